Source: an optimization exercise on an open RTL-to-GDS flow (aim: small area). Production flows keep margins and buffers that such runs may drop. RTL that was checked went through simulation tests only; none was proved equivalent to the original. Order is by start time. A run may have started before the one above it ended, and the first run may already hold edits. The series may have gaps, and a smaller design here may also do less where the tests do not look. No functional check of the RTL was part of runs 8 and 9. Power figures rest on the tool's default switching activity, not on a simulated workload.

==> flow/design.v <==
module car_ram_lut 
   #(
    parameter ADDR_WIDTH = 10,   
              DATA_WIDTH = 2     
   )
   (
    input  logic clk,
    input  logic we,
    input  logic [ADDR_WIDTH-1:0] addr_r,
    input  logic [ADDR_WIDTH-1:0] addr_w,
    input  logic [DATA_WIDTH-1:0] din,
    output logic [DATA_WIDTH-1:0] dout
   );
   logic [DATA_WIDTH-1:0] ram [0:2**ADDR_WIDTH-1];
   logic [DATA_WIDTH-1:0] data_reg;
   initial 
      $readmemb("car.mem", ram);
   always_ff @(posedge clk)
   begin
      data_reg <= ram[addr_r];
   end
   assign dout = data_reg;
endmodule   
module car_src 
   #(
    parameter CD = 12,       
              ADDR = 10,     
              KEY_COLOR =0   
   )
   (
    input  logic clk,
    input  logic [10:0] x, y,    
    input  logic [10:0] x0, y0,  
    input  logic [10:0] x1, y1,  
    input  logic [10:0] x2, y2,  
    input  logic [10:0] x3, y3,  
    input  logic [10:0] x4, y4,  
    input  logic [10:0] x5, y5,  
    input  logic [10:0] x6, y6,  
    input  logic [10:0] x7, y7,  
    input  logic [10:0] x8, y8,  
    input  logic [10:0] x9, y9,  
    input  logic [10:0] x10, y10,  
    input  logic [10:0] x11, y11,  
    input  logic [10:0] x12, y12,  
    input  logic [10:0] x13, y13,  
    input  logic [10:0] x14, y14,  
    input  logic [10:0] x15, y15,  
    input  logic [10:0] x16, y16,  
    input  logic [10:0] x17, y17,  
    input  logic [10:0] x18, y18,  
    input  logic [10:0] x19, y19,  
    input  logic [3:0] ctrl_0,     
    input  logic [3:0] ctrl_1,     
    input  logic [3:0] ctrl_2,     
    input  logic [3:0] ctrl_3,     
    input  logic [3:0] ctrl_4,     
    input  logic [3:0] ctrl_5,     
    input  logic [3:0] ctrl_6,     
    input  logic [3:0] ctrl_7,     
    input  logic [3:0] ctrl_8,     
    input  logic [3:0] ctrl_9,     
    input  logic [3:0] ctrl_10,     
    input  logic [3:0] ctrl_11,     
    input  logic [3:0] ctrl_12,     
    input  logic [3:0] ctrl_13,     
    input  logic [3:0] ctrl_14,     
    input  logic [3:0] ctrl_15,     
    input  logic [3:0] ctrl_16,     
    input  logic [3:0] ctrl_17,     
    input  logic [3:0] ctrl_18,     
    input  logic [3:0] ctrl_19,     
    input  logic we ,
    input  logic [ADDR-1:0] addr_w,
    input  logic [1:0] pixel_in,
    output logic [CD-1:0] sprite_rgb
   );
   localparam H_SIZE = 32;  
   localparam V_SIZE = 32;  
   logic signed [11:0] xr0, yr0, xr1, yr1, xr2, yr2, xr3, yr3,   
                        xr4, yr4, xr5, yr5, xr6, yr6, xr7, yr7,
                        xr8, yr8, xr9, yr9, xr10, yr10, xr11, yr11,
                        xr12, yr12, xr13, yr13, xr14, yr14, xr15, yr15,
                        xr16, yr16, xr17, yr17, xr18, yr18, xr19, yr19;  
   logic in_region, in_region0, in_region1, in_region2, in_region3,
            in_region4, in_region5, in_region6, in_region7,
            in_region8, in_region9, in_region10, in_region11,
            in_region12, in_region13, in_region14, in_region15,
            in_region16, in_region17, in_region18, in_region19;
   logic [ADDR-1:0] addr_r;
   logic [1:0] plt_code;      
   logic [10:0] x_d1_reg;
   logic [CD-1:0]  out_rgb;
   logic [CD-1:0] full_rgb, sel_rgb;
   logic [CD-1:0] out_rgb_d1_reg;
   logic [1:0] color_sel, color_sel_0, color_sel_1, color_sel_2, color_sel_3,    
                    color_sel_4, color_sel_5, color_sel_6, color_sel_7,  
                    color_sel_8, color_sel_9, color_sel_10, color_sel_11,  
                    color_sel_12, color_sel_13, color_sel_14, color_sel_15,  
                    color_sel_16, color_sel_17, color_sel_18, color_sel_19;
   logic [1:0] id_sel_0, id_sel_1, id_sel_2, id_sel_3, 
                id_sel_4, id_sel_5, id_sel_6, id_sel_7,   
                id_sel_8, id_sel_9, id_sel_10, id_sel_11, 
                id_sel_12, id_sel_13, id_sel_14, id_sel_15, 
                id_sel_16, id_sel_17, id_sel_18, id_sel_19;
    assign color_sel_0 = ctrl_0[3:2];
    assign id_sel_0 = ctrl_0[1:0];
    assign color_sel_1 = ctrl_1[3:2];
    assign id_sel_1 = ctrl_1[1:0];
    assign color_sel_2 = ctrl_2[3:2];
    assign id_sel_2 = ctrl_2[1:0];
    assign color_sel_3 = ctrl_3[3:2];
    assign id_sel_3 = ctrl_3[1:0];
    assign color_sel_4 = ctrl_4[3:2];
    assign id_sel_4 = ctrl_4[1:0];
    assign color_sel_5 = ctrl_5[3:2];
    assign id_sel_5 = ctrl_5[1:0];
    assign color_sel_6 = ctrl_6[3:2];
    assign id_sel_6 = ctrl_6[1:0];
    assign color_sel_7 = ctrl_7[3:2];
    assign id_sel_7 = ctrl_7[1:0];
    assign color_sel_8 = ctrl_8[3:2];
    assign id_sel_8 = ctrl_8[1:0];
    assign color_sel_9 = ctrl_9[3:2];
    assign id_sel_9 = ctrl_9[1:0];
    assign color_sel_10 = ctrl_10[3:2];
    assign id_sel_10 = ctrl_10[1:0];
    assign color_sel_11 = ctrl_11[3:2];
    assign id_sel_11 = ctrl_11[1:0];
    assign color_sel_12 = ctrl_12[3:2];
    assign id_sel_12 = ctrl_12[1:0];
    assign color_sel_13 = ctrl_13[3:2];
    assign id_sel_13 = ctrl_13[1:0];
    assign color_sel_14 = ctrl_14[3:2];
    assign id_sel_14 = ctrl_14[1:0];
    assign color_sel_15 = ctrl_15[3:2];
    assign id_sel_15 = ctrl_15[1:0];
    assign color_sel_16 = ctrl_16[3:2];
    assign id_sel_16 = ctrl_16[1:0];
    assign color_sel_17 = ctrl_17[3:2];
    assign id_sel_17 = ctrl_17[1:0];
    assign color_sel_18 = ctrl_18[3:2];
    assign id_sel_18 = ctrl_18[1:0];
    assign color_sel_19 = ctrl_19[3:2];
    assign id_sel_19 = ctrl_19[1:0];
   car_ram_lut #(.ADDR_WIDTH(ADDR), .DATA_WIDTH(2)) ram_unit (
      .clk(clk), .we(we), .addr_w(addr_w), .din(pixel_in),
      .addr_r(addr_r), .dout(plt_code));
   always_comb
      case (color_sel)
         2'b00:   sel_rgb = 12'hfff;   
         2'b01:   sel_rgb = 12'hf00;   
         2'b10:   sel_rgb = 12'hfa0;   
         default: sel_rgb = 12'h088;   
      endcase   
   always_comb
      case (plt_code)
         2'b00:   full_rgb = 12'h000;    
         2'b01:   full_rgb = 12'h0f0;    
         2'b10:   full_rgb = sel_rgb;    
         default: full_rgb = 12'hf00;    
      endcase     
    assign xr0 = $signed({1'b0, x}) - $signed({1'b0, x0});
    assign yr0 = $signed({1'b0, y}) - $signed({1'b0, y0});
    assign xr1 = $signed({1'b0, x}) - $signed({1'b0, x1});
    assign yr1 = $signed({1'b0, y}) - $signed({1'b0, y1});
    assign xr2 = $signed({1'b0, x}) - $signed({1'b0, x2});
    assign yr2 = $signed({1'b0, y}) - $signed({1'b0, y2});
    assign xr3 = $signed({1'b0, x}) - $signed({1'b0, x3});
    assign yr3 = $signed({1'b0, y}) - $signed({1'b0, y3});
    assign xr4 = $signed({1'b0, x}) - $signed({1'b0, x4});
    assign yr4 = $signed({1'b0, y}) - $signed({1'b0, y4});
    assign xr5 = $signed({1'b0, x}) - $signed({1'b0, x5});
    assign yr5 = $signed({1'b0, y}) - $signed({1'b0, y5});
    assign xr6 = $signed({1'b0, x}) - $signed({1'b0, x6});
    assign yr6 = $signed({1'b0, y}) - $signed({1'b0, y6});
    assign xr7 = $signed({1'b0, x}) - $signed({1'b0, x7});
    assign yr7 = $signed({1'b0, y}) - $signed({1'b0, y7});
    assign xr8 = $signed({1'b0, x}) - $signed({1'b0, x8});
    assign yr8 = $signed({1'b0, y}) - $signed({1'b0, y8});
    assign xr9 = $signed({1'b0, x}) - $signed({1'b0, x9});
    assign yr9 = $signed({1'b0, y}) - $signed({1'b0, y9});
    assign xr10 = $signed({1'b0, x}) - $signed({1'b0, x10});
    assign yr10 = $signed({1'b0, y}) - $signed({1'b0, y10});
    assign xr11 = $signed({1'b0, x}) - $signed({1'b0, x11});
    assign yr11 = $signed({1'b0, y}) - $signed({1'b0, y11});
    assign xr12 = $signed({1'b0, x}) - $signed({1'b0, x12});
    assign yr12 = $signed({1'b0, y}) - $signed({1'b0, y12});
    assign xr13 = $signed({1'b0, x}) - $signed({1'b0, x13});
    assign yr13 = $signed({1'b0, y}) - $signed({1'b0, y13});
    assign xr14 = $signed({1'b0, x}) - $signed({1'b0, x14});
    assign yr14 = $signed({1'b0, y}) - $signed({1'b0, y14});
    assign xr15 = $signed({1'b0, x}) - $signed({1'b0, x15});
    assign yr15 = $signed({1'b0, y}) - $signed({1'b0, y15});
    assign xr16 = $signed({1'b0, x}) - $signed({1'b0, x16});
    assign yr16 = $signed({1'b0, y}) - $signed({1'b0, y16});
    assign xr17 = $signed({1'b0, x}) - $signed({1'b0, x17});
    assign yr17 = $signed({1'b0, y}) - $signed({1'b0, y17});
    assign xr18 = $signed({1'b0, x}) - $signed({1'b0, x18});
    assign yr18 = $signed({1'b0, y}) - $signed({1'b0, y18});
    assign xr19 = $signed({1'b0, x}) - $signed({1'b0, x19});
    assign yr19 = $signed({1'b0, y}) - $signed({1'b0, y19});
    assign in_region0 = ((0<= xr0) && (xr0<H_SIZE) && (0<=yr0) && (yr0<V_SIZE));
    assign in_region1 = ((0<= xr1) && (xr1<H_SIZE) && (0<=yr1) && (yr1<V_SIZE));
    assign in_region2 = ((0<= xr2) && (xr2<H_SIZE) && (0<=yr2) && (yr2<V_SIZE));
    assign in_region3 = ((0<= xr3) && (xr3<H_SIZE) && (0<=yr3) && (yr3<V_SIZE));
    assign in_region4 = ((0<= xr4) && (xr4<H_SIZE) && (0<=yr4) && (yr4<V_SIZE));
    assign in_region5 = ((0<= xr5) && (xr5<H_SIZE) && (0<=yr5) && (yr5<V_SIZE));
    assign in_region6 = ((0<= xr6) && (xr6<H_SIZE) && (0<=yr6) && (yr6<V_SIZE));
    assign in_region7 = ((0<= xr7) && (xr7<H_SIZE) && (0<=yr7) && (yr7<V_SIZE));
    assign in_region8 = ((0<= xr8) && (xr8<H_SIZE) && (0<=yr8) && (yr8<V_SIZE));
    assign in_region9 = ((0<= xr9) && (xr9<H_SIZE) && (0<=yr9) && (yr9<V_SIZE));
    assign in_region10 = ((0<= xr10) && (xr10<H_SIZE) && (0<=yr10) && (yr10<V_SIZE));
    assign in_region11 = ((0<= xr11) && (xr11<H_SIZE) && (0<=yr11) && (yr11<V_SIZE));
    assign in_region12 = ((0<= xr12) && (xr12<H_SIZE) && (0<=yr12) && (yr12<V_SIZE));
    assign in_region13 = ((0<= xr13) && (xr13<H_SIZE) && (0<=yr13) && (yr13<V_SIZE));
    assign in_region14 = ((0<= xr14) && (xr14<H_SIZE) && (0<=yr14) && (yr14<V_SIZE));
    assign in_region15 = ((0<= xr15) && (xr15<H_SIZE) && (0<=yr15) && (yr15<V_SIZE));
    assign in_region16 = ((0<= xr16) && (xr16<H_SIZE) && (0<=yr16) && (yr16<V_SIZE));
    assign in_region17 = ((0<= xr17) && (xr17<H_SIZE) && (0<=yr17) && (yr17<V_SIZE));
    assign in_region18 = ((0<= xr18) && (xr18<H_SIZE) && (0<=yr18) && (yr18<V_SIZE));
    assign in_region19 = ((0<= xr19) && (xr19<H_SIZE) && (0<=yr19) && (yr19<V_SIZE));
    always_comb 
    begin
        if (in_region0) begin addr_r = {id_sel_0, yr0[4:0], xr0[4:0]}; color_sel = color_sel_0; end
        else if (in_region1) begin addr_r = {id_sel_1, yr1[4:0], xr1[4:0]}; color_sel = color_sel_1; end
        else if (in_region2) begin addr_r = {id_sel_2, yr2[4:0], xr2[4:0]}; color_sel = color_sel_2; end
        else if (in_region3) begin addr_r = {id_sel_3, yr3[4:0], xr3[4:0]}; color_sel = color_sel_3; end
        else if (in_region4) begin addr_r = {id_sel_4, yr4[4:0], xr4[4:0]}; color_sel = color_sel_4; end
        else if (in_region5) begin addr_r = {id_sel_5, yr5[4:0], xr5[4:0]}; color_sel = color_sel_5; end
        else if (in_region6) begin addr_r = {id_sel_6, yr6[4:0], xr6[4:0]}; color_sel = color_sel_6; end
        else if (in_region7) begin addr_r = {id_sel_7, yr7[4:0], xr7[4:0]}; color_sel = color_sel_7; end
        else if (in_region8) begin addr_r = {id_sel_8, yr8[4:0], xr8[4:0]}; color_sel = color_sel_8; end
        else if (in_region9) begin addr_r = {id_sel_9, yr9[4:0], xr9[4:0]}; color_sel = color_sel_9; end
        else if (in_region10) begin addr_r = {id_sel_10, yr10[4:0], xr10[4:0]}; color_sel = color_sel_10; end
        else if (in_region11) begin addr_r = {id_sel_11, yr11[4:0], xr11[4:0]}; color_sel = color_sel_11; end
        else if (in_region12) begin addr_r = {id_sel_12, yr12[4:0], xr12[4:0]}; color_sel = color_sel_12; end
        else if (in_region13) begin addr_r = {id_sel_13, yr13[4:0], xr13[4:0]}; color_sel = color_sel_13; end
        else if (in_region14) begin addr_r = {id_sel_14, yr14[4:0], xr14[4:0]}; color_sel = color_sel_14; end
        else if (in_region15) begin addr_r = {id_sel_15, yr15[4:0], xr15[4:0]}; color_sel = color_sel_15; end
        else if (in_region16) begin addr_r = {id_sel_16, yr16[4:0], xr16[4:0]}; color_sel = color_sel_16; end
        else if (in_region17) begin addr_r = {id_sel_17, yr17[4:0], xr17[4:0]}; color_sel = color_sel_17; end
        else if (in_region18) begin addr_r = {id_sel_18, yr18[4:0], xr18[4:0]}; color_sel = color_sel_18; end
        else begin addr_r = {id_sel_19, yr19[4:0], xr19[4:0]}; color_sel = color_sel_19; end
    end
   assign in_region = (in_region0) | (in_region1) | (in_region2) | (in_region3) |
            (in_region4) | (in_region5) | (in_region6) | (in_region7) |
            (in_region8) | (in_region9) | (in_region10) | (in_region11) |
            (in_region12) | (in_region13) | (in_region14) | (in_region15) |
            (in_region16) | (in_region17) | (in_region18) | (in_region19);
   assign out_rgb = in_region ? full_rgb : KEY_COLOR;
   always_ff @(posedge clk) begin
      x_d1_reg <= x;
   end
   always_ff @(posedge clk) 
      out_rgb_d1_reg <= out_rgb;
   assign sprite_rgb = out_rgb_d1_reg;
endmodule
module vga_sprite_car_core
   #(parameter CD = 12,    
               ADDR_WIDTH = 13,
               KEY_COLOR = 0
   )
   (
    input  logic clk, reset,
    input logic [10:0] x, y,
    input  logic cs,      
    input  logic write,  
    input  logic [13:0] addr,    
    input  logic [31:0] wr_data,
    input  logic [11:0] si_rgb,
    output logic [11:0] so_rgb
   );
   logic wr_en, wr_ram, wr_reg, wr_bypass;  
   logic wr_ctrl_0, wr_x0, wr_y0, wr_ctrl_1, wr_x1, wr_y1, wr_ctrl_2, wr_x2, wr_y2, wr_ctrl_3, wr_x3, wr_y3,
            wr_ctrl_4, wr_x4, wr_y4, wr_ctrl_5, wr_x5, wr_y5, wr_ctrl_6, wr_x6, wr_y6, wr_ctrl_7, wr_x7, wr_y7,
            wr_ctrl_8, wr_x8, wr_y8, wr_ctrl_9, wr_x9, wr_y9, wr_ctrl_10, wr_x10, wr_y10, wr_ctrl_11, wr_x11, wr_y11,
            wr_ctrl_12, wr_x12, wr_y12, wr_ctrl_13, wr_x13, wr_y13, wr_ctrl_14, wr_x14, wr_y14, wr_ctrl_15, wr_x15, wr_y15,
            wr_ctrl_16, wr_x16, wr_y16, wr_ctrl_17, wr_x17, wr_y17, wr_ctrl_18, wr_x18, wr_y18, wr_ctrl_19, wr_x19, wr_y19;
   logic [CD-1:0] sprite_rgb, chrom_rgb;
   logic [10:0] x0_reg, y0_reg, x1_reg, y1_reg, x2_reg, y2_reg, x3_reg, y3_reg, 
                x4_reg, y4_reg, x5_reg, y5_reg, x6_reg, y6_reg, x7_reg, y7_reg, 
                x8_reg, y8_reg, x9_reg, y9_reg, x10_reg, y10_reg, x11_reg, y11_reg, 
                x12_reg, y12_reg, x13_reg, y13_reg, x14_reg, y14_reg, x15_reg, y15_reg,
                x16_reg, y16_reg, x17_reg, y17_reg, x18_reg, y18_reg, x19_reg, y19_reg;
   logic [3:0] ctrl_0_reg, ctrl_1_reg, ctrl_2_reg, ctrl_3_reg,
                ctrl_4_reg, ctrl_5_reg, ctrl_6_reg, ctrl_7_reg,
                ctrl_8_reg, ctrl_9_reg, ctrl_10_reg, ctrl_11_reg,
                ctrl_12_reg, ctrl_13_reg, ctrl_14_reg, ctrl_15_reg,
            ctrl_16_reg, ctrl_17_reg, ctrl_18_reg, ctrl_19_reg;
   logic bypass_reg;
    car_src #(.CD(12), .KEY_COLOR(0), .ADDR(ADDR_WIDTH)) car_src_unit (
       .clk(clk), .x(x), .y(y), 
       .x0(x0_reg), .y0(y0_reg), .x1(x1_reg), .y1(y1_reg), .x2(x2_reg), .y2(y2_reg), .x3(x3_reg), .y3(y3_reg),
        .x4(x4_reg), .y4(y4_reg), .x5(x5_reg), .y5(y5_reg), .x6(x6_reg), .y6(y6_reg), .x7(x7_reg), .y7(y7_reg),
        .x8(x8_reg), .y8(y8_reg), .x9(x9_reg), .y9(y9_reg), .x10(x10_reg), .y10(y10_reg), .x11(x11_reg), .y11(y11_reg),
        .x12(x12_reg), .y12(y12_reg), .x13(x13_reg), .y13(y13_reg), .x14(x14_reg), .y14(y14_reg), .x15(x15_reg), .y15(y15_reg),
        .x16(x16_reg), .y16(y16_reg), .x17(x17_reg), .y17(y17_reg), .x18(x18_reg), .y18(y18_reg), .x19(x19_reg), .y19(y19_reg),
        .ctrl_0(ctrl_0_reg), .ctrl_1(ctrl_1_reg), .ctrl_2(ctrl_2_reg), .ctrl_3(ctrl_3_reg), 
        .ctrl_4(ctrl_4_reg), .ctrl_5(ctrl_5_reg), .ctrl_6(ctrl_6_reg), .ctrl_7(ctrl_7_reg), 
        .ctrl_8(ctrl_8_reg), .ctrl_9(ctrl_9_reg), .ctrl_10(ctrl_10_reg), .ctrl_11(ctrl_11_reg), 
        .ctrl_12(ctrl_12_reg), .ctrl_13(ctrl_13_reg), .ctrl_14(ctrl_14_reg), .ctrl_15(ctrl_15_reg), 
        .ctrl_16(ctrl_16_reg), .ctrl_17(ctrl_17_reg), .ctrl_18(ctrl_18_reg), .ctrl_19(ctrl_19_reg), 
       .we(wr_ram), .addr_w(addr[ADDR_WIDTH-1:0]),
       .pixel_in(wr_data[1:0]), .sprite_rgb(sprite_rgb));
   always_ff @(posedge clk, posedge reset)
      if (reset) begin
        x0_reg <= 0;
        y0_reg <= 0;
        x1_reg <= 0;
        y1_reg <= 0;
        x2_reg <= 0;
        y2_reg <= 0;
        x3_reg <= 0;
        y3_reg <= 0;
        x4_reg <= 0;
        y4_reg <= 0;
        x5_reg <= 0;
        y5_reg <= 0;
        x6_reg <= 0;
        y6_reg <= 0;
        x7_reg <= 0;
        y7_reg <= 0;
        x8_reg <= 0;
        y8_reg <= 0;
        x9_reg <= 0;
        y9_reg <= 0;
        x10_reg <= 0;
        y10_reg <= 0;
        x11_reg <= 0;
        y11_reg <= 0;
        x12_reg <= 0;
        y12_reg <= 0;
        x13_reg <= 0;
        y13_reg <= 0;
        x14_reg <= 0;
        y14_reg <= 0;
        x15_reg <= 0;
        y15_reg <= 0;
        x16_reg <= 0;
        y16_reg <= 0;
        x17_reg <= 0;
        y17_reg <= 0;
        x18_reg <= 0;
        y18_reg <= 0;
        x19_reg <= 0;
        y19_reg <= 0;
        ctrl_0_reg <= 4'b0000;    
        ctrl_1_reg <= 4'b0000;
        ctrl_2_reg <= 4'b0000;
        ctrl_3_reg <= 4'b0000;
        ctrl_4_reg <= 4'b0000;
        ctrl_5_reg <= 4'b0000;
        ctrl_6_reg <= 4'b0000;
        ctrl_7_reg <= 4'b0000;
        ctrl_8_reg <= 4'b0000;
        ctrl_9_reg <= 4'b0000;
        ctrl_10_reg <= 4'b0000;
        ctrl_11_reg <= 4'b0000;
        ctrl_12_reg <= 4'b0000;
        ctrl_13_reg <= 4'b0000;
        ctrl_14_reg <= 4'b0000;
        ctrl_15_reg <= 4'b0000;
        ctrl_16_reg <= 4'b0000;
        ctrl_17_reg <= 4'b0000;
        ctrl_18_reg <= 4'b0000;
        ctrl_19_reg <= 4'b0000;
        bypass_reg <= 0;
      end   
      else begin
        if (wr_x0)
            x0_reg <= wr_data[10:0];
        if (wr_y0)
            y0_reg <= wr_data[10:0];
        if (wr_x1)
            x1_reg <= wr_data[10:0];
        if (wr_y1)
            y1_reg <= wr_data[10:0];
        if (wr_x2)
            x2_reg <= wr_data[10:0];
        if (wr_y2)
            y2_reg <= wr_data[10:0];
        if (wr_x3)
            x3_reg <= wr_data[10:0];
        if (wr_y3)
            y3_reg <= wr_data[10:0];
        if (wr_x4)
            x4_reg <= wr_data[10:0];
        if (wr_y4)
            y4_reg <= wr_data[10:0];
        if (wr_x5)
            x5_reg <= wr_data[10:0];
        if (wr_y5)
            y5_reg <= wr_data[10:0];
        if (wr_x6)
            x6_reg <= wr_data[10:0];
        if (wr_y6)
            y6_reg <= wr_data[10:0];
        if (wr_x7)
            x7_reg <= wr_data[10:0];
        if (wr_y7)
            y7_reg <= wr_data[10:0];
        if (wr_x8)
            x8_reg <= wr_data[10:0];
        if (wr_y8)
            y8_reg <= wr_data[10:0];
        if (wr_x9)
            x9_reg <= wr_data[10:0];
        if (wr_y9)
            y9_reg <= wr_data[10:0];
        if (wr_x10)
            x10_reg <= wr_data[10:0];
        if (wr_y10)
            y10_reg <= wr_data[10:0];
        if (wr_x11)
            x11_reg <= wr_data[10:0];
        if (wr_y11)
            y11_reg <= wr_data[10:0];
        if (wr_x12)
            x12_reg <= wr_data[10:0];
        if (wr_y12)
            y12_reg <= wr_data[10:0];
        if (wr_x13)
            x13_reg <= wr_data[10:0];
        if (wr_y13)
            y13_reg <= wr_data[10:0];
        if (wr_x14)
            x14_reg <= wr_data[10:0];
        if (wr_y14)
            y14_reg <= wr_data[10:0];
        if (wr_x15)
            x15_reg <= wr_data[10:0];
        if (wr_y15)
            y15_reg <= wr_data[10:0];
        if (wr_x16)
            x16_reg <= wr_data[10:0];
        if (wr_y16)
            y16_reg <= wr_data[10:0];
        if (wr_x17)
            x17_reg <= wr_data[10:0];
        if (wr_y17)
            y17_reg <= wr_data[10:0];
        if (wr_x18)
            x18_reg <= wr_data[10:0];
        if (wr_y18)
            y18_reg <= wr_data[10:0];
        if (wr_x19)
            x19_reg <= wr_data[10:0];
        if (wr_y19)
            y19_reg <= wr_data[10:0];
         if (wr_bypass)
            bypass_reg <= wr_data[0];
        if (wr_ctrl_0)
            ctrl_0_reg <= wr_data[3:0];
        if (wr_ctrl_1)
            ctrl_1_reg <= wr_data[3:0];
        if (wr_ctrl_2)
            ctrl_2_reg <= wr_data[3:0];
        if (wr_ctrl_3)
            ctrl_3_reg <= wr_data[3:0];
        if (wr_ctrl_4)
            ctrl_4_reg <= wr_data[3:0];
        if (wr_ctrl_5)
            ctrl_5_reg <= wr_data[3:0];
        if (wr_ctrl_6)
            ctrl_6_reg <= wr_data[3:0];
        if (wr_ctrl_7)
            ctrl_7_reg <= wr_data[3:0];
        if (wr_ctrl_8)
            ctrl_8_reg <= wr_data[3:0];
        if (wr_ctrl_9)
            ctrl_9_reg <= wr_data[3:0];
        if (wr_ctrl_10)
            ctrl_10_reg <= wr_data[3:0];
        if (wr_ctrl_11)
            ctrl_11_reg <= wr_data[3:0];
        if (wr_ctrl_12)
            ctrl_12_reg <= wr_data[3:0];
        if (wr_ctrl_13)
            ctrl_13_reg <= wr_data[3:0];
        if (wr_ctrl_14)
            ctrl_14_reg <= wr_data[3:0];
        if (wr_ctrl_15)
            ctrl_15_reg <= wr_data[3:0];
        if (wr_ctrl_16)
            ctrl_16_reg <= wr_data[3:0];
        if (wr_ctrl_17)
            ctrl_17_reg <= wr_data[3:0];
        if (wr_ctrl_18)
            ctrl_18_reg <= wr_data[3:0];
        if (wr_ctrl_19)
            ctrl_19_reg <= wr_data[3:0];
      end      
    assign wr_en = write & cs;
    assign wr_ram = ~addr[13] && wr_en;
    assign wr_reg = addr[13] && wr_en;
    assign wr_bypass = wr_reg && (addr[5:0]==6'b000000);
    assign wr_x0 = wr_reg && (addr[5:0]==1);
    assign wr_y0 = wr_reg && (addr[5:0]==2);
    assign wr_ctrl_0 = wr_reg && (addr[5:0]==3);
    assign wr_x1 = wr_reg && (addr[5:0]==4);
    assign wr_y1 = wr_reg && (addr[5:0]==5);
    assign wr_ctrl_1 = wr_reg && (addr[5:0]==6);
    assign wr_x2 = wr_reg && (addr[5:0]==7);
    assign wr_y2 = wr_reg && (addr[5:0]==8);
    assign wr_ctrl_2 = wr_reg && (addr[5:0]==9);
    assign wr_x3 = wr_reg && (addr[5:0]==10);
    assign wr_y3 = wr_reg && (addr[5:0]==11);
    assign wr_ctrl_3 = wr_reg && (addr[5:0]==12);
    assign wr_x4 = wr_reg && (addr[5:0]==13);
    assign wr_y4 = wr_reg && (addr[5:0]==14);
    assign wr_ctrl_4 = wr_reg && (addr[5:0]==15);
    assign wr_x5 = wr_reg && (addr[5:0]==16);
    assign wr_y5 = wr_reg && (addr[5:0]==17);
    assign wr_ctrl_5 = wr_reg && (addr[5:0]==18);
    assign wr_x6 = wr_reg && (addr[5:0]==19);
    assign wr_y6 = wr_reg && (addr[5:0]==20);
    assign wr_ctrl_6 = wr_reg && (addr[5:0]==21);
    assign wr_x7 = wr_reg && (addr[5:0]==22);
    assign wr_y7 = wr_reg && (addr[5:0]==23);
    assign wr_ctrl_7 = wr_reg && (addr[5:0]==24);
    assign wr_x8 = wr_reg && (addr[5:0]==25);
    assign wr_y8 = wr_reg && (addr[5:0]==26);
    assign wr_ctrl_8 = wr_reg && (addr[5:0]==27);
    assign wr_x9 = wr_reg && (addr[5:0]==28);
    assign wr_y9 = wr_reg && (addr[5:0]==29);
    assign wr_ctrl_9 = wr_reg && (addr[5:0]==30);
    assign wr_x10 = wr_reg && (addr[5:0]==31);
    assign wr_y10 = wr_reg && (addr[5:0]==32);
    assign wr_ctrl_10 = wr_reg && (addr[5:0]==33);
    assign wr_x11 = wr_reg && (addr[5:0]==34);
    assign wr_y11 = wr_reg && (addr[5:0]==35);
    assign wr_ctrl_11 = wr_reg && (addr[5:0]==36);
    assign wr_x12 = wr_reg && (addr[5:0]==37);
    assign wr_y12 = wr_reg && (addr[5:0]==38);
    assign wr_ctrl_12 = wr_reg && (addr[5:0]==39);
    assign wr_x13 = wr_reg && (addr[5:0]==40);
    assign wr_y13 = wr_reg && (addr[5:0]==41);
    assign wr_ctrl_13 = wr_reg && (addr[5:0]==42);
    assign wr_x14 = wr_reg && (addr[5:0]==43);
    assign wr_y14 = wr_reg && (addr[5:0]==44);
    assign wr_ctrl_14 = wr_reg && (addr[5:0]==45);
    assign wr_x15 = wr_reg && (addr[5:0]==46);
    assign wr_y15 = wr_reg && (addr[5:0]==47);
    assign wr_ctrl_15 = wr_reg && (addr[5:0]==48);
    assign wr_x16 = wr_reg && (addr[5:0]==49);
    assign wr_y16 = wr_reg && (addr[5:0]==50);
    assign wr_ctrl_16 = wr_reg && (addr[5:0]==51);
    assign wr_x17 = wr_reg && (addr[5:0]==52);
    assign wr_y17 = wr_reg && (addr[5:0]==53);
    assign wr_ctrl_17 = wr_reg && (addr[5:0]==54);
    assign wr_x18 = wr_reg && (addr[5:0]==55);
    assign wr_y18 = wr_reg && (addr[5:0]==56);
    assign wr_ctrl_18 = wr_reg && (addr[5:0]==57);
    assign wr_x19 = wr_reg && (addr[5:0]==58);
    assign wr_y19 = wr_reg && (addr[5:0]==59);
    assign wr_ctrl_19 = wr_reg && (addr[5:0]==60);
   assign chrom_rgb = (sprite_rgb != KEY_COLOR) ? sprite_rgb : si_rgb;
   assign so_rgb = (bypass_reg) ? si_rgb : chrom_rgb;
endmodule
==> flow/car.mem <==
00
00
11
11
11
11
11
11
11
11
11
11
00
00
00
00
00
00
00
00
00
00
00
00
00
00
00
00
00
00
00
00
00
00
11
11
11
11
11
11
11
11
11
11
00
00
00
00
00
00
00
00
00
00
00
00
00
00
00
00
00
00
00
00
00
00
11
11
11
11
11
11
11
11
11
11
00
00
00
00
00
00
11
11
11
11
11
11
11
11
11
11
00
00
00
00
00
00
11
11
11
11
11
11
11
11
11
11
00
00
00
00
00
00
11
11
11
11
11
11
11
11
11
11
00
00
00
00
00
00
11
11
11
11
11
11
11
11
11
11
00
00
00
00
00
00
11
11
11
11
11
11
11
11
11
11
00
00
00
00
00
00
11
11
11
11
11
11
11
11
11
11
00
00
00
00
00
00
11
11
11
11
11
11
11
11
11
11
00
00
00
00
00
00
11
11
11
11
11
11
11
11
11
11
00
00
00
00
00
00
11
11
11
11
11
11
11
11
11
11
00
00
00
00
00
00
00
00
00
01
01
01
00
00
00
00
00
00
00
00
00
00
00
00
00
00
01
01
00
00
00
00
00
00
00
00
00
00
00
00
00
01
01
01
00
00
00
00
00
00
00
00
00
00
00
00
00
00
01
01
00
00
00
00
00
00
00
00
00
00
10
10
10
10
10
10
10
10
10
10
10
10
10
10
10
10
10
10
10
10
10
10
10
10
10
10
00
00
00
00
00
00
10
10
10
10
10
10
10
10
10
10
10
10
10
10
10
10
10
10
10
10
10
10
10
10
10
10
00
00
00
00
01
01
01
01
01
01
01
01
01
01
01
01
10
10
10
10
01
01
01
01
01
01
10
10
10
10
10
10
10
10
00
00
01
01
01
01
01
01
01
01
01
01
01
01
10
10
10
10
01
01
01
01
01
01
10
10
10
10
10
10
10
10
00
00
01
01
10
10
11
11
10
10
11
11
10
10
11
10
10
10
10
10
01
01
01
01
01
01
10
10
10
10
10
10
10
00
00
00
10
10
11
11
10
10
11
11
10
10
11
11
10
10
10
10
01
01
01
01
01
01
10
10
10
10
10
10
10
10
00
00
10
10
11
11
10
10
11
11
10
10
11
11
10
10
10
10
01
01
01
01
01
01
10
10
10
10
10
10
10
10
00
00
10
10
11
11
10
10
11
11
10
10
11
11
10
10
10
10
01
01
01
01
01
01
10
10
10
10
10
10
10
10
00
00
10
10
11
11
10
10
11
11
10
10
11
11
10
10
10
10
01
01
01
01
01
01
10
10
10
10
10
10
10
10
01
01
10
10
11
11
10
10
11
11
10
10
11
10
10
10
10
10
01
01
01
01
01
01
10
10
10
10
10
10
10
00
01
01
01
01
01
01
01
01
01
01
01
01
10
10
10
10
01
01
01
01
01
01
10
10
10
10
10
10
10
10
00
00
01
01
01
01
01
01
01
01
01
01
01
01
10
10
10
10
01
01
01
01
01
01
10
10
10
10
10
10
10
10
00
00
00
00
10
10
10
10
10
10
10
10
10
10
10
10
10
10
10
10
10
10
10
10
10
10
10
10
10
10
00
00
00
00
00
00
10
10
10
10
10
10
10
10
10
10
10
10
10
10
10
10
10
10
10
10
10
10
10
10
10
10
00
00
00
00
00
00
00
00
00
01
01
01
00
00
00
00
00
00
00
00
00
00
00
00
00
00
01
01
00
00
00
00
00
00
00
00
00
00
00
00
00
01
01
01
00
00
00
00
00
00
00
00
00
00
00
00
00
00
01
01
00
00
00
00
00
00
00
00
00
00
11
11
11
11
11
11
11
11
11
11
00
00
00
00
00
00
11
11
11
11
11
11
11
11
11
11
00
00
00
00
00
00
11
11
11
11
11
11
11
11
11
11
00
00
00
00
00
00
11
11
11
11
11
11
11
11
11
11
00
00
00
00
00
00
11
11
11
11
11
11
11
11
11
11
00
00
00
00
00
00
11
11
11
11
11
11
11
11
11
11
00
00
00
00
00
00
11
11
11
11
11
11
11
11
11
11
00
00
00
00
00
00
11
11
11
11
11
11
11
11
11
11
00
00
00
00
00
00
11
11
11
11
11
11
11
11
11
11
00
00
00
00
00
00
11
11
11
11
11
11
11
11
11
11
00
00
00
00
00
00
11
11
11
11
11
11
11
11
11
11
00
00
00
00
00
00
00
00
00
00
00
00
00
00
00
00
00
00
00
00
00
00
11
11
11
11
11
11
11
11
11
11
00
00
00
00
00
00
00
00
00
00
00
00
00
00
00
00
00
00
00
00
00
00
00
00
00
00
00
00
00
00
00
00
00
00
00
00
00
00
00
00
11
11
11
11
11
11
11
11
11
11
00
00
00
00
00
00
00
00
00
00
00
00
00
00
00
00
00
00
00
00
00
00
11
11
11
11
11
11
11
11
11
11
00
00
00
00
00
00
11
11
11
11
11
11
11
11
11
11
00
00
00
00
00
00
11
11
11
11
11
11
11
11
11
11
00
00
00
00
00
00
11
11
11
11
11
11
11
11
11
11
00
00
00
00
00
00
11
11
11
11
11
11
11
11
11
11
00
00
00
00
00
00
11
11
11
11
11
11
11
11
11
11
00
00
00
00
00
00
11
11
11
11
11
11
11
11
11
11
00
00
00
00
00
00
11
11
11
11
11
11
11
11
11
11
00
00
00
00
00
00
11
11
11
11
11
11
11
11
11
11
00
00
00
00
00
00
11
11
11
11
11
11
11
11
11
11
00
00
00
00
00
00
11
11
11
11
11
11
11
11
11
11
00
00
00
00
00
00
00
00
00
00
01
01
00
00
00
00
00
00
00
00
00
00
00
00
00
00
01
01
01
00
00
00
00
00
00
00
00
00
00
00
00
00
01
01
00
00
00
00
00
00
00
00
00
00
00
00
00
00
01
01
01
00
00
00
00
00
00
00
00
00
10
10
10
10
10
10
10
10
10
10
10
10
10
10
10
10
10
10
10
10
10
10
10
10
10
10
00
00
00
00
00
00
10
10
10
10
10
10
10
10
10
10
10
10
10
10
10
10
10
10
10
10
10
10
10
10
10
10
00
00
00
00
10
10
10
10
10
10
10
10
01
01
01
01
01
01
10
10
10
10
01
01
01
01
01
01
01
01
01
01
01
01
00
00
10
10
10
10
10
10
10
10
01
01
01
01
01
01
10
10
10
10
01
01
01
01
01
01
01
01
01
01
01
01
00
10
10
10
10
10
10
10
01
01
01
01
01
01
10
10
10
10
10
11
10
10
11
11
10
10
11
11
10
10
01
01
10
10
10
10
10
10
10
10
01
01
01
01
01
01
10
10
10
10
11
11
10
10
11
11
10
10
11
11
10
10
00
00
10
10
10
10
10
10
10
10
01
01
01
01
01
01
10
10
10
10
11
11
10
10
11
11
10
10
11
11
10
10
00
00
10
10
10
10
10
10
10
10
01
01
01
01
01
01
10
10
10
10
11
11
10
10
11
11
10
10
11
11
10
10
00
00
10
10
10
10
10
10
10
10
01
01
01
01
01
01
10
10
10
10
11
11
10
10
11
11
10
10
11
11
10
10
00
00
00
10
10
10
10
10
10
10
01
01
01
01
01
01
10
10
10
10
10
11
10
10
11
11
10
10
11
11
10
10
01
01
00
00
10
10
10
10
10
10
10
10
01
01
01
01
01
01
10
10
10
10
01
01
01
01
01
01
01
01
01
01
01
01
00
00
10
10
10
10
10
10
10
10
01
01
01
01
01
01
10
10
10
10
01
01
01
01
01
01
01
01
01
01
01
01
00
00
00
00
10
10
10
10
10
10
10
10
10
10
10
10
10
10
10
10
10
10
10
10
10
10
10
10
10
10
00
00
00
00
00
00
10
10
10
10
10
10
10
10
10
10
10
10
10
10
10
10
10
10
10
10
10
10
10
10
10
10
00
00
00
00
00
00
00
00
00
00
01
01
00
00
00
00
00
00
00
00
00
00
00
00
00
00
01
01
01
00
00
00
00
00
00
00
00
00
00
00
00
00
01
01
00
00
00
00
00
00
00
00
00
00
00
00
00
00
01
01
01
00
00
00
00
00
00
00
00
00
11
11
11
11
11
11
11
11
11
11
00
00
00
00
00
00
11
11
11
11
11
11
11
11
11
11
00
00
00
00
00
00
11
11
11
11
11
11
11
11
11
11
00
00
00
00
00
00
11
11
11
11
11
11
11
11
11
11
00
00
00
00
00
00
11
11
11
11
11
11
11
11
11
11
00
00
00
00
00
00
11
11
11
11
11
11
11
11
11
11
00
00
00
00
00
00
11
11
11
11
11
11
11
11
11
11
00
00
00
00
00
00
11
11
11
11
11
11
11
11
11
11
00
00
00
00
00
00
11
11
11
11
11
11
11
11
11
11
00
00
00
00
00
00
11
11
11
11
11
11
11
11
11
11
00
00
00
00
00
00
00
00
00
00
00
00
00
00
00
00
00
00
00
00
00
00
11
11
11
11
11
11
11
11
11
11
00
00
00
00
00
00
00
00
00
00
00
00
00
00
00
00
00
00
00
00
00
00
11
11
11
11
11
11
11
11
11
11
00
00
00
00
00
00
00
00
00
00
00
00
00
00
00
00
00
00
00
00
00
00
00
00
00
00
00
00
00
00
00
00
00
00
00
00
00
00
00
00
00
00
00
00
00
00
00
00
00
00
00
00
00
00
00
00
00
00
00
00
00
00
00
00
00
00
00
00
00
00
00
00
00
00
00
00
00
00
00
00
00
00
00
00
00
00
00
00
00
00
00
00
00
00
00
00
00
00
00
00
00
00
00
00
00
00
00
00
00
00
00
00
00
00
00
00
00
00
00
00
00
00
00
00
00
00
00
00
00
00
00
00
00
00
00
00
00
00
00
00
00
00
00
00
00
00
00
00
00
00
00
00
00
00
00
00
00
00
00
00
00
00
00
00
00
00
00
00
00
00
00
00
00
00
00
00
00
00
00
00
00
00
00
00
00
00
00
00
00
00
00
00
00
00
00
00
00
00
00
00
00
00
00
00
00
00
00
00
00
00
00
00
00
00
00
00
00
00
00
00
00
00
00
00
00
00
00
00
00
00
00
00
00
00
00
00
00
00
00
00
00
00
00
00
00
00
00
00
00
00
00
00
00
00
00
00
00
00
00
00
00
00
00
00
00
00
00
00
00
00
00
00
00
00
00
00
00
00
00
00
00
00
00
00
00
00
00
00
00
00
00
00
00
00
00
00
00
00
00
00
00
00
00
00
00
00
00
00
00
00
00
00
00
00
00
00
00
00
00
00
00
00
00
00
00
00
00
00
00
00
00
00
00
00
00
00
00
00
00
00
00
00
00
00
00
00
00
00
00
00
00
00
00
00
00
00
00
00
00
00
00
00
00
00
00
00
00
00
00
00
00
00
00
00
00
00
00
00
00
00
00
00
00
00
00
00
00
00
00
00
00
00
00
00
00
00
00
00
00
00
00
00
00
00
00
00
00
00
00
00
00
00
00
00
00
00
00
00
00
00
00
00
00
00
00
00
00
00
00
00
00
00
00
00
00
00
00
00
00
00
00
00
00
00
00
00
00
00
00
00
00
00
00
00
00
00
00
00
00
00
00
00
00
00
00
00
00
00
00
00
00
00
00
00
00
00
00
00
00
00
00
00
00
00
00
00
00
00
00
00
00
00
00
00
00
00
00
00
00
00
00
00
00
00
00
00
00
00
00
00
00
00
00
00
00
00
00
00
00
00
00
00
00
00
00
00
00
00
00
00
00
00
00
00
00
00
00
00
00
00
00
00
00
00
00
00
00
00
00
00
00
00
00
00
00
00
00
00
00
00
00
00
00
00
00
00
00
00
00
00
00
00
00
00
00
00
00
00
00
00
00
00
00
00
00
00
00
00
00
00
00
00
00
00
00
00
00
00
00
00
00
00
00
00
00
00
00
00
00
00
00
00
00
00
00
00
00
00
00
00
00
00
00
00
00
00
00
00
00
00
00
00
00
00
00
00
00
00
00
00
00
00
00
00
00
00
00
00
00
00
00
00
00
00
00
00
00
00
00
00
00
00
00
00
00
00
00
00
00
00
00
00
00
00
00
00
00
00
00
00
00
00
00
00
00
00
00
00
00
00
00
00
00
00
00
00
00
00
00
00
00
00
00
00
00
00
00
00
00
00
00
00
00
00
00
00
00
00
00
00
00
00
00
00
00
00
00
00
00
00
00
00
00
00
00
00
00
00
00
00
00
00
00
00
00
00
00
00
00
00
00
00
00
00
00
00
00
00
00
00
00
00
00
00
00
00
00
00
00
00
00
00
00
00
00
00
00
00
00
00
00
00
00
00
00
00
00
00
00
00
00
00
00
00
00
00
00
00
00
00
00
00
00
00
00
00
00
00
00
00
00
00
00
00
00
00
00
00
00
00
00
00
00
00
00
00
00
00
00
00
00
00
00
00
00
00
00
00
00
00
00
00
00
00
00
00
00
00
00
00
00
00
00
00
00
00
00
00
00
00
00
00
00
00
00
00
00
00
00
00
00
00
00
00
00
00
00
00
00
00
00
00
00
00
00
00
00
00
00
00
00
00
00
00
00
00
00
00
00
00
00
00
00
00
00
00
00
00
00
00
00
00
00
00
00
00
00
00
00
00
00
00
00
00
00
00
00
00
00
00
00
00
00
00
00
00
00
00
00
00
00
00
00
00
00
00
00
00
00
00
00
00
00
00
00
00
00
00
00
00
00
00
00
00
00
00
00
00
00
00
00
00
00
00
00
00
00
00
00
00
00
00
00
00
00
00
00
00
00
00
00
00
00
00
00
00
00
00
00
00
00
00
00
00
00
00
00
00
00
00
00
00
00
00
00
00
00
00
00
00
00
00
00
00
00
00
00
00
00
00
00
00
00
00
00
00
00
00
00
00
00
00
00
00
00
00
00
00
00
00
00
00
00
00
00
00
00
00
00
00
00
00
00
00
00
00
00
00
00
00
00
00
00
00
00
00
00
00
00
00
00
00
00
00
00
00
00
00
00
00
00
00
00
00
00
00
00
00
00
00
00
00
00
00
00
00
00
00
00
00
00
00
00
00
00
00
00
00
00
00
00
00
00
00
00
00
00
00
00
00
00
00
00
00
00
00
00
00
00
00
00
00
00
00
00
00
00
00
00
00
00
00
00
00
00
00
00
00
00
00
00
00
00
00
00
00
00
00
00
00
00
00
00
00
00
00
00
00
00
00
00
00
00
00
00
00
00
00
00
00
00
00
00
00
00
00
00
00
00
00
00
00
00
00
00
00
00
00
00
00
00
00
00
00
00
00
00
00
00
00
00
00
00
00
00
00
00
00
00
00
00
00
00
00
00
00
00
00
00
00
00
00
00
00
00
00
00
00
00
00
00
00
00
00
00
00
00
00
00
00
00
00
00
00
00
00
00
00
00
00
00
00
00
00
00
00
00
00
00
00
00
00
00
00
00
00
00
00
00
00
00
00
00
00
00
00
00
00
00
00
00
00
00
00
00
00
00
00
00
00
00
00
00
00
00
00
00
00
00
00
00
00
00
00
00
00
00
00
00
00
00
00
00
00
00
00
00
00
00
00
00
00
00
00
00
00
00
00
00
00
00
00
00
00
00
00
00
00
00
00
00
00
00
00
00
00
00
00
00
00
00
00
00
00
00
00
00
00
00
00
00
00
00
00
00
00
00
00
00
00
00
00
00
00
00
00
00
00
00
00
00
00
00
00
00
00
00
00
00
00
00
00
00
00
00
00
00
00
00
00
00
00
00
00
00
00
00
00
00
00
00
00
00
00
00
00
00
00
00
00
00
00
00
00
00
00
00
00
00
00
00
00
00
00
00
00
00
00
00
00
00
00
00
00
00
00
00
00
00
00
00
00
00
00
00
00
00
00
00
00
00
00
00
00
00
00
00
00
00
00
00
00
00
00
00
00
00
00
00
00
00
00
00
00
00
00
00
00
00
00
00
00
00
00
00
00
00
00
00
00
00
00
00
00
00
00
00
00
00
00
00
00
00
00
00
00
00
00
00
00
00
00
00
00
00
00
00
00
00
00
00
00
00
00
00
00
00
00
00
00
00
00
00
00
00
00
00
00
00
00
00
00
00
00
00
00
00
00
00
00
00
00
00
00
00
00
00
00
00
00
00
00
00
00
00
00
00
00
00
00
00
00
00
00
00
00
00
00
00
00
00
00
00
00
00
00
00
00
00
00
00
00
00
00
00
00
00
00
00
00
00
00
00
00
00
00
00
00
00
00
00
00
00
00
00
00
00
00
00
00
00
00
00
00
00
00
00
00
00
00
00
00
00
00
00
00
00
00
00
00
00
00
00
00
00
00
00
00
00
00
00
00
00
00
00
00
00
00
00
00
00
00
00
00
00
00
00
00
00
00
00
00
00
00
00
00
00
00
00
00
00
00
00
00
00
00
00
00
00
00
00
00
00
00
00
00
00
00
00
00
00
00
00
00
00
00
00
00
00
00
00
00
00
00
00
00
00
00
00
00
00
00
00
00
00
00
00
00
00
00
00
00
00
00
00
00
00
00
00
00
00
00
00
00
00
00
00
00
00
00
00
00
00
00
00
00
00
00
00
00
00
00
00
00
00
00
00
00
00
00
00
00
00
00
00
00
00
00
00
00
00
00
00
00
00
00
00
00
00
00
00
00
00
00
00
00
00
00
00
00
00
00
00
00
00
00
00
00
00
00
00
00
00
00
00
00
00
00
00
00
00
00
00
00
00
00
00
00
00
00
00
00
00
00
00
00
00
00
00
00
00
00
00
00
00
00
00
00
00
00
00
00
00
00
00
00
00
00
00
00
00
00
00
00
00
00
00
00
00
00
00
00
00
00
00
00
00
00
00
00
00
00
00
00
00
00
00
00
00
00
00
00
00
00
00
00
00
00
00
00
00
00
00
00
00
00
00
00
00
00
00
00
00
00
00
00
00
00
00
00
00
00
00
00
00
00
00
00
00
00
00
00
00
00
00
00
00
00
00
00
00
00
00
00
00
00
00
00
00
00
00
00
00
00
00
00
00
00
00
00
00
00
00
00
00
00
00
00
00
00
00
00
00
00
00
00
00
00
00
00
00
00
00
00
00
00
00
00
00
00
00
00
00
00
00
00
00
00
00
00
00
00
00
00
00
00
00
00
00
00
00
00
00
00
00
00
00
00
00
00
00
00
00
00
00
00
00
00
00
00
00
00
00
00
00
00
00
00
00
00
00
00
00
00
00
00
00
00
00
00
00
00
00
00
00
00
00
00
00
00
00
00
00
00
00
00
00
00
00
00
00
00
00
00
00
00
00
00
00
00
00
00
00
00
00
00
00
00
00
00
00
00
00
00
00
00
00
00
00
00
00
00
00
00
00
00
00
00
00
00
00
00
00
00
00
00
00
00
00
00
00
00
00
00
00
00
00
00
00
00
00
00
00
00
00
00
00
00
00
00
00
00
00
00
00
00
00
00
00
00
00
00
00
00
00
00
00
00
00
00
00
00
00
00
00
00
00
00
00
00
00
00
00
00
00
00
00
00
00
00
00
00
00
00
00
00
00
00
00
00
00
00
00
00
00
00
00
00
00
00
00
00
00
00
00
00
00
00
00
00
00
00
00
00
00
00
00
00
00
00
00
00
00
00
00
00
00
00
00
00
00
00
00
00
00
00
00
00
00
00
00
00
00
00
00
00
00
00
00
00
00
00
00
00
00
00
00
00
00
00
00
00
00
00
00
00
00
00
00
00
00
00
00
00
00
00
00
00
00
00
00
00
00
00
00
00
00
00
00
00
00
00
00
00
00
00
00
00
00
00
00
00
00
00
00
00
00
00
00
00
00
00
00
00
00
00
00
00
00
00
00
00
00
00
00
00
00
00
00
00
00
00
00
00
00
00
00
00
00
00
00
00
00
00
00
00
00
00
00
00
00
00
00
00
00
00
00
00
00
00
00
00
00
00
00
00
00
00
00
00
00
00
00
00
00
00
00
00
00
00
00
00
00
00
00
00
00
00
00
00
00
00
00
00
00
00
00
00
00
00
00
00
00
00
00
00
00
00
00
00
00
00
00
00
00
00
00
00
00
00
00
00
00
00
00
00
00
00
00
00
00
00
00
00
00
00
00
00
00
00
00
00
00
00
00
00
00
00
00
00
00
00
00
00
00
00
00
00
00
00
00
00
00
00
00
00
00
00
00
00
00
00
00
00
00
00
00
00
00
00
00
00
00
00
00
00
00
00
00
00
00
00
00
00
00
00
00
00
00
00
00
00
00
00
00
00
00
00
00
00
00
00
00
00
00
00
00
00
00
00
00
00
00
00
00
00
00
00
00
00
00
00
00
00
00
00
00
00
00
00
00
00
00
00
00
00
00
00
00
00
00
00
00
00
00
00
00
00
00
00
00
00
00
00
00
00
00
00
00
00
00
00
00
00
00
00
00
00
00
00
00
00
00
00
00
00
00
00
00
00
00
00
00
00
00
00
00
00
00
00
00
00
00
00
00
00
00
00
00
00
00
00
00
00
00
00
00
00
00
00
00
00
00
00
00
00
00
00
00
00
00
00
00
00
00
00
00
00
00
00
00
00
00
00
00
00
00
00
00
00
00
00
00
00
00
00
00
00
00
00
00
00
00
00
00
00
00
00
00
00
00
00
00
00
00
00
00
00
00
00
00
00
00
00
00
00
00
00
00
00
00
00
00
00
00
00
00
00
00
00
00
00
00
00
00
00
00
00
00
00
00
00
00
00
00
00
00
00
00
00
00
00
00
00
00
00
00
00
00
00
00
00
00
00
00
00
00
00
00
00
00
00
00
00
00
00
00
00
00
00
00
00
00
00
00
00
00
00
00
00
00
00
00
00
00
00
00
00
00
00
00
00
00
00
00
00
00
00
00
00
00
00
00
00
00
00
00
00
00
00
00
00
00
00
00
00
00
00
00
00
00
00
00
00
00
00
00
00
00
00
00
00
00
00
00
00
00
00
00
00
00
00
00
00
00
00
00
00
00
00
00
00
00
00
00
00
00
00
00
00
00
00
00
00
00
00
00
00
00
00
00
00
00
00
00
00
00
00
00
00
00
00
00
00
00
00
00
00
00
00
00
00
00
00
00
00
00
00
00
00
00
00
00
00
00
00
00
00
00
00
00
00
00
00
00
00
00
00
00
00
00
00
00
00
00
00
00
00
00
00
00
00
00
00
00
00
00
00
00
00
00
00
00
00
00
00
00
00
00
00
00
00
00
00
00
00
00
00
00
00
00
00
00
00
00
00
00
00
00
00
00
00
00
00
00
00
00
00
00
00
00
00
00
00
00
00
00
00
00
00
00
00
00
00
00
00
00
00
00
00
00
00
00
00
00
00
00
00
00
00
00
00
00
00
00
00
00
00
00
00
00
00
00
00
00
00
00
00
00
00
00
00
00
00
00
00
00
00
00
00
00
00
00
00
00
00
00
00
00
00
00
00
00
00
00
00
00
00
00
00
00
00
00
00
00
00
00
00
00
00
00
00
00
00
00
00
00
00
00
00
00
00
00
00
00
00
00
00
00
00
00
00
00
00
00
00
00
00
00
00
00
00
00
00
00
00
00
00
00
00
00
00
00
00
00
00
00
00
00
00
00
00
00
00
00
00
00
00
00
00
00
00
00
00
00
00
00
00
00
00
00
00
00
00
00
00
00
00
00
00
00
00
00
00
00
00
00
00
00
00
00
00
00
00
00
00
00
00
00
00
00
00
00
00
00
00
00
00
00
00
00
00
00
00
00
00
00
00
00
00
00
00
00
00
00
00
00
00
00
00
00
00
00
00
00
00
00
00
00
00
00
00
00
00
00
00
00
00
00
00
00
00
00
00
00
00
00
00
00
00
00
00
00
00
00
00
00
00
00
00
00
00
00
00
00
00
00
00
00
00
00
00
00
00
00
00
00
00
00
00
00
00
00
00
00
00
00
00
00
00
00
00
00
00
00
00
00
00
00
00
00
00
00
00
00
00
00
00
00
00
00
00
00
00
00
00
00
00
00
00
00
00
00
00
00
00
00
00
00
00
00
00
00
00
00
00
00
00
00
00
00
00
00
00
00
00
00
00
00
00
00
00
00
00
00
00
00
00
00
00
00
00
00
00
00
00
00
00
00
00
00
00
00
00
00
00
00
00
00
00
00
00
00
00
00
00
00
00
00
00
00
00
00
00
00
00
00
00
00
00
00
00
00
00
00
00
00
00
00
00
00
00
00
00
00
00
00
00
00
00
00
00
00
00
00
00
00
00
00
00
00
00
00
00
00
00
00
00
00
00
00
00
00
00
00
00
00
00
00
00
00
00
00
00
00
00
00
00
00
00
00
00
00
00
00
00
00
00
00
00
00
00
00
00
00
00
00
00
00
00
00
00
00
00
00
00
00
00
00
00
00
00
00
00
00
00
00
00
00
00
00
00
00
00
00
00
00
00
00
00
00
00
00
00
00
00
00
00
00
00
00
00
00
00
00
00
00
00
00
00
00
00
00
00
00
00
00
00
00
00
00
00
00
00
00
00
00
00
00
00
00
00
00
00
00
00
00
00
00
00
00
00
00
00
00
00
00
00
00
00
00
00
00
00
00
00
00
00
00
00
00
00
00
00
00
00
00
00
00
00
00
00
00
00
00
00
00
00
00
00
00
00
00
00
00
00
00
00
00
00
00
00
00
00
00
00
00
00
00
00
00
00
00
00
00
00
00
00
00
00
00
00
00
00
00
00
00
00
00
00
00
00
00
00
00
00
00
00
00
00
00
00
00
00
00
00
00
00
00
00
00
00
00
00
00
00
00
00
00
00
00
00
00
00
00
00
00
00
00
00
00
00
00
00
00
00
00
00
00
00
00
00
00
00
00
00
00
00
00
00
00
00
00
00
00
00
00
00
00
00
00
00
00
00
00
00
00
00
00
00
00
00
00
00
00
00
00
00
00
00
00
00
00
00
00
00
00
00
00
00
00
00
00
00
00
00
00
00
00
00
00
00
00
00
00
00
00
00
00
00
00
00
00
00
00
00
00
00
00
00
00
00
00
00
00
00
00
00
00
00
00
00
00
00
00
00
00
00
00
00
00
00
00
00
00
00
00
00
00
00
00
00
00
00
00
00
00
00
00
00
00
00
00
00
00
00
00
00
00
00
00
00
00
00
00
00
00
00
00
00
00
00
00
00
00
00
00
00
00
00
00
00
00
00
00
00
00
00
00
00
00
00
00
00
00
00
00
00
00
00
00
00
00
00
00
00
00
00
00
00
00
00
00
00
00
00
00
00
00
00
00
00
00
00
00
00
00
00
00
00
00
00
00
00
00
00
00
00
00
00
00
00
00
00
00
00
00
00
00
00
00
00
00
00
00
00
00
00
00
00
00
00
00
00
00
00
00
00
00
00
00
00
00
00
00
00
00
00
00
00
00
00
00
00
00
00
00
00
00
00
00
00
00
00
00
00
00
00
00
00
00
00
00
00
00
00
00
00
00
00
00
00
00
00
00
00
00
00
00
00
00
00
00
00
00
00
00
00
00
00
00
00
00
00
00
00
00
00
00
00
00
00
00
00
00
00
00
00
00
00
00
00
00
00
00
00
00
00
00
00
00
00
00
00
00
00
00
00
00
00
00
00
00
00
00
00
00
00
00
00
00
00
00
00
00
00
00
00
00
00
00
00
00
00
00
00
00
00
00
00
00
00
00
00
00
00
00
00
00
00
00
00
00
00
00
00
00
00
00
00
00
00
00
00
00
00
00
00
00
00
00
00
00
00
00
00
00
00
00
00
00
00
00
00
00
00
00
00
00
00
00
00
00
00
00
00
00
00
00
00
00
00
00
00
00
00
00
00
00
00
00
00
00
00
00
00
00
00
00
00
00
00
00
00
00
00
00
00
00
00
00
00
00
00
00
00
00
00
00
00
00
00
00
00
00
00
00
00
00
00
00
00
00
00
00
00
00
00
00
00
00
00
00
00
00
00
00
00
00
00
00
00
00
00
00
00
00
00
00
00
00
00
00
00
00
00
00
00
00
00
00
00
00
00
00
00
00
00
00
00
00
00
00
00
00
00
00
00
00
00
00
00
00
00
00
00
00
00
00
00
00
00
00
00
00
00
00
00
00
00
00
00
00
00
00
00
00
00
00
00
00
00
00
00
00
00
00
00
00
00
00
00
00
00
00
00
00
00
00
00
00
00
00
00
00
00
00
00
00
00
00
00
00
00
00
00
00
00
00
00
00
00
00
00
00
00
00
00
00
00
00
00
00
00
00
00
00
00
00
00
00
00
00
00
00
00
00
00
00
00
00
00
00
00
00
00
00
00
00
00
00
00
00
00
00
00
00
00
00
00
00
00
00
00
00
00
00
00
00
00
00
00
00
00
00
00
00
00
00
00
00
00
00
00
00
00
00
00
00
00
00
00
00
00
00
00
00
00
00
00
00
00
00
00
00
00
00
00
00
00
00
00
00
00
00
00
00
00
00
00
00
00
00
00
00
00
00
00
00
00
00
00
00
00
00
00
00
00
00
00
00
00
00
00
00
00
00
00
00
00
00
00
00
00
00
00
00
00
00
00
00
00
00
00
00
00
00
00
00
00
00
00
00
00
00
00
00
00
00
00
00
00
00
00
00
00
00
00
00
00
00
00
00
00
00
00
00
00
00
00
00
00
00
00
00
00
00
00
00
00
00
00
00
00
00
00
00
00
00
00
00
00
00
00
00
00
00
00
00
00
00
00
00
00
00
00
00
00
00
00
00
00
00
00
00
00
00
00
00
00
00
00
00
00
00
00
00
00
00
00
00
00
00
00
00
00
00
00
00
00
00
00
00
00
00
00
00
00
00
00
00
00
00
00
00
00
00
00
00
00
00
00
00
00
00
00
00
00
00
00
00
00
00
00
00
00
00
00
00
00
00
00
00
00
00
00
00
00
00
00
00
00
00
00
00
00
00
00
00
00
00
00
00
00
00
00
00
00
00
00
00
00
00
00
00
00
00
00
00
00
00
00
00
00
00
00
00
00
00
00
00
00
00
00
00
00
00
00
00
00
00
00
00
00
00
00
00
00
00
00
00
00
00
00
00
00
00
00
00
00
00
00
00
00
00
00
00
00
00
00
00
00
00
00
00
00
00
00
00
00
00
00
00
00
00
00
00
00
00
00
00
00
00
00
00
00
00
00
00
00
00
00
00
00
00
00
00
00
00
00
00
00
00
00
00
00
00
00
00
00
00
00
00
00
00
00
00
00
00
00
00
00
00
00
00
00
00
00
00
00
00
00
00
00
00
00
00
00
00
00
00
00
00
00
00
00
00
00
00
00
00
00
00
00
00
00
00
00
00
00
00
00
00
00
00
00
00
00
00
00
00
00
00
00
00
00
00
00
00
00
00
00
00
00
00
00
00
00
00
00
00
00
00
00
00
00
00
00
00
00
00
00
00
00
00
00
00
00
00
00
00
00
00
00
00
00
00
00
00
00
00
00
00
00
00
00
00
00
00
00
00
00
00
00
00
00
00
00
00
00
00
00
00
00
00
00
00
00
00
00
00
00
00
00
00
00
00
00
00
00
00
00
00
00
00
00
00
00
00
00
00
00
00
00
00
00
00
00
00
00
00
00
00
00
00
00
00
00
00
00
00
00
00
00
00
00
00
00
00
00
00
00
00
00
00
00
00
00
00
00
00
00
00
00
00
00
00
00
00
00
00
00
00
00
00
00
00
00
00
00
00
00
00
00
00
00
00
00
00
00
00
00
00
00
00
00
00
00
00
00
00
00
00
00
00
00
00
00
00
00
00
00
00
00
00
00
00
00
00
00
00
00
00
00
00
00
00
00
00
00
00
00
00
00
00
00
00
00
00
00
00
00
00
00
00
00
00
00
00
00
00
00
00
00
00
00
00
00
00
00
00
00
00
00
00
00
00
00
00
00
00
00
00
00
00
00
00
00
00
00
00
00
00
00
00
00
00
00
00
00
00
00
00
00
00
00
00
00
00
00
00
00
00
00
00
00
00
00
00
00
00
00
00
00
00
00
00
00
00
00
00
00
00
00
00
00
00
00
00
00
00
00
00
00
00
00
00
00
00
00
00
00
00
00
00
00
00
00
00
00
00
00
00
00
00
00
00
00
00
00
00
00
00
00
00
00
00
00
00
00
00
00
00
00
00
00
00
00
00
00
00
00
00
00
00
00
00
00
00
00
00
00
00
00
00
00
00
00
00
00
00
00
00
00
00
00
00
00
00
00
00
00
00
00
00
00
00
00
00
00
00
00
00
00
00
00
00
00
00
00
00
00
00
00
00
00
00
00
00
00
00
00
00
00
00
00
00
00
00
00
00
00
00
00
00
00
00
00
00
00
00
00
00
00
00
00
00
00
00
00
00
00
00
00
00
00
00
00
00
00
00
00
00
00
00
00
00
00
00
00
00
00
00
00
00
00
00
00
00
00
00
00
00
00
00
00
00
00
00
00
00
00
00
00
00
00
00
00
00
00
00
00
00
00
00
00
00
00
00
00
00
00
00
00
00
00
00
00
00
00
00
00
00
00
00
00
00
00
00
00
00
00
00
00
00
00
00
00
00
00
00
00
00
00
00
00
00
00
00
00
00
00
00
00
00
00
00
00
00
00
00
00
00
00
00
00
00
00
00
00
00
00
00
00
00
00
00
00
00
00
00
00
00
00
00
00
00
00
00
00
00
00
00
00
00
00
00
00
00
00
00
00
00
00
00
00
00
00
00
00
00
00
00
00
00
00
00
00
00
00
00
00
00
00
00
00
00
00
00
00
00
00
00
00
00
00
00
00
00
00
00
00
00
00
00
00
00
00
00
00
00
00
00
00
00
00
00
00
00
00
00
00
00
00
00
00
00
00
00
00
00
00
00
00
00
00
00
00
00
00
00
00
00
00
00
00
00
00
00
00
00
00
00
00
00
00
00
00
00
00
00
00
00
00
00
00
00
00
00
00
00
00
00
00
00
00
00
00
00
00
00
00
00
00
00
00
00
00
00
00
00
00
00
00
00
00
00
00
00
00
00
00
00
00
00
00
00
00
00
00
00
00
00
00
00
00
00
00
00
00
00
00
00
00
00
00
00
00
00
00
00
00
00
00
00
00
00
00
00
00
00
00
00
00
00
00
00
00
00
00
00
00
00
00
00
00
00
00
00
00
00
00
00
00
00
00
00
00
00
00
00
00
00
00
00
00
00
00
00
00
00
00
00
00
00
00
00
00
00
00
00
00
00
00
00
00
00
00
00
00
00
00
00
00
00
00
00
00
00
00
00
00
00
00
00
00
00
00
00
00
00
00
00
00
00
00
00
00
00
00
00
00
00
00
00
00
00
00
00
00
00
00
00
00
00
00
00
00
00
00
00
00
00
00
00
00
00
00
00
00
00
00
00
00
00
00
00
00
00
00
00
00
00
00
00
00
00
00
00
00
00
00
00
00
00
00
00
00
00
00
00
00
00
00
00
00
00
00
00
00
00
00
00
00
00
00
00
00
00
00
00
00
00
00
00
00
00
00
00
00
00
00
00
00
00
00
00
00
00
00
00
00
00
00
00
00
00
00
00
00
00
00
00
00
00
00
00
00
00
00
00
00
00
00
00
00
00
00
00
00
00
00
00
00
00
00
00
00
00
00
00
00
00
00
00
00
00
00
00
00
00
00
00
00
00
00
00
00
00
00
00
00
00
00
00
00
00
00
00
00
00
00
00
00
00
00
00
00
00
00
00
00
00
00
00
00
00
00
00
00
00
00
00
00
00
00
00
00
00
00
00
00
00
00
00
00
00
00
00
00
00
00
00
00
00
00
00
00
00
00
00
00
00
00
00
00
00
00
00
00
00
00
00
00
00
00
00
00
00
00
00
00
00
00
00
00
00
00
00
00
00
00
00
00
00
00
00
00
00
00
00
00
00
00
00
00
00
00
00
00
00
00
00
00
00
00
00
00
00
00
00
00
00
00
00
00
00
00
00
00
00
00
00
00
00
00
00
00
00
00
00
00
00
00
00
00
00
00
00
00
00
00
00
00
00
00
00
00
00
00
00
00
00
00
00
00
00
00
00
00
00
00
00
00
00
00
00
00
00
00
00
00
00
00
00
00
00
00
00
00
00
00
00
00
00
00
00
00
00
00
00
00
00
00
00
00
00
00
00
00
00
00
00
00
00
00
00
00
00
00
00
00
00
00
00
00
00
00
00
00
00
00
00
00
00
00
00
00
00
00
00
00
00
00
00
00
00
00
00
00
00
00
00
00
00
00
00
00
00
00
00
00
00
00
00
00
00
00
00
00
00
00
00
00
00
00
00
00
00
00
00
00
00
00
00
00
00
00
00
00
00
00
00
00
00
00
00
00
00
00
00
00
00
00
00
00
00
00
00
00
00
00
00
00
00
00
00
00
00
00
00
00
00
00
00
00
==> flow/run.sh <==
#!/bin/bash
# synth_recipe.tcl (not shown) runs the flow's synth.tcl, then flattens the netlist and writes it again
# the make line also repeats each setting of config.mk as NAME=value (left out here)
make -C /OpenROAD-flow-scripts/flow DESIGN_CONFIG=/design/flow/config.mk WORK_HOME=/design/flow/orfs CLKGATE_MAP_FILE= SYNTH_SCRIPT=/design/flow/synth_recipe.tcl finish
==> flow/config.mk <==
export PLATFORM = sky130hd
export DESIGN_NAME = vga_sprite_car_core
export DESIGN_NICKNAME = vga_sprite_car_core
export VERILOG_FILES = /design/flow/design.v
export SDC_FILE = /design/flow/constraint.sdc
export NUM_CORES = 4
export LEC_CHECK = 0
export CAP_MARGIN = 20
export CORE_MARGIN = 2
export CORE_UTILIZATION = 40
export PLACE_DENSITY = 0.6
export SLEW_MARGIN = 20
export SYNTH_MEMORY_MAX_BITS = 16384
==> flow/constraint.sdc <==
create_clock -name core_clock -period 10.0 [get_ports {clk}]
set_input_delay 2.0000 -clock core_clock [delete_from_list [all_inputs] [get_ports {clk}]]
set_output_delay 2.0000 -clock core_clock [all_outputs]
set_load 0.01 [all_outputs]
==> Flow_metrics.wiki, run 1 <==
{| class="wikitable"
! Metric !! Value
|-
| Clk root buf || sky130_fd_sc_hd__clkbuf_16
|-
| XOR/XNOR share of the synthesized area || 2.24%
|-
| Arithmetic-cell share of the synthesized area counting full adders, half adders and majority gates || 13.3%
|-
| Final Hold Vio Count || 0
|-
| Flops & latches, synth || about 530
|-
| Length of the first detailed-routing pass in iterations || 7
|-
| Die height || roughly 350 microns
|-
| Fraction of power consumed by combinational cells || 31.4%
|-
| Total grt overflow || 0
|-
| Average wire per cell in the routed design || 23.3 microns
|-
| Power per Cell Area || roughly 130 mW/mm^2
|-
| Vias/cell || 6.04
|-
| Insertion delay to the later sink of the worst-skew pair || 0.65 ns
|-
| Leakage power figure || 24.0 nW
|-
| Setup Skew || 0.0225 ns
|-
| CP dominant cell by count || sky130_fd_sc_hd__inv_1
|-
| Internal Dissipation || about 0.0046 W
|-
| Combined buffer and inverter count along the critical path || 4
|-
| Clock edge transition at the registers on the reported setup and hold paths || 0.06 ns
|-
| Part of the power in the clock network || ~36%
|-
| Transition time at the pin with the least slew margin || 1.17 ns
|-
| Cell total after placement || 7342
|-
| Filler Cell Count || 11900
|-
| Delay of the slowest cell on the worst path || roughly 0.64 ns
|-
| Setup slack at placement || 0.683 ns
|-
| Share of the synthesized area in compound gates (AO/OA/AOI/OAI) || 23.5%
|-
| Combinational family with the most area after synthesis || compound AO/OA/AOI/OAI gates
|-
| Data required time of the critical path || about 11 ns
|-
| Post-synthesis instance area || ~0.048 sq mm
|-
| Fin crit period || 8.81 ns
|-
| Ports placed on the boundary || 96
|-
| Slowest library cell on the worst path || sky130_fd_sc_hd__or4b_1
|-
| Routability cong. || slightly below 1
|-
| Number of synthesized flops with an enable pin || 0
|-
| Starting Density || approximately two fifths
|-
| Worst hold margin || around 0.46 ns
|-
| Routed wire length || 174 mm
|-
| Cell with the most instances after synthesis || sky130_fd_sc_hd__inv_1
|-
| Number of cells upsized or downsized after cts || 0
|-
| FF-to-FF setup slack || 3.01 ns
|-
| Tightest Hold Check Type || flip-flop to flip-flop
|-
| Clock tree from TritonCTS || yes
|-
| Post-DRT Antenna Nets || 0
|-
| Sinks on Clock Net || 529
|-
| Via Count || 45100
|-
| Core area || 0.120 sq mm
|-
| # DRC || 0
|-
| Post-cts hold buffer count || 0
|-
| Cell type contributing the most total cell area after synthesis || sky130_fd_sc_hd__dfrtp_1
|-
| Most used flip-flop cell after synthesis || sky130_fd_sc_hd__dfrtp_1
|-
| Switching share of total power || roughly a third
|-
| Part of the cycle the worst path needs || a little under 90%
|-
| Die Area || 0.124 sq mm
|-
| Number of setup buffers added after CTS || 0
|-
| Count of non-filler cells in the finished layout || 7461
|-
| DIE WIDTH || 352 microns
|-
| Remaining max-slew budget at the tightest pin || 21.9%
|-
| Max-slew violations || 0
|-
| Launching element type of the critical path || input pin
|-
| Top area cells in the synthesized netlist || sky130_fd_sc_hd__dfrtp_1 27%, sky130_fd_sc_hd__ha_1 12%, sky130_fd_sc_hd__mux2_2 7.8%
|-
| Setup TNS after final layout || 0 ns
|-
| Total of warnings raised by yosys || 3
|-
| Part of the Yosys area used for sequential elements || 27.3%
|-
| Ranking of synthesized cells by instance count || 603 x sky130_fd_sc_hd__inv_1, 521 x sky130_fd_sc_hd__dfrtp_1, 476 x sky130_fd_sc_hd__nand2_1
|-
| Final net count || 6372
|-
| Switching power summed over all nets || 0.00247 W
|-
| Critical path class || input pin to flip-flop
|-
| Global routing usage summed across all routing layers || 27.3%
|-
| Multiplexer fraction of the synthesized cell area || a little under a tenth
|-
| Detailed-placement wirelength estimate || ~130 mm
|-
| Result of the run || finished clean
|-
| Post-Synthesis Net Count || about 6300
|-
| Share of post-route cells with drive strength above 1 || 11.8%
|-
| Synthesis-to-finish area growth || 10.2%
|-
| Max-cap violations || 0
|-
| Vias in the first global route || 42000
|-
| Number of levels the H-tree was split into || 3
|-
| Top Family by Delay on Critical Path || compound AO/OA/AOI/OAI gates
|-
| Seq pwr share || 33.0%
|-
| Final core area utilization || approximately 44%
|-
| Count of different cell masters after synthesis || 112
|-
| Maximum ir drop on the vdd rail || 0.125 mV
|-
| Worst-case clock buffer depth || 3
|-
| Data arrival at the endpoint of the critical path || 9.35 ns
|-
| TritonCTS Buffers || 67
|-
| Post-synthesis average cell area || roughly 8.4 sq um
|-
| Antenna violations before repair || 14
|-
| Post-synth ARST share || 98.5%
|-
| Maximum fanout along the worst path || 7
|-
| Number of I/O port buffers || 67
|-
| Achievable Freq || about 110 MHz
|-
| Share of synthesized cell area in and, or, nand and nor gates || 18.3%
|-
| Wire length of the first global-routing pass || between 200 and 300 mm
|-
| Unrepaired setup endpoints after global routing || false
|-
| Starting DRT DRC Count || 4317
|-
| Pin count of the biggest net entering global routing || 151
|-
| Nature of the critical path endpoint || flip-flop
|-
| Share of Yosys cell area claimed by the top area cell type || around 27%
|-
| Post-synthesis instance total || 5756
|-
| Number of failing setup endpoints in the final timing report || 0
|-
| Cell Rows || 127
|-
| Post-route setup slack || 1.19 ns
|}
kinds of logic (layout without fill, tap and decap cells):
logic type      after synthesis  in the layout
buf+inv                     816            907
other cells                   0              2
fa+ha+maj                   489            489
mux                         395            395
flops                       529            529
simple gates               1727           1727
xor+xnor                    124            124
compound gates             1676           1676
per-layer routing:
layer  vias to the layer above  routed length, microns  track usage (%)
met3                       316                   14500             4.99
li1                      21100                       -                -
met1                     22000                   79800             39.0
met2                      1626                   72400             40.5
met5                         -                     107                0
met4                        16                    7150             10.4
tightest hold or removal path: stages (launching register included):
cell,delay [ns]
sky130_fd_sc_hd__dfxtp_1,0.32
sky130_fd_sc_hd__nand2_1,0.06
sky130_fd_sc_hd__a21oi_1,0.04
cell usage in the layout (no fill, tap or decap), types with 40 or more instances in the layout:
cell type                   synthesis  routed
sky130_fd_sc_hd__a211oi_1          73      73
sky130_fd_sc_hd__a21o_1            99      99
sky130_fd_sc_hd__a21oi_1          281     281
sky130_fd_sc_hd__buf_4              3     116
sky130_fd_sc_hd__clkbuf_16          0      68
sky130_fd_sc_hd__dfrtp_1          521     521
sky130_fd_sc_hd__fa_1              40      40
sky130_fd_sc_hd__ha_1             449     449
sky130_fd_sc_hd__inv_1            603     602
sky130_fd_sc_hd__mux2_2           336     336
sky130_fd_sc_hd__mux2i_1           58      58
sky130_fd_sc_hd__nand2_1          476     476
sky130_fd_sc_hd__nand2b_1         114     114
sky130_fd_sc_hd__nand3_1          106     106
sky130_fd_sc_hd__nand4_1           58      58
sky130_fd_sc_hd__nor2_1           361     357
sky130_fd_sc_hd__nor2b_1           92      92
sky130_fd_sc_hd__nor3_1           117     117
sky130_fd_sc_hd__nor4_1            70      68
sky130_fd_sc_hd__o2111ai_1         47      46
sky130_fd_sc_hd__o211ai_1          68      68
sky130_fd_sc_hd__o21a_1           110     110
sky130_fd_sc_hd__o21ai_0          461     461
sky130_fd_sc_hd__o22ai_1           41      41
sky130_fd_sc_hd__o31ai_1           42      42
sky130_fd_sc_hd__or3_1             44      44
sky130_fd_sc_hd__xnor2_1           71      71
sky130_fd_sc_hd__xor2_1            53      53
layout make-up:
class	count	area [sq um]	area share, %
flip-flops and latches	529	13200	24.7
diodes	2	5.00	0.00938
well taps	1612	2020	3.78
inverters	603	2270	4.25
clock inverters	21	254	0.476
clock buffers	96	1950	3.65
multi-input cells	4411	32200	60.3
repair buffers	187	1510	2.83
power by group through the flow:
stage	logic, W	clock network (W)	registers [W]
after detailed placement	0.00215	0	0.00236
final	0.00221	0.00250	0.00232
after global routing	0.00242	0.00263	0.00233
after CTS	0.00216	0.00255	0.00232
after floorplan	0.00151	0	0.00235
after global placement	0.00213	0	0.00235
through the flow:
stage | total power, W | cell area, sq um
floorplan | 0.00386 | 48400
global placement | 0.00448 | 51100
detailed placement | 0.00451 | 51100
CTS | 0.00703 | 53300
global route | 0.00739 | 53300
finish | 0.00703 | 53400
worst paths after layout:
check | start | end | cells after the start
hold reg to reg | car_src_unit.ram_unit.data_reg[1] | car_src_unit.out_rgb_d1_reg[10] | 2
hold / removal | car_src_unit.ram_unit.data_reg[1] | car_src_unit.out_rgb_d1_reg[10] | 2
setup reg to reg | y17_reg[0] | car_src_unit.ram_unit.data_reg[0] | 23
min in group asynchronous | reset | y15_reg[10] | 2
setup / recovery | x[0] | car_src_unit.ram_unit.data_reg[0] | 25
max in group asynchronous | reset | x3_reg[7] | 4
==> inputs of run 2 (changes only) <==
==> flow/design.v (replaced) <==
module car_ram_lut (
   input  logic [3:0] yf,
   input  logic [4:0] xm,
   output logic [1:0] code
);
   always_comb
      case ({yf, xm})
         9'd2: code = 2'd3;
         9'd3: code = 2'd3;
         9'd4: code = 2'd3;
         9'd5: code = 2'd3;
         9'd6: code = 2'd3;
         9'd7: code = 2'd3;
         9'd8: code = 2'd3;
         9'd9: code = 2'd3;
         9'd10: code = 2'd3;
         9'd11: code = 2'd3;
         9'd34: code = 2'd3;
         9'd35: code = 2'd3;
         9'd36: code = 2'd3;
         9'd37: code = 2'd3;
         9'd38: code = 2'd3;
         9'd39: code = 2'd3;
         9'd40: code = 2'd3;
         9'd41: code = 2'd3;
         9'd42: code = 2'd3;
         9'd43: code = 2'd3;
         9'd66: code = 2'd3;
         9'd67: code = 2'd3;
         9'd68: code = 2'd3;
         9'd69: code = 2'd3;
         9'd70: code = 2'd3;
         9'd71: code = 2'd3;
         9'd72: code = 2'd3;
         9'd73: code = 2'd3;
         9'd74: code = 2'd3;
         9'd75: code = 2'd3;
         9'd82: code = 2'd3;
         9'd83: code = 2'd3;
         9'd84: code = 2'd3;
         9'd85: code = 2'd3;
         9'd86: code = 2'd3;
         9'd87: code = 2'd3;
         9'd88: code = 2'd3;
         9'd89: code = 2'd3;
         9'd90: code = 2'd3;
         9'd91: code = 2'd3;
         9'd98: code = 2'd3;
         9'd99: code = 2'd3;
         9'd100: code = 2'd3;
         9'd101: code = 2'd3;
         9'd102: code = 2'd3;
         9'd103: code = 2'd3;
         9'd104: code = 2'd3;
         9'd105: code = 2'd3;
         9'd106: code = 2'd3;
         9'd107: code = 2'd3;
         9'd114: code = 2'd3;
         9'd115: code = 2'd3;
         9'd116: code = 2'd3;
         9'd117: code = 2'd3;
         9'd118: code = 2'd3;
         9'd119: code = 2'd3;
         9'd120: code = 2'd3;
         9'd121: code = 2'd3;
         9'd122: code = 2'd3;
         9'd123: code = 2'd3;
         9'd130: code = 2'd3;
         9'd131: code = 2'd3;
         9'd132: code = 2'd3;
         9'd133: code = 2'd3;
         9'd134: code = 2'd3;
         9'd135: code = 2'd3;
         9'd136: code = 2'd3;
         9'd137: code = 2'd3;
         9'd138: code = 2'd3;
         9'd139: code = 2'd3;
         9'd146: code = 2'd3;
         9'd147: code = 2'd3;
         9'd148: code = 2'd3;
         9'd149: code = 2'd3;
         9'd150: code = 2'd3;
         9'd151: code = 2'd3;
         9'd152: code = 2'd3;
         9'd153: code = 2'd3;
         9'd154: code = 2'd3;
         9'd155: code = 2'd3;
         9'd162: code = 2'd3;
         9'd163: code = 2'd3;
         9'd164: code = 2'd3;
         9'd165: code = 2'd3;
         9'd166: code = 2'd3;
         9'd167: code = 2'd3;
         9'd168: code = 2'd3;
         9'd169: code = 2'd3;
         9'd170: code = 2'd3;
         9'd171: code = 2'd3;
         9'd178: code = 2'd3;
         9'd179: code = 2'd3;
         9'd180: code = 2'd3;
         9'd181: code = 2'd3;
         9'd182: code = 2'd3;
         9'd183: code = 2'd3;
         9'd184: code = 2'd3;
         9'd185: code = 2'd3;
         9'd186: code = 2'd3;
         9'd187: code = 2'd3;
         9'd194: code = 2'd3;
         9'd195: code = 2'd3;
         9'd196: code = 2'd3;
         9'd197: code = 2'd3;
         9'd198: code = 2'd3;
         9'd199: code = 2'd3;
         9'd200: code = 2'd3;
         9'd201: code = 2'd3;
         9'd202: code = 2'd3;
         9'd203: code = 2'd3;
         9'd210: code = 2'd3;
         9'd211: code = 2'd3;
         9'd212: code = 2'd3;
         9'd213: code = 2'd3;
         9'd214: code = 2'd3;
         9'd215: code = 2'd3;
         9'd216: code = 2'd3;
         9'd217: code = 2'd3;
         9'd218: code = 2'd3;
         9'd219: code = 2'd3;
         9'd229: code = 2'd1;
         9'd230: code = 2'd1;
         9'd231: code = 2'd1;
         9'd246: code = 2'd1;
         9'd247: code = 2'd1;
         9'd261: code = 2'd1;
         9'd262: code = 2'd1;
         9'd263: code = 2'd1;
         9'd278: code = 2'd1;
         9'd279: code = 2'd1;
         9'd290: code = 2'd2;
         9'd291: code = 2'd2;
         9'd292: code = 2'd2;
         9'd293: code = 2'd2;
         9'd294: code = 2'd2;
         9'd295: code = 2'd2;
         9'd296: code = 2'd2;
         9'd297: code = 2'd2;
         9'd298: code = 2'd2;
         9'd299: code = 2'd2;
         9'd300: code = 2'd2;
         9'd301: code = 2'd2;
         9'd302: code = 2'd2;
         9'd303: code = 2'd2;
         9'd304: code = 2'd2;
         9'd305: code = 2'd2;
         9'd306: code = 2'd2;
         9'd307: code = 2'd2;
         9'd308: code = 2'd2;
         9'd309: code = 2'd2;
         9'd310: code = 2'd2;
         9'd311: code = 2'd2;
         9'd312: code = 2'd2;
         9'd313: code = 2'd2;
         9'd314: code = 2'd2;
         9'd315: code = 2'd2;
         9'd322: code = 2'd2;
         9'd323: code = 2'd2;
         9'd324: code = 2'd2;
         9'd325: code = 2'd2;
         9'd326: code = 2'd2;
         9'd327: code = 2'd2;
         9'd328: code = 2'd2;
         9'd329: code = 2'd2;
         9'd330: code = 2'd2;
         9'd331: code = 2'd2;
         9'd332: code = 2'd2;
         9'd333: code = 2'd2;
         9'd334: code = 2'd2;
         9'd335: code = 2'd2;
         9'd336: code = 2'd2;
         9'd337: code = 2'd2;
         9'd338: code = 2'd2;
         9'd339: code = 2'd2;
         9'd340: code = 2'd2;
         9'd341: code = 2'd2;
         9'd342: code = 2'd2;
         9'd343: code = 2'd2;
         9'd344: code = 2'd2;
         9'd345: code = 2'd2;
         9'd346: code = 2'd2;
         9'd347: code = 2'd2;
         9'd352: code = 2'd1;
         9'd353: code = 2'd1;
         9'd354: code = 2'd1;
         9'd355: code = 2'd1;
         9'd356: code = 2'd1;
         9'd357: code = 2'd1;
         9'd358: code = 2'd1;
         9'd359: code = 2'd1;
         9'd360: code = 2'd1;
         9'd361: code = 2'd1;
         9'd362: code = 2'd1;
         9'd363: code = 2'd1;
         9'd364: code = 2'd2;
         9'd365: code = 2'd2;
         9'd366: code = 2'd2;
         9'd367: code = 2'd2;
         9'd368: code = 2'd1;
         9'd369: code = 2'd1;
         9'd370: code = 2'd1;
         9'd371: code = 2'd1;
         9'd372: code = 2'd1;
         9'd373: code = 2'd1;
         9'd374: code = 2'd2;
         9'd375: code = 2'd2;
         9'd376: code = 2'd2;
         9'd377: code = 2'd2;
         9'd378: code = 2'd2;
         9'd379: code = 2'd2;
         9'd380: code = 2'd2;
         9'd381: code = 2'd2;
         9'd384: code = 2'd1;
         9'd385: code = 2'd1;
         9'd386: code = 2'd1;
         9'd387: code = 2'd1;
         9'd388: code = 2'd1;
         9'd389: code = 2'd1;
         9'd390: code = 2'd1;
         9'd391: code = 2'd1;
         9'd392: code = 2'd1;
         9'd393: code = 2'd1;
         9'd394: code = 2'd1;
         9'd395: code = 2'd1;
         9'd396: code = 2'd2;
         9'd397: code = 2'd2;
         9'd398: code = 2'd2;
         9'd399: code = 2'd2;
         9'd400: code = 2'd1;
         9'd401: code = 2'd1;
         9'd402: code = 2'd1;
         9'd403: code = 2'd1;
         9'd404: code = 2'd1;
         9'd405: code = 2'd1;
         9'd406: code = 2'd2;
         9'd407: code = 2'd2;
         9'd408: code = 2'd2;
         9'd409: code = 2'd2;
         9'd410: code = 2'd2;
         9'd411: code = 2'd2;
         9'd412: code = 2'd2;
         9'd413: code = 2'd2;
         9'd416: code = 2'd1;
         9'd417: code = 2'd1;
         9'd418: code = 2'd2;
         9'd419: code = 2'd2;
         9'd420: code = 2'd3;
         9'd421: code = 2'd3;
         9'd422: code = 2'd2;
         9'd423: code = 2'd2;
         9'd424: code = 2'd3;
         9'd425: code = 2'd3;
         9'd426: code = 2'd2;
         9'd427: code = 2'd2;
         9'd428: code = 2'd3;
         9'd429: code = 2'd2;
         9'd430: code = 2'd2;
         9'd431: code = 2'd2;
         9'd432: code = 2'd2;
         9'd433: code = 2'd2;
         9'd434: code = 2'd1;
         9'd435: code = 2'd1;
         9'd436: code = 2'd1;
         9'd437: code = 2'd1;
         9'd438: code = 2'd1;
         9'd439: code = 2'd1;
         9'd440: code = 2'd2;
         9'd441: code = 2'd2;
         9'd442: code = 2'd2;
         9'd443: code = 2'd2;
         9'd444: code = 2'd2;
         9'd445: code = 2'd2;
         9'd446: code = 2'd2;
         9'd450: code = 2'd2;
         9'd451: code = 2'd2;
         9'd452: code = 2'd3;
         9'd453: code = 2'd3;
         9'd454: code = 2'd2;
         9'd455: code = 2'd2;
         9'd456: code = 2'd3;
         9'd457: code = 2'd3;
         9'd458: code = 2'd2;
         9'd459: code = 2'd2;
         9'd460: code = 2'd3;
         9'd461: code = 2'd3;
         9'd462: code = 2'd2;
         9'd463: code = 2'd2;
         9'd464: code = 2'd2;
         9'd465: code = 2'd2;
         9'd466: code = 2'd1;
         9'd467: code = 2'd1;
         9'd468: code = 2'd1;
         9'd469: code = 2'd1;
         9'd470: code = 2'd1;
         9'd471: code = 2'd1;
         9'd472: code = 2'd2;
         9'd473: code = 2'd2;
         9'd474: code = 2'd2;
         9'd475: code = 2'd2;
         9'd476: code = 2'd2;
         9'd477: code = 2'd2;
         9'd478: code = 2'd2;
         9'd479: code = 2'd2;
         9'd482: code = 2'd2;
         9'd483: code = 2'd2;
         9'd484: code = 2'd3;
         9'd485: code = 2'd3;
         9'd486: code = 2'd2;
         9'd487: code = 2'd2;
         9'd488: code = 2'd3;
         9'd489: code = 2'd3;
         9'd490: code = 2'd2;
         9'd491: code = 2'd2;
         9'd492: code = 2'd3;
         9'd493: code = 2'd3;
         9'd494: code = 2'd2;
         9'd495: code = 2'd2;
         9'd496: code = 2'd2;
         9'd497: code = 2'd2;
         9'd498: code = 2'd1;
         9'd499: code = 2'd1;
         9'd500: code = 2'd1;
         9'd501: code = 2'd1;
         9'd502: code = 2'd1;
         9'd503: code = 2'd1;
         9'd504: code = 2'd2;
         9'd505: code = 2'd2;
         9'd506: code = 2'd2;
         9'd507: code = 2'd2;
         9'd508: code = 2'd2;
         9'd509: code = 2'd2;
         9'd510: code = 2'd2;
         9'd511: code = 2'd2;
         default: code = 2'd0;
      endcase
endmodule
module car_src (
   input  logic [10:0] p,
   input  logic [5:0]  p_hi_m1,
   input  logic        p_hi_nz,
   input  logic [10:0] p0,
   output logic        hit
);
   logic lo_ok;
   assign lo_ok = p0[4:0] <= p[4:0];
   assign hit = lo_ok ? (p0[10:5] == p[10:5])
                      : (p_hi_nz && (p0[10:5] == p_hi_m1));
endmodule
module vga_sprite_car_core
   #(parameter CD = 12,    
               ADDR_WIDTH = 13,
               KEY_COLOR = 0
   )
   (
    input  logic clk, reset,
    input  logic [10:0] x, y,
    input  logic cs,
    input  logic write,
    input  logic [13:0] addr,
    input  logic [31:0] wr_data,
    input  logic [11:0] si_rgb,
    output logic [11:0] so_rgb
   );
   localparam N = 20;
   logic [10:0] xo [0:N-1];
   logic [10:0] yo [0:N-1];
   logic [3:0]  ct [0:N-1];
   logic [N-1:0] vld;
   logic bypass_reg;
   logic wr_reg;
   logic [5:0] a;
   logic a_x, a_y, a_c;
   assign wr_reg = cs & write & addr[13];
   assign a = addr[5:0];
   always_comb begin
      a_x = 1'b0; a_y = 1'b0; a_c = 1'b0;
      for (int k = 0; k < N; k++) begin
         if (a == 6'(3*k+1)) a_x = 1'b1;
         if (a == 6'(3*k+2)) a_y = 1'b1;
         if (a == 6'(3*k+3)) a_c = 1'b1;
      end
   end
   logic [10:0] dx, dy;
   logic [3:0]  dc;
   assign dx = wr_data[10:0] & {11{a_x}};
   assign dy = wr_data[10:0] & {11{a_y}};
   assign dc = wr_data[3:0] & {4{a_c}};
   always_ff @(posedge clk, posedge reset)
      if (reset)
         bypass_reg <= 1'b0;
      else if (wr_reg && a == 6'd0)
         bypass_reg <= wr_data[0];
   logic [5:0] x_hi_m1, y_hi_m1;
   logic x_hi_nz, y_hi_nz, base_hit;
   assign x_hi_m1 = x[10:5] - 6'd1;
   assign y_hi_m1 = y[10:5] - 6'd1;
   assign x_hi_nz = |x[10:5];
   assign y_hi_nz = |y[10:5];
   assign base_hit = ~x_hi_nz & ~y_hi_nz;    
   logic [N-1:0] hit;
   logic [14:0] d [0:N-1];
   genvar i;
   generate
      for (i = 0; i < N; i++) begin : spr
         logic wx, wy, wc, ws, hx, hy;
         assign wx = wr_reg && a == 6'(3*i+1);
         assign wy = wr_reg && a == 6'(3*i+2);
         assign wc = wr_reg && a == 6'(3*i+3);
         assign ws = wx | wy | wc;
         always_ff @(posedge clk)
            if (wx | (ws & ~vld[i])) xo[i] <= dx;
         always_ff @(posedge clk)
            if (wy | (ws & ~vld[i])) yo[i] <= dy;
         always_ff @(posedge clk)
            if (wc | (ws & ~vld[i])) ct[i] <= dc;
         always_ff @(posedge clk, posedge reset)
            if (reset)
               vld[i] <= 1'b0;
            else if (ws)
               vld[i] <= 1'b1;
         car_src hxu (.p(x), .p_hi_m1(x_hi_m1), .p_hi_nz(x_hi_nz), .p0(xo[i]), .hit(hx));
         car_src hyu (.p(y), .p_hi_m1(y_hi_m1), .p_hi_nz(y_hi_nz), .p0(yo[i]), .hit(hy));
         assign hit[i] = vld[i] ? (hx & hy) : base_hit;
         assign d[i] = {vld[i], ct[i], yo[i][4:0], xo[i][4:0]};
      end
   endgenerate
   logic [14:0] ds, de;
   always_comb begin
      ds = d[N-1];
      for (int k = N-2; k >= 0; k--)
         if (hit[k]) ds = d[k];
   end
   assign de = ds[14] ? ds : 15'd0;
   logic covered;
   assign covered = |hit;
   logic [4:0] xr, yr, xm;
   logic [3:0] yf;
   logic [1:0] img, body, code;
   assign xr = x[4:0] - de[4:0];
   assign yr = y[4:0] - de[9:5];
   assign img = de[11:10];
   assign body = de[13:12];
   assign xm = xr ^ {5{img[0]}};
   assign yf = yr[3:0] ^ {4{yr[4]}};
   car_ram_lut rom (.yf(yf), .xm(xm), .code(code));
   logic [1:0] code_reg, ecode_reg, body_reg;
   always_ff @(posedge clk)
      code_reg <= img[1] ? 2'd0 : code;
   always_ff @(posedge clk) begin
      ecode_reg <= covered ? code_reg : 2'd0;
      body_reg <= body;
   end
   logic [11:0] spr_rgb;
   always_comb
      case (ecode_reg)
         2'd1: spr_rgb = 12'h0f0;
         2'd2:
            case (body_reg)
               2'd0: spr_rgb = 12'hfff;
               2'd1: spr_rgb = 12'hf00;
               2'd2: spr_rgb = 12'hfa0;
               default: spr_rgb = 12'h088;
            endcase
         default: spr_rgb = 12'hf00;
      endcase
   assign so_rgb = (bypass_reg || ecode_reg == 2'd0) ? si_rgb : spr_rgb;
endmodule
--- a/flow/config.mk
+++ b/flow/config.mk
@@ -6,4 +6,5 @@
 export NUM_CORES = 4
 export LEC_CHECK = 0
+export ABC_AREA = 1
 export CAP_MARGIN = 20
 export CORE_MARGIN = 2
removed: flow/car.mem
==> run 2 against run 1 <==
Sequential power increased by 9.9%. Final cell count decreased by 38%. Setup slack got worse by 0.11 ns.
==> Flow_metrics.wiki, run 2 <==
{| class="wikitable"
! Metric !! Value
|-
| Maximum fanout along the worst path || 20 (+13)
|-
| Length of the first detailed-routing pass in iterations || 5 (-2)
|-
| FF-to-FF setup slack || 3.02 ns (about the same)
|-
| Antenna violations before repair || 1 (-13)
|-
| Ports placed on the boundary || 96 (unchanged)
|-
| Insertion delay to the later sink of the worst-skew pair || 0.63 ns (-0.02 ns)
|-
| Part of the cycle the worst path needs || 89.3% (+1.1 points)
|-
| Starting Density || 40.3% (-0.097 points)
|-
| Fin crit period || 8.93 ns (+0.115 ns)
|-
| Vias in the first global route || 24300 (-42%)
|-
| Via Count || 25000 (-44%)
|-
| Global routing usage summed across all routing layers || 23.1% (-4.2 points)
|-
| Registers with the highest flip-flop counts || xo (220), yo (220), ct (80)
|-
| Filler Cell Count || 7660 (-36%)
|-
| Worst-case clock buffer depth || 3 (unchanged)
|-
| DIE WIDTH || 291 microns (-17%)
|-
| Number of synthesized flops with an enable pin || 520 (+520)
|-
| Most common cell after layout, fill and taps aside || sky130_fd_sc_hd__nand2_1
|-
| Count of non-filler cells in the finished layout || 4609 (-38%)
|-
| Starting DRT DRC Count || 2166 (-50%)
|-
| TritonCTS Buffers || 59 (-12%)
|-
| Worst hold path cell count || 2 (unchanged)
|-
| Unrepaired setup endpoints after global routing || false
|-
| Cell type contributing the most total cell area after synthesis || sky130_fd_sc_hd__edfxtp_1
|-
| Endpoint, Worst Hold || ecode_reg[0]
|-
| Post-DRT Antenna Nets || 0 (unchanged)
|-
| Top area cells in the synthesized netlist || sky130_fd_sc_hd__edfxtp_1 47%, sky130_fd_sc_hd__ha_1 8.3%, sky130_fd_sc_hd__nand2_1 7.2%
|-
| Synthesis-to-finish area growth || 12.9%
|-
| Number of cells upsized or downsized after cts || 0 (unchanged)
|-
| Power per Cell Area || 151 mW/mm^2 (+15%)
|-
| Endpoint of the lowest-slack register-to-register path || code_reg[0]
|-
| Detailed-placement wirelength estimate || 73.2 mm (-42%)
|-
| Data arrival at the endpoint of the critical path || 9.48 ns (+0.13 ns)
|-
| FF-to-FF path depth || 42 (+83%)
|-
| Max-cap violations || 0 (unchanged)
|-
| Leakage power figure || 14.6 nW (-39%)
|-
| Share of Yosys cell area claimed by the top area cell type || 47.4% (+20 points)
|-
| Total of warnings raised by yosys || 10 (+7)
|-
| Clock edge transition at the registers on the reported setup and hold paths || 0.06 ns (about the same)
|-
| Part of the Yosys area used for sequential elements || 49.3% (+22 points)
|-
| Achievable Freq || 112 MHz (-1.3%)
|-
| Post-cts hold buffer count || 0 (unchanged)
|-
| CP dominant cell by count || sky130_fd_sc_hd__nand2_1
|-
| Launching element type of the critical path || input pin
|-
| Wire length of the first global-routing pass || 148 mm (-43%)
|-
| Setup TNS after final layout || 0 ns (unchanged)
|-
| Final net count || 3796 (-40%)
|-
| Number of failing setup endpoints in the final timing report || 0 (unchanged)
|-
| Final antenna diode count || 0 (-2)
|-
| Clk root buf || sky130_fd_sc_hd__clkbuf_16
|-
| Count of different cell masters after synthesis || 76 (-32%)
|-
| Pin count of the biggest net entering global routing || 35 (-77%)
|-
| Setup Skew || 0.0144 ns (-0.00804 ns)
|-
| Die height || 291 microns (-17%)
|-
| Core area || 0.0818 sq mm (-32%)
|-
| Clock tree from TritonCTS || yes
|-
| Nature of the critical path endpoint || flip-flop
|-
| Post-synthesis instance total || 3371 (-41%)
|-
| Critical path class || input pin to flip-flop
|-
| Delay of the slowest cell on the worst path || 0.62 ns (-0.02 ns)
|-
| Number of levels the H-tree was split into || 2 (-1)
|-
| Routed wire length || 99.1 mm (-43%)
|-
| Slowest library cell on the worst path || sky130_fd_sc_hd__a2111oi_0
|-
| Total grt overflow || 0 (unchanged)
|-
| Tightest Hold Check Type || flip-flop to flip-flop
|-
| Flops & latches, synth || 547 (+3.4%)
|-
| Number of setup buffers added after CTS || 0 (unchanged)
|-
| Vias/cell || 5.43 (-10%)
|-
| Sinks on Clock Net || 547 (+3.4%)
|-
| # DRC || 0 (unchanged)
|-
| Remaining max-slew budget at the tightest pin || 24.1% (+2.2 points)
|-
| Post-Synthesis Net Count || 3676 (-42%)
|-
| Worst reg2reg startpoint || yo[16][4]
|-
| Post-synthesis instance area || 0.0330 sq mm (-32%)
|-
| Data required time of the critical path || 10.55 ns (about the same)
|-
| Max-slew violations || 0 (unchanged)
|-
| Post-synthesis average cell area || 9.78 sq um (+16%)
|-
| Post-synth ARST share || 3.84% (-95 points)
|-
| Final Hold Vio Count || 0 (unchanged)
|-
| Most used flip-flop cell after synthesis || sky130_fd_sc_hd__edfxtp_1
|-
| Start point of the worst hold path || code_reg[0]
|-
| Average wire per cell in the routed design || 21.5 microns (-7.7%)
|-
| Routability cong. || 0.921 (-6.9%)
|-
| Ranking of synthesized cells by instance count || 632 x sky130_fd_sc_hd__nand2_1, 520 x sky130_fd_sc_hd__edfxtp_1, 302 x sky130_fd_sc_hd__nor2_1
|-
| Cell with the most instances after synthesis || sky130_fd_sc_hd__nand2_1
|-
| Die Area || 0.0847 sq mm (-32%)
|-
| Number of I/O port buffers || 67 (unchanged)
|-
| Transition time at the pin with the least slew margin || 1.13 ns (-0.0438 ns)
|-
| Cell Rows || 105 (-17%)
|-
| Cell total after placement || 4500 (-39%)
|-
| Maximum ir drop on the vdd rail || 0.125 mV (+0.24%)
|-
| Most frequent cells in the layout || 632 x sky130_fd_sc_hd__nand2_1, 520 x sky130_fd_sc_hd__edfxtp_1, 301 x sky130_fd_sc_hd__inv_1
|-
| Share of post-route cells with drive strength above 1 || 8.17% (-3.6 points)
|-
| Result of the run || finished clean
|}
==> run 2: cell types whose count changed after synthesis, sizes merged, moves of 206 or more <==
cell / delta
edfxtp: +520
dfrtp: -500
o21ai: -355
mux2: -337
inv: -287
ha: -230
xor2: +206
==> run 2: stage by stage <==
step	setup WS [ns]	hold WS [ns]	area (sq um)	power, W	utilization [%]
2_1_floorplan	2.06	0.394	33000	0.00310	-
3_3_place_gp	0.620	0.428	35200	0.00337	43.0
3_5_place_dp	0.487	0.418	35200	0.00337	43.0
4_1_cts	1.16	0.436	37200	0.00566	45.5
5_1_grt	0.385	0.448	37200	0.00583	45.5
6_report	1.07	0.428	37200	0.00563	45.5
==> run 2: final cells by class <==
class | count | area, sq um | area share [%]
flip-flops and latches | 547 | 16300 | 43.7
multi-input cells | 2402 | 15000 | 40.4
clock buffers | 79 | 1670 | 4.50
well taps | 1070 | 1340 | 3.60
repair buffers | 159 | 1340 | 3.59
inverters | 322 | 1210 | 3.25
clock inverters | 30 | 355 | 0.955
==> run 2: kinds of logic after synthesis <==
kind of cell               after synthesis  share of synthesized area, %
AOI/OAI and AO/OA                      576                          11.0
xor gates and xnor gates               356                          9.66
adders and majority gates              221                          8.43
buffers and inverters                  422                          5.19
DFF                                    547                          49.3
muxes                                    2                        0.0607
and+or+nand+nor                       1247                          16.3
==> run 2: per-layer routing <==
metal	wire (microns)	GRT usage [%]	part of all wire (%)	up-vias
met5	0	0	0	-
met2	45600	37.8	46	787
met4	3350	7.70	3.4	0
li1	-	-	-	12000
met1	44300	31.6	45	12100
met3	5870	2.99	5.9	158
==> run 2: worst max-delay path, delay by kind of cell <==
kind            cells  cell delay, ns
compound gates     15            2.98
xor+xnor            1            0.20
fa+ha+maj           3            1.02
buf+inv             6            1.39
simple gates       15            1.85
==> run 2: worst max-delay path by stage <==
stage / start / end / slack (ns)
2_1_floorplan: y[5] / code_reg[0] / 2.06
3_3_place_gp: x[1] / code_reg[0] / 0.62
3_5_place_dp: x[5] / code_reg[0] / 0.49
4_1_cts: x[5] / code_reg[0] / 1.16
5_1_grt: x[5] / code_reg[0] / 0.39
6_report: x[5] / code_reg[0] / 1.07
==> run 2: where the power goes <==
| part | internal (W) | switching (W) | total (W) |
|---|---|---|---|
| Clock | 0.00137 | 0.000928 | 0.00230 |
| Combinational | 0.000265 | 0.000516 | 0.000781 |
| Sequential | 0.00254 | 0.00000722 | 0.00255 |
==> inputs of run 3 (changes only) <==
--- a/flow/design.v
+++ b/flow/design.v
@@ -349,8 +349,11 @@
    output logic        hit
 );
-   logic lo_ok;
-   assign lo_ok = p0[4:0] <= p[4:0];
-   assign hit = lo_ok ? (p0[10:5] == p[10:5])
-                      : (p_hi_nz && (p0[10:5] == p_hi_m1));
+   logic [5:0] g;
+   assign g[0] = 1'b1;
+   for (genvar k = 0; k < 5; k++) begin : c
+      assign g[k+1] = (~p0[k] & p[k]) | (~p0[k] & g[k]) | (p[k] & g[k]);
+   end
+   assign hit = g[5] ? (p0[10:5] == p[10:5])
+                     : (p_hi_nz && (p0[10:5] == p_hi_m1));
 endmodule
 module vga_sprite_car_core
@@ -390,6 +393,6 @@
    logic [10:0] dx, dy;
    logic [3:0]  dc;
-   assign dx = wr_data[10:0] & {11{a_x}};
-   assign dy = wr_data[10:0] & {11{a_y}};
+   assign dx = ~(wr_data[10:0] & {11{a_x}});    
+   assign dy = ~(wr_data[10:0] & {11{a_y}});
    assign dc = wr_data[3:0] & {4{a_c}};
    always_ff @(posedge clk, posedge reset)
@@ -426,8 +429,8 @@
             else if (ws)
                vld[i] <= 1'b1;
-         car_src hxu (.p(x), .p_hi_m1(x_hi_m1), .p_hi_nz(x_hi_nz), .p0(xo[i]), .hit(hx));
-         car_src hyu (.p(y), .p_hi_m1(y_hi_m1), .p_hi_nz(y_hi_nz), .p0(yo[i]), .hit(hy));
+         car_src hxu (.p(x), .p_hi_m1(x_hi_m1), .p_hi_nz(x_hi_nz), .p0(~xo[i]), .hit(hx));
+         car_src hyu (.p(y), .p_hi_m1(y_hi_m1), .p_hi_nz(y_hi_nz), .p0(~yo[i]), .hit(hy));
          assign hit[i] = vld[i] ? (hx & hy) : base_hit;
-         assign d[i] = {vld[i], ct[i], yo[i][4:0], xo[i][4:0]};
+         assign d[i] = {vld[i], ct[i], ~yo[i][4:0], ~xo[i][4:0]};
       end
    endgenerate
--- a/flow/config.mk
+++ b/flow/config.mk
@@ -10,4 +10,5 @@
 export CORE_MARGIN = 2
 export CORE_UTILIZATION = 40
+export CTS_BUF_LIST = sky130_fd_sc_hd__clkbuf_8
 export PLACE_DENSITY = 0.6
 export SLEW_MARGIN = 20
==> run 3 against run 2 <==
Setup slack gained 0.0067 ns. Total power shrank 9.8%. Clock power shrank 15%. Critical path depth grew 1. Non-clock buffer count shrank 5. Largest cell class unchanged. Largest power group unchanged.
==> Flow_metrics.wiki, run 3 <==
{| class="wikitable"
! Metric !! Value
|-
| Routed wire length || 94.0 mm (-5.2%)
|-
| Share of post-route cells with drive strength above 1 || 8.17% (+0.0088 points)
|-
| Setup Skew || 0.0264 ns (+0.0120 ns)
|-
| Internal Dissipation || 0.00373 W (-11%)
|-
| Pin count of the biggest net entering global routing || 36 (+2.9%)
|-
| Clock tree from TritonCTS || yes
|-
| Number of cells upsized or downsized after cts || 0 (unchanged)
|-
| Remaining max-slew budget at the tightest pin || 28.8% (+4.7 points)
|-
| Critical path class || input pin to flip-flop
|-
| Worst-case clock buffer depth || 3 (unchanged)
|-
| Unrepaired setup endpoints after global routing || false
|-
| Core area || 0.0747 sq mm (-8.7%)
|-
| Most frequent cells in the layout || 586 x sky130_fd_sc_hd__nand2_1, 520 x sky130_fd_sc_hd__edfxtp_1, 304 x sky130_fd_sc_hd__inv_1
|-
| Synthesis-to-finish area growth || 12.2%
|-
| Fin crit period || 8.92 ns (-0.00666 ns)
|-
| Cell total after placement || 4109 (-8.7%)
|-
| Post-synthesis instance total || 3119 (-7.5%)
|-
| Switching power summed over all nets || 0.00134 W (-7.4%)
|-
| Part of the cycle the worst path needs || 89.2% (about the same)
|-
| Number of synthesized flops with an enable pin || 520 (unchanged)
|-
| Ranking of synthesized cells by instance count || 586 x sky130_fd_sc_hd__nand2_1, 520 x sky130_fd_sc_hd__edfxtp_1, 269 x sky130_fd_sc_hd__inv_1
|-
| Post-DRT Antenna Nets || 0 (unchanged)
|-
| Wire length of the first global-routing pass || 139 mm (-6.1%)
|-
| Count of different cell masters after synthesis || 69 (-9.2%)
|-
| Leakage power figure || 13.7 nW (-6.4%)
|-
| Max-slew violations || 0 (unchanged)
|-
| Starting DRT DRC Count || 2263 (+4.5%)
|-
| Top Family by Delay on Critical Path || compound AO/OA/AOI/OAI gates
|-
| Average wire per cell in the routed design || 21.9 microns (+2.0%)
|-
| Ports placed on the boundary || 96 (unchanged)
|-
| Final Hold Vio Count || 0 (unchanged)
|-
| Share of Yosys cell area claimed by the top area cell type || 51.5% (+4.1 points)
|-
| Clock edge transition at the registers on the reported setup and hold paths || 0.06 ns (about the same)
|-
| Total grt overflow || 0 (unchanged)
|-
| Worst reg2reg startpoint || yo[17][6]
|-
| Final core area utilization || 45.6% (+0.082 points)
|-
| Post-Synthesis Net Count || 3224 (-12%)
|-
| Part of the power in the clock network || 38.5% (-2.4 points)
|-
| TritonCTS Buffers || 92 (+56%)
|-
| Top area cells in the synthesized netlist || sky130_fd_sc_hd__edfxtp_1 51%, sky130_fd_sc_hd__nand2_1 7.3%, sky130_fd_sc_hd__xor2_1 5.9%
|-
| Start point of the worst hold path || code_reg[0]
|-
| Post-synth ARST share || 3.84% (unchanged)
|-
| DIE WIDTH || 279 microns (-4.0%)
|-
| Delay of the slowest cell on the worst path || 0.48 ns (-0.14 ns)
|-
| Vias in the first global route || 22500 (-7.6%)
|-
| Instance area after placement || 0.0322 sq mm (-8.4%)
|-
| Combined buffer and inverter count along the critical path || 5 (-1)
|-
| Max-cap violations || 0 (unchanged)
|-
| Starting Density || 40.6% (+0.33 points)
|-
| Post-synthesis average cell area || 9.72 sq um (-0.56%)
|-
| # DRC || 0 (unchanged)
|-
| Achievable Freq || 112 MHz (about the same)
|-
| Count of non-filler cells in the finished layout || 4285 (-7.0%)
|-
| Post-cts hold buffer count || 0 (unchanged)
|-
| Maximum ir drop on the vdd rail || 0.0886 mV (-29%)
|-
| Switching share of total power || 26.5% (+0.69 points)
|-
| Die height || 279 microns (-4.0%)
|-
| Detailed-placement wirelength estimate || 68.8 mm (-6.0%)
|-
| Tightest Hold Check Type || flip-flop to flip-flop
|-
| Most common cell after layout, fill and taps aside || sky130_fd_sc_hd__nand2_1
|-
| Post-synthesis instance area || 0.0303 sq mm (-8.0%)
|-
| Launching element type of the critical path || input pin
|-
| Worst setup path startpoint || x[6]
|-
| Register area || 0.0163 sq mm (unchanged)
|-
| Final net count || 3340 (-12%)
|-
| Summed area of non-filler cells in the final layout || 0.0340 sq mm (-8.6%)
|-
| Insertion delay to the later sink of the worst-skew pair || 0.70 ns (+0.07 ns)
|-
| Clk root buf || sky130_fd_sc_hd__clkbuf_8
|-
| Power per Cell Area || 149 mW/mm^2 (-1.3%)
|-
| Flops & latches, synth || 547 (unchanged)
|-
| Worst hold margin || 0.427 ns (-0.00183 ns)
|-
| Routability cong. || 0.955 (+3.7%)
|-
| Cell Rows || 100 (-4.8%)
|-
| CP dominant cell by count || sky130_fd_sc_hd__nand2_1
|-
| Data required time of the critical path || 10.62 ns (+0.07 ns)
|-
| Result of the run || finished clean
|-
| Part of the Yosys area used for sequential elements || 53.6% (+4.3 points)
|-
| Number of I/O port buffers || 67 (unchanged)
|-
| Number of setup buffers added after CTS || 0 (unchanged)
|-
| Length of the first detailed-routing pass in iterations || 5 (unchanged)
|-
| Sinks on Clock Net || 547 (unchanged)
|-
| Global routing usage summed across all routing layers || 23.9% (+0.83 points)
|-
| Filler Cell Count || 7049 (-8.0%)
|-
| Fraction of power consumed by combinational cells || 11.4% (-2.5 points)
|-
| Via Count || 23700 (-5.4%)
|-
| Die Area || 0.0780 sq mm (-7.9%)
|-
| Number of levels the H-tree was split into || 3 (+1)
|-
| Total of warnings raised by yosys || 6 (-4)
|-
| Maximum fanout along the worst path || 15 (-25%)
|-
| Most used flip-flop cell after synthesis || sky130_fd_sc_hd__edfxtp_1
|-
| Number of failing setup endpoints in the final timing report || 0 (unchanged)
|-
| Cell with the most instances after synthesis || sky130_fd_sc_hd__nand2_1
|-
| Seq pwr share || 50.1% (+4.8 points)
|-
| Registers with the highest flip-flop counts || xo (220), yo (220), ct (80)
|-
| Transition time at the pin with the least slew margin || 1.05 ns (-0.0734 ns)
|-
| Combined area of the multi-input logic cells || 0.0123 sq mm (-18%)
|-
| Cell type contributing the most total cell area after synthesis || sky130_fd_sc_hd__edfxtp_1
|-
| Antenna violations before repair || 1 (unchanged)
|-
| Setup TNS after final layout || 0 ns (unchanged)
|-
| Slowest library cell on the worst path || sky130_fd_sc_hd__inv_1
|-
| Nature of the critical path endpoint || flip-flop
|-
| Vias/cell || 5.53 (+1.8%)
|-
| Data arrival at the endpoint of the critical path || 9.54 ns (+0.06 ns)
|}
[run 3: final cells by class]
cell class,count,area share (%)
clock buffer,97,3.92
antenna,1,0.00735
timing repair buffer,154,3.90
inverter,294,3.26
clock inverter,77,1.32
tap,969,3.56
multi-input combinational,2146,36.3
sequential,547,47.8
[run 3: per-stage QoR]
stage / power (W) / setup WS, ns
6_report: 0.00508 / 1.08
5_1_grt: 0.00528 / 0.296
4_1_cts: 0.00511 / 1.14
3_5_place_dp: 0.00316 / 0.428
3_3_place_gp: 0.00316 / 0.431
2_1_floorplan: 0.00296 / 2.51
[run 3: power by group through the flow]
| stage | Clock (W) | Combinational (W) | Sequential (W) |
|---|---|---|---|
| 2_1_floorplan | 0 | 0.000370 | 0.00259 |
| 3_3_place_gp | 0 | 0.000570 | 0.00259 |
| 3_5_place_dp | 0 | 0.000572 | 0.00259 |
| 4_1_cts | 0.00199 | 0.000574 | 0.00254 |
| 5_1_grt | 0.00210 | 0.000634 | 0.00254 |
| 6_report | 0.00196 | 0.000577 | 0.00254 |
[run 3: final timing paths]
check	slack (ns)	end	cells after the start
worst min register to register	0.43	ecode_reg[0]	2
max in group asynchronous	7.73	vld[10]	2
worst min-delay path	0.43	ecode_reg[0]	2
worst max register to register	3.30	code_reg[0]	40
min in group asynchronous	1.80	vld[17]	2
worst max-delay path	1.08	code_reg[0]	41
[run 3: worst register-to-register path: cells and delay by family, from the launching register on]
kind	cells	cell delay, ns
AO/OA/AOI/OAI	21	3.36
flip-flops	1	0.41
AND/OR/NAND/NOR	15	1.78
buffers and inverters	1	0.24
XOR/XNOR	1	0.22
adder cells (fa/ha/maj)	2	0.64
[run 3: cell families (layout without fill, tap and decap cells)]
| family | Yosys count | count (layout) | share of synthesized area [%] |
|---|---|---|---|
| flops | 547 | 547 | 53.6 |
| xor+xnor | 363 | 363 | 10.6 |
| other cells | 0 | 1 | 0 |
| compound gates | 649 | 649 | 13.2 |
| buf+inv | 426 | 622 | 5.69 |
| simple gates | 1109 | 1109 | 15.8 |
| fa+ha+maj | 25 | 25 | 1.05 |
[run 3: per-layer routing]
metal | up-vias | routed length, microns | track usage [%]
met5 | - | 0 | 0
met4 | 0 | 3160 | 8.92
met3 | 138 | 5970 | 3.20
met2 | 813 | 43000 | 38.5
met1 | 11500 | 41800 | 32.9
li1 | 11200 | - | -
==> inputs of run 4 (changes only) <==
--- a/flow/config.mk
+++ b/flow/config.mk
@@ -10,5 +10,5 @@
 export CORE_MARGIN = 2
 export CORE_UTILIZATION = 40
-export CTS_BUF_LIST = sky130_fd_sc_hd__clkbuf_8
+export CTS_BUF_LIST = sky130_fd_sc_hd__clkbuf_4
 export PLACE_DENSITY = 0.6
 export SLEW_MARGIN = 20
==> run 4 against run 3 <==
Still clean on timing, DRC and antenna. Count of clock-buffer cells in the layout is 115 higher. Total power is 3.4% higher. Register-to-register slack worse by 0.02 ns. Combinational power hardly changed. Clock skew is 0.023 ns higher. Critical path depth stayed put. Area after synthesis stayed put. First-iteration DRC count is 8.3% lower. Sequential share of layout area is 0.30 points lower.
==> Flow_metrics.wiki, run 4 <==
{| class="wikitable"
! Metric !! Value
|-
| Post-synth ARST share || 3.84% (unchanged)
|-
| Arithmetic-cell share of the synthesized area counting full adders, half adders and majority gates || 1.05% (unchanged)
|-
| Share of synthesized cell area in and, or, nand and nor gates || 15.8% (unchanged)
|-
| Power, Total || 0.00525 W (+3.4%)
|-
| Worst hold path cell count || 2 (unchanged)
|-
| Max-slew violations || 0 (unchanged)
|-
| Maximum ir drop on the vdd rail || 0.0765 mV (-14%)
|-
| Starting DRT DRC Count || 2075 (-8.3%)
|-
| Post-route setup slack || 1.36 ns (+0.283 ns)
|-
| Insertion delay to the later sink of the worst-skew pair || 1.01 ns (+0.31 ns)
|-
| Final net count || 3396 (+1.7%)
|-
| Setup TNS after final layout || 0 ns (unchanged)
|-
| Post-Synthesis Net Count || 3224 (unchanged)
|-
| Nature of the critical path endpoint || flip-flop
|-
| Clock tree from TritonCTS || yes
|-
| Count of non-filler cells in the finished layout || 4378 (+2.2%)
|-
| Number of cells upsized or downsized after cts || 0 (unchanged)
|-
| Most used flip-flop cell after synthesis || sky130_fd_sc_hd__edfxtp_1
|-
| Combinational family with the most area after synthesis || simple AND/OR/NAND/NOR gates
|-
| Wire length of the first global-routing pass || 140 mm (+0.39%)
|-
| Die height || 279 microns (unchanged)
|-
| Post-synthesis average cell area || 9.72 sq um (unchanged)
|-
| Data required time of the critical path || 10.92 ns (+0.30 ns)
|-
| Flops & latches, synth || 547 (unchanged)
|-
| Vias in the first global route || 22900 (+2.1%)
|-
| Ports placed on the boundary || 96 (unchanged)
|-
| Number of synthesized flops with an enable pin || 520 (unchanged)
|-
| Critical path class || input pin to flip-flop
|-
| Sinks on Clock Net || 547 (unchanged)
|-
| Total grt overflow || 0 (unchanged)
|-
| Cell Rows || 100 (unchanged)
|-
| FF-to-FF path depth || 40 (unchanged)
|-
| Result of the run || finished clean
|-
| Pin count of the biggest net entering global routing || 36 (unchanged)
|-
| Top area cells in the synthesized netlist || sky130_fd_sc_hd__edfxtp_1 51%, sky130_fd_sc_hd__nand2_1 7.3%, sky130_fd_sc_hd__xor2_1 5.9%
|-
| Post-cts hold buffer count || 0 (unchanged)
|-
| Multiplexer fraction of the synthesized cell area || 0% (unchanged)
|-
| Endpoint of the lowest-slack register-to-register path || code_reg[0]
|-
| Setup Skew || 0.0495 ns (+0.0230 ns)
|-
| Number of failing setup endpoints in the final timing report || 0 (unchanged)
|-
| Clk root buf || sky130_fd_sc_hd__clkbuf_4
|-
| Max-cap violations || 0 (unchanged)
|-
| Registers with the highest flip-flop counts || xo (220), yo (220), ct (80)
|-
| Endpoint, Worst Hold || ecode_reg[0]
|-
| Launching element type of the critical path || input pin
|-
| Transition time at the pin with the least slew margin || 1.09 ns (+0.0336 ns)
|-
| TritonCTS Buffers || 148 (+61%)
|-
| Post-synthesis instance total || 3119 (unchanged)
|-
| Unrepaired setup endpoints after global routing || false
|-
| Number of levels the H-tree was split into || 4 (+1)
|-
| Routability cong. || 0.955 (unchanged)
|-
| Worst hold margin || 0.434 ns (+0.00698 ns)
|-
| XOR/XNOR share of the synthesized area || 10.6% (unchanged)
|-
| Share of post-route cells with drive strength above 1 || 11.3% (+3.2 points)
|-
| Maximum fanout along the worst path || 15 (unchanged)
|-
| FF-to-FF setup slack || 3.28 ns (-0.02 ns)
|-
| Total of warnings raised by yosys || 6 (unchanged)
|-
| Cell type contributing the most total cell area after synthesis || sky130_fd_sc_hd__edfxtp_1
|-
| Data arrival at the endpoint of the critical path || 9.56 ns (+0.02 ns)
|-
| Remaining max-slew budget at the tightest pin || 27.3% (-1.5 points)
|-
| Antenna violations before repair || 2 (+1)
|-
| Final Hold Vio Count || 0 (unchanged)
|-
| CP dominant cell by count || sky130_fd_sc_hd__nand2_1
|-
| Part of the Yosys area used for sequential elements || 53.6% (unchanged)
|-
| Length of the first detailed-routing pass in iterations || 6 (+1)
|-
| Post-synthesis instance area || 0.0303 sq mm (unchanged)
|-
| Share of the synthesized area in compound gates (AO/OA/AOI/OAI) || 13.2% (unchanged)
|-
| Fin crit period || 8.64 ns (-0.283 ns)
|-
| Part of the cycle the worst path needs || 86.4% (-2.8 points)
|-
| Delay of the slowest cell on the worst path || 0.47 ns (about the same)
|-
| Detailed-placement wirelength estimate || 68.8 mm (unchanged)
|-
| Starting Density || 40.6% (unchanged)
|-
| Cell with the most instances after synthesis || sky130_fd_sc_hd__nand2_1
|-
| Average wire per cell in the routed design || 21.6 microns (-1.6%)
|-
| Number of I/O port buffers || 67 (unchanged)
|-
| Number of setup buffers added after CTS || 0 (unchanged)
|-
| DIE WIDTH || 279 microns (unchanged)
|-
| # DRC || 0 (unchanged)
|-
| Power per Cell Area || 153 mW/mm^2 (+2.8%)
|-
| Global routing usage summed across all routing layers || 24.1% (+0.22 points)
|-
| Cell total after placement || 4109 (unchanged)
|-
| Most frequent cells in the layout || 586 x sky130_fd_sc_hd__nand2_1, 520 x sky130_fd_sc_hd__edfxtp_1, 268 x sky130_fd_sc_hd__inv_1
|-
| Routed wire length || 94.4 mm (+0.50%)
|-
| Tightest Hold Check Type || flip-flop to flip-flop
|-
| Vias/cell || 5.51 (-0.37%)
|-
| Clock edge transition at the registers on the reported setup and hold paths || 0.06 ns (about the same)
|-
| Share of Yosys cell area claimed by the top area cell type || 51.5% (unchanged)
|-
| Setup slack at placement || 0.428 ns (unchanged)
|-
| Die Area || 0.0780 sq mm (unchanged)
|-
| Achievable Freq || 116 MHz (+3.3%)
|-
| Count of different cell masters after synthesis || 69 (unchanged)
|-
| Filler Cell Count || 7073 (+0.34%)
|-
| Worst-case clock buffer depth || 3 (unchanged)
|-
| Via Count || 24100 (+1.8%)
|-
| Worst reg2reg startpoint || yo[17][6]
|-
| Most common cell after layout, fill and taps aside || sky130_fd_sc_hd__nand2_1
|-
| Start point of the worst hold path || code_reg[0]
|-
| Slowest library cell on the worst path || sky130_fd_sc_hd__inv_1
|-
| Post-DRT Antenna Nets || 0 (unchanged)
|-
| Synthesis-to-finish area growth || 12.9%
|-
| Ranking of synthesized cells by instance count || 586 x sky130_fd_sc_hd__nand2_1, 520 x sky130_fd_sc_hd__edfxtp_1, 269 x sky130_fd_sc_hd__inv_1
|-
| Core area || 0.0747 sq mm (unchanged)
|-
| Leakage power figure || 13.8 nW (+0.92%)
|}
==> run 4: logic make-up (layout without fill, tap and decap cells) <==
logic type	after synthesis	in the layout
AOI/OAI and AO/OA	649	649
xor gates and xnor gates	363	363
adders and majority gates	25	25
buffers and inverters	426	711
DFF	547	547
other	0	5
and+or+nand+nor	1109	1109
==> run 4: where the power goes <==
group | leakage [nW] | internal (W) | switching, W
Sequential | 5.68 | 0.00254 | 0.00000447
Clock | 1.16 | 0.00116 | 0.000975
Combinational | 6.95 | 0.000186 | 0.000391
==> run 4: worst max-delay path by stage <==
stage | start | end | depth (start not counted)
6_report | x[6] | code_reg[0] | 41
5_1_grt | x[7] | code_reg[0] | 43
4_1_cts | x[5] | code_reg[0] | 41
3_5_place_dp | x[5] | code_reg[0] | 41
3_3_place_gp | x[5] | code_reg[1] | 43
2_1_floorplan | x[6] | code_reg[0] | 44
==> run 4: routing by layer <==
metal | track usage, % | share of wire [%] | up-vias
li1 | - | - | 11400
met1 | 32.5 | 44 | 11600
met2 | 38.5 | 46 | 945
met3 | 4.52 | 7.5 | 167
met4 | 9.48 | 3.3 | 0
met5 | 0 | 0 | -
==> run 4: layout make-up <==
cell class	count	area [sq um]	area share [%]
antenna	5	12.5	0.0365
clock inverter	51	399	1.17
sequential	547	16300	47.5
clock buffer	212	1590	4.65
timing repair buffer	154	1330	3.87
tap	969	1210	3.54
inverter	294	1110	3.24
multi-input combinational	2146	12300	36.0
==> run 4: worst max-delay path: cells and delay by family <==
family / cells / cell delay, ns
XOR/XNOR: 1 / 0.22
AO/OA/AOI/OAI: 16 / 2.60
adder cells (fa/ha/maj): 3 / 0.85
buffers and inverters: 5 / 1.78
AND/OR/NAND/NOR: 16 / 2.09
==> run 4: through the flow <==
step                instance area [sq um]  utilization (%)
floorplan                           30300                -
global placement                    32200             43.2
detailed placement                  32200             43.2
CTS                                 34200             45.8
global route                        34300             45.9
finish                              34300             45.9
==> inputs of run 5 (changes only) <==
--- a/flow/config.mk
+++ b/flow/config.mk
@@ -7,9 +7,11 @@
 export LEC_CHECK = 0
 export ABC_AREA = 1
-export CAP_MARGIN = 20
+export CAP_MARGIN = 0
 export CORE_MARGIN = 2
 export CORE_UTILIZATION = 40
-export CTS_BUF_LIST = sky130_fd_sc_hd__clkbuf_4
+export CTS_BUF_LIST = sky130_fd_sc_hd__clkbuf_16
+export CTS_CLUSTER_DIAMETER = 100
+export CTS_CLUSTER_SIZE = 30
 export PLACE_DENSITY = 0.6
-export SLEW_MARGIN = 20
+export SLEW_MARGIN = 0
 export SYNTH_MEMORY_MAX_BITS = 16384
==> run 5 against run 4 <==
Still clean. Final cell count fell by 5.2%. Global-route usage down 0.83 points. Setup slack worse by 0.41 ns. Fmax down 4.5%. Non-clock buffer count down 1. Worst hold slack gained 0.011 ns. Clock skew shrank 0.028 ns. Cell area down 4.0%. Critical endpoint unchanged.
==> Flow_metrics.wiki, run 5 <==
{| class="wikitable"
! Metric !! Value
|-
| Endpoint of the lowest-slack register-to-register path || code_reg[0]
|-
| Antenna violations before repair || 0 (-2)
|-
| Average wire per cell in the routed design || 22.2 microns (+3.1%)
|-
| Number of failing setup endpoints in the final timing report || 0 (unchanged)
|-
| Detailed-placement wirelength estimate || 68.8 mm (unchanged)
|-
| Worst setup path startpoint || x[5]
|-
| Leakage power figure || 13.0 nW (-5.8%)
|-
| Nature of the critical path endpoint || flip-flop
|-
| Number of setup buffers added after CTS || 0 (unchanged)
|-
| Final antenna diode count || 0 (-5)
|-
| Count of different cell masters after synthesis || 69 (unchanged)
|-
| Data required time of the critical path || 10.54 ns (-0.38 ns)
|-
| Number of synthesized flops with an enable pin || 520 (unchanged)
|-
| Ports placed on the boundary || 96 (unchanged)
|-
| # DRC || 0 (unchanged)
|-
| Wire length of the first global-routing pass || 137 mm (-2.2%)
|-
| Synthesis-to-finish area growth || 8.45%
|-
| Instance area after placement || 0.0322 sq mm (unchanged)
|-
| Post-synthesis instance total || 3119 (unchanged)
|-
| Amount of wire on met2 after detailed routing || 43.0 mm (-0.38%)
|-
| Clock edge transition at the registers on the reported setup and hold paths || 0.12 ns (+0.06 ns)
|-
| Starting Density || 40.6% (unchanged)
|-
| Most frequent cells in the layout || 586 x sky130_fd_sc_hd__nand2_1, 520 x sky130_fd_sc_hd__edfxtp_1, 282 x sky130_fd_sc_hd__inv_1
|-
| Remaining max-slew budget at the tightest pin || 26.9% (-0.36 points)
|-
| Via Count || 23100 (-4.2%)
|-
| Part of the Yosys area used for sequential elements || 53.6% (unchanged)
|-
| Most common cell after layout, fill and taps aside || sky130_fd_sc_hd__nand2_1
|-
| FF-to-FF setup slack || 3.22 ns (-0.06 ns)
|-
| Achievable Freq || 111 MHz (-4.5%)
|-
| Unrepaired setup endpoints after global routing || false
|-
| Number of cells upsized or downsized after cts || 0 (unchanged)
|-
| Total of warnings raised by yosys || 6 (unchanged)
|-
| Setup TNS after final layout || 0 ns (unchanged)
|-
| Launching element type of the critical path || input pin
|-
| Number of levels the H-tree was split into || 1 (-3)
|-
| Wl on met1 || 41.4 mm (+0.69%)
|-
| Sinks on Clock Net || 547 (unchanged)
|-
| Cell with the most instances after synthesis || sky130_fd_sc_hd__nand2_1
|-
| Worst-case clock buffer depth || 3 (unchanged)
|-
| Registers with the highest flip-flop counts || xo (220), yo (220), ct (80)
|-
| Post-synth ARST share || 3.84% (unchanged)
|-
| Vias in the first global route || 21700 (-5.4%)
|-
| Worst hold margin || 0.445 ns (+0.0114 ns)
|-
| Post-synthesis average cell area || 9.72 sq um (unchanged)
|-
| Top area cells in the synthesized netlist || sky130_fd_sc_hd__edfxtp_1 51%, sky130_fd_sc_hd__nand2_1 7.3%, sky130_fd_sc_hd__xor2_1 5.9%
|-
| Die Area || 0.0780 sq mm (unchanged)
|-
| Flops & latches, synth || 547 (unchanged)
|-
| Slowest library cell on the worst path || sky130_fd_sc_hd__clkdlybuf4s50_1
|-
| Summed area of non-filler cells in the final layout || 0.0329 sq mm (-4.0%)
|-
| CP dominant cell by count || sky130_fd_sc_hd__nand2_1
|-
| Die height || 279 microns (unchanged)
|-
| Routed wire length || 92.3 mm (-2.3%)
|-
| WL met3 || 5.67 mm (-19%)
|-
| Fin crit period || 9.05 ns (+0.409 ns)
|-
| Cell Rows || 100 (unchanged)
|-
| Tightest Hold Check Type || flip-flop to flip-flop
|-
| Pin count of the biggest net entering global routing || 36 (unchanged)
|-
| Most used flip-flop cell after synthesis || sky130_fd_sc_hd__edfxtp_1
|-
| Post-synthesis instance area || 0.0303 sq mm (unchanged)
|-
| Max-slew violations || 0 (unchanged)
|-
| Data arrival at the endpoint of the critical path || 9.58 ns (+0.02 ns)
|-
| Global routing usage summed across all routing layers || 23.3% (-0.83 points)
|-
| Worst reg2reg startpoint || yo[17][6]
|-
| Power per Cell Area || 129 mW/mm^2 (-16%)
|-
| Share of post-route cells with drive strength above 1 || 5.72% (-5.6 points)
|-
| Insertion delay to the later sink of the worst-skew pair || 0.61 ns (-0.40 ns)
|-
| FF-to-FF path depth || 40 (unchanged)
|-
| Ranking of synthesized cells by instance count || 586 x sky130_fd_sc_hd__nand2_1, 520 x sky130_fd_sc_hd__edfxtp_1, 269 x sky130_fd_sc_hd__inv_1
|-
| DIE WIDTH || 279 microns (unchanged)
|-
| Critical path class || input pin to flip-flop
|-
| Maximum ir drop on the vdd rail || 0.0954 mV (+25%)
|-
| Cell type contributing the most total cell area after synthesis || sky130_fd_sc_hd__edfxtp_1
|-
| Max-cap violations || 0 (unchanged)
|-
| Post-DRT Antenna Nets || 0 (unchanged)
|-
| Number of I/O port buffers || 67 (unchanged)
|-
| Length of the first detailed-routing pass in iterations || 6 (unchanged)
|-
| Part of the cycle the worst path needs || 90.5% (+4.1 points)
|-
| Post-cts hold buffer count || 0 (unchanged)
|-
| Starting DRT DRC Count || 2443 (+18%)
|-
| Final core area utilization || 44.0% (-1.8 points)
|-
| Maximum fanout along the worst path || 15 (unchanged)
|-
| Vias/cell || 5.57 (+1.1%)
|-
| Post-Synthesis Net Count || 3224 (unchanged)
|-
| Total grt overflow || 0 (unchanged)
|-
| TritonCTS Buffers || 22 (-85%)
|-
| Share of Yosys cell area claimed by the top area cell type || 51.5% (unchanged)
|-
| Routability cong. || 0.955 (unchanged)
|-
| Core area || 0.0747 sq mm (unchanged)
|-
| Clk root buf || sky130_fd_sc_hd__clkbuf_16
|-
| Final Hold Vio Count || 0 (unchanged)
|-
| Final net count || 3269 (-3.7%)
|-
| Setup Skew || 0.0210 ns (-0.0285 ns)
|-
| Clock tree from TritonCTS || yes
|-
| Result of the run || finished clean
|-
| Transition time at the pin with the least slew margin || 1.09 ns (+0.000710 ns)
|-
| Capture point of the critical path || code_reg[0]
|-
| Post-route setup slack || 0.954 ns (-0.409 ns)
|-
| Setup slack at placement || 0.428 ns (unchanged)
|-
| Delay of the slowest cell on the worst path || 0.49 ns (+0.02 ns)
|-
| Top routing layer in use || met4
|}
[run 5: routing by layer]
metal,global-route usage [%],vias to the layer above
li1,-,11000
met1,33.2,11200
met2,38.7,772
met3,1.78,88
met4,5.64,0
met5,0,-
[run 5: cell type report]
class | count | area (sq um)
clock buffer | 22 | 551
clock inverter | 18 | 96.3
fill | 7078 | 41800
inverter | 294 | 1110
multi-input combinational | 2146 | 12300
sequential | 547 | 16300
tap | 969 | 1210
timing repair buffer | 153 | 1320
[run 5: worst min path at each step]
stage,start,end,slack (ns),cells past startpoint
3_5_place_dp,code_reg[0],ecode_reg[0],0.42,2
3_3_place_gp,code_reg[1],ecode_reg[1],0.42,2
2_1_floorplan,code_reg[0],ecode_reg[0],0.39,2
6_report,code_reg[0],ecode_reg[0],0.44,2
4_1_cts,code_reg[0],ecode_reg[0],0.44,2
5_1_grt,code_reg[1],ecode_reg[1],0.47,2
[run 5: logic make-up (layout without fill, tap and decap cells)]
kind of cell               count (synthesis)  after routing  synth area share (%)
and+or+nand+nor                         1109           1109                  15.8
AOI/OAI and AO/OA                        649            649                  13.2
buffers and inverters                    426            487                  5.69
adders and majority gates                 25             25                  1.05
xor gates and xnor gates                 363            363                  10.6
DFF                                      547            547                  53.6
[run 5: report_power, final]
| group | total [W] | switching, W | internal [W] |
|---|---|---|---|
| Clock | 0.00113 | 0.000717 | 0.000416 |
| Sequential | 0.00254 | 0.00000447 | 0.00254 |
| Combinational | 0.000577 | 0.000391 | 0.000186 |
| Total | 0.00425 | 0.00111 | 0.00314 |
[run 5: worst max-delay path: cells and delay by family]
kind	cells	cell delay [ns]
XOR/XNOR	1	0.22
adder cells (fa/ha/maj)	3	0.84
AND/OR/NAND/NOR	16	2.11
buffers and inverters	5	1.82
AO/OA/AOI/OAI	16	2.60
[run 5: stage by stage]
step | total power [W] | std cells
2_1_floorplan | 0.00296 | 3119
3_3_place_gp | 0.00316 | 4109
3_5_place_dp | 0.00316 | 4109
4_1_cts | 0.00426 | 4149
5_1_grt | 0.00440 | 4149
6_report | 0.00425 | 4149
==> inputs of run 6 (changes only) <==
==> flow/flow/run.sh (new file) <==
#!/bin/bash
# The standard layout (standard.sh, the standard synthesis script included) with
# three changes made through ORFS's own variables:
#  - ABC maps the logic for area only (flow/abc_area.script: deepsyn, then an
#    area-recovering map, no delay-driven buffering or upsizing);
#  - clock tree synthesis without dummy loads;
#  - the port buffers are the smallest buffer cell.
# Registers are untouched: ABC runs without -dff, so the standard synthesis's
# flip-flops, their names and cell types, are kept.
set -euo pipefail
W=$PWD
rm -rf "$W/scripts_local"
cp -r "$FLOW_HOME/scripts" "$W/scripts_local"
cp "$W/flow/abc_area.script" "$W/scripts_local/abc_area.script"
export SCRIPTS_DIR="$W/scripts_local"
export CTS_ARGS="-sink_clustering_enable -repair_clock_nets -dont_use_dummy_load -buf_list sky130_fd_sc_hd__clkbuf_16 -sink_clustering_size 20 -sink_clustering_max_diameter 100"
export BUFFER_PORTS_ARGS="-buffer_cell sky130_fd_sc_hd__buf_1"
bash standard.sh > "$W/standard_flow.log" 2>&1
==> flow/flow/abc_area.script (new file) <==
strash
&get -n
&deepsyn -T 60
&put
dch -f
map -a
topo
dnsize -c
==> flow/standard.sh (new file) <==
#!/bin/bash
# synth_recipe.tcl (not shown) runs the flow's synth.tcl, then flattens the netlist and writes it again
# the make line also repeats each setting of config.mk as NAME=value (left out here)
make -C /OpenROAD-flow-scripts/flow DESIGN_CONFIG=/design/flow/config.mk WORK_HOME=/design/flow/orfs CLKGATE_MAP_FILE= SYNTH_SCRIPT=/design/flow/synth_recipe.tcl "${@:-finish}"
--- a/flow/config.mk
+++ b/flow/config.mk
@@ -12,5 +12,5 @@
 export CTS_BUF_LIST = sky130_fd_sc_hd__clkbuf_16
 export CTS_CLUSTER_DIAMETER = 100
-export CTS_CLUSTER_SIZE = 30
+export CTS_CLUSTER_SIZE = 20
 export PLACE_DENSITY = 0.6
 export SLEW_MARGIN = 0
removed: flow/run.sh
==> run 6 against run 5 <==
Critical path depth is 6 higher. Sequential share of layout area up 2.1 points. Clock skew fell by 0.00092 ns. Global-route usage grew 2.9 points. Area after synthesis fell by 7.1%. Final cell count is 7.3% lower. Register-to-register slack worse by 0.72 ns. Critical endpoint unchanged. Largest cell class unchanged. Largest power group unchanged.
==> Flow_metrics.wiki, run 6 <==
{| class="wikitable"
! Metric !! Value
|-
| Count of different cell masters after synthesis || 55 (-20%)
|-
| Vias in the first global route || 21800 (+0.72%)
|-
| Worst reg2reg startpoint || xo[15][1]
|-
| Top Family by Delay on Critical Path || compound AO/OA/AOI/OAI gates
|-
| Remaining max-slew budget at the tightest pin || 12.1% (-15 points)
|-
| Combinational family with the most area after synthesis || compound AO/OA/AOI/OAI gates
|-
| Met3 Use GR || 3.64% (+1.9 points)
|-
| Wire length of the first global-routing pass || 142 mm (+3.8%)
|-
| Share of post-route cells with drive strength above 1 || 8.26% (+2.5 points)
|-
| Most common cell after layout, fill and taps aside || sky130_fd_sc_hd__edfxtp_1
|-
| Setup slack at placement || -0.102 ns (-0.530 ns)
|-
| Power, Total || 0.00443 W (+4.3%)
|-
| Share of Yosys cell area claimed by the top area cell type || 55.5% (+4.0 points)
|-
| Maximum fanout along the worst path || 9 (-6)
|-
| Worst-case clock buffer depth || 3 (unchanged)
|-
| Antenna violations before repair || 3 (+3)
|-
| Cell type contributing the most total cell area after synthesis || sky130_fd_sc_hd__edfxtp_1
|-
| Worst setup path startpoint || y[5]
|-
| Met2 track utilization from global routing || 43.2% (+4.5 points)
|-
| Share of synthesized cell area in and, or, nand and nor gates || 11.6% (-4.2 points)
|-
| Number of I/O port buffers || 67 (unchanged)
|-
| Post-synthesis average cell area || 10.6 sq um (+9.0%)
|-
| Post-cts hold buffer count || 0 (unchanged)
|-
| Nature of the critical path endpoint || flip-flop
|-
| Leakage power figure || 10.9 nW (-16%)
|-
| Power per Cell Area || 140 mW/mm^2 (+8.7%)
|-
| Critical path class || input pin to flip-flop
|-
| DIE WIDTH || 269 microns (-3.6%)
|-
| Multiplexer fraction of the synthesized cell area || 0% (unchanged)
|-
| Launching element type of the critical path || input pin
|-
| Data arrival at the endpoint of the critical path || 9.79 ns (+0.21 ns)
|-
| Count of non-filler cells in the finished layout || 3846 (-7.3%)
|-
| Post-synthesis instance area || 0.0282 sq mm (-7.1%)
|-
| Post-route setup slack || 0.735 ns (-0.219 ns)
|-
| Insertion delay to the later sink of the worst-skew pair || 0.63 ns (+0.02 ns)
|-
| Length of the first detailed-routing pass in iterations || 5 (-1)
|-
| Tightest Hold Check Type || flip-flop to flip-flop
|-
| Max-slew violations || 0 (unchanged)
|-
| Detailed-placement wirelength estimate || 74.0 mm (+7.4%)
|-
| Slowest library cell on the worst path || sky130_fd_sc_hd__o41ai_1
|-
| Ports placed on the boundary || 96 (unchanged)
|-
| Final net count || 3013 (-7.8%)
|-
| Max-cap violations || 0 (unchanged)
|-
| Final antenna diode count || 0 (unchanged)
|-
| Top area cells in the synthesized netlist || sky130_fd_sc_hd__edfxtp_1 55%, sky130_fd_sc_hd__nand2_1 4.5%, sky130_fd_sc_hd__xor2_1 4.2%
|-
| Post-synthesis instance total || 2658 (-15%)
|-
| XOR/XNOR share of the synthesized area || 7.81% (-2.8 points)
|-
| Vias/cell || 5.95 (+6.8%)
|-
| Cell total after placement || 3813 (-7.2%)
|-
| Combined buffer and inverter count along the critical path || 8 (+3)
|-
| Routed wire length || 97.7 mm (+5.8%)
|-
| Result of the run || finished clean
|-
| Final core area utilization || 45.1% (+1.1 points)
|-
| Setup Skew || 0.0201 ns (-0.000924 ns)
|-
| Post-Synthesis Net Count || 2763 (-14%)
|-
| Part of the cycle the worst path needs || 92.6% (+2.2 points)
|-
| Die height || 269 microns (-3.6%)
|-
| Number of failing setup endpoints in the final timing report || 0 (unchanged)
|-
| Cell with the most instances after synthesis || sky130_fd_sc_hd__edfxtp_1
|-
| Share of the synthesized area in compound gates (AO/OA/AOI/OAI) || 18.0% (+4.8 points)
|-
| Post-synth ARST share || 3.84% (unchanged)
|-
| TritonCTS Buffers || 31 (+41%)
|-
| Ranking of synthesized cells by instance count || 520 x sky130_fd_sc_hd__edfxtp_1, 336 x sky130_fd_sc_hd__nand2_1, 280 x sky130_fd_sc_hd__clkinv_1
|-
| Via Count || 22900 (-1.0%)
|-
| Pin count of the biggest net entering global routing || 36 (unchanged)
|-
| # DRC || 0 (unchanged)
|-
| Start point of the worst hold path || code_reg[0]
|-
| Most frequent cells in the layout || 520 x sky130_fd_sc_hd__edfxtp_1, 336 x sky130_fd_sc_hd__nand2_1, 278 x sky130_fd_sc_hd__clkinv_1
|-
| Global routing usage summed across all routing layers || 26.2% (+2.9 points)
|-
| Synthesis-to-finish area growth || 12.0%
|-
| Cell Rows || 97 (-3.0%)
|-
| Instance area after placement || 0.0307 sq mm (-4.7%)
|-
| Delay of the slowest cell on the worst path || 0.86 ns (+0.37 ns)
|-
| Clock edge transition at the registers on the reported setup and hold paths || 0.09 ns (-0.03 ns)
|-
| Clk root buf || sky130_fd_sc_hd__clkbuf_16
|-
| Registers with the highest flip-flop counts || xo (220), yo (220), ct (80)
|-
| Post-DRT Antenna Nets || 0 (unchanged)
|-
| Part of the Yosys area used for sequential elements || 57.7% (+4.1 points)
|-
| Core area || 0.0699 sq mm (-6.4%)
|-
| Achievable Freq || 108 MHz (-2.4%)
|-
| Starting DRT DRC Count || 2417 (-1.1%)
|-
| Met1 usage || 35.6% (+2.5 points)
|-
| Number of synthesized flops with an enable pin || 520 (unchanged)
|-
| Total of warnings raised by yosys || 6 (unchanged)
|-
| Starting Density || 40.3% (-0.32 points)
|-
| Routability cong. || 1.03 (+7.5%)
|-
| Clock tree from TritonCTS || yes
|-
| Average wire per cell in the routed design || 25.4 microns (+14%)
|-
| Layer carrying the most global-route usage || met2
|-
| Arithmetic-cell share of the synthesized area counting full adders, half adders and majority gates || 1.06% (+0.0096 points)
|-
| CP dominant cell by count || sky130_fd_sc_hd__nand2_1
|-
| Fin crit period || 9.26 ns (+0.219 ns)
|-
| Die Area || 0.0725 sq mm (-7.0%)
|-
| Data required time of the critical path || 10.52 ns (-0.02 ns)
|-
| Summed area of non-filler cells in the final layout || 0.0315 sq mm (-4.1%)
|-
| Final Hold Vio Count || 0 (unchanged)
|-
| Number of levels the H-tree was split into || 1 (unchanged)
|-
| Total grt overflow || 0 (unchanged)
|-
| Flops & latches, synth || 547 (unchanged)
|-
| Sinks on Clock Net || 547 (unchanged)
|-
| Maximum ir drop on the vdd rail || 0.181 mV (+89%)
|-
| Transition time at the pin with the least slew margin || 1.32 ns (+0.230 ns)
|-
| Most used flip-flop cell after synthesis || sky130_fd_sc_hd__edfxtp_1
|}
[run 6: metrics by stage]
step / hold WS, ns / setup TNS [ns]
final: 0.440 / 0
after global routing: 0.467 / -0.0162
after CTS: 0.444 / 0
after detailed placement: 0.425 / -0.102
after global placement: 0.426 / -0.0224
after floorplan: 0.388 / 0
[run 6: final cells by class]
type | instances | area (sq um)
Inverter | 280 | 1050
Tap cell | 940 | 1180
Fill cell | 6625 | 38400
Timing Repair Buffer | 217 | 1400
Sequential cell | 547 | 16300
Multi-Input combinational cell | 1831 | 10900
Clock buffer | 31 | 776
[run 6: metal layers]
| metal | up-vias | share of wire (%) | wire length, microns |
|---|---|---|---|
| li1 | 10400 | - | - |
| met1 | 11100 | 42 | 40600 |
| met2 | 1085 | 46 | 45400 |
| met3 | 207 | 8.1 | 7930 |
| met4 | 6 | 3.8 | 3750 |
| met5 | - | 0.036 | 35 |
[run 6: logic make-up (layout without fill, tap and decap cells)]
| logic type | Yosys count | after routing |
|---|---|---|
| AND/OR/NAND/NOR | 783 | 783 |
| adder cells (fa/ha/maj) | 23 | 23 |
| flip-flops | 547 | 547 |
| XOR/XNOR | 251 | 251 |
| buffers and inverters | 280 | 528 |
| AO/OA/AOI/OAI | 774 | 774 |
[run 6: worst reg2reg max path: cells and delay by family (launching register included)]
family / cells / cell delay, ns
fa+ha+maj: 2 / 0.64
compound gates: 16 / 3.77
flops: 1 / 0.43
simple gates: 15 / 1.85
xor+xnor: 1 / 0.15
buf+inv: 5 / 0.62
[run 6: power by group]
part	switching (W)	internal (W)
Sequential	0.0000104	0.00255
Clock	0.000723	0.000547
Combinational	0.000428	0.000177
Total	0.00116	0.00327
[run 6: path summary, 6_finish.rpt]
| path | slack, ns | cells past startpoint | end |
|---|---|---|---|
| hold reg to reg | 0.44 | 2 | ecode_reg[0] |
| hold / removal | 0.44 | 2 | ecode_reg[0] |
| setup reg to reg | 2.50 | 39 | code_reg[0] |
| setup / recovery | 0.74 | 47 | code_reg[0] |
| min in group asynchronous | 1.53 | 2 | vld[11] |
| max in group asynchronous | 8.01 | 2 | vld[1] |
[run 6: timing repair]
item / 4_1_cts / 5_1_grt
setup buffers: 0 / 1
resized for setup: 0 / 6
endpoints found under the setup margin: 0 / 2
==> inputs of run 7 (changes only) <==
--- a/flow/config.mk
+++ b/flow/config.mk
@@ -13,4 +13,5 @@
 export CTS_CLUSTER_DIAMETER = 100
 export CTS_CLUSTER_SIZE = 20
+export GPL_TIMING_DRIVEN = 0
 export PLACE_DENSITY = 0.6
 export SLEW_MARGIN = 0
==> run 7 against run 6 <==
Largest cell class unchanged. Routed wire length down 1.9%. Setup slack got worse by 0.33 ns. Register-to-register slack worse by 0.03 ns. Critical endpoint unchanged. Global-route usage down 0.56 points. Count of clock-buffer cells in the layout unchanged. Via count hardly changed. Combinational power fell by 2%. Total power fell by 0.19%. Critical path depth shrank 3. Core utilization shrank 0.47 points.
==> Flow_metrics.wiki, run 7 <==
{| class="wikitable"
! Metric !! Value
|-
| Register area || 0.0163 sq mm (unchanged)
|-
| Number of failing setup endpoints in the final timing report || 0 (unchanged)
|-
| Via Count || 22900 (+0.070%)
|-
| Final net count || 2901 (-3.7%)
|-
| Top area cells in the synthesized netlist || sky130_fd_sc_hd__edfxtp_1 55%, sky130_fd_sc_hd__nand2_1 4.5%, sky130_fd_sc_hd__xor2_1 4.2%
|-
| Synthesis-to-finish area growth || 10.9%
|-
| Total grt overflow || 0 (unchanged)
|-
| Ports placed on the boundary || 96 (unchanged)
|-
| Top Family by Delay on Critical Path || compound AO/OA/AOI/OAI gates
|-
| Switching share of total power || 26.3% (+0.087 points)
|-
| Internal Dissipation || 0.00326 W (-0.31%)
|-
| Global routing usage summed across all routing layers || 25.6% (-0.56 points)
|-
| Delay of the slowest cell on the worst path || 0.44 ns (-0.42 ns)
|-
| Tightest Hold Check Type || flip-flop to flip-flop
|-
| Post-DRT Antenna Nets || 0 (unchanged)
|-
| Slowest library cell on the worst path || sky130_fd_sc_hd__fa_1
|-
| Worst hold margin || 0.422 ns (-0.0181 ns)
|-
| Most frequent cells in the layout || 520 x sky130_fd_sc_hd__edfxtp_1, 328 x sky130_fd_sc_hd__nand2_1, 253 x sky130_fd_sc_hd__clkinv_1
|-
| Seq pwr share || 57.8% (about the same)
|-
| Launching element type of the critical path || input pin
|-
| Remaining max-slew budget at the tightest pin || 6.89% (-5.2 points)
|-
| Post-route setup slack || 0.406 ns (-0.329 ns)
|-
| Length of the first detailed-routing pass in iterations || 6 (+1)
|-
| Total of warnings raised by yosys || 6 (unchanged)
|-
| Die Area || 0.0725 sq mm (unchanged)
|-
| Number of levels the H-tree was split into || 1 (unchanged)
|-
| Cell Rows || 97 (unchanged)
|-
| Number of synthesized flops with an enable pin || 520 (unchanged)
|-
| Starting Density || 40.3% (unchanged)
|-
| Registers with the highest flip-flop counts || xo (220), yo (220), ct (80)
|-
| Data arrival at the endpoint of the critical path || 10.11 ns (+0.32 ns)
|-
| Part of the cycle the worst path needs || 95.9% (+3.3 points)
|-
| Vias/cell || 6.13 (+3.1%)
|-
| Clock edge transition at the registers on the reported setup and hold paths || 0.08 ns (about the same)
|-
| Count of non-filler cells in the finished layout || 3734 (-2.9%)
|-
| Nature of the critical path endpoint || flip-flop
|-
| Flops & latches, synth || 547 (unchanged)
|-
| Setup Skew || 0.0350 ns (+0.0149 ns)
|-
| Routed wire length || 95.9 mm (-1.9%)
|-
| Most used flip-flop cell after synthesis || sky130_fd_sc_hd__edfxtp_1
|-
| Post-cts hold buffer count || 0 (unchanged)
|-
| Share of post-route cells with drive strength above 1 || 7.62% (-0.64 points)
|-
| Cell with the most instances after synthesis || sky130_fd_sc_hd__edfxtp_1
|-
| Pin count of the biggest net entering global routing || 42 (+17%)
|-
| Switching power summed over all nets || 0.00116 W (+0.14%)
|-
| # DRC || 0 (unchanged)
|-
| Starting DRT DRC Count || 2269 (-6.1%)
|-
| Setup slack at placement || -4.33 ns (-4.23 ns)
|-
| Achievable Freq || 104 MHz (-3.4%)
|-
| Insertion delay to the later sink of the worst-skew pair || 0.63 ns (about the same)
|-
| DIE WIDTH || 269 microns (unchanged)
|-
| Final core area utilization || 44.7% (-0.47 points)
|-
| Part of the Yosys area used for sequential elements || 57.7% (unchanged)
|-
| Final Hold Vio Count || 0 (unchanged)
|-
| Post-synthesis instance area || 0.0282 sq mm (unchanged)
|-
| Maximum fanout along the worst path || 21 (+12)
|-
| Power, Total || 0.00442 W (-0.19%)
|-
| Cell type contributing the most total cell area after synthesis || sky130_fd_sc_hd__edfxtp_1
|-
| Post-synthesis instance total || 2658 (unchanged)
|-
| Core area || 0.0699 sq mm (unchanged)
|-
| Power per Cell Area || 142 mW/mm^2 (+0.85%)
|-
| Wire length of the first global-routing pass || 140 mm (-1.2%)
|-
| Ranking of synthesized cells by instance count || 520 x sky130_fd_sc_hd__edfxtp_1, 336 x sky130_fd_sc_hd__nand2_1, 280 x sky130_fd_sc_hd__clkinv_1
|-
| Fin crit period || 9.59 ns (+0.329 ns)
|-
| Final antenna diode count || 0 (unchanged)
|-
| Average wire per cell in the routed design || 25.7 microns (+1.1%)
|-
| Combined area of the multi-input logic cells || 0.0112 sq mm (+2.6%)
|-
| Result of the run || finished clean
|-
| CP dominant cell by count || sky130_fd_sc_hd__nand2_1
|-
| Sinks on Clock Net || 547 (unchanged)
|-
| Post-synthesis average cell area || 10.6 sq um (unchanged)
|-
| Count of different cell masters after synthesis || 55 (unchanged)
|-
| Unrepaired setup endpoints after global routing || false
|-
| Max-slew violations || 0 (unchanged)
|-
| Share of Yosys cell area claimed by the top area cell type || 55.5% (unchanged)
|-
| Most common cell after layout, fill and taps aside || sky130_fd_sc_hd__edfxtp_1
|-
| Data required time of the critical path || 10.51 ns (about the same)
|-
| Die height || 269 microns (unchanged)
|-
| Leakage power figure || 10.5 nW (-3.5%)
|-
| Vias in the first global route || 21700 (-0.81%)
|-
| Worst-case clock buffer depth || 3 (unchanged)
|-
| Maximum ir drop on the vdd rail || 0.159 mV (-12%)
|-
| Detailed-placement wirelength estimate || 70.1 mm (-5.3%)
|-
| Critical path class || input pin to flip-flop
|-
| Fraction of power consumed by combinational cells || 13.4% (-0.2 points)
|-
| Transition time at the pin with the least slew margin || 1.40 ns (+0.0786 ns)
|-
| Clock tree from TritonCTS || yes
|-
| Cell total after placement || 3690 (-3.2%)
|-
| Number of I/O port buffers || 67 (unchanged)
|-
| Max-cap violations || 0 (unchanged)
|-
| Clk root buf || sky130_fd_sc_hd__clkbuf_16
|-
| Post-Synthesis Net Count || 2763 (unchanged)
|-
| Combined buffer and inverter count along the critical path || 9 (+1)
|-
| Part of the power in the clock network || 28.8% (about the same)
|-
| Antenna violations before repair || 3 (unchanged)
|-
| TritonCTS Buffers || 31 (unchanged)
|-
| Routability cong. || 1.01 (-1.6%)
|-
| Filler Cell Count || 6644 (+0.29%)
|-
| Post-synth ARST share || 3.84% (unchanged)
|}
==> run 7: cell count changes in the layout (fill, tap and decap cells not counted), moves of 8 or more <==
cell and delta:
sky130_fd_sc_hd__buf_4 -124, sky130_fd_sc_hd__clkinv_1 -25, sky130_fd_sc_hd__nor2_1 -21, sky130_fd_sc_hd__clkbuf_2 -13
sky130_fd_sc_hd__nor2_4 +13, sky130_fd_sc_hd__buf_6 +12, sky130_fd_sc_hd__buf_2 +11, sky130_fd_sc_hd__o21ai_0 -10
sky130_fd_sc_hd__a21oi_1 -8, sky130_fd_sc_hd__nand2_1 -8, sky130_fd_sc_hd__nor2_2 +8
==> run 7: worst paths after layout <==
check | from | endpoint | slack (ns) | depth (start not counted)
max | y[6] | code_reg[0] | 0.41 | 44
min | code_reg[1] | ecode_reg[1] | 0.42 | 2
max reg2reg | xo[6][2] | code_reg[0] | 2.47 | 36
min reg2reg | code_reg[1] | ecode_reg[1] | 0.42 | 2
max in group asynchronous | reset | vld[9] | 7.94 | 2
min in group asynchronous | reset | vld[3] | 1.56 | 2
==> run 7: cell families after synthesis <==
group	share of synthesized area, %
AOI/OAI and AO/OA	18.0
xor gates and xnor gates	7.81
DFF	57.7
adders and majority gates	1.06
buffers and inverters	3.73
and+or+nand+nor	11.6
==> run 7: area by class of cell <==
| type | count | share of cell area [%] |
|---|---|---|
| Clock buffer | 31 | 2.49 |
| Inverter | 280 | 3.64 |
| Tap cell | 940 | 3.77 |
| Timing Repair Buffer | 105 | 2.24 |
| Sequential cell | 547 | 52.1 |
| Multi-Input combinational cell | 1831 | 35.8 |
==> run 7: worst reg2reg max path, delay by kind of cell, from the launching register on <==
kind	cells	cell delay [ns]
AO/OA/AOI/OAI	18	3.50
AND/OR/NAND/NOR	10	1.80
flip-flops	1	0.39
XOR/XNOR	1	0.15
adder cells (fa/ha/maj)	2	0.61
buffers and inverters	5	0.96
==> run 7: per-stage QoR <==
step	TNS, ns	instance area (sq um)
final	0	31200
after global routing	0	31200
after CTS	0	30900
after detailed placement	-14.35	29900
after global placement	-26.94	29600
after floorplan	0	28200
==> run 7: per-layer routing <==
metal  up-vias  part of all wire, %  track usage (%)
met2      1185                   46             41.8
li1      10200                    -                -
met1     11300                   42             35.5
met3       180                  8.7             3.31
met4         4                  3.5             8.26
met5         -                0.022                0
==> run 7: what timing repair did <==
item / in CTS / in global routing
resized for setup: 65 / 65
buffers inserted: 4 / 8
pin swaps: 5 / 3
endpoints found under the setup margin: 6 / 2
==> run 7: power by group through the flow <==
stage / clock (W) / sequential (W) / combinational [W]
6_report: 0.00127 / 0.00256 / 0.000592
5_1_grt: 0.00136 / 0.00256 / 0.000642
4_1_cts: 0.00129 / 0.00256 / 0.000574
3_5_place_dp: 0 / 0.00261 / 0.000565
3_3_place_gp: 0 / 0.00261 / 0.000542
2_1_floorplan: 0 / 0.00260 / 0.000322
==> inputs of run 8 (changes only) <==
--- a/flow/design.v
+++ b/flow/design.v
@@ -354,6 +354,7 @@
       assign g[k+1] = (~p0[k] & p[k]) | (~p0[k] & g[k]) | (p[k] & g[k]);
    end
-   assign hit = g[5] ? (p0[10:5] == p[10:5])
-                     : (p_hi_nz && (p0[10:5] == p_hi_m1));
+   logic [5:0] tgt;
+   assign tgt = g[5] ? p[10:5] : p_hi_m1;
+   assign hit = (g[5] | p_hi_nz) & (p0[10:5] == tgt);
 endmodule
 module vga_sprite_car_core
@@ -413,15 +414,12 @@
    generate
       for (i = 0; i < N; i++) begin : spr
-         logic wx, wy, wc, ws, hx, hy;
-         assign wx = wr_reg && a == 6'(3*i+1);
-         assign wy = wr_reg && a == 6'(3*i+2);
-         assign wc = wr_reg && a == 6'(3*i+3);
-         assign ws = wx | wy | wc;
+         logic ws, hx, hy;
+         assign ws = wr_reg && a >= 6'(3*i+1) && a <= 6'(3*i+3);
          always_ff @(posedge clk)
-            if (wx | (ws & ~vld[i])) xo[i] <= dx;
+            if (ws & (a_x | ~vld[i])) xo[i] <= dx;
          always_ff @(posedge clk)
-            if (wy | (ws & ~vld[i])) yo[i] <= dy;
+            if (ws & (a_y | ~vld[i])) yo[i] <= dy;
          always_ff @(posedge clk)
-            if (wc | (ws & ~vld[i])) ct[i] <= dc;
+            if (ws & (a_c | ~vld[i])) ct[i] <= dc;
          always_ff @(posedge clk, posedge reset)
             if (reset)
@@ -435,11 +433,18 @@
       end
    endgenerate
-   logic [14:0] ds, de;
+   logic [N-1:0] sel, above;
    always_comb begin
-      ds = d[N-1];
-      for (int k = N-2; k >= 0; k--)
-         if (hit[k]) ds = d[k];
+      above[0] = 1'b0;
+      for (int k = 1; k < N; k++)
+         above[k] = above[k-1] | hit[k-1];
+      for (int k = 0; k < N; k++)
+         sel[k] = (k == N-1 ? 1'b1 : hit[k]) & ~above[k] & vld[k];
+   end
+   logic [13:0] de;
+   always_comb begin
+      de = 14'd0;
+      for (int k = 0; k < N; k++)
+         de = de | ({14{sel[k]}} & d[k][13:0]);
    end
-   assign de = ds[14] ? ds : 15'd0;
    logic covered;
    assign covered = |hit;
--- a/flow/flow/run.sh
+++ b/flow/flow/run.sh
@@ -2,6 +2,6 @@
 # The standard layout (standard.sh, the standard synthesis script included) with
 # three changes made through ORFS's own variables:
-#  - ABC maps the logic for area only (flow/abc_area.script: deepsyn, then an
-#    area-recovering map, no delay-driven buffering or upsizing);
+#  - ABC maps the logic for area only (flow/abc_area.script: deepsyn, then
+#    area-oriented &nf map with the delay target relaxed, no buffering or upsizing);
 #  - clock tree synthesis without dummy loads;
 #  - the port buffers are the smallest buffer cell.
==> flow/flow/abc_area.script (replaced) <==
strash
&get -n
&deepsyn -J 10 -T 900
&put
strash
&get -n
&nf -p -R 1000
&put
topo
dnsize -c
==> flow/config.mk (replaced) <==
export PLATFORM = sky130hd
export DESIGN_NAME = vga_sprite_car_core
export DESIGN_NICKNAME = vga_sprite_car_core
export VERILOG_FILES = /design/flow/design.v
export SDC_FILE = /design/flow/constraint.sdc
export NUM_CORES = 4
export LEC_CHECK = 0
export ABC_AREA = 1
export CAP_MARGIN = 10
export CORE_MARGIN = 2
export CORE_UTILIZATION = 40
export PLACE_DENSITY = 0.6
export SLEW_MARGIN = 10
export SYNTH_MEMORY_MAX_BITS = 16384
==> run 8 against run 7 <==
Now fails the layout checks on negative setup slack. Sequential power rose by 2%. Die area fell by 3.2%. Count of clock-buffer cells in the layout did not move. Clock skew rose by 0.0052 ns. Combinational power rose by 36%. Area after synthesis fell by 3.2%. Largest power group unchanged. Worst hold slack improved by 0.019 ns. Register-to-register slack got worse by 2.0 ns. Critical endpoint is now code_reg[1]. Cell area rose by 0.96%. Final cell count fell by 9.8%. Sequential cell count did not move. Synthesized cell count fell by 18%.
==> Flow_metrics.wiki, run 8 <==
{| class="wikitable"
! Metric !! Value
|-
| Post-route setup slack || -0.605 ns (-1.01 ns)
|-
| Total of warnings raised by yosys || 6 (unchanged)
|-
| # DRC || 0 (unchanged)
|-
| Total grt overflow || 0 (unchanged)
|-
| Unrepaired setup endpoints after global routing || true
|-
| CP dominant cell by count || sky130_fd_sc_hd__buf_4
|-
| Wire length of the first global-routing pass || 121 mm (-14%)
|-
| Number of levels the H-tree was split into || 1 (unchanged)
|-
| Post-synthesis instance total || 2171 (-18%)
|-
| Worst-case clock buffer depth || 3 (unchanged)
|-
| Data arrival at the endpoint of the critical path || 11.15 ns (+1.04 ns)
|-
| Post-cts hold buffer count || 0 (unchanged)
|-
| Setup TNS after final layout || -1.14 ns (-1.14 ns)
|-
| Fraction of power consumed by combinational cells || 17.2% (+3.8 points)
|-
| Most common cell after layout, fill and taps aside || sky130_fd_sc_hd__edfxtp_1
|-
| Internal Dissipation || 0.00343 W (+5.3%)
|-
| Power per Cell Area || 149 mW/mm^2 (+4.9%)
|-
| Fin crit period || 10.60 ns (+1.01 ns)
|-
| Vias/cell || 5.73 (-6.6%)
|-
| Met3 Use GR || 3.68% (+0.36 points)
|-
| Die Area || 0.0702 sq mm (-3.2%)
|-
| FF-to-FF path depth || 43 (+19%)
|-
| Worst hold path cell count || 1 (-1)
|-
| Number of synthesized flops with an enable pin || 520 (unchanged)
|-
| Antenna violations before repair || 2 (-1)
|-
| Checks that blocked a clean result || negative setup slack
|-
| Maximum fanout along the worst path || 8 (-62%)
|-
| Most frequent cells in the layout || 520 x sky130_fd_sc_hd__edfxtp_1, 218 x sky130_fd_sc_hd__buf_4, 154 x sky130_fd_sc_hd__a21oi_1
|-
| Sinks on Clock Net || 547 (unchanged)
|-
| Registers with the highest flip-flop counts || xo (220), yo (220), ct (80)
|-
| Count of different cell masters after synthesis || 54 (-1.8%)
|-
| Core area || 0.0673 sq mm (-3.8%)
|-
| Part of the cycle the worst path needs || 106% (+10 points)
|-
| Part of the Yosys area used for sequential elements || 59.7% (+1.9 points)
|-
| Remaining max-slew budget at the tightest pin || 18.4% (+11 points)
|-
| Global routing usage summed across all routing layers || 22.8% (-2.8 points)
|-
| Starting Density || 40.5% (+0.23 points)
|-
| Clk root buf || sky130_fd_sc_hd__clkbuf_16
|-
| Arithmetic-cell share of the synthesized area counting full adders, half adders and majority gates || 5.43% (+4.4 points)
|-
| Die height || 265 microns (-1.6%)
|-
| Final net count || 2602 (-10%)
|-
| Post-synthesis average cell area || 12.6 sq um (+18%)
|-
| Length of the first detailed-routing pass in iterations || 6 (unchanged)
|-
| Delay of the slowest cell on the worst path || 0.54 ns (+0.10 ns)
|-
| Start point of the worst hold path || code_reg[0]
|-
| Clock edge transition at the registers on the reported setup and hold paths || 0.09 ns (about the same)
|-
| Post-synthesis instance area || 0.0273 sq mm (-3.2%)
|-
| DIE WIDTH || 265 microns (-1.6%)
|-
| Nature of the critical path endpoint || flip-flop
|-
| Transition time at the pin with the least slew margin || 1.19 ns (-0.203 ns)
|-
| Worst setup path startpoint || x[0]
|-
| Met1 usage || 32.4% (-3.1 points)
|-
| Share of synthesized cell area in and, or, nand and nor gates || 8.18% (-3.4 points)
|-
| Vias in the first global route || 18600 (-14%)
|-
| Combinational family with the most area after synthesis || compound AO/OA/AOI/OAI gates
|-
| Cell type contributing the most total cell area after synthesis || sky130_fd_sc_hd__edfxtp_1
|-
| Starting DRT DRC Count || 1853 (-18%)
|-
| Final Hold Vio Count || 0 (unchanged)
|-
| Insertion delay to the later sink of the worst-skew pair || 0.62 ns (about the same)
|-
| Slowest library cell on the worst path || sky130_fd_sc_hd__xnor2_1
|-
| Final antenna diode count || 0 (unchanged)
|-
| Cell with the most instances after synthesis || sky130_fd_sc_hd__edfxtp_1
|-
| Part of the power in the clock network || 27.1% (-1.7 points)
|-
| Average wire per cell in the routed design || 24.2 microns (-5.8%)
|-
| Result of the run || finished with violations
|-
| Share of Yosys cell area claimed by the top area cell type || 57.3% (+1.8 points)
|-
| Routability cong. || 0.905 (-11%)
|-
| Share of post-route cells with drive strength above 1 || 13.8% (+6.2 points)
|-
| Via Count || 19300 (-16%)
|-
| Post-DRT Antenna Nets || 0 (unchanged)
|-
| Final core area utilization || 46.8% (+2.2 points)
|-
| Number of I/O port buffers || 67 (unchanged)
|-
| Layer carrying the most global-route usage || met2
|-
| Detailed-placement wirelength estimate || 62.4 mm (-11%)
|-
| Critical path class || input pin to flip-flop
|-
| Post-synth ARST share || 3.84% (unchanged)
|-
| Ranking of synthesized cells by instance count || 520 x sky130_fd_sc_hd__edfxtp_1, 164 x sky130_fd_sc_hd__a21oi_1, 155 x sky130_fd_sc_hd__nor2_1
|-
| Maximum ir drop on the vdd rail || 0.134 mV (-16%)
|-
| TritonCTS Buffers || 31 (unchanged)
|-
| Met2 track utilization from global routing || 36.7% (-5.1 points)
|-
| Synthesis-to-finish area growth || 15.6%
|-
| Switching power summed over all nets || 0.00125 W (+7.4%)
|-
| Switching share of total power || 26.7% (+0.37 points)
|-
| Launching element type of the critical path || input pin
|-
| Data required time of the critical path || 10.54 ns (+0.03 ns)
|-
| Count of non-filler cells in the finished layout || 3368 (-9.8%)
|-
| Pin count of the biggest net entering global routing || 29 (-31%)
|-
| Number of failing setup endpoints in the final timing report || 2 (+2)
|-
| Max-cap violations || 0 (unchanged)
|-
| Seq pwr share || 55.7% (-2.1 points)
|-
| XOR/XNOR share of the synthesized area || 7.81% (about the same)
|-
| Worst reg2reg startpoint || xo[0][1]
|-
| Leakage power figure || 11.2 nW (+6.8%)
|-
| Routed wire length || 81.5 mm (-15%)
|-
| Top area cells in the synthesized netlist || sky130_fd_sc_hd__edfxtp_1 57%, sky130_fd_sc_hd__maj3_1 4.4%, sky130_fd_sc_hd__xnor2_1 4.0%
|-
| Max-slew violations || 0 (unchanged)
|-
| Cell total after placement || 3322 (-10%)
|-
| Achievable Freq || 94.3 MHz (-9.5%)
|-
| Most used flip-flop cell after synthesis || sky130_fd_sc_hd__edfxtp_1
|-
| Post-Synthesis Net Count || 2276 (-18%)
|-
| Clock tree from TritonCTS || yes
|-
| Share of the synthesized area in compound gates (AO/OA/AOI/OAI) || 12.4% (-5.7 points)
|-
| Cell Rows || 95 (-2.1%)
|-
| Tightest Hold Check Type || flip-flop to flip-flop
|-
| FF-to-FF setup slack || 0.49 ns (-1.98 ns)
|-
| Multiplexer fraction of the synthesized cell area || 4.71% (+4.7 points)
|-
| Setup Skew || 0.0402 ns (+0.00518 ns)
|-
| Flops & latches, synth || 547 (unchanged)
|-
| Ports placed on the boundary || 96 (unchanged)
|}
[run 8: changes by cell type after synthesis, sizes merged, moves of 58 or more]
cell,before,now
a22oi,67,2
clkinv,280,133
maj3,2,120
mux2i,0,98
nand2,336,104
nand3,80,22
nor2,263,155
o22ai,120,28
[run 8: logic make-up after synthesis]
kind of cell,count (synthesis)
DFF,547
AOI/OAI and AO/OA,519
and+or+nand+nor,463
xor gates and xnor gates,243
adders and majority gates,141
buffers and inverters,133
muxes,125
[run 8: final timing paths]
check / end
min in group asynchronous: bypass_reg
max in group asynchronous: vld[12]
setup reg to reg: code_reg[1]
hold / removal: ecode_reg[0]
hold reg to reg: ecode_reg[0]
setup / recovery: code_reg[1]
[run 8: layout make-up]
cell class / count / area, sq um
Multi-Input combinational cell: 1491 / 10900
Sequential cell: 547 / 16300
Timing Repair Buffer: 293 / 2020
Fill cell: 6095 / 35800
Inverter: 133 / 503
Tap cell: 873 / 1090
Clock buffer: 31 / 776
[run 8: per-layer routing]
metal | vias up | routed length [microns] | share of wire (%)
li1 | 8954 | - | -
met1 | 9517 | 36100 | 44
met2 | 715 | 37300 | 46
met3 | 105 | 6050 | 7.4
met4 | 0 | 2030 | 2.5
met5 | - | 0 | 0
[run 8: per-stage QoR]
| step | hold WS (ns) | total power (W) | area, sq um | worst slack [ns] |
|---|---|---|---|---|
| 6_report | 0.441 | 0.00468 | 31500 | -0.605 |
| 5_1_grt | 0.470 | 0.00485 | 31500 | -1.06 |
| 4_1_cts | 0.448 | 0.00467 | 31400 | -0.391 |
| 3_5_place_dp | 0.427 | 0.00341 | 30400 | -1.48 |
| 3_3_place_gp | 0.425 | 0.00340 | 30400 | -1.30 |
| 2_1_floorplan | 0.414 | 0.00307 | 27400 | -0.334 |
[run 8: timing repair]
item / 4_1_cts / 5_1_grt
buffers inserted: 8 / 6
gates resized for setup: 45 / 15
setup endpoints to repair: 2 / 2
pin swaps: 28 / 20
[run 8: worst max-delay path, delay by kind of cell]
kind	cells	cell delay, ns
and+or+nand+nor	13	3.45
AOI/OAI and AO/OA	19	2.77
buffers and inverters	8	1.20
adders and majority gates	3	1.04
xor gates and xnor gates	2	0.67
[run 8: power by group through the flow]
stage / clock (W) / sequential [W] / combinational, W
2_1_floorplan: 0 / 0.00264 / 0.000425
3_3_place_gp: 0 / 0.00265 / 0.000741
3_5_place_dp: 0 / 0.00266 / 0.000754
4_1_cts: 0.00129 / 0.00260 / 0.000775
5_1_grt: 0.00137 / 0.00261 / 0.000869
6_report: 0.00127 / 0.00261 / 0.000807
==> inputs of run 9 (changes only) <==
--- a/flow/config.mk
+++ b/flow/config.mk
@@ -10,4 +10,5 @@
 export CORE_MARGIN = 2
 export CORE_UTILIZATION = 40
+export GPL_TIMING_DRIVEN = 0
 export PLACE_DENSITY = 0.6
 export SLEW_MARGIN = 10
==> run 9 against run 8 <==
The layout still fails its checks (negative setup slack). Cell area fell by 1.8%. Worst hold slack improved by 0.0013 ns. Routed wire length down 0.10%. Sequential cell count unchanged. Largest cell class unchanged. Highest routed layer unchanged.
==> Flow_metrics.wiki, run 9 <==
{| class="wikitable"
! Metric !! Value
|-
| DIE WIDTH || 265 microns (unchanged)
|-
| Number of levels the H-tree was split into || 1 (unchanged)
|-
| Post-route setup slack || -0.760 ns (-0.155 ns)
|-
| Endpoint, Worst Hold || ecode_reg[1]
|-
| Setup slack at placement || -4.21 ns (-2.74 ns)
|-
| Cell with the most instances after synthesis || sky130_fd_sc_hd__edfxtp_1
|-
| Endpoint of the lowest-slack register-to-register path || code_reg[1]
|-
| Total of warnings raised by yosys || 6 (unchanged)
|-
| # DRC || 0 (unchanged)
|-
| Critical path class || input pin to flip-flop
|-
| Final antenna diode count || 0 (unchanged)
|-
| Achievable Freq || 92.9 MHz (-1.4%)
|-
| Start point of the worst hold path || code_reg[1]
|-
| Post-synth ARST share || 3.84% (unchanged)
|-
| Post-Synthesis Net Count || 2276 (unchanged)
|-
| Post-synthesis instance total || 2171 (unchanged)
|-
| Transition time at the pin with the least slew margin || 1.23 ns (+0.0371 ns)
|-
| Setup Skew || 0.0386 ns (-0.00157 ns)
|-
| Power per Cell Area || 151 mW/mm^2 (+1.9%)
|-
| Maximum fanout along the worst path || 33 (+25)
|-
| TritonCTS Buffers || 31 (unchanged)
|-
| Wire length of the first global-routing pass || 119 mm (-0.88%)
|-
| Detailed-placement wirelength estimate || 58.0 mm (-6.9%)
|-
| Cell total after placement || 3117 (-6.2%)
|-
| Maximum ir drop on the vdd rail || 0.122 mV (-8.9%)
|-
| Die height || 265 microns (unchanged)
|-
| Leakage power figure || 10.7 nW (-5.1%)
|-
| Starting Density || 40.5% (unchanged)
|-
| Most used flip-flop cell after synthesis || sky130_fd_sc_hd__edfxtp_1
|-
| Post-DRT Antenna Nets || 0 (unchanged)
|-
| Worst hold path cell count || 1 (unchanged)
|-
| Tightest Hold Check Type || flip-flop to flip-flop
|-
| Fin crit period || 10.76 ns (+0.155 ns)
|-
| Max-slew violations || 0 (unchanged)
|-
| Met2 track utilization from global routing || 36.4% (-0.24 points)
|-
| Vias in the first global route || 18500 (-0.61%)
|-
| Total grt overflow || 0 (unchanged)
|-
| Antenna violations before repair || 1 (-1)
|-
| Cell Rows || 95 (unchanged)
|-
| Data arrival at the endpoint of the critical path || 11.24 ns (+0.09 ns)
|-
| Registers with the highest flip-flop counts || xo (220), yo (220), ct (80)
|-
| Number of I/O port buffers || 67 (unchanged)
|-
| FF-to-FF path depth || 46 (+7.0%)
|-
| Ports placed on the boundary || 96 (unchanged)
|-
| Share of Yosys cell area claimed by the top area cell type || 57.3% (unchanged)
|-
| Core area || 0.0673 sq mm (unchanged)
|-
| Routed wire length || 81.4 mm (-0.10%)
|-
| Result of the run || finished with violations
|-
| Delay of the slowest cell on the worst path || 0.72 ns (+0.18 ns)
|-
| Unrepaired setup endpoints after global routing || true
|-
| Routability cong. || 0.872 (-3.7%)
|-
| Ranking of synthesized cells by instance count || 520 x sky130_fd_sc_hd__edfxtp_1, 164 x sky130_fd_sc_hd__a21oi_1, 155 x sky130_fd_sc_hd__nor2_1
|-
| Slowest library cell on the worst path || sky130_fd_sc_hd__a2111oi_0
|-
| Nature of the critical path endpoint || flip-flop
|-
| Launching element type of the critical path || input pin
|-
| Starting DRT DRC Count || 2005 (+8.2%)
|-
| Worst reg2reg startpoint || xo[1][1]
|-
| Number of synthesized flops with an enable pin || 520 (unchanged)
|-
| Final net count || 2448 (-5.9%)
|-
| Clock edge transition at the registers on the reported setup and hold paths || 0.08 ns (about the same)
|-
| Data required time of the critical path || 10.48 ns (-0.06 ns)
|-
| Remaining max-slew budget at the tightest pin || 17.9% (-0.41 points)
|-
| CP dominant cell by count || sky130_fd_sc_hd__buf_4
|-
| Most frequent cells in the layout || 520 x sky130_fd_sc_hd__edfxtp_1, 149 x sky130_fd_sc_hd__nor2_1, 137 x sky130_fd_sc_hd__a21oi_1
|-
| Share of post-route cells with drive strength above 1 || 11.2% (-2.6 points)
|-
| Clk root buf || sky130_fd_sc_hd__clkbuf_16
|-
| Insertion delay to the later sink of the worst-skew pair || 0.62 ns (about the same)
|-
| Part of the cycle the worst path needs || 108% (+1.5 points)
|-
| Met3 Use GR || 2.31% (-1.4 points)
|-
| Length of the first detailed-routing pass in iterations || 5 (-1)
|-
| Final Hold Vio Count || 0 (unchanged)
|-
| Part of the Yosys area used for sequential elements || 59.7% (unchanged)
|-
| Count of different cell masters after synthesis || 54 (unchanged)
|-
| Synthesis-to-finish area growth || 13.6%
|-
| Most common cell after layout, fill and taps aside || sky130_fd_sc_hd__edfxtp_1
|-
| Cell type contributing the most total cell area after synthesis || sky130_fd_sc_hd__edfxtp_1
|-
| Sinks on Clock Net || 547 (unchanged)
|-
| Global routing usage summed across all routing layers || 22.7% (-0.088 points)
|-
| Met1 usage || 32.0% (-0.35 points)
|-
| Pin count of the biggest net entering global routing || 34 (+17%)
|-
| Clock tree from TritonCTS || yes
|-
| Vias/cell || 5.92 (+3.4%)
|-
| Worst-case clock buffer depth || 3 (unchanged)
|-
| Checks that blocked a clean result || negative setup slack
|-
| FF-to-FF setup slack || 0.30 ns (-0.19 ns)
|-
| Top area cells in the synthesized netlist || sky130_fd_sc_hd__edfxtp_1 57%, sky130_fd_sc_hd__maj3_1 4.4%, sky130_fd_sc_hd__xnor2_1 4.0%
|-
| Post-synthesis instance area || 0.0273 sq mm (unchanged)
|-
| Max-cap violations || 0 (unchanged)
|-
| Flops & latches, synth || 547 (unchanged)
|-
| Post-synthesis average cell area || 12.6 sq um (unchanged)
|-
| Count of non-filler cells in the finished layout || 3214 (-4.6%)
|-
| Layer carrying the most global-route usage || met2
|-
| Power, Total || 0.00469 W (+0.11%)
|-
| Die Area || 0.0702 sq mm (unchanged)
|-
| Via Count || 19000 (-1.3%)
|-
| Average wire per cell in the routed design || 25.3 microns (+4.7%)
|-
| Number of failing setup endpoints in the final timing report || 2 (unchanged)
|}
-- run 9: cell counts after synthesis --
No cell type changed its count.
-- run 9: how the worst max path moves through the flow --
| stage | startpoint | to |
|---|---|---|
| CTS | x[1] | code_reg[1] |
| finish | y[1] | code_reg[1] |
| global placement | y[5] | code_reg[1] |
| global route | x[1] | code_reg[0] |
| detailed placement | x[6] | code_reg[1] |
| floorplan | y[1] | code_reg[1] |
-- run 9: layout make-up --
cell class | count | area [sq um]
Timing Repair Buffer | 137 | 972
Clock buffer | 31 | 776
Fill cell | 6023 | 36300
Inverter | 133 | 528
Sequential cell | 547 | 16300
Multi-Input combinational cell | 1493 | 11300
Tap cell | 873 | 1090
-- run 9: stage by stage --
stage          area (sq um)  hold WS, ns  util [%]  setup TNS (ns)
6_report              31000        0.443      46.0           -1.46
5_1_grt               31000        0.462      46.0           -2.26
4_1_cts               30700        0.444      45.6           -1.06
3_5_place_dp          29000        0.424      43.1          -14.13
3_3_place_gp          28800        0.421      42.7          -18.68
2_1_floorplan         27400        0.414         -          -0.632
-- run 9: logic make-up (layout without fill, tap and decap cells) --
family / after synthesis / count (layout) / share of synthesized area, %
buffers and inverters: 133 / 301 / 1.83
adders and majority gates: 141 / 141 / 5.43
AOI/OAI and AO/OA: 519 / 519 / 12.4
xor gates and xnor gates: 243 / 245 / 7.81
and+or+nand+nor: 463 / 463 / 8.18
muxes: 125 / 125 / 4.71
DFF: 547 / 547 / 59.7
-- run 9: what timing repair did --
action / 4_1_cts / 5_1_grt
setup endpoints to repair: 6 / 2
hold buffers: 0 / 0
cloned: 3 / 0
buffers inserted: 48 / 5
gates resized for setup: 122 / 20
pin swaps: 50 / 23
-- run 9: per-layer routing --
metal	wire, microns	vias up	share of wire, %
met2	37700	774	46
met1	35100	9514	43
met4	3190	0	3.9
li1	-	8637	-
met5	0	-	0
met3	5360	114	6.6
-- run 9: power by group --
group | switching, W | internal (W)
logic | 0.000518 | 0.000301
clock network | 0.000712 | 0.000547
registers | 0.0000394 | 0.00257
total | 0.00127 | 0.00342
-- run 9: worst max-delay path: cells and delay by family --
kind | cells | cell delay, ns
AO/OA/AOI/OAI | 24 | 5.64
adder cells (fa/ha/maj) | 4 | 1.31
buffers and inverters | 9 | 1.30
AND/OR/NAND/NOR | 3 | 0.50
XOR/XNOR | 3 | 0.43
==> inputs of run 10 (changes only) <==
--- a/flow/design.v
+++ b/flow/design.v
@@ -433,18 +433,30 @@
       end
    endgenerate
-   logic [N-1:0] sel, above;
+   logic [15:0] t0 [0:19];
+   logic [15:0] t1 [0:9];
+   logic [15:0] t2 [0:4];
+   logic [15:0] t3 [0:2];
+   logic [15:0] t4 [0:1];
+   logic [15:0] t5;
+   function automatic logic [15:0] pick(input logic [15:0] lo, input logic [15:0] hi);
+      pick = {lo[15] | hi[15], lo[15] ? lo[14:0] : hi[14:0]};
+   endfunction
    always_comb begin
-      above[0] = 1'b0;
-      for (int k = 1; k < N; k++)
-         above[k] = above[k-1] | hit[k-1];
       for (int k = 0; k < N; k++)
-         sel[k] = (k == N-1 ? 1'b1 : hit[k]) & ~above[k] & vld[k];
-   end
-   logic [13:0] de;
-   always_comb begin
-      de = 14'd0;
-      for (int k = 0; k < N; k++)
-         de = de | ({14{sel[k]}} & d[k][13:0]);
+         t0[k] = {(k == N-1) ? 1'b1 : hit[k], d[k]};
+      for (int k = 0; k < 10; k++)
+         t1[k] = pick(t0[2*k], t0[2*k+1]);
+      for (int k = 0; k < 5; k++)
+         t2[k] = pick(t1[2*k], t1[2*k+1]);
+      t3[0] = pick(t2[0], t2[1]);
+      t3[1] = pick(t2[2], t2[3]);
+      t3[2] = t2[4];
+      t4[0] = pick(t3[0], t3[1]);
+      t4[1] = t3[2];
+      t5 = pick(t4[0], t4[1]);
    end
+   logic [14:0] ds, de;
+   assign ds = t5[14:0];
+   assign de = ds[14] ? ds : 15'd0;
    logic covered;
    assign covered = |hit;
==> flow/flow/abc_area.script (replaced) <==
strash
&get -n
&deepsyn -J 10 -T 900
&put
strash
&get -n
&nf -p -R 1000
&put
topo
buffer -c -N 12
dnsize -c
--- a/flow/config.mk
+++ b/flow/config.mk
@@ -10,5 +10,4 @@
 export CORE_MARGIN = 2
 export CORE_UTILIZATION = 40
-export GPL_TIMING_DRIVEN = 0
 export PLACE_DENSITY = 0.6
 export SLEW_MARGIN = 10
==> run 10 against run 9 <==
Clock skew shrank 0.015 ns. Non-clock buffer count up 107. Largest cell class unchanged. Final cell count up 5.3%. Worst hold slack worse by 0.0066 ns. The run now finishes clean. Highest routed layer is now met5. Combinational power fell by 3.9%.
==> Flow_metrics.wiki, run 10 <==
{| class="wikitable"
! Metric !! Value
|-
| Top area cells in the synthesized netlist || sky130_fd_sc_hd__edfxtp_1 56%, sky130_fd_sc_hd__xnor2_1 3.6%, sky130_fd_sc_hd__xor2_1 3.4%
|-
| Number of I/O port buffers || 67 (unchanged)
|-
| Post-route setup slack || 0.300 ns (+1.06 ns)
|-
| Launching element type of the critical path || input pin
|-
| Delay of the slowest cell on the worst path || 0.77 ns (+0.05 ns)
|-
| Number of levels the H-tree was split into || 1 (unchanged)
|-
| Switching share of total power || 27.9% (+0.87 points)
|-
| Post-synthesis average cell area || 11.9 sq um (-5.3%)
|-
| Global routing usage summed across all routing layers || 28.3% (+5.6 points)
|-
| Max-cap violations || 0 (unchanged)
|-
| Multiplexer fraction of the synthesized cell area || 4.69% (-0.028 points)
|-
| Result of the run || finished clean
|-
| Nature of the critical path endpoint || flip-flop
|-
| Via Count || 21800 (+15%)
|-
| Vias/cell || 6.45 (+8.8%)
|-
| Data required time of the critical path || 10.56 ns (+0.08 ns)
|-
| TritonCTS Buffers || 31 (unchanged)
|-
| Post-synth ARST share || 3.84% (unchanged)
|-
| Most used flip-flop cell after synthesis || sky130_fd_sc_hd__edfxtp_1
|-
| Post-synthesis instance total || 2327 (+7.2%)
|-
| Part of the cycle the worst path needs || 97.0% (-11 points)
|-
| Final core area utilization || 45.1% (-0.97 points)
|-
| Max-slew violations || 0 (unchanged)
|-
| Critical path class || input pin to flip-flop
|-
| Power per Cell Area || 153 mW/mm^2 (+0.81%)
|-
| Detailed-placement wirelength estimate || 73.4 mm (+26%)
|-
| Filler Cell Count || 6281 (+4.3%)
|-
| Maximum fanout along the worst path || 20 (-39%)
|-
| Die height || 267 microns (+0.72%)
|-
| Flops & latches, synth || 547 (unchanged)
|-
| Setup Skew || 0.0238 ns (-0.0148 ns)
|-
| Antenna violations before repair || 2 (+1)
|-
| Post-Synthesis Net Count || 2432 (+6.9%)
|-
| Length of the first detailed-routing pass in iterations || 6 (+1)
|-
| Sinks on Clock Net || 547 (unchanged)
|-
| Core area || 0.0685 sq mm (+1.8%)
|-
| Synthesis-to-finish area growth || 11.5%
|-
| Leakage power figure || 10.8 nW (+1.5%)
|-
| Instance area after placement || 0.0301 sq mm (+3.6%)
|-
| Starting Density || 40.4% (-0.12 points)
|-
| Most common cell after layout, fill and taps aside || sky130_fd_sc_hd__edfxtp_1
|-
| Tightest Hold Check Type || flip-flop to flip-flop
|-
| XOR/XNOR share of the synthesized area || 7.03% (-0.78 points)
|-
| Unrepaired setup endpoints after global routing || false
|-
| Routed wire length || 103 mm (+26%)
|-
| Summed area of non-filler cells in the final layout || 0.0308 sq mm (-0.38%)
|-
| Number of failing setup endpoints in the final timing report || 0 (-2)
|-
| Remaining max-slew budget at the tightest pin || 17.7% (-0.21 points)
|-
| Total grt overflow || 0 (unchanged)
|-
| Registers with the highest flip-flop counts || xo (220), yo (220), ct (80)
|-
| Insertion delay to the later sink of the worst-skew pair || 0.62 ns (about the same)
|-
| Fraction of power consumed by combinational cells || 16.7% (-0.8 points)
|-
| Share of Yosys cell area claimed by the top area cell type || 56.5% (-0.83 points)
|-
| Number of synthesized flops with an enable pin || 520 (unchanged)
|-
| Ranking of synthesized cells by instance count || 520 x sky130_fd_sc_hd__edfxtp_1, 196 x sky130_fd_sc_hd__nand2_1, 187 x sky130_fd_sc_hd__a21oi_1
|-
| Ports placed on the boundary || 96 (unchanged)
|-
| Clock tree from TritonCTS || yes
|-
| Cell type contributing the most total cell area after synthesis || sky130_fd_sc_hd__edfxtp_1
|-
| Die Area || 0.0713 sq mm (+1.4%)
|-
| Pin count of the biggest net entering global routing || 26 (-24%)
|-
| Setup slack at placement || -0.141 ns (+4.07 ns)
|-
| Post-synthesis instance area || 0.0277 sq mm (+1.5%)
|-
| Power, Total || 0.00471 W (+0.43%)
|-
| # DRC || 0 (unchanged)
|-
| Share of post-route cells with drive strength above 1 || 12.0% (+0.84 points)
|-
| Share of synthesized cell area in and, or, nand and nor gates || 9.02% (+0.85 points)
|-
| Arithmetic-cell share of the synthesized area counting full adders, half adders and majority gates || 1.26% (-4.2 points)
|-
| Setup TNS after final layout || 0 ns (+1.46 ns)
|-
| Count of different cell masters after synthesis || 72 (+33%)
|-
| Average wire per cell in the routed design || 30.4 microns (+20%)
|-
| Total of warnings raised by yosys || 11 (+5)
|-
| Slowest library cell on the worst path || sky130_fd_sc_hd__o22ai_1
|-
| Seq pwr share || 56.1% (+0.4 points)
|-
| Share of the synthesized area in compound gates (AO/OA/AOI/OAI) || 17.0% (+4.6 points)
|-
| Most frequent cells in the layout || 520 x sky130_fd_sc_hd__edfxtp_1, 196 x sky130_fd_sc_hd__nand2_1, 183 x sky130_fd_sc_hd__a21oi_1
|-
| Maximum ir drop on the vdd rail || 0.158 mV (+29%)
|-
| Transition time at the pin with the least slew margin || 1.23 ns (+0.00314 ns)
|-
| Cell Rows || 96 (+1.1%)
|-
| Number of setup buffers added after CTS || 0 (-100%)
|-
| Data arrival at the endpoint of the critical path || 10.26 ns (-0.98 ns)
|-
| Part of the Yosys area used for sequential elements || 58.8% (-0.86 points)
|-
| Post-DRT Antenna Nets || 0 (unchanged)
|-
| Clock edge transition at the registers on the reported setup and hold paths || 0.08 ns (about the same)
|-
| Part of the power in the clock network || 27.2% (+0.3 points)
|-
| Cell with the most instances after synthesis || sky130_fd_sc_hd__edfxtp_1
|-
| Clk root buf || sky130_fd_sc_hd__clkbuf_16
|-
| Internal Dissipation || 0.00339 W (-0.76%)
|-
| Wire length of the first global-routing pass || 144 mm (+20%)
|-
| Routability cong. || 0.944 (+8.3%)
|-
| Fin crit period || 9.70 ns (-1.06 ns)
|-
| Final Hold Vio Count || 0 (unchanged)
|-
| Switching power summed over all nets || 0.00132 W (+3.7%)
|-
| Achievable Freq || 103 MHz (+11%)
|-
| Combinational family with the most area after synthesis || compound AO/OA/AOI/OAI gates
|-
| DIE WIDTH || 267 microns (+0.72%)
|-
| Worst-case clock buffer depth || 3 (unchanged)
|-
| Final net count || 2609 (+6.6%)
|-
| Starting DRT DRC Count || 3148 (+57%)
|-
| Vias in the first global route || 20300 (+9.7%)
|}
[run 10: cell types whose count changed after synthesis, moves of 22 or more]
cell / before / now
sky130_fd_sc_hd__a22oi_1: 2 / 48
sky130_fd_sc_hd__mux2i_1: 98 / 71
sky130_fd_sc_hd__a21oi_1: 164 / 187
sky130_fd_sc_hd__maj3_1: 120 / 7
sky130_fd_sc_hd__o21ai_1: 0 / 22
sky130_fd_sc_hd__clkbuf_1: 0 / 81
sky130_fd_sc_hd__mux2_1: 27 / 0
sky130_fd_sc_hd__a222oi_1: 0 / 26
sky130_fd_sc_hd__clkinv_1: 133 / 1
sky130_fd_sc_hd__o22ai_1: 28 / 94
sky130_fd_sc_hd__inv_1: 0 / 59
sky130_fd_sc_hd__mux2_2: 0 / 52
sky130_fd_sc_hd__nand2_1: 104 / 196
[run 10: logic make-up after synthesis]
logic type	Yosys count
xor gates and xnor gates	222
adders and majority gates	28
muxes	123
DFF	547
AOI/OAI and AO/OA	710
buffers and inverters	161
and+or+nand+nor	536
[run 10: power by group through the flow]
stage	logic [W]	registers [W]	clock network (W)
2_1_floorplan	0.000463	0.00265	0
3_5_place_dp	0.000773	0.00269	0
3_3_place_gp	0.000755	0.00269	0
6_report	0.000787	0.00264	0.00128
5_1_grt	0.000836	0.00264	0.00136
4_1_cts	0.000775	0.00264	0.00129
[run 10: cell type report]
| type | instances | area, sq um | share of cell area [%] |
|---|---|---|---|
| inverters | 61 | 229 | 0.742 |
| diodes | 1 | 2.50 | 0.00811 |
| flip-flops and latches | 547 | 16300 | 52.7 |
| well taps | 882 | 1100 | 3.58 |
| multi-input cells | 1619 | 10900 | 35.2 |
| clock buffers | 31 | 776 | 2.52 |
| repair buffers | 244 | 1610 | 5.21 |
[run 10: worst paths after layout]
kind,slack (ns),cells after the start,start,endpoint
worst max-delay path,0.30,28,y[1],code_reg[0]
worst min-delay path,0.44,1,code_reg[0],ecode_reg[0]
worst max register to register,1.73,27,xo[17][1],code_reg[0]
worst min register to register,0.44,1,code_reg[0],ecode_reg[0]
max in group asynchronous,7.74,2,reset,vld[3]
min in group asynchronous,1.61,2,reset,vld[13]
[run 10: stage by stage]
stage	hold WS [ns]	std cells
2_1_floorplan	0.406	2327
3_3_place_gp	0.424	3353
3_5_place_dp	0.422	3353
4_1_cts	0.443	3384
5_1_grt	0.464	3384
6_report	0.436	3385
[run 10: what timing repair did]
| action | CTS | global route |
|---|---|---|
| hold buffers | 0 | 0 |
| endpoints found under the setup margin | 0 | 1 |
| gates resized for setup | 0 | 1 |
[run 10: worst max-delay path, delay by kind of cell]
| kind | cells | cell delay (ns) |
|---|---|---|
| fa+ha+maj | 1 | 0.47 |
| simple gates | 4 | 1.37 |
| xor+xnor | 3 | 0.59 |
| buf+inv | 4 | 1.05 |
| mux | 1 | 0.43 |
| compound gates | 15 | 4.34 |
[run 10: metal layers]
metal	GRT usage, %	part of all wire [%]	vias up
li1	-	-	9356
met2	43.9	44	1364
met4	14.4	6.1	4
met1	38.3	39	10800
met3	4.85	10	244
met5	0	0.11	-
==> inputs of run 11 (changes only) <==
--- a/flow/flow/run.sh
+++ b/flow/flow/run.sh
@@ -16,3 +16,4 @@
 export CTS_ARGS="-sink_clustering_enable -repair_clock_nets -dont_use_dummy_load -buf_list sky130_fd_sc_hd__clkbuf_16 -sink_clustering_size 20 -sink_clustering_max_diameter 100"
 export BUFFER_PORTS_ARGS="-buffer_cell sky130_fd_sc_hd__buf_1"
+export DONT_USE_CELLS="sky130_fd_sc_hd__buf_4 sky130_fd_sc_hd__buf_6 sky130_fd_sc_hd__buf_8 sky130_fd_sc_hd__buf_12 sky130_fd_sc_hd__buf_16"
 bash standard.sh > "$W/standard_flow.log" 2>&1
==> flow/flow/abc_area.script (replaced) <==
strash
&get -n
&deepsyn -J 10 -T 900
&put
strash
&get -n
&nf -p -R 1000
&put
topo
dnsize -c
==> run 11 against run 10 <==
Still clean on timing, DRC and antenna. Routed wire length is 0.54% higher. Total power hardly changed. Clock power hardly changed. Setup slack better by 0.75 ns. Sequential power hardly changed. Combinational power is 0.5% higher. Die area is 1.4% lower. Core utilization is 1.2 points higher. First-iteration DRC count is 7.8% higher. Fmax is 8.4% higher. Cell area is 0.95% higher. Non-clock buffer count is 41 higher. Largest power group unchanged.
==> Flow_metrics.wiki, run 11 <==
{| class="wikitable"
! Metric !! Value
|-
| Cell type contributing the most total cell area after synthesis || sky130_fd_sc_hd__edfxtp_1
|-
| Endpoint, Worst Hold || ecode_reg[1]
|-
| Starting DRT DRC Count || 3394 (+7.8%)
|-
| Part of the cycle the worst path needs || 89.5% (-7.5 points)
|-
| Total of warnings raised by yosys || 11 (unchanged)
|-
| Number of cells upsized or downsized after cts || 0 (unchanged)
|-
| Starting Density || 40.5% (+0.14 points)
|-
| Routability cong. || 0.959 (+1.7%)
|-
| Core area || 0.0673 sq mm (-1.7%)
|-
| Remaining max-slew budget at the tightest pin || 13.4% (-4.4 points)
|-
| Total grt overflow || 0 (unchanged)
|-
| Filler Cell Count || 6075 (-3.3%)
|-
| Clock tree from TritonCTS || yes
|-
| Top Family by Delay on Critical Path || compound AO/OA/AOI/OAI gates
|-
| Post-synthesis average cell area || 12.2 sq um (+3.0%)
|-
| Data required time of the critical path || 10.55 ns (about the same)
|-
| Most frequent cells in the layout || 520 x sky130_fd_sc_hd__edfxtp_1, 217 x sky130_fd_sc_hd__buf_4, 196 x sky130_fd_sc_hd__nand2_1
|-
| Transition time at the pin with the least slew margin || 1.30 ns (+0.0624 ns)
|-
| Most common cell after layout, fill and taps aside || sky130_fd_sc_hd__edfxtp_1
|-
| Unrepaired setup endpoints after global routing || false
|-
| Worst reg2reg startpoint || yo[13][1]
|-
| Fin crit period || 8.95 ns (-0.753 ns)
|-
| # DRC || 0 (unchanged)
|-
| Share of synthesized cell area in and, or, nand and nor gates || 9.13% (+0.11 points)
|-
| Slowest library cell on the worst path || sky130_fd_sc_hd__fa_1
|-
| Via Count || 21900 (+0.16%)
|-
| Ranking of synthesized cells by instance count || 520 x sky130_fd_sc_hd__edfxtp_1, 196 x sky130_fd_sc_hd__nand2_1, 187 x sky130_fd_sc_hd__a21oi_1
|-
| Critical path class || input pin to flip-flop
|-
| Die Area || 0.0703 sq mm (-1.4%)
|-
| Cell Rows || 95 (-1.0%)
|-
| Arithmetic-cell share of the synthesized area counting full adders, half adders and majority gates || 1.28% (+0.018 points)
|-
| Worst hold path cell count || 1 (unchanged)
|-
| Vias/cell || 6.40 (-0.75%)
|-
| Leakage power figure || 10.8 nW (about the same)
|-
| Combined buffer and inverter count along the critical path || 6 (+2)
|-
| CP dominant cell by count || sky130_fd_sc_hd__buf_4
|-
| XOR/XNOR share of the synthesized area || 7.13% (+0.099 points)
|-
| Synthesis-to-finish area growth || 14.2%
|-
| Share of Yosys cell area claimed by the top area cell type || 57.3% (+0.80 points)
|-
| Ports placed on the boundary || 96 (unchanged)
|-
| Share of the synthesized area in compound gates (AO/OA/AOI/OAI) || 17.2% (+0.24 points)
|-
| Final net count || 2650 (+1.6%)
|-
| DIE WIDTH || 265 microns (-0.69%)
|-
| Length of the first detailed-routing pass in iterations || 6 (unchanged)
|-
| Data arrival at the endpoint of the critical path || 9.49 ns (-0.77 ns)
|-
| Number of failing setup endpoints in the final timing report || 0 (unchanged)
|-
| Endpoint of the lowest-slack register-to-register path || code_reg[1]
|-
| Number of I/O port buffers || 67 (unchanged)
|-
| Combinational family with the most area after synthesis || compound AO/OA/AOI/OAI gates
|-
| Count of different cell masters after synthesis || 64 (-11%)
|-
| Top area cells in the synthesized netlist || sky130_fd_sc_hd__edfxtp_1 57%, sky130_fd_sc_hd__xnor2_1 3.7%, sky130_fd_sc_hd__xor2_1 3.4%
|-
| Maximum fanout along the worst path || 24 (+20%)
|-
| Final antenna diode count || 0 (-1)
|-
| FF-to-FF path depth || 32 (+19%)
|-
| Achievable Freq || 112 MHz (+8.4%)
|-
| Insertion delay to the later sink of the worst-skew pair || 0.63 ns (about the same)
|-
| Post-DRT Antenna Nets || 0 (unchanged)
|-
| Maximum ir drop on the vdd rail || 0.149 mV (-5.9%)
|-
| Result of the run || finished clean
|-
| Launching element type of the critical path || input pin
|-
| Tightest Hold Check Type || flip-flop to flip-flop
|-
| Routed wire length || 103 mm (+0.54%)
|-
| Setup TNS after final layout || 0 ns (unchanged)
|-
| Pin count of the biggest net entering global routing || 27 (+3.8%)
|-
| Die height || 265 microns (-0.69%)
|-
| Multiplexer fraction of the synthesized cell area || 4.75% (+0.066 points)
|-
| Delay of the slowest cell on the worst path || 0.50 ns (-0.27 ns)
|-
| Detailed-placement wirelength estimate || 75.0 mm (+2.2%)
|-
| Post-synthesis instance total || 2227 (-4.3%)
|-
| Worst setup path startpoint || x[1]
|-
| Clock edge transition at the registers on the reported setup and hold paths || 0.09 ns (about the same)
|-
| Average wire per cell in the routed design || 30.3 microns (-0.37%)
|-
| Nature of the critical path endpoint || flip-flop
|-
| Worst-case clock buffer depth || 3 (unchanged)
|-
| Post-route setup slack || 1.05 ns (+0.753 ns)
|-
| FF-to-FF setup slack || 2.51 ns (+0.78 ns)
|-
| Power, Total || 0.00471 W (about the same)
|-
| Clk root buf || sky130_fd_sc_hd__clkbuf_16
|-
| Setup Skew || 0.0439 ns (+0.0201 ns)
|-
| Post-synthesis instance area || 0.0273 sq mm (-1.4%)
|-
| Flops & latches, synth || 547 (unchanged)
|-
| Post-cts hold buffer count || 0 (unchanged)
|-
| Cell with the most instances after synthesis || sky130_fd_sc_hd__edfxtp_1
|-
| Sinks on Clock Net || 547 (unchanged)
|-
| Most used flip-flop cell after synthesis || sky130_fd_sc_hd__edfxtp_1
|-
| Setup slack at placement || 0.384 ns (+0.525 ns)
|-
| Post-Synthesis Net Count || 2332 (-4.1%)
|-
| Vias in the first global route || 20200 (-0.41%)
|-
| Power per Cell Area || 151 mW/mm^2 (-0.95%)
|-
| Registers with the highest flip-flop counts || xo (220), yo (220), ct (80)
|-
| Part of the Yosys area used for sequential elements || 59.6% (+0.83 points)
|-
| Start point of the worst hold path || code_reg[1]
|-
| Antenna violations before repair || 2 (unchanged)
|-
| Share of post-route cells with drive strength above 1 || 10.8% (-1.2 points)
|-
| Number of setup buffers added after CTS || 0 (unchanged)
|-
| Number of levels the H-tree was split into || 1 (unchanged)
|-
| Final Hold Vio Count || 0 (unchanged)
|-
| Post-synth ARST share || 3.84% (unchanged)
|-
| Max-slew violations || 0 (unchanged)
|-
| Wire length of the first global-routing pass || 146 mm (+1.6%)
|-
| Max-cap violations || 0 (unchanged)
|-
| Worst hold margin || 0.516 ns (+0.0795 ns)
|-
| Global routing usage summed across all routing layers || 28.8% (+0.47 points)
|-
| TritonCTS Buffers || 31 (unchanged)
|-
| Number of synthesized flops with an enable pin || 520 (unchanged)
|}
-- run 11: per-stage QoR --
step,utilization [%],area [sq um],cells
6_report,46.3,31100,3416
5_1_grt,46.3,31100,3416
4_1_cts,46.3,31100,3416
3_5_place_dp,45.1,30400,3385
3_3_place_gp,45.1,30400,3385
2_1_floorplan,-,27300,2227
-- run 11: worst max path at each step --
stage / endpoint / slack, ns / depth (start not counted)
floorplan: code_reg[0] / 0.24 / 29
global placement: code_reg[1] / 0.51 / 36
detailed placement: code_reg[1] / 0.38 / 36
CTS: code_reg[1] / 0.97 / 36
global route: code_reg[0] / 0.34 / 37
finish: code_reg[1] / 1.05 / 36
-- run 11: cell families after synthesis --
logic type | count (synthesis)
buf+inv | 61
compound gates | 710
fa+ha+maj | 28
simple gates | 536
flops | 547
xor+xnor | 222
mux | 123
-- run 11: worst register-to-register path: cells and delay by family (launching register included) --
| kind | cells | cell delay, ns |
|---|---|---|
| flops | 1 | 0.39 |
| mux | 1 | 0.42 |
| buf+inv | 4 | 0.71 |
| fa+ha+maj | 1 | 0.50 |
| simple gates | 6 | 1.03 |
| xor+xnor | 3 | 0.55 |
| compound gates | 17 | 3.80 |
-- run 11: per-layer routing --
metal  track usage [%]  routed length, microns
met1              40.3                   41800
met3              4.62                   10600
met5                 0                       0
met2              45.4                   46800
met4              10.4                    4230
-- run 11: power by group --
| group | internal [W] | switching [W] | leakage [nW] |
|---|---|---|---|
| sequential | 0.00257 | 0.0000668 | 5.58 |
| clock | 0.000548 | 0.000730 | 0.382 |
| combinational | 0.000280 | 0.000511 | 4.88 |
| total | 0.00340 | 0.00131 | 10.8 |
-- run 11: area by class of cell --
type,instances,area (sq um),area share [%]
Tap cell,873,1090,3.51
Inverter,61,229,0.735
Timing Repair Buffer,285,1920,6.15
Multi-Input combinational cell,1619,10900,34.9
Sequential cell,547,16300,52.2
Clock buffer,31,776,2.49
==> inputs of run 12 (changes only) <==
--- a/flow/flow/run.sh
+++ b/flow/flow/run.sh
@@ -16,4 +16,3 @@
 export CTS_ARGS="-sink_clustering_enable -repair_clock_nets -dont_use_dummy_load -buf_list sky130_fd_sc_hd__clkbuf_16 -sink_clustering_size 20 -sink_clustering_max_diameter 100"
 export BUFFER_PORTS_ARGS="-buffer_cell sky130_fd_sc_hd__buf_1"
-export DONT_USE_CELLS="sky130_fd_sc_hd__buf_4 sky130_fd_sc_hd__buf_6 sky130_fd_sc_hd__buf_8 sky130_fd_sc_hd__buf_12 sky130_fd_sc_hd__buf_16"
 bash standard.sh > "$W/standard_flow.log" 2>&1
==> flow/flow/abc_area.script (replaced) <==
strash
&get -n
&deepsyn -J 10 -T 900
&put
strash
&get -n
&nf -p -R 1000
&put
topo
buffer -c -N 12
dnsize -c
--- a/flow/config.mk
+++ b/flow/config.mk
@@ -10,5 +10,7 @@
 export CORE_MARGIN = 2
 export CORE_UTILIZATION = 40
+export GPL_TIMING_DRIVEN = 0
 export PLACE_DENSITY = 0.6
+export SETUP_SLACK_MARGIN = 0.3
 export SLEW_MARGIN = 10
 export SYNTH_MEMORY_MAX_BITS = 16384
==> run 12 against run 11 <==
Largest cell class unchanged. Critical endpoint is now code_reg[0]. Count of clock-buffer cells in the layout is the same. Synthesized cell count is 4.5% higher. Still clean on timing, DRC and antenna. Die area up 1.4%. Global-route usage up 0.82 points. Non-clock buffer count down 69. Highest routed layer is now met5. Cell area up 0.45%.
==> Flow_metrics.wiki, run 12 <==
{| class="wikitable"
! Metric !! Value
|-
| Ranking of synthesized cells by instance count || 520 x sky130_fd_sc_hd__edfxtp_1, 196 x sky130_fd_sc_hd__nand2_1, 187 x sky130_fd_sc_hd__a21oi_1
|-
| Part of the Yosys area used for sequential elements || 58.8% (-0.83 points)
|-
| Post-synthesis instance total || 2327 (+4.5%)
|-
| Power, Total || 0.00474 W (+0.78%)
|-
| Part of the cycle the worst path needs || 95.2% (+5.7 points)
|-
| Total grt overflow || 0 (unchanged)
|-
| Share of Yosys cell area claimed by the top area cell type || 56.5% (-0.80 points)
|-
| Met2 track utilization from global routing || 46.3% (+0.86 points)
|-
| Clock edge transition at the registers on the reported setup and hold paths || 0.09 ns (about the same)
|-
| Transition time at the pin with the least slew margin || 1.31 ns (+0.00936 ns)
|-
| Post-DRT Antenna Nets || 0 (unchanged)
|-
| Leakage power figure || 10.7 nW (-1.7%)
|-
| Registers with the highest flip-flop counts || xo (220), yo (220), ct (80)
|-
| Vias/cell || 6.52 (+1.9%)
|-
| Pin count of the biggest net entering global routing || 22 (-19%)
|-
| Via Count || 21900 (+0.17%)
|-
| Post-cts hold buffer count || 0 (unchanged)
|-
| Most common cell after layout, fill and taps aside || sky130_fd_sc_hd__edfxtp_1
|-
| Number of synthesized flops with an enable pin || 520 (unchanged)
|-
| Remaining max-slew budget at the tightest pin || 13.0% (-0.42 points)
|-
| Most used flip-flop cell after synthesis || sky130_fd_sc_hd__edfxtp_1
|-
| Setup Skew || 0.0504 ns (+0.00651 ns)
|-
| Number of I/O port buffers || 55 (-18%)
|-
| Combined area of the multi-input logic cells || 0.0116 sq mm (+6.3%)
|-
| Routed wire length || 108 mm (+4.0%)
|-
| Synthesis-to-finish area growth || 13.1%
|-
| Worst-case clock buffer depth || 3 (unchanged)
|-
| Die height || 267 microns (+0.69%)
|-
| Power per Cell Area || 152 mW/mm^2 (+0.33%)
|-
| FF-to-FF setup slack || 1.96 ns (-0.55 ns)
|-
| Tightest Hold Check Type || flip-flop to flip-flop
|-
| XOR/XNOR share of the synthesized area || 7.03% (-0.099 points)
|-
| Post-Synthesis Net Count || 2432 (+4.3%)
|-
| Critical path class || input pin to flip-flop
|-
| DIE WIDTH || 267 microns (+0.69%)
|-
| Instance area after placement || 0.0297 sq mm (-2.3%)
|-
| Starting DRT DRC Count || 3272 (-3.6%)
|-
| Length of the first detailed-routing pass in iterations || 9 (+3)
|-
| Maximum ir drop on the vdd rail || 0.156 mV (+5.1%)
|-
| Sinks on Clock Net || 547 (unchanged)
|-
| Share of synthesized cell area in and, or, nand and nor gates || 9.02% (-0.11 points)
|-
| Endpoint of the lowest-slack register-to-register path || code_reg[0]
|-
| Post-route setup slack || 0.484 ns (-0.569 ns)
|-
| Worst hold margin || 0.452 ns (-0.0632 ns)
|-
| Max-slew violations || 0 (unchanged)
|-
| Filler Cell Count || 6205 (+2.1%)
|-
| Detailed-placement wirelength estimate || 78.7 mm (+4.9%)
|-
| Launching element type of the critical path || input pin
|-
| Clk root buf || sky130_fd_sc_hd__clkbuf_16
|-
| # DRC || 0 (unchanged)
|-
| Die Area || 0.0713 sq mm (+1.4%)
|-
| Achievable Freq || 105 MHz (-6.0%)
|-
| Combinational family with the most area after synthesis || compound AO/OA/AOI/OAI gates
|-
| Unrepaired setup endpoints after global routing || false
|-
| Number of failing setup endpoints in the final timing report || 0 (unchanged)
|-
| Nature of the critical path endpoint || flip-flop
|-
| Data arrival at the endpoint of the critical path || 10.12 ns (+0.63 ns)
|-
| Count of non-filler cells in the finished layout || 3357 (-1.7%)
|-
| Data required time of the critical path || 10.61 ns (+0.06 ns)
|-
| Most frequent cells in the layout || 520 x sky130_fd_sc_hd__edfxtp_1, 195 x sky130_fd_sc_hd__nand2_1, 140 x sky130_fd_sc_hd__a21oi_1
|-
| Layer carrying the most global-route usage || met2
|-
| Worst setup path startpoint || y[7]
|-
| Post-synthesis average cell area || 11.9 sq um (-2.9%)
|-
| Met3 Use GR || 6.59% (+2.0 points)
|-
| Setup slack at placement || -4.23 ns (-4.61 ns)
|-
| Summed area of non-filler cells in the final layout || 0.0313 sq mm (+0.45%)
|-
| Arithmetic-cell share of the synthesized area counting full adders, half adders and majority gates || 1.26% (-0.018 points)
|-
| Wire length of the first global-routing pass || 149 mm (+2.3%)
|-
| FF-to-FF path depth || 31 (-3.1%)
|-
| Slowest library cell on the worst path || sky130_fd_sc_hd__buf_1
|-
| Clock tree from TritonCTS || yes
|-
| Worst reg2reg startpoint || xo[1][1]
|-
| Post-synth ARST share || 3.84% (unchanged)
|-
| Count of different cell masters after synthesis || 72 (+13%)
|-
| Ports placed on the boundary || 96 (unchanged)
|-
| Capture point of the critical path || code_reg[0]
|-
| Routability cong. || 0.977 (+1.8%)
|-
| Cell type contributing the most total cell area after synthesis || sky130_fd_sc_hd__edfxtp_1
|-
| Starting Density || 40.4% (-0.14 points)
|-
| Vias in the first global route || 20900 (+3.4%)
|-
| Cell total after placement || 3302 (-2.5%)
|-
| Post-synthesis instance area || 0.0277 sq mm (+1.4%)
|-
| Maximum fanout along the worst path || 12 (-50%)
|-
| Fin crit period || 9.52 ns (+0.569 ns)
|-
| Number of levels the H-tree was split into || 1 (unchanged)
|-
| Flops & latches, synth || 547 (unchanged)
|-
| Share of post-route cells with drive strength above 1 || 13.1% (+2.3 points)
|-
| Core area || 0.0685 sq mm (+1.8%)
|-
| Delay of the slowest cell on the worst path || 0.91 ns (+0.41 ns)
|-
| CP dominant cell by count || sky130_fd_sc_hd__nor2_1
|-
| Met1 usage || 38.3% (-2.0 points)
|-
| Multiplexer fraction of the synthesized cell area || 4.69% (-0.066 points)
|-
| Antenna violations before repair || 5 (+3)
|-
| Result of the run || finished clean
|-
| Register area || 0.0163 sq mm (unchanged)
|-
| Max-cap violations || 0 (unchanged)
|-
| TritonCTS Buffers || 31 (unchanged)
|-
| Share of the synthesized area in compound gates (AO/OA/AOI/OAI) || 17.0% (-0.24 points)
|-
| Top area cells in the synthesized netlist || sky130_fd_sc_hd__edfxtp_1 56%, sky130_fd_sc_hd__xnor2_1 3.6%, sky130_fd_sc_hd__xor2_1 3.4%
|-
| Final Hold Vio Count || 0 (unchanged)
|-
| Global routing usage summed across all routing layers || 29.6% (+0.82 points)
|-
| Cell Rows || 96 (+1.1%)
|-
| Final net count || 2581 (-2.6%)
|-
| Total of warnings raised by yosys || 11 (unchanged)
|-
| Cell with the most instances after synthesis || sky130_fd_sc_hd__edfxtp_1
|-
| Insertion delay to the later sink of the worst-skew pair || 0.65 ns (+0.02 ns)
|-
| Average wire per cell in the routed design || 32.1 microns (+5.8%)
|}
[run 12: changes by cell type after synthesis, sizes merged]
| cell | change |
|---|---|
| buf | +19 |
| inv | +60 |
| clkinv | -60 |
| clkbuf | +81 |
[run 12: area by class of cell]
class | instances | share of cell area, %
multi-input cells | 1619 | 36.9
repair buffers | 118 | 2.82
diodes | 1 | 0.00800
clock buffers | 31 | 2.48
inverters | 61 | 0.748
flip-flops and latches | 547 | 52.0
plain buffers | 98 | 1.50
well taps | 882 | 3.53
[run 12: repair_timing]
item,in CTS,in global routing
buffers inserted,18,7
pin swaps,9,8
setup endpoints to repair,4,2
gates resized for setup,131,54
[run 12: worst min-delay path by stage]
stage                     slack [ns]  depth (start not counted)           end   startpoint
after floorplan                 0.41                          1  ecode_reg[0]  code_reg[0]
after global placement          0.42                          1  ecode_reg[0]  code_reg[0]
after detailed placement        0.43                          1  ecode_reg[1]  code_reg[1]
after CTS                       0.46                          1  ecode_reg[1]  code_reg[1]
after global routing            0.46                          1  ecode_reg[0]  code_reg[0]
final                           0.45                          1  ecode_reg[1]  code_reg[1]
[run 12: metrics by stage]
step | utilization (%) | TNS [ns]
3_3_place_gp | 42.3 | -13.74
4_1_cts | 45.4 | 0
5_1_grt | 45.7 | 0
3_5_place_dp | 43.3 | -9.60
2_1_floorplan | - | 0
6_report | 45.7 | 0
[run 12: critical path: cells and delay by family]
kind | cells | cell delay, ns
and+or+nand+nor | 8 | 1.83
adders and majority gates | 1 | 0.49
buffers and inverters | 4 | 1.83
AOI/OAI and AO/OA | 11 | 2.99
xor gates and xnor gates | 4 | 0.98
[run 12: kinds of logic after synthesis]
kind of cell | Yosys count
AOI/OAI and AO/OA | 710
muxes | 123
buffers and inverters | 161
adders and majority gates | 28
and+or+nand+nor | 536
xor gates and xnor gates | 222
DFF | 547
[run 12: power breakdown]
group,internal (W),switching [W],leakage (nW)
Clock,0.000547,0.000744,0.382
Combinational,0.000259,0.000538,4.69
Sequential,0.00257,0.0000837,5.58
[run 12: routing by layer]
metal,up-vias,part of all wire [%],wire length (microns)
met2,1539,44,47700
met3,286,12,12600
li1,9303,-,-
met1,10800,37,40000
met5,-,0.020,21
met4,4,6.9,7400
==> inputs of run 13 (changes only) <==
--- a/flow/flow/run.sh
+++ b/flow/flow/run.sh
@@ -14,5 +14,5 @@
 cp "$W/flow/abc_area.script" "$W/scripts_local/abc_area.script"
 export SCRIPTS_DIR="$W/scripts_local"
-export CTS_ARGS="-sink_clustering_enable -repair_clock_nets -dont_use_dummy_load -buf_list sky130_fd_sc_hd__clkbuf_16 -sink_clustering_size 20 -sink_clustering_max_diameter 100"
+export CTS_ARGS='-sink_clustering_enable -repair_clock_nets -dont_use_dummy_load -buf_list {sky130_fd_sc_hd__clkbuf_8 sky130_fd_sc_hd__clkbuf_16} -sink_clustering_size 20 -sink_clustering_max_diameter 100'
 export BUFFER_PORTS_ARGS="-buffer_cell sky130_fd_sc_hd__buf_1"
 bash standard.sh > "$W/standard_flow.log" 2>&1
==> run 13 against run 12 <==
Final cell count stayed put. Cell area stayed put. Largest power group unchanged. Via count stayed put. Total power stayed put. Worst hold slack stayed put. Non-clock buffer count stayed put. Area after synthesis stayed put. Critical path type unchanged. Clock power hardly changed. Register-to-register slack hardly changed. Synthesized cell count stayed put. Count of clock-buffer cells in the layout stayed put. Sequential power hardly changed. Critical endpoint unchanged.
==> Flow_metrics.wiki, run 13 <==
{| class="wikitable"
! Metric !! Value
|-
| Tightest Hold Check Type || flip-flop to flip-flop
|-
| Number of synthesized flops with an enable pin || 520 (unchanged)
|-
| Slowest library cell on the worst path || sky130_fd_sc_hd__buf_1
|-
| # DRC || 0 (unchanged)
|-
| Sinks on Clock Net || 547 (unchanged)
|-
| Share of Yosys cell area claimed by the top area cell type || 56.5% (unchanged)
|-
| Post-synthesis instance area || 0.0277 sq mm (unchanged)
|-
| Data arrival at the endpoint of the critical path || 10.12 ns (about the same)
|-
| Average wire per cell in the routed design || 32.1 microns (unchanged)
|-
| Post-synth ARST share || 3.84% (unchanged)
|-
| Power, Total || 0.00474 W (unchanged)
|-
| Cell type contributing the most total cell area after synthesis || sky130_fd_sc_hd__edfxtp_1
|-
| Wire length of the first global-routing pass || 149 mm (unchanged)
|-
| DIE WIDTH || 267 microns (unchanged)
|-
| CP dominant cell by count || sky130_fd_sc_hd__nor2_1
|-
| Most common cell after layout, fill and taps aside || sky130_fd_sc_hd__edfxtp_1
|-
| Data required time of the critical path || 10.61 ns (about the same)
|-
| Post-cts hold buffer count || 0 (unchanged)
|-
| Power per Cell Area || 152 mW/mm^2 (unchanged)
|-
| Result of the run || finished clean
|-
| Insertion delay to the later sink of the worst-skew pair || 0.65 ns (about the same)
|-
| Starting Density || 40.4% (unchanged)
|-
| Length of the first detailed-routing pass in iterations || 9 (unchanged)
|-
| Starting DRT DRC Count || 3272 (unchanged)
|-
| Total grt overflow || 0 (unchanged)
|-
| Post-synthesis instance total || 2327 (unchanged)
|-
| Clock edge transition at the registers on the reported setup and hold paths || 0.09 ns (about the same)
|-
| Top area cells in the synthesized netlist || sky130_fd_sc_hd__edfxtp_1 56%, sky130_fd_sc_hd__xnor2_1 3.6%, sky130_fd_sc_hd__xor2_1 3.4%
|-
| Ports placed on the boundary || 96 (unchanged)
|-
| Remaining max-slew budget at the tightest pin || 13.0% (unchanged)
|-
| Share of post-route cells with drive strength above 1 || 13.1% (unchanged)
|-
| Via Count || 21900 (unchanged)
|-
| Transition time at the pin with the least slew margin || 1.31 ns (unchanged)
|-
| Total of warnings raised by yosys || 11 (unchanged)
|-
| Pin count of the biggest net entering global routing || 22 (unchanged)
|-
| Fin crit period || 9.52 ns (unchanged)
|-
| Vias/cell || 6.52 (unchanged)
|-
| Setup Skew || 0.0504 ns (unchanged)
|-
| Routed wire length || 108 mm (unchanged)
|-
| Cell with the most instances after synthesis || sky130_fd_sc_hd__edfxtp_1
|-
| Unrepaired setup endpoints after global routing || false
|-
| Post-Synthesis Net Count || 2432 (unchanged)
|-
| Cell Rows || 96 (unchanged)
|-
| Count of different cell masters after synthesis || 72 (unchanged)
|-
| Maximum fanout along the worst path || 12 (unchanged)
|-
| Routability cong. || 0.977 (unchanged)
|-
| Detailed-placement wirelength estimate || 78.7 mm (unchanged)
|-
| Number of levels the H-tree was split into || 1 (unchanged)
|-
| Synthesis-to-finish area growth || 13.1% (unchanged)
|-
| Core area || 0.0685 sq mm (unchanged)
|-
| Post-DRT Antenna Nets || 0 (unchanged)
|-
| Most frequent cells in the layout || 520 x sky130_fd_sc_hd__edfxtp_1, 195 x sky130_fd_sc_hd__nand2_1, 140 x sky130_fd_sc_hd__a21oi_1
|-
| Nature of the critical path endpoint || flip-flop
|-
| Max-cap violations || 0 (unchanged)
|-
| Achievable Freq || 105 MHz (unchanged)
|-
| Flops & latches, synth || 547 (unchanged)
|-
| Die height || 267 microns (unchanged)
|-
| Top Family by Delay on Critical Path || compound AO/OA/AOI/OAI gates
|-
| Vias in the first global route || 20900 (unchanged)
|-
| Clk root buf || sky130_fd_sc_hd__clkbuf_16
|-
| Most used flip-flop cell after synthesis || sky130_fd_sc_hd__edfxtp_1
|-
| Antenna violations before repair || 5 (unchanged)
|-
| Critical path class || input pin to flip-flop
|-
| Worst-case clock buffer depth || 3 (unchanged)
|-
| Launching element type of the critical path || input pin
|-
| Global routing usage summed across all routing layers || 29.6% (unchanged)
|-
| Post-synthesis average cell area || 11.9 sq um (unchanged)
|-
| Number of failing setup endpoints in the final timing report || 0 (unchanged)
|-
| Max-slew violations || 0 (unchanged)
|-
| Final net count || 2581 (unchanged)
|-
| Delay of the slowest cell on the worst path || 0.91 ns (about the same)
|-
| Part of the Yosys area used for sequential elements || 58.8% (unchanged)
|-
| Registers with the highest flip-flop counts || xo (220), yo (220), ct (80)
|-
| Clock tree from TritonCTS || yes
|-
| Maximum ir drop on the vdd rail || 0.156 mV (unchanged)
|-
| Part of the cycle the worst path needs || 95.2% (unchanged)
|-
| Ranking of synthesized cells by instance count || 520 x sky130_fd_sc_hd__edfxtp_1, 196 x sky130_fd_sc_hd__nand2_1, 187 x sky130_fd_sc_hd__a21oi_1
|-
| Combined buffer and inverter count along the critical path || 4 (unchanged)
|-
| TritonCTS Buffers || 31 (unchanged)
|-
| Number of I/O port buffers || 55 (unchanged)
|-
| Die Area || 0.0713 sq mm (unchanged)
|-
| Worst hold margin || 0.452 ns (unchanged)
|-
| Leakage power figure || 10.7 nW (unchanged)
|-
| Final Hold Vio Count || 0 (unchanged)
|}
## run 13: layout make-up
type	count	area, sq um
diodes	1	2.50
plain buffers	98	468
clock buffers	31	776
fillers	6205	37200
inverters	61	234
multi-input cells	1619	11600
flip-flops and latches	547	16300
well taps	882	1100
repair buffers	118	881
## run 13: metal layers
| layer | global-route usage (%) | vias to the layer above | wire length, microns |
|---|---|---|---|
| met3 | 6.59 | 286 | 12600 |
| met2 | 46.3 | 1539 | 47700 |
| met1 | 38.3 | 10800 | 40000 |
| met5 | 0 | - | 21 |
| li1 | - | 9303 | - |
| met4 | 16.2 | 4 | 7400 |
## run 13: cells by family after synthesis
kind of cell    count (synthesis)  share of synthesized area, %
fa+ha+maj                      28                          1.26
buf+inv                       161                          2.20
simple gates                  536                          9.02
mux                           123                          4.69
compound gates                710                          17.0
flops                         547                          58.8
xor+xnor                      222                          7.03
## run 13: worst reg2reg max path, delay by kind of cell, from the launching register on
kind / cells / cell delay (ns)
buffers and inverters: 3 / 0.73
AOI/OAI and AO/OA: 13 / 3.11
DFF: 1 / 0.39
xor gates and xnor gates: 3 / 0.78
muxes: 1 / 0.45
adders and majority gates: 1 / 0.32
and+or+nand+nor: 10 / 2.19
## run 13: worst paths after layout
| check | slack [ns] | cells after the start | to | startpoint |
|---|---|---|---|---|
| max in group asynchronous | 7.89 | 2 | vld[4] | reset |
| min in group asynchronous | 1.52 | 2 | bypass_reg | reset |
| hold reg to reg | 0.45 | 1 | ecode_reg[1] | code_reg[1] |
| setup reg to reg | 1.96 | 31 | code_reg[0] | xo[1][1] |
| hold / removal | 0.45 | 1 | ecode_reg[1] | code_reg[1] |
| setup / recovery | 0.48 | 28 | code_reg[0] | y[7] |
## run 13: power by group
| group | switching (W) | leakage, nW | internal, W | total, W |
|---|---|---|---|---|
| Sequential | 0.0000837 | 5.58 | 0.00257 | 0.00266 |
| Clock | 0.000744 | 0.382 | 0.000547 | 0.00129 |
| Combinational | 0.000538 | 4.69 | 0.000259 | 0.000798 |
## run 13: per-stage QoR
stage | TNS (ns) | cells | area, sq um | utilization [%] | setup slack, ns
after CTS | 0 | 3349 | 31100 | 45.4 | 0.348
after global placement | -13.74 | 3264 | 29000 | 42.3 | -5.20
after floorplan | 0 | 2327 | 27700 | - | 0.449
final | 0 | 3357 | 31300 | 45.7 | 0.484
after detailed placement | -9.60 | 3302 | 29700 | 43.3 | -4.23
after global routing | 0 | 3356 | 31300 | 45.7 | 0.288
## run 13: what timing repair did
| item | CTS | global route |
|---|---|---|
| pin swaps | 9 | 8 |
| gates resized for setup | 131 | 54 |
| buffers inserted | 18 | 7 |
| setup endpoints to repair | 4 | 2 |
==> inputs of run 14 (changes only) <==
--- a/flow/flow/run.sh
+++ b/flow/flow/run.sh
@@ -14,5 +14,5 @@
 cp "$W/flow/abc_area.script" "$W/scripts_local/abc_area.script"
 export SCRIPTS_DIR="$W/scripts_local"
-export CTS_ARGS='-sink_clustering_enable -repair_clock_nets -dont_use_dummy_load -buf_list {sky130_fd_sc_hd__clkbuf_8 sky130_fd_sc_hd__clkbuf_16} -sink_clustering_size 20 -sink_clustering_max_diameter 100'
+export CTS_ARGS="-sink_clustering_enable -repair_clock_nets -dont_use_dummy_load -buf_list sky130_fd_sc_hd__clkbuf_16 -sink_clustering_size 20 -sink_clustering_max_diameter 100"
 export BUFFER_PORTS_ARGS="-buffer_cell sky130_fd_sc_hd__buf_1"
 bash standard.sh > "$W/standard_flow.log" 2>&1
==> flow/flow/abc_area.script (replaced) <==
strash
&get -n
&deepsyn -J 10 -T 900
&put
strash
&get -n
&nf -p -R 10
&put
topo
buffer -c -N 12
dnsize -c
--- a/flow/config.mk
+++ b/flow/config.mk
@@ -10,7 +10,5 @@
 export CORE_MARGIN = 2
 export CORE_UTILIZATION = 40
-export GPL_TIMING_DRIVEN = 0
 export PLACE_DENSITY = 0.6
-export SETUP_SLACK_MARGIN = 0.3
 export SLEW_MARGIN = 10
 export SYNTH_MEMORY_MAX_BITS = 16384
==> run 14 against run 13 <==
Still clean on timing, DRC and antenna. Sequential share of layout area down 1.9 points. Via count is 9.5% higher. Clock power increased by 9%. Global-route usage grew 2.3 points. Combinational power up 13%. Register-to-register slack better by 0.24 ns. Count of clock-buffer cells in the layout up 4. Cell area is 3.8% higher. Sequential power barely moved. Clock skew fell by 0.015 ns. Setup slack got worse by 0.0056 ns. Critical path type unchanged.
==> Flow_metrics.wiki, run 14 <==
{| class="wikitable"
! Metric !! Value
|-
| Result of the run || finished clean
|-
| Total of warnings raised by yosys || 11 (unchanged)
|-
| Core area || 0.0712 sq mm (+4.1%)
|-
| Fraction of power consumed by combinational cells || 18.2% (+1.4 points)
|-
| Register area || 0.0163 sq mm (unchanged)
|-
| Part of the cycle the worst path needs || 95.2% (about the same)
|-
| Starting DRT DRC Count || 3860 (+18%)
|-
| Routability cong. || 0.990 (+1.3%)
|-
| Antenna violations before repair || 1 (-4)
|-
| Vias in the first global route || 22200 (+6.4%)
|-
| Die Area || 0.0740 sq mm (+3.8%)
|-
| Ranking of synthesized cells by instance count || 520 x sky130_fd_sc_hd__edfxtp_1, 209 x sky130_fd_sc_hd__a21oi_1, 171 x sky130_fd_sc_hd__nand2_1
|-
| Most frequent cells in the layout || 520 x sky130_fd_sc_hd__edfxtp_1, 222 x sky130_fd_sc_hd__buf_4, 201 x sky130_fd_sc_hd__a21oi_1
|-
| Post-synthesis instance area || 0.0287 sq mm (+3.9%)
|-
| Insertion delay to the later sink of the worst-skew pair || 0.59 ns (-0.06 ns)
|-
| Number of levels the H-tree was split into || 2 (+1)
|-
| Switching share of total power || 28.8% (about the same)
|-
| Final antenna diode count || 0 (-1)
|-
| Max-cap violations || 0 (unchanged)
|-
| TritonCTS Buffers || 35 (+13%)
|-
| DIE WIDTH || 272 microns (+1.9%)
|-
| Ports placed on the boundary || 96 (unchanged)
|-
| Launching element type of the critical path || input pin
|-
| Sinks on Clock Net || 547 (unchanged)
|-
| Most common cell after layout, fill and taps aside || sky130_fd_sc_hd__edfxtp_1
|-
| Post-synthesis instance total || 2523 (+8.4%)
|-
| Combined area of the multi-input logic cells || 0.0119 sq mm (+2.9%)
|-
| Unrepaired setup endpoints after global routing || false
|-
| Share of Yosys cell area claimed by the top area cell type || 54.3% (-2.1 points)
|-
| Maximum fanout along the worst path || 9 (-3)
|-
| Setup TNS after final layout || 0 ns (unchanged)
|-
| Tightest Hold Check Type || flip-flop to flip-flop
|-
| Average wire per cell in the routed design || 32.7 microns (+1.8%)
|-
| Final net count || 2852 (+10%)
|-
| Power per Cell Area || 152 mW/mm^2 (+0.42%)
|-
| Leakage power figure || 11.5 nW (+8.0%)
|-
| Data required time of the critical path || 10.52 ns (-0.09 ns)
|-
| Final Hold Vio Count || 0 (unchanged)
|-
| Post-cts hold buffer count || 0 (unchanged)
|-
| Count of different cell masters after synthesis || 80 (+11%)
|-
| Starting Density || 40.3% (-0.059 points)
|-
| Cell type contributing the most total cell area after synthesis || sky130_fd_sc_hd__edfxtp_1
|-
| Critical path class || input pin to flip-flop
|-
| Registers with the highest flip-flop counts || xo (220), yo (220), ct (80)
|-
| Post-DRT Antenna Nets || 0 (unchanged)
|-
| Remaining max-slew budget at the tightest pin || 17.5% (+4.6 points)
|-
| Number of setup buffers added after CTS || 0 (-18)
|-
| Seq pwr share || 53.5% (-2.5 points)
|-
| Data arrival at the endpoint of the critical path || 10.04 ns (-0.08 ns)
|-
| Cell with the most instances after synthesis || sky130_fd_sc_hd__edfxtp_1
|-
| Switching power summed over all nets || 0.00143 W (+4.4%)
|-
| Top area cells in the synthesized netlist || sky130_fd_sc_hd__edfxtp_1 54%, sky130_fd_sc_hd__a21oi_1 3.6%, sky130_fd_sc_hd__xnor2_1 3.6%
|-
| Fin crit period || 9.52 ns (+0.00565 ns)
|-
| Number of I/O port buffers || 67 (+22%)
|-
| Clk root buf || sky130_fd_sc_hd__clkbuf_16
|-
| Via Count || 24000 (+9.5%)
|-
| Nature of the critical path endpoint || flip-flop
|-
| Internal Dissipation || 0.00352 W (+4.2%)
|-
| Worst-case clock buffer depth || 3 (unchanged)
|-
| Number of synthesized flops with an enable pin || 520 (unchanged)
|-
| Setup Skew || 0.0350 ns (-0.0154 ns)
|-
| Number of cells upsized or downsized after cts || 0 (-100%)
|-
| Post-synth ARST share || 3.84% (unchanged)
|-
| Max-slew violations || 0 (unchanged)
|-
| Part of the Yosys area used for sequential elements || 56.6% (-2.2 points)
|-
| Post-synthesis average cell area || 11.4 sq um (-4.2%)
|-
| Wire length of the first global-routing pass || 167 mm (+12%)
|-
| Detailed-placement wirelength estimate || 89.8 mm (+14%)
|-
| Post-Synthesis Net Count || 2628 (+8.1%)
|-
| Share of post-route cells with drive strength above 1 || 12.0% (-1.2 points)
|-
| Routed wire length || 121 mm (+12%)
|-
| Part of the power in the clock network || 28.3% (+1.1 points)
|-
| Synthesis-to-finish area growth || 13.0% (about the same)
|-
| Global routing usage summed across all routing layers || 31.9% (+2.3 points)
|-
| Filler Cell Count || 6532 (+5.3%)
|-
| Flops & latches, synth || 547 (unchanged)
|-
| Clock tree from TritonCTS || yes
|-
| Achievable Freq || 105 MHz (about the same)
|-
| Transition time at the pin with the least slew margin || 1.22 ns (-0.0815 ns)
|-
| Number of failing setup endpoints in the final timing report || 0 (unchanged)
|-
| Maximum ir drop on the vdd rail || 0.141 mV (-9.6%)
|-
| # DRC || 0 (unchanged)
|-
| Pin count of the biggest net entering global routing || 35 (+59%)
|-
| Vias/cell || 6.49 (-0.49%)
|-
| Power, Total || 0.00495 W (+4.3%)
|-
| Die height || 272 microns (+1.9%)
|-
| Clock edge transition at the registers on the reported setup and hold paths || 0.08 ns (about the same)
|-
| Total grt overflow || 0 (unchanged)
|-
| Cell Rows || 98 (+2.1%)
|-
| Most used flip-flop cell after synthesis || sky130_fd_sc_hd__edfxtp_1
|-
| Length of the first detailed-routing pass in iterations || 8 (-1)
|}
-- run 14: layer usage --
layer  part of all wire, %  up-vias  track usage, %
met4                   6.2        0            17.3
li1                      -    10300               -
met5                     0        -               0
met1                    40    11700            44.0
met3                    12      231            8.09
met2                    42     1680            46.1
-- run 14: power groups by stage --
stage | logic, W | clock network, W | registers [W]
6_report | 0.000902 | 0.00140 | 0.00265
5_1_grt | 0.000955 | 0.00148 | 0.00265
4_1_cts | 0.000880 | 0.00141 | 0.00264
3_5_place_dp | 0.000874 | 0 | 0.00270
3_3_place_gp | 0.000865 | 0 | 0.00269
2_1_floorplan | 0.000494 | 0 | 0.00265
-- run 14: critical path, cell delays in order --
cell	delay, ns
sky130_fd_sc_hd__buf_1	0.12
sky130_fd_sc_hd__clkinv_1	0.49
sky130_fd_sc_hd__xnor2_1	1.05
sky130_fd_sc_hd__nand3_1	0.22
sky130_fd_sc_hd__and3_1	0.27
sky130_fd_sc_hd__o22ai_1	0.56
sky130_fd_sc_hd__or4_1	0.43
sky130_fd_sc_hd__nand3b_1	0.27
sky130_fd_sc_hd__nor3_1	0.72
sky130_fd_sc_hd__and2_1	0.42
sky130_fd_sc_hd__o211ai_1	0.21
sky130_fd_sc_hd__nand2_1	0.22
sky130_fd_sc_hd__buf_4	0.25
sky130_fd_sc_hd__o21ai_0	0.14
sky130_fd_sc_hd__ha_1	0.22
sky130_fd_sc_hd__fa_1	0.39
sky130_fd_sc_hd__buf_4	0.15
sky130_fd_sc_hd__xnor2_1	0.14
sky130_fd_sc_hd__xnor2_1	0.50
sky130_fd_sc_hd__nor2_1	0.15
sky130_fd_sc_hd__xor2_1	0.20
sky130_fd_sc_hd__o211a_1	0.27
sky130_fd_sc_hd__or3b_2	0.47
sky130_fd_sc_hd__a21oi_1	0.15
-- run 14: final timing paths --
path | start | endpoint | slack [ns] | cells past startpoint
min in group asynchronous | reset | vld[13] | 1.61 | 2
max reg2reg | yo[14][1] | code_reg[1] | 2.20 | 25
max in group asynchronous | reset | vld[19] | 7.77 | 2
min | code_reg[0] | ecode_reg[0] | 0.46 | 1
min reg2reg | code_reg[0] | ecode_reg[0] | 0.46 | 1
max | y[9] | code_reg[1] | 0.48 | 24
-- run 14: final cells by class --
cell class	count	share of cell area, %
inverters	70	0.809
multi-input cells	1801	36.6
well taps	950	3.66
clock buffers	35	2.70
repair buffers	292	6.14
flip-flops and latches	547	50.1
-- run 14: kinds of logic after synthesis --
family / count (synthesis) / synth area share [%]
AO/OA/AOI/OAI: 845 / 19.9
AND/OR/NAND/NOR: 675 / 11.9
flip-flops: 547 / 56.6
XOR/XNOR: 196 / 6.07
buffers and inverters: 175 / 2.29
multiplexers: 64 / 2.29
adder cells (fa/ha/maj): 21 / 0.967
-- run 14: metrics by stage --
stage                     std cells  hold slack (ns)  instance area, sq um  setup WS [ns]  util [%]
after floorplan                2523            0.406                 28700          0.534         -
after global placement         3660            0.445                 31600          0.317      44.4
after detailed placement       3660            0.441                 31600          0.253      44.4
after CTS                      3695            0.460                 32500          0.799      45.6
after global routing           3695            0.471                 32500          0.316      45.6
final                          3695            0.457                 32500          0.478      45.6
==> inputs of run 15 (changes only) <==
==> flow/flow/abc_area.script (replaced) <==
strash
&get -n
&deepsyn -J 10 -T 900
&put
strash
&get -n
&nf -p
&put
topo
buffer -c -N 12
dnsize -c
==> run 15 against run 14 <==
Routed wire length down 8.7%. Critical path depth up 4. Cell area down 0.64%. Fmax up 7.9%. Worst hold slack worse by 0.023 ns. Clock power down 8%. First-iteration DRC count down 3.2%. Largest cell class unchanged. Largest power group unchanged. Count of clock-buffer cells in the layout down 4. Via count about the same.
==> Flow_metrics.wiki, run 15 <==
{| class="wikitable"
! Metric !! Value
|-
| Post-DRT Antenna Nets || 0 (unchanged)
|-
| Sinks on Clock Net || 547 (unchanged)
|-
| Endpoint of the lowest-slack register-to-register path || code_reg[0]
|-
| Total of warnings raised by yosys || 11 (unchanged)
|-
| Number of levels the H-tree was split into || 1 (-1)
|-
| Wl on met1 || 43.3 mm (-10%)
|-
| Post-synthesis instance total || 2524 (+0.040%)
|-
| Max-slew violations || 0 (unchanged)
|-
| Vias in the first global route || 22700 (+2.3%)
|-
| Achievable Freq || 113 MHz (+7.9%)
|-
| Tightest Hold Check Type || flip-flop to flip-flop
|-
| Starting Density || 40.4% (+0.055 points)
|-
| Antenna violations before repair || 5 (+4)
|-
| Routability cong. || 0.972 (-1.8%)
|-
| Via Count || 24000 (-0.038%)
|-
| WL met3 || 11.3 mm (-22%)
|-
| Data arrival at the endpoint of the critical path || 9.38 ns (-0.66 ns)
|-
| Maximum ir drop on the vdd rail || 0.147 mV (+3.9%)
|-
| Insertion delay to the later sink of the worst-skew pair || 0.64 ns (+0.05 ns)
|-
| Ports placed on the boundary || 96 (unchanged)
|-
| Data required time of the critical path || 10.56 ns (+0.04 ns)
|-
| Critical path class || input pin to flip-flop
|-
| FF-to-FF setup slack || 2.67 ns (+0.47 ns)
|-
| Combinational family with the most area after synthesis || compound AO/OA/AOI/OAI gates
|-
| Post-cts hold buffer count || 0 (unchanged)
|-
| Post-Synthesis Net Count || 2629 (+0.038%)
|-
| Number of I/O port buffers || 67 (unchanged)
|-
| Vias/cell || 6.52 (+0.51%)
|-
| Post-synthesis instance area || 0.0288 sq mm (+0.31%)
|-
| Start point of the worst hold path || code_reg[1]
|-
| FF-to-FF path depth || 24 (-4.0%)
|-
| Worst hold path cell count || 1 (unchanged)
|-
| Part of the cycle the worst path needs || 88.2% (-7.0 points)
|-
| # DRC || 0 (unchanged)
|-
| Instance area after placement || 0.0315 sq mm (-0.37%)
|-
| TritonCTS Buffers || 31 (-11%)
|-
| Register area || 0.0163 sq mm (unchanged)
|-
| Total grt overflow || 0 (unchanged)
|-
| Share of Yosys cell area claimed by the top area cell type || 54.2% (-0.17 points)
|-
| Worst hold margin || 0.435 ns (-0.0226 ns)
|-
| Top routing layer in use || met5
|-
| Fin crit period || 8.82 ns (-0.700 ns)
|-
| Nature of the critical path endpoint || flip-flop
|-
| Multiplexer fraction of the synthesized cell area || 2.21% (-0.081 points)
|-
| Clock tree from TritonCTS || yes
|-
| Number of setup buffers added after CTS || 0 (unchanged)
|-
| Part of the Yosys area used for sequential elements || 56.4% (-0.17 points)
|-
| Setup Skew || 0.0395 ns (+0.00451 ns)
|-
| Setup TNS after final layout || 0 ns (unchanged)
|-
| Final net count || 2828 (-0.84%)
|-
| Most common cell after layout, fill and taps aside || sky130_fd_sc_hd__edfxtp_1
|-
| Pin count of the biggest net entering global routing || 31 (-11%)
|-
| Core area || 0.0714 sq mm (+0.17%)
|-
| Routed wire length || 110 mm (-8.7%)
|-
| Number of failing setup endpoints in the final timing report || 0 (unchanged)
|-
| XOR/XNOR share of the synthesized area || 6.12% (+0.046 points)
|-
| Starting DRT DRC Count || 3735 (-3.2%)
|-
| Top area cells in the synthesized netlist || sky130_fd_sc_hd__edfxtp_1 54%, sky130_fd_sc_hd__xnor2_1 3.6%, sky130_fd_sc_hd__a21oi_1 3.5%
|-
| Post-synthesis average cell area || 11.4 sq um (+0.27%)
|-
| Result of the run || finished clean
|-
| Remaining max-slew budget at the tightest pin || 19.5% (+1.9 points)
|-
| Maximum fanout along the worst path || 7 (-2)
|-
| Launching element type of the critical path || input pin
|-
| Share of the synthesized area in compound gates (AO/OA/AOI/OAI) || 20.2% (+0.29 points)
|-
| Transition time at the pin with the least slew margin || 1.21 ns (-0.0161 ns)
|-
| Final Hold Vio Count || 0 (unchanged)
|-
| DIE WIDTH || 272 microns (+0.15%)
|-
| Number of synthesized flops with an enable pin || 520 (unchanged)
|-
| Clock edge transition at the registers on the reported setup and hold paths || 0.08 ns (about the same)
|-
| Leakage power figure || 11.4 nW (-0.89%)
|-
| Power, Total || 0.00479 W (-3.2%)
|-
| Detailed-placement wirelength estimate || 80.2 mm (-11%)
|-
| Final core area utilization || 45.2% (-0.37 points)
|-
| Unrepaired setup endpoints after global routing || false
|-
| Share of synthesized cell area in and, or, nand and nor gates || 11.8% (-0.13 points)
|-
| Clk root buf || sky130_fd_sc_hd__clkbuf_16
|-
| Wire length of the first global-routing pass || 156 mm (-6.7%)
|-
| Average wire per cell in the routed design || 30.0 microns (-8.2%)
|-
| Number of cells upsized or downsized after cts || 0 (unchanged)
|-
| Combined area of the multi-input logic cells || 0.0119 sq mm (+0.42%)
|-
| Cell type contributing the most total cell area after synthesis || sky130_fd_sc_hd__edfxtp_1
|-
| Synthesis-to-finish area growth || 12.0%
|-
| Post-synth ARST share || 3.84% (unchanged)
|-
| Registers with the highest flip-flop counts || xo (220), yo (220), ct (80)
|-
| Filler Cell Count || 6604 (+1.1%)
|-
| Length of the first detailed-routing pass in iterations || 8 (unchanged)
|-
| Worst reg2reg startpoint || yo[12][2]
|-
| Worst-case clock buffer depth || 3 (unchanged)
|-
| Die height || 272 microns (+0.15%)
|-
| Power per Cell Area || 148 mW/mm^2 (-2.5%)
|-
| Flops & latches, synth || 547 (unchanged)
|-
| Count of different cell masters after synthesis || 82 (+2.5%)
|-
| Most used flip-flop cell after synthesis || sky130_fd_sc_hd__edfxtp_1
|-
| Ranking of synthesized cells by instance count || 520 x sky130_fd_sc_hd__edfxtp_1, 204 x sky130_fd_sc_hd__a21oi_1, 172 x sky130_fd_sc_hd__nand2_1
|-
| Cell with the most instances after synthesis || sky130_fd_sc_hd__edfxtp_1
|-
| Endpoint, Worst Hold || ecode_reg[1]
|-
| Die Area || 0.0742 sq mm (+0.30%)
|-
| Max-cap violations || 0 (unchanged)
|-
| Share of post-route cells with drive strength above 1 || 11.2% (-0.81 points)
|-
| Arithmetic-cell share of the synthesized area counting full adders, half adders and majority gates || 0.964% (-0.0030 points)
|-
| Global routing usage summed across all routing layers || 28.9% (-3.0 points)
|-
| Most frequent cells in the layout || 520 x sky130_fd_sc_hd__edfxtp_1, 204 x sky130_fd_sc_hd__a21oi_1, 202 x sky130_fd_sc_hd__buf_4
|-
| Summed area of non-filler cells in the final layout || 0.0323 sq mm (-0.64%)
|-
| Cell Rows || 98 (unchanged)
|-
| Amount of wire on met2 after detailed routing || 50.2 mm (-0.79%)
|}
## run 15: changes by cell type after synthesis, moves of 4 or more
cell / delta
sky130_fd_sc_hd__o21ai_0: +4
sky130_fd_sc_hd__nor3_1: -11
sky130_fd_sc_hd__a2111oi_0: -4
sky130_fd_sc_hd__nand3_1: +8
sky130_fd_sc_hd__a31oi_1: -5
sky130_fd_sc_hd__inv_1: +5
sky130_fd_sc_hd__nor2b_1: -8
sky130_fd_sc_hd__a21boi_0: +6
sky130_fd_sc_hd__a21oi_1: -5
sky130_fd_sc_hd__a32oi_1: +4
## run 15: final cells by class
| cell class | count | share of cell area (%) |
|---|---|---|
| Inverter | 76 | 0.884 |
| Sequential cell | 547 | 50.4 |
| Tap cell | 950 | 3.68 |
| Timing Repair Buffer | 270 | 5.59 |
| Antenna cell | 4 | 0.0310 |
| Clock buffer | 31 | 2.40 |
| Multi-Input combinational cell | 1797 | 37.0 |
## run 15: cells by family after synthesis
kind of cell | after synthesis
compound gates | 850
xor+xnor | 195
fa+ha+maj | 21
buf+inv | 180
flops | 547
mux | 62
simple gates | 669
## run 15: layer usage
metal	up-vias	track usage (%)
li1	10300	-
met1	11900	39.0
met2	1518	46.4
met3	276	4.52
met4	2	12.4
met5	-	0
## run 15: how the worst max path moves through the flow
stage                     startpoint     endpoint  slack [ns]  cells past startpoint
final                           y[5]  code_reg[0]        1.18                     28
after global routing            y[6]  code_reg[0]        0.83                     30
after CTS                       x[6]  code_reg[0]        1.33                     29
after detailed placement        x[1]  code_reg[0]        0.67                     26
after global placement          x[6]  code_reg[0]        0.71                     29
after floorplan                 y[5]  code_reg[0]        0.60                     32
## run 15: report_power, final
group | switching, W | internal [W] | leakage, nW
logic | 0.000556 | 0.000307 | 5.44
clock network | 0.000743 | 0.000547 | 0.382
registers | 0.0000659 | 0.00257 | 5.58
## run 15: per-stage QoR
step                setup slack [ns]  std cells
floorplan                      0.603       2524
global placement               0.710       3639
detailed placement             0.671       3640
CTS                             1.33       3671
global route                   0.829       3671
finish                          1.18       3675
## run 15: worst max-delay path, stage by stage
cell and delay (ns):
sky130_fd_sc_hd__clkbuf_2 0.12, sky130_fd_sc_hd__inv_1 0.08, sky130_fd_sc_hd__ha_1 0.36, sky130_fd_sc_hd__nor3b_2 0.84, sky130_fd_sc_hd__xnor2_1 0.23, sky130_fd_sc_hd__buf_4 0.28, sky130_fd_sc_hd__a21oi_1 0.11, sky130_fd_sc_hd__o21ai_0 0.23
sky130_fd_sc_hd__o2111ai_1 0.13, sky130_fd_sc_hd__nor4b_1 0.38, sky130_fd_sc_hd__buf_4 0.21, sky130_fd_sc_hd__a21oi_1 0.08, sky130_fd_sc_hd__nand2b_1 0.19, sky130_fd_sc_hd__o221ai_1 0.19, sky130_fd_sc_hd__a21oi_1 0.09, sky130_fd_sc_hd__a2111o_1 0.47
sky130_fd_sc_hd__a222oi_1 0.37, sky130_fd_sc_hd__and3_1 0.32, sky130_fd_sc_hd__a41oi_1 0.13, sky130_fd_sc_hd__fa_1 0.48, sky130_fd_sc_hd__a21o_1 0.18, sky130_fd_sc_hd__a21oi_1 0.20, sky130_fd_sc_hd__xnor2_1 0.25, sky130_fd_sc_hd__xnor3_1 0.31
sky130_fd_sc_hd__o21ai_0 0.38, sky130_fd_sc_hd__o211ai_1 0.18, sky130_fd_sc_hd__or2_2 0.32, sky130_fd_sc_hd__a32oi_1 0.21
==> inputs of run 16 (changes only) <==
--- a/flow/flow/run.sh
+++ b/flow/flow/run.sh
@@ -16,3 +16,4 @@
 export CTS_ARGS="-sink_clustering_enable -repair_clock_nets -dont_use_dummy_load -buf_list sky130_fd_sc_hd__clkbuf_16 -sink_clustering_size 20 -sink_clustering_max_diameter 100"
 export BUFFER_PORTS_ARGS="-buffer_cell sky130_fd_sc_hd__buf_1"
+export GPL_KEEP_OVERFLOW=0
 bash standard.sh > "$W/standard_flow.log" 2>&1
==> flow/flow/abc_area.script (replaced) <==
strash
&get -n
&deepsyn -J 10 -T 900
&put
strash
&get -n
&nf -p -R 1000
&put
topo
buffer -c -N 12
dnsize -c
==> run 16 against run 15 <==
Still clean. Global-route usage fell by 1.7 points. Sequential power barely moved. Area after synthesis fell by 4.1%. First-iteration DRC count fell by 12%. Clock power barely moved. Critical path depth rose by 3. Clock skew rose by 0.020 ns. Die area fell by 4.0%. Count of clock-buffer cells in the layout did not move. Routed wire length fell by 10%. Critical endpoint is now code_reg[1]. Largest power group unchanged.
==> Flow_metrics.wiki, run 16 <==
{| class="wikitable"
! Metric !! Value
|-
| Result of the run || finished clean
|-
| Worst-case clock buffer depth || 3 (unchanged)
|-
| Fraction of power consumed by combinational cells || 16.7% (-1.3 points)
|-
| Post-synth ARST share || 3.84% (unchanged)
|-
| Pin count of the biggest net entering global routing || 43 (+39%)
|-
| Final Hold Vio Count || 0 (unchanged)
|-
| Slowest library cell on the worst path || sky130_fd_sc_hd__and3_1
|-
| Ranking of synthesized cells by instance count || 520 x sky130_fd_sc_hd__edfxtp_1, 196 x sky130_fd_sc_hd__nand2_1, 187 x sky130_fd_sc_hd__a21oi_1
|-
| Part of the power in the clock network || 27.2% (+0.3 points)
|-
| Vias in the first global route || 20200 (-11%)
|-
| Total of warnings raised by yosys || 11 (unchanged)
|-
| Data arrival at the endpoint of the critical path || 10.34 ns (+0.96 ns)
|-
| Detailed-placement wirelength estimate || 68.9 mm (-14%)
|-
| Remaining max-slew budget at the tightest pin || 13.7% (-5.8 points)
|-
| Clock tree from TritonCTS || yes
|-
| Cell with the most instances after synthesis || sky130_fd_sc_hd__edfxtp_1
|-
| Clock edge transition at the registers on the reported setup and hold paths || 0.09 ns (about the same)
|-
| Cell type contributing the most total cell area after synthesis || sky130_fd_sc_hd__edfxtp_1
|-
| Via Count || 21400 (-11%)
|-
| Part of the Yosys area used for sequential elements || 58.8% (+2.4 points)
|-
| Instance area after placement || 0.0296 sq mm (-5.9%)
|-
| Number of synthesized flops with an enable pin || 520 (unchanged)
|-
| Internal Dissipation || 0.00338 W (-1.2%)
|-
| Post-DRT Antenna Nets || 0 (unchanged)
|-
| Routed wire length || 99.0 mm (-10%)
|-
| Antenna violations before repair || 2 (-3)
|-
| Max-cap violations || 0 (unchanged)
|-
| Maximum fanout along the worst path || 19 (+12)
|-
| Launching element type of the critical path || input pin
|-
| Number of I/O port buffers || 67 (unchanged)
|-
| Average wire per cell in the routed design || 30.1 microns (+0.25%)
|-
| Most common cell after layout, fill and taps aside || sky130_fd_sc_hd__edfxtp_1
|-
| Wire length of the first global-routing pass || 139 mm (-11%)
|-
| Tightest Hold Check Type || flip-flop to flip-flop
|-
| Total grt overflow || 0 (unchanged)
|-
| Starting DRT DRC Count || 3301 (-12%)
|-
| Max-slew violations || 0 (unchanged)
|-
| Number of levels the H-tree was split into || 1 (unchanged)
|-
| Delay of the slowest cell on the worst path || 0.55 ns (-0.29 ns)
|-
| Synthesis-to-finish area growth || 11.7%
|-
| Seq pwr share || 56.1% (+1.1 points)
|-
| Switching power summed over all nets || 0.00133 W (-2.7%)
|-
| Power per Cell Area || 153 mW/mm^2 (+2.7%)
|-
| Clk root buf || sky130_fd_sc_hd__clkbuf_16
|-
| Maximum ir drop on the vdd rail || 0.142 mV (-3.2%)
|-
| Cell Rows || 96 (-2.0%)
|-
| Transition time at the pin with the least slew margin || 1.29 ns (+0.0833 ns)
|-
| Core area || 0.0685 sq mm (-4.1%)
|-
| Number of failing setup endpoints in the final timing report || 0 (unchanged)
|-
| Summed area of non-filler cells in the final layout || 0.0309 sq mm (-4.2%)
|-
| Registers with the highest flip-flop counts || xo (220), yo (220), ct (80)
|-
| Vias/cell || 6.49 (-0.56%)
|-
| Share of Yosys cell area claimed by the top area cell type || 56.5% (+2.3 points)
|-
| Filler Cell Count || 6146 (-6.9%)
|-
| DIE WIDTH || 267 microns (-2.0%)
|-
| Fin crit period || 9.77 ns (+0.951 ns)
|-
| Switching share of total power || 28.2% (-0.32 points)
|-
| Length of the first detailed-routing pass in iterations || 7 (-1)
|-
| # DRC || 0 (unchanged)
|-
| Final net count || 2516 (-11%)
|-
| Post-synthesis instance area || 0.0277 sq mm (-4.1%)
|-
| Nature of the critical path endpoint || flip-flop
|-
| Starting Density || 40.4% (about the same)
|-
| Post-synthesis average cell area || 11.9 sq um (+4.1%)
|-
| Data required time of the critical path || 10.56 ns (about the same)
|-
| Post-synthesis instance total || 2327 (-7.8%)
|-
| Power, Total || 0.00471 W (-1.6%)
|-
| Achievable Freq || 102 MHz (-9.7%)
|-
| TritonCTS Buffers || 31 (unchanged)
|-
| Most frequent cells in the layout || 520 x sky130_fd_sc_hd__edfxtp_1, 194 x sky130_fd_sc_hd__nand2_1, 147 x sky130_fd_sc_hd__a21oi_1
|-
| Die Area || 0.0713 sq mm (-4.0%)
|-
| Post-Synthesis Net Count || 2432 (-7.5%)
|-
| Share of post-route cells with drive strength above 1 || 12.3% (+1.2 points)
|-
| Global routing usage summed across all routing layers || 27.3% (-1.7 points)
|-
| Insertion delay to the later sink of the worst-skew pair || 0.65 ns (about the same)
|-
| Most used flip-flop cell after synthesis || sky130_fd_sc_hd__edfxtp_1
|-
| Ports placed on the boundary || 96 (unchanged)
|-
| Top area cells in the synthesized netlist || sky130_fd_sc_hd__edfxtp_1 56%, sky130_fd_sc_hd__xnor2_1 3.6%, sky130_fd_sc_hd__xor2_1 3.4%
|-
| Leakage power figure || 10.5 nW (-7.5%)
|-
| Routability cong. || 0.933 (-4.0%)
|-
| Die height || 267 microns (-2.0%)
|-
| Critical path class || input pin to flip-flop
|-
| Setup Skew || 0.0595 ns (+0.0200 ns)
|-
| Part of the cycle the worst path needs || 97.7% (+9.5 points)
|-
| Sinks on Clock Net || 547 (unchanged)
|-
| Flops & latches, synth || 547 (unchanged)
|-
| Count of different cell masters after synthesis || 72 (-12%)
|}
[run 16: repair_timing]
item / in CTS / in global routing
gates cloned: 0 / 0
pin swaps: 7 / 4
buffers inserted: 22 / 6
hold buffers: 0 / 0
setup endpoints to repair: 2 / 2
gates resized for setup: 34 / 23
[run 16: final timing paths]
kind / from / endpoint / slack [ns] / depth (start not counted)
worst max-delay path: y[6] / code_reg[1] / 0.23 / 31
worst min-delay path: code_reg[0] / ecode_reg[0] / 0.44 / 1
worst max register to register: xo[17][1] / code_reg[1] / 1.93 / 28
worst min register to register: code_reg[0] / ecode_reg[0] / 0.44 / 1
max in group asynchronous: reset / vld[2] / 7.85 / 2
min in group asynchronous: reset / vld[11] / 1.55 / 2
[run 16: kinds of logic after synthesis]
| kind of cell | Yosys count | synth area share [%] |
|---|---|---|
| adder cells (fa/ha/maj) | 28 | 1.26 |
| AO/OA/AOI/OAI | 710 | 17.0 |
| buffers and inverters | 161 | 2.20 |
| flip-flops | 547 | 58.8 |
| multiplexers | 123 | 4.69 |
| XOR/XNOR | 222 | 7.03 |
| AND/OR/NAND/NOR | 536 | 9.02 |
[run 16: critical path: cells and delay by family]
family,cells,cell delay [ns]
buf+inv,3,0.87
fa+ha+maj,2,0.63
compound gates,11,2.98
xor+xnor,3,0.82
simple gates,12,3.00
[run 16: cell type report]
type,instances,area (sq um),share of cell area [%]
sequential,547,16300,52.6
inverter,61,234,0.757
clock buffer,31,776,2.51
multi-input combinational,1619,11300,36.7
antenna,3,7.51,0.0243
timing repair buffer,151,1170,3.78
tap,882,1100,3.57
[run 16: per-layer routing]
metal,vias up,part of all wire (%),GRT usage [%]
li1,9170,-,-
met1,10500,39,37.2
met2,1406,45,43.0
met3,235,10,3.97
met4,2,5.6,12.6
met5,-,0.010,0
[run 16: per-stage QoR]
| step | cells | TNS (ns) | setup WS (ns) | utilization (%) | hold WS [ns] |
|---|---|---|---|---|---|
| CTS | 3282 | 0 | 0.00566 | 44.9 | 0.448 |
| global route | 3291 | -0.00820 | -0.00472 | 45.1 | 0.454 |
| floorplan | 2327 | 0 | 0.449 | - | 0.406 |
| detailed placement | 3229 | -7.98 | -3.57 | 43.3 | 0.427 |
| finish | 3294 | 0 | 0.228 | 45.1 | 0.441 |
| global placement | 3176 | -56.69 | -9.64 | 41.8 | 0.420 |
[run 16: power groups by stage]
stage / logic (W) / registers [W] / clock network [W]
3_5_place_dp: 0.000733 / 0.00269 / 0
4_1_cts: 0.000762 / 0.00264 / 0.00129
6_report: 0.000785 / 0.00264 / 0.00128
2_1_floorplan: 0.000463 / 0.00265 / 0
3_3_place_gp: 0.000689 / 0.00269 / 0
5_1_grt: 0.000836 / 0.00264 / 0.00136
==> inputs of run 17 (changes only) <==
--- a/flow/flow/run.sh
+++ b/flow/flow/run.sh
@@ -16,4 +16,3 @@
 export CTS_ARGS="-sink_clustering_enable -repair_clock_nets -dont_use_dummy_load -buf_list sky130_fd_sc_hd__clkbuf_16 -sink_clustering_size 20 -sink_clustering_max_diameter 100"
 export BUFFER_PORTS_ARGS="-buffer_cell sky130_fd_sc_hd__buf_1"
-export GPL_KEEP_OVERFLOW=0
 bash standard.sh > "$W/standard_flow.log" 2>&1
==> flow/flow/abc_area.script (replaced) <==
strash
&get -n
&deepsyn -J 10 -T 900
&put
strash
&get -n
&nf -p -R 1000
&put
topo
dnsize -c
==> run 17 against run 16 <==
Total power fell by 0.11%. Critical path type unchanged. Area after synthesis fell by 1.4%. Clock skew fell by 0.016 ns. Critical endpoint unchanged. Via count rose by 2.3%. Non-clock buffer count rose by 134. Fmax rose by 9.2%. Sequential share of layout area fell by 0.40 points. Still clean on timing, DRC and antenna.
==> Flow_metrics.wiki, run 17 <==
{| class="wikitable"
! Metric !! Value
|-
| Number of synthesized flops with an enable pin || 520 (unchanged)
|-
| Number of I/O port buffers || 67 (unchanged)
|-
| Power, Total || 0.00471 W (-0.11%)
|-
| Transition time at the pin with the least slew margin || 1.30 ns (+0.00496 ns)
|-
| Most frequent cells in the layout || 520 x sky130_fd_sc_hd__edfxtp_1, 217 x sky130_fd_sc_hd__buf_4, 196 x sky130_fd_sc_hd__nand2_1
|-
| Data arrival at the endpoint of the critical path || 9.49 ns (-0.85 ns)
|-
| Number of failing setup endpoints in the final timing report || 0 (unchanged)
|-
| Final Hold Vio Count || 0 (unchanged)
|-
| Synthesis-to-finish area growth || 14.2%
|-
| Share of post-route cells with drive strength above 1 || 10.8% (-1.5 points)
|-
| Antenna violations before repair || 2 (unchanged)
|-
| Internal Dissipation || 0.00340 W (+0.46%)
|-
| Total grt overflow || 0 (unchanged)
|-
| Insertion delay to the later sink of the worst-skew pair || 0.63 ns (-0.02 ns)
|-
| Die height || 265 microns (-0.69%)
|-
| Total of warnings raised by yosys || 11 (unchanged)
|-
| Detailed-placement wirelength estimate || 75.0 mm (+8.8%)
|-
| Via Count || 21900 (+2.3%)
|-
| Nature of the critical path endpoint || flip-flop
|-
| Clk root buf || sky130_fd_sc_hd__clkbuf_16
|-
| DIE WIDTH || 265 microns (-0.69%)
|-
| Global routing usage summed across all routing layers || 28.8% (+1.5 points)
|-
| Worst-case clock buffer depth || 3 (unchanged)
|-
| Sinks on Clock Net || 547 (unchanged)
|-
| FF-to-FF path depth || 32 (+14%)
|-
| Fraction of power consumed by combinational cells || 16.8% (about the same)
|-
| Share of Yosys cell area claimed by the top area cell type || 57.3% (+0.80 points)
|-
| Maximum fanout along the worst path || 24 (+5)
|-
| TritonCTS Buffers || 31 (unchanged)
|-
| Number of setup buffers added after CTS || 0 (-100%)
|-
| Starting DRT DRC Count || 3394 (+2.8%)
|-
| Setup TNS after final layout || 0 ns (unchanged)
|-
| Post-cts hold buffer count || 0 (unchanged)
|-
| Delay of the slowest cell on the worst path || 0.50 ns (-0.05 ns)
|-
| XOR/XNOR share of the synthesized area || 7.13% (+0.099 points)
|-
| Flops & latches, synth || 547 (unchanged)
|-
| Final antenna diode count || 0 (-3)
|-
| Clock tree from TritonCTS || yes
|-
| Ports placed on the boundary || 96 (unchanged)
|-
| Endpoint of the lowest-slack register-to-register path || code_reg[1]
|-
| Achievable Freq || 112 MHz (+9.2%)
|-
| Part of the power in the clock network || 27.1% (about the same)
|-
| Post-Synthesis Net Count || 2332 (-4.1%)
|-
| Ranking of synthesized cells by instance count || 520 x sky130_fd_sc_hd__edfxtp_1, 196 x sky130_fd_sc_hd__nand2_1, 187 x sky130_fd_sc_hd__a21oi_1
|-
| Wire length of the first global-routing pass || 146 mm (+4.6%)
|-
| Max-slew violations || 0 (unchanged)
|-
| Switching power summed over all nets || 0.00131 W (-1.6%)
|-
| Most common cell after layout, fill and taps aside || sky130_fd_sc_hd__edfxtp_1
|-
| Fin crit period || 8.95 ns (-0.825 ns)
|-
| Top area cells in the synthesized netlist || sky130_fd_sc_hd__edfxtp_1 57%, sky130_fd_sc_hd__xnor2_1 3.7%, sky130_fd_sc_hd__xor2_1 3.4%
|-
| Worst hold path cell count || 1 (unchanged)
|-
| Setup Skew || 0.0439 ns (-0.0156 ns)
|-
| Cell type contributing the most total cell area after synthesis || sky130_fd_sc_hd__edfxtp_1
|-
| Vias/cell || 6.40 (-1.4%)
|-
| Post-DRT Antenna Nets || 0 (unchanged)
|-
| Maximum ir drop on the vdd rail || 0.149 mV (+4.7%)
|-
| Number of cells upsized or downsized after cts || 0 (-100%)
|-
| Combinational family with the most area after synthesis || compound AO/OA/AOI/OAI gates
|-
| Remaining max-slew budget at the tightest pin || 13.4% (-0.33 points)
|-
| Power per Cell Area || 151 mW/mm^2 (-0.88%)
|-
| Part of the Yosys area used for sequential elements || 59.6% (+0.83 points)
|-
| Pin count of the biggest net entering global routing || 27 (-37%)
|-
| Cell Rows || 95 (-1.0%)
|-
| CP dominant cell by count || sky130_fd_sc_hd__buf_4
|-
| Slowest library cell on the worst path || sky130_fd_sc_hd__fa_1
|-
| Clock edge transition at the registers on the reported setup and hold paths || 0.09 ns (about the same)
|-
| Final net count || 2650 (+5.3%)
|-
| Routed wire length || 103 mm (+4.5%)
|-
| Vias in the first global route || 20200 (-0.054%)
|-
| Part of the cycle the worst path needs || 89.5% (-8.3 points)
|-
| Length of the first detailed-routing pass in iterations || 6 (-1)
|-
| FF-to-FF setup slack || 2.51 ns (+0.58 ns)
|-
| Multiplexer fraction of the synthesized cell area || 4.75% (+0.066 points)
|-
| Starting Density || 40.5% (+0.14 points)
|-
| Number of levels the H-tree was split into || 1 (unchanged)
|-
| Leakage power figure || 10.8 nW (+2.8%)
|-
| Most used flip-flop cell after synthesis || sky130_fd_sc_hd__edfxtp_1
|-
| Share of synthesized cell area in and, or, nand and nor gates || 9.13% (+0.11 points)
|-
| Cell with the most instances after synthesis || sky130_fd_sc_hd__edfxtp_1
|-
| Critical path class || input pin to flip-flop
|-
| Average wire per cell in the routed design || 30.3 microns (+0.75%)
|-
| Core area || 0.0673 sq mm (-1.7%)
|-
| Registers with the highest flip-flop counts || xo (220), yo (220), ct (80)
|-
| Unrepaired setup endpoints after global routing || false
|-
| Result of the run || finished clean
|-
| Post-synthesis instance area || 0.0273 sq mm (-1.4%)
|-
| Tightest Hold Check Type || flip-flop to flip-flop
|-
| Die Area || 0.0703 sq mm (-1.4%)
|-
| Data required time of the critical path || 10.55 ns (about the same)
|-
| Post-synthesis average cell area || 12.2 sq um (+3.0%)
|-
| Count of different cell masters after synthesis || 64 (-11%)
|-
| Launching element type of the critical path || input pin
|-
| Seq pwr share || 56.1% (about the same)
|-
| Post-synth ARST share || 3.84% (unchanged)
|-
| Routability cong. || 0.959 (+2.8%)
|-
| # DRC || 0 (unchanged)
|-
| Worst reg2reg startpoint || yo[13][1]
|-
| Post-synthesis instance total || 2227 (-4.3%)
|-
| Switching share of total power || 27.8% (-0.41 points)
|-
| Share of the synthesized area in compound gates (AO/OA/AOI/OAI) || 17.2% (+0.24 points)
|-
| Endpoint, Worst Hold || ecode_reg[1]
|-
| Max-cap violations || 0 (unchanged)
|-
| Start point of the worst hold path || code_reg[1]
|-
| Arithmetic-cell share of the synthesized area counting full adders, half adders and majority gates || 1.28% (+0.018 points)
|}
[run 17: changes by cell type after synthesis, moves of 22 or more]
| cell | previous run | this run |
|---|---|---|
| sky130_fd_sc_hd__mux2_2 | 52 | 0 |
| sky130_fd_sc_hd__o21ai_0 | 94 | 116 |
| sky130_fd_sc_hd__inv_1 | 59 | 0 |
| sky130_fd_sc_hd__mux2_1 | 0 | 52 |
| sky130_fd_sc_hd__clkinv_1 | 1 | 61 |
| sky130_fd_sc_hd__clkbuf_1 | 81 | 0 |
| sky130_fd_sc_hd__o21ai_1 | 22 | 0 |
[run 17: metal layers]
layer	part of all wire, %	wire length (microns)	vias up	global-route usage (%)
met3	10	10600	182	4.62
li1	-	-	9455	-
met1	40	41800	10900	40.3
met5	0	0	-	0
met4	4.1	4230	0	10.4
met2	45	46800	1355	45.4
[run 17: cell type report]
class                           instances  area [sq um]
Clock buffer                           31           776
Fill cell                            6075         36100
Inverter                               61           229
Multi-Input combinational cell       1619         10900
Sequential cell                       547         16300
Tap cell                              873          1090
Timing Repair Buffer                  285          1920
[run 17: power by group through the flow]
stage / sequential (W) / clock (W) / combinational [W]
finish: 0.00264 / 0.00128 / 0.000791
CTS: 0.00264 / 0.00129 / 0.000780
global placement: 0.00269 / 0 / 0.000766
floorplan: 0.00265 / 0 / 0.000420
global route: 0.00264 / 0.00136 / 0.000853
detailed placement: 0.00269 / 0 / 0.000777
[run 17: worst max-delay path by stage]
stage | endpoint | cells past startpoint | slack [ns] | start
finish | code_reg[1] | 36 | 1.05 | x[1]
global placement | code_reg[1] | 36 | 0.51 | x[1]
floorplan | code_reg[0] | 29 | 0.24 | x[6]
CTS | code_reg[1] | 36 | 0.97 | x[1]
global route | code_reg[0] | 37 | 0.34 | x[1]
detailed placement | code_reg[1] | 36 | 0.38 | x[1]
[run 17: kinds of logic after synthesis]
family,Yosys count
xor gates and xnor gates,222
muxes,123
adders and majority gates,28
DFF,547
and+or+nand+nor,536
buffers and inverters,61
AOI/OAI and AO/OA,710
[run 17: stage by stage]
stage                     setup WS [ns]  hold WS (ns)  instances  util [%]  area (sq um)
after floorplan                   0.235         0.407       2227         -         27300
after detailed placement          0.384         0.488       3385      45.1         30400
after global routing              0.338         0.531       3416      46.3         31100
after global placement            0.510         0.496       3385      45.1         30400
after CTS                         0.972         0.510       3416      46.3         31100
final                              1.05         0.516       3416      46.3         31100
[run 17: critical path, delay by kind of cell]
kind,cells,cell delay [ns]
buffers and inverters,6,1.31
adder cells (fa/ha/maj),1,0.50
AO/OA/AOI/OAI,18,3.85
XOR/XNOR,4,0.68
AND/OR/NAND/NOR,7,1.13
==> inputs of run 18 (changes only) <==
--- a/flow/design.v
+++ b/flow/design.v
@@ -470,10 +470,16 @@
    assign xm = xr ^ {5{img[0]}};
    assign yf = yr[3:0] ^ {4{yr[4]}};
-   car_ram_lut rom (.yf(yf), .xm(xm), .code(code));
-   logic [1:0] code_reg, ecode_reg, body_reg;
-   always_ff @(posedge clk)
-      code_reg <= img[1] ? 2'd0 : code;
+   logic [3:0] yf_reg;
+   logic [4:0] xm_reg;
+   logic blank_reg;
    always_ff @(posedge clk) begin
-      ecode_reg <= covered ? code_reg : 2'd0;
+      yf_reg <= yf;
+      xm_reg <= xm;
+      blank_reg <= img[1];
+   end
+   car_ram_lut rom (.yf(yf_reg), .xm(xm_reg), .code(code));
+   logic [1:0] ecode_reg, body_reg;
+   always_ff @(posedge clk) begin
+      ecode_reg <= (covered && !blank_reg) ? code : 2'd0;
       body_reg <= body;
    end
==> flow/flow/abc_area.script (replaced) <==
strash
&get -n
&deepsyn -J 10 -T 900
&put
strash
&get -n
&nf -p -R 1000
&put
topo
buffer -c -N 12
dnsize -c
==> run 18 against run 17 <==
Largest cell class unchanged. Routed wire length down 1.2%. Count of clock-buffer cells in the layout unchanged. Sequential share of layout area up 1.1 points. First-iteration DRC count down 14%. Final cell count down 1.8%. Non-clock buffer count down 81. Fmax up 0.81%. Clock power about the same. Global-route usage down 0.89 points. Worst hold slack better by 0.022 ns. Clock skew down 0.0097 ns. Largest power group unchanged.
==> Flow_metrics.wiki, run 18 <==
{| class="wikitable"
! Metric !! Value
|-
| Result of the run || finished clean
|-
| Post-DRT Antenna Nets || 0 (unchanged)
|-
| Number of synthesized flops with an enable pin || 520 (unchanged)
|-
| Antenna violations before repair || 4 (+2)
|-
| Achievable Freq || 113 MHz (+0.81%)
|-
| Clock edge transition at the registers on the reported setup and hold paths || 0.09 ns (about the same)
|-
| Nature of the critical path endpoint || flip-flop
|-
| Starting Density || 40.5% (about the same)
|-
| Combinational family with the most area after synthesis || compound AO/OA/AOI/OAI gates
|-
| Average wire per cell in the routed design || 30.5 microns (+0.70%)
|-
| Core area || 0.0687 sq mm (+2.1%)
|-
| Cell with the most instances after synthesis || sky130_fd_sc_hd__edfxtp_1
|-
| Unrepaired setup endpoints after global routing || false
|-
| Multiplexer fraction of the synthesized cell area || 4.47% (-0.29 points)
|-
| Routed wire length || 102 mm (-1.2%)
|-
| Flops & latches, synth || 555 (+1.5%)
|-
| Part of the Yosys area used for sequential elements || 59.0% (-0.66 points)
|-
| Wire length of the first global-routing pass || 142 mm (-2.7%)
|-
| Max-cap violations || 0 (unchanged)
|-
| Die Area || 0.0717 sq mm (+2.1%)
|-
| Slowest library cell on the worst path || sky130_fd_sc_hd__o21ai_0
|-
| Number of levels the H-tree was split into || 1 (unchanged)
|-
| Most used flip-flop cell after synthesis || sky130_fd_sc_hd__edfxtp_1
|-
| Share of post-route cells with drive strength above 1 || 9.95% (-0.86 points)
|-
| Setup TNS after final layout || 0 ns (unchanged)
|-
| Setup slack at placement || 0.664 ns (+0.280 ns)
|-
| Data arrival at the endpoint of the critical path || 9.38 ns (-0.11 ns)
|-
| Most common cell after layout, fill and taps aside || sky130_fd_sc_hd__edfxtp_1
|-
| Remaining max-slew budget at the tightest pin || 17.0% (+3.7 points)
|-
| Total grt overflow || 0 (unchanged)
|-
| Post-synth ARST share || 3.78% (-0.055 points)
|-
| Number of failing setup endpoints in the final timing report || 0 (unchanged)
|-
| Post-Synthesis Net Count || 2392 (+2.6%)
|-
| Share of synthesized cell area in and, or, nand and nor gates || 9.00% (-0.13 points)
|-
| Worst-case clock buffer depth || 3 (unchanged)
|-
| Maximum fanout along the worst path || 13 (-46%)
|-
| Filler Cell Count || 6306 (+3.8%)
|-
| Part of the cycle the worst path needs || 88.8% (-0.71 points)
|-
| Tightest Hold Check Type || flip-flop to flip-flop
|-
| Maximum ir drop on the vdd rail || 0.132 mV (-11%)
|-
| Clock tree from TritonCTS || yes
|-
| Share of Yosys cell area claimed by the top area cell type || 56.1% (-1.2 points)
|-
| Delay of the slowest cell on the worst path || 0.62 ns (+0.12 ns)
|-
| Setup Skew || 0.0342 ns (-0.00973 ns)
|-
| Post-synthesis instance area || 0.0278 sq mm (+2.1%)
|-
| Fin crit period || 8.88 ns (-0.0715 ns)
|-
| Post-synthesis average cell area || 12.2 sq um (-0.57%)
|-
| Detailed-placement wirelength estimate || 72.7 mm (-3.0%)
|-
| Number of I/O port buffers || 67 (unchanged)
|-
| Combined buffer and inverter count along the critical path || 7 (+1)
|-
| Instance area after placement || 0.0300 sq mm (-1.2%)
|-
| Top area cells in the synthesized netlist || sky130_fd_sc_hd__edfxtp_1 56%, sky130_fd_sc_hd__maj3_1 4.3%, sky130_fd_sc_hd__xnor2_1 3.5%
|-
| Power per Cell Area || 153 mW/mm^2 (+1.4%)
|-
| Max-slew violations || 0 (unchanged)
|-
| Die height || 268 microns (+1.0%)
|-
| Final Hold Vio Count || 0 (unchanged)
|-
| Pin count of the biggest net entering global routing || 35 (+30%)
|-
| Share of the synthesized area in compound gates (AO/OA/AOI/OAI) || 13.4% (-3.8 points)
|-
| Cell Rows || 96 (+1.1%)
|-
| Post-route setup slack || 1.12 ns (+0.0715 ns)
|-
| Number of cells upsized or downsized after cts || 0 (unchanged)
|-
| Data required time of the critical path || 10.50 ns (-0.05 ns)
|-
| Total of warnings raised by yosys || 11 (unchanged)
|-
| Critical path class || input pin to flip-flop
|-
| Most frequent cells in the layout || 520 x sky130_fd_sc_hd__edfxtp_1, 197 x sky130_fd_sc_hd__nor2_1, 146 x sky130_fd_sc_hd__nand2_1
|-
| Transition time at the pin with the least slew margin || 1.24 ns (-0.0520 ns)
|-
| TritonCTS Buffers || 31 (unchanged)
|-
| CP dominant cell by count || sky130_fd_sc_hd__buf_4
|-
| # DRC || 0 (unchanged)
|-
| Summed area of non-filler cells in the final layout || 0.0308 sq mm (-1.2%)
|-
| Routability cong. || 1.01 (+5.0%)
|-
| Synthesis-to-finish area growth || 10.5%
|-
| Post-cts hold buffer count || 0 (unchanged)
|-
| Registers with the highest flip-flop counts || xo (220), yo (220), ct (80)
|-
| Count of different cell masters after synthesis || 67 (+4.7%)
|-
| Vias/cell || 6.23 (-2.6%)
|-
| Sinks on Clock Net || 555 (+1.5%)
|-
| Ports placed on the boundary || 96 (unchanged)
|-
| Global routing usage summed across all routing layers || 27.9% (-0.89 points)
|-
| Number of setup buffers added after CTS || 0 (unchanged)
|-
| Power, Total || 0.00472 W (+0.22%)
|-
| Leakage power figure || 10.6 nW (-1.8%)
|-
| Starting DRT DRC Count || 2913 (-14%)
|-
| Final net count || 2528 (-4.6%)
|-
| Arithmetic-cell share of the synthesized area counting full adders, half adders and majority gates || 5.31% (+4.0 points)
|-
| Vias in the first global route || 19500 (-3.3%)
|-
| Cell type contributing the most total cell area after synthesis || sky130_fd_sc_hd__edfxtp_1
|-
| DIE WIDTH || 268 microns (+1.0%)
|-
| Insertion delay to the later sink of the worst-skew pair || 0.64 ns (about the same)
|-
| Post-synthesis instance total || 2287 (+2.7%)
|-
| Length of the first detailed-routing pass in iterations || 6 (unchanged)
|-
| Ranking of synthesized cells by instance count || 520 x sky130_fd_sc_hd__edfxtp_1, 197 x sky130_fd_sc_hd__nor2_1, 148 x sky130_fd_sc_hd__a21oi_1
|-
| Top Family by Delay on Critical Path || simple AND/OR/NAND/NOR gates
|-
| Launching element type of the critical path || input pin
|-
| Via Count || 20900 (-4.4%)
|-
| XOR/XNOR share of the synthesized area || 6.70% (-0.43 points)
|-
| Clk root buf || sky130_fd_sc_hd__clkbuf_16
|}
## run 18: layout make-up
cell class                 count  area, sq um  area share [%]
antenna                        1         2.50         0.00813
clock buffer                  31          776            2.52
inverter                      58          218           0.708
multi-input combinational   1573        10900            35.4
tap                          931         1160            3.79
sequential                   555        16400            53.4
timing repair buffer         204         1290            4.18
## run 18: through the flow
stage / std cells / util, % / hold slack, ns
floorplan: 2287 / - / 0.461
global placement: 3321 / 43.6 / 0.527
detailed placement: 3321 / 43.6 / 0.526
CTS: 3352 / 44.8 / 0.540
global route: 3352 / 44.8 / 0.545
finish: 3353 / 44.8 / 0.537
## run 18: path summary, 6_finish.rpt
kind / from / end / slack, ns / cells past startpoint
worst max register to register: xo[1][1] / yf_reg[1] / 2.40 / 27
max in group asynchronous: reset / vld[8] / 7.72 / 2
worst max-delay path: x[2] / yf_reg[1] / 1.12 / 27
min in group asynchronous: reset / vld[16] / 1.60 / 2
worst min register to register: blank_reg / ecode_reg[1] / 0.54 / 2
worst min-delay path: blank_reg / ecode_reg[1] / 0.54 / 2
## run 18: power by group
part           internal (W)  total (W)  switching, W
Clock              0.000548    0.00130      0.000749
Combinational      0.000235   0.000696      0.000461
Sequential          0.00262    0.00272      0.000106
Total               0.00340    0.00472       0.00132
## run 18: cells by family (layout without fill, tap and decap cells)
kind of cell	after synthesis	in the layout
adder cells (fa/ha/maj)	141	141
other	0	1
AO/OA/AOI/OAI	557	557
AND/OR/NAND/NOR	543	543
flip-flops	555	555
XOR/XNOR	213	213
buffers and inverters	159	293
multiplexers	119	119
## run 18: worst min-delay path: stages (launching register included)
cell                      delay [ns]
sky130_fd_sc_hd__dfxtp_1        0.32
sky130_fd_sc_hd__nor2_1         0.07
sky130_fd_sc_hd__o21a_1         0.11
## run 18: metal layers
| metal | up-vias | track usage [%] | routed length, microns |
|---|---|---|---|
| li1 | 8987 | - | - |
| met2 | 1237 | 42.5 | 44700 |
| met4 | 2 | 13.0 | 5270 |
| met3 | 205 | 5.86 | 11100 |
| met1 | 10500 | 38.3 | 41200 |
| met5 | - | 0 | 15 |
==> inputs of run 19 (changes only) <==
==> flow/flow/abc_area.script (replaced) <==
strash
&get -n
&deepsyn -J 10 -T 900
&put
strash
&get -n
&nf -p -R 1000
&put
topo
dnsize -c
==> run 19 against run 18 <==
Via count shrank 0.22%. Critical path depth grew 2. Cell area grew 0.57%. Die area down 1.4%. Sequential share of layout area down 0.30 points. Sequential cell count stayed put. Routed wire length is 0.19% higher. Synthesized cell count decreased by 4.4%.
==> Flow_metrics.wiki, run 19 <==
{| class="wikitable"
! Metric !! Value
|-
| Nature of the critical path endpoint || flip-flop
|-
| Share of synthesized cell area in and, or, nand and nor gates || 9.11% (+0.10 points)
|-
| Number of cells upsized or downsized after cts || 0 (unchanged)
|-
| Vias/cell || 6.26 (+0.47%)
|-
| DIE WIDTH || 266 microns (-0.69%)
|-
| Post-cts hold buffer count || 0 (unchanged)
|-
| Die height || 266 microns (-0.69%)
|-
| Post-Synthesis Net Count || 2291 (-4.2%)
|-
| Length of the first detailed-routing pass in iterations || 8 (+2)
|-
| Met2 track utilization from global routing || 43.8% (+1.3 points)
|-
| Starting DRT DRC Count || 3267 (+12%)
|-
| Slowest library cell on the worst path || sky130_fd_sc_hd__o41ai_1
|-
| Result of the run || finished clean
|-
| Ranking of synthesized cells by instance count || 520 x sky130_fd_sc_hd__edfxtp_1, 197 x sky130_fd_sc_hd__nor2_1, 148 x sky130_fd_sc_hd__a21oi_1
|-
| Post-DRT Antenna Nets || 0 (unchanged)
|-
| Vias in the first global route || 19400 (-0.51%)
|-
| Met3 Use GR || 6.63% (+0.77 points)
|-
| Flops & latches, synth || 555 (unchanged)
|-
| Starting Density || 40.2% (-0.28 points)
|-
| Number of synthesized flops with an enable pin || 520 (unchanged)
|-
| Leakage power figure || 10.6 nW (-0.30%)
|-
| Cell type contributing the most total cell area after synthesis || sky130_fd_sc_hd__edfxtp_1
|-
| Ports placed on the boundary || 96 (unchanged)
|-
| Top Family by Delay on Critical Path || compound AO/OA/AOI/OAI gates
|-
| Share of Yosys cell area claimed by the top area cell type || 56.9% (+0.79 points)
|-
| Number of levels the H-tree was split into || 2 (+1)
|-
| Setup TNS after final layout || 0 ns (unchanged)
|-
| Sinks on Clock Net || 555 (unchanged)
|-
| # DRC || 0 (unchanged)
|-
| Maximum fanout along the worst path || 11 (-2)
|-
| Most frequent cells in the layout || 520 x sky130_fd_sc_hd__edfxtp_1, 197 x sky130_fd_sc_hd__nor2_1, 160 x sky130_fd_sc_hd__buf_4
|-
| Post-synthesis instance area || 0.0275 sq mm (-1.4%)
|-
| Top area cells in the synthesized netlist || sky130_fd_sc_hd__edfxtp_1 57%, sky130_fd_sc_hd__maj3_1 4.4%, sky130_fd_sc_hd__xnor2_1 3.6%
|-
| CP dominant cell by count || sky130_fd_sc_hd__nand2_1
|-
| Layer carrying the most global-route usage || met2
|-
| Most used flip-flop cell after synthesis || sky130_fd_sc_hd__edfxtp_1
|-
| Max-slew violations || 0 (unchanged)
|-
| XOR/XNOR share of the synthesized area || 6.79% (+0.094 points)
|-
| Combined buffer and inverter count along the critical path || 4 (-3)
|-
| Delay of the slowest cell on the worst path || 0.86 ns (+0.24 ns)
|-
| Data arrival at the endpoint of the critical path || 9.53 ns (+0.15 ns)
|-
| Power per Cell Area || 155 mW/mm^2 (+1.2%)
|-
| Final Hold Vio Count || 0 (unchanged)
|-
| Share of the synthesized area in compound gates (AO/OA/AOI/OAI) || 13.6% (+0.19 points)
|-
| Transition time at the pin with the least slew margin || 1.21 ns (-0.0386 ns)
|-
| Cell with the most instances after synthesis || sky130_fd_sc_hd__edfxtp_1
|-
| Registers with the highest flip-flop counts || xo (220), yo (220), ct (80)
|-
| Die Area || 0.0708 sq mm (-1.4%)
|-
| Wire length of the first global-routing pass || 143 mm (+0.76%)
|-
| Maximum ir drop on the vdd rail || 0.105 mV (-21%)
|-
| Unrepaired setup endpoints after global routing || false
|-
| Remaining max-slew budget at the tightest pin || 19.4% (+2.4 points)
|-
| Synthesis-to-finish area growth || 12.7%
|-
| Multiplexer fraction of the synthesized cell area || 4.53% (+0.063 points)
|-
| Setup Skew || 0.0691 ns (+0.0349 ns)
|-
| Max-cap violations || 0 (unchanged)
|-
| Part of the cycle the worst path needs || 90.3% (+1.5 points)
|-
| Combinational family with the most area after synthesis || compound AO/OA/AOI/OAI gates
|-
| Met1 usage || 39.0% (+0.69 points)
|-
| Detailed-placement wirelength estimate || 73.3 mm (+0.84%)
|-
| Cell Rows || 96 (unchanged)
|-
| Data required time of the critical path || 10.50 ns (about the same)
|-
| Most common cell after layout, fill and taps aside || sky130_fd_sc_hd__edfxtp_1
|-
| Antenna violations before repair || 2 (-2)
|-
| TritonCTS Buffers || 34 (+9.7%)
|-
| Launching element type of the critical path || input pin
|-
| Achievable Freq || 111 MHz (-1.7%)
|-
| Tightest Hold Check Type || flip-flop to flip-flop
|-
| Via Count || 20800 (-0.22%)
|-
| Total grt overflow || 0 (unchanged)
|-
| Insertion delay to the later sink of the worst-skew pair || 0.60 ns (-0.04 ns)
|-
| Post-synthesis average cell area || 12.6 sq um (+3.2%)
|-
| Clock tree from TritonCTS || yes
|-
| Clk root buf || sky130_fd_sc_hd__clkbuf_16
|-
| Number of setup buffers added after CTS || 0 (unchanged)
|-
| Number of I/O port buffers || 67 (unchanged)
|-
| Routability cong. || 0.964 (-4.2%)
|-
| Power, Total || 0.00480 W (+1.8%)
|-
| Number of failing setup endpoints in the final timing report || 0 (unchanged)
|-
| Fin crit period || 9.03 ns (+0.155 ns)
|-
| Critical path class || input pin to flip-flop
|-
| Average wire per cell in the routed design || 30.8 microns (+0.88%)
|-
| Pin count of the biggest net entering global routing || 35 (unchanged)
|-
| Final net count || 2554 (+1.0%)
|-
| Global routing usage summed across all routing layers || 28.6% (+0.65 points)
|-
| Post-synth ARST share || 3.78% (unchanged)
|-
| Share of post-route cells with drive strength above 1 || 8.66% (-1.3 points)
|-
| Count of different cell masters after synthesis || 62 (-7.5%)
|-
| Total of warnings raised by yosys || 11 (unchanged)
|-
| Clock edge transition at the registers on the reported setup and hold paths || 0.09 ns (about the same)
|-
| Core area || 0.0682 sq mm (-0.70%)
|-
| Arithmetic-cell share of the synthesized area counting full adders, half adders and majority gates || 5.39% (+0.075 points)
|-
| Final core area utilization || 45.4% (+0.57 points)
|-
| Part of the Yosys area used for sequential elements || 59.8% (+0.83 points)
|-
| Routed wire length || 102 mm (+0.19%)
|-
| Worst-case clock buffer depth || 3 (unchanged)
|-
| Worst hold margin || 0.523 ns (-0.0141 ns)
|-
| Post-synthesis instance total || 2186 (-4.4%)
|}
-- run 19: cell count changes in the layout (fill, tap and decap cells not counted), sizes merged --
cell    change
inv        -58
buf        +23
clkinv     +58
clkbuf      +3
-- run 19: tightest hold or removal path: cells and delay by family (launching register included) --
kind	cells	cell delay (ns)
flops	1	0.31
compound gates	1	0.11
simple gates	1	0.07
-- run 19: path summary, 6_finish.rpt --
check,depth (start not counted),end,slack (ns),startpoint
min in group asynchronous,2,vld[1],1.46,reset
max,29,yf_reg[1],0.97,y[0]
max in group asynchronous,2,vld[5],8.08,reset
min,2,ecode_reg[1],0.52,blank_reg
min reg2reg,2,ecode_reg[1],0.52,blank_reg
max reg2reg,28,yf_reg[1],2.30,yo[0][0]
-- run 19: per-layer routing --
metal	wire length, microns	vias to the layer above
li1	-	9061
met1	40600	10300
met2	45400	1293
met3	11600	199
met4	4930	0
met5	0	-
-- run 19: cells by family (layout without fill, tap and decap cells) --
family                   Yosys count  in the layout
AO/OA/AOI/OAI                    557            557
XOR/XNOR                         213            213
adder cells (fa/ha/maj)          141            141
buffers and inverters             58            319
flip-flops                       555            555
multiplexers                     119            119
other                              0              1
AND/OR/NAND/NOR                  543            543
-- run 19: layout make-up --
class	instances	area, sq um
fill	6191	37300
multi-input combinational	1573	10900
sequential	555	16400
tap	882	1100
timing repair buffer	227	1460
antenna	1	2.50
inverter	58	218
clock buffer	34	851
-- run 19: through the flow --
stage	instances	setup WS (ns)	instance area [sq um]
global placement	3295	0.628	30100
CTS	3329	1.09	30900
detailed placement	3295	0.467	30100
finish	3330	0.969	30900
floorplan	2186	1.12	27500
global route	3329	0.614	30900
-- run 19: where the power goes --
group / internal, W / switching (W) / leakage, nW / total [W]
combinational: 0.000242 / 0.000461 / 4.66 / 0.000702
clock: 0.000608 / 0.000760 / 0.419 / 0.00137
sequential: 0.00262 / 0.000112 / 5.53 / 0.00273
==> inputs of run 20 (changes only) <==
--- a/flow/flow/run.sh
+++ b/flow/flow/run.sh
@@ -14,5 +14,5 @@
 cp "$W/flow/abc_area.script" "$W/scripts_local/abc_area.script"
 export SCRIPTS_DIR="$W/scripts_local"
-export CTS_ARGS="-sink_clustering_enable -repair_clock_nets -dont_use_dummy_load -buf_list sky130_fd_sc_hd__clkbuf_16 -sink_clustering_size 20 -sink_clustering_max_diameter 100"
+export CTS_ARGS='-sink_clustering_enable -repair_clock_nets -dont_use_dummy_load -buf_list sky130_fd_sc_hd__clkbuf_8 -sink_clustering_size 16 -sink_clustering_max_diameter 60'
 export BUFFER_PORTS_ARGS="-buffer_cell sky130_fd_sc_hd__buf_1"
 bash standard.sh > "$W/standard_flow.log" 2>&1
==> flow/flow/abc_area.script (replaced) <==
strash
&get -n
&deepsyn -J 10 -T 900
&put
strash
&get -n
&nf -p -R 1000
&put
topo
buffer -c -N 12
dnsize -c
==> run 20 against run 19 <==
Via count is 0.25% higher. Sequential power hardly changed. Cell area is 1.1% lower. Largest cell class unchanged. Count of clock-buffer cells in the layout is 11 higher. Non-clock buffer count is 23 lower. Routed wire length is 0.25% higher. Total power is 4.8% lower. Clock power is 16% lower. Worst hold slack better by 0.025 ns.
==> Flow_metrics.wiki, run 20 <==
{| class="wikitable"
! Metric !! Value
|-
| Clock tree from TritonCTS || yes
|-
| Data arrival at the endpoint of the critical path || 9.44 ns (-0.09 ns)
|-
| Post-DRT Antenna Nets || 0 (unchanged)
|-
| Clk root buf || sky130_fd_sc_hd__clkbuf_8
|-
| Transition time at the pin with the least slew margin || 1.22 ns (+0.0178 ns)
|-
| Post-synthesis instance area || 0.0278 sq mm (+1.4%)
|-
| Endpoint of the lowest-slack register-to-register path || yf_reg[1]
|-
| # DRC || 0 (unchanged)
|-
| Post-cts hold buffer count || 0 (unchanged)
|-
| Setup Skew || 0.0781 ns (+0.00901 ns)
|-
| Core area || 0.0687 sq mm (+0.70%)
|-
| Global routing usage summed across all routing layers || 28.2% (-0.39 points)
|-
| Sinks on Clock Net || 555 (unchanged)
|-
| Launching element type of the critical path || input pin
|-
| Worst hold margin || 0.548 ns (+0.0251 ns)
|-
| TritonCTS Buffers || 45 (+32%)
|-
| Remaining max-slew budget at the tightest pin || 18.4% (-0.99 points)
|-
| Share of Yosys cell area claimed by the top area cell type || 56.1% (-0.79 points)
|-
| Final core area utilization || 44.6% (-0.79 points)
|-
| Number of I/O port buffers || 67 (unchanged)
|-
| Flops & latches, synth || 555 (unchanged)
|-
| CP dominant cell by count || sky130_fd_sc_hd__nand2_1
|-
| Via Count || 20900 (+0.25%)
|-
| Cell type contributing the most total cell area after synthesis || sky130_fd_sc_hd__edfxtp_1
|-
| Pin count of the biggest net entering global routing || 35 (unchanged)
|-
| Post-synthesis instance total || 2287 (+4.6%)
|-
| Data required time of the critical path || 10.54 ns (+0.04 ns)
|-
| Fin crit period || 8.89 ns (-0.138 ns)
|-
| Number of synthesized flops with an enable pin || 520 (unchanged)
|-
| Max-cap violations || 0 (unchanged)
|-
| Worst setup path startpoint || y[0]
|-
| Internal Dissipation || 0.00326 W (-6.1%)
|-
| Part of the Yosys area used for sequential elements || 59.0% (-0.83 points)
|-
| Switching share of total power || 28.7% (+0.98 points)
|-
| FF-to-FF path depth || 29 (+3.6%)
|-
| Total grt overflow || 0 (unchanged)
|-
| Seq pwr share || 59.7% (+2.8 points)
|-
| Tightest Hold Check Type || flip-flop to flip-flop
|-
| Slowest library cell on the worst path || sky130_fd_sc_hd__o41ai_1
|-
| Maximum fanout along the worst path || 11 (unchanged)
|-
| Insertion delay to the later sink of the worst-skew pair || 0.69 ns (+0.09 ns)
|-
| Switching power summed over all nets || 0.00131 W (-1.5%)
|-
| Final Hold Vio Count || 0 (unchanged)
|-
| Most frequent cells in the layout || 520 x sky130_fd_sc_hd__edfxtp_1, 197 x sky130_fd_sc_hd__nor2_1, 146 x sky130_fd_sc_hd__nand2_1
|-
| Registers with the highest flip-flop counts || xo (220), yo (220), ct (80)
|-
| Count of different cell masters after synthesis || 67 (+8.1%)
|-
| Total of warnings raised by yosys || 11 (unchanged)
|-
| Top area cells in the synthesized netlist || sky130_fd_sc_hd__edfxtp_1 56%, sky130_fd_sc_hd__maj3_1 4.3%, sky130_fd_sc_hd__xnor2_1 3.5%
|-
| Fraction of power consumed by combinational cells || 15.2% (+0.6 points)
|-
| Cell Rows || 96 (unchanged)
|-
| Number of failing setup endpoints in the final timing report || 0 (unchanged)
|-
| Cell with the most instances after synthesis || sky130_fd_sc_hd__edfxtp_1
|-
| Antenna violations before repair || 5 (+3)
|-
| Nature of the critical path endpoint || flip-flop
|-
| Wire length of the first global-routing pass || 142 mm (-0.41%)
|-
| Setup TNS after final layout || 0 ns (unchanged)
|-
| Part of the power in the clock network || 25.1% (-3.4 points)
|-
| Power per Cell Area || 149 mW/mm^2 (-3.8%)
|-
| Share of post-route cells with drive strength above 1 || 10.5% (+1.8 points)
|-
| Synthesis-to-finish area growth || 9.94%
|-
| Number of cells upsized or downsized after cts || 0 (unchanged)
|-
| Capture point of the critical path || yf_reg[1]
|-
| DIE WIDTH || 268 microns (+0.69%)
|-
| Most used flip-flop cell after synthesis || sky130_fd_sc_hd__edfxtp_1
|-
| Average wire per cell in the routed design || 30.5 microns (-0.88%)
|-
| Number of levels the H-tree was split into || 2 (unchanged)
|-
| Worst reg2reg startpoint || yo[0][0]
|-
| Detailed-placement wirelength estimate || 72.7 mm (-0.83%)
|-
| Number of setup buffers added after CTS || 0 (unchanged)
|-
| Leakage power figure || 10.6 nW (-0.25%)
|-
| Length of the first detailed-routing pass in iterations || 9 (+1)
|-
| Post-Synthesis Net Count || 2392 (+4.4%)
|-
| Final net count || 2542 (-0.47%)
|-
| Maximum ir drop on the vdd rail || 0.0977 mV (-6.7%)
|-
| Starting DRT DRC Count || 3027 (-7.3%)
|-
| Post-synthesis average cell area || 12.2 sq um (-3.1%)
|-
| Max-slew violations || 0 (unchanged)
|-
| Part of the cycle the worst path needs || 88.9% (-1.4 points)
|-
| Vias/cell || 6.20 (-0.88%)
|-
| Delay of the slowest cell on the worst path || 0.76 ns (-0.10 ns)
|-
| Clock edge transition at the registers on the reported setup and hold paths || 0.10 ns (about the same)
|-
| Routed wire length || 103 mm (+0.25%)
|-
| Starting Density || 40.5% (+0.28 points)
|-
| Post-synth ARST share || 3.78% (unchanged)
|-
| Vias in the first global route || 19600 (+0.73%)
|-
| Unrepaired setup endpoints after global routing || false
|-
| Worst-case clock buffer depth || 3 (unchanged)
|-
| FF-to-FF setup slack || 2.37 ns (+0.07 ns)
|-
| Routability cong. || 1.01 (+4.4%)
|-
| Most common cell after layout, fill and taps aside || sky130_fd_sc_hd__edfxtp_1
|-
| Achievable Freq || 112 MHz (+1.5%)
|-
| Ports placed on the boundary || 96 (unchanged)
|-
| Critical path class || input pin to flip-flop
|-
| Ranking of synthesized cells by instance count || 520 x sky130_fd_sc_hd__edfxtp_1, 197 x sky130_fd_sc_hd__nor2_1, 148 x sky130_fd_sc_hd__a21oi_1
|-
| Die Area || 0.0717 sq mm (+1.4%)
|-
| Result of the run || finished clean
|-
| Die height || 268 microns (+0.69%)
|}
run 20: cells by family (layout without fill, tap and decap cells):
logic type,after synthesis,after routing,share of synthesized area (%)
other,0,2,0
AND/OR/NAND/NOR,543,543,9.00
AO/OA/AOI/OAI,557,557,13.4
flip-flops,555,555,59.0
multiplexers,119,119,4.47
XOR/XNOR,213,213,6.70
adder cells (fa/ha/maj),141,141,5.31
buffers and inverters,159,307,2.14
run 20: metrics by stage:
| stage | total power, W | instances | instance area [sq um] | worst slack [ns] |
|---|---|---|---|---|
| 4_1_cts | 0.00457 | 3366 | 30600 | 1.39 |
| 6_report | 0.00457 | 3368 | 30600 | 1.11 |
| 3_3_place_gp | 0.00343 | 3321 | 30000 | 0.744 |
| 5_1_grt | 0.00470 | 3367 | 30600 | 0.954 |
| 3_5_place_dp | 0.00345 | 3321 | 30000 | 0.664 |
| 2_1_floorplan | 0.00315 | 2287 | 27800 | 1.45 |
run 20: cell type report:
class                           instances  area (sq um)
Fill cell                            6328         38100
Sequential cell                       555         16400
Multi-Input combinational cell       1573         10900
Timing Repair Buffer                  204          1290
Tap cell                              931          1160
Clock buffer                           45           619
Inverter                               58           218
Antenna cell                            2          5.00
run 20: metal layers:
| metal | GRT usage, % | part of all wire [%] | wire, microns |
|---|---|---|---|
| met4 | 13.2 | 5.1 | 5200 |
| met3 | 6.55 | 11 | 11500 |
| met1 | 38.2 | 40 | 40700 |
| met5 | 0 | 0.018 | 18 |
| met2 | 42.9 | 44 | 45300 |
run 20: worst min path at each step:
stage               slack, ns  depth (start not counted)            to  startpoint
finish                   0.55                          2  ecode_reg[1]   blank_reg
global route             0.56                          2  ecode_reg[1]   blank_reg
detailed placement       0.53                          2  ecode_reg[1]   blank_reg
CTS                      0.55                          2  ecode_reg[1]   blank_reg
floorplan                0.46                          2  ecode_reg[1]   blank_reg
global placement         0.53                          2  ecode_reg[1]   blank_reg
run 20: power groups by stage:
stage / Combinational (W) / Sequential, W / Clock [W]
2_1_floorplan: 0.000446 / 0.00271 / 0
3_5_place_dp: 0.000680 / 0.00277 / 0
5_1_grt: 0.000740 / 0.00273 / 0.00123
4_1_cts: 0.000684 / 0.00272 / 0.00116
6_report: 0.000697 / 0.00273 / 0.00115
3_3_place_gp: 0.000665 / 0.00277 / 0
run 20: critical path: cells and delay by family:
kind | cells | cell delay, ns
adder cells (fa/ha/maj) | 5 | 2.00
XOR/XNOR | 3 | 0.68
buffers and inverters | 5 | 0.75
AO/OA/AOI/OAI | 9 | 2.54
AND/OR/NAND/NOR | 8 | 1.45
==> inputs of run 21 (changes only) <==
==> flow/flow/run.sh (replaced) <==
#!/bin/bash
# The standard layout (standard.sh, with the standard synthesis script) with
# three changes made through ORFS's own variables:
#  - ABC maps the logic for area (flow/abc_area.script replaces ORFS's
#    abc_area.script in a copy of ORFS's scripts folder: deepsyn, then the
#    area-oriented &nf mapper with the delay target relaxed, then fanout
#    buffering and downsizing; no delay-driven upsizing);
#  - clock tree synthesis without dummy loads (CTS_ARGS);
#  - the port buffers are the smallest buffer cell (BUFFER_PORTS_ARGS).
# Registers are untouched: ABC runs without -dff, so the standard synthesis's
# flip-flops, their names and cell types, are kept.
# make's full output goes to standard_flow.log; each step's log is under orfs/logs.
set -euo pipefail
W=$PWD
rm -rf "$W/scripts_local"
cp -r "$FLOW_HOME/scripts" "$W/scripts_local"
cp "$W/flow/abc_area.script" "$W/scripts_local/abc_area.script"
export SCRIPTS_DIR="$W/scripts_local"
export CTS_ARGS="-sink_clustering_enable -repair_clock_nets -dont_use_dummy_load -buf_list sky130_fd_sc_hd__clkbuf_16 -sink_clustering_size 20 -sink_clustering_max_diameter 100"
export BUFFER_PORTS_ARGS="-buffer_cell sky130_fd_sc_hd__buf_1"
bash standard.sh > "$W/standard_flow.log" 2>&1
==> run 21 against run 20 <==
Non-clock buffer count unchanged. Register-to-register slack better by 0.03 ns. Worst hold slack worse by 0.011 ns. Via count hardly changed. Setup slack better by 0.017 ns. Routed wire length is 0.44% lower. Combinational power about the same. Total power grew 3.3%. Still clean on timing, DRC and antenna. Highest routed layer unchanged. Die area unchanged. Clock skew decreased by 0.044 ns. Core utilization rose by 0.22 points. Sequential share of layout area decreased by 0.27 points.
==> Flow_metrics.wiki, run 21 <==
{| class="wikitable"
! Metric !! Value
|-
| Multiplexer fraction of the synthesized cell area || 4.47% (unchanged)
|-
| Clock tree from TritonCTS || yes
|-
| Cell type contributing the most total cell area after synthesis || sky130_fd_sc_hd__edfxtp_1
|-
| Ranking of synthesized cells by instance count || 520 x sky130_fd_sc_hd__edfxtp_1, 197 x sky130_fd_sc_hd__nor2_1, 148 x sky130_fd_sc_hd__a21oi_1
|-
| Wire length of the first global-routing pass || 142 mm (-0.35%)
|-
| Result of the run || finished clean
|-
| Insertion delay to the later sink of the worst-skew pair || 0.64 ns (-0.05 ns)
|-
| Max-cap violations || 0 (unchanged)
|-
| Final Hold Vio Count || 0 (unchanged)
|-
| Slowest library cell on the worst path || sky130_fd_sc_hd__o21ai_0
|-
| Capture point of the critical path || yf_reg[1]
|-
| Maximum ir drop on the vdd rail || 0.132 mV (+35%)
|-
| Vias/cell || 6.23 (+0.41%)
|-
| Total grt overflow || 0 (unchanged)
|-
| Antenna violations before repair || 4 (-1)
|-
| Worst reg2reg startpoint || xo[1][1]
|-
| Clk root buf || sky130_fd_sc_hd__clkbuf_16
|-
| Flops & latches, synth || 555 (unchanged)
|-
| Nature of the critical path endpoint || flip-flop
|-
| Registers with the highest flip-flop counts || xo (220), yo (220), ct (80)
|-
| Max-slew violations || 0 (unchanged)
|-
| Post-synth ARST share || 3.78% (unchanged)
|-
| Starting Density || 40.5% (unchanged)
|-
| Worst hold margin || 0.537 ns (-0.0110 ns)
|-
| Average wire per cell in the routed design || 30.5 microns (about the same)
|-
| Number of failing setup endpoints in the final timing report || 0 (unchanged)
|-
| Global routing usage summed across all routing layers || 27.9% (-0.25 points)
|-
| Register area || 0.0164 sq mm (unchanged)
|-
| Share of Yosys cell area claimed by the top area cell type || 56.1% (unchanged)
|-
| Setup TNS after final layout || 0 ns (unchanged)
|-
| CP dominant cell by count || sky130_fd_sc_hd__buf_4
|-
| Top area cells in the synthesized netlist || sky130_fd_sc_hd__edfxtp_1 56%, sky130_fd_sc_hd__maj3_1 4.3%, sky130_fd_sc_hd__xnor2_1 3.5%
|-
| Most common cell after layout, fill and taps aside || sky130_fd_sc_hd__edfxtp_1
|-
| Arithmetic-cell share of the synthesized area counting full adders, half adders and majority gates || 5.31% (unchanged)
|-
| Number of setup buffers added after CTS || 0 (unchanged)
|-
| Number of cells upsized or downsized after cts || 0 (unchanged)
|-
| FF-to-FF setup slack || 2.40 ns (+0.03 ns)
|-
| Total of warnings raised by yosys || 11 (unchanged)
|-
| Detailed-placement wirelength estimate || 72.7 mm (unchanged)
|-
| Endpoint of the lowest-slack register-to-register path || yf_reg[1]
|-
| Combined area of the multi-input logic cells || 0.0109 sq mm (unchanged)
|-
| Data required time of the critical path || 10.50 ns (-0.04 ns)
|-
| Most used flip-flop cell after synthesis || sky130_fd_sc_hd__edfxtp_1
|-
| Post-cts hold buffer count || 0 (unchanged)
|-
| Worst setup path startpoint || x[2]
|-
| Part of the Yosys area used for sequential elements || 59.0% (unchanged)
|-
| Die Area || 0.0717 sq mm (unchanged)
|-
| Sinks on Clock Net || 555 (unchanged)
|-
| Share of synthesized cell area in and, or, nand and nor gates || 9.00% (unchanged)
|-
| Routed wire length || 102 mm (-0.44%)
|-
| Number of levels the H-tree was split into || 1 (-1)
|-
| Count of different cell masters after synthesis || 67 (unchanged)
|-
| Unrepaired setup endpoints after global routing || false
|-
| Achievable Freq || 113 MHz (+0.19%)
|-
| XOR/XNOR share of the synthesized area || 6.70% (unchanged)
|-
| # DRC || 0 (unchanged)
|-
| Filler Cell Count || 6306 (-0.35%)
|-
| Top Family by Delay on Critical Path || simple AND/OR/NAND/NOR gates
|-
| Cell Rows || 96 (unchanged)
|-
| Vias in the first global route || 19500 (-0.22%)
|-
| Pin count of the biggest net entering global routing || 35 (unchanged)
|-
| Tightest Hold Check Type || flip-flop to flip-flop
|-
| Routability cong. || 1.01 (unchanged)
|-
| Worst-case clock buffer depth || 3 (unchanged)
|-
| Transition time at the pin with the least slew margin || 1.24 ns (+0.0208 ns)
|-
| Power per Cell Area || 153 mW/mm^2 (+2.7%)
|-
| Post-synthesis average cell area || 12.2 sq um (unchanged)
|-
| Ports placed on the boundary || 96 (unchanged)
|-
| Post-DRT Antenna Nets || 0 (unchanged)
|-
| Post-synthesis instance total || 2287 (unchanged)
|-
| Launching element type of the critical path || input pin
|-
| Critical path class || input pin to flip-flop
|-
| Data arrival at the endpoint of the critical path || 9.38 ns (-0.06 ns)
|-
| Synthesis-to-finish area growth || 10.5%
|-
| Delay of the slowest cell on the worst path || 0.62 ns (-0.14 ns)
|-
| Setup Skew || 0.0342 ns (-0.0439 ns)
|-
| Final net count || 2528 (-0.55%)
|-
| Share of the synthesized area in compound gates (AO/OA/AOI/OAI) || 13.4% (unchanged)
|-
| Maximum fanout along the worst path || 13 (+2)
|-
| Combined buffer and inverter count along the critical path || 7 (+2)
|-
| Most frequent cells in the layout || 520 x sky130_fd_sc_hd__edfxtp_1, 197 x sky130_fd_sc_hd__nor2_1, 146 x sky130_fd_sc_hd__nand2_1
|-
| Core area || 0.0687 sq mm (unchanged)
|-
| FF-to-FF path depth || 27 (-6.9%)
|-
| Via Count || 20900 (-0.038%)
|-
| CP Depth || 27 (-10%)
|-
| Post-synthesis instance area || 0.0278 sq mm (unchanged)
|-
| Post-Synthesis Net Count || 2392 (unchanged)
|-
| Length of the first detailed-routing pass in iterations || 6 (-3)
|-
| Combinational family with the most area after synthesis || compound AO/OA/AOI/OAI gates
|-
| Clock edge transition at the registers on the reported setup and hold paths || 0.09 ns (about the same)
|-
| Fin crit period || 8.88 ns (-0.0171 ns)
|-
| Number of synthesized flops with an enable pin || 520 (unchanged)
|-
| Part of the cycle the worst path needs || 88.8% (-0.17 points)
|-
| Starting DRT DRC Count || 2913 (-3.8%)
|-
| Remaining max-slew budget at the tightest pin || 17.0% (-1.4 points)
|-
| Cell with the most instances after synthesis || sky130_fd_sc_hd__edfxtp_1
|-
| DIE WIDTH || 268 microns (unchanged)
|-
| TritonCTS Buffers || 31 (-31%)
|-
| Die height || 268 microns (unchanged)
|-
| Number of I/O port buffers || 67 (unchanged)
|-
| Leakage power figure || 10.6 nW (+0.55%)
|-
| Share of post-route cells with drive strength above 1 || 9.95% (-0.52 points)
|}
## run 21: per-layer routing
metal	GRT usage, %	vias up	part of all wire (%)
met2	42.5	1237	44
met1	38.3	10500	40
met3	5.86	205	11
met4	13.0	2	5.2
met5	0	-	0.015
li1	-	8987	-
## run 21: worst min-delay path by stage
stage / startpoint / end / depth (start not counted)
6_report: blank_reg / ecode_reg[1] / 2
3_5_place_dp: blank_reg / ecode_reg[1] / 2
5_1_grt: blank_reg / ecode_reg[1] / 2
2_1_floorplan: blank_reg / ecode_reg[1] / 2
3_3_place_gp: blank_reg / ecode_reg[1] / 2
4_1_cts: blank_reg / ecode_reg[1] / 2
## run 21: layout make-up
cell class / count / share of cell area (%)
inverters: 58 / 0.708
repair buffers: 204 / 4.18
flip-flops and latches: 555 / 53.4
diodes: 1 / 0.00813
well taps: 931 / 3.79
multi-input cells: 1573 / 35.4
clock buffers: 31 / 2.52
## run 21: worst register-to-register path, delay by kind of cell, from the launching register on
family / cells / cell delay (ns)
and+or+nand+nor: 7 / 2.01
AOI/OAI and AO/OA: 8 / 2.12
buffers and inverters: 5 / 0.72
adders and majority gates: 4 / 1.53
DFF: 1 / 0.44
xor gates and xnor gates: 3 / 0.67
## run 21: power breakdown
part,leakage (nW),switching (W),internal [W]
Sequential,5.53,0.000106,0.00262
Combinational,4.73,0.000461,0.000235
Clock,0.382,0.000749,0.000548
Total,10.6,0.00132,0.00340
## run 21: cell families (layout without fill, tap and decap cells)
family,after synthesis,count (layout)
multiplexers,119,119
flip-flops,555,555
AO/OA/AOI/OAI,557,557
other,0,1
AND/OR/NAND/NOR,543,543
buffers and inverters,159,293
XOR/XNOR,213,213
adder cells (fa/ha/maj),141,141
## run 21: through the flow
stage	setup WS [ns]	cell area, sq um	util (%)	cells	total power, W
6_report	1.12	30800	44.8	3353	0.00472
2_1_floorplan	1.45	27800	-	2287	0.00315
5_1_grt	0.846	30800	44.8	3352	0.00484
3_5_place_dp	0.664	30000	43.6	3321	0.00345
4_1_cts	1.31	30800	44.8	3352	0.00470
3_3_place_gp	0.744	30000	43.6	3321	0.00343
==> inputs of run 22 (changes only) <==
==> flow/flow/run.sh (replaced) <==
#!/bin/bash
# The standard layout (standard.sh, the standard synthesis script included) with
# three changes made through ORFS's own variables:
#  - ABC maps the logic for area only (flow/abc_area.script: deepsyn, then
#    area-oriented &nf map with the delay target relaxed, no buffering or upsizing);
#  - clock tree synthesis without dummy loads;
#  - the port buffers are the smallest buffer cell.
# Registers are untouched: ABC runs without -dff, so the standard synthesis's
# flip-flops, their names and cell types, are kept.
set -euo pipefail
W=$PWD
rm -rf "$W/scripts_local"
cp -r "$FLOW_HOME/scripts" "$W/scripts_local"
cp "$W/flow/abc_area.script" "$W/scripts_local/abc_area.script"
export SCRIPTS_DIR="$W/scripts_local"
export CTS_ARGS='-sink_clustering_enable -repair_clock_nets -dont_use_dummy_load -buf_list sky130_fd_sc_hd__clkbuf_8 -sink_clustering_size 16 -sink_clustering_max_diameter 60'
export BUFFER_PORTS_ARGS="-buffer_cell sky130_fd_sc_hd__buf_1"
export GPL_KEEP_OVERFLOW=0.3
bash standard.sh > "$W/standard_flow.log" 2>&1
==> run 22 against run 21 <==
Fmax rose by 2.9%. Count of clock-buffer cells in the layout rose by 14. Critical endpoint unchanged. Critical path type unchanged. Still clean on timing, DRC and antenna. Setup slack improved by 0.25 ns. First-iteration DRC count fell by 2.4%. Highest routed layer is now met4. Area after synthesis did not move.
==> Flow_metrics.wiki, run 22 <==
{| class="wikitable"
! Metric !! Value
|-
| Clock tree from TritonCTS || yes
|-
| Post-Synthesis Net Count || 2392 (unchanged)
|-
| XOR/XNOR share of the synthesized area || 6.70% (unchanged)
|-
| Post-cts hold buffer count || 0 (unchanged)
|-
| Leakage power figure || 11.0 nW (+3.5%)
|-
| Maximum fanout along the worst path || 23 (+10)
|-
| Antenna violations before repair || 5 (+1)
|-
| Core area || 0.0687 sq mm (unchanged)
|-
| Vias/cell || 6.10 (-2.0%)
|-
| Setup Skew || 0.0635 ns (+0.0293 ns)
|-
| Top Family by Delay on Critical Path || simple AND/OR/NAND/NOR gates
|-
| Total of warnings raised by yosys || 11 (unchanged)
|-
| Number of setup buffers added after CTS || 0 (unchanged)
|-
| Final net count || 2628 (+4.0%)
|-
| Worst hold path cell count || 2 (unchanged)
|-
| Fraction of power consumed by combinational cells || 15.7% (+0.9 points)
|-
| Clk root buf || sky130_fd_sc_hd__clkbuf_8
|-
| Post-DRT Antenna Nets || 0 (unchanged)
|-
| Combinational family with the most area after synthesis || compound AO/OA/AOI/OAI gates
|-
| Part of the cycle the worst path needs || 86.2% (-2.5 points)
|-
| Layer carrying the most global-route usage || met2
|-
| Number of levels the H-tree was split into || 2 (+1)
|-
| Unrepaired setup endpoints after global routing || false
|-
| Data arrival at the endpoint of the critical path || 9.20 ns (-0.18 ns)
|-
| Most used flip-flop cell after synthesis || sky130_fd_sc_hd__edfxtp_1
|-
| Flops & latches, synth || 555 (unchanged)
|-
| CP Depth || 31 (+15%)
|-
| Pin count of the biggest net entering global routing || 25 (-29%)
|-
| Multiplexer fraction of the synthesized cell area || 4.47% (unchanged)
|-
| Arithmetic-cell share of the synthesized area counting full adders, half adders and majority gates || 5.31% (unchanged)
|-
| Length of the first detailed-routing pass in iterations || 9 (+3)
|-
| Routability cong. || 0.976 (-3.1%)
|-
| Average wire per cell in the routed design || 28.8 microns (-5.7%)
|-
| Most common cell after layout, fill and taps aside || sky130_fd_sc_hd__edfxtp_1
|-
| Number of failing setup endpoints in the final timing report || 0 (unchanged)
|-
| Share of post-route cells with drive strength above 1 || 14.8% (+4.8 points)
|-
| Seq pwr share || 59.3% (+1.6 points)
|-
| Nature of the critical path endpoint || flip-flop
|-
| Starting DRT DRC Count || 2842 (-2.4%)
|-
| Internal Dissipation || 0.00328 W (-3.5%)
|-
| Ranking of synthesized cells by instance count || 520 x sky130_fd_sc_hd__edfxtp_1, 197 x sky130_fd_sc_hd__nor2_1, 148 x sky130_fd_sc_hd__a21oi_1
|-
| Post-synthesis average cell area || 12.2 sq um (unchanged)
|-
| Share of synthesized cell area in and, or, nand and nor gates || 9.00% (unchanged)
|-
| Met1 usage || 35.8% (-2.5 points)
|-
| Worst-case clock buffer depth || 3 (unchanged)
|-
| Insertion delay to the later sink of the worst-skew pair || 0.69 ns (+0.05 ns)
|-
| Remaining max-slew budget at the tightest pin || 7.81% (-9.2 points)
|-
| FF-to-FF setup slack || 2.83 ns (+0.43 ns)
|-
| Switching power summed over all nets || 0.00130 W (-1.3%)
|-
| Via Count || 21100 (+0.90%)
|-
| Post-synthesis instance total || 2287 (unchanged)
|-
| CP dominant cell by count || sky130_fd_sc_hd__buf_4
|-
| Synthesis-to-finish area growth || 12.9%
|-
| Sinks on Clock Net || 555 (unchanged)
|-
| Tightest Hold Check Type || flip-flop to flip-flop
|-
| Delay of the slowest cell on the worst path || 0.52 ns (-0.10 ns)
|-
| Most frequent cells in the layout || 520 x sky130_fd_sc_hd__edfxtp_1, 221 x sky130_fd_sc_hd__buf_4, 197 x sky130_fd_sc_hd__nor2_1
|-
| Combined buffer and inverter count along the critical path || 8 (+1)
|-
| Part of the power in the clock network || 24.9% (-2.6 points)
|-
| Transition time at the pin with the least slew margin || 1.38 ns (+0.139 ns)
|-
| Die height || 268 microns (unchanged)
|-
| Critical path class || input pin to flip-flop
|-
| Clock edge transition at the registers on the reported setup and hold paths || 0.10 ns (about the same)
|-
| Cell with the most instances after synthesis || sky130_fd_sc_hd__edfxtp_1
|-
| Detailed-placement wirelength estimate || 71.6 mm (-1.5%)
|-
| Cell total after placement || 3407 (+2.6%)
|-
| Global routing usage summed across all routing layers || 27.5% (-0.42 points)
|-
| Power per Cell Area || 146 mW/mm^2 (-4.9%)
|-
| Final Hold Vio Count || 0 (unchanged)
|-
| Maximum ir drop on the vdd rail || 0.0817 mV (-38%)
|-
| Setup TNS after final layout || 0 ns (unchanged)
|-
| Slowest library cell on the worst path || sky130_fd_sc_hd__maj3_1
|-
| Data required time of the critical path || 10.58 ns (+0.08 ns)
|-
| Met3 Use GR || 4.88% (-0.97 points)
|-
| Part of the Yosys area used for sequential elements || 59.0% (unchanged)
|-
| Result of the run || finished clean
|-
| Switching share of total power || 28.4% (+0.46 points)
|-
| TritonCTS Buffers || 45 (+45%)
|-
| Max-slew violations || 0 (unchanged)
|-
| DIE WIDTH || 268 microns (unchanged)
|-
| Starting Density || 40.5% (unchanged)
|-
| Count of different cell masters after synthesis || 67 (unchanged)
|-
| Die Area || 0.0717 sq mm (unchanged)
|-
| Routed wire length || 99.4 mm (-2.9%)
|-
| Total grt overflow || 0 (unchanged)
|-
| Ports placed on the boundary || 96 (unchanged)
|-
| Cell Rows || 96 (unchanged)
|-
| Number of cells upsized or downsized after cts || 0 (unchanged)
|-
| # DRC || 0 (unchanged)
|-
| Number of synthesized flops with an enable pin || 520 (unchanged)
|-
| Share of Yosys cell area claimed by the top area cell type || 56.1% (unchanged)
|-
| Fin crit period || 8.62 ns (-0.253 ns)
|-
| Count of non-filler cells in the finished layout || 3454 (+3.0%)
|-
| Cell type contributing the most total cell area after synthesis || sky130_fd_sc_hd__edfxtp_1
|-
| Met2 track utilization from global routing || 45.0% (+2.6 points)
|-
| Top area cells in the synthesized netlist || sky130_fd_sc_hd__edfxtp_1 56%, sky130_fd_sc_hd__maj3_1 4.3%, sky130_fd_sc_hd__xnor2_1 3.5%
|-
| Launching element type of the critical path || input pin
|-
| Post-synth ARST share || 3.78% (unchanged)
|-
| Wire length of the first global-routing pass || 141 mm (-0.54%)
|-
| Achievable Freq || 116 MHz (+2.9%)
|-
| Vias in the first global route || 20600 (+5.4%)
|-
| Registers with the highest flip-flop counts || xo (220), yo (220), ct (80)
|-
| FF-to-FF path depth || 30 (+11%)
|-
| Number of I/O port buffers || 67 (unchanged)
|-
| Share of the synthesized area in compound gates (AO/OA/AOI/OAI) || 13.4% (unchanged)
|-
| Post-synthesis instance area || 0.0278 sq mm (unchanged)
|-
| Max-cap violations || 0 (unchanged)
|}
[run 22: cell counts after synthesis]
No cell type changed its count.
[run 22: area by class of cell]
cell class,instances,area (sq um)
diodes,2,5.00
clock buffers,45,619
fillers,6293,37300
inverters,58,218
multi-input cells,1573,11000
flip-flops and latches,555,16400
well taps,931,1160
repair buffers,290,1970
[run 22: routing by layer]
layer	vias to the layer above	part of all wire, %
li1	9179	-
met1	10600	39
met2	1054	47
met3	227	9.0
met4	0	4.8
met5	-	0
[run 22: worst register-to-register path, delay by kind of cell (launching register included)]
family / cells / cell delay [ns]
muxes: 1 / 0.25
AOI/OAI and AO/OA: 9 / 1.68
adders and majority gates: 4 / 1.47
and+or+nand+nor: 6 / 1.49
DFF: 1 / 0.42
xor gates and xnor gates: 4 / 0.93
buffers and inverters: 6 / 0.86
[run 22: worst paths after layout]
path,start,to
max in group asynchronous,reset,vld[19]
hold reg to reg,blank_reg,ecode_reg[1]
hold / removal,blank_reg,ecode_reg[1]
setup / recovery,x[1],yf_reg[1]
setup reg to reg,xo[5][0],yf_reg[1]
min in group asynchronous,reset,vld[17]
[run 22: cells by family after synthesis]
kind of cell | count (synthesis)
buffers and inverters | 159
AND/OR/NAND/NOR | 543
flip-flops | 555
XOR/XNOR | 213
multiplexers | 119
adder cells (fa/ha/maj) | 141
AO/OA/AOI/OAI | 557
[run 22: through the flow]
stage / worst slack (ns) / utilization [%] / hold WS (ns) / total power [W] / instance area, sq um
floorplan: 1.45 / - / 0.461 / 0.00315 / 27800
global placement: 0.840 / 44.8 / 0.490 / 0.00345 / 30800
detailed placement: 0.862 / 44.8 / 0.511 / 0.00347 / 30800
CTS: 1.51 / 45.7 / 0.532 / 0.00458 / 31400
global route: 1.07 / 45.8 / 0.555 / 0.00474 / 31400
finish: 1.38 / 45.8 / 0.530 / 0.00458 / 31400
[run 22: power by group through the flow]
| stage | clock, W | combinational [W] | sequential, W |
|---|---|---|---|
| 6_report | 0.00114 | 0.000721 | 0.00272 |
| 5_1_grt | 0.00124 | 0.000772 | 0.00273 |
| 4_1_cts | 0.00116 | 0.000707 | 0.00272 |
| 3_5_place_dp | 0 | 0.000703 | 0.00277 |
| 3_3_place_gp | 0 | 0.000689 | 0.00276 |
| 2_1_floorplan | 0 | 0.000446 | 0.00271 |
==> inputs of run 23 (changes only) <==
--- a/flow/flow/run.sh
+++ b/flow/flow/run.sh
@@ -16,4 +16,3 @@
 export CTS_ARGS='-sink_clustering_enable -repair_clock_nets -dont_use_dummy_load -buf_list sky130_fd_sc_hd__clkbuf_8 -sink_clustering_size 16 -sink_clustering_max_diameter 60'
 export BUFFER_PORTS_ARGS="-buffer_cell sky130_fd_sc_hd__buf_1"
-export GPL_KEEP_OVERFLOW=0.3
 bash standard.sh > "$W/standard_flow.log" 2>&1
--- a/flow/config.mk
+++ b/flow/config.mk
@@ -9,6 +9,6 @@
 export CAP_MARGIN = 10
 export CORE_MARGIN = 2
-export CORE_UTILIZATION = 40
-export PLACE_DENSITY = 0.6
+export CORE_UTILIZATION = 55
+export PLACE_DENSITY = 0.75
 export SLEW_MARGIN = 10
 export SYNTH_MEMORY_MAX_BITS = 16384
==> run 23 against run 22 <==
First-iteration DRC count is 6.1% higher. Final cell count is 10% lower. Via count up 1.6%. Count of clock-buffer cells in the layout down 2. Clock power is essentially flat. Still clean on timing, DRC and antenna. Fmax fell by 6.6%. Combinational power shrank 3.1%.
==> Flow_metrics.wiki, run 23 <==
{| class="wikitable"
! Metric !! Value
|-
| Result of the run || finished clean
|-
| Cell type contributing the most total cell area after synthesis || sky130_fd_sc_hd__edfxtp_1
|-
| Achievable Freq || 108 MHz (-6.6%)
|-
| Summed area of non-filler cells in the final layout || 0.0302 sq mm (-3.9%)
|-
| Max-cap violations || 0 (unchanged)
|-
| Launching element type of the critical path || input pin
|-
| Flops & latches, synth || 555 (unchanged)
|-
| Delay of the slowest cell on the worst path || 0.71 ns (+0.19 ns)
|-
| Number of synthesized flops with an enable pin || 520 (unchanged)
|-
| Die height || 229 microns (-15%)
|-
| Post-Synthesis Net Count || 2392 (unchanged)
|-
| Most common cell after layout, fill and taps aside || sky130_fd_sc_hd__edfxtp_1
|-
| Power per Cell Area || 150 mW/mm^2 (+3.2%)
|-
| Worst hold margin || 0.490 ns (-0.0403 ns)
|-
| DIE WIDTH || 229 microns (-15%)
|-
| Antenna violations before repair || 4 (-1)
|-
| Share of Yosys cell area claimed by the top area cell type || 56.1% (unchanged)
|-
| Average wire per cell in the routed design || 31.4 microns (+9.1%)
|-
| Total of warnings raised by yosys || 11 (unchanged)
|-
| Nature of the critical path endpoint || flip-flop
|-
| Tightest Hold Check Type || flip-flop to flip-flop
|-
| Worst-case clock buffer depth || 3 (unchanged)
|-
| Part of the Yosys area used for sequential elements || 59.0% (unchanged)
|-
| Fin crit period || 9.23 ns (+0.605 ns)
|-
| Maximum fanout along the worst path || 26 (+13%)
|-
| Post-cts hold buffer count || 0 (unchanged)
|-
| Seq pwr share || 60.0% (+0.7 points)
|-
| Part of the power in the clock network || 24.6% (-0.3 points)
|-
| Final Hold Vio Count || 0 (unchanged)
|-
| TritonCTS Buffers || 43 (-4.4%)
|-
| Total grt overflow || 0 (unchanged)
|-
| Slowest library cell on the worst path || sky130_fd_sc_hd__o41ai_1
|-
| Die Area || 0.0524 sq mm (-27%)
|-
| Switching power summed over all nets || 0.00130 W (+0.18%)
|-
| Cell Rows || 82 (-15%)
|-
| Part of the cycle the worst path needs || 92.3% (+6.1 points)
|-
| Final antenna diode count || 0 (-2)
|-
| Data required time of the critical path || 10.56 ns (-0.02 ns)
|-
| Post-synthesis instance total || 2287 (unchanged)
|-
| Final net count || 2538 (-3.4%)
|-
| Number of cells upsized or downsized after cts || 0 (unchanged)
|-
| Detailed-placement wirelength estimate || 68.7 mm (-4.1%)
|-
| Number of failing setup endpoints in the final timing report || 0 (unchanged)
|-
| Clock edge transition at the registers on the reported setup and hold paths || 0.09 ns (about the same)
|-
| Setup Skew || 0.0603 ns (-0.00317 ns)
|-
| Starting DRT DRC Count || 3015 (+6.1%)
|-
| Clock tree from TritonCTS || yes
|-
| Remaining max-slew budget at the tightest pin || 12.7% (+4.8 points)
|-
| Most frequent cells in the layout || 520 x sky130_fd_sc_hd__edfxtp_1, 197 x sky130_fd_sc_hd__nor2_1, 146 x sky130_fd_sc_hd__nand2_1
|-
| CP dominant cell by count || sky130_fd_sc_hd__nand2_1
|-
| Fraction of power consumed by combinational cells || 15.4% (-0.3 points)
|-
| Clk root buf || sky130_fd_sc_hd__clkbuf_8
|-
| Transition time at the pin with the least slew margin || 1.31 ns (-0.0727 ns)
|-
| Power, Total || 0.00454 W (-0.83%)
|-
| Cell with the most instances after synthesis || sky130_fd_sc_hd__edfxtp_1
|-
| Top area cells in the synthesized netlist || sky130_fd_sc_hd__edfxtp_1 56%, sky130_fd_sc_hd__maj3_1 4.3%, sky130_fd_sc_hd__xnor2_1 3.5%
|-
| Post-DRT Antenna Nets || 0 (unchanged)
|-
| Insertion delay to the later sink of the worst-skew pair || 0.69 ns (about the same)
|-
| Routability cong. || 1.04 (+7.0%)
|-
| Starting Density || 55.6% (+15 points)
|-
| Core area || 0.0501 sq mm (-27%)
|-
| Sinks on Clock Net || 555 (unchanged)
|-
| Registers with the highest flip-flop counts || xo (220), yo (220), ct (80)
|-
| Number of setup buffers added after CTS || 0 (unchanged)
|-
| Instance area after placement || 0.0296 sq mm (-3.8%)
|-
| Length of the first detailed-routing pass in iterations || 9 (unchanged)
|-
| Unrepaired setup endpoints after global routing || false
|-
| Post-synth ARST share || 3.78% (unchanged)
|-
| Data arrival at the endpoint of the critical path || 9.79 ns (+0.59 ns)
|-
| Critical path class || input pin to flip-flop
|-
| Pin count of the biggest net entering global routing || 27 (+8.0%)
|-
| Most used flip-flop cell after synthesis || sky130_fd_sc_hd__edfxtp_1
|-
| Switching share of total power || 28.7% (+0.29 points)
|-
| Synthesis-to-finish area growth || 8.53%
|-
| Number of levels the H-tree was split into || 2 (unchanged)
|-
| Number of I/O port buffers || 67 (unchanged)
|-
| # DRC || 0 (unchanged)
|-
| Filler Cell Count || 4036 (-36%)
|-
| Routed wire length || 97.4 mm (-2.0%)
|-
| Global routing usage summed across all routing layers || 36.7% (+9.2 points)
|-
| Leakage power figure || 10.5 nW (-4.3%)
|-
| Count of different cell masters after synthesis || 67 (unchanged)
|-
| Vias in the first global route || 20700 (+0.41%)
|-
| Internal Dissipation || 0.00324 W (-1.2%)
|-
| Max-slew violations || 0 (unchanged)
|-
| Share of post-route cells with drive strength above 1 || 10.2% (-4.5 points)
|-
| Wire length of the first global-routing pass || 139 mm (-1.7%)
|-
| Post-synthesis instance area || 0.0278 sq mm (unchanged)
|-
| Vias/cell || 6.90 (+13%)
|-
| Post-synthesis average cell area || 12.2 sq um (unchanged)
|-
| Via Count || 21400 (+1.6%)
|-
| Setup TNS after final layout || 0 ns (unchanged)
|-
| Ports placed on the boundary || 96 (unchanged)
|-
| Maximum ir drop on the vdd rail || 0.102 mV (+24%)
|-
| Ranking of synthesized cells by instance count || 520 x sky130_fd_sc_hd__edfxtp_1, 197 x sky130_fd_sc_hd__nor2_1, 148 x sky130_fd_sc_hd__a21oi_1
|}
run 23: changes by cell type in the layout (fill, tap and decap cells not counted), sizes merged:
cell	before	now
buf	278	195
clkbuf	57	50
diode	2	0
run 23: power groups by stage:
stage | Clock, W | Combinational, W | Sequential, W
final | 0.00112 | 0.000699 | 0.00273
after global routing | 0.00119 | 0.000740 | 0.00273
after CTS | 0.00111 | 0.000676 | 0.00272
after detailed placement | 0 | 0.000672 | 0.00277
after global placement | 0 | 0.000647 | 0.00277
after floorplan | 0 | 0.000446 | 0.00271
run 23: final timing paths:
| kind | startpoint | endpoint | slack, ns | depth (start not counted) |
|---|---|---|---|---|
| min in group asynchronous | reset | vld[4] | 1.51 | 2 |
| worst max register to register | yo[0][0] | yf_reg[0] | 2.09 | 28 |
| worst min register to register | blank_reg | ecode_reg[1] | 0.49 | 2 |
| worst min-delay path | blank_reg | ecode_reg[1] | 0.49 | 2 |
| worst max-delay path | y[1] | yf_reg[0] | 0.77 | 29 |
| max in group asynchronous | reset | vld[11] | 7.87 | 2 |
run 23: layout make-up:
| cell class | instances | area [sq um] | area share [%] |
|---|---|---|---|
| flip-flops and latches | 555 | 16400 | 54.3 |
| inverters | 58 | 218 | 0.720 |
| multi-input cells | 1573 | 10900 | 36.0 |
| clock buffers | 43 | 592 | 1.96 |
| well taps | 672 | 841 | 2.78 |
| repair buffers | 202 | 1270 | 4.21 |
run 23: cells by family (layout without fill, tap and decap cells):
family / count (synthesis) / after routing / synth area share [%]
AO/OA/AOI/OAI: 557 / 557 / 13.4
flip-flops: 555 / 555 / 59.0
AND/OR/NAND/NOR: 543 / 543 / 9.00
XOR/XNOR: 213 / 213 / 6.70
buffers and inverters: 159 / 303 / 2.14
adder cells (fa/ha/maj): 141 / 141 / 5.31
multiplexers: 119 / 119 / 4.47
run 23: critical path, delay by kind of cell:
family / cells / cell delay [ns]
AOI/OAI and AO/OA: 9 / 2.63
xor gates and xnor gates: 3 / 0.58
adders and majority gates: 5 / 1.96
buffers and inverters: 4 / 0.85
and+or+nand+nor: 8 / 1.74
run 23: per-layer routing:
metal  track usage (%)  up-vias  part of all wire [%]  routed length (microns)
met5                 0        -                 0.050                       49
met4              18.8        8                   6.1                     5920
met3              12.5      314                    14                    13900
met2              55.3     1549                    44                    42400
met1              47.3    10600                    36                    35100
li1                  -     8987                     -                        -
run 23: through the flow:
stage / instances / util, % / setup slack (ns)
2_1_floorplan: 2287 / - / 1.45
3_3_place_gp: 3060 / 59.2 / 0.788
5_1_grt: 3103 / 60.4 / 0.559
3_5_place_dp: 3060 / 59.2 / 0.636
6_report: 3103 / 60.4 / 0.773
4_1_cts: 3103 / 60.3 / 1.25
==> inputs of run 24 (changes only) <==
--- a/flow/flow/run.sh
+++ b/flow/flow/run.sh
@@ -1,11 +1,15 @@
 #!/bin/bash
-# The standard layout (standard.sh, the standard synthesis script included) with
+# The standard layout (standard.sh, with the standard synthesis script) with
 # three changes made through ORFS's own variables:
-#  - ABC maps the logic for area only (flow/abc_area.script: deepsyn, then
-#    area-oriented &nf map with the delay target relaxed, no buffering or upsizing);
-#  - clock tree synthesis without dummy loads;
-#  - the port buffers are the smallest buffer cell.
+#  - ABC maps the logic for area (flow/abc_area.script replaces ORFS's
+#    abc_area.script in a copy of ORFS's scripts folder: deepsyn, then the
+#    area-oriented &nf mapper with the delay target relaxed, then fanout
+#    buffering and downsizing; no delay-driven upsizing);
+#  - clock tree synthesis with clkbuf_8 buffers, clusters of at most 16 sinks
+#    and no dummy loads (CTS_ARGS);
+#  - the port buffers are the smallest buffer cell (BUFFER_PORTS_ARGS).
 # Registers are untouched: ABC runs without -dff, so the standard synthesis's
 # flip-flops, their names and cell types, are kept.
+# make's full output goes to standard_flow.log; each step's log is under orfs/logs.
 set -euo pipefail
 W=$PWD
--- a/flow/config.mk
+++ b/flow/config.mk
@@ -9,6 +9,6 @@
 export CAP_MARGIN = 10
 export CORE_MARGIN = 2
-export CORE_UTILIZATION = 55
-export PLACE_DENSITY = 0.75
+export CORE_UTILIZATION = 40
+export PLACE_DENSITY = 0.6
 export SLEW_MARGIN = 10
 export SYNTH_MEMORY_MAX_BITS = 16384
==> run 24 against run 23 <==
Still clean. Global-route usage shrank 8.5 points. Synthesized cell count is the same. Core utilization shrank 16 points. Critical endpoint is now yf_reg[1]. Largest power group unchanged.
==> Flow_metrics.wiki, run 24 <==
{| class="wikitable"
! Metric !! Value
|-
| Result of the run || finished clean
|-
| Start point of the worst hold path || blank_reg
|-
| Switching share of total power || 28.7% (+0.081 points)
|-
| Seq pwr share || 59.7% (-0.3 points)
|-
| Insertion delay to the later sink of the worst-skew pair || 0.69 ns (about the same)
|-
| Power, Total || 0.00457 W (+0.55%)
|-
| Most common cell after layout, fill and taps aside || sky130_fd_sc_hd__edfxtp_1
|-
| Transition time at the pin with the least slew margin || 1.22 ns (-0.0866 ns)
|-
| Starting Density || 40.5% (-15 points)
|-
| Worst-case clock buffer depth || 3 (unchanged)
|-
| Average wire per cell in the routed design || 30.5 microns (-2.8%)
|-
| Worst setup path startpoint || y[0]
|-
| Post-Synthesis Net Count || 2392 (unchanged)
|-
| Power per Cell Area || 149 mW/mm^2 (-0.75%)
|-
| Ranking of synthesized cells by instance count || 520 x sky130_fd_sc_hd__edfxtp_1, 197 x sky130_fd_sc_hd__nor2_1, 148 x sky130_fd_sc_hd__a21oi_1
|-
| Part of the cycle the worst path needs || 88.9% (-3.3 points)
|-
| Routed wire length || 103 mm (+5.5%)
|-
| Synthesis-to-finish area growth || 9.94%
|-
| Pin count of the biggest net entering global routing || 35 (+30%)
|-
| Count of non-filler cells in the finished layout || 3368 (+8.5%)
|-
| Number of cells upsized or downsized after cts || 0 (unchanged)
|-
| DIE WIDTH || 268 microns (+17%)
|-
| Delay of the slowest cell on the worst path || 0.76 ns (+0.05 ns)
|-
| Cell type contributing the most total cell area after synthesis || sky130_fd_sc_hd__edfxtp_1
|-
| Count of different cell masters after synthesis || 67 (unchanged)
|-
| CP dominant cell by count || sky130_fd_sc_hd__nand2_1
|-
| Critical path class || input pin to flip-flop
|-
| Maximum ir drop on the vdd rail || 0.0977 mV (-3.8%)
|-
| Number of synthesized flops with an enable pin || 520 (unchanged)
|-
| Filler Cell Count || 6328 (+57%)
|-
| Maximum fanout along the worst path || 11 (-58%)
|-
| Slowest library cell on the worst path || sky130_fd_sc_hd__o41ai_1
|-
| Setup Skew || 0.0781 ns (+0.0178 ns)
|-
| Sinks on Clock Net || 555 (unchanged)
|-
| TritonCTS Buffers || 45 (+4.7%)
|-
| Routability cong. || 1.01 (-3.6%)
|-
| Via Count || 20900 (-2.4%)
|-
| Setup TNS after final layout || 0 ns (unchanged)
|-
| Worst reg2reg startpoint || yo[0][0]
|-
| Part of the Yosys area used for sequential elements || 59.0% (unchanged)
|-
| Cell with the most instances after synthesis || sky130_fd_sc_hd__edfxtp_1
|-
| Switching power summed over all nets || 0.00131 W (+0.83%)
|-
| Clock tree from TritonCTS || yes
|-
| Post-cts hold buffer count || 0 (unchanged)
|-
| Vias/cell || 6.20 (-10%)
|-
| Remaining max-slew budget at the tightest pin || 18.4% (+5.8 points)
|-
| Combined area of the multi-input logic cells || 0.0109 sq mm (+0.22%)
|-
| Data required time of the critical path || 10.54 ns (-0.02 ns)
|-
| Global routing usage summed across all routing layers || 28.2% (-8.5 points)
|-
| Nature of the critical path endpoint || flip-flop
|-
| Vias in the first global route || 19600 (-5.3%)
|-
| Core area || 0.0687 sq mm (+37%)
|-
| Total grt overflow || 0 (unchanged)
|-
| Registers with the highest flip-flop counts || xo (220), yo (220), ct (80)
|-
| Final Hold Vio Count || 0 (unchanged)
|-
| Unrepaired setup endpoints after global routing || false
|-
| Total of warnings raised by yosys || 11 (unchanged)
|-
| Leakage power figure || 10.6 nW (+0.31%)
|-
| Number of levels the H-tree was split into || 2 (unchanged)
|-
| Clk root buf || sky130_fd_sc_hd__clkbuf_8
|-
| Number of failing setup endpoints in the final timing report || 0 (unchanged)
|-
| # DRC || 0 (unchanged)
|-
| Fin crit period || 8.89 ns (-0.335 ns)
|-
| Clock edge transition at the registers on the reported setup and hold paths || 0.10 ns (about the same)
|-
| Top area cells in the synthesized netlist || sky130_fd_sc_hd__edfxtp_1 56%, sky130_fd_sc_hd__maj3_1 4.3%, sky130_fd_sc_hd__xnor2_1 3.5%
|-
| Share of Yosys cell area claimed by the top area cell type || 56.1% (unchanged)
|-
| Post-route setup slack || 1.11 ns (+0.335 ns)
|-
| Post-synthesis average cell area || 12.2 sq um (unchanged)
|-
| Die Area || 0.0717 sq mm (+37%)
|-
| Most frequent cells in the layout || 520 x sky130_fd_sc_hd__edfxtp_1, 197 x sky130_fd_sc_hd__nor2_1, 146 x sky130_fd_sc_hd__nand2_1
|-
| Most used flip-flop cell after synthesis || sky130_fd_sc_hd__edfxtp_1
|-
| Achievable Freq || 112 MHz (+3.8%)
|-
| Cell Rows || 96 (+17%)
|-
| Max-slew violations || 0 (unchanged)
|-
| Fraction of power consumed by combinational cells || 15.2% (-0.2 points)
|-
| Detailed-placement wirelength estimate || 72.7 mm (+5.9%)
|-
| Number of I/O port buffers || 67 (unchanged)
|-
| Register area || 0.0164 sq mm (unchanged)
|-
| Cell total after placement || 3321 (+8.5%)
|-
| Length of the first detailed-routing pass in iterations || 9 (unchanged)
|-
| Tightest Hold Check Type || flip-flop to flip-flop
|-
| Die height || 268 microns (+17%)
|-
| Number of setup buffers added after CTS || 0 (unchanged)
|-
| Post-DRT Antenna Nets || 0 (unchanged)
|-
| Post-synthesis instance total || 2287 (unchanged)
|-
| Flops & latches, synth || 555 (unchanged)
|-
| Setup slack at placement || 0.664 ns (+0.0279 ns)
|-
| Antenna violations before repair || 5 (+1)
|-
| Part of the power in the clock network || 25.1% (+0.5 points)
|-
| Share of post-route cells with drive strength above 1 || 10.5% (+0.23 points)
|-
| Starting DRT DRC Count || 3027 (+0.40%)
|-
| Post-synthesis instance area || 0.0278 sq mm (unchanged)
|-
| Data arrival at the endpoint of the critical path || 9.44 ns (-0.35 ns)
|-
| Ports placed on the boundary || 96 (unchanged)
|-
| Launching element type of the critical path || input pin
|-
| Final net count || 2542 (+0.16%)
|-
| Post-synth ARST share || 3.78% (unchanged)
|-
| Internal Dissipation || 0.00326 W (+0.43%)
|-
| Max-cap violations || 0 (unchanged)
|-
| Wire length of the first global-routing pass || 142 mm (+2.7%)
|}
-- run 24: cell counts after synthesis --
No cell type changed its count.
-- run 24: power groups by stage --
stage                     combinational (W)  sequential (W)  clock [W]
after floorplan                    0.000446         0.00271          0
after global placement             0.000665         0.00277          0
after detailed placement           0.000680         0.00277          0
after CTS                          0.000684         0.00272    0.00116
after global routing               0.000740         0.00273    0.00123
final                              0.000697         0.00273    0.00115
-- run 24: worst max-delay path: cells and delay by family --
kind,cells,cell delay (ns)
compound gates,9,2.54
fa+ha+maj,5,2.00
xor+xnor,3,0.68
simple gates,8,1.45
buf+inv,5,0.75
-- run 24: layout make-up --
type	instances	share of cell area, %
timing repair buffer	204	4.21
multi-input combinational	1573	35.6
clock buffer	45	2.02
inverter	58	0.711
tap	931	3.80
sequential	555	53.6
antenna	2	0.0163
-- run 24: kinds of logic after synthesis --
group | count (synthesis) | synth area share, %
and+or+nand+nor | 543 | 9.00
muxes | 119 | 4.47
DFF | 555 | 59.0
buffers and inverters | 159 | 2.14
xor gates and xnor gates | 213 | 6.70
AOI/OAI and AO/OA | 557 | 13.4
adders and majority gates | 141 | 5.31
-- run 24: layer usage --
layer	vias to the layer above	global-route usage (%)	routed length, microns
li1	9016	-	-
met1	10400	38.2	40700
met2	1239	42.9	45300
met3	207	6.55	11500
met4	2	13.2	5200
met5	-	0	18
-- run 24: through the flow --
stage / instance area, sq um / hold WS (ns) / utilization (%)
floorplan: 27800 / 0.461 / -
global placement: 30000 / 0.527 / 43.6
detailed placement: 30000 / 0.526 / 43.6
CTS: 30600 / 0.548 / 44.6
global route: 30600 / 0.557 / 44.6
finish: 30600 / 0.548 / 44.6
-- run 24: worst paths after layout --
| path | end | slack, ns | cells past startpoint |
|---|---|---|---|
| worst max-delay path | yf_reg[1] | 1.11 | 30 |
| min in group asynchronous | vld[2] | 1.57 | 2 |
| worst max register to register | yf_reg[1] | 2.37 | 29 |
| worst min-delay path | ecode_reg[1] | 0.55 | 2 |
| max in group asynchronous | vld[18] | 7.72 | 2 |
| worst min register to register | ecode_reg[1] | 0.55 | 2 |

==> re-timing with driven ports <==
In the flow no input, the clock included, has a driving cell. The finished layouts below were timed again as built, in two steps. Step 1: set_driving_cell puts a clkbuf_16 on clk and a buf_2 on each other input, an assumption about the parent block. Step 2 moves the port delays by t, midway between the first and last clock arrival at a register: inputs arrive t later, outputs are due t later. That takes back most of the time a late clock gives input paths. Slacks: no drivers / after step 1 / after step 2; pairs: no drivers / after step 1.
run	t (ns)	slack for setup (ns)	worst register clock-pin slew, ns
run 1	0.708	1.189 / 1.220 / 0.512	0.07 / 0.07
run 2	0.684	1.074 / 1.117 / 0.433	0.07 / 0.07
run 3	0.738	1.081 / 1.097 / 0.358	0.07 / 0.07
run 4	1.043	1.364 / 1.384 / 0.340	0.07 / 0.07
run 5	0.653	0.954 / 0.954 / 0.301	0.12 / 0.12
run 6	0.682	0.735 / 0.775 / 0.092	0.09 / 0.09
run 7	0.671	0.406 / 0.433 / -0.239	0.09 / 0.09
run 8	0.657	-0.605 / -0.612 / -1.269	0.09 / 0.09
run 9	0.663	-0.760 / -0.758 / -1.421	0.09 / 0.09
run 10	0.673	0.300 / 0.336 / -0.337	0.09 / 0.09
run 11	0.665	1.053 / 1.029 / 0.364	0.09 / 0.09
run 12	0.692	0.484 / 0.515 / -0.177	0.09 / 0.09
run 13	0.692	0.484 / 0.515 / -0.177	0.09 / 0.09
run 14	0.633	0.478 / 0.518 / -0.115	0.09 / 0.09
run 15	0.689	1.179 / 1.223 / 0.534	0.10 / 0.10
run 16	0.682	0.228 / 0.267 / -0.415	0.09 / 0.09
run 17	0.665	1.053 / 1.029 / 0.364	0.09 / 0.09
run 18	0.683	1.124 / 1.164 / 0.481	0.09 / 0.09
run 19	0.631	0.969 / 1.018 / 0.388	0.09 / 0.09
run 20	0.702	1.107 / 1.136 / 0.434	0.11 / 0.11
run 21	0.683	1.124 / 1.164 / 0.481	0.09 / 0.09
run 22	0.713	1.378 / 1.386 / 0.673	0.11 / 0.11
run 23	0.717	0.773 / 0.777 / 0.060	0.11 / 0.11
run 24	0.702	1.107 / 1.136 / 0.434	0.11 / 0.11
With both steps, setup timing fails in 6 of these runs, where it was met with ideal ports. The setup slack of run 4, which loses most, moves by +0.020 ns with the drivers and by -1.024 ns with both steps.
